What follows belongs to an exercise in optimizing a design on an open flow for small area and a short achievable clock period; a production flow would make more cautious choices.
At most, simulation tests tie the RTL to the original design; equivalence was not proved.
Runs are listed by start time; runs that overlapped did not see each other's results, and the first one shown may already differ from the original design.
Some runs may be left out. An edit can pass the tests and still lose a function that they never use.
The RTL of runs 2 to 6, 9, 11 to 22, 26, 27, 30 to 33, 36, 37, 47, 48 and 50 to 57 was laid out without a check of its function.
Power and IR drop assume default switching activity.

[design/flow/design.v]
`timescale 1ns / 1ps
module int_to_fp(
    input [7:0] int_in,
    output [31:0] fp
    );
    assign fp[31] = 1'b0;       
    wire [7:0]exponent;
    wire [22:0]mantissa;
    assign {exponent, mantissa} = (int_in[7]) ? {8'd7, {int_in[6:0], 16'd0}}: 
                                  (int_in[6]) ? {8'd6, {int_in[5:0], 17'd0}}: 
                                  (int_in[5]) ? {8'd5, {int_in[4:0], 18'd0}}: 
                                  (int_in[4]) ? {8'd4, {int_in[3:0], 19'd0}}: 
                                  (int_in[3]) ? {8'd3, {int_in[2:0], 20'd0}}: 
                                  (int_in[2]) ? {8'd2, {int_in[1:0], 21'd0}}: 
                                  (int_in[1]) ? {8'd1, {int_in[0]  , 22'd0}}: 
                                                    {8'd0, 23'd0};                   
    assign fp[30:23] = (int_in == 0) ? 8'd0 : exponent + 8'd127;
    assign fp[22:0]  =  (int_in == 0) ? 8'd0 : mantissa;
endmodule
`timescale 1ns / 1ps
module fp_to_int(
    input [31:0] fp,
    output [7:0] int_out
    );
wire unsigned [7:0] e;
wire unsigned [7:0] e_a;
assign e=fp[30:23]-8'd127;
assign e_a=2**(e);
assign int_out= (e==8'd7) ? e_a + {1'd0,fp[22:16]} : 
(e==8'd6) ? e_a + {2'd0,fp[22:17]} : 
(e==8'd5) ? e_a + {3'd0,fp[22:18]} : 
(e==8'd4) ? e_a + {4'd0,fp[22:19]} : 
(e==8'd3) ? e_a + {5'd0,fp[22:20]} : 
(e==8'd2) ? e_a + {6'd0,fp[22:21]} : 
(e==8'd1) ? e_a + {7'd0,fp[22]}:
e_a;
endmodule
module Multiplication(
		input [31:0] a_operand,
		input [31:0] b_operand,
		output Exception,Overflow,Underflow,
		output [31:0] result
		);
wire sign,product_round,normalised,zero;
wire [8:0] exponent,sum_exponent;
wire [22:0] product_mantissa;
wire [23:0] operand_a,operand_b;
wire [47:0] product,product_normalised;  
wire check_mantissa;
wire [8:0] new_exponent_a,new_exponent_b,new_exponent;
assign sign = a_operand[31] ^ b_operand[31];
assign Exception = (&a_operand[30:23]) | (&b_operand[30:23]);
assign operand_a = (|a_operand[30:23]) ? {1'b1,a_operand[22:0]} : {1'b0,a_operand[22:0]};
assign operand_b = (|b_operand[30:23]) ? {1'b1,b_operand[22:0]} : {1'b0,b_operand[22:0]};
assign product = operand_a * operand_b;			 
assign product_round = |product_normalised[22:0];   
assign normalised = product[47] ? 1'b1 : 1'b0;	
assign product_normalised = normalised ? product : product << 1;	 
assign product_mantissa = product_normalised[46:24] + (product_normalised[23] & product_round); 
assign zero = Exception ? 1'b0 : (product_mantissa == 23'd0) ? 1'b1 : 1'b0;
assign sum_exponent = a_operand[30:23] + b_operand[30:23];
assign exponent = sum_exponent - 8'd127 + normalised;
assign Overflow = ((exponent[8] & !exponent[7]) & !zero) ;  
assign Underflow = ((exponent[8] & exponent[7]) & !zero) ? 1'b1 : 1'b0; 
assign check_mantissa = ((a_operand[22:0] == 23'd0) & (b_operand [22:0] == 23'd0)) ? 1'd1 : 1'd0;
assign new_exponent_a= a_operand[30:23] - 8'd127;
assign new_exponent_b= b_operand[30:23] - 8'd127;
assign new_exponent= new_exponent_a+ new_exponent_b +8'd127;
assign result =(a_operand == 32'h3f800000) ? b_operand : (a_operand==32'hbf800000)? {~b_operand[31],b_operand[30:0]} : (b_operand==32'h3f800000) ? a_operand :(b_operand==32'hbf800000)? {~a_operand[31],a_operand[30:0]}
: (a_operand==32'd0 | a_operand==32'h80000000) ? 32'd0 : (b_operand==32'd0 | b_operand==32'h80000000) ? 32'd0: 
	(check_mantissa & sign) ? {1'd1,new_exponent[7:0],23'd0} : (check_mantissa==1'd1 & sign==1'd0) ? {1'd0,new_exponent[7:0],23'd0} :
		Exception ? 32'd0 : zero ? {sign,31'd0} : Overflow ? {sign,8'hFF,23'd0} : Underflow ? {sign,31'd0} : {sign,exponent[7:0],product_mantissa};
endmodule
module priority_encoder(
			input [24:0] significand,
			input [7:0] Exponent_a,
			output reg [24:0] Significand,
			output [7:0] Exponent_sub
			);
reg [4:0] shift;
always @(significand)
begin
	casex (significand)
		25'b1_1xxx_xxxx_xxxx_xxxx_xxxx_xxxx :	begin
													Significand = significand;
									 				shift = 5'd0;
								 			  	end
		25'b1_01xx_xxxx_xxxx_xxxx_xxxx_xxxx : 	begin						
										 			Significand = significand << 1;
									 				shift = 5'd1;
								 			  	end
		25'b1_001x_xxxx_xxxx_xxxx_xxxx_xxxx : 	begin						
										 			Significand = significand << 2;
									 				shift = 5'd2;
								 				end
		25'b1_0001_xxxx_xxxx_xxxx_xxxx_xxxx : 	begin 							
													Significand = significand << 3;
								 	 				shift = 5'd3;
								 				end
		25'b1_0000_1xxx_xxxx_xxxx_xxxx_xxxx : 	begin						
									 				Significand = significand << 4;
								 	 				shift = 5'd4;
								 				end
		25'b1_0000_01xx_xxxx_xxxx_xxxx_xxxx : 	begin						
									 				Significand = significand << 5;
								 	 				shift = 5'd5;
								 				end
		25'b1_0000_001x_xxxx_xxxx_xxxx_xxxx : 	begin						 
									 				Significand = significand << 6;
								 	 				shift = 5'd6;
								 				end
		25'b1_0000_0001_xxxx_xxxx_xxxx_xxxx : 	begin						 
									 				Significand = significand << 7;
								 	 				shift = 5'd7;
								 				end
		25'b1_0000_0000_1xxx_xxxx_xxxx_xxxx : 	begin						 
									 				Significand = significand << 8;
								 	 				shift = 5'd8;
								 				end
		25'b1_0000_0000_01xx_xxxx_xxxx_xxxx : 	begin						 
									 				Significand = significand << 9;
								 	 				shift = 5'd9;
								 				end
		25'b1_0000_0000_001x_xxxx_xxxx_xxxx : 	begin						 
									 				Significand = significand << 10;
								 	 				shift = 5'd10;
								 				end
		25'b1_0000_0000_0001_xxxx_xxxx_xxxx : 	begin						 
									 				Significand = significand << 11;
								 	 				shift = 5'd11;
								 				end
		25'b1_0000_0000_0000_1xxx_xxxx_xxxx : 	begin						 
									 				Significand = significand << 12;
								 	 				shift = 5'd12;
								 				end
		25'b1_0000_0000_0000_01xx_xxxx_xxxx : 	begin						 
									 				Significand = significand << 13;
								 	 				shift = 5'd13;
								 				end
		25'b1_0000_0000_0000_001x_xxxx_xxxx : 	begin						 
									 				Significand = significand << 14;
								 	 				shift = 5'd14;
								 				end
		25'b1_0000_0000_0000_0001_xxxx_xxxx  : 	begin						 
									 				Significand = significand << 15;
								 	 				shift = 5'd15;
								 				end
		25'b1_0000_0000_0000_0000_1xxx_xxxx : 	begin						 
									 				Significand = significand << 16;
								 	 				shift = 5'd16;
								 				end
		25'b1_0000_0000_0000_0000_01xx_xxxx : 	begin						 
											 		Significand = significand << 17;
										 	 		shift = 5'd17;
												end
		25'b1_0000_0000_0000_0000_001x_xxxx : 	begin						 
									 				Significand = significand << 18;
								 	 				shift = 5'd18;
								 				end
		25'b1_0000_0000_0000_0000_0001_xxxx : 	begin						 
									 				Significand = significand << 19;
								 	 				shift = 5'd19;
												end
		25'b1_0000_0000_0000_0000_0000_1xxx :	begin						 
									 				Significand = significand << 20;
								 					shift = 5'd20;
								 				end
		25'b1_0000_0000_0000_0000_0000_01xx : 	begin						 
									 				Significand = significand << 21;
								 	 				shift = 5'd21;
								 				end
		25'b1_0000_0000_0000_0000_0000_001x : 	begin						 
									 				Significand = significand << 22;
								 	 				shift = 5'd22;
								 				end
		25'b1_0000_0000_0000_0000_0000_0001 : 	begin						 
									 				Significand = significand << 23;
								 	 				shift = 5'd23;
								 				end
		25'b1_0000_0000_0000_0000_0000_0000 : 	begin						 
								 					Significand = significand << 24;
							 	 					shift = 5'd24;
								 				end
		default : 	begin
						Significand = (~significand) + 1'b1;
						shift = 5'd0;
					end
	endcase
end
assign Exponent_sub = Exponent_a - shift;
endmodule
module Addition_Subtraction(
input [31:0] a_operand,b_operand,  
input AddBar_Sub,	 
output Exception,
output [31:0] result  
);
wire operation_sub_addBar;
wire Comp_enable;
wire output_sign;
wire perform;
wire [31:0] operand_a,operand_b;
wire [23:0] significand_a,significand_b;
wire [7:0] exponent_diff;
wire [7:0] exp_a,exp_b;
wire [23:0] significand_b_add_sub;
wire [7:0] exponent_b_add_sub;
wire [24:0] significand_add;
wire [30:0] add_sum;
wire [23:0] significand_sub_complement;
wire [24:0] significand_sub;
wire [30:0] sub_diff;
wire [24:0] subtraction_diff; 
wire [7:0] exponent_sub;
assign {Comp_enable,operand_a,operand_b} = (a_operand[30:0] < b_operand[30:0]) ? {1'b1,b_operand,a_operand} : {1'b0,a_operand,b_operand};
assign exp_a = operand_a[30:23];
assign exp_b = operand_b[30:23];
assign Exception = (&operand_a[30:23]) | (&operand_b[30:23]);
assign output_sign = AddBar_Sub ? Comp_enable ? !operand_a[31] : operand_a[31] : operand_a[31] ;
assign operation_sub_addBar = AddBar_Sub ? operand_a[31] ^ operand_b[31] : ~(operand_a[31] ^ operand_b[31]);
assign significand_a = (|operand_a[30:23]) ? {1'b1,operand_a[22:0]} : {1'b0,operand_a[22:0]};
assign significand_b = (|operand_b[30:23]) ? {1'b1,operand_b[22:0]} : {1'b0,operand_b[22:0]};
assign exponent_diff = operand_a[30:23] - operand_b[30:23];
assign significand_b_add_sub = significand_b >> exponent_diff;
assign exponent_b_add_sub = operand_b[30:23] + exponent_diff; 
assign perform = (operand_a[30:23] == exponent_b_add_sub);
assign significand_add = (perform & operation_sub_addBar) ? (significand_a + significand_b_add_sub) : 25'd0; 
assign add_sum[22:0] = significand_add[24] ? significand_add[23:1] : significand_add[22:0];
assign add_sum[30:23] = significand_add[24] ? (1'b1 + operand_a[30:23]) : operand_a[30:23];
assign significand_sub_complement = (perform & !operation_sub_addBar) ? ~(significand_b_add_sub) + 24'd1 : 24'd0 ; 
assign significand_sub = perform ? (significand_a + significand_sub_complement) : 25'd0;
priority_encoder pe(significand_sub,operand_a[30:23],subtraction_diff,exponent_sub);
assign sub_diff[30:23] = exponent_sub;
assign sub_diff[22:0] = subtraction_diff[22:0];
assign result =((b_operand==32'd0) | (b_operand==32'h80000000)) ? a_operand 
						: ((a_operand==32'd0) | (a_operand==32'h80000000)) ? (AddBar_Sub) ? {~(b_operand[31]),b_operand[30:0]} 
							: b_operand
							: Exception ? 32'b0 : ((!operation_sub_addBar) ? {output_sign,sub_diff} : {output_sign,add_sum});
endmodule
`timescale 1ns / 1ps
module Addition(
    input [31:0] a_operand,
    input [31:0] b_operand,
    input [31:0] c_operand,
    output [31:0] result
    );
    wire [31:0] result1, result2;
    Addition_Subtraction add1(.a_operand(a_operand),.b_operand(b_operand),.AddBar_Sub(1'b0),.result(result1));
    Addition_Subtraction add2(.a_operand(result1),.b_operand(c_operand),.AddBar_Sub(1'b0),.result(result2));
    assign result = result2;
endmodule
`timescale 1ns / 1ps
module Datapath(
    input [7:0] R, G, B,
    input CLK,
    input stage0, stage1, stage2, stage3, stage4,
    output reg [7:0] Gray
    );
    reg [7:0] R_reg,G_reg,B_reg;
    always @(posedge CLK) begin
        if(stage0) begin
            R_reg<=R;
            G_reg<=G;
            B_reg<=B;
        end
    end
    wire [31:0] R_fp, G_fp, B_fp;
    reg [31:0] R_fp_reg, G_fp_reg, B_fp_reg;
    int_to_fp getR_fp(.int_in(R_reg),.fp(R_fp));
    int_to_fp getG_fp(.int_in(G_reg),.fp(G_fp));
    int_to_fp getB_fp(.int_in(B_reg),.fp(B_fp));
    always @(posedge CLK) begin
        if (stage1) begin
            R_fp_reg <= R_fp;
            G_fp_reg <= G_fp;
            B_fp_reg <= B_fp;
        end
    end
    wire [31:0] R_mul, G_mul, B_mul;
    reg [31:0] R_mul_reg, G_mul_reg, B_mul_reg;
    Multiplication getR_mul(.a_operand(R_fp_reg),.b_operand(32'h3e991687),.result(R_mul));  
    Multiplication getG_mul(.a_operand(G_fp_reg),.b_operand(32'h3f1645a2),.result(G_mul));  
    Multiplication getB_mul(.a_operand(B_fp_reg),.b_operand(32'h3de978d5),.result(B_mul));  
    always @(posedge CLK) begin
        if (stage2) begin
            R_mul_reg <= R_mul;
            G_mul_reg <= G_mul;
            B_mul_reg <= B_mul;
        end
    end
    wire [31:0] Sum;
    reg [31:0] Sum_reg;
    Addition getSum(.a_operand(R_mul_reg),.b_operand(G_mul_reg),.c_operand(B_mul_reg),.result(Sum));
    always @(posedge CLK) begin
        if (stage3) begin
            Sum_reg <= Sum;
        end
    end
    wire [7:0] Int_Gray;
    fp_to_int getInt(.fp(Sum_reg),.int_out(Int_Gray));
    always @(posedge CLK) begin
        if (stage4) begin
            Gray <= Int_Gray;
        end
    end
endmodule
`timescale 1ns / 1ps
module Controller(
    input CLK,
    input In_Valid,
    output reg stage0,
    output reg stage1,
    output reg stage2,
    output reg stage3,
    output reg stage4,
    output reg Out_Valid
    );
    reg s0_stage1, s0_stage2, s0_stage3, s0_stage4, s0_OutValid;
    always @(posedge CLK) begin 
        if(In_Valid==1'd1) begin
            stage0      <=1'd1;
            s0_stage1   <=1'd1;
            s0_stage2   <=1'd1;
            s0_stage3   <=1'd1;
            s0_stage4   <=1'd1;
            s0_OutValid <=1'd1;
        end else begin
            stage0      <=1'd0;
            s0_stage1   <=1'd0;
            s0_stage2   <=1'd0;
            s0_stage3   <=1'd0;
            s0_stage4   <=1'd0;
            s0_OutValid <=1'd0;
         end      
    end
    reg s1_stage2, s1_stage3, s1_stage4, s1_OutValid;
    always @(posedge CLK) begin 
        if(s0_stage1==1'd1) begin
            stage1      <=1'd1;
            s1_stage2   <=s0_stage2;
            s1_stage3   <=s0_stage3;
            s1_stage4   <=s0_stage4;
            s1_OutValid <=s0_OutValid;
        end else begin
            stage1      <=1'd0;
            s1_stage2   <=1'd0;
            s1_stage3   <=1'd0;
            s1_stage4   <=1'd0;
            s1_OutValid <=1'd0;
         end      
    end
    reg s2_stage3, s2_stage4, s2_OutValid;
    always @(posedge CLK) begin 
        if(s1_stage2==1'd1) begin
            stage2      <=1'd1;
            s2_stage3   <=s1_stage3;
            s2_stage4   <=s1_stage4;
            s2_OutValid <=s1_OutValid;
        end else begin
            stage2      <=1'd0;
            s2_stage3   <=1'd0;
            s2_stage4   <=1'd0;
            s2_OutValid <=1'd0;
         end      
    end
    reg s3_stage4,s3_OutValid;
    always @(posedge CLK) begin 
        if(s2_stage3==1'd1) begin
            stage3          <=1'd1;
            s3_stage4       <=s2_stage4;
            s3_OutValid     <=s2_OutValid;
        end else begin
            stage3          <=1'd0;
            s3_stage4       <=1'd0;
            s3_OutValid     <=1'd0;
         end      
    end
        reg s4_OutValid;
        always @(posedge CLK) begin
        if(s3_stage4==1'd1) begin
            stage4          <=1'd1;
            s4_OutValid     <=s3_OutValid;
        end else begin
            stage4          <=1'd0;
            s4_OutValid     <=1'd0;
        end
    end 
        always @(posedge CLK) begin
        if(s3_OutValid==1'd1) begin
            Out_Valid       <=s3_OutValid;
        end else begin
            Out_Valid       <=1'd0;
        end
    end        
endmodule
`timescale 1ns / 1ps
module RGB_to_Gray(
    input CLK,
    input [7:0] R,
    input [7:0] G,
    input [7:0] B,
    input In_Valid,
    output [7:0] Gray,
    output Out_Valid
    );
wire stage0, stage1, stage2, stage3, stage4;    
Datapath Dtp(
    .R(R), 
    .G(G), 
    .B(B),
    .CLK(CLK),
    .stage0(In_Valid), 
    .stage1(stage0), 
    .stage2(stage1), 
    .stage3(stage2), 
    .stage4(stage3),
    .Gray(Gray)
    );
Controller Ctl(
    .CLK(CLK),
    .In_Valid(In_Valid),
    .stage0(stage0),
    .stage1(stage1),
    .stage2(stage2),
    .stage3(stage3),
    .stage4(stage4),
    .Out_Valid(Out_Valid)
    );
endmodule
[design/flow/run.sh]
#!/bin/bash
# synth_recipe.tcl (not shown) runs the flow's synth.tcl, then flattens the netlist and writes it again
# the make line also repeats each setting of config.mk as NAME=value (left out here)
make -C /OpenROAD-flow-scripts/flow DESIGN_CONFIG=/design/flow/config.mk WORK_HOME=/design/flow/orfs CLKGATE_MAP_FILE= SYNTH_SCRIPT=/design/flow/synth_recipe.tcl finish
[design/flow/config.mk]
export PLATFORM = sky130hd
export DESIGN_NAME = RGB_to_Gray
export DESIGN_NICKNAME = RGB_to_Gray
export VERILOG_FILES = /design/flow/design.v
export SDC_FILE = /design/flow/constraint.sdc
export NUM_CORES = 8
export LEC_CHECK = 0
export CAP_MARGIN = 20
export CORE_MARGIN = 2
export CORE_UTILIZATION = 40
export SLEW_MARGIN = 20
[design/flow/constraint.sdc]
create_clock -name core_clock -period 16.0 [get_ports {CLK}]
set_input_delay 3.2000 -clock core_clock [delete_from_list [all_inputs] [get_ports {CLK}]]
set_output_delay 3.2000 -clock core_clock [all_outputs]
set_load 0.01 [all_outputs]
==> summary.txt, run 1 <==
- Outcome: complete, no violations
- Final setup fails: 0
- Top FF cell, synth: edfxtp_1
- Die area: 91300 sq um
- # hold bufs at CTS: 0
- Iter 0 DRT Violations: 2778
- Commonest cells in the netlist: ha_1, inv_1, nor2_1, nand2_1, a21oi_1
- Core Area: 88200 sq um
- Register area share after synthesis: 15.4%
- Worst path required time: 16.38 ns
- Max clock buf depth: 2
- Hold Vio Cnt, Final: 0
- TritonCTS clock tree: built
- Leading area contributor after synthesis: ha_1
- Syn-to-layout area delta: 7.90%
- Largest family of logic cells by synthesized area: adder cells
- Synth top area share: 22.7%
- CP top delay family: compound AO/OA/AOI/OAI gates
- CP most frequent cell: a21oi_1
- Worst-Skew Late Latency: 0.52 ns
- PortBufs: 34
- Routed len/inst: 18.2 microns
- Simple-gate portion of the synthesized area: 18.8%
- Post-synth EDFFs: 179
- Area share of fa/ha/maj cells after synthesis: 28.8%
- Placed Area: 37500 sq um
- Share of post-route cells with drive strength above 1: 6.08%
- R2R Path End: Dtp.Sum_reg[20]$_DFFE_PP_
- Setup TNS: 0 ns
- Post-synthesis xor/xnor area fraction: 5.67%
- Critical path arrival: 15.68 ns
- Post-synthesis compound-gate area fraction: 19.2%
- Vias in the first global route: 30600
- Final ANT Viol Nets: 0
- Std cell rows: 109
- Total of warnings raised by yosys: 3
- Root buf cell: clkbuf_16
- Final net count: 5193
- Finished Cell Area: 38400 sq um
- WS Path Type: reg -> reg
- CP Max Fanout: 14
- Post-Syn Area: 35600 sq um
- Crit end category: flip-flop
- DP HPWL: 83300 microns
- Asr flop ratio synth: 0%
- Synthesized flop and latch total: 184
- Min-delay worst type: reg -> reg
- Die height: 302 microns
- Fillers: 8834
- Max Cap Violations: 0
- Crit-path slowest cell: a311oi_1
- Fin crit period: 15.30 ns
- R2R Setup Slk: 0.70 ns
- Num CTS Buffers: 17
- Clock Sinks: 184
- GR Overflow Total: 0
- Final-report max-slew violation count: 0
- Post-synthesis mux area share: 5.15%
- Hold Startpoint: Ctl.s3_OutValid$_DFF_P_
- Starting Density: 40.3%
- Pin count of the biggest net entering global routing: 84
- Startpoint types: flip-flop
- Clk pin slew, worst setup/hold paths: 0.08 ns
- Worst slew margin: 20.6%
- Residual DRC: 0
- RR Startpoint: Dtp.G_mul_reg[8]$_SDFFCE_PP1P_
- GR Util All Layers: 22.5%
- Pre-Repair DR Iteration Count: 6
- Synth cell types: 109
- Chip width: 302 microns
- First-pass GRT wire length: 165000 microns
- Cells after DPL: 5546
- Mapped Cells: 4412
- Top-count cell post-synth: ha_1
- Via count: 32100
- I/O Pins: 35
- Hold endpoint: Ctl.Out_Valid$_DFF_P_
- Post-Route WL: 102000 microns
- Via density: 5.75
- Fin cells: 5590
- Ranking of synthesized cells by area: ha_1, edfxtp_1, fa_1
- Fmax: 65.4 MHz
- Antenna Cells: 0
- Max incr delay on CP: 0.54 ns
- Syn Area/Cell: 8.06 sq um
- CP bufs+invs: 7
- Period utilization: 95.6%
- Initial antenna violation count: 2
- R2R cell count: 77
- Clock Skew: 0.0271 ns
- RePlAce Congestion: 0.944
- Hold depth: 0
- Slew @ Worst Pin: 1.19 ns
- Fin Hold WS: 0.522 ns
- H-Tree Level Count: 4
-- per-stage QoR --
| stage | util [%] | setup slack (ns) |
|---|---|---|
| global placement | 42.5 | 0.214 |
| detailed placement | 42.5 | -0.0232 |
| finish | 43.5 | 0.701 |
| floorplan | - | 1.12 |
| CTS | 43.2 | 0.139 |
| global route | 43.5 | -0.157 |
-- metal layers --
layer | track usage [%] | part of all wire, %
met1 | 31.3 | 47
met2 | 36.3 | 45
met3 | 2.59 | 5.3
met4 | 6.75 | 2.7
met5 | 0 | 0
-- what timing repair did --
| item | in CTS | in global routing |
|---|---|---|
| gates resized for setup | 3 | 41 |
| setup buffers | 0 | 12 |
| setup endpoints to repair | 8 | 15 |
| pin swaps | 0 | 6 |
-- kinds of logic after synthesis --
kind of cell,count (synthesis)
multiplexers,170
flip-flops,184
AO/OA/AOI/OAI,1054
adder cells (fa/ha/maj),754
AND/OR/NAND/NOR,1375
XOR/XNOR,226
buffers and inverters,649
-- worst max-delay path by stage --
| stage | from | endpoint | slack (ns) | depth (start not counted) |
|---|---|---|---|---|
| after floorplan | Dtp.G_mul_reg[27]$_SDFFCE_PP1P_ | Dtp.Sum_reg[24]$_DFFE_PP_ | 1.12 | 79 |
| after global placement | Dtp.R_mul_reg[2]$_SDFFCE_PP1P_ | Dtp.Sum_reg[24]$_DFFE_PP_ | 0.21 | 73 |
| after detailed placement | Dtp.R_mul_reg[2]$_SDFFCE_PP1P_ | Dtp.Sum_reg[24]$_DFFE_PP_ | -0.02 | 74 |
| after CTS | Dtp.R_mul_reg[18]$_SDFFCE_PP0P_ | Dtp.Sum_reg[24]$_DFFE_PP_ | 0.14 | 75 |
| after global routing | Dtp.G_mul_reg[9]$_SDFFCE_PP0P_ | Dtp.Sum_reg[20]$_DFFE_PP_ | -0.16 | 77 |
| final | Dtp.G_mul_reg[8]$_SDFFCE_PP1P_ | Dtp.Sum_reg[20]$_DFFE_PP_ | 0.70 | 77 |
-- final cells by class --
type                       count  area, sq um  share of cell area (%)
multi-input combinational   3579        27800                    72.5
timing repair buffer         140         1160                    3.03
sequential                   184         5480                    14.3
clock inverter                13          165                   0.430
clock buffer                  18          429                    1.12
inverter                     491         1840                    4.80
tap                         1165         1460                    3.80
-- worst reg2reg max path: cells and delay by family (launching register included) --
kind            cells  cell delay (ns)
compound gates     39             7.67
xor+xnor            1             0.23
buf+inv             7             1.04
simple gates       24             3.93
fa+ha+maj           6             1.86
flops               1             0.40
-- cell usage in the layout (no fill, tap or decap), types with 64 or more instances in the layout --
master,instances
edfxtp_1,179
nor2_1,406
a21oi_1,305
xnor2_1,144
ha_1,644
o21ai_0,217
xor2_1,75
fa_1,109
a21o_1,64
nor3_1,113
nand3_1,112
inv_1,488
buf_4,100
nor4_1,65
mux2i_1,135
nand2_1,313
Power of run 1 is not shown: default switching activity piles up to over one toggle a cycle in this logic, so the estimate is an artifact.
## Run 2: large edit since run 1, in outline
design/flow/design.v: 429 -> 500 lines; modules unchanged: 0
  RGB_to_Gray: edited, 33 -> 500 lines, shown in part
  removed: int_to_fp, fp_to_int, Multiplication, priority_encoder, Addition_Subtraction, Addition, Datapath, Controller
  code outside the modules changed too, not shown
==> module RGB_to_Gray, changes in run 2, first 38 of 533 lines <==
@@ -1,33 +1,500 @@
-module RGB_to_Gray(
-    input CLK,
-    input [7:0] R,
-    input [7:0] G,
-    input [7:0] B,
-    input In_Valid,
-    output [7:0] Gray,
-    output Out_Valid
-    );
-wire stage0, stage1, stage2, stage3, stage4;    
-Datapath Dtp(
-    .R(R), 
-    .G(G), 
-    .B(B),
-    .CLK(CLK),
-    .stage0(In_Valid), 
-    .stage1(stage0), 
-    .stage2(stage1), 
-    .stage3(stage2), 
-    .stage4(stage3),
-    .Gray(Gray)
-    );
-Controller Ctl(
-    .CLK(CLK),
-    .In_Valid(In_Valid),
-    .stage0(stage0),
-    .stage1(stage1),
-    .stage2(stage2),
-    .stage3(stage3),
-    .stage4(stage4),
-    .Out_Valid(Out_Valid)
-    );
+module RGB_to_Gray(input CLK, input [7:0] R, input [7:0] G, input [7:0] B, input In_Valid, output reg [7:0] Gray, output reg Out_Valid);
+    reg [7:0] r, g, b; reg v;
+    always @(posedge CLK) begin r <= R; g <= G; b <= B; v <= In_Valid; end
+    reg [3:0] kR;
+    always @* begin
==> run 2 against run 1 <==
  * Critical path depth decreased by 31
  * Design area is 72% lower
  * Final cell count fell by 74%
  * Sequential share of layout area down 7.8 points
  * Register-to-register slack better by 4.5 ns
  * Die area down 72%
  * Clock skew fell by 0.021 ns
  * Non-clock buffer count down 105
  * Still clean
  * Critical path type unchanged
  * Fmax grew 42%
  * Critical endpoint is now Gray[7]$_DFF_P_
==> summary.txt, run 2 <==
- Outcome: complete, no violations
- Initial antenna violation count: 0
- Vias in the first global route: 7898
- Simple-gate portion of the synthesized area: 10.7%
- Max Cap Violations: 0
- RePlAce Congestion: 0.905
- Max Used Layer: met4
- Post-synth EDFFs: 0
- I/O Pins: 35
- Syn-to-layout area delta: 8.83%
- Chip width: 160 microns
- Post-Route M1 WL: 11700 microns
- Final net count: 1447
- # resized after CTS: 0
- Std cell rows: 57
- Worst-Skew Late Latency: 0.29 ns
- Core Area: 24100 sq um
- Ranking of synthesized cells by area: fa_1, ha_1, inv_1
- Synthesized flop and latch total: 34
- Pre-Repair DR Iteration Count: 6
- Fmax: 92.5 MHz
- Synth cell types: 69
- Area share of fa/ha/maj cells after synthesis: 52.3%
- Metal2 WL: 12300 microns
- First-pass GRT wire length: 42200 microns
- Max incr delay on CP: 0.73 ns
- Register area share after synthesis: 7.00%
- Routed len/inst: 18.1 microns
- Crit-path slowest cell: o311ai_0
- Residual DRC: 0
- Post-synthesis compound-gate area fraction: 16.2%
- Post-Route WL: 25900 microns
- Fin crit period: 10.81 ns
- Via density: 5.21
- Met3 Resource Use GR: 2.31%
- Iter 0 DRT Violations: 388
- Root buf cell: clkbuf_16
- Clock Skew: 0.00623 ns
- Crit end category: flip-flop
- Fin Hold WS: 0.332 ns
- Clk pin slew, worst setup/hold paths: 0.06 ns
- Starting Density: 40.3%
- Syn Area/Cell: 9.06 sq um
- Top-count cell post-synth: inv_1
- Worst path required time: 16.22 ns
- Final-report max-slew violation count: 0
- GR Util All Layers: 21.1%
- GRT met1 Usage: 27.5%
- CP Max Fanout: 12
- Post-synthesis xor/xnor area fraction: 4.51%
- Setup TNS: 0 ns
- DP HPWL: 22400 microns
- Antenna Cells: 0
- WS Path Type: reg -> reg
- Top FF cell, synth: dfxtp_1
- PortBufs: 34
- Die height: 160 microns
- Commonest cells in the netlist: inv_1, ha_1, fa_1, a21oi_1, nor2_1
- Synth top area share: 30.9%
- Total of warnings raised by yosys: 1
- Post-synthesis mux area share: 0.322%
- Min-delay worst type: reg -> reg
- Hold Vio Cnt, Final: 0
- Final setup fails: 0
- Clock Sinks: 34
- H-Tree Level Count: 2
- Slew @ Worst Pin: 0.870 ns
- WL met3: 831 microns
- # hold bufs at CTS: 0
- TritonCTS clock tree: built
- Num CTS Buffers: 5
- Worst slew margin: 41.9%
- Asr flop ratio synth: 0%
- Startpoint types: flip-flop
- Max clock buf depth: 2
- CP most frequent cell: ha_1
- Share of post-route cells with drive strength above 1: 2.08%
- Postcts setup bufs: 0
- Mapped Cells: 1073
- Post-Syn Area: 9720 sq um
- Via count: 7444
- Leading area contributor after synthesis: fa_1
- Global Route met2 Usage: 36.0%
- Die area: 25600 sq um
- Busiest grt layer: met2
- GR Overflow Total: 0
- Pin count of the biggest net entering global routing: 15
- Fillers: 2457
- Most frequent cells in the layout: inv_1, ha_1, fa_1
- Largest family of logic cells by synthesized area: adder cells
- RSZ-0062 raised after global routing: no
- Critical path arrival: 11.03 ns
- Commonest non-fill, non-tap cell in the layout: inv_1
- Final ANT Viol Nets: 0
- Period utilization: 67.6%
## run 2: changes by cell type after synthesis, moves of 65 or more
cell	previous run	this run
ha_1	645	166
nor2_1	409	41
nand2_1	314	39
inv_1	488	218
a21oi_1	310	67
o21ai_0	221	35
edfxtp_1	179	0
mux2i_1	135	2
clkbuf_1	126	8
xnor2_1	147	40
nor3_1	114	19
nand3_1	112	22
xor2_1	75	10
## run 2: final timing paths
path / cells after the start / startpoint / to / slack (ns)
max: 46 / r[4]$_DFF_P_ / Gray[7]$_DFF_P_ / 5.19
min: 0 / v$_DFF_P_ / Out_Valid$_DFF_P_ / 0.33
max reg2reg: 46 / r[4]$_DFF_P_ / Gray[7]$_DFF_P_ / 5.19
min reg2reg: 0 / v$_DFF_P_ / Out_Valid$_DFF_P_ / 0.33
## run 2: final cells by class
| class | instances | area [sq um] | area share [%] |
|---|---|---|---|
| Clock buffer | 7 | 143 | 1.35 |
| Clock inverter | 1 | 5.00 | 0.0473 |
| Inverter | 219 | 822 | 7.77 |
| Multi-Input combinational cell | 810 | 8170 | 77.3 |
| Sequential cell | 34 | 681 | 6.43 |
| Tap cell | 324 | 405 | 3.83 |
| Timing Repair Buffer | 35 | 348 | 3.29 |
## run 2: per-stage QoR
step / utilization, % / cells / worst slack [ns] / cell area, sq um
final: 43.9 / 1430 / 5.19 / 10600
after global routing: 43.9 / 1430 / 4.15 / 10600
after CTS: 43.9 / 1430 / 5.19 / 10600
after detailed placement: 43.3 / 1422 / 5.25 / 10400
after global placement: 43.3 / 1422 / 5.58 / 10400
after floorplan: - / 1075 / 6.36 / 9730
## run 2: cells by family after synthesis
| kind of cell | after synthesis |
|---|---|
| other cells | 2 |
| flops | 34 |
| compound gates | 236 |
| fa+ha+maj | 316 |
| buf+inv | 231 |
| simple gates | 201 |
| xor+xnor | 50 |
| mux | 3 |
## run 2: worst max-delay path, delay by kind of cell, from the launching register on
family                   cells  cell delay (ns)
AO/OA/AOI/OAI               22             4.43
adder cells (fa/ha/maj)      9             3.26
AND/OR/NAND/NOR              8             1.19
buffers and inverters        4             0.62
XOR/XNOR                     3             0.71
flip-flops                   1             0.51
Power of run 2 is left out for the same reason.
## Run 3: large edit since run 2, in outline
design/flow/design.v: 500 -> 747 lines; modules unchanged: 0
  RGB_to_Gray: edited, 500 -> 724 lines, shown in part
  fa: new, 4 lines, not shown
  ha: new, 4 lines, not shown
  xr: new, 3 lines
  xn: new, 3 lines, not shown
  ao: new, 3 lines, not shown
  an2: new, 3 lines
  or2: new, 3 lines
==> module RGB_to_Gray, changes in run 3, first 7 of 1163 lines <==
@@ -13,6 +13,15 @@
         else if (r[0]) kR = 4'd0;
         else kR = 4'd0;
     end
+    wire [7:0] hR, mR;
+    assign hR[0] = (kR > 4'd1); assign mR[0] = (kR <= 4'd0);
+    assign hR[1] = (kR > 4'd2); assign mR[1] = (kR <= 4'd1);
==> module xr as of run 3 <==
module xr(input a, input b, output y);
    assign y = a ^ b;
endmodule
==> module an2 as of run 3 <==
module an2(input a, input b, output y);
    assign y = a & b;
endmodule
==> module or2 as of run 3 <==
module or2(input a, input b, output y);
    assign y = a | b;
endmodule
--- a/design/flow/config.mk
+++ b/design/flow/config.mk
@@ -9,3 +9,5 @@
 export CORE_MARGIN = 2
 export CORE_UTILIZATION = 40
 export SLEW_MARGIN = 20
+export SYNTH_HIERARCHICAL = 1
+export SYNTH_MINIMUM_KEEP_SIZE = 0
==> run 3 against run 2 <==
  * Still clean
  * Non-clock buffer count is 1 lower
  * Utilization is 0.65 points higher
  * Fmax grew 45%
  * Critical path depth fell by 23
  * Global-route usage is 2.4 points lower
  * Via count is 23% lower
==> summary.txt, run 3 <==
- Std cell rows: 54
- Residual DRC: 0
- Critical path arrival: 7.61 ns
- Startpoint types: flip-flop
- GR Util All Layers: 18.8%
- Area occupied by registers: 681 sq um
- Fin crit period: 7.44 ns
- Worst-Skew Late Latency: 0.29 ns
- Placed Area: 9570 sq um
- Post-synth EDFFs: 0
- Post-Route WL: 20900 microns
- Max incr delay on CP: 0.97 ns
- Top FF cell, synth: dfxtp_1
- Synthesized flop and latch total: 34
- Pre-Repair DR Iteration Count: 4
- GR Overflow Total: 0
- Number of non-clock inverters: 47
- Cells after DPL: 1099
- Pin count of the biggest net entering global routing: 21
- Multi-input gate area in the final layout: 8020 sq um
- Outcome: complete, no violations
- Hold Startpoint: v$_DFF_P_
- Max Cap Violations: 0
- WS Path Type: reg -> reg
- Setup ws final: 8.56 ns
- Period utilization: 46.5%
- Core Area: 21800 sq um
- Vias in the first global route: 6273
- Total of warnings raised by yosys: 7
- Initial antenna violation count: 0
- Min-delay worst type: reg -> reg
- H-Tree Level Count: 2
- Final-report max-slew violation count: 0
- Slew @ Worst Pin: 1.00 ns
- Fin Hold WS: 0.340 ns
- Top-count cell post-synth: fa_1
- Asr flop ratio synth: 0%
- Clock Skew: 0.00651 ns
- Crit end category: flip-flop
- Iter 0 DRT Violations: 212
- R2R Path End: Gray[3]$_DFF_P_
- Finished Cell Area: 9720 sq um
- Postcts setup bufs: 0
- Critical-path cell list: fa_1 > or2_1 > fa_1 > fa_1 > ha_1 > and2_1 > a21o_1 > a21o_1 > a21o_1 > xor2_1 > or3_4 > or4_4 > or3_4 > and2_1 > inv_1 > fa_1 > ha_1 > a21o_1 > a21o_1 > a21o_1 > a21o_1 > a21o_1 > xor2_1
- RR Startpoint: g[4]$_DFF_P_
- Clock buffers: 7
- Hold Vio Cnt, Final: 0
- Tapcells: 280
- Crit-path slowest cell: dfxtp_1
- Via count: 5769
- Clk pin slew, worst setup/hold paths: 0.06 ns
- Hold endpoint: Out_Valid$_DFF_P_
- Final net count: 1157
- Non-clock buffer share of cell area: 3.50%
- Fraction of area in multi-input gates: 82.6%
- Via density: 5.21
- I/O Pins: 35
- Seq cells: 34
- # resized after CTS: 0
- Share of post-route cells with drive strength above 1: 1.93%
- Ranking of synthesized cells by area: fa_1, ha_1, a21o_1
- Syn-to-layout area delta: 9.44%
- R2R Setup Slk: 8.56 ns
- RePlAce Congestion: 0.877
- Seq area share: 7.00%
- PortBufs: 34
- Non-CTS buffers: 34
- Synth cell types: 36
- Final ANT Viol Nets: 0
- Fin cells: 1107
- CP most frequent cell: a21o_1
- RSZ-0062 raised after global routing: no
- TritonCTS clock tree: built
- Chip width: 153 microns
- Hold depth: 0
- Worst slew margin: 33.3%
- Num CTS Buffers: 5
- Die area: 23400 sq um
- Most frequent cells in the layout: fa_1, a21o_1, ha_1
- Setup TNS: 0 ns
- Post-Syn Area: 8880 sq um
- Clk tree area frac: 1.52%
- Commonest non-fill, non-tap cell in the layout: fa_1
- Routed len/inst: 18.9 microns
- DP HPWL: 18000 microns
- Max clock buf depth: 2
- Multi-input logic cell count: 704
- First-pass GRT wire length: 34200 microns
- Root buf cell: clkbuf_16
- Dpl ws: 8.56 ns
- Largest cell class by area: multi-input combinational cells
- Mapped Cells: 785
- # hold bufs at CTS: 0
- Syn Area/Cell: 11.3 sq um
- Synth top area share: 43.7%
- Worst path required time: 16.16 ns
- Leading area contributor after synthesis: fa_1
- Fmax: 134 MHz
- Starting Density: 40.7%
- Die height: 153 microns
- Antenna Cells: 0
- Final setup fails: 0
- Fillers: 2057
- Register area share after synthesis: 7.67%
- Clock Sinks: 34
- R2R cell count: 23
- Commonest cells in the netlist: fa_1, a21o_1, ha_1, and2_1, inv_1
- CP Max Fanout: 18
- Final core occ: 44.5%
==> run 3: changes by cell type after synthesis, moves of 44 or more <==
cell	delta
a21oi_1	-59
a21o_1	+81
ha_1	-55
and2_1	+96
inv_1	-171
fa_1	+44
==> run 3: cell families (layout without fill, tap and decap cells) <==
| family | Yosys count | after routing | share of synthesized area [%] |
|---|---|---|---|
| other | 1 | 3 | 0.0422 |
| DFF | 34 | 34 | 7.67 |
| and+or+nand+nor | 186 | 186 | 12.4 |
| buffers and inverters | 49 | 89 | 2.07 |
| xor gates and xnor gates | 66 | 66 | 6.51 |
| AOI/OAI and AO/OA | 144 | 144 | 11.9 |
| adders and majority gates | 305 | 305 | 59.4 |
==> run 3: routing by layer <==
| metal | track usage [%] | share of wire [%] | vias to the layer above |
|---|---|---|---|
| li1 | - | - | 2703 |
| met1 | 25.4 | 45 | 2933 |
| met2 | 32.5 | 50 | 106 |
| met3 | 1.59 | 2.6 | 27 |
| met4 | 5.34 | 2.6 | 0 |
| met5 | 0 | 0 | - |
==> run 3: per-module statistics from Yosys (local to each module, per instance) <==
module	area, sq um	flip-flops and latches	times used
fa	20.0	0	194
ha	12.5	0	111
RGB_to_Gray	1340	34	1
an2	6.26	0	102
xn	8.76	0	27
or2	6.26	0	27
xr	8.76	0	39
ao	7.51	0	117
==> run 3: critical path, delay by kind of cell, from the launching register on <==
family	cells	cell delay (ns)
adders and majority gates	6	2.68
and+or+nand+nor	6	1.74
AOI/OAI and AO/OA	8	1.52
DFF	1	0.97
xor gates and xnor gates	2	0.32
buffers and inverters	1	0.06
==> run 3: worst max-delay path by stage <==
stage | startpoint | end | slack, ns | cells past startpoint
detailed placement | g[4]$_DFF_P_ | Gray[3]$_DFF_P_ | 8.56 | 23
floorplan | g[4]$_DFF_P_ | Gray[1]$_DFF_P_ | 9.20 | 23
CTS | g[4]$_DFF_P_ | Gray[3]$_DFF_P_ | 8.56 | 23
global placement | g[3]$_DFF_P_ | Gray[5]$_DFF_P_ | 8.61 | 23
finish | g[4]$_DFF_P_ | Gray[3]$_DFF_P_ | 8.56 | 23
global route | g[3]$_DFF_P_ | Gray[3]$_DFF_P_ | 8.23 | 23
Power of run 3 is not shown: the default activity estimate is doubtful for this run.
## Run 4: large edit since run 3, in outline
design/flow/design.v: 747 -> 927 lines; modules unchanged: 7
  RGB_to_Gray: edited, 724 -> 904 lines, shown in part
==> module RGB_to_Gray, changes in run 4, first 18 of 1626 lines <==
@@ -1,724 +1,904 @@
 module RGB_to_Gray(input CLK, input [7:0] R, input [7:0] G, input [7:0] B, input In_Valid, output reg [7:0] Gray, output reg Out_Valid);
-    reg [7:0] r, g, b; reg v;
-    always @(posedge CLK) begin r <= R; g <= G; b <= B; v <= In_Valid; end
-    reg [3:0] kR;
-    always @* begin
-        if (r[7]) kR = ((r >= 8'd215) ? 4'd8 : 4'd7);
-        else if (r[6]) kR = ((r >= 8'd108) ? 4'd7 : 4'd6);
-        else if (r[5]) kR = ((r >= 8'd54) ? 4'd6 : 4'd5);
-        else if (r[4]) kR = ((r >= 8'd27) ? 4'd5 : 4'd4);
-        else if (r[3]) kR = ((r >= 8'd14) ? 4'd4 : 4'd3);
-        else if (r[2]) kR = ((r >= 8'd7) ? 4'd3 : 4'd2);
-        else if (r[1]) kR = 4'd1;
-        else if (r[0]) kR = 4'd0;
-        else kR = 4'd0;
+    reg [7:0] r, g, b; reg v0;
+    always @(posedge CLK) begin r <= R; g <= G; b <= B; v0 <= In_Valid; end
+    wire w8 = ({p7_0_1, p6_0_1, p5_0_1, p4_0_1, p3_0_1, p2_0_1, p1_0_1, p0_0_1} >= 8'd2);
==> run 4 against run 3 <==
  * Worst setup slack improved by 3.0 ns
  * Design area rose by 28%
  * Count of clock-buffer cells in the layout up 10
  * Worst hold slack worse by 0.011 ns
  * Via count rose by 9.4%
  * Largest cell class unchanged
  * Die area increased by 24%
  * Highest routed layer unchanged
==> summary.txt, run 4 <==
- Period utilization: 28.1%
- Share of post-route cells with drive strength above 1: 5.02%
- Total of warnings raised by yosys: 7
- Setup TNS: 0 ns
- Pre-Repair DR Iteration Count: 4
- Core Area: 27000 sq um
- Ranking of synthesized cells by area: fa_1, dfxtp_1, ha_1
- RePlAce Congestion: 0.817
- Hold Vio Cnt, Final: 0
- Via count: 6314
- Max Cap Violations: 0
- Synth cell types: 38
- Crit-path slowest cell: clkdlybuf4s50_1
- CP bufs+invs: 1
- Dpl ws: 11.96 ns
- Postcts setup bufs: 0
- Final net count: 1238
- Post-Syn Area: 11100 sq um
- RR Startpoint: p35_0_1$_DFF_P_
- Min-delay worst type: reg -> reg
- Worst vdd ir: 0.0000793 V
- H-Tree Level Count: 4
- Worst slew margin: 38.2%
- GR Util All Layers: 17.8%
- Pin count of the biggest net entering global routing: 21
- Register area share after synthesis: 28.2%
- Initial antenna violation count: 3
- Critical-path cell list: clkdlybuf4s50_1
- Asr flop ratio synth: 0%
- Iter 0 DRT Violations: 269
- Clock Skew: 0.0131 ns
- Worst path required time: 12.80 ns
- Leading area contributor after synthesis: fa_1
- Root buf cell: clkbuf_16
- Commonest cells in the netlist: fa_1, dfxtp_1, a21o_1, ha_1, and2_1
- Syn Area/Cell: 13.0 sq um
- Residual DRC: 0
- Commonest non-fill, non-tap cell in the layout: fa_1
- Routed len/inst: 18.3 microns
- Power per Cell Area: 183 nW/um^2
- Clk pin slew, worst setup/hold paths: 0.08 ns
- DP HPWL: 18400 microns
- Final ANT Viol Nets: 0
- Setup ws final: 11.51 ns
- Post-synthesis compound-gate area fraction: 9.37%
- Outcome: complete, no violations
- Area share of fa/ha/maj cells after synthesis: 48.3%
- Post-Route WL: 23000 microns
- Post-synthesis xor/xnor area fraction: 3.33%
- CP Max Fanout: 1
- Via density: 5.02
- Critical path arrival: 1.29 ns
- Syn-to-layout area delta: 12.6%
- Slew @ Worst Pin: 0.926 ns
- Hold Startpoint: v0$_DFF_P_
- Post-synth EDFFs: 0
- # resized after CTS: 0
- Critical path origin: Gray[0]$_DFF_P_
- Synthesized flop and latch total: 156
- Max clock buf depth: 2
- Final-report max-slew violation count: 0
- First-pass GRT wire length: 38200 microns
- RSZ-0062 raised after global routing: no
- Mapped Cells: 851
- Worst-Skew Late Latency: 0.43 ns
- Starting Density: 40.9%
- Std cell rows: 60
- Vias in the first global route: 7100
- TritonCTS clock tree: built
- Final setup fails: 0
- Clock Sinks: 156
- Die height: 170 microns
- Largest family of logic cells by synthesized area: adder cells
- Crit end category: primary output
- Leak pwr: 5.74 nW
- Num CTS Buffers: 17
- Fin crit period: 4.49 ns
- I/O Pins: 35
- Top FF cell, synth: dfxtp_1
- Synth top area share: 35.9%
- Most frequent cells in the layout: fa_1, dfxtp_1, a21o_1
- GR Overflow Total: 0
- Startpoint types: flip-flop
- WS Path Type: reg -> out
- Chip width: 170 microns
- Top-count cell post-synth: fa_1
- CP top delay family: buffers and inverters
- Die area: 29000 sq um
- # hold bufs at CTS: 0
- PortBufs: 34
- Fmax: 223 MHz
- Post-synthesis mux area share: 0%
- Simple-gate portion of the synthesized area: 9.50%
- Antenna Cells: 0
- Max incr delay on CP: 0.53 ns
## run 4: cell types whose count changed in the layout (fill, tap and decap cells not counted), moves of 7 or more
cell,change
dfxtp_1,+122
or2_1,-16
inv_1,-15
xnor2_1,-15
clkbuf_16,+12
xor2_1,-9
clkinv_8,+7
## run 4: area by class of cell
| cell class | count | area, sq um |
|---|---|---|
| clock buffers | 17 | 425 |
| clock inverters | 15 | 209 |
| fillers | 2473 | 14600 |
| inverters | 34 | 128 |
| multi-input cells | 660 | 7790 |
| flip-flops and latches | 156 | 3120 |
| well taps | 341 | 427 |
| repair buffers | 35 | 348 |
## run 4: Yosys stat by module, one instance, submodules excluded
module | copies in the design | cell area [sq um] | flops+latches | cells inside
ao | 117 | 7.51 | 0 | 1
RGB_to_Gray | 1 | 3760 | 156 | 270
or2 | 12 | 6.26 | 0 | 1
fa | 198 | 20.0 | 0 | 1
xn | 12 | 8.76 | 0 | 1
xr | 30 | 8.76 | 0 | 1
ha | 110 | 12.5 | 0 | 1
an2 | 102 | 6.26 | 0 | 1
## run 4: stage by stage
stage	hold slack (ns)	cells	total power, mW	util, %	area (sq um)
after floorplan	0.310	851	1.51	-	11100
after global placement	0.311	1226	1.85	43.7	11800
after detailed placement	0.313	1226	1.87	43.7	11800
after CTS	0.333	1258	2.31	46.1	12500
after global routing	0.340	1258	2.52	46.1	12500
final	0.330	1258	2.27	46.1	12500
## run 4: per-layer routing
layer / part of all wire, % / track usage, %
met1: 46 / 23.9
met2: 48 / 29.3
met3: 2.8 / 2.84
met4: 2.7 / 6.32
met5: 0 / 0
## run 4: report_power, final
group          internal (mW)  switching (mW)
Sequential             0.525           0.104
Combinational          0.629           0.595
Clock                  0.216           0.204
## run 4: final timing paths
path / end / slack (ns) / cells past startpoint
min: v1$_DFF_P_ / 0.33 / 0
max: Gray[0] / 11.51 / 1
max reg2reg: p564_0_1$_DFF_P_ / 11.99 / 11
min reg2reg: v1$_DFF_P_ / 0.33 / 0
==> run 5: too many edits to list; what changed since run 4 <==
design/flow/design.v: 927 -> 896 lines; modules unchanged: 7
  RGB_to_Gray: edited, 904 -> 873 lines, not shown
==> run 5 against run 4 <==
  * Via count fell by 3.5%
  * Final cell count fell by 1.4%
  * Sequential power fell by 12%
  * Critical path type unchanged
  * Die area fell by 2.9%
  * Still clean on timing, DRC and antenna
  * Register-to-register slack got worse by 0.26 ns
  * Worst hold slack got worse by 0.0019 ns
  * Synthesized area fell by 2.9%
  * Critical path depth did not move
  * First-iteration DRC count rose by 16%
  * Sequential share of layout area fell by 2.0 points
  * Global-route usage fell by 0.57 points
  * Power rose by 8.4%
  * Highest routed layer unchanged
==> summary.txt, run 5 <==
- Outcome: complete, no violations
- Post-Route WL: 22200 microns
- Num CTS Buffers: 17
- Via count: 6094
- Final ANT Viol Nets: 0
- Die area: 28200 sq um
- Max Cap Violations: 0
- # resized after CTS: 0
- Synthesized flop and latch total: 140
- CP Max Fanout: 1
- Critical-path cell list: clkdlybuf4s50_1
- Fin Hold WS: 0.328 ns
- DP HPWL: 17800 microns
- Max clock buf depth: 2
- PortBufs: 34
- Worst path required time: 12.80 ns
- Leak pwr: 5.58 nW
- I/O Pins: 35
- Asr flop ratio synth: 0%
- TritonCTS clock tree: built
- WS Path Type: reg -> out
- Postcts setup bufs: 0
- Max incr delay on CP: 0.53 ns
- Via density: 4.91
- Clock Skew: 0.0143 ns
- Worst vdd ir: 0.0000972 V
- Fillers: 2367
- Synth cell types: 36
- Final core occ: 46.3%
- Setup TNS: 0 ns
- Setup ws final: 11.52 ns
- Synth top area share: 36.9%
- H-Tree Level Count: 4
- Syn-to-layout area delta: 13.0%
- Syn Area/Cell: 12.9 sq um
- First-pass GRT wire length: 36700 microns
- Top FF cell, synth: dfxtp_1
- Clock Sinks: 140
- Design Power: 2.46 mW
- Final setup fails: 0
- Vias in the first global route: 6561
- Root buf cell: clkbuf_16
- Core Area: 26200 sq um
- Crit-path slowest cell: clkdlybuf4s50_1
- Fin crit period: 4.48 ns
- Pre-Repair DR Iteration Count: 4
- Ranking of synthesized cells by area: fa_1, dfxtp_1, ha_1
- GR Overflow Total: 0
- RSZ-0062 raised after global routing: no
- Worst slew margin: 36.0%
- Residual DRC: 0
- Final net count: 1227
- Crit end category: primary output
- Fmax: 223 MHz
- Slew @ Worst Pin: 0.959 ns
- Post-Syn Area: 10700 sq um
- Mapped Cells: 831
- Worst-Skew Late Latency: 0.43 ns
- # hold bufs at CTS: 0
- Share of post-route cells with drive strength above 1: 6.18%
- Antenna Cells: 0
- Dpl ws: 11.72 ns
- Std cell rows: 59
- Chip width: 168 microns
- Die height: 168 microns
- Post-synth EDFFs: 0
- Starting Density: 41.0%
- Register area share after synthesis: 26.1%
- Initial antenna violation count: 0
- Leading area contributor after synthesis: fa_1
- Commonest cells in the netlist: fa_1, dfxtp_1, a21o_1, ha_1, and2_1
- Final-report max-slew violation count: 0
- Clk pin slew, worst setup/hold paths: 0.06 ns
- CP top delay family: buffers and inverters
- CP bufs+invs: 1
- RePlAce Congestion: 0.825
- Min-delay worst type: reg -> reg
- Most frequent cells in the layout: fa_1, dfxtp_1, a21o_1
- Period utilization: 28.0%
- Hold Vio Cnt, Final: 0
- Startpoint types: flip-flop
- GR Util All Layers: 17.2%
- Commonest non-fill, non-tap cell in the layout: fa_1
- Power per Cell Area: 203 nW/um^2
- Iter 0 DRT Violations: 312
- Routed len/inst: 17.9 microns
- Critical path arrival: 1.28 ns
- Top-count cell post-synth: fa_1
- Pin count of the biggest net entering global routing: 18
- Total of warnings raised by yosys: 7
==> run 5: changes by cell type after synthesis, sizes merged, moves of 2 or more <==
cell,before,now
or3,2,4
nand4,2,0
nand3,5,1
and3,0,2
dfxtp,156,140
a31oi,1,3
nor3,7,5
==> run 5: stage by stage <==
stage / instance area [sq um] / cells
floorplan: 10700 / 831
global placement: 11600 / 1209
detailed placement: 11600 / 1209
CTS: 12100 / 1241
global route: 12100 / 1241
finish: 12100 / 1241
==> run 5: logic make-up (layout without fill, tap and decap cells) <==
family | Yosys count | count (layout) | synth area share, %
adder cells (fa/ha/maj) | 308 | 308 | 49.8
AO/OA/AOI/OAI | 141 | 141 | 9.82
flip-flops | 140 | 140 | 26.1
buffers and inverters | 34 | 109 | 1.19
XOR/XNOR | 42 | 42 | 3.43
AND/OR/NAND/NOR | 166 | 166 | 9.69
==> run 5: metal layers <==
layer,track usage (%),vias to the layer above,routed length (microns)
met5,0,-,0
li1,-,2914,-
met3,3.81,18,1130
met4,4.50,0,403
met1,26.2,3032,11300
met2,24.8,130,9410
==> run 5: worst paths after layout <==
| check | start | endpoint | slack [ns] | cells after the start |
|---|---|---|---|---|
| worst min-delay path | v0$_DFF_P_ | v1$_DFF_P_ | 0.33 | 0 |
| worst max register to register | p37_0_1$_DFF_P_ | Gray[2]$_DFF_P_ | 11.73 | 12 |
| worst min register to register | v0$_DFF_P_ | v1$_DFF_P_ | 0.33 | 0 |
| worst max-delay path | Gray[3]$_DFF_P_ | Gray[3] | 11.52 | 1 |
==> run 5: power breakdown <==
| group | internal [mW] | switching [mW] | total [mW] |
|---|---|---|---|
| clock | 0.208 | 0.170 | 0.378 |
| combinational | 0.780 | 0.753 | 1.53 |
| sequential | 0.469 | 0.0830 | 0.552 |
| total | 1.46 | 1.01 | 2.46 |
==> run 5: area by class of cell <==
type                            count  area [sq um]  share of cell area (%)
Multi-Input combinational cell    657          7800                    64.3
Inverter                           33           124                    1.02
Tap cell                          335           419                    3.46
Clock inverter                     14           126                    1.04
Timing Repair Buffer               44           415                    3.42
Sequential cell                   140          2800                    23.1
Clock buffer                       18           439                    3.62
--- run 6: outline of the changes from run 5 ---
design/flow/design.v: 896 -> 741 lines; modules unchanged: 7
  RGB_to_Gray: edited, 873 -> 718 lines, not shown
==> run 6 against run 5 <==
  * Worst setup slack got worse by 0.66 ns
  * Highest routed layer unchanged
  * Count of clock-buffer cells in the layout fell by 9
  * Worst hold slack barely moved
  * Largest power group unchanged
  * Still clean
==> summary.txt, run 6 <==
- Outcome: complete, no violations
- Fin Hold WS: 0.327 ns
- Post-Syn Area: 9420 sq um
- Commonest cells in the netlist: fa_1, ha_1, dfxtp_1, a21o_1, and2_1
- Top-count cell post-synth: fa_1
- Std cell rows: 56
- Synth top area share: 42.1%
- Chip width: 157 microns
- TritonCTS clock tree: built
- Clock Skew: 0.00951 ns
- Final setup fails: 0
- Leading area contributor after synthesis: fa_1
- Clock Sinks: 103
- Post-Route WL: 18400 microns
- R2R Setup Slk: 10.86 ns
- Worst slew margin: 38.4%
- Logic pwr share: 68.8%
- Via density: 4.82
- Commonest non-fill, non-tap cell in the layout: fa_1
- # hold bufs at CTS: 0
- Non-CTS buffers: 45
- Min-delay worst type: reg -> reg
- Startpoint types: flip-flop
- GR Util All Layers: 16.7%
- Pin count of the biggest net entering global routing: 22
- Fraction of area in multi-input gates: 68.6%
- Worst vdd ir: 0.000126 V
- Worst-Skew Late Latency: 0.36 ns
- CP Max Fanout: 17
- P_comb: 1.29 mW
- Clk pin slew, worst setup/hold paths: 0.08 ns
- Psw: 0.773 mW
- Internal power: 1.10 mW
- Routed len/inst: 16.8 microns
- Num CTS Buffers: 9
- Most frequent cells in the layout: fa_1, ha_1, dfxtp_1
- Initial antenna violation count: 1
- Syn Area/Cell: 13.1 sq um
- Clock Power Share: 11.9%
- Clock Power: 0.222 mW
- Ranking of synthesized cells by area: fa_1, dfxtp_1, ha_1
- Critical path arrival: 5.39 ns
- H-Tree Level Count: 3
- Root buf cell: clkbuf_16
- First-pass GRT wire length: 31000 microns
- Net switching fraction of the power: 41.3%
- Vias in the first global route: 5927
- Fin crit period: 5.14 ns
- Asr flop ratio synth: 0%
- Synthesized flop and latch total: 103
- Largest cell class by area: multi-input combinational cells
- GR Overflow Total: 0
- Final ANT Viol Nets: 0
- Die height: 157 microns
- Residual DRC: 0
- Seq area share: 19.6%
- Starting Density: 40.5%
- # resized after CTS: 0
- Final-report max-slew violation count: 0
- Setup TNS: 0 ns
- Worst path required time: 16.26 ns
- WS Path Type: reg -> reg
- Multi-input logic cell count: 582
- Iter 0 DRT Violations: 200
- Hold Vio Cnt, Final: 0
- DP HPWL: 15300 microns
- I/O Pins: 35
- PortBufs: 34
- Sequential cell power: 0.362 mW
- Multi-input gate area in the final layout: 7230 sq um
- Pre-Repair DR Iteration Count: 4
- Final net count: 1103
- Fillers: 2169
- Post-synth EDFFs: 0
- Top FF cell, synth: dfxtp_1
- Final core occ: 45.3%
- Top Consumer: combinational cells
- Tapcells: 319
- Max Cap Violations: 0
- Postcts setup bufs: 0
- RSZ-0062 raised after global routing: no
- Clock buffers: 9
- Core Area: 23300 sq um
- Leak pwr: 4.74 nW
- Power per Cell Area: 178 nW/um^2
- Fmax: 195 MHz
- Max clock buf depth: 2
- Period utilization: 32.1%
- Area occupied by registers: 2060 sq um
- Register area share after synthesis: 21.9%
- RePlAce Congestion: 0.777
- Sequential Power Share: 19.3%
- Number of non-clock inverters: 31
- Mapped Cells: 717
- Total of warnings raised by yosys: 7
- Die area: 24800 sq um
- Seq cells: 103
- Synth cell types: 36
- Via count: 5282
- Non-clock buffer share of cell area: 4.01%
- Slew @ Worst Pin: 0.923 ns
- Share of post-route cells with drive strength above 1: 4.89%
- Clk tree area frac: 2.95%
- Antenna Cells: 0
- Crit end category: flip-flop
- Syn-to-layout area delta: 12.0%
==> run 6: changes by cell type in the layout (fill, tap and decap cells not counted), moves of 5 or more <==
cell and delta:
a21o_1 -39, and2_1 -35, clkbuf_16 -8, clkinvlp_4 -5, dfxtp_1 -36, nor2_1 +5
==> run 6: metrics by stage <==
stage	setup slack [ns]	instance area [sq um]	power (mW)	std cells
floorplan	11.16	9420	1.35	717
global placement	10.87	10200	1.66	1080
detailed placement	10.85	10200	1.68	1080
CTS	10.81	10500	1.92	1096
global route	10.60	10500	2.12	1096
finish	10.86	10500	1.87	1096
==> run 6: final timing paths <==
check                 startpoint          endpoint  cells after the start
setup / recovery  p3_0_1$_DFF_P_  p572_0_1$_DFF_P_                     12
hold / removal      b[3]$_DFF_P_   p35_0_1$_DFF_P_                      0
setup reg to reg  p3_0_1$_DFF_P_  p572_0_1$_DFF_P_                     12
hold reg to reg     b[3]$_DFF_P_   p35_0_1$_DFF_P_                      0
==> run 6: kinds of logic (layout without fill, tap and decap cells) <==
family / count (synthesis) / in the layout / share of synthesized area [%]
buf+inv: 32 / 92 / 1.28
xor+xnor: 42 / 42 / 3.91
fa+ha+maj: 305 / 305 / 56.3
simple gates: 136 / 136 / 8.80
flops: 103 / 103 / 21.9
compound gates: 99 / 99 / 7.81
==> run 6: critical path: stages, from the launching register on <==
cell,delay (ns)
dfxtp_1,0.93
fa_1,0.58
fa_1,0.39
fa_1,0.50
fa_1,0.47
or2_1,0.27
fa_1,0.52
fa_1,0.42
ha_1,0.29
and2_1,0.17
and2_1,0.16
and2_1,0.16
a21o_1,0.17
==> run 6: modules after synthesis, one instance, submodules excluded <==
| module | times used | flip-flops and latches | area [sq um] |
|---|---|---|---|
| or2 | 12 | 0 | 6.26 |
| xn | 12 | 0 | 8.76 |
| xr | 30 | 0 | 8.76 |
| ha | 107 | 0 | 12.5 |
| fa | 198 | 0 | 20.0 |
| an2 | 64 | 0 | 6.26 |
| ao | 78 | 0 | 7.51 |
| RGB_to_Gray | 1 | 103 | 2690 |
==> run 6: layer usage <==
metal  global-route usage, %  routed length (microns)
met2                    28.1                     9270
met1                    22.2                     8250
met4                    3.16                      142
met5                       0                        0
met3                    4.16                      767
==> run 7, diff against run 6 <==
--- a/design/flow/design.v
+++ b/design/flow/design.v
@@ -18,9 +18,9 @@
     wire w30 = ({p23_0_1, p22_0_1, p21_0_1, p20_0_1, p19_0_1, p18_0_1, p17_0_1, p16_0_1} >= 8'd110);
     wire w31 = ({p23_0_1, p22_0_1, p21_0_1, p20_0_1, p19_0_1, p18_0_1, p17_0_1, p16_0_1} >= 8'd219);
     wire w41 = ({p39_0_1, p38_0_1, p37_0_1, p36_0_1, p35_0_1, p34_0_1, p33_0_1, p32_0_1} >= 8'd3);
-    wire w42 = ({p39_0_1, p38_0_1, p37_0_1, p36_0_1, p35_0_1, p34_0_1, p33_0_1, p32_0_1} >= 8'd5);
+    wire w42 = ({b[7], b[6], b[5], b[4], b[3], b[2], b[1], b[0]} >= 8'd5);
     wire w43 = ({p39_0_1, p38_0_1, p37_0_1, p36_0_1, p35_0_1, p34_0_1, p33_0_1, p32_0_1} >= 8'd9);
-    wire w44 = ({p39_0_1, p38_0_1, p37_0_1, p36_0_1, p35_0_1, p34_0_1, p33_0_1, p32_0_1} >= 8'd18);
+    wire w44 = ({b[7], b[6], b[5], b[4], b[3], b[2], b[1], b[0]} >= 8'd18);
     wire w45 = ({p39_0_1, p38_0_1, p37_0_1, p36_0_1, p35_0_1, p34_0_1, p33_0_1, p32_0_1} >= 8'd36);
     wire w46 = ({p39_0_1, p38_0_1, p37_0_1, p36_0_1, p35_0_1, p34_0_1, p33_0_1, p32_0_1} >= 8'd71);
     wire w47 = ({p39_0_1, p38_0_1, p37_0_1, p36_0_1, p35_0_1, p34_0_1, p33_0_1, p32_0_1} >= 8'd141);
@@ -293,7 +293,7 @@
     wire w327_0, w327_1; fa u327 (p33_0_1, w313, w320_1, w327_0, w327_1);
     wire w328_0, w328_1; fa u328 (p38_0_1, p34_0_1, w314, w328_0, w328_1);
     wire w329_0, w329_1; ha u329 (p34_0_1, p32_0_1, w329_0, w329_1);
-    wire w330_0, w330_1; fa u330 (p35_0_1, p33_0_1, w44, w330_0, w330_1);
+    wire w330_0, w330_1; fa u330 (p35_0_1, p33_0_1, p44_0_1, w330_0, w330_1);
     wire w331_0, w331_1; fa u331 (p32_0_1, w322_0, w45, w331_0, w331_1);
     wire w332_0, w332_1; fa u332 (w322_1, w46, w323_0, w332_0, w332_1);
     wire w333; xn u333 (w323_1, w324_0, w333);
@@ -303,7 +303,7 @@
     wire w337_0, w337_1; fa u337 (w321_0, w326_1, w327_0, w337_0, w337_1);
     wire w338_0, w338_1; fa u338 (w321_1, w328_0, w327_1, w338_0, w338_1);
     wire w339_0, w339_1; ha u339 (p32_0_1, w41, w339_0, w339_1);
-    wire w340_0, w340_1; ha u340 (p33_0_1, w42, w340_0, w340_1);
+    wire w340_0, w340_1; ha u340 (p33_0_1, p42_0_1, w340_0, w340_1);
     wire w341_0, w341_1; ha u341 (w329_0, w43, w341_0, w341_1);
     wire w342_0, w342_1; ha u342 (w329_1, w330_0, w342_0, w342_1);
     wire w343_0, w343_1; ha u343 (w330_1, w331_0, w343_0, w343_1);
@@ -332,7 +332,7 @@
     wire w367; xr u367 (w347_0, w356, w367);
     wire w368; xr u368 (w348_0, w357, w368);
     wire w369; xr u369 (w349_0, w358, w369);
-    wire w370 = ~w42;
+    wire w370 = ~p42_0_1;
     wire w371; an2 u371 (w361, w370, w371);
     wire w372; an2 u372 (w371, w301, w372);
     wire w373 = ~w372;
@@ -340,18 +340,18 @@
     wire w375; an2 u375 (w362, w374, w375);
     wire w376; an2 u376 (w375, w302, w376);
     wire w377 = ~w376;
-    wire w378 = ~w44;
+    wire w378 = ~p44_0_1;
     wire w379; an2 u379 (w363, w378, w379);
     wire w380; an2 u380 (w379, w303, w380);
     wire w381 = ~w380;
     wire w382 = ~w45;
     wire w383; an2 u383 (w364, w382, w383);
     wire w384; an2 u384 (w383, w304, w384);
-    wire w385 = ~w384;
+    wire w385 = ~p384_0_1;
     wire w386 = ~w46;
     wire w387; an2 u387 (w365, w386, w387);
     wire w388; an2 u388 (w387, w305, w388);
-    wire w389 = ~w388;
+    wire w389 = ~p388_0_1;
     wire w390 = ~w47;
     wire w391; an2 u391 (w366, w390, w391);
     wire w392; an2 u392 (w391, w306, w392);
@@ -359,7 +359,7 @@
     wire w394; an2 u394 (w367, w307, w394);
     wire w395 = ~w394;
     wire w396; an2 u396 (w368, w308, w396);
-    wire w397 = ~p396_0_1;
+    wire w397 = ~w396;
     wire w398; an2 u398 (w369, w309, w398);
     wire w399 = ~w398;
     wire w400_0, w400_1; fa u400 (p39_0_1, p35_0_1, w315, w400_0, w400_1);
@@ -444,11 +444,11 @@
     wire w479_0, w479_1; ha u479 (w447_0, w373, w479_0, w479_1);
     wire w480_0, w480_1; fa u480 (w447_1, w448_0, w377, w480_0, w480_1);
     wire w481_0, w481_1; fa u481 (w448_1, w449_0, w381, w481_0, w481_1);
-    wire w482_0, w482_1; fa u482 (w449_1, w450_0, w385, w482_0, w482_1);
-    wire w483_0, w483_1; fa u483 (p450_1_1, p451_0_1, p389_0_1, w483_0, w483_1);
+    wire w482_0, w482_1; fa u482 (p449_1_1, p450_0_1, w385, w482_0, w482_1);
+    wire w483_0, w483_1; fa u483 (p450_1_1, p451_0_1, w389, w483_0, w483_1);
     wire w484_0, w484_1; fa u484 (p451_1_1, p452_0_1, w393, w484_0, w484_1);
     wire w485_0, w485_1; fa u485 (p452_1_1, p453_0_1, p395_0_1, w485_0, w485_1);
-    wire w486_0, w486_1; fa u486 (p453_1_1, p454_0_1, w397, w486_0, w486_1);
+    wire w486_0, w486_1; fa u486 (p453_1_1, p454_0_1, p397_0_1, w486_0, w486_1);
     wire w487_0, w487_1; fa u487 (p454_1_1, p455_0_1, p399_0_1, w487_0, w487_1);
     wire w488_0, w488_1; fa u488 (w359, w456_0, w455_1, w488_0, w488_1);
     wire w489_0, w489_1; fa u489 (w222_1, w457_0, w456_1, w489_0, w489_1);
@@ -479,10 +479,10 @@
     wire w514; xn u514 (w478_0, w477_1, w514);
     wire w515; or2 u515 (w478_0, w477_1, w515);
     wire w516 = ~w478_1;
-    wire w518_0, w518_1; ha u518 (w479_1, w480_0, w518_0, w518_1);
+    wire w518_0, w518_1; ha u518 (p479_1_1, p480_0_1, w518_0, w518_1);
     wire w519_0, w519_1; ha u519 (p480_1_1, p481_0_1, w519_0, w519_1);
-    wire w520_0, w520_1; ha u520 (p481_1_1, p482_0_1, w520_0, w520_1);
-    wire w521_0, w521_1; ha u521 (p482_1_1, w483_0, w521_0, w521_1);
+    wire w520_0, w520_1; ha u520 (p481_1_1, w482_0, w520_0, w520_1);
+    wire w521_0, w521_1; ha u521 (w482_1, w483_0, w521_0, w521_1);
     wire w522_0, w522_1; ha u522 (w483_1, w484_0, w522_0, w522_1);
     wire w523_0, w523_1; ha u523 (w484_1, w485_0, w523_0, w523_1);
     wire w524_0, w524_1; ha u524 (w485_1, w486_0, w524_0, w524_1);
@@ -533,8 +533,8 @@
     wire w569; an2 u569 (w567, w529_0, w569);
     wire w570; ao u570 (w564, w565, w568, w570);
     wire w571; an2 u571 (w565, w569, w571);
-    wire w572; ao u572 (w560, w561, w570, w572);
-    wire w573; an2 u573 (w561, w571, w573);
+    wire w572; ao u572 (p560_0_1, p561_0_1, p570_0_1, w572);
+    wire w573; an2 u573 (p561_0_1, p571_0_1, w573);
     wire w574; ao u574 (w528_1, w528_0, w527_1, w574);
     wire w575; an2 u575 (w528_0, w527_0, w575);
     wire w576; ao u576 (p574_0_1, p575_0_1, w526_1, w576);
@@ -549,25 +549,25 @@
     wire w585; an2 u585 (w522_0, w521_0, w585);
     wire w586; ao u586 (w584, w585, w520_1, w586);
     wire w587; an2 u587 (w585, w520_0, w587);
-    wire w588; ao u588 (w519_1, w519_0, p518_1_1, w588);
-    wire w589; an2 u589 (w519_0, p518_0_1, w589);
+    wire w588; ao u588 (w519_1, w519_0, w518_1, w588);
+    wire w589; an2 u589 (w519_0, w518_0, w589);
     wire w590; ao u590 (w588, w589, p479_0_1, w590);
     wire w592; ao u592 (w586, w587, w590, w592);
     wire w594; ao u594 (w582, w583, w592, w594);
-    wire w596; ao u596 (p572_0_1, p573_0_1, w594, w596);
+    wire w596; ao u596 (w572, w573, w594, w596);
     wire w598; ao u598 (p542_1_1, p542_0_1, w596, w598);
     wire w599; ao u599 (p543_1_1, p543_0_1, w598, w599);
     wire w601; ao u601 (p545_1_1, p545_0_1, p544_1_1, w601);
     wire w602; an2 u602 (p545_0_1, p544_0_1, w602);
-    wire w603; ao u603 (w547_1, w547_0, w546_1, w603);
+    wire w603; ao u603 (p547_1_1, p547_0_1, p546_1_1, w603);
     wire w604; an2 u604 (p547_0_1, p546_0_1, w604);
     wire w607; ao u607 (p544_1_1, p544_0_1, w599, w607);
     wire w609; ao u609 (w601, w602, w599, w609);
-    wire w611; ao u611 (w548_1, w548_0, w603, w611);
+    wire w611; ao u611 (p548_1_1, p548_0_1, w603, w611);
     wire w612; an2 u612 (p548_0_1, w604, w612);
     wire w615; ao u615 (p546_1_1, p546_0_1, w609, w615);
-    wire w617; ao u617 (p603_0_1, w604, w609, w617);
-    wire w619; ao u619 (p611_0_1, w612, w609, w619);
+    wire w617; ao u617 (w603, w604, w609, w617);
+    wire w619; ao u619 (w611, w612, w609, w619);
     wire w623; xr u623 (p542_0_1, w596, w623);
     wire w624; xr u624 (p543_0_1, w598, w624);
     wire w625; xr u625 (p544_0_1, w599, w625);
@@ -600,11 +600,15 @@
     reg p37_0_1;
     reg p38_0_1;
     reg p39_0_1;
+    reg p44_0_1;
+    reg p42_0_1;
+    reg p384_0_1;
+    reg p388_0_1;
     reg p392_0_1;
-    reg p396_0_1;
+    reg p449_1_1;
+    reg p450_0_1;
     reg p450_1_1;
     reg p451_0_1;
-    reg p389_0_1;
     reg p451_1_1;
     reg p452_0_1;
     reg p452_1_1;
@@ -612,22 +616,23 @@
     reg p395_0_1;
     reg p453_1_1;
     reg p454_0_1;
+    reg p397_0_1;
     reg p454_1_1;
     reg p455_0_1;
     reg p399_0_1;
+    reg p479_1_1;
+    reg p480_0_1;
     reg p480_1_1;
     reg p481_0_1;
     reg p481_1_1;
-    reg p482_0_1;
-    reg p482_1_1;
     reg p488_0_1;
+    reg p560_0_1;
+    reg p561_0_1;
+    reg p570_0_1;
+    reg p571_0_1;
     reg p574_0_1;
     reg p575_0_1;
-    reg p518_1_1;
-    reg p518_0_1;
     reg p479_0_1;
-    reg p572_0_1;
-    reg p573_0_1;
     reg p542_1_1;
     reg p542_0_1;
     reg p543_1_1;
@@ -636,12 +641,12 @@
     reg p545_0_1;
     reg p544_1_1;
     reg p544_0_1;
+    reg p547_1_1;
     reg p547_0_1;
     reg p546_1_1;
     reg p546_0_1;
+    reg p548_1_1;
     reg p548_0_1;
-    reg p603_0_1;
-    reg p611_0_1;
     reg p549_0_1;
     always @(posedge CLK) begin
         p0_0_1 <= r[0];
@@ -668,11 +673,15 @@
         p37_0_1 <= b[5];
         p38_0_1 <= b[6];
         p39_0_1 <= b[7];
+        p44_0_1 <= w44;
+        p42_0_1 <= w42;
+        p384_0_1 <= w384;
+        p388_0_1 <= w388;
         p392_0_1 <= w392;
-        p396_0_1 <= w396;
+        p449_1_1 <= w449_1;
+        p450_0_1 <= w450_0;
         p450_1_1 <= w450_1;
         p451_0_1 <= w451_0;
-        p389_0_1 <= w389;
         p451_1_1 <= w451_1;
         p452_0_1 <= w452_0;
         p452_1_1 <= w452_1;
@@ -680,22 +689,23 @@
         p395_0_1 <= w395;
         p453_1_1 <= w453_1;
         p454_0_1 <= w454_0;
+        p397_0_1 <= w397;
         p454_1_1 <= w454_1;
         p455_0_1 <= w455_0;
         p399_0_1 <= w399;
+        p479_1_1 <= w479_1;
+        p480_0_1 <= w480_0;
         p480_1_1 <= w480_1;
         p481_0_1 <= w481_0;
         p481_1_1 <= w481_1;
-        p482_0_1 <= w482_0;
-        p482_1_1 <= w482_1;
         p488_0_1 <= w488_0;
+        p560_0_1 <= w560;
+        p561_0_1 <= w561;
+        p570_0_1 <= w570;
+        p571_0_1 <= w571;
         p574_0_1 <= w574;
         p575_0_1 <= w575;
-        p518_1_1 <= w518_1;
-        p518_0_1 <= w518_0;
         p479_0_1 <= w479_0;
-        p572_0_1 <= w572;
-        p573_0_1 <= w573;
         p542_1_1 <= w542_1;
         p542_0_1 <= w542_0;
         p543_1_1 <= w543_1;
@@ -704,12 +714,12 @@
         p545_0_1 <= w545_0;
         p544_1_1 <= w544_1;
         p544_0_1 <= w544_0;
+        p547_1_1 <= w547_1;
         p547_0_1 <= w547_0;
         p546_1_1 <= w546_1;
         p546_0_1 <= w546_0;
+        p548_1_1 <= w548_1;
         p548_0_1 <= w548_0;
-        p603_0_1 <= w603;
-        p611_0_1 <= w611;
         p549_0_1 <= w549_0;
     end
     reg v1; always @(posedge CLK) v1 <= v0;
==> run 7 against run 6 <==
  * Via count increased by 1.5%
  * Fmax increased by 1.4%
  * Register-to-register slack improved by 0.07 ns
  * Sequential share of layout area increased by 0.84 points
  * Utilization about the same
  * Critical path type unchanged
  * Highest routed layer unchanged
==> summary.txt, run 7 <==
- Crit-path slowest cell: dfxtp_1
- Final ANT Viol Nets: 0
- Chip width: 158 microns
- Max incr delay on CP: 0.95 ns
- Core Area: 23400 sq um
- Register area share after synthesis: 22.7%
- Die height: 158 microns
- Fillers: 2142
- Synth top area share: 41.7%
- Slew @ Worst Pin: 1.04 ns
- Design Power: 1.87 mW
- Clock Skew: 0.0146 ns
- Iter 0 DRT Violations: 217
- Share of post-route cells with drive strength above 1: 4.74%
- Leading area contributor after synthesis: fa_1
- Residual DRC: 0
- Post-Syn Area: 9510 sq um
- Worst-Skew Late Latency: 0.37 ns
- Std cell rows: 56
- Final-report max-slew violation count: 0
- Pin count of the biggest net entering global routing: 20
- Cells after DPL: 1083
- Max clock buf depth: 2
- CP most frequent cell: fa_1
- Worst path required time: 16.23 ns
- Syn-to-layout area delta: 11.5%
- RePlAce Congestion: 0.792
- Worst vdd ir: 0.000129 V
- Postcts setup bufs: 0
- Commonest cells in the netlist: fa_1, dfxtp_1, ha_1, a21o_1, and2_1
- Post-Route WL: 18900 microns
- Mapped Cells: 722
- Top FF cell, synth: dfxtp_1
- Via density: 4.88
- Clk pin slew, worst setup/hold paths: 0.08 ns
- Final core occ: 45.3%
- Post-synthesis mux area share: 0%
- Initial antenna violation count: 2
- Pre-Repair DR Iteration Count: 5
- GR Util All Layers: 17.1%
- Commonest non-fill, non-tap cell in the layout: fa_1
- Num CTS Buffers: 9
- PortBufs: 34
- Post-synthesis compound-gate area fraction: 7.66%
- Final setup fails: 0
- Fmax: 197 MHz
- Simple-gate portion of the synthesized area: 8.73%
- Critical-path cell list: fa_1 > fa_1 > fa_1 > fa_1 > ha_1 > a21o_1 > a21o_1 > a21o_1 > or4_1 > and2_1 > inv_1 > fa_1
- RSZ-0062 raised after global routing: no
- Fin cells: 1100
- Total of warnings raised by yosys: 7
- CP top delay family: adder cells
- GR Overflow Total: 0
- Synth cell types: 37
- Largest family of logic cells by synthesized area: adder cells
- Power per Cell Area: 176 nW/um^2
- Min-delay worst type: reg -> reg
- Hold Vio Cnt, Final: 0
- Max Cap Violations: 0
- Crit end category: flip-flop
- Area occupied by registers: 2160 sq um
- Vias in the first global route: 6026
- First-pass GRT wire length: 31900 microns
- Multi-input gate area in the final layout: 7230 sq um
- I/O Pins: 35
- Synthesized flop and latch total: 108
- Top-count cell post-synth: fa_1
- Setup TNS: 0 ns
- DP HPWL: 15600 microns
- Ranking of synthesized cells by area: fa_1, dfxtp_1, ha_1
- Startpoint types: flip-flop
- Syn Area/Cell: 13.2 sq um
- Via count: 5363
- Asr flop ratio synth: 0%
- Worst slew margin: 30.4%
- # resized after CTS: 0
- TritonCTS clock tree: built
- Area share of fa/ha/maj cells after synthesis: 55.7%
- Fin crit period: 5.07 ns
- # hold bufs at CTS: 0
- CP Max Fanout: 17
- Clock Sinks: 108
- Outcome: complete, no violations
- Leak pwr: 4.77 nW
- Root buf cell: clkbuf_16
- Post-synthesis xor/xnor area fraction: 3.87%
- Routed len/inst: 17.2 microns
- Period utilization: 31.7%
- Post-synth EDFFs: 0
- H-Tree Level Count: 3
- Final net count: 1106
- Critical path arrival: 5.30 ns
- Fin Hold WS: 0.329 ns
- Starting Density: 40.6%
- WS Path Type: reg -> reg
- Die area: 25000 sq um
- Most frequent cells in the layout: fa_1, dfxtp_1, ha_1
- CP bufs+invs: 1
## run 7: cell types whose count changed after synthesis, moves of 2 or more
cell	delta
and2_1	-3
dfxtp_1	+5
o21ai_0	+2
or3_1	-2
## run 7: cell families after synthesis
logic type | count (synthesis)
fa+ha+maj | 305
simple gates | 136
buf+inv | 32
xor+xnor | 42
compound gates | 99
flops | 108
## run 7: final timing paths
check / startpoint / to / slack (ns) / depth (start not counted)
setup / recovery: p3_0_1$_DFF_P_ / p481_0_1$_DFF_P_ / 10.93 / 12
hold / removal: g[5]$_DFF_P_ / p21_0_1$_DFF_P_ / 0.33 / 0
setup reg to reg: p3_0_1$_DFF_P_ / p481_0_1$_DFF_P_ / 10.93 / 12
hold reg to reg: g[5]$_DFF_P_ / p21_0_1$_DFF_P_ / 0.33 / 0
## run 7: Yosys stat by module, one instance, submodules excluded, excerpt
module	times used	flops+latches
RGB_to_Gray	1	108
xn	12	0
or2	12	0
xr	30	0
fa	198	0
ao	78	0
an2	64	0
## run 7: per-stage QoR
stage                     area, sq um  setup slack, ns
after floorplan                  9510            11.32
after global placement          10300            11.01
after detailed placement        10300            10.92
after CTS                       10600            10.89
after global routing            10600            10.74
final                           10600            10.93
## run 7: cell type report
class                   instances  share of cell area, %
multi-input cells             582                   68.2
flip-flops and latches        108                   20.4
repair buffers                 42                   3.78
well taps                     319                   3.76
clock buffers                  10                   2.25
inverters                      32                   1.13
clock inverters                 6                  0.496
diodes                          1                 0.0236
## run 7: where the power goes
group	leakage (nW)	switching, mW	internal (mW)
combinational	3.72	0.612	0.648
sequential	0.905	0.0399	0.344
clock	0.143	0.112	0.113
## run 7: metal layers
| layer | global-route usage (%) | part of all wire [%] | vias to the layer above |
|---|---|---|---|
| li1 | - | - | 2508 |
| met1 | 23.2 | 45 | 2739 |
| met2 | 27.6 | 49 | 93 |
| met3 | 3.28 | 4.0 | 23 |
| met4 | 5.58 | 1.9 | 0 |
| met5 | 0 | 0 | - |
==> run 8, diff against run 7 <==
==> design/flow/flow/run.sh (new file) <==
#!/bin/bash
# Standard ORFS layout, with timing repair asked to reach a larger setup slack
# at the design's own clock period and constraints.
set -euo pipefail
export SETUP_SLACK_MARGIN=${MARGIN:-11.6}
bash standard.sh synth > synth.log 2>&1
bash standard.sh > layout.log 2>&1
==> design/flow/standard.sh (new file) <==
#!/bin/bash
# synth_recipe.tcl (not shown) runs the flow's synth.tcl, then flattens the netlist and writes it again
# the make line also repeats each setting of config.mk as NAME=value (left out here)
make -C /OpenROAD-flow-scripts/flow DESIGN_CONFIG=/design/flow/config.mk WORK_HOME=/design/flow/orfs CLKGATE_MAP_FILE= SYNTH_SCRIPT=/design/flow/synth_recipe.tcl "${@:-finish}"
removed: design/flow/run.sh
==> run 8 against run 7 <==
  * Synthesized cell count unchanged
  * Still clean
  * Power increased by 5.0%
  * Via count increased by 4.9%
  * Worst setup slack improved by 0.73 ns
  * Synthesized area unchanged
  * Routed wire length increased by 6.3%
  * Design area increased by 6.5%
  * Critical path type unchanged
  * Highest routed layer unchanged
==> summary.txt, run 8 <==
- Outcome: complete, no violations
- Fin crit period: 4.34 ns
- Pre-Repair DR Iteration Count: 4
- Critical-path cell list: buf_12 > fa_2 > fa_2 > fa_1 > fa_2 > fa_2 > fa_2 > fa_1 > ha_1 > and2_4 > a21o_1 > a21o_1
- RePlAce Congestion: 0.874
- CP bufs+invs: 1
- Std cell rows: 56
- Clk pin slew, worst setup/hold paths: 0.08 ns
- Core Area: 23400 sq um
- Pin count of the biggest net entering global routing: 21
- Synth top area share: 41.7%
- Placed Area: 10300 sq um
- Setup TNS: 0 ns
- Synth cell types: 37
- Top FF cell, synth: dfxtp_1
- Most frequent cells in the layout: fa_1, ha_1, dfxtp_1
- Via count: 5628
- Largest cell class by area: multi-input combinational cells
- WS Path Type: reg -> reg
- Leading area contributor after synthesis: fa_1
- Clk tree area frac: 2.58%
- Fillers: 2135
- GR Overflow Total: 0
- DP HPWL: 15600 microns
- Max clock buf depth: 2
- Initial antenna violation count: 2
- Multi-input logic cell count: 582
- Mapped Cells: 722
- Total of warnings raised by yosys: 7
- CP most frequent cell: fa_2
- TritonCTS clock tree: built
- Number of non-clock inverters: 32
- Power per Cell Area: 174 nW/um^2
- Startpoint types: flip-flop
- Max Cap Violations: 0
- Post-synth EDFFs: 0
- Non-clock buffer share of cell area: 7.78%
- Final core occ: 48.3%
- Worst slew margin: 76.4%
- Syn Area/Cell: 13.2 sq um
- Commonest non-fill, non-tap cell in the layout: fa_1
- Post-Route WL: 20100 microns
- Fraction of area in multi-input gates: 65.0%
- Design Power: 1.96 mW
- Antenna Cells: 0
- Via density: 4.87
- Top-count cell post-synth: fa_1
- I/O Pins: 35
- Synthesized flop and latch total: 108
- Post-Syn Area: 9510 sq um
- Worst-Skew Late Latency: 0.36 ns
- Worst path required time: 16.26 ns
- Min-delay worst type: reg -> reg
- Asr flop ratio synth: 0%
- Area occupied by registers: 2240 sq um
- First-pass GRT wire length: 32200 microns
- Multi-input gate area in the final layout: 7350 sq um
- Chip width: 158 microns
- Iter 0 DRT Violations: 263
- Residual DRC: 0
- Die area: 25000 sq um
- Seq cells: 108
- Vias in the first global route: 6055
- Num CTS Buffers: 9
- Finished Cell Area: 11300 sq um
- Root buf cell: clkbuf_16
- Fmax: 231 MHz
- Crit end category: flip-flop
- Commonest cells in the netlist: fa_1, dfxtp_1, ha_1, a21o_1, and2_1
- Register area share after synthesis: 22.7%
- Non-CTS buffers: 99
- Period utilization: 27.1%
- Slew @ Worst Pin: 0.354 ns
- Syn-to-layout area delta: 18.8%
- CP Max Fanout: 4
- Routed len/inst: 17.4 microns
- Starting Density: 40.6%
- Share of post-route cells with drive strength above 1: 18.0%
- Worst vdd ir: 0.000106 V
- Hold Vio Cnt, Final: 0
- Critical path arrival: 4.60 ns
- Crit-path slowest cell: fa_1
- Ranking of synthesized cells by area: fa_1, dfxtp_1, ha_1
- Final ANT Viol Nets: 0
- CP top delay family: adder cells
- GR Util All Layers: 17.4%
- Seq area share: 19.8%
- Clock buffers: 9
- Final setup fails: 0
- Die height: 158 microns
- PortBufs: 34
- Max incr delay on CP: 0.52 ns
- H-Tree Level Count: 3
- Final-report max-slew violation count: 0
- Leak pwr: 5.06 nW
- Clock Skew: 0.0101 ns
- Tapcells: 319
- Final net count: 1163
- RSZ-0062 raised after global routing: yes
- Clock Sinks: 108
[run 8: path summary, 6_finish.rpt]
check                                    start                to  slack [ns]  cells after the start
worst max register to register  p7_0_1$_DFF_P_  p570_0_1$_DFF_P_       11.66                     12
worst min register to register    r[7]$_DFF_P_    p7_0_1$_DFF_P_        0.32                      0
worst min-delay path              r[7]$_DFF_P_    p7_0_1$_DFF_P_        0.32                      0
worst max-delay path            p7_0_1$_DFF_P_  p570_0_1$_DFF_P_       11.66                     12
[run 8: layer usage]
layer	routed length, microns	part of all wire [%]	track usage (%)	vias to the layer above
li1	-	-	-	2621
met1	8780	44	23.2	2899
met2	10100	50	29.4	90
met3	895	4.4	3.18	18
met4	320	1.6	4.16	0
met5	0	0	0	-
[run 8: cell families after synthesis]
kind of cell / after synthesis / share of synthesized area [%]
XOR/XNOR: 42 / 3.87
AND/OR/NAND/NOR: 136 / 8.73
adder cells (fa/ha/maj): 305 / 55.7
buffers and inverters: 32 / 1.26
AO/OA/AOI/OAI: 99 / 7.66
flip-flops: 108 / 22.7
[run 8: metrics by stage]
step	worst slack (ns)	std cells	hold slack, ns
2_1_floorplan	11.56	722	0.310
4_1_cts	11.55	1120	0.327
3_3_place_gp	11.22	1078	0.312
6_report	11.66	1156	0.324
5_1_grt	11.53	1156	0.330
3_5_place_dp	11.18	1078	0.312
[run 8: Yosys stat by module (local to each module, per instance)]
module / flops+latches / times used / cells inside / area (sq um)
RGB_to_Gray: 108 / 1 / 221 / 2780
fa: 0 / 198 / 1 / 20.0
ha: 0 / 107 / 1 / 12.5
xn: 0 / 12 / 1 / 8.76
xr: 0 / 30 / 1 / 8.76
ao: 0 / 78 / 1 / 7.51
an2: 0 / 64 / 1 / 6.26
or2: 0 / 12 / 1 / 6.26
[run 8: report_power, final]
part / leakage [nW] / internal [mW] / switching (mW)
registers: 0.912 / 0.343 / 0.0371
clock network: 0.141 / 0.109 / 0.113
logic: 4.00 / 0.719 / 0.640
total: 5.06 / 1.17 / 0.791
[run 8: what timing repair did]
item                       in CTS  in global routing
setup endpoints to repair      20                 10
resized for setup              40                 41
hold buffers                    0                  0
buffers inserted               26                 36
pin swaps                       0                 14
==> run 9, diff against run 8 <==
==> design/flow/design.v: back to that of run 5 <==
==> design/flow/flow/run.sh (replaced) <==
#!/bin/bash
# Standard ORFS layout (standard synthesis unchanged); timing repair is asked to
# reach a setup slack of 11.8 ns at the design's own clock period and constraints.
set -euo pipefail
export SETUP_SLACK_MARGIN=11.8
bash standard.sh synth > synth.log 2>&1
bash standard.sh > layout.log 2>&1
==> run 9 against run 8 <==
  * Still clean on timing, DRC and antenna
  * Sequential share of layout area rose by 3.3 points
  * Final cell count rose by 7.6%
  * Synthesized area rose by 13%
  * Sequential power rose by 45%
  * Worst hold slack improved by 0.0036 ns
  * Critical path type is now reg -> out
  * Largest power group unchanged
==> summary.txt, run 9 <==
- Met3 Resource Use GR: 3.81%
- Final setup fails: 0
- Hold endpoint: v1$_DFF_P_
- Top-count cell post-synth: fa_1
- Vias in the first global route: 6561
- Post-Syn Area: 10700 sq um
- PortBufs: 34
- Commonest non-fill, non-tap cell in the layout: fa_1
- Worst vdd ir: 0.0000973 V
- Startpoint types: flip-flop
- # resized after CTS: 18
- Mapped Cells: 831
- Multi-input gate area in the final layout: 7810 sq um
- Die area: 28200 sq um
- Asr flop ratio synth: 0%
- Starting Density: 41.0%
- Max incr delay on CP: 0.31 ns
- WS Path Type: reg -> out
- Root buf cell: clkbuf_16
- Final-report max-slew violation count: 0
- Outcome: complete, no violations
- Period utilization: 26.0%
- Worst path required time: 12.80 ns
- Postcts setup bufs: 0
- Clock Sinks: 140
- Busiest grt layer: met1
- Slew @ Worst Pin: 0.959 ns
- Worst slew margin: 36.0%
- R2R Setup Slk: 11.99 ns
- Hold Vio Cnt, Final: 0
- Hold Startpoint: v0$_DFF_P_
- Synth cell types: 36
- Clk pin slew, worst setup/hold paths: 0.06 ns
- Fin crit period: 4.17 ns
- CP bufs+invs: 1
- Syn Area/Cell: 12.9 sq um
- Post-Route WL: 22200 microns
- Fmax: 240 MHz
- Setup TNS: 0 ns
- Iter 0 DRT Violations: 359
- Synth top area share: 36.9%
- Min-delay worst type: reg -> reg
- Final ANT Viol Nets: 0
- Pre-Repair DR Iteration Count: 4
- Finished Cell Area: 12100 sq um
- TritonCTS clock tree: built
- Worst-Skew Late Latency: 0.43 ns
- Fin Hold WS: 0.328 ns
- CP Max Fanout: 1
- Post-Route M1 WL: 11300 microns
- Std cell rows: 59
- Chip width: 168 microns
- R2R Path End: Gray[2]$_DFF_P_
- Leading area contributor after synthesis: fa_1
- R2R cell count: 12
- Die height: 168 microns
- RR Startpoint: p37_0_1$_DFF_P_
- GR Util All Layers: 17.2%
- GRT met1 Usage: 26.2%
- RePlAce Congestion: 0.825
- CP top delay family: flip-flops
- Initial antenna violation count: 0
- I/O Pins: 35
- Clock Skew: 0.0155 ns
- Register area share after synthesis: 26.1%
- Total of warnings raised by yosys: 7
- Hold depth: 0
- Most frequent cells in the layout: fa_1, dfxtp_1, a21o_1
- H-Tree Level Count: 4
- Fin cells: 1244
- Syn-to-layout area delta: 13.1%
- Residual DRC: 0
- Commonest cells in the netlist: fa_1, dfxtp_1, a21o_1, ha_1, and2_1
- Share of post-route cells with drive strength above 1: 7.81%
- Fillers: 2361
- First-pass GRT wire length: 36700 microns
- Routed len/inst: 17.9 microns
- Pin count of the biggest net entering global routing: 18
- Synthesized flop and latch total: 140
- Cells after DPL: 1209
- Via count: 6071
- Placed Area: 11600 sq um
- Num CTS Buffers: 17
- Max Used Layer: met4
- Max Cap Violations: 0
- Critical-path cell list: clkdlybuf4s15_1
- Final net count: 1230
- RSZ-0062 raised after global routing: no
- Antenna Cells: 0
- Post-synth EDFFs: 0
- Critical path arrival: 0.97 ns
- Crit-path slowest cell: dfxtp_1
- Leak pwr: 5.59 nW
- Ranking of synthesized cells by area: fa_1, dfxtp_1, ha_1
- Global Route met2 Usage: 24.8%
- DP HPWL: 17800 microns
- Via density: 4.88
- Metal2 WL: 9540 microns
- Area occupied by registers: 2810 sq um
- Design Power: 2.47 mW
- # hold bufs at CTS: 0
- WL met3: 1060 microns
- Core Area: 26200 sq um
- Power per Cell Area: 203 nW/um^2
- GR Overflow Total: 0
- Top FF cell, synth: dfxtp_1
- Max clock buf depth: 2
- Crit end category: primary output
## run 9: modules after synthesis (local to each module, per instance)
module | cell area [sq um] | cells | flip-flops and latches | copies in the design
xn | 8.76 | 1 | 0 | 12
xr | 8.76 | 1 | 0 | 30
ha | 12.5 | 1 | 0 | 110
fa | 20.0 | 1 | 0 | 198
ao | 7.51 | 1 | 0 | 117
an2 | 6.26 | 1 | 0 | 102
or2 | 6.26 | 1 | 0 | 12
RGB_to_Gray | 3430 | 250 | 140 | 1
## run 9: worst max path at each step
stage | from | endpoint | slack [ns] | depth (start not counted)
finish | Gray[0]$_DFF_P_ | Gray[0] | 11.83 | 1
global placement | p37_0_1$_DFF_P_ | Gray[7]$_DFF_P_ | 11.77 | 12
global route | Gray[0]$_DFF_P_ | Gray[0] | 11.80 | 1
detailed placement | p37_0_1$_DFF_P_ | Gray[7]$_DFF_P_ | 11.72 | 12
floorplan | p37_0_1$_DFF_P_ | Gray[1]$_DFF_P_ | 12.06 | 12
CTS | Gray[3]$_DFF_P_ | Gray[3] | 11.77 | 1
## run 9: metrics by stage
| stage | setup slack (ns) | utilization [%] |
|---|---|---|
| after floorplan | 12.06 | - |
| after global placement | 11.77 | 44.1 |
| after detailed placement | 11.72 | 44.1 |
| after CTS | 11.77 | 46.3 |
| after global routing | 11.80 | 46.3 |
| final | 11.83 | 46.3 |
## run 9: logic make-up after synthesis
| group | after synthesis | synth area share [%] |
|---|---|---|
| flops | 140 | 26.1 |
| buf+inv | 34 | 1.19 |
| fa+ha+maj | 308 | 49.8 |
| xor+xnor | 42 | 3.43 |
| simple gates | 166 | 9.69 |
| compound gates | 141 | 9.82 |
## run 9: area by class of cell
type,count,area share (%)
Clock buffer,18,3.62
Clock inverter,14,1.04
Timing Repair Buffer,47,3.32
Tap cell,335,3.45
Multi-Input combinational cell,657,64.4
Sequential cell,140,23.2
Inverter,33,1.05
## run 9: power by group
group	internal (mW)	total, mW	leakage, nW	switching (mW)
clock network	0.208	0.378	0.264	0.169
logic	0.781	1.54	4.16	0.758
registers	0.469	0.552	1.17	0.0824
total	1.46	2.47	5.59	1.01
==> run 10, diff against run 9 <==
==> design/flow/design.v: back to that of run 7 <==
==> run 10 against run 9 <==
  * Still clean
  * Worst hold slack got worse by 0.0042 ns
  * Sequential share of layout area down 3.4 points
  * Clock skew shrank 0.0037 ns
  * Count of clock-buffer cells in the layout fell by 9
  * Largest cell class unchanged
  * Largest power group unchanged
  * Highest routed layer unchanged
==> summary.txt, run 10 <==
- Num CTS Buffers: 9
- CP bufs+invs: 2
- Ranking of synthesized cells by area: fa_1, dfxtp_1, ha_1
- Residual DRC: 0
- Crit-path slowest cell: fa_1
- Post-Route WL: 20500 microns
- Share of post-route cells with drive strength above 1: 20.4%
- Most frequent cells in the layout: fa_1, ha_1, dfxtp_1
- Multi-input logic cell count: 582
- Largest cell class by area: multi-input combinational cells
- GR Util All Layers: 18.0%
- I/O Pins: 35
- Fin crit period: 4.32 ns
- Syn-to-layout area delta: 19.9%
- Clock buffers: 9
- Critical-path cell list: buf_6 > fa_2 > fa_2 > fa_1 > fa_1 > ha_4 > a21o_1 > a21o_1 > a21o_1 > or4_4 > and2_4 > inv_1 > fa_1
- Die height: 158 microns
- Seq area share: 19.8%
- Clock Sinks: 108
- Post-synth EDFFs: 0
- Clock Skew: 0.0118 ns
- Pre-Repair DR Iteration Count: 4
- H-Tree Level Count: 3
- Worst slew margin: 75.5%
- Setup TNS: 0 ns
- PortBufs: 34
- RR Startpoint: p4_0_1$_DFF_P_
- Leading area contributor after synthesis: fa_1
- Slew @ Worst Pin: 0.366 ns
- RePlAce Congestion: 0.820
- WS Path Type: reg -> reg
- Critical path arrival: 4.56 ns
- Worst path required time: 16.24 ns
- Design Power: 1.99 mW
- Startpoint types: flip-flop
- Top-count cell post-synth: fa_1
- Die area: 25000 sq um
- CP Max Fanout: 5
- Area share of fa/ha/maj cells after synthesis: 55.7%
- DP HPWL: 15900 microns
- Commonest non-fill, non-tap cell in the layout: fa_1
- Fmax: 231 MHz
- Number of non-clock inverters: 32
- Synth top area share: 41.7%
- Hold Startpoint: r[1]$_DFF_P_
- Fraction of area in multi-input gates: 65.0%
- Final-report max-slew violation count: 0
- Crit end category: flip-flop
- Pin count of the biggest net entering global routing: 20
- Period utilization: 27.0%
- Post-synthesis mux area share: 0%
- Max clock buf depth: 2
- Antenna Cells: 0
- Max Cap Violations: 0
- Chip width: 158 microns
- Hold depth: 0
- Mapped Cells: 722
- Root buf cell: clkbuf_16
- RSZ-0062 raised after global routing: yes
- Largest family of logic cells by synthesized area: adder cells
- Via count: 5639
- Iter 0 DRT Violations: 212
- Register area share after synthesis: 22.7%
- Hold endpoint: p1_0_1$_DFF_P_
- Outcome: complete, no violations
- Synth cell types: 37
- Final ANT Viol Nets: 0
- Non-CTS buffers: 101
- Routed len/inst: 17.7 microns
- Worst vdd ir: 0.000106 V
- Clk tree area frac: 2.70%
- Std cell rows: 56
- Clk pin slew, worst setup/hold paths: 0.08 ns
- Max incr delay on CP: 0.59 ns
- GR Overflow Total: 0
- Min-delay worst type: reg -> reg
- Final net count: 1165
- Cells after DPL: 1075
- Multi-input gate area in the final layout: 7410 sq um
- R2R cell count: 13
- Commonest cells in the netlist: fa_1, dfxtp_1, ha_1, a21o_1, and2_1
- Tapcells: 319
- Core Area: 23400 sq um
- R2R Setup Slk: 11.68 ns
- Leak pwr: 5.08 nW
- Asr flop ratio synth: 0%
- CP top delay family: adder cells
- Starting Density: 40.6%
- Seq cells: 108
- Fillers: 2111
- R2R Path End: p481_0_1$_DFF_P_
- Syn Area/Cell: 13.2 sq um
- Synthesized flop and latch total: 108
- Non-clock buffer share of cell area: 7.85%
- Simple-gate portion of the synthesized area: 8.73%
- TritonCTS clock tree: built
- Vias in the first global route: 6406
- Top FF cell, synth: dfxtp_1
- First-pass GRT wire length: 33400 microns
- # hold bufs at CTS: 0
- Total of warnings raised by yosys: 7
- Post-synthesis compound-gate area fraction: 7.66%
- Post-Syn Area: 9510 sq um
- Worst-Skew Late Latency: 0.37 ns
- Hold Vio Cnt, Final: 0
- Fin Hold WS: 0.324 ns
- Power per Cell Area: 175 nW/um^2
- Initial antenna violation count: 1
- Area occupied by registers: 2250 sq um
- Fin cells: 1158
- Via density: 4.87
- Final setup fails: 0
- Post-synthesis xor/xnor area fraction: 3.87%
-- run 10: cell types whose count changed in the layout (fill, tap and decap cells not counted), sizes merged, moves of 10 or more --
cell and delta:
a21o -39, and2 -38, buf +54, clkbuf -16
dfxtp -32, inv -10
-- run 10: logic make-up (layout without fill, tap and decap cells) --
kind of cell | Yosys count | after routing
AOI/OAI and AO/OA | 99 | 99
xor gates and xnor gates | 42 | 42
adders and majority gates | 305 | 305
buffers and inverters | 32 | 149
DFF | 108 | 108
and+or+nand+nor | 136 | 136
-- run 10: routing by layer --
layer / global-route usage (%) / share of wire [%] / wire, microns / up-vias
met5: 0 / 0 / 0 / -
met4: 5.23 / 2.2 / 446 / 0
met3: 3.15 / 4.0 / 811 / 31
met2: 30.2 / 51 / 10400 / 87
met1: 23.9 / 43 / 8800 / 2894
li1: - / - / - / 2627
-- run 10: repair_timing --
item	in CTS	in global routing
gates resized for setup	62	21
setup buffers	42	25
endpoints found under the hold margin	0	0
pin swaps	15	13
endpoints found under the setup margin	20	11
-- run 10: stage by stage --
step	worst slack (ns)	util [%]	cell area [sq um]
after detailed placement	11.19	44.1	10300
final	11.68	48.7	11400
after global placement	11.25	44.1	10300
after floorplan	11.78	-	9570
after CTS	11.67	47.5	11100
after global routing	11.58	48.7	11400
-- run 10: report_power, final --
group / leakage, nW / internal [mW] / switching (mW) / total (mW)
Clock: 0.150 / 0.124 / 0.111 / 0.235
Combinational: 4.02 / 0.727 / 0.651 / 1.38
Sequential: 0.913 / 0.342 / 0.0381 / 0.380
Total: 5.08 / 1.19 / 0.800 / 1.99
-- run 10: how the worst max path moves through the flow --
stage	from	slack, ns	to	cells after the start
3_3_place_gp	p38_0_1$_DFF_P_	11.25	p575_0_1$_DFF_P_	15
2_1_floorplan	p6_0_1$_DFF_P_	11.78	p560_0_1$_DFF_P_	11
4_1_cts	p7_0_1$_DFF_P_	11.67	p570_0_1$_DFF_P_	12
5_1_grt	p3_0_1$_DFF_P_	11.58	p570_0_1$_DFF_P_	12
3_5_place_dp	p38_0_1$_DFF_P_	11.19	p575_0_1$_DFF_P_	15
6_report	p4_0_1$_DFF_P_	11.68	p481_0_1$_DFF_P_	13
==> run 11, diff against run 10 <==
==> design/flow/design.v: back to that of run 5 <==
==> design/flow/flow/run.sh (replaced) <==
#!/bin/bash
# Standard ORFS layout (standard synthesis unchanged); timing repair is asked to
# reach a setup slack of 11.9 ns at the design's own clock period and constraints.
set -euo pipefail
export SETUP_SLACK_MARGIN=11.9
export BUFFER_PORTS_ARGS="-buffer_cell sky130_fd_sc_hd__buf_2"
bash standard.sh synth > synth.log 2>&1
bash standard.sh > layout.log 2>&1
==> run 11 against run 10 <==
  * Still clean
  * Synthesized area is 13% higher
  * Worst hold slack better by 0.0048 ns
  * Register-to-register slack better by 0.38 ns
  * Clock skew is 0.0029 ns higher
  * Sequential share of layout area is 3.7 points higher
  * Routed wire length is 8.4% higher
  * Die area is 12% higher
  * Count of clock-buffer cells in the layout is 9 higher
  * Non-clock buffer count is 58 lower
  * Largest cell class unchanged
  * Largest power group unchanged
==> summary.txt, run 11 <==
- R2R Setup Slk: 12.06 ns
- Vias in the first global route: 6623
- Final-report max-slew violation count: 0
- Multi-input gate area in the final layout: 7810 sq um
- Clock Sinks: 140
- Min-delay worst type: reg -> reg
- Syn Area/Cell: 12.9 sq um
- Seq area share: 23.4%
- Chip width: 168 microns
- Clock Skew: 0.0147 ns
- Die area: 28200 sq um
- # resized after CTS: 5
- Non-clock buffer share of cell area: 1.98%
- Share of post-route cells with drive strength above 1: 10.6%
- Multi-input logic cell count: 657
- Final core occ: 45.8%
- Iter 0 DRT Violations: 340
- GR Util All Layers: 17.1%
- Final setup fails: 0
- Hold Vio Cnt, Final: 0
- Worst path required time: 12.80 ns
- R2R cell count: 12
- Leading area contributor after synthesis: fa_1
- Asr flop ratio synth: 0%
- Routed len/inst: 17.9 microns
- Worst slew margin: 26.1%
- Fin Hold WS: 0.328 ns
- Largest cell class by area: multi-input combinational cells
- Residual DRC: 0
- RR Startpoint: p37_0_1$_DFF_P_
- First-pass GRT wire length: 36500 microns
- Mapped Cells: 831
- TritonCTS clock tree: built
- Startpoint types: flip-flop
- RePlAce Congestion: 0.847
- Clk pin slew, worst setup/hold paths: 0.06 ns
- DP HPWL: 17800 microns
- Root buf cell: clkbuf_16
- Synth top area share: 36.9%
- Fillers: 2358
- Hold depth: 0
- R2R Path End: Gray[3]$_DFF_P_
- Hold endpoint: Out_Valid$_DFF_P_
- Pin count of the biggest net entering global routing: 18
- Top FF cell, synth: dfxtp_1
- Post-synth EDFFs: 0
- Via density: 4.99
- Syn-to-layout area delta: 11.8%
- Die height: 168 microns
- Final ANT Viol Nets: 0
- Post-Route WL: 22200 microns
- Non-CTS buffers: 43
- Max Cap Violations: 0
- CP top delay family: flip-flops
- Area occupied by registers: 2810 sq um
- Fraction of area in multi-input gates: 65.1%
- Post-Syn Area: 10700 sq um
- RSZ-0062 raised after global routing: no
- Power per Cell Area: 206 nW/um^2
- Commonest non-fill, non-tap cell in the layout: fa_1
- Leak pwr: 5.59 nW
- Seq cells: 140
- Std cell rows: 59
- H-Tree Level Count: 4
- Total of warnings raised by yosys: 7
- Worst vdd ir: 0.0000930 V
- Crit end category: primary output
- Clk tree area frac: 4.94%
- PortBufs: 34
- Fin crit period: 4.06 ns
- Period utilization: 25.4%
- # hold bufs at CTS: 0
- Most frequent cells in the layout: fa_1, dfxtp_1, a21o_1
- Num CTS Buffers: 17
- Core Area: 26200 sq um
- Final net count: 1226
- Postcts setup bufs: 0
- Antenna Cells: 0
- GR Overflow Total: 0
- Pre-Repair DR Iteration Count: 8
- Max incr delay on CP: 0.31 ns
- Commonest cells in the netlist: fa_1, dfxtp_1, a21o_1, ha_1, and2_1
- Slew @ Worst Pin: 1.11 ns
- CP Max Fanout: 1
- I/O Pins: 35
- Outcome: complete, no violations
- Synth cell types: 36
- Crit-path slowest cell: dfxtp_1
- Critical path arrival: 0.86 ns
- Via count: 6189
- Worst-Skew Late Latency: 0.43 ns
- Fmax: 246 MHz
- Tapcells: 335
- Max clock buf depth: 2
- Starting Density: 41.0%
- Top-count cell post-synth: fa_1
- Hold Startpoint: v1$_DFF_P_
- CP bufs+invs: 1
- Number of non-clock inverters: 33
- Ranking of synthesized cells by area: fa_1, dfxtp_1, ha_1
- Register area share after synthesis: 26.1%
- Critical-path cell list: buf_2
- Initial antenna violation count: 0
- Clock buffers: 18
- Setup TNS: 0 ns
- WS Path Type: reg -> out
- Synthesized flop and latch total: 140
[run 11: cells by family (layout without fill, tap and decap cells)]
| family | count (synthesis) | after routing | synth area share, % |
|---|---|---|---|
| adder cells (fa/ha/maj) | 308 | 308 | 49.8 |
| XOR/XNOR | 42 | 42 | 3.43 |
| buffers and inverters | 34 | 108 | 1.19 |
| AO/OA/AOI/OAI | 141 | 141 | 9.82 |
| AND/OR/NAND/NOR | 166 | 166 | 9.69 |
| flip-flops | 140 | 140 | 26.1 |
[run 11: routing by layer]
layer	global-route usage, %	up-vias	wire length (microns)
li1	-	2917	-
met1	25.2	3084	11200
met2	24.8	167	9390
met3	4.61	21	1330
met4	4.57	0	247
met5	0	-	0
[run 11: power by group]
part | leakage (nW) | internal, mW | switching [mW]
combinational | 4.14 | 0.776 | 0.753
clock | 0.280 | 0.225 | 0.166
sequential | 1.17 | 0.470 | 0.0868
total | 5.59 | 1.47 | 1.01
[run 11: per-module statistics from Yosys, one instance, submodules excluded]
module,area (sq um),copies in the design,cells,flip-flops and latches
xr,8.76,30,1,0
RGB_to_Gray,3430,1,250,140
an2,6.26,102,1,0
ao,7.51,117,1,0
ha,12.5,110,1,0
fa,20.0,198,1,0
or2,6.26,12,1,0
xn,8.76,12,1,0
[run 11: per-stage QoR]
stage               cell area, sq um  setup WS, ns  power (mW)  instances
finish                         12000         11.94        2.48       1240
global placement               11400         11.78        2.05       1208
detailed placement             11400         11.71        2.08       1208
CTS                            12000         11.90        2.49       1240
floorplan                      10700         12.06        1.71        831
global route                   12000         11.90        2.75       1240
[run 11: worst max path at each step]
stage	from	endpoint	slack, ns	depth (start not counted)
CTS	p35_0_1$_DFF_P_	Gray[7]$_DFF_P_	11.90	11
detailed placement	p37_0_1$_DFF_P_	Gray[4]$_DFF_P_	11.71	12
finish	Gray[4]$_DFF_P_	Gray[4]	11.94	1
global placement	p37_0_1$_DFF_P_	Gray[5]$_DFF_P_	11.78	12
global route	Gray[6]$_DFF_P_	Gray[6]	11.90	1
floorplan	p37_0_1$_DFF_P_	Gray[1]$_DFF_P_	12.06	12
==> run 12, diff against run 11 <==
==> design/flow/flow/run.sh (replaced) <==
#!/bin/bash
# Standard ORFS layout (standard synthesis unchanged); timing repair is asked to
# reach a setup slack of 11.9 ns at the design's own clock period and constraints.
set -euo pipefail
export SETUP_SLACK_MARGIN=11.9
export BUFFER_PORTS_ARGS="-buffer_cell sky130_fd_sc_hd__buf_4"
bash standard.sh synth > synth.log 2>&1
bash standard.sh > layout.log 2>&1
==> run 12 against run 11 <==
  * Still clean on timing, DRC and antenna
  * Critical path depth did not move
  * Flip-flop and latch count did not move
  * Register-to-register slack improved by 0.03 ns
  * Sequential share of layout area fell by 0.23 points
  * Via count fell by 0.89%
  * Global-route usage rose by 0.39 points
  * Sequential power barely moved
  * Clock skew fell by 0.0026 ns
  * Worst setup slack got worse by 0.00090 ns
  * Synthesized area did not move
  * Utilization rose by 0.47 points
  * Largest cell class unchanged
==> summary.txt, run 12 <==
- Slew @ Worst Pin: 1.02 ns
- Clock Sinks: 140
- Chip width: 168 microns
- Dpl ws: 11.69 ns
- Post-Syn Area: 10700 sq um
- Leading area contributor after synthesis: fa_1
- Asr flop ratio synth: 0%
- Startpoint types: flip-flop
- Min-delay worst type: reg -> reg
- Total of warnings raised by yosys: 7
- Outcome: complete, no violations
- WS Path Type: reg -> out
- Hold Vio Cnt, Final: 0
- Iter 0 DRT Violations: 311
- Hold Startpoint: v0$_DFF_P_
- Setup TNS: 0 ns
- R2R cell count: 12
- # hold bufs at CTS: 0
- # resized after CTS: 7
- Clk pin slew, worst setup/hold paths: 0.06 ns
- Setup ws final: 11.94 ns
- Core Area: 26200 sq um
- Max incr delay on CP: 0.30 ns
- CP Max Fanout: 1
- Design Power: 2.53 mW
- Critical-path cell list: buf_4
- H-Tree Level Count: 4
- Via count: 6134
- Top-count cell post-synth: fa_1
- Hold endpoint: v1$_DFF_P_
- RSZ-0062 raised after global routing: no
- Worst-Skew Late Latency: 0.43 ns
- Worst slew margin: 32.0%
- Fillers: 2371
- Share of post-route cells with drive strength above 1: 10.5%
- Final-report max-slew violation count: 0
- Hold depth: 0
- Fin crit period: 4.06 ns
- Initial antenna violation count: 0
- Worst path required time: 12.80 ns
- CP top delay family: flip-flops
- Num CTS Buffers: 17
- Pin count of the biggest net entering global routing: 18
- Finished Cell Area: 12100 sq um
- R2R Path End: Gray[6]$_DFF_P_
- First-pass GRT wire length: 37100 microns
- Synthesized flop and latch total: 140
- Fin cells: 1238
- Die area: 28200 sq um
- Die height: 168 microns
- Final net count: 1225
- Mapped Cells: 831
- RePlAce Congestion: 0.831
- Clock Skew: 0.0121 ns
- Fin Hold WS: 0.327 ns
- Final core occ: 46.2%
- GR Util All Layers: 17.5%
- Leak pwr: 5.65 nW
- Post-synth EDFFs: 0
- Period utilization: 25.4%
- PortBufs: 34
- I/O Pins: 35
- Post-Route WL: 22400 microns
- Top FF cell, synth: dfxtp_1
- Commonest non-fill, non-tap cell in the layout: fa_1
- Max Cap Violations: 0
- Pre-Repair DR Iteration Count: 5
- Synth cell types: 36
- Register area share after synthesis: 26.1%
- Crit-path slowest cell: dfxtp_1
- Ranking of synthesized cells by area: fa_1, dfxtp_1, ha_1
- CP bufs+invs: 1
- Postcts setup bufs: 0
- Worst vdd ir: 0.0000946 V
- Syn Area/Cell: 12.9 sq um
- Starting Density: 41.0%
- GR Overflow Total: 0
- Routed len/inst: 18.1 microns
- Crit end category: primary output
- Fmax: 246 MHz
- Final setup fails: 0
- Std cell rows: 59
- R2R Setup Slk: 12.09 ns
- Synth top area share: 36.9%
- TritonCTS clock tree: built
- Most frequent cells in the layout: fa_1, dfxtp_1, a21o_1
- DP HPWL: 17900 microns
- Placed Area: 11500 sq um
- Critical path arrival: 0.86 ns
- Max clock buf depth: 2
- Vias in the first global route: 6704
- Commonest cells in the netlist: fa_1, dfxtp_1, a21o_1, ha_1, and2_1
- RR Startpoint: p37_0_1$_DFF_P_
- Antenna Cells: 0
- Power per Cell Area: 208 nW/um^2
- Final ANT Viol Nets: 0
- Via density: 4.95
- Root buf cell: clkbuf_16
- Residual DRC: 0
- Cells after DPL: 1207
- Syn-to-layout area delta: 12.9%
-- run 12: changes by cell type in the layout (fill, tap and decap cells not counted), sizes merged --
cell,delta
buf,-1
bufinv,+3
clkbuf,-1
clkinv,+2
clkinvlp,-4
inv,-1
-- run 12: layer usage --
metal | global-route usage, % | part of all wire, % | vias up
met2 | 25.3 | 43 | 146
met1 | 25.8 | 50 | 3057
met3 | 5.17 | 6.3 | 14
li1 | - | - | 2917
met5 | 0 | 0 | -
met4 | 4.12 | 0.95 | 0
-- run 12: area by class of cell --
cell class | instances | area (sq um) | area share (%)
Tap cell | 335 | 419 | 3.46
Sequential cell | 140 | 2810 | 23.2
Multi-Input combinational cell | 657 | 7810 | 64.4
Clock inverter | 14 | 204 | 1.68
Inverter | 33 | 126 | 1.04
Clock buffer | 17 | 425 | 3.51
Timing Repair Buffer | 42 | 323 | 2.66
-- run 12: worst max-delay path by stage --
stage,startpoint,to,slack (ns),cells after the start
floorplan,p37_0_1$_DFF_P_,Gray[1]$_DFF_P_,12.06,12
global placement,p37_0_1$_DFF_P_,Gray[5]$_DFF_P_,11.78,12
detailed placement,p37_0_1$_DFF_P_,Gray[3]$_DFF_P_,11.69,12
CTS,p35_0_1$_DFF_P_,Gray[6]$_DFF_P_,11.91,11
global route,Gray[3]$_DFF_P_,Gray[3],11.90,1
finish,Gray[4]$_DFF_P_,Gray[4],11.94,1
-- run 12: cell families (layout without fill, tap and decap cells) --
kind of cell	after synthesis	count (layout)	synth area share, %
XOR/XNOR	42	42	3.43
flip-flops	140	140	26.1
adder cells (fa/ha/maj)	308	308	49.8
AND/OR/NAND/NOR	166	166	9.69
buffers and inverters	34	106	1.19
AO/OA/AOI/OAI	141	141	9.82
-- run 12: per-module statistics from Yosys, one instance, submodules excluded, a selection --
module	copies in the design	cells
fa	198	1
ha	110	1
xn	12	1
xr	30	1
ao	117	1
an2	102	1
or2	12	1
-- run 12: power breakdown --
group | internal, mW | total (mW) | switching, mW
Combinational | 0.786 | 1.54 | 0.754
Sequential | 0.470 | 0.558 | 0.0879
Clock | 0.263 | 0.428 | 0.164
--- run 13: outline of the changes from run 12 ---
design/flow/design.v: 896 -> 827 lines; modules unchanged: 7
  RGB_to_Gray: edited, 873 -> 804 lines, shown in part
==> module RGB_to_Gray as of run 13, first 7 of 804 lines <==
module RGB_to_Gray(input CLK, input [7:0] R, input [7:0] G, input [7:0] B, input In_Valid, output reg [7:0] Gray, output reg Out_Valid);
    reg [7:0] r, g, b; reg v0;
    always @(posedge CLK) begin r <= R; g <= G; b <= B; v0 <= In_Valid; end
    wire w8 = ({r[7], r[6], r[5], r[4], r[3], r[2], r[1], r[0]} >= 8'd2);
    wire w9 = ({r[7], r[6], r[5], r[4], r[3], r[2], r[1], r[0]} >= 8'd4);
    wire w10 = ({r[7], r[6], r[5], r[4], r[3], r[2], r[1], r[0]} >= 8'd7);
    wire w11 = ({r[7], r[6], r[5], r[4], r[3], r[2], r[1], r[0]} >= 8'd14);
==> design/flow/flow/run.sh (replaced) <==
#!/bin/bash
# Standard ORFS layout with the standard synthesis unchanged. Port buffers are
# sky130_fd_sc_hd__buf_2, and timing repair is asked to reach a setup slack of
# 11.95 ns at the design's own clock period and constraints.
set -euo pipefail
export SETUP_SLACK_MARGIN=11.95
export BUFFER_PORTS_ARGS="-buffer_cell sky130_fd_sc_hd__buf_2"
bash standard.sh synth > synth.log 2>&1
bash standard.sh > layout.log 2>&1
==> run 13 against run 12 <==
  * First-iteration DRC count decreased by 11%
  * Critical path depth unchanged
  * Sequential power increased by 3%
  * Fmax increased by 0.37%
  * Die area decreased by 4.1%
  * Via count decreased by 6.9%
  * Highest routed layer unchanged
  * Still clean
  * Critical endpoint is now Gray[7]
  * Clock power decreased by 9.1%
==> summary.txt, run 13 <==
- I/O Pins: 35
- Fmax: 247 MHz
- Max Cap Violations: 0
- Dpl ws: 12.24 ns
- Root buf cell: clkbuf_16
- Leak pwr: 5.21 nW
- Crit end category: primary output
- Syn-to-layout area delta: 11.9%
- Final net count: 1149
- Starting Density: 40.8%
- Via density: 4.92
- Synthesized flop and latch total: 146
- Pin count of the biggest net entering global routing: 18
- Min-delay worst type: reg -> reg
- GR Overflow Total: 0
- CP bufs+invs: 1
- Worst vdd ir: 0.0000815 V
- Num CTS Buffers: 17
- Chip width: 164 microns
- PortBufs: 34
- WS Path Type: reg -> out
- Core Area: 25200 sq um
- Die area: 27000 sq um
- Iter 0 DRT Violations: 277
- Setup ws final: 11.95 ns
- Final ANT Viol Nets: 0
- Fin Hold WS: 0.328 ns
- Mapped Cells: 757
- Final core occ: 45.7%
- Hold depth: 0
- Post-Syn Area: 10300 sq um
- Vias in the first global route: 6326
- Residual DRC: 0
- RR Startpoint: r[6]$_DFF_P_
- Max clock buf depth: 2
- Post-Route WL: 20700 microns
- Setup TNS: 0 ns
- Critical path origin: Gray[7]$_DFF_P_
- Fillers: 2288
- Via count: 5708
- Ranking of synthesized cells by area: fa_1, dfxtp_1, ha_1
- Clock Sinks: 146
- Critical path arrival: 0.85 ns
- Period utilization: 25.3%
- Std cell rows: 58
- Top-count cell post-synth: fa_1
- First-pass GRT wire length: 34100 microns
- Synth cell types: 36
- CP top delay family: flip-flops
- Syn Area/Cell: 13.6 sq um
- Clock Skew: 0.0114 ns
- Hold Vio Cnt, Final: 0
- Worst slew margin: 29.9%
- CP Max Fanout: 1
- Cells after DPL: 1129
- DP HPWL: 16900 microns
- Hold Startpoint: v0$_DFF_P_
- Worst path required time: 12.80 ns
- # resized after CTS: 0
- Fin crit period: 4.05 ns
- Outcome: complete, no violations
- RePlAce Congestion: 0.841
- Asr flop ratio synth: 0%
- Total of warnings raised by yosys: 7
- Fin cells: 1161
- GR Util All Layers: 17.2%
- Final setup fails: 0
- # hold bufs at CTS: 0
- R2R cell count: 11
- Post-synth EDFFs: 0
- Power per Cell Area: 180 nW/um^2
- Most frequent cells in the layout: fa_1, dfxtp_1, ha_1
- Pre-Repair DR Iteration Count: 4
- Commonest cells in the netlist: fa_1, dfxtp_1, ha_1, a21o_1, and2_1
- TritonCTS clock tree: built
- Routed len/inst: 17.9 microns
- Clk pin slew, worst setup/hold paths: 0.07 ns
- Top FF cell, synth: dfxtp_1
- Leading area contributor after synthesis: fa_1
- RSZ-0062 raised after global routing: yes
- Critical-path cell list: buf_2
- Register area share after synthesis: 28.4%
- Crit-path slowest cell: dfxtp_1
- Initial antenna violation count: 0
- Startpoint types: flip-flop
- Worst-Skew Late Latency: 0.43 ns
- Max incr delay on CP: 0.30 ns
- H-Tree Level Count: 4
- Antenna Cells: 0
- Share of post-route cells with drive strength above 1: 10.6%
- Final-report max-slew violation count: 0
- Die height: 164 microns
- Slew @ Worst Pin: 1.05 ns
- Stages on worst setup path: 1
- Commonest non-fill, non-tap cell in the layout: fa_1
- Synth top area share: 38.5%
-- run 13: layer usage --
metal	wire [microns]	GRT usage [%]	up-vias
met5	0	0	-
met4	203	3.87	0
met3	768	3.33	16
met2	10300	28.5	107
met1	9440	23.3	2936
li1	-	-	2649
-- run 13: timing repair --
action | 4_1_cts | 5_1_grt
cloned | 0 | 0
setup buffers | 0 | 0
endpoints found under the setup margin | 9 | 9
-- run 13: final timing paths --
path	slack, ns	end
setup / recovery	11.95	Gray[7]
hold / removal	0.33	v1$_DFF_P_
setup reg to reg	12.23	p452_0_1$_DFF_P_
hold reg to reg	0.33	v1$_DFF_P_
-- run 13: report_power, final --
part / switching, mW / leakage (nW) / internal, mW
sequential: 0.0895 / 1.22 / 0.484
combinational: 0.544 / 3.71 / 0.565
clock: 0.171 / 0.271 / 0.218
total: 0.804 / 5.21 / 1.27
-- run 13: kinds of logic after synthesis --
group	count (synthesis)	synth area share, %
AOI/OAI and AO/OA	102	7.40
xor gates and xnor gates	42	3.58
adders and majority gates	305	51.6
buffers and inverters	34	1.24
DFF	146	28.4
and+or+nand+nor	128	7.80
-- run 13: final cells by class --
cell class / count / area [sq um] / share of cell area [%]
tap: 330 / 413 / 3.59
clock buffer: 17 / 425 / 3.70
sequential: 146 / 2920 / 25.4
multi-input combinational: 577 / 7230 / 62.9
inverter: 33 / 124 / 1.08
clock inverter: 15 / 149 / 1.29
timing repair buffer: 43 / 238 / 2.07
-- run 13: Yosys stat by module (local to each module, per instance) --
module       area [sq um]  flip-flops and latches  cells inside  copies in the design
RGB_to_Gray          3550                     146           256                     1
fa                   20.0                       0             1                   198
ha                   12.5                       0             1                   107
xn                   8.76                       0             1                    12
xr                   8.76                       0             1                    30
ao                   7.51                       0             1                    78
an2                  6.26                       0             1                    64
or2                  6.26                       0             1                    12
-- run 13: stage by stage --
| stage | area [sq um] | power (mW) |
|---|---|---|
| final | 11500 | 2.07 |
| after global routing | 11500 | 2.31 |
| after CTS | 11500 | 2.11 |
| after detailed placement | 10900 | 1.70 |
| after global placement | 10900 | 1.68 |
| after floorplan | 10300 | 1.39 |
## Run 14: large edit since run 13, in outline
design/flow/design.v: 827 -> 845 lines; modules unchanged: 7
  RGB_to_Gray: edited, 804 -> 822 lines, shown in part
==> module RGB_to_Gray, changes in run 14, first 13 of 784 lines <==
@@ -220,18 +220,18 @@
     wire w241_0, w241_1; fa u241 (w197_1, w219_0, w218_1, w241_0, w241_1);
     wire w242_0, w242_1; fa u242 (w198_1, w220_0, w219_1, w242_0, w242_1);
     wire w243_0, w243_1; fa u243 (r[7], g[6], w220_1, w243_0, w243_1);
-    wire w244_0, w244_1; ha u244 (p231_1_1, p232_0_1, w244_0, w244_1);
-    wire w245_0, w245_1; ha u245 (p232_1_1, p233_0_1, w245_0, w245_1);
-    wire w246_0, w246_1; ha u246 (p233_1_1, p234_0_1, w246_0, w246_1);
-    wire w247_0, w247_1; ha u247 (p234_1_1, p235_0_1, w247_0, w247_1);
-    wire w248_0, w248_1; ha u248 (p235_1_1, p236_0_1, w248_0, w248_1);
-    wire w249_0, w249_1; ha u249 (p236_1_1, p237_0_1, w249_0, w249_1);
-    wire w250_0, w250_1; ha u250 (p237_1_1, p238_0_1, w250_0, w250_1);
-    wire w251_0, w251_1; ha u251 (p238_1_1, p239_0_1, w251_0, w251_1);
-    wire w252_0, w252_1; ha u252 (p239_1_1, p240_0_1, w252_0, w252_1);
==> run 14 against run 13 <==
  * Clock skew about the same
  * Critical endpoint unchanged
  * Via count increased by 2.9%
  * Register-to-register slack worse by 0.05 ns
  * Worst setup slack worse by 0.014 ns
  * Synthesized cell count grew 4.0%
  * Fmax decreased by 0.35%
  * Worst hold slack better by 0.0015 ns
  * Routed wire length increased by 6.5%
  * Clock power grew 4%
  * Power up 13%
  * Still clean on timing, DRC and antenna
==> summary.txt, run 14 <==
- TritonCTS clock tree: built
- Logic pwr share: 59.1%
- Clock Power Share: 17.2%
- Chip width: 165 microns
- DP HPWL: 17500 microns
- Setup TNS: 0 ns
- Placed Area: 11000 sq um
- Share of post-route cells with drive strength above 1: 11.6%
- Leading area contributor after synthesis: fa_1
- Iter 0 DRT Violations: 260
- Critical path origin: Gray[7]$_DFF_P_
- Commonest cells in the netlist: fa_1, dfxtp_1, ha_1, a21o_1, and2_1
- Final net count: 1181
- Synth top area share: 38.2%
- Max Cap Violations: 0
- Hold Vio Cnt, Final: 0
- Critical path arrival: 0.86 ns
- Worst-Skew Late Latency: 0.43 ns
- Post-Syn Area: 10400 sq um
- R2R Path End: p453_0_1$_DFF_P_
- Power per Cell Area: 201 nW/um^2
- First-pass GRT wire length: 36900 microns
- RePlAce Congestion: 0.829
- Fmax: 246 MHz
- CP Max Fanout: 1
- Die height: 165 microns
- Pin count of the biggest net entering global routing: 20
- Net switching fraction of the power: 40.9%
- Cells after DPL: 1161
- # resized after CTS: 2
- WS Path Type: reg -> out
- RSZ-0062 raised after global routing: yes
- CP bufs+invs: 1
- Commonest non-fill, non-tap cell in the layout: fa_1
- Critical-path cell list: buf_2
- GR Util All Layers: 18.4%
- Worst slew margin: 53.5%
- # hold bufs at CTS: 0
- Max incr delay on CP: 0.31 ns
- Leak pwr: 5.35 nW
- Pre-Repair DR Iteration Count: 4
- Residual DRC: 0
- Outcome: complete, no violations
- Final ANT Viol Nets: 0
- Fin crit period: 4.06 ns
- Synth cell types: 33
- Final-report max-slew violation count: 0
- Routed len/inst: 18.5 microns
- Final core occ: 46.1%
- Mapped Cells: 787
- Worst path required time: 12.80 ns
- Fin cells: 1193
- PortBufs: 34
- Slew @ Worst Pin: 0.697 ns
- Startpoint types: flip-flop
- R2R cell count: 13
- Final setup fails: 0
- Clk pin slew, worst setup/hold paths: 0.07 ns
- R2R Setup Slk: 12.18 ns
- Total of warnings raised by yosys: 7
- Register area share after synthesis: 26.8%
- Asr flop ratio synth: 0%
- Synthesized flop and latch total: 139
- Psw: 0.959 mW
- Crit end category: primary output
- Top FF cell, synth: dfxtp_1
- GR Overflow Total: 0
- Ranking of synthesized cells by area: fa_1, dfxtp_1, ha_1
- Vias in the first global route: 6541
- Finished Cell Area: 11700 sq um
- H-Tree Level Count: 4
- Antenna Cells: 0
- Syn Area/Cell: 13.2 sq um
- RR Startpoint: b[4]$_DFF_P_
- Num CTS Buffers: 17
- Max clock buf depth: 2
- Hold depth: 0
- Internal power: 1.38 mW
- Clock Sinks: 139
- Die area: 27200 sq um
- Root buf cell: clkbuf_16
- Sequential Power Share: 23.7%
- Via density: 4.93
- Core Area: 25300 sq um
- Post-Route WL: 22100 microns
- Top-count cell post-synth: fa_1
- Via count: 5876
- Postcts setup bufs: 0
- Worst vdd ir: 0.000105 V
- Min-delay worst type: reg -> reg
- Syn-to-layout area delta: 12.5%
- Hold Startpoint: v0$_DFF_P_
- Initial antenna violation count: 0
- Most frequent cells in the layout: fa_1, dfxtp_1, ha_1
- CP top delay family: flip-flops
- Design Power: 2.34 mW
- Hold endpoint: v1$_DFF_P_
- Starting Density: 41.0%
- Post-synth EDFFs: 0
- Crit-path slowest cell: dfxtp_1
- Clock Skew: 0.0110 ns
- Std cell rows: 58
- I/O Pins: 35
- Period utilization: 25.4%
[run 14: how the worst max path moves through the flow]
stage / end / slack [ns] / cells past startpoint
2_1_floorplan: p499_0_1$_DFF_P_ / 12.12 / 7
4_1_cts: Gray[7] / 11.91 / 1
6_report: Gray[7] / 11.94 / 1
5_1_grt: Gray[4] / 11.88 / 1
3_3_place_gp: p499_0_1$_DFF_P_ / 11.96 / 7
3_5_place_dp: p499_0_1$_DFF_P_ / 11.90 / 7
[run 14: power groups by stage]
| stage | clock network [mW] | logic (mW) | registers [mW] |
|---|---|---|---|
| 3_3_place_gp | 0 | 1.36 | 0.564 |
| 6_report | 0.403 | 1.38 | 0.556 |
| 4_1_cts | 0.412 | 1.40 | 0.558 |
| 3_5_place_dp | 0 | 1.38 | 0.565 |
| 2_1_floorplan | 0 | 1.03 | 0.555 |
| 5_1_grt | 0.427 | 1.60 | 0.570 |
[run 14: logic make-up after synthesis]
| family | after synthesis | synth area share (%) |
|---|---|---|
| xor+xnor | 42 | 3.55 |
| flops | 139 | 26.8 |
| buf+inv | 33 | 1.19 |
| fa+ha+maj | 305 | 51.1 |
| simple gates | 154 | 9.10 |
| compound gates | 114 | 8.21 |
[run 14: layer usage]
metal  vias up  global-route usage, %  part of all wire, %
met1      2967                   25.8                   47
met3        12                   4.52                  5.6
met2       133                   29.3                   46
met4         0                   3.28                 0.90
met5         -                      0                    0
li1       2764                      -                    -
[run 14: layout make-up]
class | instances | area [sq um]
multi-input cells | 615 | 7470
clock buffers | 17 | 425
fillers | 2280 | 13700
inverters | 32 | 124
repair buffers | 45 | 259
well taps | 330 | 413
flip-flops and latches | 139 | 2790
clock inverters | 15 | 186
[run 14: modules after synthesis (local to each module, per instance), excerpt]
module	flip-flops and latches	cell area, sq um	times used
RGB_to_Gray	139	3430	1
ha	0	12.5	107
fa	0	20.0	198
ao	0	7.51	94
xr	0	8.76	30
an2	0	6.26	79
or2	0	6.26	12
[run 14: metrics by stage]
stage	setup WS, ns	hold slack, ns
floorplan	12.12	0.310
global placement	11.96	0.314
CTS	11.91	0.331
finish	11.94	0.329
detailed placement	11.90	0.314
global route	11.88	0.339
## Run 15: large edit since run 14, in outline
design/flow/design.v: 845 -> 797 lines; modules unchanged: 7
  RGB_to_Gray: edited, 822 -> 774 lines, shown in part
==> module RGB_to_Gray, changes in run 15, first 14 of 716 lines <==
@@ -228,11 +228,11 @@
     wire w249_0, w249_1; ha u249 (w236_1, w237_0, w249_0, w249_1);
     wire w250_0, w250_1; ha u250 (w237_1, w238_0, w250_0, w250_1);
     wire w251_0, w251_1; ha u251 (w238_1, w239_0, w251_0, w251_1);
-    wire w252_0, w252_1; ha u252 (w239_1, w240_0, w252_0, w252_1);
-    wire w253_0, w253_1; ha u253 (w240_1, w241_0, w253_0, w253_1);
-    wire w254_0, w254_1; ha u254 (w241_1, w242_0, w254_0, w254_1);
-    wire w255_0, w255_1; ha u255 (w242_1, w243_0, w255_0, w255_1);
-    wire w256_0, w256_1; ha u256 (w243_1, g[7], w256_0, w256_1);
+    wire w252_0, w252_1; ha u252 (p239_1_1, p240_0_1, w252_0, w252_1);
+    wire w253_0, w253_1; ha u253 (p240_1_1, p241_0_1, w253_0, w253_1);
+    wire w254_0, w254_1; ha u254 (p241_1_1, p242_0_1, w254_0, w254_1);
+    wire w255_0, w255_1; ha u255 (p242_1_1, p243_0_1, w255_0, w255_1);
+    wire w256_0, w256_1; ha u256 (p243_1_1, p23_0_1, w256_0, w256_1);
==> run 15 against run 14 <==
  * Still clean on timing, DRC and antenna
  * Count of clock-buffer cells in the layout up 2
  * Power shrank 11%
  * Clock power is 12% higher
  * Via count fell by 4.4%
  * Die area down 3.3%
  * Routed wire length fell by 6.7%
  * Flip-flop and latch count shrank 8
  * Final cell count down 3.2%
  * Register-to-register slack worse by 0.16 ns
  * Clock skew is 0.0030 ns higher
  * Non-clock buffer count grew 11
  * Synthesized area decreased by 3.4%
  * Critical path type unchanged
  * Critical endpoint is now Gray[0]
  * Largest cell class unchanged
  * Largest power group unchanged
  * Highest routed layer unchanged
==> summary.txt, run 15 <==
- Commonest cells in the netlist: fa_1, dfxtp_1, ha_1, a21o_1, and2_1
- Hold Vio Cnt, Final: 0
- Syn-to-layout area delta: 15.0%
- Pin count of the biggest net entering global routing: 19
- RePlAce Congestion: 0.864
- Startpoint types: flip-flop
- Most frequent cells in the layout: fa_1, dfxtp_1, ha_1
- Via count: 5620
- Die height: 162 microns
- Critical path origin: Gray[0]$_DFF_P_
- Final core occ: 47.1%
- Fin cells: 1155
- Max incr delay on CP: 0.31 ns
- CP bufs+invs: 1
- Stages on worst setup path: 1
- Chip width: 162 microns
- Share of post-route cells with drive strength above 1: 15.5%
- Starting Density: 41.0%
- Final-report max-slew violation count: 0
- Routed len/inst: 17.8 microns
- I/O Pins: 35
- PortBufs: 34
- Critical path endpoint: Gray[0]
- Synth cell types: 34
- RSZ-0062 raised after global routing: yes
- Dpl ws: 11.63 ns
- Clock Power Share: 21.6%
- Internal power: 1.31 mW
- Finished Cell Area: 11500 sq um
- R2R Setup Slk: 12.02 ns
- Commonest non-fill, non-tap cell in the layout: fa_1
- First-pass GRT wire length: 34100 microns
- Sequential Power Share: 25.1%
- Clock Skew: 0.0139 ns
- Residual DRC: 0
- R2R Path End: p553_0_1$_DFF_P_
- Min-delay worst type: reg -> reg
- Final ANT Viol Nets: 0
- CP top delay family: flip-flops
- Period utilization: 25.3%
- Ranking of synthesized cells by area: fa_1, dfxtp_1, ha_1
- Vias in the first global route: 6106
- R2R cell count: 8
- CP Max Fanout: 1
- H-Tree Level Count: 4
- Worst slew margin: 64.6%
- Setup ws final: 11.95 ns
- Initial antenna violation count: 0
- GR Overflow Total: 0
- TritonCTS clock tree: built
- Leading area contributor after synthesis: fa_1
- Core Area: 24500 sq um
- Crit end category: primary output
- Worst-Skew Late Latency: 0.43 ns
- Post-Syn Area: 10000 sq um
- Crit-path slowest cell: dfxtp_2
- Via density: 4.87
- Hold Startpoint: v1$_DFF_P_
- Synth top area share: 39.5%
- GR Util All Layers: 17.5%
- Antenna Cells: 0
- Top FF cell, synth: dfxtp_1
- Synthesized flop and latch total: 131
- Clock Sinks: 131
- Register area share after synthesis: 26.2%
- Placed Area: 10600 sq um
- Final setup fails: 0
- Pre-Repair DR Iteration Count: 4
- RR Startpoint: r[1]$_DFF_P_
- Top-count cell post-synth: fa_1
- Cells after DPL: 1104
- Post-Route WL: 20600 microns
- Iter 0 DRT Violations: 257
- Net switching fraction of the power: 37.4%
- Logic pwr share: 53.3%
- Slew @ Worst Pin: 0.531 ns
- DP HPWL: 16200 microns
- Worst path required time: 12.80 ns
- Fmax: 247 MHz
- Std cell rows: 57
- Clk pin slew, worst setup/hold paths: 0.06 ns
- Post-synth EDFFs: 0
- Asr flop ratio synth: 0%
- Worst vdd ir: 0.000139 V
- Fin crit period: 4.05 ns
- Critical-path cell list: buf_6
- Total of warnings raised by yosys: 7
- Final net count: 1151
- Power per Cell Area: 182 nW/um^2
- Die area: 26300 sq um
- Syn Area/Cell: 13.4 sq um
- Max Cap Violations: 0
- Max clock buf depth: 2
- Setup TNS: 0 ns
- Leak pwr: 5.22 nW
- Critical path arrival: 0.85 ns
- Root buf cell: clkbuf_16
- Psw: 0.783 mW
- Num CTS Buffers: 17
- WS Path Type: reg -> out
- Outcome: complete, no violations
- Mapped Cells: 746
run 15: final cells by class:
type,instances,area (sq um)
Clock buffer,19,453
Sequential cell,131,2690
Clock inverter,11,225
Fill cell,2170,12900
Tap cell,324,405
Timing Repair Buffer,56,342
Inverter,31,121
Multi-Input combinational cell,583,7290
run 15: per-module statistics from Yosys (local to each module, per instance):
module | cells inside | area (sq um)
RGB_to_Gray | 245 | 3290
ao | 1 | 7.51
ha | 1 | 12.5
xn | 1 | 8.76
an2 | 1 | 6.26
fa | 1 | 20.0
xr | 1 | 8.76
or2 | 1 | 6.26
run 15: repair_timing:
item	CTS	global route
hold endpoints to repair	0	0
hold buffers	0	0
endpoints found under the setup margin	40	18
gates resized for setup	29	10
setup buffers	3	18
run 15: how the worst min path moves through the flow:
stage	end	slack, ns	cells after the start
after floorplan	Out_Valid$_DFF_P_	0.31	0
after global placement	v2$_DFF_P_	0.31	0
after detailed placement	v2$_DFF_P_	0.32	0
after CTS	v2$_DFF_P_	0.33	0
after global routing	v2$_DFF_P_	0.34	0
final	v2$_DFF_P_	0.33	0
run 15: kinds of logic after synthesis:
logic type	share of synthesized area, %
xor+xnor	3.67
flops	26.2
fa+ha+maj	52.9
simple gates	8.71
buf+inv	1.20
compound gates	7.36
run 15: stage by stage:
| step | total power, mW | hold slack, ns |
|---|---|---|
| detailed placement | 1.64 | 0.316 |
| global route | 2.30 | 0.341 |
| global placement | 1.63 | 0.310 |
| CTS | 2.12 | 0.330 |
| floorplan | 1.30 | 0.310 |
| finish | 2.09 | 0.327 |
run 15: power by group through the flow:
stage | sequential [mW] | combinational [mW] | clock (mW)
after floorplan | 0.523 | 0.782 | 0
after global placement | 0.535 | 1.09 | 0
after detailed placement | 0.537 | 1.10 | 0
after CTS | 0.530 | 1.13 | 0.464
after global routing | 0.539 | 1.28 | 0.479
final | 0.525 | 1.12 | 0.453
run 15: per-layer routing:
layer	GRT usage, %	vias to the layer above	wire, microns	share of wire [%]
met4	4.79	0	334	1.6
met3	3.29	22	641	3.1
met2	28.5	80	10100	49
met5	0	-	0	0
met1	24.0	2869	9590	46
li1	-	2649	-	-
==> run 16: too many edits to list; what changed since run 15 <==
design/flow/design.v: 797 -> 776 lines; modules unchanged: 7
  RGB_to_Gray: edited, 774 -> 753 lines, shown in part
==> module RGB_to_Gray as of run 16, first 12 of 753 lines <==
module RGB_to_Gray(input CLK, input [7:0] R, input [7:0] G, input [7:0] B, input In_Valid, output reg [7:0] Gray, output reg Out_Valid);
    reg [7:0] r, g, b; reg v0;
    always @(posedge CLK) begin r <= R; g <= G; b <= B; v0 <= In_Valid; end
    wire w8 = ({r[7], r[6], r[5], r[4], r[3], r[2], r[1], r[0]} >= 8'd2);
    wire w9 = ({r[7], r[6], r[5], r[4], r[3], r[2], r[1], r[0]} >= 8'd4);
    wire w10 = ({r[7], r[6], r[5], r[4], r[3], r[2], r[1], r[0]} >= 8'd7);
    wire w11 = ({r[7], r[6], r[5], r[4], r[3], r[2], r[1], r[0]} >= 8'd14);
    wire w12 = ({r[7], r[6], r[5], r[4], r[3], r[2], r[1], r[0]} >= 8'd27);
    wire w13 = ({r[7], r[6], r[5], r[4], r[3], r[2], r[1], r[0]} >= 8'd54);
    wire w14 = ({r[7], r[6], r[5], r[4], r[3], r[2], r[1], r[0]} >= 8'd108);
    wire w15 = ({r[7], r[6], r[5], r[4], r[3], r[2], r[1], r[0]} >= 8'd215);
    wire w24 = ({g[7], g[6], g[5], g[4], g[3], g[2], g[1], g[0]} >= 8'd2);
==> run 16 against run 15 <==
  * Worst setup slack gained 0.0032 ns
  * Design area shrank 3.1%
  * Utilization grew 0.31 points
  * Register-to-register slack is essentially flat
  * Non-clock buffer count grew 9
  * Critical path depth is the same
  * Flip-flop and latch count grew 12
  * First-iteration DRC count grew 22%
  * Fmax is essentially flat
  * Largest power group unchanged
==> summary.txt, run 16 <==
- Outcome: complete, no violations
- Crit-path slowest cell: dfxtp_2
- GR Overflow Total: 0
- # resized after CTS: 35
- Fmax: 247 MHz
- Via count: 5281
- WS Path Type: reg -> out
- Synthesized flop and latch total: 143
- Placed Area: 10200 sq um
- Pre-Repair DR Iteration Count: 4
- Internal power: 1.27 mW
- Postcts setup bufs: 10
- Final-report max-slew violation count: 0
- Startpoint types: flip-flop
- Dpl ws: 11.53 ns
- Routed len/inst: 19.1 microns
- Clock Skew: 0.00561 ns
- Max clock buf depth: 2
- Design Power: 2.07 mW
- Num CTS Buffers: 17
- CP Max Fanout: 1
- Std cell rows: 56
- GR Util All Layers: 17.8%
- H-Tree Level Count: 4
- Setup TNS: 0 ns
- Commonest non-fill, non-tap cell in the layout: fa_1
- Min-delay worst type: reg -> reg
- Leak pwr: 4.68 nW
- Net switching fraction of the power: 38.6%
- Pin count of the biggest net entering global routing: 17
- Clock Sinks: 143
- Period utilization: 25.3%
- Share of post-route cells with drive strength above 1: 19.9%
- Commonest cells in the netlist: fa_1, dfxtp_1, ha_1, inv_1
- Worst-Skew Late Latency: 0.43 ns
- Worst vdd ir: 0.000109 V
- Worst path required time: 12.80 ns
- Core Area: 23500 sq um
- Fin Hold WS: 0.325 ns
- RePlAce Congestion: 0.871
- Final ANT Viol Nets: 0
- I/O Pins: 35
- Final net count: 1079
- First-pass GRT wire length: 33800 microns
- Top-count cell post-synth: fa_1
- Starting Density: 40.9%
- Finished Cell Area: 11200 sq um
- Die area: 25300 sq um
- Asr flop ratio synth: 0%
- Crit end category: primary output
- Fin cells: 1079
- Clock Power Share: 19.2%
- Vias in the first global route: 6259
- CP top delay family: flip-flops
- Iter 0 DRT Violations: 314
- PortBufs: 34
- Leading area contributor after synthesis: fa_1
- Synth top area share: 46.0%
- Max incr delay on CP: 0.31 ns
- Worst slew margin: 39.6%
- TritonCTS clock tree: built
- Final setup fails: 0
- Ranking of synthesized cells by area: fa_1, dfxtp_1, ha_1
- Syn Area/Cell: 14.5 sq um
- Psw: 0.799 mW
- Critical-path cell list: buf_6
- Total of warnings raised by yosys: 7
- Post-synth EDFFs: 0
- Cells after DPL: 1018
- Hold Vio Cnt, Final: 0
- Critical path arrival: 0.85 ns
- Power per Cell Area: 186 nW/um^2
- Post-Syn Area: 9620 sq um
- Residual DRC: 0
- Via density: 4.89
- Die height: 159 microns
- Slew @ Worst Pin: 0.905 ns
- Root buf cell: clkbuf_16
- Register area share after synthesis: 29.8%
- Mapped Cells: 664
- CP bufs+invs: 1
- Max Cap Violations: 0
- Final core occ: 47.4%
- Antenna Cells: 0
- DP HPWL: 15800 microns
- Post-Route WL: 20600 microns
- Fillers: 2124
- Fin crit period: 4.05 ns
- Chip width: 159 microns
- Top FF cell, synth: dfxtp_1
- Most frequent cells in the layout: fa_1, dfxtp_1, ha_1
- Synth cell types: 44
- Sequential Power Share: 26.6%
- Logic pwr share: 54.2%
- RSZ-0062 raised after global routing: yes
- # hold bufs at CTS: 0
- Syn-to-layout area delta: 16.1%
- Setup ws final: 11.95 ns
- Initial antenna violation count: 0
- Clk pin slew, worst setup/hold paths: 0.06 ns
## run 16: cell count changes after synthesis, sizes merged, moves of 9 or more
cell / delta
fa: +23
a21o: -60
ha: -23
and2: -64
nand2: +11
dfxtp: +12
xor2: -22
o21ai: +12
and3: +9
## run 16: cell families (layout without fill, tap and decap cells)
family | after synthesis | after routing | share of synthesized area, %
compound gates | 70 | 70 | 5.02
xor+xnor | 20 | 20 | 1.82
fa+ha+maj | 305 | 305 | 56.9
buf+inv | 24 | 120 | 0.936
flops | 143 | 143 | 29.8
other cells | 1 | 1 | 0.0390
simple gates | 101 | 101 | 5.53
## run 16: final timing paths
kind                                  startpoint           endpoint  slack (ns)  cells after the start
worst max-delay path             Gray[5]$_DFF_P_            Gray[5]       11.95                      1
worst min-delay path                  v2$_DFF_P_  Out_Valid$_DFF_P_        0.33                      0
worst max register to register  p308_0_1$_DFF_P_   p550_0_1$_DFF_P_       12.03                     11
worst min register to register        v2$_DFF_P_  Out_Valid$_DFF_P_        0.33                      0
## run 16: modules after synthesis, one instance, submodules excluded
module	area, sq um	cells	copies in the design	flip-flops and latches
RGB_to_Gray	3970	339	1	143
xr	8.76	1	8	0
xn	8.76	1	12	0
fa	20.0	1	221	0
ha	12.5	1	84	0
## run 16: final cells by class
type | count | area (sq um) | area share, %
Multi-Input combinational cell | 497 | 6710 | 60.1
Sequential cell | 143 | 2930 | 26.3
Clock buffer | 20 | 457 | 4.09
Timing Repair Buffer | 65 | 432 | 3.87
Tap cell | 319 | 399 | 3.57
Clock inverter | 11 | 131 | 1.18
Inverter | 24 | 104 | 0.930
## run 16: metal layers
metal | vias to the layer above | global-route usage [%] | share of wire (%)
met5 | - | 0 | 0
met1 | 2755 | 22.3 | 42
li1 | 2387 | - | -
met2 | 119 | 30.7 | 52
met3 | 20 | 3.91 | 4.0
met4 | 0 | 6.12 | 1.9
## run 16: power by group through the flow
stage / clock, mW / sequential (mW) / combinational, mW
after floorplan: 0 / 0.548 / 0.771
after global placement: 0 / 0.561 / 1.05
after detailed placement: 0 / 0.564 / 1.08
after CTS: 0.406 / 0.555 / 1.12
after global routing: 0.422 / 0.566 / 1.30
final: 0.397 / 0.552 / 1.12
--- run 17: outline of the changes from run 16 ---
design/flow/design.v: 776 -> 685 lines; modules unchanged: 7
  RGB_to_Gray: edited, 753 -> 662 lines, not shown
==> run 17 against run 16 <==
  * Clock power decreased by 44%
  * Non-clock buffer count up 2
  * Critical path depth up 12
  * Flip-flop and latch count down 46
  * Sequential power shrank 33%
  * Critical path type is now reg -> reg
  * Largest power group unchanged
==> summary.txt, run 17 <==
- Net switching fraction of the power: 43.6%
- Share of post-route cells with drive strength above 1: 27.4%
- Mapped Cells: 626
- Critical path arrival: 4.96 ns
- Antenna Cells: 0
- Root buf cell: clkbuf_16
- Top FF cell, synth: dfxtp_1
- Clock Power Share: 11.0%
- Fmax: 213 MHz
- Clk pin slew, worst setup/hold paths: 0.08 ns
- Via density: 5.18
- Register area share after synthesis: 22.2%
- Synth cell types: 44
- CP most frequent cell: fa_1
- Die area: 23100 sq um
- PortBufs: 34
- Multi-input gate area in the final layout: 7000 sq um
- Internal power: 1.13 mW
- CP bufs+invs: 1
- Chip width: 152 microns
- Clock Skew: 0.00970 ns
- R2R cell count: 13
- Critical-path cell list: buf_4 > fa_1 > fa_1 > fa_1 > fa_1 > fa_1 > fa_1 > ha_1 > a21o_1 > a21o_1 > a21o_1 > a21o_1 > a21o_1
- Ranking of synthesized cells by area: fa_1, dfxtp_1, ha_1
- Final-report max-slew violation count: 0
- Residual DRC: 0
- Setup TNS: 0 ns
- Max Used Layer: met4
- Leak pwr: 4.24 nW
- Max Cap Violations: 0
- Vias in the first global route: 5819
- Final net count: 1035
- CP top delay family: adder cells
- Hold endpoint: v1$_DFF_P_
- CP Max Fanout: 5
- Initial antenna violation count: 0
- Post-synth EDFFs: 0
- Asr flop ratio synth: 0%
- Num CTS Buffers: 9
- Min-delay worst type: reg -> reg
- Most frequent cells in the layout: fa_1, ha_1, dfxtp_1
- Crit end category: flip-flop
- Total of warnings raised by yosys: 7
- Synthesized flop and latch total: 97
- # resized after CTS: 56
- Worst-Skew Late Latency: 0.36 ns
- Logic pwr share: 70.6%
- Synth top area share: 50.6%
- Hold depth: 0
- Post-Route WL: 20200 microns
- Startpoint types: flip-flop
- RePlAce Congestion: 0.891
- Metal2 WL: 10300 microns
- GRT met1 Usage: 25.2%
- Top-count cell post-synth: fa_1
- Clock Sinks: 97
- TritonCTS clock tree: built
- RR Startpoint: r[4]$_DFF_P_
- Final ANT Viol Nets: 0
- Power per Cell Area: 196 nW/um^2
- Die height: 152 microns
- Max clock buf depth: 2
- Hold Vio Cnt, Final: 0
- Pin count of the biggest net entering global routing: 20
- Area occupied by registers: 2020 sq um
- Final setup fails: 0
- First-pass GRT wire length: 32400 microns
- Outcome: complete, no violations
- # hold bufs at CTS: 0
- Postcts setup bufs: 25
- P_comb: 1.41 mW
- Syn-to-layout area delta: 17.0%
- Fin crit period: 4.70 ns
- Fillers: 1914
- WL met3: 965 microns
- Via count: 5124
- Sequential Power Share: 18.4%
- R2R Setup Slk: 11.30 ns
- Period utilization: 29.3%
- Core Area: 21600 sq um
- I/O Pins: 35
- Post-Route M1 WL: 8490 microns
- Syn Area/Cell: 14.0 sq um
- Top Consumer: combinational cells
- GR Util All Layers: 18.6%
- Max incr delay on CP: 0.56 ns
- RSZ-0062 raised after global routing: yes
- WS Path Type: reg -> reg
- Worst path required time: 16.26 ns
- Commonest cells in the netlist: fa_1, dfxtp_1, ha_1, nand2_1, nor2_1
- Std cell rows: 54
- Iter 0 DRT Violations: 256
- Commonest non-fill, non-tap cell in the layout: fa_1
- Pre-Repair DR Iteration Count: 5
- Hold Startpoint: v0$_DFF_P_
- H-Tree Level Count: 3
- Leading area contributor after synthesis: fa_1
- Starting Density: 40.5%
- Worst vdd ir: 0.000153 V
- Design Power: 2.00 mW
- Met3 Resource Use GR: 3.05%
- Global Route met2 Usage: 31.2%
- Post-Syn Area: 8750 sq um
- Worst slew margin: 62.8%
- Slew @ Worst Pin: 0.558 ns
- Psw: 0.873 mW
- R2R Path End: p514_0_1$_DFF_P_
- Sequential cell power: 0.368 mW
- Busiest grt layer: met2
- Routed len/inst: 20.4 microns
- DP HPWL: 16300 microns
- Clock Power: 0.221 mW
- GR Overflow Total: 0
- Crit-path slowest cell: fa_1
[run 17: cell families (layout without fill, tap and decap cells)]
kind of cell             count (synthesis)  after routing  synth area share [%]
other                                    1              1                0.0429
adder cells (fa/ha/maj)                305            305                  62.6
flip-flops                              97             97                  22.2
buffers and inverters                   22            105                 0.944
AO/OA/AOI/OAI                           71             71                  5.95
XOR/XNOR                                20             20                  2.00
AND/OR/NAND/NOR                        110            110                  6.29
[run 17: how the worst max path moves through the flow]
stage | start | end | slack (ns) | cells past startpoint
finish | r[4]$_DFF_P_ | p514_0_1$_DFF_P_ | 11.30 | 13
global route | r[4]$_DFF_P_ | p514_0_1$_DFF_P_ | 11.20 | 13
CTS | r[4]$_DFF_P_ | p514_0_1$_DFF_P_ | 11.28 | 13
detailed placement | g[7]$_DFF_P_ | p514_0_1$_DFF_P_ | 11.16 | 14
global placement | g[7]$_DFF_P_ | p514_0_1$_DFF_P_ | 11.17 | 14
floorplan | r[7]$_DFF_P_ | p514_0_1$_DFF_P_ | 11.36 | 14
[run 17: final cells by class]
| type | instances | share of cell area (%) |
|---|---|---|
| multi-input combinational | 507 | 68.4 |
| tap | 280 | 3.42 |
| inverter | 22 | 0.929 |
| timing repair buffer | 67 | 4.59 |
| clock buffer | 9 | 2.20 |
| sequential | 97 | 19.8 |
| clock inverter | 7 | 0.684 |
[run 17: metrics by stage]
| stage | hold slack, ns | setup slack [ns] | cells | utilization [%] | instance area [sq um] |
|---|---|---|---|---|---|
| 5_1_grt | 0.339 | 11.20 | 989 | 47.4 | 10200 |
| 6_report | 0.330 | 11.30 | 989 | 47.4 | 10200 |
| 3_3_place_gp | 0.317 | 11.17 | 941 | 43.4 | 9380 |
| 3_5_place_dp | 0.315 | 11.16 | 941 | 43.4 | 9380 |
| 2_1_floorplan | 0.310 | 11.36 | 626 | - | 8850 |
| 4_1_cts | 0.333 | 11.28 | 982 | 46.4 | 10000 |
[run 17: Yosys stat by module (local to each module, per instance)]
module | flops+latches | area (sq um) | cells
RGB_to_Gray | 97 | 3100 | 301
ha | 0 | 12.5 | 1
fa | 0 | 20.0 | 1
xn | 0 | 8.76 | 1
xr | 0 | 8.76 | 1
==> run 18, diff against run 17 <==
--- a/design/flow/design.v
+++ b/design/flow/design.v
@@ -298,7 +298,7 @@
     wire w332 = ~w44;
     wire w333 = w317_0 & w332;
     wire w334 = w333 & w277;
-    wire w335 = ~w334;
+    wire w335 = ~p334_0_1;
     wire w336 = ~w45;
     wire w337 = w318_0 & w336;
     wire w338 = w337 & w278;
@@ -306,11 +306,11 @@
     wire w340 = ~w46;
     wire w341 = w319_0 & w340;
     wire w342 = w341 & w279;
-    wire w343 = ~p342_0_1;
+    wire w343 = ~w342;
     wire w344 = ~w47;
     wire w345 = w320_0 & w344;
-    wire w346 = p345_0_1 & p280_0_1;
-    wire w347 = ~w346;
+    wire w346 = w345 & w280;
+    wire w347 = ~p346_0_1;
     wire w348 = w321_0 & p281_0_1;
     wire w349 = ~w348;
     wire w350 = w322_0 & p282_0_1;
@@ -398,9 +398,9 @@
     wire w432_0, w432_1; ha u432 (g[7], w217_1, w432_0, w432_1);
     wire w433_0, w433_1; ha u433 (w401_0, w327, w433_0, w433_1);
     wire w434_0, w434_1; fa u434 (w401_1, w402_0, w331, w434_0, w434_1);
-    wire w435_0, w435_1; fa u435 (p402_1_1, p403_0_1, p335_0_1, w435_0, w435_1);
+    wire w435_0, w435_1; fa u435 (p402_1_1, p403_0_1, w335, w435_0, w435_1);
     wire w436_0, w436_1; fa u436 (p403_1_1, p404_0_1, p339_0_1, w436_0, w436_1);
-    wire w437_0, w437_1; fa u437 (p404_1_1, w343, p405_0_1, w437_0, w437_1);
+    wire w437_0, w437_1; fa u437 (p404_1_1, p343_0_1, p405_0_1, w437_0, w437_1);
     wire w438_0, w438_1; fa u438 (p405_1_1, w347, w406_0, w438_0, w438_1);
     wire w439_0, w439_1; fa u439 (w406_1, w349, w407_0, w439_0, w439_1);
     wire w440_0, w440_1; fa u440 (w407_1, w351, w408_0, w440_0, w440_1);
@@ -512,17 +512,17 @@
     wire w550 = w526 | (w527 & w548);
     wire w552 = p496_1_1 | (p496_0_1 & w550);
     wire w553 = p497_1_1 | (p497_0_1 & w552);
-    wire w555 = p499_1_1 | (p499_0_1 & p498_1_1);
+    wire w555 = w499_1 | (w499_0 & w498_1);
     wire w556 = p499_0_1 & p498_0_1;
     wire w557 = w501_1 | (w501_0 & w500_1);
     wire w558 = p501_0_1 & p500_0_1;
     wire w561 = p498_1_1 | (p498_0_1 & w553);
-    wire w563 = w555 | (w556 & w553);
-    wire w565 = w502_1 | (w502_0 & w557);
+    wire w563 = p555_0_1 | (w556 & w553);
+    wire w565 = p502_1_1 | (p502_0_1 & p557_0_1);
     wire w566 = p502_0_1 & w558;
     wire w569 = p500_1_1 | (p500_0_1 & w563);
     wire w571 = p557_0_1 | (w558 & w563);
-    wire w573 = p565_0_1 | (w566 & w563);
+    wire w573 = w565 | (w566 & w563);
     wire w577; xr u577 (p496_0_1, w550, w577);
     wire w578; xr u578 (p497_0_1, w552, w578);
     wire w579; xr u579 (p498_0_1, w553, w579);
@@ -544,9 +544,9 @@
     reg p311_0_1;
     reg p311_1_1;
     reg p312_0_1;
-    reg p342_0_1;
+    reg p334_0_1;
     reg p345_0_1;
-    reg p280_0_1;
+    reg p346_0_1;
     reg p281_0_1;
     reg p282_0_1;
     reg p98_0_1;
@@ -559,11 +559,11 @@
     reg p360_0_1;
     reg p402_1_1;
     reg p403_0_1;
-    reg p335_0_1;
     reg p403_1_1;
     reg p404_0_1;
     reg p339_0_1;
     reg p404_1_1;
+    reg p343_0_1;
     reg p405_0_1;
     reg p405_1_1;
     reg p411_0_1;
@@ -582,16 +582,16 @@
     reg p496_0_1;
     reg p497_1_1;
     reg p497_0_1;
-    reg p499_1_1;
     reg p499_0_1;
     reg p498_1_1;
     reg p498_0_1;
     reg p501_0_1;
     reg p500_1_1;
     reg p500_0_1;
+    reg p555_0_1;
+    reg p502_1_1;
     reg p502_0_1;
     reg p557_0_1;
-    reg p565_0_1;
     reg p503_0_1;
     always @(posedge CLK) begin
         p173_0_1 <= w173_0;
@@ -607,9 +607,9 @@
         p311_0_1 <= w311_0;
         p311_1_1 <= w311_1;
         p312_0_1 <= w312_0;
-        p342_0_1 <= w342;
+        p334_0_1 <= w334;
         p345_0_1 <= w345;
-        p280_0_1 <= w280;
+        p346_0_1 <= w346;
         p281_0_1 <= w281;
         p282_0_1 <= w282;
         p98_0_1 <= w98;
@@ -622,11 +622,11 @@
         p360_0_1 <= w360_0;
         p402_1_1 <= w402_1;
         p403_0_1 <= w403_0;
-        p335_0_1 <= w335;
         p403_1_1 <= w403_1;
         p404_0_1 <= w404_0;
         p339_0_1 <= w339;
         p404_1_1 <= w404_1;
+        p343_0_1 <= w343;
         p405_0_1 <= w405_0;
         p405_1_1 <= w405_1;
         p411_0_1 <= w411_0;
@@ -645,16 +645,16 @@
         p496_0_1 <= w496_0;
         p497_1_1 <= w497_1;
         p497_0_1 <= w497_0;
-        p499_1_1 <= w499_1;
         p499_0_1 <= w499_0;
         p498_1_1 <= w498_1;
         p498_0_1 <= w498_0;
         p501_0_1 <= w501_0;
         p500_1_1 <= w500_1;
         p500_0_1 <= w500_0;
+        p555_0_1 <= w555;
+        p502_1_1 <= w502_1;
         p502_0_1 <= w502_0;
         p557_0_1 <= w557;
-        p565_0_1 <= w565;
         p503_0_1 <= w503_0;
     end
     reg v1; always @(posedge CLK) v1 <= v0;
==> run 18 against run 17 <==
  * Still clean on timing, DRC and antenna
  * First-iteration DRC count grew 18%
  * Non-clock buffer count grew 29
  * Routed wire length grew 7.5%
==> summary.txt, run 18 <==
- Share of post-route cells with drive strength above 1: 34.4%
- Final-report max-slew violation count: 0
- GRT met1 Usage: 25.9%
- Critical path endpoint: p514_0_1$_DFF_P_
- Net switching fraction of the power: 43.8%
- # hold bufs at CTS: 0
- Final net count: 1077
- Power per Cell Area: 211 nW/um^2
- Post-Syn Area: 8830 sq um
- First-pass GRT wire length: 35100 microns
- Via density: 5.29
- Post-synth EDFFs: 0
- Num CTS Buffers: 9
- TritonCTS clock tree: built
- Largest family of logic cells by synthesized area: adder cells
- Total of warnings raised by yosys: 7
- Internal power: 1.28 mW
- Commonest non-fill, non-tap cell in the layout: fa_1
- Hold Vio Cnt, Final: 0
- R2R cell count: 14
- Sequential Power Share: 16.3%
- Most frequent cells in the layout: fa_1, dfxtp_1, ha_1
- Starting Density: 40.6%
- Hold Startpoint: v1$_DFF_P_
- Post-synthesis mux area share: 0%
- Synthesized flop and latch total: 97
- Logic pwr share: 74.4%
- Fmax: 226 MHz
- Worst vdd ir: 0.000200 V
- Stages on worst setup path: 14
- Fin crit period: 4.42 ns
- Top FF cell, synth: dfxtp_1
- Crit-path slowest cell: fa_2
- CP top delay family: adder cells
- Clk pin slew, worst setup/hold paths: 0.07 ns
- Iter 0 DRT Violations: 301
- Busiest grt layer: met2
- Pre-Repair DR Iteration Count: 5
- Clock Power Share: 9.4%
- Final ANT Viol Nets: 0
- Clock Sinks: 97
- CP Max Fanout: 4
- WS Path Type: reg -> reg
- Startpoint types: flip-flop
- Post-synthesis xor/xnor area fraction: 1.98%
- I/O Pins: 35
- PortBufs: 34
- Mapped Cells: 639
- RePlAce Congestion: 0.890
- Design Power: 2.27 mW
- Hold depth: 0
- Chip width: 153 microns
- Pin count of the biggest net entering global routing: 19
- GR Util All Layers: 19.8%
- Clock Skew: 0.00936 ns
- Worst path required time: 16.24 ns
- Fin cells: 1031
- Leading area contributor after synthesis: fa_1
- RR Startpoint: r[4]$_DFF_P_
- Via count: 5449
- Worst slew margin: 53.1%
- Syn-to-layout area delta: 22.2%
- Min-delay worst type: reg -> reg
- R2R Setup Slk: 11.58 ns
- Initial antenna violation count: 0
- Final setup fails: 0
- Crit end category: flip-flop
- Commonest cells in the netlist: fa_1, dfxtp_1, ha_1, nand2_1
- Post-Route WL: 21700 microns
- Top-count cell post-synth: fa_1
- CP bufs+invs: 1
- Max Cap Violations: 0
- Post-synthesis compound-gate area fraction: 6.77%
- Met3 Resource Use GR: 3.27%
- CP most frequent cell: fa_2
- Critical-path cell list: buf_12 > fa_1 > fa_2 > fa_2 > fa_2 > ha_1 > fa_1 > fa_2 > ha_1 > a21o_1 > a21o_1 > a21o_1 > a21oi_2 > o21ai_1
- Routed len/inst: 21.0 microns
- Residual DRC: 0
- Multi-input gate area in the final layout: 7280 sq um
- Fillers: 1851
- Antenna Cells: 0
- Die height: 153 microns
- Dpl ws: 11.26 ns
- Std cell rows: 54
- Area occupied by registers: 2030 sq um
- Global Route met2 Usage: 33.1%
- Max clock buf depth: 2
- Area share of fa/ha/maj cells after synthesis: 62.0%
- DP HPWL: 16800 microns
- Synth top area share: 50.1%
- Max incr delay on CP: 0.54 ns
- Simple-gate portion of the synthesized area: 6.19%
- H-Tree Level Count: 3
- Hold endpoint: Out_Valid$_DFF_P_
- Period utilization: 27.6%
- RSZ-0062 raised after global routing: yes
- Register area share after synthesis: 22.0%
- Cells after DPL: 954
- Worst-Skew Late Latency: 0.36 ns
- Leak pwr: 4.40 nW
- Ranking of synthesized cells by area: fa_1, dfxtp_1, ha_1
- Slew @ Worst Pin: 0.702 ns
- Root buf cell: clkbuf_16
- Outcome: complete, no violations
- Psw: 0.996 mW
- Vias in the first global route: 6339
- Setup TNS: 0 ns
- Setup ws final: 11.58 ns
- Synth cell types: 44
- GR Overflow Total: 0
- R2R Path End: p514_0_1$_DFF_P_
- Syn Area/Cell: 13.8 sq um
- Critical path arrival: 4.66 ns
- Die area: 23300 sq um
- Critical path origin: r[4]$_DFF_P_
- Asr flop ratio synth: 0%
- Core Area: 21800 sq um
run 18: changes by cell type in the layout (fill, tap and decap cells not counted), moves of 5 or more:
cell	before	now
buf_4	21	41
buf_6	10	17
fa_1	182	163
fa_2	39	58
ha_1	79	69
ha_4	1	12
o21ai_1	3	8
run 18: what timing repair did:
item | 4_1_cts | 5_1_grt
pin swaps | 61 | 51
gates resized for setup | 104 | 44
setup buffers | 51 | 10
endpoints found under the setup margin | 32 | 34
run 18: routing by layer:
metal	wire length (microns)	up-vias
met4	742	0
met2	11100	149
met1	8850	2880
met3	1010	45
li1	-	2375
met5	0	-
run 18: metrics by stage:
| step | area, sq um | util, % | hold WS [ns] |
|---|---|---|---|
| after detailed placement | 9450 | 43.5 | 0.313 |
| after floorplan | 8930 | - | 0.310 |
| final | 10800 | 49.6 | 0.329 |
| after CTS | 10500 | 48.4 | 0.329 |
| after global routing | 10800 | 49.6 | 0.336 |
| after global placement | 9450 | 43.5 | 0.310 |
run 18: cell families (layout without fill, tap and decap cells):
kind of cell | count (synthesis) | after routing
adder cells (fa/ha/maj) | 305 | 305
AND/OR/NAND/NOR | 110 | 110
flip-flops | 97 | 97
AO/OA/AOI/OAI | 81 | 81
buffers and inverters | 25 | 137
XOR/XNOR | 20 | 20
other | 1 | 1
run 18: layout make-up:
type	count	area share (%)
tap	280	3.25
sequential	97	18.8
clock buffer	9	2.09
inverter	25	1.02
clock inverter	7	0.556
timing repair buffer	96	6.90
multi-input combinational	517	67.4
run 18: power groups by stage:
stage / registers (mW) / clock network (mW) / logic [mW]
2_1_floorplan: 0.374 / 0 / 0.981
3_3_place_gp: 0.383 / 0 / 1.31
3_5_place_dp: 0.386 / 0 / 1.34
4_1_cts: 0.371 / 0.219 / 1.54
5_1_grt: 0.378 / 0.229 / 1.90
6_report: 0.370 / 0.214 / 1.69
run 18: Yosys stat by module, one instance, submodules excluded:
module,flops+latches,copies in the design,cell area [sq um]
RGB_to_Gray,97,1,3180
fa,0,221,20.0
ha,0,84,12.5
xn,0,12,8.76
xr,0,8,8.76
--- run 19: outline of the changes from run 18 ---
design/flow/design.v: 685 -> 728 lines; modules unchanged: 7
  RGB_to_Gray: edited, 662 -> 705 lines, shown in part
==> module RGB_to_Gray as of run 19, first 12 of 705 lines <==
module RGB_to_Gray(input CLK, input [7:0] R, input [7:0] G, input [7:0] B, input In_Valid, output reg [7:0] Gray, output reg Out_Valid);
    reg [7:0] r, g, b; reg v0;
    always @(posedge CLK) begin r <= R; g <= G; b <= B; v0 <= In_Valid; end
    wire w8 = ({r[7], r[6], r[5], r[4], r[3], r[2], r[1], r[0]} >= 8'd2);
    wire w9 = ({r[7], r[6], r[5], r[4], r[3], r[2], r[1], r[0]} >= 8'd4);
    wire w10 = ({r[7], r[6], r[5], r[4], r[3], r[2], r[1], r[0]} >= 8'd7);
    wire w11 = ({r[7], r[6], r[5], r[4], r[3], r[2], r[1], r[0]} >= 8'd14);
    wire w12 = ({r[7], r[6], r[5], r[4], r[3], r[2], r[1], r[0]} >= 8'd27);
    wire w13 = ({r[7], r[6], r[5], r[4], r[3], r[2], r[1], r[0]} >= 8'd54);
    wire w14 = ({r[7], r[6], r[5], r[4], r[3], r[2], r[1], r[0]} >= 8'd108);
    wire w15 = ({r[7], r[6], r[5], r[4], r[3], r[2], r[1], r[0]} >= 8'd215);
    wire w24 = ({g[7], g[6], g[5], g[4], g[3], g[2], g[1], g[0]} >= 8'd2);
==> run 19 against run 18 <==
  * Via count is 3.5% higher
  * Count of clock-buffer cells in the layout is 1 higher
  * Design area is 1.3% higher
  * Power is 11% lower
  * Worst setup slack better by 0.32 ns
  * Flip-flop and latch count is 1 lower
  * Routed wire length is 0.45% higher
  * Worst hold slack better by 0.0065 ns
  * Synthesized cell count is 6.7% higher
  * Register-to-register slack better by 0.32 ns
  * Critical path depth is 3 lower
  * Fmax is 7.8% higher
  * Critical endpoint is now p558_0_1$_DFF_P_
  * Highest routed layer unchanged
==> summary.txt, run 19 <==
- Outcome: complete, no violations
- Fin crit period: 4.10 ns
- Final ANT Viol Nets: 0
- Via count: 5641
- R2R Path End: p558_0_1$_DFF_P_
- Pre-Repair DR Iteration Count: 5
- Final net count: 1134
- Critical path origin: r[5]$_DFF_P_
- Pin count of the biggest net entering global routing: 19
- Clock Skew: 0.0105 ns
- Hold depth: 0
- Asr flop ratio synth: 0%
- TritonCTS clock tree: built
- R2R Setup Slk: 11.90 ns
- Final-report max-slew violation count: 0
- RePlAce Congestion: 0.907
- Post-synth EDFFs: 0
- Finished Cell Area: 10900 sq um
- Antenna Cells: 0
- Num CTS Buffers: 9
- Vias in the first global route: 6529
- Top FF cell, synth: dfxtp_1
- Post-Syn Area: 8980 sq um
- Commonest non-fill, non-tap cell in the layout: fa_1
- Placed Area: 9540 sq um
- Startpoint types: flip-flop
- Clk pin slew, worst setup/hold paths: 0.07 ns
- CP Max Fanout: 6
- Syn-to-layout area delta: 21.8%
- Residual DRC: 0
- Critical path arrival: 4.35 ns
- Clock Sinks: 96
- Routed len/inst: 20.0 microns
- Cells after DPL: 996
- Power per Cell Area: 184 nW/um^2
- Worst vdd ir: 0.0000908 V
- Leak pwr: 4.68 nW
- RR Startpoint: r[5]$_DFF_P_
- Clock Power Share: 11.7%
- Hold Startpoint: v1$_DFF_P_
- Syn Area/Cell: 13.2 sq um
- Net switching fraction of the power: 42.0%
- Synth top area share: 44.2%
- Min-delay worst type: reg -> reg
- Worst-Skew Late Latency: 0.36 ns
- Std cell rows: 54
- Mapped Cells: 682
- Worst path required time: 16.26 ns
- First-pass GRT wire length: 35400 microns
- Leading area contributor after synthesis: fa_1
- R2R cell count: 11
- Fin cells: 1088
- Initial antenna violation count: 0
- RSZ-0062 raised after global routing: yes
- Period utilization: 25.6%
- Total of warnings raised by yosys: 7
- Max clock buf depth: 2
- Synth cell types: 43
- Die height: 154 microns
- Setup TNS: 0 ns
- Hold Vio Cnt, Final: 0
- Iter 0 DRT Violations: 227
- Chip width: 154 microns
- Max Cap Violations: 0
- Fmax: 244 MHz
- GR Util All Layers: 19.7%
- Register area share after synthesis: 21.4%
- I/O Pins: 35
- Fin Hold WS: 0.336 ns
- Share of post-route cells with drive strength above 1: 30.4%
- Logic pwr share: 69.8%
- GR Overflow Total: 0
- Synthesized flop and latch total: 96
- # hold bufs at CTS: 0
- Internal power: 1.17 mW
- Final setup fails: 0
- Psw: 0.845 mW
- Critical path endpoint: p558_0_1$_DFF_P_
- Hold endpoint: Out_Valid$_DFF_P_
- DP HPWL: 16800 microns
- Crit end category: flip-flop
- H-Tree Level Count: 3
- Core Area: 22000 sq um
- Via density: 5.18
- Commonest cells in the netlist: fa_1, ha_1, dfxtp_1, a21o_1, xor2_1
- Ranking of synthesized cells by area: fa_1, dfxtp_1, ha_1
- PortBufs: 34
- Most frequent cells in the layout: fa_1, ha_1, dfxtp_1
- Root buf cell: clkbuf_16
- Design Power: 2.01 mW
- Starting Density: 40.9%
- Sequential Power Share: 18.5%
- WS Path Type: reg -> reg
- Die area: 23700 sq um
- Top-count cell post-synth: fa_1
- Post-Route WL: 21800 microns
-- run 19: per-layer routing --
| metal | track usage, % | share of wire [%] |
|---|---|---|
| met1 | 26.1 | 43 |
| met2 | 32.5 | 47 |
| met3 | 4.93 | 7.2 |
| met4 | 5.34 | 2.3 |
| met5 | 0 | 0 |
-- run 19: worst max-delay path, stage by stage, from the launching register on --
cell     delay, ns
dfxtp_4       0.40
buf_6         0.15
ha_4          0.15
fa_1          0.46
fa_2          0.55
fa_1          0.46
or2_4         0.28
fa_1          0.50
fa_1          0.42
ha_1          0.30
a21o_1        0.16
a21o_1        0.16
-- run 19: Yosys stat by module (local to each module, per instance) --
module       cells inside  flops+latches  copies in the design  cell area (sq um)
RGB_to_Gray           335             96                     1               3310
ha                      1              0                   107               12.5
xn                      1              0                    12               8.76
fa                      1              0                   198               20.0
xr                      1              0                    30               8.76
-- run 19: power by group through the flow --
stage                     Combinational (mW)  Clock, mW  Sequential [mW]
after floorplan                        0.879          0            0.377
after CTS                               1.33      0.243            0.375
after global routing                    1.60      0.252            0.381
after detailed placement                1.22          0            0.387
final                                   1.41      0.236            0.372
after global placement                  1.18          0            0.386
-- run 19: kinds of logic (layout without fill, tap and decap cells) --
| family | count (synthesis) | count (layout) | share of synthesized area, % |
|---|---|---|---|
| buf+inv | 25 | 151 | 1.05 |
| flops | 96 | 96 | 21.4 |
| compound gates | 97 | 97 | 7.71 |
| other cells | 1 | 1 | 0.0418 |
| xor+xnor | 42 | 42 | 4.10 |
| fa+ha+maj | 305 | 305 | 59.1 |
| simple gates | 116 | 116 | 6.63 |
-- run 19: area by class of cell --
type                       instances  area (sq um)
clock buffer                      10           239
sequential                        96          2010
tap                              280           350
fill                            1882         11000
multi-input combinational        561          7310
timing repair buffer             110           815
clock inverter                     6          86.3
inverter                          25           125
-- run 19: timing repair --
action / CTS / global route
pin swaps: 21 / 22
endpoints found under the setup margin: 30 / 23
setup buffers: 48 / 28
gates resized for setup: 77 / 40
-- run 19: metrics by stage --
step,setup slack [ns],utilization [%]
finish,11.90,49.8
global route,11.78,49.8
CTS,11.87,47.9
detailed placement,11.46,43.4
global placement,11.51,43.4
floorplan,11.91,-
--- run 20: outline of the changes from run 19 ---
design/flow/design.v: 728 -> 766 lines; modules unchanged: 7
  RGB_to_Gray: edited, 705 -> 743 lines, shown in part
==> module RGB_to_Gray as of run 20, first 12 of 743 lines <==
module RGB_to_Gray(input CLK, input [7:0] R, input [7:0] G, input [7:0] B, input In_Valid, output reg [7:0] Gray, output reg Out_Valid);
    reg [7:0] r, g, b; reg v0;
    always @(posedge CLK) begin r <= R; g <= G; b <= B; v0 <= In_Valid; end
    wire w8 = ({r[7], r[6], r[5], r[4], r[3], r[2], r[1], r[0]} >= 8'd2);
    wire w9 = ({r[7], r[6], r[5], r[4], r[3], r[2], r[1], r[0]} >= 8'd4);
    wire w10 = ({r[7], r[6], r[5], r[4], r[3], r[2], r[1], r[0]} >= 8'd7);
    wire w11 = ({r[7], r[6], r[5], r[4], r[3], r[2], r[1], r[0]} >= 8'd14);
    wire w12 = ({r[7], r[6], r[5], r[4], r[3], r[2], r[1], r[0]} >= 8'd27);
    wire w13 = ({r[7], r[6], r[5], r[4], r[3], r[2], r[1], r[0]} >= 8'd54);
    wire w14 = ({r[7], r[6], r[5], r[4], r[3], r[2], r[1], r[0]} >= 8'd108);
    wire w15 = ({r[7], r[6], r[5], r[4], r[3], r[2], r[1], r[0]} >= 8'd215);
    wire w24 = ({g[7], g[6], g[5], g[4], g[3], g[2], g[1], g[0]} >= 8'd2);
==> run 20 against run 19 <==
  * Routed wire length shrank 1.7%
  * Final cell count decreased by 2.4%
  * Clock power down 5%
  * Power increased by 1.8%
  * Combinational power barely moved
  * Global-route usage is 0.56 points higher
==> summary.txt, run 20 <==
- Outcome: complete, no violations
- Worst path required time: 16.23 ns
- Leak pwr: 4.37 nW
- Hold endpoint: Out_Valid$_DFF_P_
- WS Path Type: reg -> reg
- CP Max Fanout: 6
- Critical path origin: r[3]$_DFF_P_
- Hold Vio Cnt, Final: 0
- Logic pwr share: 70.1%
- Starting Density: 41.0%
- Fillers: 1870
- Critical path endpoint: p312_0_1$_DFF_P_
- Leading area contributor after synthesis: fa_1
- Asr flop ratio synth: 0%
- Iter 0 DRT Violations: 239
- Pin count of the biggest net entering global routing: 19
- Root buf cell: clkbuf_16
- H-Tree Level Count: 3
- Postcts setup bufs: 37
- Pre-Repair DR Iteration Count: 5
- Via count: 5599
- Post-Syn Area: 8640 sq um
- Worst slew margin: 57.4%
- Die area: 22800 sq um
- Chip width: 151 microns
- Final-report max-slew violation count: 0
- Hold depth: 0
- Post-Route WL: 21400 microns
- Synth top area share: 45.9%
- Die height: 151 microns
- RSZ-0062 raised after global routing: yes
- Net switching fraction of the power: 42.7%
- Residual DRC: 0
- Via density: 5.27
- Critical path arrival: 4.59 ns
- Std cell rows: 53
- Total of warnings raised by yosys: 7
- Vias in the first global route: 6241
- Fmax: 230 MHz
- Mapped Cells: 663
- Syn-to-layout area delta: 21.0%
- Post-synth EDFFs: 0
- Commonest non-fill, non-tap cell in the layout: fa_1
- Min-delay worst type: reg -> reg
- Ranking of synthesized cells by area: fa_1, dfxtp_1, ha_1
- Share of post-route cells with drive strength above 1: 31.4%
- DP HPWL: 16100 microns
- Design Power: 2.05 mW
- Most frequent cells in the layout: fa_1, dfxtp_1, buf_4
- Clock Skew: 0.00866 ns
- Psw: 0.875 mW
- Syn Area/Cell: 13.0 sq um
- Synthesized flop and latch total: 97
- RePlAce Congestion: 0.896
- # resized after CTS: 63
- Final net count: 1076
- R2R Setup Slk: 11.64 ns
- Final ANT Viol Nets: 0
- Max clock buf depth: 2
- Core Area: 21100 sq um
- Clock Sinks: 97
- Worst-Skew Late Latency: 0.35 ns
- Clock Power Share: 10.9%
- TritonCTS clock tree: built
- Register area share after synthesis: 22.5%
- Startpoint types: flip-flop
- Clk pin slew, worst setup/hold paths: 0.07 ns
- R2R cell count: 13
- Power per Cell Area: 196 nW/um^2
- Internal power: 1.18 mW
- PortBufs: 34
- Top FF cell, synth: dfxtp_1
- Hold Startpoint: v1$_DFF_P_
- Setup TNS: 0 ns
- Synth cell types: 50
- Top-count cell post-synth: fa_1
- Slew @ Worst Pin: 0.633 ns
- Period utilization: 27.2%
- Commonest cells in the netlist: fa_1, dfxtp_1, ha_1, nor2_1, a21o_1
- Initial antenna violation count: 0
- R2R Path End: p312_0_1$_DFF_P_
- Crit end category: flip-flop
- Worst vdd ir: 0.0000985 V
- Routed len/inst: 20.1 microns
- GR Util All Layers: 20.3%
- I/O Pins: 35
- # hold bufs at CTS: 0
- Fin crit period: 4.36 ns
- Sequential Power Share: 18.9%
- Antenna Cells: 0
- Final setup fails: 0
- First-pass GRT wire length: 34100 microns
- Max Cap Violations: 0
- GR Overflow Total: 0
- RR Startpoint: r[3]$_DFF_P_
- Num CTS Buffers: 9
run 20: Yosys stat by module (local to each module, per instance):
module | cell area, sq um | times used | flip-flops and latches | cells
RGB_to_Gray | 3440 | 1 | 97 | 353
fa | 20.0 | 198 | 0 | 1
ha | 12.5 | 70 | 0 | 1
xn | 8.76 | 12 | 0 | 1
xr | 8.76 | 30 | 0 | 1
run 20: metrics by stage:
stage	cells	setup slack (ns)	hold slack [ns]	util, %	instance area (sq um)
2_1_floorplan	663	11.76	0.310	-	8690
3_3_place_gp	974	11.51	0.314	43.8	9230
3_5_place_dp	974	11.42	0.312	43.8	9230
4_1_cts	1027	11.64	0.329	47.5	10000
5_1_grt	1062	11.54	0.339	49.6	10500
6_report	1062	11.64	0.328	49.6	10500
run 20: logic make-up (layout without fill, tap and decap cells):
group | after synthesis | count (layout) | share of synthesized area [%]
compound gates | 108 | 108 | 8.83
xor+xnor | 42 | 42 | 4.26
fa+ha+maj | 278 | 278 | 57.2
buf+inv | 24 | 148 | 1.04
flops | 97 | 97 | 22.5
other cells | 1 | 1 | 0.0434
simple gates | 113 | 113 | 6.17
run 20: metal layers:
layer	share of wire (%)	global-route usage, %
met3	4.6	3.89
met1	44	27.6
met5	0	0
met2	50	32.7
met4	2.3	6.82
run 20: power by group through the flow:
stage / combinational [mW] / clock (mW) / sequential (mW)
global placement: 1.14 / 0 / 0.399
finish: 1.44 / 0.225 / 0.388
floorplan: 0.874 / 0 / 0.386
detailed placement: 1.18 / 0 / 0.400
CTS: 1.29 / 0.231 / 0.391
global route: 1.61 / 0.242 / 0.398
run 20: final cells by class:
type                    count  area [sq um]  area share, %
clock buffers              13           260           2.49
clock inverters             3          47.5          0.455
repair buffers            109           748           7.15
well taps                 275           344           3.29
inverters                  23           104          0.993
flip-flops and latches     97          2010           19.2
multi-input cells         542          6940           66.4
run 20: critical path, stage by stage (launching register included):
cell and delay [ns]:
dfxtp_4 0.38, fa_1 0.53, fa_2 0.36, fa_1 0.51, fa_2 0.49, a211oi_2 0.20, o21ai_1 0.07, o21ai_1 0.13
a41o_2 0.17, a31oi_4 0.09, maj3_2 0.32, maj3_2 0.32, maj3_2 0.33, maj3_2 0.32
--- run 21: outline of the changes from run 20 ---
design/flow/design.v: 766 -> 776 lines; modules unchanged: 7
  RGB_to_Gray: edited, 743 -> 753 lines, shown in part
==> module RGB_to_Gray as of run 21, first 12 of 753 lines <==
module RGB_to_Gray(input CLK, input [7:0] R, input [7:0] G, input [7:0] B, input In_Valid, output reg [7:0] Gray, output reg Out_Valid);
    reg [7:0] r, g, b; reg v0;
    always @(posedge CLK) begin r <= R; g <= G; b <= B; v0 <= In_Valid; end
    wire w8 = ({r[7], r[6], r[5], r[4], r[3], r[2], r[1], r[0]} >= 8'd2);
    wire w9 = ({r[7], r[6], r[5], r[4], r[3], r[2], r[1], r[0]} >= 8'd4);
    wire w10 = ({r[7], r[6], r[5], r[4], r[3], r[2], r[1], r[0]} >= 8'd7);
    wire w11 = ({r[7], r[6], r[5], r[4], r[3], r[2], r[1], r[0]} >= 8'd14);
    wire w12 = ({r[7], r[6], r[5], r[4], r[3], r[2], r[1], r[0]} >= 8'd27);
    wire w13 = ({r[7], r[6], r[5], r[4], r[3], r[2], r[1], r[0]} >= 8'd54);
    wire w14 = ({r[7], r[6], r[5], r[4], r[3], r[2], r[1], r[0]} >= 8'd108);
    wire w15 = ({r[7], r[6], r[5], r[4], r[3], r[2], r[1], r[0]} >= 8'd215);
    wire w24 = ({g[7], g[6], g[5], g[4], g[3], g[2], g[1], g[0]} >= 8'd2);
==> run 21 against run 20 <==
  * Final cell count fell by 0.28%
  * Critical path depth fell by 12
  * Flip-flop and latch count is 28 higher
  * Die area up 4.8%
  * Sequential power increased by 23%
  * Worst setup slack improved by 0.29 ns
  * Worst hold slack worse by 0.0031 ns
  * Critical path type is now reg -> out
==> summary.txt, run 21 <==
- Outcome: complete, no violations
- Final core occ: 48.9%
- # hold bufs at CTS: 0
- CP Max Fanout: 1
- Synthesized flop and latch total: 125
- Period utilization: 25.4%
- R2R cell count: 11
- Logic pwr share: 59.8%
- Stages on worst setup path: 1
- Synth cell types: 52
- First-pass GRT wire length: 35200 microns
- Pre-Repair DR Iteration Count: 6
- Post-Route M1 WL: 9350 microns
- Via density: 5.25
- Final-report max-slew violation count: 0
- Residual DRC: 0
- Top FF cell, synth: dfxtp_1
- I/O Pins: 35
- Crit end category: primary output
- RR Startpoint: r[4]$_DFF_P_
- Register area share after synthesis: 27.6%
- Crit-path slowest cell: dfxtp_2
- GR Overflow Total: 0
- RSZ-0062 raised after global routing: yes
- Area share of fa/ha/maj cells after synthesis: 56.3%
- Post-Route WL: 22300 microns
- Simple-gate portion of the synthesized area: 6.12%
- Clock Power Share: 18.2%
- R2R Path End: p554_0_1$_DFF_P_
- CP top delay family: flip-flops
- Chip width: 155 microns
- Core Area: 22400 sq um
- Die area: 23900 sq um
- Num CTS Buffers: 17
- Die height: 155 microns
- Met3 Resource Use GR: 4.54%
- Syn Area/Cell: 13.8 sq um
- Worst vdd ir: 0.000125 V
- Min-delay worst type: reg -> reg
- CP bufs+invs: 1
- Most frequent cells in the layout: fa_1, dfxtp_1, buf_4
- Iter 0 DRT Violations: 333
- Dpl ws: 11.43 ns
- Post-synth EDFFs: 0
- Busiest grt layer: met2
- Starting Density: 40.4%
- Fmax: 246 MHz
- Finished Cell Area: 11000 sq um
- Slew @ Worst Pin: 0.558 ns
- Max clock buf depth: 2
- Leading area contributor after synthesis: fa_1
- Max incr delay on CP: 0.32 ns
- Global Route met2 Usage: 32.9%
- Syn-to-layout area delta: 21.0%
- Critical path arrival: 0.86 ns
- Fin Hold WS: 0.324 ns
- Startpoint types: flip-flop
- Post-Syn Area: 9070 sq um
- Final net count: 1055
- Synth top area share: 48.8%
- Psw: 0.894 mW
- Commonest non-fill, non-tap cell in the layout: fa_1
- RePlAce Congestion: 0.840
- Metal2 WL: 10900 microns
- Worst slew margin: 62.7%
- H-Tree Level Count: 4
- Clk pin slew, worst setup/hold paths: 0.06 ns
- Largest family of logic cells by synthesized area: adder cells
- Root buf cell: clkbuf_16
- Initial antenna violation count: 0
- WL met3: 1110 microns
- Final setup fails: 0
- Via count: 5561
- Worst-Skew Late Latency: 0.43 ns
- Ranking of synthesized cells by area: fa_1, dfxtp_1, ha_1
- Critical path origin: Gray[7]$_DFF_P_
- GR Util All Layers: 20.1%
- Hold Vio Cnt, Final: 0
- Max Used Layer: met4
- Sequential Power Share: 22.0%
- PortBufs: 34
- Placed Area: 9620 sq um
- Net switching fraction of the power: 41.1%
- R2R Setup Slk: 11.94 ns
- Routed len/inst: 21.1 microns
- Setup TNS: 0 ns
- Post-synthesis xor/xnor area fraction: 1.93%
- Fin crit period: 4.06 ns
- Vias in the first global route: 6352
- Critical-path cell list: buf_6
- Fillers: 1959
- Antenna Cells: 0
- Commonest cells in the netlist: fa_1, dfxtp_1, ha_1, inv_1, nor2_1
- Post-synthesis mux area share: 0%
- Power per Cell Area: 198 nW/um^2
- Mapped Cells: 655
- Share of post-route cells with drive strength above 1: 28.8%
- Total of warnings raised by yosys: 7
- Internal power: 1.28 mW
- Leak pwr: 4.39 nW
- Final ANT Viol Nets: 0
- Pin count of the biggest net entering global routing: 17
- Max Cap Violations: 0
- DP HPWL: 16200 microns
- WS Path Type: reg -> out
- Clock Sinks: 125
- Asr flop ratio synth: 0%
- Top-count cell post-synth: fa_1
- Clock Skew: 0.00781 ns
- Worst path required time: 12.80 ns
- GRT met1 Usage: 25.6%
- Post-synthesis compound-gate area fraction: 6.66%
- Critical path endpoint: Gray[7]
- TritonCTS clock tree: built
- Std cell rows: 55
- Setup ws final: 11.94 ns
## run 21: cells by family after synthesis
group	after synthesis
AOI/OAI and AO/OA	85
and+or+nand+nor	114
adders and majority gates	277
xor gates and xnor gates	20
buffers and inverters	33
DFF	125
other	1
## run 21: power by group through the flow
stage / Sequential, mW / Combinational (mW) / Clock, mW
after global routing: 0.489 / 1.44 / 0.418
after floorplan: 0.479 / 0.854 / 0
after CTS: 0.478 / 1.24 / 0.402
after detailed placement: 0.492 / 1.16 / 0
after global placement: 0.490 / 1.13 / 0
final: 0.478 / 1.30 / 0.397
## run 21: metrics by stage
step,power (mW),std cells
3_5_place_dp,1.66,973
4_1_cts,2.12,1053
5_1_grt,2.35,1059
6_report,2.18,1059
2_1_floorplan,1.33,655
3_3_place_gp,1.62,973
## run 21: worst min path at each step
stage	startpoint	endpoint	slack, ns	depth (start not counted)
2_1_floorplan	p612_0_1$_DFF_P_	Gray[0]$_DFF_P_	0.31	0
3_3_place_gp	v2$_DFF_P_	Out_Valid$_DFF_P_	0.31	0
3_5_place_dp	v0$_DFF_P_	v1$_DFF_P_	0.31	0
4_1_cts	p612_0_1$_DFF_P_	Gray[0]$_DFF_P_	0.33	0
5_1_grt	p615_0_1$_DFF_P_	Gray[3]$_DFF_P_	0.33	0
6_report	p612_0_1$_DFF_P_	Gray[0]$_DFF_P_	0.32	0
## run 21: timing repair
item,CTS,global route
gates resized for setup,65,39
buffers inserted,48,6
pin swaps,9,21
endpoints found under the setup margin,51,31
## run 21: layout make-up
class	instances	area, sq um	share of cell area, %
Clock inverter	15	175	1.60
Tap cell	285	357	3.25
Multi-Input combinational cell	497	6630	60.4
Timing Repair Buffer	88	642	5.85
Inverter	32	156	1.43
Clock buffer	17	425	3.88
Sequential cell	125	2580	23.6
## run 21: Yosys stat by module (local to each module, per instance)
module       flops+latches  cells  copies in the design  area [sq um]
RGB_to_Gray            125    367                     1          3880
fa                       0      1                   221          20.0
ha                       0      1                    47          12.5
xn                       0      1                    12          8.76
xr                       0      1                     8          8.76
==> run 22: too many edits to list; what changed since run 21 <==
design/flow/design.v: 776 -> 829 lines; modules unchanged: 7
  RGB_to_Gray: edited, 753 -> 806 lines, shown in part
==> module RGB_to_Gray as of run 22, first 12 of 806 lines <==
module RGB_to_Gray(input CLK, input [7:0] R, input [7:0] G, input [7:0] B, input In_Valid, output reg [7:0] Gray, output reg Out_Valid);
    reg [7:0] r, g, b; reg v0;
    always @(posedge CLK) begin r <= R; g <= G; b <= B; v0 <= In_Valid; end
    wire w8 = ({r[7], r[6], r[5], r[4], r[3], r[2], r[1], r[0]} >= 8'd2);
    wire w9 = ({r[7], r[6], r[5], r[4], r[3], r[2], r[1], r[0]} >= 8'd4);
    wire w10 = ({r[7], r[6], r[5], r[4], r[3], r[2], r[1], r[0]} >= 8'd7);
    wire w11 = ({r[7], r[6], r[5], r[4], r[3], r[2], r[1], r[0]} >= 8'd14);
    wire w12 = ({r[7], r[6], r[5], r[4], r[3], r[2], r[1], r[0]} >= 8'd27);
    wire w13 = ({r[7], r[6], r[5], r[4], r[3], r[2], r[1], r[0]} >= 8'd54);
    wire w14 = ({r[7], r[6], r[5], r[4], r[3], r[2], r[1], r[0]} >= 8'd108);
    wire w15 = ({r[7], r[6], r[5], r[4], r[3], r[2], r[1], r[0]} >= 8'd215);
    wire w24 = ({g[7], g[6], g[5], g[4], g[3], g[2], g[1], g[0]} >= 8'd2);
==> run 22 against run 21 <==
  * Still clean
  * Synthesized area is 4.7% higher
  * First-iteration DRC count shrank 2.4%
  * Design area is 1.8% higher
  * Final cell count rose by 9.4%
  * Fmax up 0.37%
  * Count of clock-buffer cells in the layout rose by 3
  * Routed wire length shrank 5.2%
  * Critical path type unchanged
  * Largest power group unchanged
==> summary.txt, run 22 <==
- Synthesized flop and latch total: 129
- Critical path arrival: 0.85 ns
- Core Area: 23400 sq um
- Pre-Repair DR Iteration Count: 5
- PortBufs: 34
- Fin crit period: 4.05 ns
- Register area share after synthesis: 27.2%
- DP HPWL: 16100 microns
- Metal2 WL: 10300 microns
- CP bufs+invs: 1
- Final-report max-slew violation count: 0
- Top FF cell, synth: dfxtp_1
- Area occupied by registers: 2640 sq um
- Synth top area share: 41.7%
- Top-count cell post-synth: fa_1
- Fmax: 247 MHz
- Max Used Layer: met4
- Post-Route M1 WL: 9630 microns
- Std cell rows: 56
- GR Overflow Total: 0
- Synth cell types: 56
- Leading area contributor after synthesis: fa_1
- Vias in the first global route: 6233
- Worst-Skew Late Latency: 0.43 ns
- Worst slew margin: 35.6%
- Share of post-route cells with drive strength above 1: 21.4%
- Clk pin slew, worst setup/hold paths: 0.06 ns
- Post-synth EDFFs: 0
- Mapped Cells: 725
- Clock Skew: 0.00859 ns
- Die area: 25000 sq um
- Multi-input gate area in the final layout: 6880 sq um
- Via density: 5.02
- Chip width: 158 microns
- CP top delay family: flip-flops
- Busiest grt layer: met2
- Max Cap Violations: 0
- # hold bufs at CTS: 0
- Post-Route WL: 21200 microns
- TritonCTS clock tree: built
- I/O Pins: 35
- WL met3: 743 microns
- GRT met1 Usage: 24.8%
- Routed len/inst: 18.3 microns
- Residual DRC: 0
- Slew @ Worst Pin: 0.964 ns
- First-pass GRT wire length: 34200 microns
- Global Route met2 Usage: 30.2%
- Startpoint types: flip-flop
- Max clock buf depth: 2
- Setup TNS: 0 ns
- H-Tree Level Count: 4
- Pin count of the biggest net entering global routing: 18
- Commonest cells in the netlist: fa_1, dfxtp_1, ha_1, nor2_1
- Min-delay worst type: reg -> reg
- Ranking of synthesized cells by area: fa_1, dfxtp_1, ha_1
- Crit-path slowest cell: dfxtp_2
- RePlAce Congestion: 0.832
- RSZ-0062 raised after global routing: yes
- Most frequent cells in the layout: fa_1, dfxtp_1, ha_1
- Clock Sinks: 129
- Commonest non-fill, non-tap cell in the layout: fa_1
- Initial antenna violation count: 0
- CP Max Fanout: 1
- Antenna Cells: 0
- Period utilization: 25.3%
- Root buf cell: clkbuf_16
- Met3 Resource Use GR: 3.28%
- GR Util All Layers: 18.5%
- Worst vdd ir: 0.000142 V
- Final setup fails: 0
- Power per Cell Area: 180 nW/um^2
- Via count: 5821
- Crit end category: primary output
- Final ANT Viol Nets: 0
- Final core occ: 47.8%
- Syn-to-layout area delta: 17.7%
- WS Path Type: reg -> out
- # resized after CTS: 23
- Starting Density: 40.6%
- Outcome: complete, no violations
- Post-Syn Area: 9500 sq um
- Fillers: 2125
- Critical-path cell list: buf_6
- Postcts setup bufs: 11
- Total of warnings raised by yosys: 7
- Max incr delay on CP: 0.31 ns
- Syn Area/Cell: 13.1 sq um
- Hold Vio Cnt, Final: 0
- Leak pwr: 4.68 nW
- Iter 0 DRT Violations: 325
- Worst path required time: 12.80 ns
- Asr flop ratio synth: 0%
- Final net count: 1122
- Die height: 158 microns
- Num CTS Buffers: 17
[run 22: worst register-to-register path, cell delays in order (launching register included)]
cell	delay (ns)
dfxtp_4	0.37
buf_4	0.14
fa_1	0.47
fa_1	0.40
fa_1	0.46
fa_2	0.64
nor2_2	0.05
inv_1	0.10
fa_1	0.43
fa_1	0.49
ha_1	0.30
[run 22: power by group]
part	total (mW)	leakage, nW	internal, mW	switching [mW]
logic	1.13	3.33	0.534	0.592
registers	0.513	1.09	0.448	0.0647
clock network	0.376	0.271	0.226	0.150
[run 22: final cells by class]
type | count | share of cell area [%]
clock buffer | 20 | 4.18
tap | 319 | 3.57
inverter | 25 | 0.929
timing repair buffer | 85 | 5.21
sequential | 129 | 23.6
multi-input combinational | 570 | 61.6
clock inverter | 11 | 0.940
[run 22: Yosys stat by module, one instance, submodules excluded]
module	flip-flops and latches	cells inside
fa	0	1
xn	0	1
ha	0	1
xr	0	1
RGB_to_Gray	129	415
[run 22: logic make-up (layout without fill, tap and decap cells)]
family                     after synthesis  in the layout  share of synthesized area, %
xor gates and xnor gates                42             42                          3.87
adders and majority gates              274            274                          51.6
AOI/OAI and AO/OA                      125            125                          9.58
other                                    1              1                        0.0395
and+or+nand+nor                        128            128                          6.68
DFF                                    129            129                          27.2
buffers and inverters                   26            141                          1.03
[run 22: stage by stage]
step | power [mW] | setup WS, ns | std cells | hold slack (ns) | instance area, sq um
detailed placement | 1.62 | 11.58 | 1082 | 0.312 | 10100
CTS | 2.01 | 11.94 | 1124 | 0.326 | 10800
global route | 2.20 | 11.89 | 1159 | 0.331 | 11200
floorplan | 1.29 | 11.96 | 725 | 0.310 | 9510
finish | 2.01 | 11.95 | 1159 | 0.324 | 11200
global placement | 1.59 | 11.66 | 1082 | 0.312 | 10100
[run 22: final timing paths]
path | slack, ns | to | depth (start not counted) | start
min reg2reg | 0.32 | v2$_DFF_P_ | 0 | v1$_DFF_P_
max reg2reg | 12.04 | p578_0_1$_DFF_P_ | 10 | r[4]$_DFF_P_
max | 11.95 | Gray[7] | 1 | Gray[7]$_DFF_P_
min | 0.32 | v2$_DFF_P_ | 0 | v1$_DFF_P_
--- run 23: outline of the changes from run 22 ---
design/flow/design.v: 829 -> 818 lines; modules unchanged: 7
  RGB_to_Gray: edited, 806 -> 795 lines, shown in part
==> module RGB_to_Gray as of run 23, first 12 of 795 lines <==
module RGB_to_Gray(input CLK, input [7:0] R, input [7:0] G, input [7:0] B, input In_Valid, output reg [7:0] Gray, output reg Out_Valid);
    reg [7:0] r, g, b; reg v0;
    always @(posedge CLK) begin r <= R; g <= G; b <= B; v0 <= In_Valid; end
    wire w8 = ({r[7], r[6], r[5], r[4], r[3], r[2], r[1], r[0]} >= 8'd2);
    wire w9 = ({r[7], r[6], r[5], r[4], r[3], r[2], r[1], r[0]} >= 8'd4);
    wire w10 = ({r[7], r[6], r[5], r[4], r[3], r[2], r[1], r[0]} >= 8'd7);
    wire w11 = ({r[7], r[6], r[5], r[4], r[3], r[2], r[1], r[0]} >= 8'd14);
    wire w12 = ({r[7], r[6], r[5], r[4], r[3], r[2], r[1], r[0]} >= 8'd27);
    wire w13 = ({r[7], r[6], r[5], r[4], r[3], r[2], r[1], r[0]} >= 8'd54);
    wire w14 = ({r[7], r[6], r[5], r[4], r[3], r[2], r[1], r[0]} >= 8'd108);
    wire w15 = ({r[7], r[6], r[5], r[4], r[3], r[2], r[1], r[0]} >= 8'd215);
    wire w24 = ({g[7], g[6], g[5], g[4], g[3], g[2], g[1], g[0]} >= 8'd2);
==> run 23 against run 22 <==
  * Still clean on timing, DRC and antenna
  * Critical path depth is 11 higher
  * First-iteration DRC count is 8.9% lower
  * Clock power is 14% higher
  * Critical endpoint is now p354_0_1$_DFF_P_
==> summary.txt, run 23 <==
- Hold Startpoint: v2$_DFF_P_
- Top-count cell post-synth: fa_1
- Design Power: 2.02 mW
- Register area share after synthesis: 31.2%
- Root buf cell: clkbuf_16
- Global Route met2 Usage: 32.1%
- Met3 Resource Use GR: 3.85%
- PortBufs: 34
- R2R cell count: 12
- Final setup fails: 0
- GR Overflow Total: 0
- Max clock buf depth: 2
- Most frequent cells in the layout: fa_1, dfxtp_1, ha_1
- Die height: 157 microns
- Initial antenna violation count: 0
- Final net count: 1033
- Critical path origin: b[6]$_DFF_P_
- Mapped Cells: 653
- RR Startpoint: b[6]$_DFF_P_
- Fillers: 1991
- Crit end category: flip-flop
- Final-report max-slew violation count: 0
- RSZ-0062 raised after global routing: yes
- Cells after DPL: 1000
- First-pass GRT wire length: 33100 microns
- Leading area contributor after synthesis: fa_1
- WS Path Type: reg -> reg
- Fin Hold WS: 0.329 ns
- Slew @ Worst Pin: 0.845 ns
- Worst-Skew Late Latency: 0.44 ns
- Post-synth EDFFs: 0
- Placed Area: 9930 sq um
- Post-Syn Area: 9360 sq um
- Pre-Repair DR Iteration Count: 4
- Critical path arrival: 4.43 ns
- Clock Sinks: 146
- Max Used Layer: met4
- Via density: 4.96
- TritonCTS clock tree: built
- Post-Route WL: 20500 microns
- Syn Area/Cell: 14.3 sq um
- Core Area: 22800 sq um
- Fin crit period: 4.07 ns
- Num CTS Buffers: 17
- Antenna Cells: 0
- Hold depth: 0
- Share of post-route cells with drive strength above 1: 20.6%
- R2R Setup Slk: 11.93 ns
- RePlAce Congestion: 0.863
- Commonest cells in the netlist: fa_1, dfxtp_1, ha_1, inv_1
- Via count: 5284
- CP bufs+invs: 1
- Std cell rows: 55
- Syn-to-layout area delta: 16.8%
- Finished Cell Area: 10900 sq um
- # hold bufs at CTS: 0
- Metal2 WL: 10900 microns
- CP most frequent cell: fa_1
- Residual DRC: 0
- CP Max Fanout: 10
- I/O Pins: 35
- Asr flop ratio synth: 0%
- Leak pwr: 4.45 nW
- R2R Path End: p354_0_1$_DFF_P_
- Synth cell types: 43
- Synthesized flop and latch total: 146
- Max incr delay on CP: 0.49 ns
- Hold endpoint: Out_Valid$_DFF_P_
- Total of warnings raised by yosys: 7
- GRT met1 Usage: 22.9%
- Iter 0 DRT Violations: 296
- Busiest grt layer: met2
- Critical-path cell list: nor3_4 > nand2_1 > a2111o_1 > ha_1 > fa_1 > fa_1 > fa_1 > fa_1 > fa_1 > fa_1 > inv_1 > nor2_1
- Fmax: 246 MHz
- Worst slew margin: 43.6%
- Outcome: complete, no violations
- Period utilization: 25.4%
- Top FF cell, synth: dfxtp_1
- WL met3: 742 microns
- Clk pin slew, worst setup/hold paths: 0.06 ns
- Worst vdd ir: 0.0000918 V
- Post-Route M1 WL: 8480 microns
- Vias in the first global route: 6054
- Commonest non-fill, non-tap cell in the layout: fa_1
- GR Util All Layers: 18.4%
- Synth top area share: 47.2%
- Ranking of synthesized cells by area: fa_1, dfxtp_1, ha_1
- Hold Vio Cnt, Final: 0
- Worst path required time: 16.36 ns
- Max Cap Violations: 0
- Power per Cell Area: 184 nW/um^2
- Min-delay worst type: reg -> reg
- Die area: 24700 sq um
- Starting Density: 41.1%
- CP top delay family: adder cells
- H-Tree Level Count: 4
- Setup TNS: 0 ns
- Fin cells: 1065
- Routed len/inst: 19.2 microns
- Final ANT Viol Nets: 0
- Crit-path slowest cell: fa_1
- Clock Skew: 0.0210 ns
- Multi-input gate area in the final layout: 6370 sq um
- Chip width: 157 microns
- Startpoint types: flip-flop
- Area occupied by registers: 2990 sq um
- DP HPWL: 15700 microns
- Pin count of the biggest net entering global routing: 17
## run 23: cell types whose count changed after synthesis, sizes merged, moves of 8 or more
cell   previous run  this run
fa              198       221
ha               70        47
xor2             30         8
a21o             26         8
dfxtp           129       146
o21ai            18         8
nor2             32        24
## run 23: layout make-up
class,instances,share of cell area (%)
tap,313,3.58
timing repair buffer,67,3.99
sequential,146,27.3
inverter,26,0.996
clock buffer,17,3.89
multi-input combinational,481,58.3
clock inverter,15,1.93
## run 23: modules after synthesis, one instance, submodules excluded
| module | flops+latches | cell area [sq um] | cells inside |
|---|---|---|---|
| ha | 0 | 12.5 | 1 |
| RGB_to_Gray | 146 | 4180 | 365 |
| fa | 0 | 20.0 | 1 |
| xn | 0 | 8.76 | 1 |
| xr | 0 | 8.76 | 1 |
## run 23: report_power, final
part | total [mW] | switching, mW | internal (mW)
registers | 0.562 | 0.0730 | 0.489
clock network | 0.430 | 0.176 | 0.254
logic | 1.02 | 0.526 | 0.498
total | 2.02 | 0.776 | 1.24
## run 23: cells by family after synthesis
| kind of cell | Yosys count | share of synthesized area, % |
|---|---|---|
| fa+ha+maj | 277 | 54.6 |
| flops | 146 | 31.2 |
| simple gates | 110 | 5.91 |
| compound gates | 73 | 5.37 |
| buf+inv | 26 | 1.04 |
| xor+xnor | 20 | 1.87 |
| other cells | 1 | 0.0400 |
## run 23: per-stage QoR
stage | setup slack (ns) | util, %
floorplan | 11.95 | -
global placement | 11.62 | 43.6
detailed placement | 11.56 | 43.6
CTS | 11.91 | 47.0
global route | 11.70 | 48.0
finish | 11.93 | 48.0
## run 23: worst max path at each step
stage	end	slack, ns	cells past startpoint
3_3_place_gp	p354_0_1$_DFF_P_	11.62	12
6_report	p354_0_1$_DFF_P_	11.93	12
3_5_place_dp	p354_0_1$_DFF_P_	11.56	12
5_1_grt	p354_0_1$_DFF_P_	11.70	12
4_1_cts	p354_0_1$_DFF_P_	11.91	12
2_1_floorplan	p528_0_1$_DFF_P_	11.95	8
## run 23: timing repair
item	in CTS	in global routing
setup buffers	9	24
pin swaps	0	1
setup endpoints to repair	41	22
gates resized for setup	28	16
==> run 24, diff against run 23 <==
--- a/design/flow/config.mk
+++ b/design/flow/config.mk
@@ -7,7 +7,8 @@
 export LEC_CHECK = 0
 export CAP_MARGIN = 20
 export CORE_MARGIN = 2
-export CORE_UTILIZATION = 40
+export CORE_UTILIZATION = 60
+export PLACE_DENSITY = 0.75
 export SLEW_MARGIN = 20
 export SYNTH_HIERARCHICAL = 1
 export SYNTH_MINIMUM_KEEP_SIZE = 0
==> run 24 against run 23 <==
  * Sequential power is essentially flat
  * Final cell count fell by 13%
  * Global-route usage is 9.2 points higher
  * Power increased by 0.57%
  * Utilization increased by 22 points
  * Clock skew shrank 0.014 ns
  * Critical endpoint is now Gray[6]
  * Largest cell class unchanged
  * Largest power group unchanged
==> summary.txt, run 24 <==
- Outcome: complete, no violations
- Starting Density: 61.6%
- Final setup fails: 0
- DP HPWL: 15400 microns
- RePlAce Congestion: 0.907
- GR Overflow Total: 0
- Net switching fraction of the power: 39.1%
- Fin crit period: 4.05 ns
- Pin count of the biggest net entering global routing: 17
- GRT met1 Usage: 34.3%
- Post-Syn Area: 9360 sq um
- Synth cell types: 43
- R2R Setup Slk: 11.98 ns
- Die area: 16600 sq um
- Top-count cell post-synth: fa_1
- # hold bufs at CTS: 0
- Post-Route WL: 20400 microns
- Mapped Cells: 653
- Busiest grt layer: met2
- Die height: 129 microns
- TritonCTS clock tree: built
- Final core occ: 70.2%
- Logic pwr share: 52.6%
- Fmax: 247 MHz
- Postcts setup bufs: 12
- Num CTS Buffers: 17
- Clock Skew: 0.00654 ns
- Syn-to-layout area delta: 14.0%
- Initial antenna violation count: 0
- Crit-path slowest cell: dfxtp_2
- Total of warnings raised by yosys: 7
- Most frequent cells in the layout: fa_1, dfxtp_1, ha_1
- CP bufs+invs: 1
- Via count: 5410
- Synthesized flop and latch total: 146
- Max Cap Violations: 0
- Residual DRC: 0
- Finished Cell Area: 10700 sq um
- Sequential Power Share: 27.8%
- RSZ-0062 raised after global routing: yes
- Min-delay worst type: reg -> reg
- Antenna Cells: 0
- Power per Cell Area: 190 nW/um^2
- Final ANT Viol Nets: 0
- Hold Startpoint: v2$_DFF_P_
- Chip width: 129 microns
- Synth top area share: 47.2%
- Hold depth: 0
- GR Util All Layers: 27.6%
- Worst-Skew Late Latency: 0.43 ns
- Leading area contributor after synthesis: fa_1
- Critical-path cell list: buf_6
- Final net count: 1020
- Post-synth EDFFs: 0
- Global Route met2 Usage: 46.8%
- Max incr delay on CP: 0.32 ns
- Stages on worst setup path: 1
- PortBufs: 34
- Top FF cell, synth: dfxtp_1
- RR Startpoint: b[6]$_DFF_P_
- Max clock buf depth: 2
- Setup TNS: 0 ns
- Ranking of synthesized cells by area: fa_1, dfxtp_1, ha_1
- Asr flop ratio synth: 0%
- Final-report max-slew violation count: 0
- H-Tree Level Count: 4
- Startpoint types: flip-flop
- Commonest non-fill, non-tap cell in the layout: fa_1
- Critical path endpoint: Gray[6]
- Clock Sinks: 146
- Worst slew margin: 34.8%
- Register area share after synthesis: 31.2%
- Commonest cells in the netlist: fa_1, dfxtp_1, ha_1, inv_1
- Period utilization: 25.3%
- Share of post-route cells with drive strength above 1: 19.2%
- Critical path arrival: 0.85 ns
- Fin Hold WS: 0.327 ns
- Clock Power Share: 19.6%
- Hold Vio Cnt, Final: 0
- CP top delay family: flip-flops
- R2R Path End: p354_0_1$_DFF_P_
- I/O Pins: 35
- First-pass GRT wire length: 32800 microns
- Placed Area: 9780 sq um
- Pre-Repair DR Iteration Count: 4
- Worst path required time: 12.80 ns
- Vias in the first global route: 6119
- Clk pin slew, worst setup/hold paths: 0.06 ns
- Critical path origin: Gray[6]$_DFF_P_
- CP Max Fanout: 1
- Worst vdd ir: 0.000130 V
- # resized after CTS: 32
- Crit end category: primary output
- Iter 0 DRT Violations: 437
- Core Area: 15200 sq um
- Internal power: 1.24 mW
- Std cell rows: 45
- Routed len/inst: 22.0 microns
- Met3 Resource Use GR: 5.95%
- Root buf cell: clkbuf_16
- Slew @ Worst Pin: 0.978 ns
- WS Path Type: reg -> out
- R2R cell count: 12
- Syn Area/Cell: 14.3 sq um
- Leak pwr: 4.37 nW
- Hold endpoint: Out_Valid$_DFF_P_
- Via density: 5.84
- Psw: 0.792 mW
## run 24: through the flow
| stage | instances | setup slack, ns | total power, mW |
|---|---|---|---|
| 2_1_floorplan | 653 | 11.95 | 1.28 |
| 3_5_place_dp | 875 | 11.57 | 1.58 |
| 3_3_place_gp | 875 | 11.67 | 1.53 |
| 5_1_grt | 927 | 11.83 | 2.18 |
| 6_report | 927 | 11.95 | 2.03 |
| 4_1_cts | 919 | 11.92 | 2.01 |
## run 24: cell families (layout without fill, tap and decap cells)
| logic type | count (synthesis) | in the layout | synth area share, % |
|---|---|---|---|
| adder cells (fa/ha/maj) | 277 | 277 | 54.6 |
| other | 1 | 1 | 0.0400 |
| AO/OA/AOI/OAI | 73 | 73 | 5.37 |
| AND/OR/NAND/NOR | 110 | 110 | 5.91 |
| flip-flops | 146 | 146 | 31.2 |
| XOR/XNOR | 20 | 20 | 1.87 |
| buffers and inverters | 26 | 112 | 1.04 |
## run 24: layout make-up
| type | count | area [sq um] |
|---|---|---|
| Multi-Input combinational cell | 481 | 6390 |
| Tap cell | 188 | 235 |
| Inverter | 26 | 105 |
| Clock inverter | 12 | 148 |
| Sequential cell | 146 | 2990 |
| Timing Repair Buffer | 54 | 364 |
| Fill cell | 1006 | 4530 |
| Clock buffer | 20 | 447 |
## run 24: routing by layer
metal / up-vias / routed length (microns)
met1: 2860 / 7900
li1: 2311 / -
met3: 52 / 1050
met4: 0 / 837
met2: 187 / 10600
met5: - / 0
## run 24: power by group through the flow
stage	Combinational, mW	Clock, mW	Sequential [mW]
after floorplan	0.727	0	0.557
after CTS	1.04	0.405	0.565
after global routing	1.18	0.422	0.577
after detailed placement	1.01	0	0.574
final	1.07	0.398	0.563
after global placement	0.961	0	0.569
## run 24: per-module statistics from Yosys, one instance, submodules excluded
module / flops+latches / cells / area, sq um / times used
fa: 0 / 1 / 20.0 / 221
xr: 0 / 1 / 8.76 / 8
RGB_to_Gray: 146 / 365 / 4180 / 1
ha: 0 / 1 / 12.5 / 47
xn: 0 / 1 / 8.76 / 12
==> run 25, diff against run 24 <==
--- a/design/flow/config.mk
+++ b/design/flow/config.mk
@@ -8,6 +8,8 @@
 export CAP_MARGIN = 20
 export CORE_MARGIN = 2
 export CORE_UTILIZATION = 60
+export CTS_CLUSTER_DIAMETER = 150
+export CTS_CLUSTER_SIZE = 60
 export PLACE_DENSITY = 0.75
 export SLEW_MARGIN = 20
 export SYNTH_HIERARCHICAL = 1
==> run 25 against run 24 <==
  * Combinational power hardly changed
  * Flip-flop and latch count did not move
  * Register-to-register slack is essentially flat
  * Critical path type unchanged
  * Critical endpoint unchanged
  * Highest routed layer unchanged
==> summary.txt, run 25 <==
- Outcome: complete, no violations
- Pin count of the biggest net entering global routing: 17
- Psw: 0.792 mW
- RePlAce Congestion: 0.907
- Register area share after synthesis: 31.2%
- Startpoint types: flip-flop
- PortBufs: 34
- Fillers: 1006
- GR Overflow Total: 0
- Leak pwr: 4.37 nW
- Share of post-route cells with drive strength above 1: 19.2%
- Clock Sinks: 146
- Syn Area/Cell: 14.3 sq um
- Crit end category: primary output
- Power per Cell Area: 190 nW/um^2
- Final ANT Viol Nets: 0
- RSZ-0062 raised after global routing: yes
- Final net count: 1020
- Max clock buf depth: 2
- Pre-Repair DR Iteration Count: 4
- Dpl ws: 11.57 ns
- Residual DRC: 0
- CP Max Fanout: 1
- Clock Skew: 0.00654 ns
- Max incr delay on CP: 0.32 ns
- # hold bufs at CTS: 0
- Setup TNS: 0 ns
- Worst path required time: 12.80 ns
- Fin crit period: 4.05 ns
- Synthesized flop and latch total: 146
- Hold Vio Cnt, Final: 0
- Post-Route WL: 20400 microns
- Antenna Cells: 0
- Crit-path slowest cell: dfxtp_2
- DP HPWL: 15400 microns
- Iter 0 DRT Violations: 437
- Asr flop ratio synth: 0%
- Worst vdd ir: 0.000130 V
- Min-delay worst type: reg -> reg
- Syn-to-layout area delta: 14.0%
- Top FF cell, synth: dfxtp_1
- Via count: 5410
- Most frequent cells in the layout: fa_1, dfxtp_1, ha_1
- Critical-path cell list: buf_6
- Worst-Skew Late Latency: 0.43 ns
- Core Area: 15200 sq um
- TritonCTS clock tree: built
- Ranking of synthesized cells by area: fa_1, dfxtp_1, ha_1
- Vias in the first global route: 6119
- Critical path arrival: 0.85 ns
- Num CTS Buffers: 17
- WS Path Type: reg -> out
- CP top delay family: flip-flops
- Synth top area share: 47.2%
- Logic pwr share: 52.6%
- Mapped Cells: 653
- Internal power: 1.24 mW
- Slew @ Worst Pin: 0.978 ns
- Final core occ: 70.2%
- Max Cap Violations: 0
- Starting Density: 61.6%
- Synth cell types: 43
- Final setup fails: 0
- Multi-input gate area in the final layout: 6390 sq um
- H-Tree Level Count: 4
- First-pass GRT wire length: 32800 microns
- Cells after DPL: 875
- Chip width: 129 microns
- CP bufs+invs: 1
- Root buf cell: clkbuf_16
- Die height: 129 microns
- Routed len/inst: 22.0 microns
- Commonest non-fill, non-tap cell in the layout: fa_1
- Clock Power Share: 19.6%
- Total of warnings raised by yosys: 7
- Period utilization: 25.3%
- Initial antenna violation count: 0
- GR Util All Layers: 27.6%
- Final-report max-slew violation count: 0
- Top-count cell post-synth: fa_1
- Setup ws final: 11.95 ns
- Leading area contributor after synthesis: fa_1
- Fin cells: 927
- Sequential Power Share: 27.8%
- Net switching fraction of the power: 39.1%
- Clk pin slew, worst setup/hold paths: 0.06 ns
- Post-Syn Area: 9360 sq um
- Std cell rows: 45
- Fmax: 247 MHz
- Commonest cells in the netlist: fa_1, dfxtp_1, ha_1, inv_1
- Worst slew margin: 34.8%
- Via density: 5.84
- Die area: 16600 sq um
- Post-synth EDFFs: 0
- Area occupied by registers: 2990 sq um
- I/O Pins: 35
## run 25: logic make-up (layout without fill, tap and decap cells)
| group | after synthesis | count (layout) | synth area share [%] |
|---|---|---|---|
| AO/OA/AOI/OAI | 73 | 73 | 5.37 |
| XOR/XNOR | 20 | 20 | 1.87 |
| adder cells (fa/ha/maj) | 277 | 277 | 54.6 |
| buffers and inverters | 26 | 112 | 1.04 |
| flip-flops | 146 | 146 | 31.2 |
| other | 1 | 1 | 0.0400 |
| AND/OR/NAND/NOR | 110 | 110 | 5.91 |
## run 25: path summary, 6_finish.rpt
kind / start / end / slack (ns) / cells after the start
hold / removal: v2$_DFF_P_ / Out_Valid$_DFF_P_ / 0.33 / 0
hold reg to reg: v2$_DFF_P_ / Out_Valid$_DFF_P_ / 0.33 / 0
setup reg to reg: b[6]$_DFF_P_ / p354_0_1$_DFF_P_ / 11.98 / 12
setup / recovery: Gray[6]$_DFF_P_ / Gray[6] / 11.95 / 1
## run 25: layout make-up
cell class	count	area share (%)
flip-flops and latches	146	28.0
repair buffers	54	3.41
inverters	26	0.985
well taps	188	2.20
clock buffers	20	4.19
clock inverters	12	1.38
multi-input cells	481	59.8
## run 25: timing repair
action / 4_1_cts / 5_1_grt
gates cloned: 0 / 0
setup endpoints to repair: 41 / 18
gates resized for setup: 32 / 16
buffers inserted: 12 / 8
pin swaps: 0 / 1
endpoints found under the hold margin: 0 / 0
## run 25: per-stage QoR
stage	hold WS, ns	area (sq um)	power, mW
finish	0.327	10700	2.03
global route	0.332	10700	2.18
CTS	0.331	10500	2.01
detailed placement	0.316	9780	1.58
global placement	0.314	9780	1.53
floorplan	0.310	9370	1.28
## run 25: power by group through the flow
stage	sequential (mW)	combinational [mW]	clock (mW)
after floorplan	0.557	0.727	0
after global placement	0.569	0.961	0
after detailed placement	0.574	1.01	0
after CTS	0.565	1.04	0.405
after global routing	0.577	1.18	0.422
final	0.563	1.07	0.398
## run 25: layer usage
layer  wire, microns  part of all wire [%]  track usage [%]
met5               0                     0                0
met4             837                   4.1             12.9
met3            1050                   5.1             5.95
met2           10600                    52             46.8
met1            7900                    39             34.3
## Run 26: large edit since run 25, in outline
design/flow/design.v: 818 -> 753 lines; modules unchanged: 7
  RGB_to_Gray: edited, 795 -> 730 lines, not shown
--- a/design/flow/config.mk
+++ b/design/flow/config.mk
@@ -8,8 +8,6 @@
 export CAP_MARGIN = 20
 export CORE_MARGIN = 2
 export CORE_UTILIZATION = 60
-export CTS_CLUSTER_DIAMETER = 150
-export CTS_CLUSTER_SIZE = 60
 export PLACE_DENSITY = 0.75
 export SLEW_MARGIN = 20
 export SYNTH_HIERARCHICAL = 1
==> run 26 against run 25 <==
  * Synthesized area decreased by 6.8%
  * Sequential share of layout area shrank 6.8 points
  * Power increased by 5.3%
  * Final cell count grew 1.8%
  * Still clean
  * Via count up 4.0%
  * Largest cell class unchanged
  * Worst hold slack better by 0.0017 ns
  * First-iteration DRC count down 17%
==> summary.txt, run 26 <==
- Hold endpoint: v1$_DFF_P_
- Most frequent cells in the layout: fa_1, dfxtp_1, buf_4
- CP top delay family: adder cells
- Register area share after synthesis: 24.5%
- CP most frequent cell: fa_2
- Routed len/inst: 22.4 microns
- Commonest cells in the netlist: fa_1, dfxtp_1, ha_1, nor2_1, nand2_1
- Max Cap Violations: 0
- CP Max Fanout: 3
- GR Util All Layers: 28.5%
- Pre-Repair DR Iteration Count: 5
- Setup TNS: 0 ns
- H-Tree Level Count: 3
- Num CTS Buffers: 9
- Hold Startpoint: v0$_DFF_P_
- Post-synthesis mux area share: 0%
- Post-synth EDFFs: 0
- PortBufs: 34
- Clock Skew: 0.0123 ns
- Die height: 125 microns
- Hold depth: 0
- RSZ-0062 raised after global routing: yes
- Chip width: 125 microns
- Period utilization: 26.9%
- Pin count of the biggest net entering global routing: 18
- GR Overflow Total: 0
- Fin cells: 944
- Total of warnings raised by yosys: 7
- Residual DRC: 0
- Clock Sinks: 107
- Cells after DPL: 862
- Clk pin slew, worst setup/hold paths: 0.07 ns
- First-pass GRT wire length: 33100 microns
- Fin crit period: 4.30 ns
- Max clock buf depth: 2
- Simple-gate portion of the synthesized area: 6.52%
- R2R Path End: Gray[7]$_DFF_P_
- Area share of fa/ha/maj cells after synthesis: 58.4%
- Final net count: 1049
- Post-synthesis compound-gate area fraction: 7.21%
- Iter 0 DRT Violations: 362
- Crit end category: flip-flop
- Share of post-route cells with drive strength above 1: 32.8%
- Syn Area/Cell: 13.6 sq um
- R2R cell count: 13
- Critical path arrival: 4.56 ns
- Commonest non-fill, non-tap cell in the layout: fa_1
- Core Area: 14400 sq um
- Min-delay worst type: reg -> reg
- Asr flop ratio synth: 0%
- Synth top area share: 50.7%
- Post-synthesis xor/xnor area fraction: 2.01%
- Stages on worst setup path: 13
- Worst path required time: 16.26 ns
- Worst vdd ir: 0.000178 V
- Leading area contributor after synthesis: fa_1
- RR Startpoint: p322_1_1$_DFF_P_
- Final-report max-slew violation count: 0
- Std cell rows: 44
- Antenna Cells: 0
- Vias in the first global route: 6207
- Top FF cell, synth: dfxtp_1
- Outcome: complete, no violations
- DP HPWL: 15200 microns
- I/O Pins: 35
- Synth cell types: 53
- Root buf cell: clkbuf_16
- Largest family of logic cells by synthesized area: adder cells
- Syn-to-layout area delta: 20.2%
- Max incr delay on CP: 0.60 ns
- Crit-path slowest cell: fa_2
- Via count: 5629
- Leak pwr: 4.17 nW
- Post-Syn Area: 8730 sq um
- Synthesized flop and latch total: 107
- Mapped Cells: 644
- Critical path origin: p322_1_1$_DFF_P_
- Final setup fails: 0
- R2R Setup Slk: 11.70 ns
- Fmax: 232 MHz
- # hold bufs at CTS: 0
- Initial antenna violation count: 0
- Power per Cell Area: 203 nW/um^2
- Critical-path cell list: fa_2 > fa_2 > fa_2 > fa_1 > fa_1 > o22ai_2 > nor4_1 > a211oi_2 > o31ai_4 > a31o_4 > a221oi_4 > o21ai_1 > xor2_1
- Top-count cell post-synth: fa_1
- Ranking of synthesized cells by area: fa_1, dfxtp_1, ha_1
- CP bufs+invs: 0
- Post-Route WL: 21200 microns
- WS Path Type: reg -> reg
- RePlAce Congestion: 0.893
- Critical path endpoint: Gray[7]$_DFF_P_
- Starting Density: 60.8%
- Final ANT Viol Nets: 0
- Hold Vio Cnt, Final: 0
- Worst-Skew Late Latency: 0.37 ns
- TritonCTS clock tree: built
- Startpoint types: flip-flop
- Die area: 15500 sq um
- Via density: 5.96
[run 26: cell types whose count changed after synthesis, moves of 6 or more]
cell / before / now
a21oi_1: 15 / 22
nor2_1: 24 / 36
dfxtp_1: 146 / 107
or2_2: 18 / 6
and2_1: 10 / 4
nand2_1: 24 / 32
[run 26: cell type report]
type	count	area (sq um)
fillers	897	3870
flip-flops and latches	107	2220
inverters	31	146
clock buffers	11	243
clock inverters	5	60.1
well taps	184	230
multi-input cells	506	6850
repair buffers	100	746
[run 26: metal layers]
metal / share of wire, % / up-vias / track usage (%)
met5: 0 / - / 0
met4: 3.6 / 0 / 10.4
met3: 6.6 / 47 / 5.24
met2: 52 / 221 / 48.7
met1: 38 / 2979 / 36.7
li1: - / 2382 / -
[run 26: where the power goes]
part	internal (mW)	switching [mW]	leakage (nW)	total (mW)
registers	0.353	0.0508	0.902	0.404
logic	0.736	0.763	3.12	1.50
clock network	0.127	0.104	0.152	0.231
[run 26: cells by family (layout without fill, tap and decap cells)]
| logic type | Yosys count | count (layout) |
|---|---|---|
| other | 1 | 1 |
| adder cells (fa/ha/maj) | 276 | 276 |
| AND/OR/NAND/NOR | 121 | 121 |
| buffers and inverters | 31 | 147 |
| XOR/XNOR | 20 | 20 |
| AO/OA/AOI/OAI | 88 | 88 |
| flip-flops | 107 | 107 |
[run 26: timing repair]
item,CTS,global route
setup buffers,37,29
gates resized for setup,72,68
endpoints found under the setup margin,40,33
pin swaps,18,58
[run 26: Yosys stat by module (local to each module, per instance)]
module,flip-flops and latches,area [sq um],cells,times used
RGB_to_Gray,107,3540,356,1
fa,0,20.0,1,221
ha,0,12.5,1,47
xn,0,8.76,1,12
xr,0,8.76,1,8
[run 26: stage by stage]
stage	worst slack [ns]	total power [mW]	hold WS [ns]	cell area (sq um)	utilization (%)
floorplan	11.83	1.35	0.310	8770	-
global placement	11.52	1.60	0.314	9170	63.8
detailed placement	11.49	1.66	0.312	9170	63.8
CTS	11.64	1.99	0.329	10000	69.8
global route	11.53	2.31	0.343	10500	73.1
finish	11.70	2.13	0.329	10500	73.1
## Run 27: large edit since run 26, in outline
design/flow/design.v: 753 -> 808 lines; modules unchanged: 7
  RGB_to_Gray: edited, 730 -> 785 lines, not shown
==> run 27 against run 26 <==
  * Still clean
  * Sequential power increased by about 30%
  * Power up 0.59%
  * Worst setup slack better by 0.17 ns
  * Non-clock buffer count shrank 37
  * Critical path depth unchanged
  * Synthesized area grew 5.5%
  * Combinational power down 18%
  * First-iteration DRC count rose by 31%
  * Utilization down 2.1 points
  * Largest power group unchanged
==> summary.txt, run 27 <==
- Period utilization: 25.8%
- Pin count of the biggest net entering global routing: 17
- CP top delay family: adder cells
- Crit end category: flip-flop
- Post-synth EDFFs: 0
- GR Util All Layers: 28.4%
- Multi-input gate area in the final layout: 6540 sq um
- Share of post-route cells with drive strength above 1: 24.1%
- Clock Sinks: 135
- Worst path required time: 16.32 ns
- Psw: 0.877 mW
- Starting Density: 61.0%
- PortBufs: 34
- Max incr delay on CP: 0.56 ns
- Pre-Repair DR Iteration Count: 5
- Outcome: complete, no violations
- CP most frequent cell: fa_2
- H-Tree Level Count: 4
- Met3 Resource Use GR: 8.06%
- Most frequent cells in the layout: fa_1, dfxtp_1, ha_1
- Critical-path cell list: fa_2 > fa_2 > fa_2 > fa_2 > fa_2 > fa_2 > o211a_1 > a221oi_2 > or4_1 > o211ai_1 > buf_4 > or2_4 > a41o_1
- Mapped Cells: 652
- Via density: 6.00
- Setup ws final: 11.87 ns
- Commonest non-fill, non-tap cell in the layout: fa_1
- Final setup fails: 0
- GR Overflow Total: 0
- Critical path arrival: 4.45 ns
- Clock Power: 0.389 mW
- Area occupied by registers: 2770 sq um
- Sequential cell power: 0.526 mW
- Cells after DPL: 874
- Commonest cells in the netlist: fa_1, dfxtp_1, ha_1, inv_1, nor2_1
- CP bufs+invs: 1
- Syn Area/Cell: 14.1 sq um
- Sequential Power Share: 24.5%
- Die area: 16400 sq um
- RePlAce Congestion: 0.965
- Std cell rows: 45
- GRT met1 Usage: 34.6%
- Worst vdd ir: 0.000165 V
- Leak pwr: 4.33 nW
- Clock Power Share: 18.1%
- RSZ-0062 raised after global routing: yes
- Fillers: 989
- Initial antenna violation count: 0
- Chip width: 128 microns
- Synth cell types: 44
- Max clock buf depth: 2
- Worst-Skew Late Latency: 0.43 ns
- Root buf cell: clkbuf_16
- Vias in the first global route: 6371
- # hold bufs at CTS: 0
- Fin crit period: 4.13 ns
- Internal power: 1.27 mW
- Register area share after synthesis: 29.4%
- Design Power: 2.15 mW
- Synthesized flop and latch total: 135
- Top Consumer: combinational cells
- Routed len/inst: 22.4 microns
- Final core occ: 71.0%
- Final-report max-slew violation count: 0
- Crit-path slowest cell: fa_2
- Synth top area share: 48.1%
- Final net count: 1028
- Max Cap Violations: 0
- Top FF cell, synth: dfxtp_1
- Fmax: 242 MHz
- CP Max Fanout: 3
- Iter 0 DRT Violations: 473
- Fin cells: 935
- Dpl ws: 11.64 ns
- Post-Route WL: 21000 microns
- Net switching fraction of the power: 40.8%
- Leading area contributor after synthesis: fa_1
- Hold Vio Cnt, Final: 0
- Busiest grt layer: met2
- Startpoint types: flip-flop
- Syn-to-layout area delta: 16.3%
- Die height: 128 microns
- WS Path Type: reg -> reg
- Slew @ Worst Pin: 0.812 ns
- Power per Cell Area: 200 nW/um^2
- DP HPWL: 15500 microns
- Worst slew margin: 45.8%
- TritonCTS clock tree: built
- Logic pwr share: 57.4%
- P_comb: 1.23 mW
- Asr flop ratio synth: 0%
- Final ANT Viol Nets: 0
- First-pass GRT wire length: 33700 microns
- Top-count cell post-synth: fa_1
- Setup TNS: 0 ns
- Num CTS Buffers: 17
- Clk pin slew, worst setup/hold paths: 0.06 ns
- I/O Pins: 35
- Via count: 5614
- Global Route met2 Usage: 47.2%
- Residual DRC: 0
- Core Area: 15100 sq um
- Clock Skew: 0.00915 ns
- Ranking of synthesized cells by area: fa_1, dfxtp_1, ha_1
- Antenna Cells: 0
- Post-Syn Area: 9210 sq um
- Min-delay worst type: reg -> reg
- Total of warnings raised by yosys: 7
==> run 27: cell types whose count changed in the layout (fill, tap and decap cells not counted), sizes merged, moves of 5 or more <==
cell / delta
buf: -37
or2: +5
dfxtp: +28
o21ai: +6
nor2: -11
o22a: +5
nand3: +5
nand2: -11
clkbuf: +6
==> run 27: kinds of logic after synthesis <==
| family | share of synthesized area [%] |
|---|---|
| adder cells (fa/ha/maj) | 55.3 |
| flip-flops | 29.4 |
| AND/OR/NAND/NOR | 6.14 |
| AO/OA/AOI/OAI | 6.28 |
| buffers and inverters | 1.02 |
| XOR/XNOR | 1.90 |
| other | 0.0407 |
==> run 27: final cells by class <==
type | count | area share [%]
sequential | 135 | 25.9
tap | 188 | 2.20
inverter | 25 | 1.04
multi-input combinational | 492 | 61.1
clock inverter | 15 | 1.51
clock buffer | 17 | 3.97
timing repair buffer | 63 | 4.31
==> run 27: per-module statistics from Yosys (local to each module, per instance) <==
module	cell area, sq um	cells
RGB_to_Gray	4020	364
fa	20.0	1
ha	12.5	1
xn	8.76	1
xr	8.76	1
==> run 27: layer usage <==
layer	vias to the layer above	routed length [microns]
li1	2365	-
met1	2923	7810
met2	263	10700
met3	63	1590
met4	0	855
met5	-	0
==> run 27: final timing paths <==
check,startpoint,to,slack (ns),depth (start not counted)
worst max-delay path,p332_1_1$_DFF_P_,p613_0_1$_DFF_P_,11.87,13
worst min-delay path,v2$_DFF_P_,Out_Valid$_DFF_P_,0.32,0
worst max register to register,p332_1_1$_DFF_P_,p613_0_1$_DFF_P_,11.87,13
worst min register to register,v2$_DFF_P_,Out_Valid$_DFF_P_,0.32,0
==> run 27: what timing repair did <==
item / 4_1_cts / 5_1_grt
pin swaps: 11 / 15
gates cloned: 0 / 0
endpoints found under the setup margin: 41 / 29
setup buffers: 18 / 11
gates resized for setup: 40 / 50
==> run 27: stage by stage <==
step | instance area, sq um | hold WS (ns)
2_1_floorplan | 9220 | 0.310
3_3_place_gp | 9620 | 0.310
3_5_place_dp | 9620 | 0.312
5_1_grt | 10700 | 0.339
6_report | 10700 | 0.325
4_1_cts | 10500 | 0.326
==> run 28, diff against run 27 <==
==> design/flow/design.v: back to that of run 23 <==
--- a/design/flow/config.mk
+++ b/design/flow/config.mk
@@ -7,8 +7,8 @@
 export LEC_CHECK = 0
 export CAP_MARGIN = 20
 export CORE_MARGIN = 2
-export CORE_UTILIZATION = 60
-export PLACE_DENSITY = 0.75
+export CORE_UTILIZATION = 75
+export PLACE_DENSITY = 0.85
 export SLEW_MARGIN = 20
 export SYNTH_HIERARCHICAL = 1
 export SYNTH_MINIMUM_KEEP_SIZE = 0
==> run 28 against run 27 <==
  * Clock power rose by 12%
  * Utilization rose by 19 points
  * Die area fell by 18%
  * Register-to-register slack got worse by 0.10 ns
  * Count of clock-buffer cells in the layout rose by 2
  * Global-route usage rose by 13 points
  * Combinational power barely moved
  * Non-clock buffer count rose by 6
  * Sequential share of layout area rose by 1.6 points
  * Routed wire length rose by 31%
  * Design area rose by 1.7%
  * Critical path type unchanged
  * Highest routed layer unchanged
==> summary.txt, run 28 <==
- Outcome: complete, no violations
- Post-Route WL: 27400 microns
- Critical path endpoint: p530_0_1$_DFF_P_
- Via density: 7.00
- Post-Syn Area: 9360 sq um
- I/O Pins: 35
- Worst slew margin: 25.5%
- Via count: 6454
- Routed len/inst: 29.8 microns
- R2R Path End: p530_0_1$_DFF_P_
- Fmax: 236 MHz
- RSZ-0062 raised after global routing: yes
- Leak pwr: 4.46 nW
- WL met3: 2980 microns
- Crit-path slowest cell: fa_1
- Hold Vio Cnt, Final: 0
- Clock Power: 0.434 mW
- Final-report max-slew violation count: 0
- Setup ws final: 11.77 ns
- Clock Skew: 0.00808 ns
- RR Startpoint: r[6]$_DFF_P_
- Vias in the first global route: 6819
- CP top delay family: adder cells
- Clock Power Share: 19.3%
- Cells after DPL: 855
- Commonest cells in the netlist: fa_1, dfxtp_1, ha_1, inv_1
- Pre-Repair DR Iteration Count: 8
- Fillers: 441
- Syn Area/Cell: 14.3 sq um
- Startpoint types: flip-flop
- Post-synth EDFFs: 0
- Metal2 WL: 13100 microns
- Register area share after synthesis: 31.2%
- Total of warnings raised by yosys: 7
- Clk pin slew, worst setup/hold paths: 0.06 ns
- Max clock buf depth: 2
- Critical path origin: r[6]$_DFF_P_
- Synth cell types: 43
- Core Area: 12100 sq um
- Ranking of synthesized cells by area: fa_1, dfxtp_1, ha_1
- Slew @ Worst Pin: 1.12 ns
- Num CTS Buffers: 17
- Leading area contributor after synthesis: fa_1
- Net switching fraction of the power: 41.2%
- CP Max Fanout: 8
- R2R cell count: 8
- Fin crit period: 4.23 ns
- Power per Cell Area: 207 nW/um^2
- Asr flop ratio synth: 0%
- P_comb: 1.24 mW
- Initial antenna violation count: 0
- Top-count cell post-synth: fa_1
- Starting Density: 77.3%
- Internal power: 1.32 mW
- Finished Cell Area: 10900 sq um
- Dpl ws: 11.53 ns
- PortBufs: 34
- Critical-path cell list: fa_2 > fa_1 > fa_1 > fa_1 > or2_2 > fa_1 > fa_1 > or2_2
- Final setup fails: 0
- RePlAce Congestion: 0.901
- Most frequent cells in the layout: fa_1, dfxtp_1, ha_1
- Clock Sinks: 146
- Synthesized flop and latch total: 146
- Antenna Cells: 0
- Top Consumer: combinational cells
- Mapped Cells: 653
- GR Util All Layers: 41.8%
- Fin cells: 922
- GR Overflow Total: 0
- Share of post-route cells with drive strength above 1: 23.5%
- Psw: 0.927 mW
- Std cell rows: 40
- Iter 0 DRT Violations: 854
- Chip width: 116 microns
- Placed Area: 9750 sq um
- Commonest non-fill, non-tap cell in the layout: fa_1
- Final core occ: 89.9%
- # hold bufs at CTS: 0
- H-Tree Level Count: 4
- Die area: 13400 sq um
- Max incr delay on CP: 0.55 ns
- Crit end category: flip-flop
- Stages on worst setup path: 8
- Top FF cell, synth: dfxtp_1
- CP bufs+invs: 0
- Pin count of the biggest net entering global routing: 17
- Final ANT Viol Nets: 0
- Design Power: 2.25 mW
- DP HPWL: 16200 microns
- Max Used Layer: met4
- Logic pwr share: 55.1%
- Residual DRC: 0
- First-pass GRT wire length: 38700 microns
- Post-Route M1 WL: 8300 microns
- Sequential Power Share: 25.6%
- Worst vdd ir: 0.000166 V
- Setup TNS: 0 ns
- GRT met1 Usage: 48.4%
- CP most frequent cell: fa_1
- TritonCTS clock tree: built
- R2R Setup Slk: 11.77 ns
- Final net count: 1035
- Global Route met2 Usage: 69.9%
- Syn-to-layout area delta: 16.3%
- Critical path arrival: 4.54 ns
- Met3 Resource Use GR: 9.41%
- Fin Hold WS: 0.327 ns
- Worst path required time: 16.31 ns
- Root buf cell: clkbuf_16
- Worst-Skew Late Latency: 0.42 ns
- Die height: 116 microns
- Synth top area share: 47.2%
- Period utilization: 26.4%
- Sequential cell power: 0.574 mW
- Max Cap Violations: 0
- Min-delay worst type: reg -> reg
- Busiest grt layer: met2
- WS Path Type: reg -> reg
==> run 28: changes by cell type in the layout (fill, tap and decap cells not counted), sizes merged, moves of 4 or more <==
cell / before / now
o22a: 7 / 0
buf: 63 / 69
a21o: 3 / 8
a31oi: 13 / 9
nand3: 10 / 6
o21ai: 12 / 8
inv: 31 / 27
a22oi: 4 / 0
dfxtp: 135 / 146
o22ai: 1 / 5
==> run 28: per-module statistics from Yosys (local to each module, per instance) <==
module	flip-flops and latches	copies in the design	cells inside	cell area (sq um)
RGB_to_Gray	146	1	365	4180
fa	0	221	1	20.0
ha	0	47	1	12.5
xn	0	12	1	8.76
xr	0	8	1	8.76
==> run 28: final cells by class <==
type | instances | area, sq um | area share, %
Clock inverter | 13 | 199 | 1.83
Sequential cell | 146 | 2990 | 27.5
Inverter | 26 | 109 | 1.00
Multi-Input combinational cell | 481 | 6440 | 59.1
Timing Repair Buffer | 69 | 487 | 4.47
Clock buffer | 19 | 453 | 4.16
Tap cell | 168 | 210 | 1.93
==> run 28: cells by family after synthesis <==
| logic type | count (synthesis) | synth area share [%] |
|---|---|---|
| XOR/XNOR | 20 | 1.87 |
| flip-flops | 146 | 31.2 |
| AO/OA/AOI/OAI | 73 | 5.37 |
| other | 1 | 0.0400 |
| buffers and inverters | 26 | 1.04 |
| adder cells (fa/ha/maj) | 277 | 54.6 |
| AND/OR/NAND/NOR | 110 | 5.91 |
==> run 28: how the worst min path moves through the flow <==
stage	startpoint	to	slack, ns	depth (start not counted)
after global placement	v0$_DFF_P_	v1$_DFF_P_	0.31	0
after global routing	v1$_DFF_P_	v2$_DFF_P_	0.33	0
after CTS	v1$_DFF_P_	v2$_DFF_P_	0.33	0
after floorplan	v2$_DFF_P_	Out_Valid$_DFF_P_	0.31	0
after detailed placement	v1$_DFF_P_	v2$_DFF_P_	0.32	0
final	v1$_DFF_P_	v2$_DFF_P_	0.33	0
==> run 28: repair_timing <==
item | CTS | global route
gates resized for setup | 34 | 35
pin swaps | 1 | 3
setup buffers | 21 | 14
endpoints found under the setup margin | 47 | 25
endpoints found under the hold margin | 0 | 0
==> run 29, diff against run 28 <==
--- a/design/flow/config.mk
+++ b/design/flow/config.mk
@@ -7,8 +7,9 @@
 export LEC_CHECK = 0
 export CAP_MARGIN = 20
 export CORE_MARGIN = 2
-export CORE_UTILIZATION = 75
-export PLACE_DENSITY = 0.85
+export CORE_UTILIZATION = 60
+export CTS_BUF_LIST = sky130_fd_sc_hd__clkbuf_8
+export PLACE_DENSITY = 0.75
 export SLEW_MARGIN = 20
 export SYNTH_HIERARCHICAL = 1
 export SYNTH_MINIMUM_KEEP_SIZE = 0
==> run 29 against run 28 <==
  * First-iteration DRC count shrank 55%
  * Non-clock buffer count down 10
  * Critical path depth fell by 7
  * Final cell count rose by 1.1%
  * Combinational power decreased by 15%
  * Die area up 24%
  * Fmax is 3.5% higher
  * Synthesized cell count stayed put
  * Design area is 3.6% lower
  * Routed wire length is 28% lower
  * Sequential power fell by 2%
  * Critical endpoint is now Gray[6]
==> summary.txt, run 29 <==
- Outcome: complete, no violations
- Via density: 5.76
- Final core occ: 69.0%
- Max Cap Violations: 0
- Root buf cell: clkbuf_8
- Worst-Skew Late Latency: 0.46 ns
- Most frequent cells in the layout: fa_1, dfxtp_1, ha_1
- Slew @ Worst Pin: 0.973 ns
- Post-Syn Area: 9360 sq um
- Hold Vio Cnt, Final: 0
- Pre-Repair DR Iteration Count: 4
- Clock Sinks: 146
- Via count: 5366
- Routed len/inst: 21.3 microns
- Final-report max-slew violation count: 0
- Final setup fails: 0
- Die area: 16600 sq um
- Post-synth EDFFs: 0
- Syn-to-layout area delta: 12.1%
- Syn Area/Cell: 14.3 sq um
- CP top delay family: flip-flops
- Finished Cell Area: 10500 sq um
- Antenna Cells: 0
- Pin count of the biggest net entering global routing: 17
- PortBufs: 34
- Startpoint types: flip-flop
- Stages on worst setup path: 1
- Leading area contributor after synthesis: fa_1
- Net switching fraction of the power: 40.3%
- Asr flop ratio synth: 0%
- Design Power: 1.91 mW
- Hold depth: 0
- Synthesized flop and latch total: 146
- Residual DRC: 0
- Commonest non-fill, non-tap cell in the layout: fa_1
- Logic pwr share: 55.4%
- I/O Pins: 35
- Postcts setup bufs: 13
- Fmax: 245 MHz
- Fin cells: 932
- Share of post-route cells with drive strength above 1: 20.2%
- Leak pwr: 4.31 nW
- # resized after CTS: 32
- Post-Route WL: 19900 microns
- TritonCTS clock tree: built
- Clk pin slew, worst setup/hold paths: 0.08 ns
- Synth cell types: 43
- Clock Skew: 0.00976 ns
- Critical path arrival: 0.89 ns
- Total of warnings raised by yosys: 7
- Internal power: 1.14 mW
- Iter 0 DRT Violations: 386
- GR Util All Layers: 26.8%
- Std cell rows: 45
- Setup TNS: 0 ns
- # hold bufs at CTS: 0
- Fin Hold WS: 0.332 ns
- Mapped Cells: 653
- First-pass GRT wire length: 32000 microns
- DP HPWL: 15400 microns
- CP Max Fanout: 1
- Top FF cell, synth: dfxtp_1
- Placed Area: 9780 sq um
- Starting Density: 61.6%
- Fillers: 1041
- Register area share after synthesis: 31.2%
- Top-count cell post-synth: fa_1
- Initial antenna violation count: 0
- Cells after DPL: 875
- Fin crit period: 4.09 ns
- WS Path Type: reg -> out
- Commonest cells in the netlist: fa_1, dfxtp_1, ha_1, inv_1
- Setup ws final: 11.91 ns
- Die height: 129 microns
- H-Tree Level Count: 4
- Final net count: 1025
- RePlAce Congestion: 0.907
- Vias in the first global route: 6021
- Crit end category: primary output
- GR Overflow Total: 0
- Crit-path slowest cell: dfxtp_2
- Max incr delay on CP: 0.32 ns
- Core Area: 15200 sq um
- Psw: 0.770 mW
- R2R cell count: 11
- Period utilization: 25.5%
- Dpl ws: 11.57 ns
- Critical-path cell list: buf_6
- Worst path required time: 12.80 ns
- Num CTS Buffers: 17
- Worst vdd ir: 0.000126 V
- CP bufs+invs: 1
- Chip width: 129 microns
- Power per Cell Area: 182 nW/um^2
- Clock Power Share: 15.3%
- Min-delay worst type: reg -> reg
- Final ANT Viol Nets: 0
- RSZ-0062 raised after global routing: yes
- Sequential Power Share: 29.4%
- Worst slew margin: 35.1%
- Max clock buf depth: 2
- Ranking of synthesized cells by area: fa_1, dfxtp_1, ha_1
- Synth top area share: 47.2%
==> run 29: cell counts after synthesis <==
No cell type changed its count.
==> run 29: area by class of cell <==
| cell class | count | area, sq um | share of cell area, % |
|---|---|---|---|
| timing repair buffer | 59 | 377 | 3.59 |
| clock buffer | 18 | 248 | 2.36 |
| clock inverter | 14 | 155 | 1.48 |
| tap | 188 | 235 | 2.24 |
| sequential | 146 | 2990 | 28.5 |
| inverter | 26 | 108 | 1.03 |
| multi-input combinational | 481 | 6390 | 60.8 |
==> run 29: power groups by stage <==
| stage | clock network [mW] | registers, mW | logic [mW] |
|---|---|---|---|
| floorplan | 0 | 0.557 | 0.727 |
| global route | 0.315 | 0.574 | 1.18 |
| detailed placement | 0 | 0.574 | 1.01 |
| global placement | 0 | 0.569 | 0.961 |
| CTS | 0.298 | 0.563 | 1.03 |
| finish | 0.292 | 0.561 | 1.06 |
==> run 29: cell families (layout without fill, tap and decap cells) <==
group           count (synthesis)  in the layout  synth area share [%]
buf+inv                        26            117                  1.04
fa+ha+maj                     277            277                  54.6
flops                         146            146                  31.2
simple gates                  110            110                  5.91
xor+xnor                       20             20                  1.87
other cells                     1              1                0.0400
compound gates                 73             73                  5.37
==> run 29: final timing paths <==
path | slack, ns | from | end
max reg2reg | 12.01 | p321_0_1$_DFF_P_ | p585_0_1$_DFF_P_
max | 11.91 | Gray[6]$_DFF_P_ | Gray[6]
min | 0.33 | v2$_DFF_P_ | Out_Valid$_DFF_P_
min reg2reg | 0.33 | v2$_DFF_P_ | Out_Valid$_DFF_P_
==> run 29: worst register-to-register path: stages, from the launching register on <==
cell and delay, ns:
dfxtp_1 0.33, fa_1 0.43, fa_1 0.39, fa_1 0.42, fa_2 0.59, fa_1 0.44
fa_1 0.43, a31oi_1 0.21, nor2_1 0.07, a21oi_1 0.13, o311a_1 0.32, o21ai_2 0.12
==> run 29: metal layers <==
metal / global-route usage, % / vias up / part of all wire, %
met3: 5.90 / 51 / 4.9
li1: - / 2335 / -
met4: 11.4 / 0 / 3.7
met1: 34.3 / 2811 / 40
met2: 44.8 / 169 / 52
met5: 0 / - / 0
## Run 30: large edit since run 29, in outline
design/flow/design.v: 818 -> 755 lines; modules unchanged: 7
  RGB_to_Gray: edited, 795 -> 732 lines, shown in part
==> module RGB_to_Gray, changes in run 30, first 25 of 679 lines <==
@@ -54,7 +54,7 @@
     wire w75_0, w75_1; fa u75 (g[3], w29, w74_1, w75_0, w75_1);
     wire w76_0, w76_1; fa u76 (w69_0, w30, w75_1, w76_0, w76_1);
     wire w77_0, w77_1; fa u77 (w69_1, w70_0, w76_1, w77_0, w77_1);
-    wire w78_0, w78_1; fa u78 (p70_1_1, p71_0_1, p77_1_1, w78_0, w78_1);
+    wire w78_0, w78_1; fa u78 (w70_1, w71_0, w77_1, w78_0, w78_1);
     wire w79 = ~w8;
     wire w80 = w61_0 & w79;
     wire w81 = ~w24;
@@ -80,12 +80,12 @@
     wire w101 = ~w29;
     wire w102 = w76_0 & w101;
     wire w103 = ~w14;
-    wire w104 = p67_0_1 & p103_0_1;
+    wire w104 = w67_0 & w103;
     wire w105 = ~w30;
     wire w106 = w77_0 & w105;
-    wire w107 = ~w15;
-    wire w108 = w68_0 & p107_0_1;
-    wire w109 = ~p31_0_1;
+    wire w107 = ~p15_0_1;
+    wire w108 = w68_0 & w107;
+    wire w109 = ~w31;
     wire w110 = w78_0 & w109;
     wire w111_0, w111_1; ha u111 (r[7], r[6], w111_0, w111_1);
==> run 30 against run 29 <==
  * First-iteration DRC count grew 6.5%
  * Register-to-register slack lost 0.46 ns
  * Sequential share of layout area shrank 6.9 points
  * Sequential power shrank 27%
  * Routed wire length grew 4.3%
  * Fmax shrank 8.1%
  * Power grew 8.5%
  * Final cell count grew 0.32%
  * Clock power shrank 43%
  * Combinational power grew 42%
  * Largest cell class unchanged
==> summary.txt, run 30 <==
- Pin count of the biggest net entering global routing: 18
- Logic pwr share: 72.4%
- RSZ-0062 raised after global routing: yes
- Core Area: 14400 sq um
- Synth top area share: 50.5%
- Placed Area: 9220 sq um
- R2R Path End: Gray[7]$_DFF_P_
- Vias in the first global route: 6223
- Clock Power: 0.165 mW
- Net switching fraction of the power: 43.6%
- Setup ws final: 11.55 ns
- Root buf cell: clkbuf_8
- Met3 Resource Use GR: 7.13%
- H-Tree Level Count: 3
- Via count: 5555
- GR Util All Layers: 28.3%
- Critical-path cell list: fa_2 > fa_2 > fa_1 > fa_1 > fa_2 > o211ai_1 > a21oi_2 > a2111oi_4 > o21ai_2 > a221o_1 > a31o_1 > a21o_1 > xor2_1
- Post-Route WL: 20700 microns
- Residual DRC: 0
- PortBufs: 34
- Commonest non-fill, non-tap cell in the layout: fa_1
- Global Route met2 Usage: 47.6%
- Max incr delay on CP: 0.53 ns
- # hold bufs at CTS: 0
- Synth cell types: 61
- Startpoint types: flip-flop
- Ranking of synthesized cells by area: fa_1, dfxtp_1, ha_1
- Dpl ws: 11.39 ns
- Hold Vio Cnt, Final: 0
- Worst slew margin: 63.3%
- Most frequent cells in the layout: fa_1, dfxtp_1, buf_4
- Post-synthesis mux area share: 0%
- Crit-path slowest cell: fa_1
- RePlAce Congestion: 0.932
- Min-delay worst type: reg -> reg
- R2R Setup Slk: 11.55 ns
- Setup TNS: 0 ns
- Sequential cell power: 0.408 mW
- Total of warnings raised by yosys: 7
- CP Max Fanout: 3
- Leading area contributor after synthesis: fa_1
- Clock Sinks: 108
- CP bufs+invs: 0
- Psw: 0.903 mW
- Top-count cell post-synth: fa_1
- Chip width: 125 microns
- Period utilization: 27.8%
- I/O Pins: 35
- P_comb: 1.50 mW
- Final ANT Viol Nets: 0
- GRT met1 Usage: 35.9%
- Routed len/inst: 22.2 microns
- Initial antenna violation count: 0
- Final-report max-slew violation count: 0
- Syn-to-layout area delta: 18.4%
- Sequential Power Share: 19.7%
- Area share of fa/ha/maj cells after synthesis: 57.9%
- Antenna Cells: 0
- Clock Power Share: 8.0%
- CP top delay family: adder cells
- Worst-Skew Late Latency: 0.39 ns
- Final net count: 1041
- Post-synthesis xor/xnor area fraction: 2.00%
- Post-synthesis compound-gate area fraction: 7.47%
- Std cell rows: 44
- Post-synth EDFFs: 0
- Crit end category: flip-flop
- TritonCTS clock tree: built
- Die area: 15600 sq um
- Max clock buf depth: 2
- DP HPWL: 15500 microns
- R2R cell count: 13
- Mapped Cells: 637
- Commonest cells in the netlist: fa_1, dfxtp_1, ha_1, nor2_1, inv_1
- Busiest grt layer: met2
- Top FF cell, synth: dfxtp_1
- Hold Startpoint: v1$_DFF_P_
- Synthesized flop and latch total: 108
- Fin crit period: 4.45 ns
- Largest family of logic cells by synthesized area: adder cells
- Fin Hold WS: 0.334 ns
- Cells after DPL: 854
- Top Consumer: combinational cells
- Fin cells: 935
- Num CTS Buffers: 9
- Syn Area/Cell: 13.8 sq um
- Outcome: complete, no violations
- Final setup fails: 0
- Simple-gate portion of the synthesized area: 6.72%
- Fillers: 927
- Iter 0 DRT Violations: 411
- Finished Cell Area: 10400 sq um
- Power per Cell Area: 200 nW/um^2
- Worst path required time: 16.29 ns
- Multi-input gate area in the final layout: 6830 sq um
- Via density: 5.94
- CP most frequent cell: fa_2
- Pre-Repair DR Iteration Count: 7
- Die height: 125 microns
- Internal power: 1.17 mW
- Max Cap Violations: 0
- Fmax: 225 MHz
- Asr flop ratio synth: 0%
- Post-Syn Area: 8760 sq um
- Hold depth: 0
- GR Overflow Total: 0
- RR Startpoint: p322_1_1$_DFF_P_
- Share of post-route cells with drive strength above 1: 33.3%
- Clk pin slew, worst setup/hold paths: 0.10 ns
- Area occupied by registers: 2240 sq um
- Hold endpoint: Out_Valid$_DFF_P_
- Worst vdd ir: 0.000159 V
- Clock Skew: 0.0215 ns
- Critical path arrival: 4.74 ns
- Starting Density: 60.8%
- Register area share after synthesis: 24.7%
- WS Path Type: reg -> reg
- First-pass GRT wire length: 33100 microns
- Leak pwr: 4.14 nW
- Slew @ Worst Pin: 0.549 ns
[run 30: worst max-delay path by stage]
| stage | cells after the start | end | start | slack, ns |
|---|---|---|---|---|
| after detailed placement | 14 | Gray[7]$_DFF_P_ | p322_1_1$_DFF_P_ | 11.39 |
| after global routing | 13 | Gray[7]$_DFF_P_ | p322_1_1$_DFF_P_ | 11.42 |
| after global placement | 14 | Gray[7]$_DFF_P_ | p322_1_1$_DFF_P_ | 11.46 |
| after CTS | 13 | Gray[7]$_DFF_P_ | p322_1_1$_DFF_P_ | 11.55 |
| after floorplan | 8 | p548_0_1$_DFF_P_ | g[0]$_DFF_P_ | 11.83 |
| final | 13 | Gray[7]$_DFF_P_ | p322_1_1$_DFF_P_ | 11.55 |
[run 30: per-layer routing]
layer	part of all wire [%]	vias up
met3	6.8	49
met4	3.4	0
li1	-	2372
met1	38	2891
met5	0	-
met2	52	243
[run 30: modules after synthesis, one instance, submodules excluded]
| module | flops+latches | cells | cell area (sq um) | times used |
|---|---|---|---|---|
| xr | 0 | 1 | 8.76 | 8 |
| fa | 0 | 1 | 20.0 | 221 |
| RGB_to_Gray | 108 | 349 | 3580 | 1 |
| xn | 0 | 1 | 8.76 | 12 |
| ha | 0 | 1 | 12.5 | 47 |
[run 30: cell type report]
| cell class | count | area share, % |
|---|---|---|
| multi-input combinational | 501 | 65.8 |
| sequential | 108 | 21.6 |
| timing repair buffer | 100 | 7.40 |
| tap | 184 | 2.22 |
| clock buffer | 9 | 1.19 |
| inverter | 27 | 1.17 |
| clock inverter | 6 | 0.615 |
[run 30: timing repair]
action	CTS	global route
setup buffers	50	16
endpoints found under the setup margin	39	39
cloned	0	0
pin swaps	50	49
resized for setup	94	43
[run 30: stage by stage]
| stage | power, mW | util [%] |
|---|---|---|
| after floorplan | 1.34 | - |
| after global placement | 1.62 | 63.9 |
| after detailed placement | 1.69 | 63.9 |
| after CTS | 1.99 | 69.9 |
| after global routing | 2.24 | 72.0 |
| final | 2.07 | 72.0 |
--- run 31: outline of the changes from run 30 ---
design/flow/design.v: 755 -> 741 lines; modules unchanged: 7
  RGB_to_Gray: edited, 732 -> 718 lines, shown in part
==> module RGB_to_Gray, changes in run 31, first 20 of 352 lines <==
@@ -44,7 +44,7 @@
     wire w65_0, w65_1; fa u65 (w56_1, w57_0, w64_1, w65_0, w65_1);
     wire w66_0, w66_1; fa u66 (w57_1, w58_0, w65_1, w66_0, w66_1);
     wire w67_0, w67_1; fa u67 (w58_1, w59_0, w66_1, w67_0, w67_1);
-    wire w68_0, w68_1; fa u68 (p59_1_1, p60_0_1, p67_1_1, w68_0, w68_1);
+    wire w68_0, w68_1; fa u68 (w59_1, w60_0, w67_1, w68_0, w68_1);
     wire w69_0, w69_1; ha u69 (g[4], g[0], w69_0, w69_1);
     wire w70_0, w70_1; fa u70 (g[5], g[1], w31, w70_0, w70_1);
     wire w71_0, w71_1; fa u71 (g[6], g[2], g[0], w71_0, w71_1);
@@ -84,7 +84,7 @@
     wire w105 = ~w30;
     wire w106 = w77_0 & w105;
     wire w107 = ~p15_0_1;
-    wire w108 = w68_0 & w107;
+    wire w108 = p68_0_1 & w107;
     wire w109 = ~w31;
     wire w110 = w78_0 & w109;
     wire w111_0, w111_1; ha u111 (r[7], r[6], w111_0, w111_1);
@@ -172,7 +172,7 @@
     wire w193_0, w193_1; fa u193 (g[4], w172_0, w170_1, w193_0, w193_1);
==> run 31 against run 30 <==
  * Critical path type unchanged
  * Design area rose by 1.2%
  * Flip-flop and latch count fell by 7
  * Die area fell by 0.53%
  * Routed wire length rose by 5.1%
  * Via count rose by 5.9%
  * Worst hold slack barely moved
  * Global-route usage rose by 0.69 points
  * Fmax rose by 5.0%
  * Register-to-register slack improved by 0.21 ns
  * Critical path depth fell by 2
  * Worst setup slack improved by 0.21 ns
  * Non-clock buffer count rose by 6
==> summary.txt, run 31 <==
- Max clock buf depth: 2
- Crit end category: flip-flop
- Slew @ Worst Pin: 0.543 ns
- Pre-Repair DR Iteration Count: 5
- R2R Setup Slk: 11.76 ns
- Final setup fails: 0
- RePlAce Congestion: 0.897
- Area occupied by registers: 2110 sq um
- Register area share after synthesis: 23.2%
- Chip width: 125 microns
- CP bufs+invs: 1
- I/O Pins: 35
- Synthesized flop and latch total: 101
- Max Cap Violations: 0
- GR Util All Layers: 29.0%
- Startpoint types: flip-flop
- Core Area: 14400 sq um
- PortBufs: 34
- Mapped Cells: 662
- Post-synth EDFFs: 0
- Multi-input gate area in the final layout: 7060 sq um
- Share of post-route cells with drive strength above 1: 34.6%
- Fmax: 236 MHz
- Clk pin slew, worst setup/hold paths: 0.11 ns
- Final net count: 1072
- Asr flop ratio synth: 0%
- Pin count of the biggest net entering global routing: 19
- Commonest cells in the netlist: fa_1, dfxtp_1, ha_1, nor2_1, nand2_1
- Post-Syn Area: 8720 sq um
- Vias in the first global route: 6445
- Critical path arrival: 4.53 ns
- Ranking of synthesized cells by area: fa_1, dfxtp_1, ha_1
- Total of warnings raised by yosys: 7
- # hold bufs at CTS: 0
- Post-Route WL: 21800 microns
- Via count: 5882
- Crit-path slowest cell: fa_1
- Fillers: 936
- Residual DRC: 0
- TritonCTS clock tree: built
- CP top delay family: adder cells
- RSZ-0062 raised after global routing: yes
- Fin crit period: 4.24 ns
- Setup TNS: 0 ns
- Worst-Skew Late Latency: 0.40 ns
- Cells after DPL: 879
- Top-count cell post-synth: fa_1
- Routed len/inst: 22.5 microns
- Hold Vio Cnt, Final: 0
- Via density: 6.08
- Iter 0 DRT Violations: 328
- Std cell rows: 44
- Most frequent cells in the layout: fa_1, dfxtp_1, buf_4
- Top FF cell, synth: dfxtp_1
- Root buf cell: clkbuf_8
- CP most frequent cell: fa_1
- Clock Sinks: 101
- CP Max Fanout: 6
- First-pass GRT wire length: 34100 microns
- Starting Density: 60.7%
- WS Path Type: reg -> reg
- Final ANT Viol Nets: 0
- Initial antenna violation count: 0
- Final-report max-slew violation count: 0
- Fin cells: 967
- Syn-to-layout area delta: 20.5%
- Max incr delay on CP: 0.49 ns
- Commonest non-fill, non-tap cell in the layout: fa_1
- Synth top area share: 50.8%
- Leading area contributor after synthesis: fa_1
- Synth cell types: 55
- DP HPWL: 15500 microns
- Worst path required time: 16.30 ns
- Antenna Cells: 0
- Num CTS Buffers: 9
- Die height: 125 microns
- Worst slew margin: 63.5%
- GR Overflow Total: 0
- Syn Area/Cell: 13.2 sq um
- Clock Skew: 0.0170 ns
- Die area: 15500 sq um
- Critical-path cell list: buf_4 > fa_2 > fa_1 > fa_1 > fa_1 > ha_1 > fa_2 > fa_1 > o21a_1 > maj3_2 > maj3_2
- Period utilization: 26.5%
- H-Tree Level Count: 3
- Outcome: complete, no violations
- Min-delay worst type: reg -> reg
==> run 31: cell type report <==
class	instances	share of cell area, %
inverters	31	1.16
clock buffers	9	1.18
flip-flops and latches	101	20.1
well taps	184	2.19
multi-input cells	529	67.2
clock inverters	7	0.774
repair buffers	106	7.48
==> run 31: per-module statistics from Yosys, one instance, submodules excluded <==
module	cell area [sq um]	flip-flops and latches
RGB_to_Gray	3530	101
fa	20.0	0
ha	12.5	0
xn	8.76	0
xr	8.76	0
==> run 31: layer usage <==
metal | GRT usage [%] | vias to the layer above | part of all wire (%)
li1 | - | 2473 | -
met4 | 10.5 | 0 | 3.4
met3 | 6.79 | 45 | 7.2
met1 | 38.7 | 3099 | 38
met2 | 47.0 | 265 | 51
met5 | 0 | - | 0
==> run 31: worst paths after layout <==
kind,from,to,depth (start not counted)
worst max-delay path,r[3]$_DFF_P_,p548_0_1$_DFF_P_,11
worst min-delay path,v1$_DFF_P_,Out_Valid$_DFF_P_,0
worst max register to register,r[3]$_DFF_P_,p548_0_1$_DFF_P_,11
worst min register to register,v1$_DFF_P_,Out_Valid$_DFF_P_,0
==> run 31: through the flow <==
stage | utilization, % | setup WS (ns) | hold slack, ns | cell area (sq um)
after floorplan | - | 11.83 | 0.310 | 8790
after global placement | 63.9 | 11.61 | 0.312 | 9190
after detailed placement | 63.9 | 11.57 | 0.318 | 9190
after CTS | 69.6 | 11.74 | 0.343 | 10000
after global routing | 73.1 | 11.70 | 0.349 | 10500
final | 73.1 | 11.76 | 0.334 | 10500
==> run 31: logic make-up after synthesis <==
| kind of cell | Yosys count | synth area share, % |
|---|---|---|
| adders and majority gates | 276 | 58.5 |
| and+or+nand+nor | 136 | 7.44 |
| DFF | 101 | 23.2 |
| AOI/OAI and AO/OA | 96 | 7.48 |
| buffers and inverters | 32 | 1.38 |
| xor gates and xnor gates | 20 | 2.01 |
| other | 1 | 0.0430 |
==> run 31: what timing repair did <==
item	4_1_cts	5_1_grt
setup endpoints to repair	43	45
buffers inserted	43	29
endpoints found under the hold margin	0	0
gates resized for setup	81	65
pin swaps	26	49
Power of run 31 is not shown: the default activity estimate is doubtful for this run.
## Run 32: large edit since run 31, in outline
design/flow/design.v: 741 -> 814 lines; modules unchanged: 7
  RGB_to_Gray: edited, 718 -> 791 lines, not shown
==> run 32 against run 31 <==
  * Design area increased by 1.5%
  * Flip-flop and latch count is 37 higher
  * Via count decreased by 4.7%
  * Clock skew decreased by 0.0057 ns
  * Global-route usage down 1.9 points
  * Die area up 6.5%
  * Fmax is 4.2% higher
  * Count of clock-buffer cells in the layout up 9
  * Routed wire length decreased by 5.5%
  * Critical path depth fell by 10
  * Register-to-register slack better by 0.20 ns
  * Sequential share of layout area increased by 6.5 points
  * Critical endpoint is now Gray[6]
  * Largest cell class unchanged
==> summary.txt, run 32 <==
- Outcome: complete, no violations
- Most frequent cells in the layout: fa_1, dfxtp_1, ha_1, buf_4, buf_2
- Fin Hold WS: 0.330 ns
- Period utilization: 25.4%
- Power per Cell Area: 186 nW/um^2
- Antenna Cells: 0
- H-Tree Level Count: 4
- I/O Pins: 35
- Chip width: 128 microns
- Die height: 128 microns
- Design Power: 1.98 mW
- Num CTS Buffers: 17
- Initial antenna violation count: 0
- Commonest cells in the netlist: fa_1, dfxtp_1, ha_1, nor2_1, nand2_1
- Critical-path cell list: buf_6
- Iter 0 DRT Violations: 408
- Setup ws final: 11.93 ns
- Crit end category: primary output
- Pre-Repair DR Iteration Count: 5
- Via count: 5608
- Top FF cell, synth: dfxtp_1
- Hold Startpoint: v0$_DFF_P_
- GR Overflow Total: 0
- Vias in the first global route: 6290
- Post-synth EDFFs: 0
- Final-report max-slew violation count: 0
- DP HPWL: 15400 microns
- Synth top area share: 47.6%
- GR Util All Layers: 27.1%
- Final ANT Viol Nets: 0
- Startpoint types: flip-flop
- Worst-Skew Late Latency: 0.44 ns
- Syn Area/Cell: 14.1 sq um
- Commonest non-fill, non-tap cell in the layout: fa_1
- Starting Density: 61.4%
- Register area share after synthesis: 29.7%
- Clock Skew: 0.0113 ns
- Core Area: 15100 sq um
- Min-delay worst type: reg -> reg
- Critical path origin: Gray[6]$_DFF_P_
- Ranking of synthesized cells by area: fa_1, dfxtp_1, ha_1
- Std cell rows: 45
- Share of post-route cells with drive strength above 1: 24.0%
- RR Startpoint: b[5]$_DFF_P_
- CP bufs+invs: 1
- Crit-path slowest cell: dfxtp_2
- CP top delay family: flip-flops
- Synthesized flop and latch total: 138
- Worst slew margin: 54.2%
- WS Path Type: reg -> out
- Leading area contributor after synthesis: fa_1
- Slew @ Worst Pin: 0.686 ns
- Mapped Cells: 659
- Hold Vio Cnt, Final: 0
- Max Cap Violations: 0
- Root buf cell: clkbuf_8
- Worst path required time: 12.80 ns
- Fin crit period: 4.07 ns
- Post-Syn Area: 9300 sq um
- Final net count: 1056
- Die area: 16500 sq um
- Post-Route WL: 20600 microns
- RSZ-0062 raised after global routing: yes
- Top-count cell post-synth: fa_1
- Final core occ: 70.4%
- Clock Sinks: 138
- Syn-to-layout area delta: 14.6%
- TritonCTS clock tree: built
- Clk pin slew, worst setup/hold paths: 0.07 ns
- First-pass GRT wire length: 32600 microns
- Critical path arrival: 0.87 ns
- R2R Setup Slk: 11.96 ns
- Routed len/inst: 21.4 microns
- Dpl ws: 11.63 ns
- Max incr delay on CP: 0.32 ns
- CP Max Fanout: 1
- Asr flop ratio synth: 0%
- RePlAce Congestion: 0.884
- Pin count of the biggest net entering global routing: 17
- Synth cell types: 49
- Via density: 5.83
- Fmax: 246 MHz
- Max clock buf depth: 2
- PortBufs: 34
- Total of warnings raised by yosys: 7
- Residual DRC: 0
- Leak pwr: 4.36 nW
- Final setup fails: 0
- Setup TNS: 0 ns
- Worst vdd ir: 0.000123 V
## run 32: changes by cell type after synthesis, moves of 4 or more
cell / delta
or2_2: +7
o22ai_1: -4
inv_1: -10
nand2_1: -9
dfxtp_1: +37
nor2_1: -14
## run 32: cell type report
type / count / area [sq um]
Inverter: 21 / 90.1
Clock buffer: 18 / 248
Sequential cell: 138 / 2830
Multi-Input combinational cell: 500 / 6540
Fill cell: 1006 / 4490
Tap cell: 188 / 235
Timing Repair Buffer: 84 / 587
Clock inverter: 13 / 126
## run 32: stage by stage
| step | cells | area, sq um |
|---|---|---|
| detailed placement | 882 | 9730 |
| floorplan | 659 | 9320 |
| CTS | 947 | 10500 |
| finish | 962 | 10700 |
| global placement | 882 | 9730 |
| global route | 962 | 10700 |
## run 32: final timing paths
path,cells after the start,endpoint
setup / recovery,1,Gray[6]
hold / removal,0,v1$_DFF_P_
setup reg to reg,10,p417_0_1$_DFF_P_
hold reg to reg,0,v1$_DFF_P_
## run 32: kinds of logic after synthesis
logic type               share of synthesized area (%)
flip-flops                                        29.7
AND/OR/NAND/NOR                                   6.19
XOR/XNOR                                          1.88
buffers and inverters                            0.848
adder cells (fa/ha/maj)                           55.0
other                                           0.0403
AO/OA/AOI/OAI                                     6.31
## run 32: routing by layer
| layer | vias up | global-route usage, % | share of wire, % |
|---|---|---|---|
| li1 | 2429 | - | - |
| met2 | 213 | 45.5 | 51 |
| met5 | - | 0 | 0 |
| met1 | 2917 | 34.2 | 39 |
| met3 | 49 | 6.36 | 6.1 |
| met4 | 0 | 11.3 | 3.6 |
## run 32: where the power goes
part           internal, mW  total (mW)  switching, mW
logic                 0.581        1.18          0.600
clock network         0.140       0.268          0.129
registers             0.463       0.533         0.0704
## run 32: timing repair
| item | CTS | global route |
|---|---|---|
| pin swaps | 3 | 8 |
| gates resized for setup | 28 | 25 |
| endpoints found under the setup margin | 20 | 20 |
| cloned | 0 | 0 |
| hold buffers | 0 | 0 |
| setup buffers | 34 | 15 |
## run 32: Yosys stat by module, one instance, submodules excluded
module / copies in the design / cell area [sq um]
ha: 47 / 12.5
fa: 221 / 20.0
RGB_to_Gray: 1 / 4110
xr: 8 / 8.76
xn: 12 / 8.76
## Run 33: large edit since run 32, in outline
design/flow/design.v: 814 -> 794 lines; modules unchanged: 7
  RGB_to_Gray: edited, 791 -> 771 lines, shown in part
==> module RGB_to_Gray, changes in run 33, first 21 of 639 lines <==
@@ -54,7 +54,7 @@
     wire w75_0, w75_1; fa u75 (g[3], w29, w74_1, w75_0, w75_1);
     wire w76_0, w76_1; fa u76 (w69_0, w30, w75_1, w76_0, w76_1);
     wire w77_0, w77_1; fa u77 (w69_1, w70_0, w76_1, w77_0, w77_1);
-    wire w78_0, w78_1; fa u78 (p70_1_1, p71_0_1, p77_1_1, w78_0, w78_1);
+    wire w78_0, w78_1; fa u78 (w70_1, w71_0, w77_1, w78_0, w78_1);
     wire w79 = ~w8;
     wire w80 = w61_0 & w79;
     wire w81 = ~w24;
@@ -85,7 +85,7 @@
     wire w106 = w77_0 & w105;
     wire w107 = ~p15_0_1;
     wire w108 = w68_0 & w107;
-    wire w109 = ~p31_0_1;
+    wire w109 = ~w31;
     wire w110 = w78_0 & w109;
     wire w111_0, w111_1; ha u111 (r[7], r[6], w111_0, w111_1);
     wire w112_0, w112_1; fa u112 (r[7], r[2], r[0], w112_0, w112_1);
@@ -149,7 +149,7 @@
     wire w170_0, w170_1; fa u170 (r[7], r[4], g[6], w170_0, w170_1);
     wire w171_0, w171_1; ha u171 (g[3], w132_1, w171_0, w171_1);
==> run 33 against run 32 <==
  * Synthesized area fell by 1.6%
  * Routed wire length shrank 2.1%
  * Global-route usage rose by 0.057 points
  * Still clean on timing, DRC and antenna
  * Utilization rose by 0.29 points
  * Count of clock-buffer cells in the layout increased by 1
  * Combinational power increased by 14%
  * Fmax shrank 1.9%
==> summary.txt, run 33 <==
- Top-count cell post-synth: fa_1
- H-Tree Level Count: 4
- Power per Cell Area: 197 nW/um^2
- Worst slew margin: 63.2%
- Fin crit period: 4.15 ns
- Vias in the first global route: 6410
- R2R Setup Slk: 11.85 ns
- Setup TNS: 0 ns
- Critical path origin: r[7]$_DFF_P_
- Pin count of the biggest net entering global routing: 17
- Asr flop ratio synth: 0%
- Commonest non-fill, non-tap cell in the layout: fa_1
- Dpl ws: 11.55 ns
- Commonest cells in the netlist: fa_1, dfxtp_1, ha_1, nor2_1, nand2_1
- WS Path Type: reg -> reg
- Most frequent cells in the layout: fa_1, dfxtp_1, ha_1
- PortBufs: 34
- Final setup fails: 0
- Crit-path slowest cell: fa_2
- Clk pin slew, worst setup/hold paths: 0.07 ns
- I/O Pins: 35
- TritonCTS clock tree: built
- Num CTS Buffers: 17
- Initial antenna violation count: 0
- Routed len/inst: 21.2 microns
- Worst path required time: 16.33 ns
- Top FF cell, synth: dfxtp_1
- RePlAce Congestion: 0.904
- Total of warnings raised by yosys: 7
- Max Cap Violations: 0
- Register area share after synthesis: 28.0%
- Crit end category: flip-flop
- Leak pwr: 4.27 nW
- Fillers: 966
- GR Overflow Total: 0
- Clock Sinks: 128
- Final net count: 1044
- Worst vdd ir: 0.000173 V
- Placed Area: 9600 sq um
- Max incr delay on CP: 0.55 ns
- Critical path arrival: 4.47 ns
- R2R cell count: 10
- Post-Syn Area: 9150 sq um
- CP most frequent cell: fa_2
- Max clock buf depth: 2
- RSZ-0062 raised after global routing: yes
- Pre-Repair DR Iteration Count: 4
- Startpoint types: flip-flop
- Outcome: complete, no violations
- Leading area contributor after synthesis: fa_1
- Slew @ Worst Pin: 0.551 ns
- Std cell rows: 45
- Die height: 127 microns
- R2R Path End: p548_0_1$_DFF_P_
- Fmax: 241 MHz
- Iter 0 DRT Violations: 333
- Final core occ: 70.7%
- First-pass GRT wire length: 32500 microns
- Core Area: 15000 sq um
- Setup ws final: 11.85 ns
- Critical path endpoint: p548_0_1$_DFF_P_
- Final ANT Viol Nets: 0
- Finished Cell Area: 10600 sq um
- Hold Vio Cnt, Final: 0
- Hold Startpoint: p538_0_1$_DFF_P_
- Fin cells: 950
- Post-synth EDFFs: 0
- Root buf cell: clkbuf_8
- Mapped Cells: 655
- Die area: 16300 sq um
- Synth cell types: 44
- Fin Hold WS: 0.328 ns
- Worst-Skew Late Latency: 0.44 ns
- Period utilization: 25.9%
- Final-report max-slew violation count: 0
- Synthesized flop and latch total: 128
- Design Power: 2.09 mW
- Antenna Cells: 0
- GR Util All Layers: 27.1%
- Via density: 5.93
- Chip width: 127 microns
- Cells after DPL: 878
- Synth top area share: 48.4%
- Critical-path cell list: fa_1 > fa_2 > fa_2 > fa_2 > ha_4 > fa_2 > fa_1 > o21a_1 > maj3_2 > maj3_2
- Syn-to-layout area delta: 16.1%
- Post-Route WL: 20200 microns
- DP HPWL: 15300 microns
- Ranking of synthesized cells by area: fa_1, dfxtp_1, ha_1
- CP Max Fanout: 8
- Clock Skew: 0.00910 ns
- Via count: 5631
- RR Startpoint: r[7]$_DFF_P_
- Starting Density: 60.9%
- Min-delay worst type: reg -> reg
- Residual DRC: 0
- Syn Area/Cell: 14.0 sq um
- Share of post-route cells with drive strength above 1: 29.3%
==> run 33: kinds of logic after synthesis <==
| group | share of synthesized area [%] |
|---|---|
| buf+inv | 0.985 |
| flops | 28.0 |
| xor+xnor | 1.91 |
| other cells | 0.0410 |
| compound gates | 6.13 |
| fa+ha+maj | 56.3 |
| simple gates | 6.62 |
==> run 33: report_power, final <==
group	total, mW	internal, mW	leakage [nW]	switching, mW
combinational	1.34	0.652	3.00	0.687
sequential	0.482	0.431	1.08	0.0503
clock	0.274	0.146	0.191	0.128
total	2.09	1.23	4.27	0.865
==> run 33: worst min-delay path by stage <==
stage	end	slack, ns	cells after the start
2_1_floorplan	Out_Valid$_DFF_P_	0.31	0
3_3_place_gp	p537_0_2$_DFF_P_	0.31	0
3_5_place_dp	p536_1_2$_DFF_P_	0.31	0
4_1_cts	p538_0_2$_DFF_P_	0.33	0
5_1_grt	p538_0_2$_DFF_P_	0.34	0
6_report	p538_0_2$_DFF_P_	0.33	0
==> run 33: critical path, delay by kind of cell (launching register included) <==
family                     cells  cell delay [ns]
DFF                            1             0.39
AOI/OAI and AO/OA              1             0.12
adders and majority gates      9             3.53
==> run 33: repair_timing <==
action                                  CTS  global route
pin swaps                                12            19
hold buffers                              0             0
gates resized for setup                  67            34
endpoints found under the setup margin   38            33
setup buffers                            30            11
==> run 33: per-module statistics from Yosys, one instance, submodules excluded <==
module	cells	cell area [sq um]	times used
xn	1	8.76	12
xr	1	8.76	8
RGB_to_Gray	367	3960	1
fa	1	20.0	221
ha	1	12.5	47
==> run 33: layer usage <==
metal	global-route usage, %	wire (microns)	up-vias	part of all wire (%)
met4	13.1	975	0	4.8
met5	0	0	-	0
met3	6.57	1220	65	6.1
li1	-	-	2385	-
met2	46.7	10500	257	52
met1	32.3	7440	2924	37
==> run 33: layout make-up <==
class	count	area, sq um	share of cell area (%)
clock buffer	19	262	2.46
clock inverter	12	133	1.25
inverter	24	103	0.966
multi-input combinational	503	6730	63.3
sequential	128	2640	24.9
tap	188	235	2.21
timing repair buffer	76	523	4.92
==> run 34, diff against run 33 <==
==> design/flow/design.v: back to that of run 23 <==
==> design/flow/flow/run.sh (replaced) <==
#!/bin/bash
# Standard ORFS layout with the standard synthesis unchanged. Port buffers are
# sky130_fd_sc_hd__buf_2, and timing repair is asked to reach a setup slack of
# 11.90 ns at the design's own clock period and constraints.
set -euo pipefail
export SETUP_SLACK_MARGIN=11.90
export BUFFER_PORTS_ARGS="-buffer_cell sky130_fd_sc_hd__buf_2"
bash standard.sh synth > synth.log 2>&1
bash standard.sh > layout.log 2>&1
==> run 34 against run 33 <==
  * Clock skew up 0.0095 ns
  * Routed wire length down 3.5%
  * Clock power up 4%
  * Flip-flop and latch count up 18
  * Fmax up 1.2%
  * Largest cell class unchanged
  * Largest power group unchanged
==> summary.txt, run 34 <==
- Finished Cell Area: 10600 sq um
- Iter 0 DRT Violations: 305
- Ranking of synthesized cells by area: fa_1, dfxtp_1, ha_1
- Top FF cell, synth: dfxtp_1
- Chip width: 129 microns
- Final setup fails: 0
- GR Overflow Total: 0
- Fmax: 244 MHz
- Fin cells: 947
- H-Tree Level Count: 4
- Global Route met2 Usage: 42.9%
- RePlAce Congestion: 0.905
- Num CTS Buffers: 17
- Met3 Resource Use GR: 7.28%
- CP top delay family: flip-flops
- Max clock buf depth: 2
- Total of warnings raised by yosys: 7
- Worst vdd ir: 0.000142 V
- Crit-path slowest cell: dfxtp_2
- Power per Cell Area: 177 nW/um^2
- Setup TNS: 0 ns
- Min-delay worst type: reg -> reg
- Leak pwr: 4.36 nW
- Share of post-route cells with drive strength above 1: 21.1%
- CP bufs+invs: 1
- Dpl ws: 11.57 ns
- Max Used Layer: met4
- Max incr delay on CP: 0.33 ns
- Mapped Cells: 653
- Via density: 5.69
- Asr flop ratio synth: 0%
- Via count: 5391
- Vias in the first global route: 6005
- Synth cell types: 43
- Final-report max-slew violation count: 0
- First-pass GRT wire length: 31400 microns
- Crit end category: primary output
- Core Area: 15200 sq um
- Slew @ Worst Pin: 0.856 ns
- Critical-path cell list: buf_6
- Final net count: 1039
- Startpoint types: flip-flop
- GR Util All Layers: 26.2%
- CP Max Fanout: 1
- Clock Sinks: 146
- Commonest cells in the netlist: fa_1, dfxtp_1, ha_1, inv_1
- Placed Area: 9780 sq um
- Root buf cell: clkbuf_8
- GRT met1 Usage: 33.0%
- DP HPWL: 14900 microns
- Die height: 129 microns
- Synthesized flop and latch total: 146
- Worst-Skew Late Latency: 0.47 ns
- Clk pin slew, worst setup/hold paths: 0.08 ns
- Syn Area/Cell: 14.3 sq um
- # hold bufs at CTS: 0
- Most frequent cells in the layout: fa_1, dfxtp_1, ha_1
- Post-Route M1 WL: 7850 microns
- Worst path required time: 12.80 ns
- Critical path arrival: 0.90 ns
- Final core occ: 69.6%
- Post-Route WL: 19500 microns
- PortBufs: 34
- Post-Syn Area: 9360 sq um
- TritonCTS clock tree: built
- Outcome: complete, no violations
- Top-count cell post-synth: fa_1
- Fin crit period: 4.10 ns
- Metal2 WL: 9890 microns
- Cells after DPL: 876
- Commonest non-fill, non-tap cell in the layout: fa_1
- Post-synth EDFFs: 0
- Register area share after synthesis: 31.2%
- Pre-Repair DR Iteration Count: 5
- Design Power: 1.87 mW
- Starting Density: 61.6%
- Leading area contributor after synthesis: fa_1
- Max Cap Violations: 0
- Busiest grt layer: met2
- I/O Pins: 35
- Syn-to-layout area delta: 12.9%
- Residual DRC: 0
- Pin count of the biggest net entering global routing: 18
- Synth top area share: 47.2%
- Clock Skew: 0.0186 ns
- Initial antenna violation count: 0
- Fin Hold WS: 0.331 ns
- Die area: 16600 sq um
- Std cell rows: 45
- Routed len/inst: 20.5 microns
- Worst slew margin: 42.9%
- RSZ-0062 raised after global routing: yes
- Period utilization: 25.6%
- WL met3: 993 microns
- Final ANT Viol Nets: 0
- Setup ws final: 11.90 ns
- WS Path Type: reg -> out
- Hold Vio Cnt, Final: 0
==> run 34: changes by cell type in the layout (fill, tap and decap cells not counted), moves of 4 or more <==
cell and delta:
or2_2 +5, o22a_1 -4, dfxtp_2 +6, fa_2 -42, dfxtp_4 -8, dfxtp_1 +20
fa_1 +42, maj3_1 -8, and2_1 +4, nor4_1 +4
==> run 34: where the power goes <==
part	leakage [nW]	internal, mW	total, mW	switching [mW]
logic	2.94	0.500	1.03	0.526
clock network	0.198	0.132	0.285	0.153
registers	1.23	0.490	0.561	0.0717
total	4.36	1.12	1.87	0.751
==> run 34: cells by family after synthesis <==
| logic type | Yosys count | share of synthesized area (%) |
|---|---|---|
| adder cells (fa/ha/maj) | 277 | 54.6 |
| flip-flops | 146 | 31.2 |
| AND/OR/NAND/NOR | 110 | 5.91 |
| AO/OA/AOI/OAI | 73 | 5.37 |
| buffers and inverters | 26 | 1.04 |
| XOR/XNOR | 20 | 1.87 |
| other | 1 | 0.0400 |
==> run 34: path summary, 6_finish.rpt <==
kind,start,to,slack (ns),depth (start not counted)
setup / recovery,Gray[6]$_DFF_P_,Gray[6],11.90,1
hold / removal,v1$_DFF_P_,v2$_DFF_P_,0.33,0
setup reg to reg,p321_0_1$_DFF_P_,p585_0_1$_DFF_P_,12.01,9
hold reg to reg,v1$_DFF_P_,v2$_DFF_P_,0.33,0
==> run 34: cell type report <==
class | instances | area (sq um)
Clock inverter | 14 | 144
Antenna cell | 1 | 2.50
Fill cell | 1051 | 4630
Sequential cell | 146 | 2980
Timing Repair Buffer | 73 | 492
Inverter | 26 | 108
Tap cell | 188 | 235
Clock buffer | 18 | 248
Multi-Input combinational cell | 481 | 6370
==> run 34: timing repair <==
| item | 4_1_cts | 5_1_grt |
|---|---|---|
| resized for setup | 25 | 18 |
| gates cloned | 0 | 0 |
| setup endpoints to repair | 38 | 21 |
| buffers inserted | 4 | 34 |
| hold endpoints to repair | 0 | 0 |
==> run 34: modules after synthesis (local to each module, per instance) <==
module	cells inside	area (sq um)	times used	flip-flops and latches
xn	1	8.76	12	0
ha	1	12.5	47	0
xr	1	8.76	8	0
fa	1	20.0	221	0
RGB_to_Gray	365	4180	1	146
==> run 35, diff against run 34 <==
==> design/flow/flow/run.sh (replaced) <==
#!/bin/bash
# Standard ORFS layout with the standard synthesis unchanged. Port buffers are
# sky130_fd_sc_hd__buf_2, and timing repair is asked to reach a setup slack of
# 12.00 ns at the design's own clock period and constraints.
set -euo pipefail
export SETUP_SLACK_MARGIN=12.00
export BUFFER_PORTS_ARGS="-buffer_cell sky130_fd_sc_hd__buf_2"
bash standard.sh synth > synth.log 2>&1
bash standard.sh > layout.log 2>&1
==> run 35 against run 34 <==
  * Still clean on timing, DRC and antenna
  * Utilization down 0.28 points
  * Global-route usage up 0.46 points
  * Worst hold slack about the same
  * Largest cell class unchanged
  * Highest routed layer unchanged
==> summary.txt, run 35 <==
- Max clock buf depth: 2
- Asr flop ratio synth: 0%
- Residual DRC: 0
- Via density: 5.80
- Chip width: 129 microns
- Hold Vio Cnt, Final: 0
- Clock Skew: 0.0148 ns
- Top-count cell post-synth: fa_1
- Clock Power Share: 15.0%
- Fin Hold WS: 0.331 ns
- CP Max Fanout: 1
- Worst slew margin: 44.2%
- CP bufs+invs: 1
- Leading area contributor after synthesis: fa_1
- Top FF cell, synth: dfxtp_1
- DP HPWL: 15300 microns
- RSZ-0062 raised after global routing: yes
- Most frequent cells in the layout: fa_1, dfxtp_1, ha_1
- GRT met1 Usage: 35.2%
- P_comb: 1.05 mW
- Placed Area: 9790 sq um
- Hold depth: 0
- Hold Startpoint: v0$_DFF_P_
- Via count: 5420
- Root buf cell: clkbuf_8
- Commonest cells in the netlist: fa_1, dfxtp_1, ha_1, inv_1
- Clk pin slew, worst setup/hold paths: 0.08 ns
- Post-Syn Area: 9360 sq um
- Startpoint types: flip-flop
- GR Overflow Total: 0
- R2R Setup Slk: 12.01 ns
- Initial antenna violation count: 0
- H-Tree Level Count: 4
- Final ANT Viol Nets: 0
- Final setup fails: 0
- Hold endpoint: v1$_DFF_P_
- Iter 0 DRT Violations: 341
- Outcome: complete, no violations
- Starting Density: 61.6%
- I/O Pins: 35
- Stages on worst setup path: 1
- # hold bufs at CTS: 0
- TritonCTS clock tree: built
- Final-report max-slew violation count: 0
- Dpl ws: 11.56 ns
- Total of warnings raised by yosys: 7
- R2R Path End: p354_0_1$_DFF_P_
- Post-Route WL: 19800 microns
- CP top delay family: flip-flops
- Die height: 129 microns
- Setup TNS: 0 ns
- Clock Sinks: 146
- Psw: 0.759 mW
- Vias in the first global route: 5959
- Synth top area share: 47.2%
- Worst-Skew Late Latency: 0.48 ns
- Ranking of synthesized cells by area: fa_1, dfxtp_1, ha_1
- Worst vdd ir: 0.000173 V
- Setup ws final: 11.90 ns
- Period utilization: 25.6%
- Finished Cell Area: 10500 sq um
- Die area: 16600 sq um
- Commonest non-fill, non-tap cell in the layout: fa_1
- Sequential Power Share: 29.6%
- R2R cell count: 12
- Max incr delay on CP: 0.32 ns
- Crit-path slowest cell: dfxtp_2
- Multi-input gate area in the final layout: 6400 sq um
- Mapped Cells: 653
- Area occupied by registers: 2990 sq um
- Post-synth EDFFs: 0
- Global Route met2 Usage: 43.7%
- Fin crit period: 4.10 ns
- Fillers: 1051
- Max Cap Violations: 0
- Std cell rows: 45
- Slew @ Worst Pin: 0.837 ns
- Sequential cell power: 0.559 mW
- Routed len/inst: 21.2 microns
- Synth cell types: 43
- Leak pwr: 4.32 nW
- Critical path arrival: 0.90 ns
- Internal power: 1.13 mW
- RePlAce Congestion: 0.906
- Synthesized flop and latch total: 146
- Crit end category: primary output
- Num CTS Buffers: 17
- Core Area: 15200 sq um
- First-pass GRT wire length: 31900 microns
- Logic pwr share: 55.4%
- Net switching fraction of the power: 40.2%
- Power per Cell Area: 179 nW/um^2
- Antenna Cells: 0
- Met3 Resource Use GR: 5.61%
- Final net count: 1028
- Min-delay worst type: reg -> reg
- Busiest grt layer: met2
- Worst path required time: 12.80 ns
- Share of post-route cells with drive strength above 1: 20.6%
- WS Path Type: reg -> out
- Pre-Repair DR Iteration Count: 5
- PortBufs: 34
- Fmax: 244 MHz
- Syn Area/Cell: 14.3 sq um
- Clock Power: 0.284 mW
- Syn-to-layout area delta: 12.5%
- GR Util All Layers: 26.7%
- Critical-path cell list: buf_6
- Top Consumer: combinational cells
- RR Startpoint: b[5]$_DFF_P_
- Pin count of the biggest net entering global routing: 17
- Register area share after synthesis: 31.2%
## run 35: cell counts after synthesis
Identical to the previous run, type by type.
## run 35: cells by family (layout without fill, tap and decap cells)
family | count (synthesis) | count (layout) | share of synthesized area, %
flip-flops | 146 | 146 | 31.2
XOR/XNOR | 20 | 20 | 1.87
AND/OR/NAND/NOR | 110 | 110 | 5.91
buffers and inverters | 26 | 120 | 1.04
other | 1 | 1 | 0.0400
AO/OA/AOI/OAI | 73 | 73 | 5.37
adder cells (fa/ha/maj) | 277 | 277 | 54.6
## run 35: layout make-up
type | count | area share (%)
multi-input combinational | 481 | 60.7
sequential | 146 | 28.4
timing repair buffer | 62 | 3.91
clock buffer | 19 | 2.48
tap | 188 | 2.23
clock inverter | 13 | 1.20
inverter | 26 | 1.01
## run 35: per-module statistics from Yosys (local to each module, per instance)
module | area (sq um) | times used | cells inside | flip-flops and latches
xn | 8.76 | 12 | 1 | 0
ha | 12.5 | 47 | 1 | 0
RGB_to_Gray | 4180 | 1 | 365 | 146
fa | 20.0 | 221 | 1 | 0
xr | 8.76 | 8 | 1 | 0
## run 35: stage by stage
step	util (%)	instances	power [mW]
6_report	69.3	935	1.89
4_1_cts	68.0	919	1.88
3_5_place_dp	64.4	876	1.57
5_1_grt	69.3	935	2.07
2_1_floorplan	-	653	1.28
3_3_place_gp	64.4	876	1.53
## run 35: how the worst max path moves through the flow
stage / startpoint / endpoint / slack [ns]
2_1_floorplan: r[3]$_DFF_P_ / p530_0_1$_DFF_P_ / 12.00
3_3_place_gp: b[5]$_DFF_P_ / p354_0_1$_DFF_P_ / 11.71
3_5_place_dp: b[5]$_DFF_P_ / p354_0_1$_DFF_P_ / 11.56
4_1_cts: Gray[7]$_DFF_P_ / Gray[7] / 11.87
5_1_grt: Gray[0]$_DFF_P_ / Gray[0] / 11.85
6_report: Gray[6]$_DFF_P_ / Gray[6] / 11.90
## run 35: per-layer routing
metal	part of all wire [%]	up-vias
met5	0	-
li1	-	2332
met3	5.8	42
met4	3.2	0
met2	50	208
met1	41	2838
## run 35: what timing repair did
action / in CTS / in global routing
resized for setup: 30 / 24
endpoints found under the setup margin: 33 / 19
gates cloned: 0 / 0
setup buffers: 11 / 16
==> run 36: too many edits to list; what changed since run 35 <==
design/flow/design.v: 818 -> 834 lines; modules unchanged: 7
  RGB_to_Gray: edited, 795 -> 811 lines, not shown
==> design/flow/flow/run.sh (replaced) <==
#!/bin/bash
# Standard ORFS layout with the standard synthesis unchanged. Port buffers are
# sky130_fd_sc_hd__buf_2, and timing repair is asked to reach a setup slack of
# 11.95 ns at the design's own clock period and constraints.
set -euo pipefail
export SETUP_SLACK_MARGIN=11.95
export BUFFER_PORTS_ARGS="-buffer_cell sky130_fd_sc_hd__buf_2"
bash standard.sh synth > synth.log 2>&1
bash standard.sh > layout.log 2>&1
==> run 36 against run 35 <==
  * Still clean
  * Clock power grew 7.7%
  * Die area grew 2.6%
  * Synthesized cell count rose by 2.8%
  * Worst setup slack improved by 0.021 ns
  * Sequential share of layout area increased by 1.0 points
  * Utilization shrank 2.0 points
  * Via count grew 1.9%
  * Count of clock-buffer cells in the layout shrank 1
  * Highest routed layer unchanged
==> summary.txt, run 36 <==
- Outcome: complete, no violations
- Final ANT Viol Nets: 0
- Syn-to-layout area delta: 10.4%
- H-Tree Level Count: 4
- Hold Vio Cnt, Final: 0
- Busiest grt layer: met2
- Register area share after synthesis: 32.1%
- Ranking of synthesized cells by area: fa_1, dfxtp_1, ha_1
- Syn Area/Cell: 14.3 sq um
- Chip width: 131 microns
- Internal power: 1.17 mW
- RePlAce Congestion: 0.891
- Slew @ Worst Pin: 0.847 ns
- First-pass GRT wire length: 32900 microns
- Critical-path cell list: buf_6
- Share of post-route cells with drive strength above 1: 16.8%
- Top FF cell, synth: dfxtp_1
- Fmax: 245 MHz
- Iter 0 DRT Violations: 333
- Final net count: 1021
- Fin cells: 956
- Worst slew margin: 43.5%
- GR Overflow Total: 0
- GR Util All Layers: 26.6%
- Min-delay worst type: reg -> reg
- Post-synth EDFFs: 0
- Final-report max-slew violation count: 0
- Die area: 17000 sq um
- Startpoint types: flip-flop
- Cells after DPL: 923
- Die height: 131 microns
- DP HPWL: 15700 microns
- CP Max Fanout: 1
- PortBufs: 34
- TritonCTS clock tree: built
- Core Area: 15800 sq um
- # hold bufs at CTS: 0
- CP top delay family: flip-flops
- Total of warnings raised by yosys: 7
- Fin Hold WS: 0.333 ns
- Global Route met2 Usage: 45.7%
- Via count: 5522
- Max Cap Violations: 0
- Synthesized flop and latch total: 154
- Asr flop ratio synth: 0%
- R2R Setup Slk: 12.06 ns
- Num CTS Buffers: 17
- Crit end category: primary output
- Leading area contributor after synthesis: fa_1
- Std cell rows: 46
- Residual DRC: 0
- Synth top area share: 46.0%
- Worst-Skew Late Latency: 0.46 ns
- Most frequent cells in the layout: fa_1, dfxtp_1, ha_1
- Net switching fraction of the power: 39.5%
- Via density: 5.78
- Critical path arrival: 0.88 ns
- Setup TNS: 0 ns
- Clock Sinks: 154
- Leak pwr: 4.30 nW
- Power per Cell Area: 183 nW/um^2
- Top-count cell post-synth: fa_1
- Setup ws final: 11.92 ns
- Pre-Repair DR Iteration Count: 6
- Mapped Cells: 671
- Postcts setup bufs: 0
- Crit-path slowest cell: dfxtp_2
- Met3 Resource Use GR: 5.54%
- Clock Power Share: 15.8%
- Vias in the first global route: 6280
- Clock Skew: 0.0140 ns
- Logic pwr share: 53.0%
- RSZ-0062 raised after global routing: yes
- Root buf cell: clkbuf_8
- CP bufs+invs: 1
- Starting Density: 60.9%
- Commonest non-fill, non-tap cell in the layout: fa_1
- Sequential Power Share: 31.2%
- Max incr delay on CP: 0.32 ns
- Period utilization: 25.5%
- GRT met1 Usage: 33.8%
- Worst path required time: 12.80 ns
- Final setup fails: 0
- Fin crit period: 4.08 ns
- Psw: 0.766 mW
- Routed len/inst: 21.1 microns
- # resized after CTS: 17
- Antenna Cells: 0
- WS Path Type: reg -> out
- Max clock buf depth: 2
- Pin count of the biggest net entering global routing: 18
- Post-Route WL: 20200 microns
- Post-Syn Area: 9610 sq um
- Dpl ws: 11.68 ns
- Clk pin slew, worst setup/hold paths: 0.08 ns
- Commonest cells in the netlist: fa_1, dfxtp_1, ha_1, nand2_1
- I/O Pins: 35
- Synth cell types: 48
- Initial antenna violation count: 0
- Worst vdd ir: 0.000130 V
## run 36: cell count changes in the layout (fill, tap and decap cells not counted), moves of 5 or more
cell	delta
dfxtp_4	-11
dfxtp_1	+8
buf_4	-24
nand2_1	+8
maj3_2	-5
a21oi_1	-5
dfxtp_2	+11
## run 36: metrics by stage
| step | power (mW) | utilization (%) | cell area, sq um |
|---|---|---|---|
| detailed placement | 1.60 | 63.8 | 10100 |
| floorplan | 1.29 | - | 9610 |
| CTS | 1.92 | 66.7 | 10500 |
| finish | 1.94 | 67.3 | 10600 |
| global placement | 1.54 | 63.8 | 10100 |
| global route | 2.10 | 67.3 | 10600 |
## run 36: cell families (layout without fill, tap and decap cells)
family | count (synthesis) | in the layout | synth area share, %
xor+xnor | 20 | 20 | 1.82
compound gates | 79 | 79 | 5.88
simple gates | 122 | 122 | 6.51
buf+inv | 20 | 89 | 0.781
fa+ha+maj | 275 | 275 | 52.9
flops | 154 | 154 | 32.1
other cells | 1 | 1 | 0.0390
## run 36: per-layer routing
layer,up-vias,share of wire [%]
met1,2891,40
met2,211,52
met4,0,2.7
met3,42,5.0
met5,-,0
li1,2378,-
## run 36: power by group through the flow
stage               Sequential (mW)  Combinational (mW)  Clock [mW]
floorplan                     0.595               0.700           0
global route                  0.622                1.15       0.331
CTS                           0.604               0.999       0.314
finish                        0.605                1.03       0.306
detailed placement            0.611               0.986           0
global placement              0.606               0.937           0
## run 36: final cells by class
type / instances / area (sq um)
multi-input combinational: 497 / 6480
sequential: 154 / 3130
clock buffer: 18 / 248
clock inverter: 14 / 171
timing repair buffer: 37 / 230
inverter: 20 / 82.6
tap: 216 / 270
fill: 1161 / 5160
## run 36: path summary, 6_finish.rpt
path / to / from / cells after the start
worst min register to register: p471_1_2$_DFF_P_ / p471_1_1$_DFF_P_ / 0
worst max-delay path: Gray[3] / Gray[3]$_DFF_P_ / 1
worst min-delay path: p471_1_2$_DFF_P_ / p471_1_1$_DFF_P_ / 0
worst max register to register: p526_0_1$_DFF_P_ / g[3]$_DFF_P_ / 7
--- run 37: outline of the changes from run 36 ---
design/flow/design.v: 834 -> 808 lines; modules unchanged: 7
  RGB_to_Gray: edited, 811 -> 785 lines, not shown
==> run 37 against run 36 <==
  * Still clean on timing, DRC and antenna
  * Design area fell by 0.77%
  * First-iteration DRC count rose by 19%
  * Sequential power fell by 9.3%
  * Worst hold slack improved by 0.0075 ns
  * Critical endpoint unchanged
==> summary.txt, run 37 <==
- Die height: 129 microns
- Antenna Cells: 0
- Via density: 5.79
- RePlAce Congestion: 0.920
- CP bufs+invs: 1
- Clock Skew: 0.0137 ns
- Worst path required time: 12.80 ns
- Most frequent cells in the layout: fa_1, dfxtp_1, ha_1
- Starting Density: 61.4%
- Critical path endpoint: Gray[3]
- Metal2 WL: 10800 microns
- Commonest cells in the netlist: fa_1, dfxtp_1, ha_1, nor2_1
- Residual DRC: 0
- Setup ws final: 11.91 ns
- Stages on worst setup path: 1
- DP HPWL: 15900 microns
- Outcome: complete, no violations
- Crit end category: primary output
- Fillers: 1018
- Post-synthesis compound-gate area fraction: 6.36%
- Commonest non-fill, non-tap cell in the layout: fa_1
- CP Max Fanout: 1
- Mapped Cells: 660
- Pin count of the biggest net entering global routing: 18
- Top-count cell post-synth: fa_1
- Leading area contributor after synthesis: fa_1
- Post-Route M1 WL: 8310 microns
- Startpoint types: flip-flop
- Fin crit period: 4.09 ns
- Slew @ Worst Pin: 0.703 ns
- Area share of fa/ha/maj cells after synthesis: 54.3%
- Asr flop ratio synth: 0%
- Std cell rows: 45
- R2R Setup Slk: 12.01 ns
- RR Startpoint: r[5]$_DFF_P_
- Post-synthesis mux area share: 0%
- GR Util All Layers: 27.7%
- Max Used Layer: met4
- Pre-Repair DR Iteration Count: 4
- Syn-to-layout area delta: 12.8%
- Register area share after synthesis: 30.2%
- GR Overflow Total: 0
- Leak pwr: 4.32 nW
- WS Path Type: reg -> out
- Max Cap Violations: 0
- Routed len/inst: 21.9 microns
- Min-delay worst type: reg -> reg
- Post-synth EDFFs: 0
- Final-report max-slew violation count: 0
- # hold bufs at CTS: 0
- Share of post-route cells with drive strength above 1: 21.7%
- First-pass GRT wire length: 33000 microns
- TritonCTS clock tree: built
- Initial antenna violation count: 0
- R2R Path End: p528_0_1$_DFF_P_
- Largest family of logic cells by synthesized area: adder cells
- Via count: 5502
- Vias in the first global route: 6142
- Post-Syn Area: 9340 sq um
- Die area: 16600 sq um
- I/O Pins: 35
- Iter 0 DRT Violations: 395
- Period utilization: 25.6%
- Post-synthesis xor/xnor area fraction: 1.88%
- R2R cell count: 8
- Simple-gate portion of the synthesized area: 6.24%
- Worst-Skew Late Latency: 0.47 ns
- Critical path origin: Gray[3]$_DFF_P_
- Critical path arrival: 0.89 ns
- Chip width: 129 microns
- PortBufs: 34
- Hold Startpoint: p612_0_1$_DFF_P_
- Worst vdd ir: 0.000174 V
- RSZ-0062 raised after global routing: yes
- Critical-path cell list: buf_6
- Final setup fails: 0
- Synth top area share: 47.4%
- H-Tree Level Count: 4
- Setup TNS: 0 ns
- Hold Vio Cnt, Final: 0
- Clk pin slew, worst setup/hold paths: 0.08 ns
- Post-Route WL: 20800 microns
- Top FF cell, synth: dfxtp_1
- Worst slew margin: 52.7%
- CP top delay family: flip-flops
- Dpl ws: 11.60 ns
- Max clock buf depth: 2
- Root buf cell: clkbuf_8
- Num CTS Buffers: 17
- Synth cell types: 44
- Syn Area/Cell: 14.2 sq um
- Clock Sinks: 141
- Total of warnings raised by yosys: 7
- Final net count: 1043
- Max incr delay on CP: 0.32 ns
- Hold depth: 0
- Fmax: 244 MHz
- Final ANT Viol Nets: 0
- Hold endpoint: Gray[0]$_DFF_P_
- Core Area: 15200 sq um
- Power per Cell Area: 179 nW/um^2
- WL met3: 1180 microns
- Crit-path slowest cell: dfxtp_2
- Ranking of synthesized cells by area: fa_1, dfxtp_1, ha_1
- Synthesized flop and latch total: 141
==> run 37: cell types whose count changed after synthesis, sizes merged, moves of 3 or more <==
cell	previous run	this run
nand2	32	23
a31oi	8	13
o2111ai	3	0
a21oi	10	17
a2bb2oi	0	3
nor2	20	26
dfxtp	154	141
o21ai	12	9
inv	20	23
==> run 37: layer usage <==
metal / up-vias / global-route usage, %
met1: 2882 / 36.1
li1: 2403 / -
met4: 0 / 10.1
met2: 179 / 45.2
met5: - / 0
met3: 38 / 7.40
==> run 37: final cells by class <==
| class | count | area (sq um) | share of cell area (%) |
|---|---|---|---|
| Multi-Input combinational cell | 496 | 6460 | 61.4 |
| Timing Repair Buffer | 70 | 490 | 4.66 |
| Tap cell | 188 | 235 | 2.23 |
| Inverter | 23 | 98.8 | 0.939 |
| Clock inverter | 13 | 92.6 | 0.879 |
| Clock buffer | 19 | 262 | 2.48 |
| Sequential cell | 141 | 2890 | 27.4 |
==> run 37: stage by stage <==
step | power [mW] | hold slack [ns] | cells | area [sq um] | util (%)
2_1_floorplan | 1.29 | 0.310 | 660 | 9350 | -
3_3_place_gp | 1.54 | 0.310 | 882 | 9750 | 64.1
3_5_place_dp | 1.58 | 0.320 | 882 | 9750 | 64.1
4_1_cts | 1.87 | 0.341 | 922 | 10200 | 67.3
5_1_grt | 2.04 | 0.344 | 950 | 10500 | 69.3
6_report | 1.88 | 0.340 | 950 | 10500 | 69.3
==> run 37: where the power goes <==
| group | leakage, nW | switching, mW | internal (mW) |
|---|---|---|---|
| logic | 2.95 | 0.556 | 0.517 |
| registers | 1.19 | 0.0743 | 0.475 |
| clock network | 0.187 | 0.142 | 0.116 |
==> run 37: Yosys stat by module, one instance, submodules excluded <==
module	times used	cells	area (sq um)	flops+latches
xn	12	1	8.76	0
RGB_to_Gray	1	372	4150	141
fa	221	1	20.0	0
ha	47	1	12.5	0
xr	8	1	8.76	0
==> run 37: what timing repair did <==
| item | in CTS | in global routing |
|---|---|---|
| setup endpoints to repair | 43 | 27 |
| gates resized for setup | 30 | 28 |
| setup buffers | 8 | 28 |
| pin swaps | 2 | 1 |
==> run 38, diff against run 37 <==
==> design/flow/design.v: back to that of run 23 <==
--- a/design/flow/config.mk
+++ b/design/flow/config.mk
@@ -7,9 +7,9 @@
 export LEC_CHECK = 0
 export CAP_MARGIN = 20
 export CORE_MARGIN = 2
-export CORE_UTILIZATION = 60
+export CORE_UTILIZATION = 65
 export CTS_BUF_LIST = sky130_fd_sc_hd__clkbuf_8
-export PLACE_DENSITY = 0.75
+export PLACE_DENSITY = 0.8
 export SLEW_MARGIN = 20
 export SYNTH_HIERARCHICAL = 1
 export SYNTH_MINIMUM_KEEP_SIZE = 0
==> run 38 against run 37 <==
  * Still clean on timing, DRC and antenna
  * Critical path depth unchanged
  * Utilization rose by 6.3 points
  * Worst setup slack better by 0.0025 ns
  * Combinational power is essentially flat
  * Register-to-register slack got worse by 0.03 ns
  * Critical endpoint is now Gray[5]
==> summary.txt, run 38 <==
- Post-synthesis mux area share: 0%
- Post-synthesis compound-gate area fraction: 5.37%
- Via density: 5.94
- Commonest cells in the netlist: fa_1, dfxtp_1, ha_1, inv_1
- CP bufs+invs: 1
- Most frequent cells in the layout: fa_1, dfxtp_1, ha_1
- Simple-gate portion of the synthesized area: 5.91%
- Final ANT Viol Nets: 0
- Internal power: 1.14 mW
- Commonest non-fill, non-tap cell in the layout: fa_1
- Fin cells: 930
- Stages on worst setup path: 1
- Slew @ Worst Pin: 0.942 ns
- Post-synth EDFFs: 0
- Post-synthesis xor/xnor area fraction: 1.87%
- Worst slew margin: 37.2%
- R2R cell count: 8
- CP top delay family: flip-flops
- Worst-Skew Late Latency: 0.47 ns
- I/O Pins: 35
- GR Overflow Total: 0
- Synth top area share: 47.2%
- Syn-to-layout area delta: 12.9%
- H-Tree Level Count: 4
- Psw: 0.797 mW
- PortBufs: 34
- Net switching fraction of the power: 41.1%
- Die area: 15400 sq um
- Clock Power Share: 14.4%
- Post-Route WL: 20600 microns
- Register area share after synthesis: 31.2%
- Post-Syn Area: 9360 sq um
- Syn Area/Cell: 14.3 sq um
- Clk pin slew, worst setup/hold paths: 0.08 ns
- Ranking of synthesized cells by area: fa_1, dfxtp_1, ha_1
- Crit end category: primary output
- Period utilization: 25.6%
- Std cell rows: 43
- WS Path Type: reg -> out
- Num CTS Buffers: 17
- Fin Hold WS: 0.329 ns
- Final-report max-slew violation count: 0
- Max incr delay on CP: 0.32 ns
- GR Util All Layers: 30.1%
- Pre-Repair DR Iteration Count: 5
- Startpoint types: flip-flop
- Min-delay worst type: reg -> reg
- Pin count of the biggest net entering global routing: 17
- Leak pwr: 4.33 nW
- Final net count: 1031
- Initial antenna violation count: 0
- Mapped Cells: 653
- Hold Vio Cnt, Final: 0
- Root buf cell: clkbuf_8
- Top FF cell, synth: dfxtp_1
- Crit-path slowest cell: dfxtp_2
- Sequential Power Share: 29.0%
- RePlAce Congestion: 0.898
- DP HPWL: 15600 microns
- Clock Skew: 0.0159 ns
- Asr flop ratio synth: 0%
- Starting Density: 66.9%
- RSZ-0062 raised after global routing: yes
- Area share of fa/ha/maj cells after synthesis: 54.6%
- Core Area: 14000 sq um
- Routed len/inst: 22.2 microns
- Worst path required time: 12.80 ns
- Final setup fails: 0
- Top-count cell post-synth: fa_1
- Power per Cell Area: 184 nW/um^2
- Total of warnings raised by yosys: 7
- Share of post-route cells with drive strength above 1: 21.9%
- Chip width: 124 microns
- TritonCTS clock tree: built
- Max Cap Violations: 0
- Fillers: 861
- Worst vdd ir: 0.000135 V
- Fin crit period: 4.09 ns
- Critical-path cell list: buf_6
- Antenna Cells: 0
- Die height: 124 microns
- Logic pwr share: 56.6%
- Residual DRC: 0
- Max clock buf depth: 2
- Iter 0 DRT Violations: 401
- CP Max Fanout: 1
- Leading area contributor after synthesis: fa_1
- Hold depth: 0
- Setup TNS: 0 ns
- Vias in the first global route: 6250
- Synth cell types: 43
- Fmax: 244 MHz
- Outcome: complete, no violations
- Synthesized flop and latch total: 146
- Via count: 5527
- R2R Setup Slk: 11.98 ns
- Critical path arrival: 0.89 ns
- Largest family of logic cells by synthesized area: adder cells
- Clock Sinks: 146
- Cells after DPL: 867
- First-pass GRT wire length: 32700 microns
[run 38: power by group through the flow]
stage                     clock [mW]  sequential, mW  combinational [mW]
final                          0.279           0.563                1.10
after global placement             0           0.568               0.961
after floorplan                    0           0.557               0.727
after CTS                      0.283           0.563                1.06
after global routing           0.299           0.577                1.22
after detailed placement           0           0.574                1.03
[run 38: per-stage QoR]
stage                     setup slack (ns)  instance area (sq um)  power, mW  util (%)
after detailed placement             11.58                   9770       1.60      69.8
after CTS                            11.88                  10300       1.91      73.8
after floorplan                      11.95                   9370       1.28         -
final                                11.91                  10600       1.94      75.6
after global placement               11.70                   9770       1.53      69.8
after global routing                 11.84                  10600       2.10      75.6
[run 38: what timing repair did]
item	CTS	global route
setup endpoints to repair	40	23
pin swaps	1	3
resized for setup	33	31
hold buffers	0	0
gates cloned	0	0
buffers inserted	13	18
[run 38: per-layer routing]
metal / wire length, microns / vias up / track usage [%]
li1: - / 2349 / -
met1: 7800 / 2863 / 37.5
met2: 10500 / 248 / 49.8
met3: 1210 / 67 / 6.91
met4: 1050 / 0 / 15.2
met5: 0 / - / 0
[run 38: logic make-up (layout without fill, tap and decap cells)]
family | count (synthesis) | count (layout)
adders and majority gates | 277 | 277
DFF | 146 | 146
and+or+nand+nor | 110 | 110
AOI/OAI and AO/OA | 73 | 73
buffers and inverters | 26 | 123
xor gates and xnor gates | 20 | 20
other | 1 | 1
[run 38: area by class of cell]
class | instances | area, sq um | share of cell area [%]
clock inverter | 15 | 145 | 1.37
sequential | 146 | 3000 | 28.4
inverter | 26 | 110 | 1.04
clock buffer | 17 | 234 | 2.21
tap | 180 | 225 | 2.13
timing repair buffer | 65 | 453 | 4.29
multi-input combinational | 481 | 6400 | 60.6
[run 38: worst reg2reg max path: cells and delay by family, from the launching register on]
family                     cells  cell delay, ns
DFF                            1            0.40
adders and majority gates      6            2.83
and+or+nand+nor                2            0.68
[run 38: path summary, 6_finish.rpt]
kind | end | start
worst max-delay path | Gray[5] | Gray[5]$_DFF_P_
worst min-delay path | v2$_DFF_P_ | v1$_DFF_P_
worst max register to register | p530_0_1$_DFF_P_ | r[6]$_DFF_P_
worst min register to register | v2$_DFF_P_ | v1$_DFF_P_
==> run 39, diff against run 38 <==
--- a/design/flow/config.mk
+++ b/design/flow/config.mk
@@ -7,9 +7,9 @@
 export LEC_CHECK = 0
 export CAP_MARGIN = 20
 export CORE_MARGIN = 2
-export CORE_UTILIZATION = 65
+export CORE_UTILIZATION = 50
 export CTS_BUF_LIST = sky130_fd_sc_hd__clkbuf_8
-export PLACE_DENSITY = 0.8
+export PLACE_DENSITY = 0.65
 export SLEW_MARGIN = 20
 export SYNTH_HIERARCHICAL = 1
 export SYNTH_MINIMUM_KEEP_SIZE = 0
==> run 39 against run 38 <==
  * First-iteration DRC count decreased by 19%
  * Still clean
  * Power is 2.2% lower
  * Via count decreased by 3.4%
==> summary.txt, run 39 <==
- First-pass GRT wire length: 32900 microns
- Top FF cell, synth: dfxtp_1
- Crit-path slowest cell: dfxtp_1
- Setup ws final: 11.92 ns
- Startpoint types: flip-flop
- Synth cell types: 43
- TritonCTS clock tree: built
- Final net count: 1033
- Leading area contributor after synthesis: fa_1
- DP HPWL: 15500 microns
- Max incr delay on CP: 0.31 ns
- Pre-Repair DR Iteration Count: 5
- Synth top area share: 47.2%
- Post-Route WL: 20300 microns
- Die area: 19800 sq um
- Setup TNS: 0 ns
- Antenna Cells: 0
- Root buf cell: clkbuf_8
- Fin Hold WS: 0.332 ns
- Std cell rows: 50
- Worst slew margin: 46.0%
- GR Util All Layers: 22.3%
- Cells after DPL: 921
- CP Max Fanout: 1
- Ranking of synthesized cells by area: fa_1, dfxtp_1, ha_1
- Register area share after synthesis: 31.2%
- Period utilization: 25.5%
- Fin cells: 984
- Fin crit period: 4.08 ns
- Worst path required time: 12.80 ns
- Share of post-route cells with drive strength above 1: 21.1%
- Asr flop ratio synth: 0%
- Final setup fails: 0
- Vias in the first global route: 6106
- Most frequent cells in the layout: fa_1, dfxtp_1, ha_1
- Leak pwr: 4.33 nW
- Clock Skew: 0.0105 ns
- CP bufs+invs: 1
- Clk pin slew, worst setup/hold paths: 0.07 ns
- Chip width: 141 microns
- GR Overflow Total: 0
- H-Tree Level Count: 4
- Commonest cells in the netlist: fa_1, dfxtp_1, ha_1, inv_1
- Residual DRC: 0
- Clock Sinks: 146
- Max clock buf depth: 2
- Final-report max-slew violation count: 0
- Final core occ: 57.3%
- Starting Density: 50.6%
- Post-Syn Area: 9360 sq um
- Max Cap Violations: 0
- Placed Area: 9830 sq um
- Total of warnings raised by yosys: 7
- Crit end category: primary output
- Mapped Cells: 653
- Pin count of the biggest net entering global routing: 17
- Via density: 5.43
- Die height: 141 microns
- CP top delay family: flip-flops
- Synthesized flop and latch total: 146
- Fmax: 245 MHz
- Critical path arrival: 0.88 ns
- Post-synth EDFFs: 0
- RePlAce Congestion: 0.922
- Via count: 5340
- Outcome: complete, no violations
- Critical-path cell list: buf_2
- Power per Cell Area: 179 nW/um^2
- Final ANT Viol Nets: 0
- Dpl ws: 11.55 ns
- RSZ-0062 raised after global routing: yes
- Min-delay worst type: reg -> reg
- Commonest non-fill, non-tap cell in the layout: fa_1
- Core Area: 18500 sq um
- Top-count cell post-synth: fa_1
- Slew @ Worst Pin: 0.809 ns
- WS Path Type: reg -> out
- Iter 0 DRT Violations: 323
- PortBufs: 34
- Finished Cell Area: 10600 sq um
- Num CTS Buffers: 17
- Worst vdd ir: 0.000122 V
- Worst-Skew Late Latency: 0.45 ns
- Syn Area/Cell: 14.3 sq um
- Hold Vio Cnt, Final: 0
- Routed len/inst: 20.6 microns
- I/O Pins: 35
- Syn-to-layout area delta: 13.4%
- Design Power: 1.90 mW
- Initial antenna violation count: 0
[run 39: cell counts after synthesis]
Identical to the previous run, type by type.
[run 39: logic make-up (layout without fill, tap and decap cells)]
logic type,after synthesis,count (layout),share of synthesized area (%)
adders and majority gates,277,277,54.6
other,1,1,0.0400
DFF,146,146,31.2
xor gates and xnor gates,20,20,1.87
buffers and inverters,26,123,1.04
AOI/OAI and AO/OA,73,73,5.37
and+or+nand+nor,110,110,5.91
[run 39: layer usage]
layer  GRT usage (%)  up-vias  share of wire (%)
li1                -     2345                  -
met3            3.46       29                4.4
met1            29.2     2809                 42
met5               0        -                  0
met2            38.4      157                 52
met4            7.58        0                2.1
[run 39: path summary, 6_finish.rpt]
check,startpoint,end,cells after the start,slack (ns)
hold reg to reg,v0$_DFF_P_,v1$_DFF_P_,0,0.33
setup / recovery,Gray[2]$_DFF_P_,Gray[2],1,11.92
setup reg to reg,r[7]$_DFF_P_,p459_0_1$_DFF_P_,8,12.02
hold / removal,v0$_DFF_P_,v1$_DFF_P_,0,0.33
[run 39: worst reg2reg max path: cells and delay by family (launching register included)]
family | cells | cell delay (ns)
buffers and inverters | 1 | 0.20
flip-flops | 1 | 0.42
adder cells (fa/ha/maj) | 7 | 3.24
[run 39: power breakdown]
| group | internal [mW] | switching (mW) | total [mW] | leakage, nW |
|---|---|---|---|---|
| sequential | 0.489 | 0.0723 | 0.562 | 1.23 |
| combinational | 0.505 | 0.536 | 1.04 | 2.91 |
| clock | 0.153 | 0.142 | 0.294 | 0.194 |
[run 39: repair_timing]
action                                 CTS  global route
buffers inserted                        15            18
endpoints found under the hold margin    0             0
pin swaps                                0             1
setup endpoints to repair               43            23
resized for setup                       30            21
hold buffers                             0             0
[run 39: final cells by class]
class | count | area (sq um)
Clock inverter | 13 | 163
Clock buffer | 17 | 234
Timing Repair Buffer | 67 | 449
Fill cell | 1481 | 7900
Multi-Input combinational cell | 481 | 6380
Sequential cell | 146 | 2990
Inverter | 26 | 108
Tap cell | 234 | 293
[run 39: Yosys stat by module (local to each module, per instance)]
module       cells  cell area, sq um
RGB_to_Gray    365              4180
fa               1              20.0
ha               1              12.5
xn               1              8.76
xr               1              8.76
## Run 40: large edit since run 39, in outline
design/flow/design.v: 818 -> 830 lines; modules unchanged: 7
  RGB_to_Gray: edited, 795 -> 807 lines, not shown
--- a/design/flow/flow/run.sh
+++ b/design/flow/flow/run.sh
@@ -4,6 +4,7 @@
 # 11.95 ns at the design's own clock period and constraints.
 set -euo pipefail
 export SETUP_SLACK_MARGIN=11.95
+export CTS_ARGS="-sink_clustering_enable -repair_clock_nets -dont_use_dummy_load -buf_list sky130_fd_sc_hd__clkbuf_8"
 export BUFFER_PORTS_ARGS="-buffer_cell sky130_fd_sc_hd__buf_2"
 bash standard.sh synth > synth.log 2>&1
 bash standard.sh > layout.log 2>&1
--- a/design/flow/config.mk
+++ b/design/flow/config.mk
@@ -7,9 +7,9 @@
 export LEC_CHECK = 0
 export CAP_MARGIN = 20
 export CORE_MARGIN = 2
-export CORE_UTILIZATION = 50
+export CORE_UTILIZATION = 60
 export CTS_BUF_LIST = sky130_fd_sc_hd__clkbuf_8
-export PLACE_DENSITY = 0.65
+export PLACE_DENSITY = 0.75
 export SLEW_MARGIN = 20
 export SYNTH_HIERARCHICAL = 1
 export SYNTH_MINIMUM_KEEP_SIZE = 0
==> run 40 against run 39 <==
  * Critical path type unchanged
  * Synthesized cell count increased by 1.1%
  * Count of clock-buffer cells in the layout stayed put
  * Non-clock buffer count down 17
  * Clock skew grew 0.020 ns
  * First-iteration DRC count rose by 20%
  * Critical path depth stayed put
  * Via count grew 1.4%
  * Sequential power increased by 2%
  * Die area fell by 16%
  * Fmax decreased by 0.27%
  * Highest routed layer unchanged
  * Worst hold slack lost 0.020 ns
==> summary.txt, run 40 <==
- Outcome: complete, no violations
- Post-synth EDFFs: 0
- Simple-gate portion of the synthesized area: 6.06%
- Pin count of the biggest net entering global routing: 18
- Fmax: 245 MHz
- Setup ws final: 11.91 ns
- Critical path origin: Gray[4]$_DFF_P_
- Initial antenna violation count: 0
- Max Cap Violations: 0
- CP bufs+invs: 1
- Final ANT Viol Nets: 0
- Finished Cell Area: 10300 sq um
- Logic pwr share: 57.1%
- RSZ-0062 raised after global routing: yes
- Num CTS Buffers: 17
- Clock Skew: 0.0303 ns
- Largest family of logic cells by synthesized area: adder cells
- Iter 0 DRT Violations: 386
- Final setup fails: 0
- Clock Sinks: 146
- RR Startpoint: b[0]$_DFF_P_
- Via density: 5.77
- Std cell rows: 45
- Post-synthesis compound-gate area fraction: 5.93%
- Final net count: 1023
- Via count: 5413
- H-Tree Level Count: 4
- Slew @ Worst Pin: 0.726 ns
- Die height: 129 microns
- Fillers: 1052
- Power per Cell Area: 176 nW/um^2
- Vias in the first global route: 5932
- I/O Pins: 35
- R2R Setup Slk: 12.02 ns
- Stages on worst setup path: 1
- Top FF cell, synth: dfxtp_1
- Root buf cell: clkbuf_8
- R2R cell count: 11
- Core Area: 15300 sq um
- CP Max Fanout: 1
- Commonest non-fill, non-tap cell in the layout: fa_1
- Mapped Cells: 660
- Crit-path slowest cell: dfxtp_2
- Sequential Power Share: 31.5%
- Internal power: 1.09 mW
- GR Overflow Total: 0
- R2R Path End: p354_0_1$_DFF_P_
- Critical-path cell list: buf_6
- GR Util All Layers: 26.0%
- Leading area contributor after synthesis: fa_1
- Post-synthesis mux area share: 0%
- Commonest cells in the netlist: fa_1, dfxtp_1, ha_1, nor2_1, inv_1
- TritonCTS clock tree: built
- First-pass GRT wire length: 31500 microns
- Synthesized flop and latch total: 146
- Asr flop ratio synth: 0%
- Fin cells: 938
- Worst slew margin: 51.5%
- Post-synthesis xor/xnor area fraction: 1.86%
- Post-Syn Area: 9410 sq um
- RePlAce Congestion: 0.905
- Cells after DPL: 905
- Worst-Skew Late Latency: 0.46 ns
- Die area: 16700 sq um
- Fin crit period: 4.09 ns
- Top-count cell post-synth: fa_1
- # hold bufs at CTS: 0
- Hold Vio Cnt, Final: 0
- Leak pwr: 4.20 nW
- Ranking of synthesized cells by area: fa_1, dfxtp_1, ha_1
- Synth cell types: 44
- Pre-Repair DR Iteration Count: 6
- Dpl ws: 11.66 ns
- Routed len/inst: 20.8 microns
- Net switching fraction of the power: 39.9%
- Register area share after synthesis: 31.0%
- Crit end category: primary output
- Hold depth: 0
- PortBufs: 34
- Psw: 0.722 mW
- Placed Area: 9850 sq um
- Hold Startpoint: p473_0_1$_DFF_P_
- Max clock buf depth: 2
- CP top delay family: flip-flops
- Hold endpoint: p473_0_2$_DFF_P_
- Total of warnings raised by yosys: 7
- Final-report max-slew violation count: 0
- Max incr delay on CP: 0.33 ns
- Critical path endpoint: Gray[4]
- Share of post-route cells with drive strength above 1: 17.5%
- Startpoint types: flip-flop
- Period utilization: 25.6%
- Post-Route WL: 19500 microns
- Worst vdd ir: 0.000137 V
- Antenna Cells: 0
- Residual DRC: 0
- Critical path arrival: 0.89 ns
- Clk pin slew, worst setup/hold paths: 0.09 ns
- Syn Area/Cell: 14.3 sq um
- DP HPWL: 15500 microns
- Chip width: 129 microns
- Setup TNS: 0 ns
- Most frequent cells in the layout: fa_1, dfxtp_1, ha_1
- Syn-to-layout area delta: 9.53%
- Area share of fa/ha/maj cells after synthesis: 54.0%
- Final core occ: 67.6%
- Starting Density: 61.7%
- Clock Power Share: 11.4%
- Min-delay worst type: reg -> reg
- Worst path required time: 12.80 ns
- WS Path Type: reg -> out
- Synth top area share: 47.0%
-- run 40: modules after synthesis, one instance, submodules excluded --
module	cells inside	times used	area [sq um]	flops+latches
fa	1	221	20.0	0
ha	1	47	12.5	0
xr	1	8	8.76	0
RGB_to_Gray	372	1	4230	146
xn	1	12	8.76	0
-- run 40: what timing repair did --
action,CTS,global route
pin swaps,2,4
buffers inserted,0,16
endpoints found under the hold margin,0,0
resized for setup,24,20
setup endpoints to repair,35,18
-- run 40: area by class of cell --
class / count / area, sq um / area share [%]
sequential: 146 / 2980 / 28.9
multi-input combinational: 488 / 6420 / 62.2
inverter: 26 / 101 / 0.983
clock buffer: 17 / 234 / 2.27
tap: 211 / 264 / 2.56
timing repair buffer: 50 / 315 / 3.06
-- run 40: power by group through the flow --
stage / clock network, mW / logic [mW] / registers, mW
after floorplan: 0 / 0.735 / 0.560
after global placement: 0 / 0.949 / 0.573
after detailed placement: 0 / 0.997 / 0.579
after CTS: 0.213 / 1.01 / 0.571
after global routing: 0.230 / 1.17 / 0.585
final: 0.206 / 1.03 / 0.571
-- run 40: worst register-to-register path: cells and delay by family (launching register included) --
family / cells / cell delay, ns
buf+inv: 2 / 0.42
fa+ha+maj: 7 / 2.74
compound gates: 1 / 0.16
simple gates: 1 / 0.09
flops: 1 / 0.52
-- run 40: per-stage QoR --
stage / hold WS (ns) / total power, mW
floorplan: 0.310 / 1.29
global placement: 0.315 / 1.52
detailed placement: 0.313 / 1.58
CTS: 0.313 / 1.80
global route: 0.311 / 1.99
finish: 0.312 / 1.81
-- run 40: cell families (layout without fill, tap and decap cells) --
logic type	after synthesis	count (layout)
compound gates	79	79
other cells	1	1
flops	146	146
fa+ha+maj	275	275
xor+xnor	20	20
simple gates	113	113
buf+inv	26	93
-- run 40: routing by layer --
| layer | GRT usage, % | up-vias | wire, microns |
|---|---|---|---|
| met2 | 42.5 | 201 | 9880 |
| met5 | 0 | - | 0 |
| met4 | 8.70 | 0 | 664 |
| li1 | - | 2332 | - |
| met3 | 5.70 | 50 | 1000 |
| met1 | 35.2 | 2830 | 7930 |
==> run 41, diff against run 40 <==
==> design/flow/flow/run.sh (replaced) <==
#!/bin/bash
# Standard ORFS layout with the standard synthesis unchanged. Port buffers are
# sky130_fd_sc_hd__buf_2, and timing repair is asked to reach a setup slack of
# 11.95 ns at the design's own clock period and constraints.
set -euo pipefail
export SETUP_SLACK_MARGIN=11.95
export CTS_ARGS="-sink_clustering_enable -repair_clock_nets -dont_use_dummy_load -buf_list sky130_fd_sc_hd__clkbuf_16 -sink_buffer_max_cap_derate 0.3"
export BUFFER_PORTS_ARGS="-buffer_cell sky130_fd_sc_hd__buf_2"
bash standard.sh synth > synth.log 2>&1
bash standard.sh > layout.log 2>&1
==> run 41 against run 40 <==
  * Still clean
  * Final cell count up 1.4%
  * Design area up 3.1%
  * Worst hold slack better by 0.012 ns
  * Clock skew down 0.013 ns
  * Utilization up 2.1 points
  * Combinational power about the same
  * Global-route usage up 0.65 points
  * Critical path depth unchanged
  * Count of clock-buffer cells in the layout unchanged
  * Via count about the same
  * Critical endpoint unchanged
  * Highest routed layer unchanged
==> summary.txt, run 41 <==
- First-pass GRT wire length: 32200 microns
- GR Util All Layers: 26.7%
- Pre-Repair DR Iteration Count: 4
- Worst-Skew Late Latency: 0.43 ns
- Vias in the first global route: 5957
- Period utilization: 25.3%
- Ranking of synthesized cells by area: fa_1, dfxtp_1, ha_1
- Max clock buf depth: 2
- Critical path arrival: 0.86 ns
- Mapped Cells: 660
- Startpoint types: flip-flop
- Synthesized flop and latch total: 146
- Via density: 5.69
- Routed len/inst: 21.3 microns
- Std cell rows: 45
- Final-report max-slew violation count: 0
- Dpl ws: 11.66 ns
- Slew @ Worst Pin: 0.710 ns
- Clock Sinks: 146
- Top-count cell post-synth: fa_1
- Final net count: 1036
- Post-Syn Area: 9410 sq um
- CP top delay family: flip-flops
- Leading area contributor after synthesis: fa_1
- GR Overflow Total: 0
- Most frequent cells in the layout: fa_1, dfxtp_1, ha_1
- Worst vdd ir: 0.000136 V
- RSZ-0062 raised after global routing: yes
- Antenna Cells: 0
- Clock Skew: 0.0177 ns
- Cells after DPL: 905
- Area occupied by registers: 2980 sq um
- CP bufs+invs: 1
- Multi-input gate area in the final layout: 6420 sq um
- Clk pin slew, worst setup/hold paths: 0.06 ns
- Max Cap Violations: 0
- Final ANT Viol Nets: 0
- Asr flop ratio synth: 0%
- Final setup fails: 0
- Via count: 5412
- Fin cells: 951
- Post-Route WL: 20300 microns
- CP Max Fanout: 1
- Critical-path cell list: buf_6
- Synth cell types: 44
- Max incr delay on CP: 0.32 ns
- # hold bufs at CTS: 0
- Share of post-route cells with drive strength above 1: 19.1%
- PortBufs: 34
- Commonest non-fill, non-tap cell in the layout: fa_1
- DP HPWL: 15500 microns
- Crit end category: primary output
- Setup ws final: 11.94 ns
- Post-Route M1 WL: 8320 microns
- Top FF cell, synth: dfxtp_1
- I/O Pins: 35
- Commonest cells in the netlist: fa_1, dfxtp_1, ha_1, nor2_1, inv_1
- Fmax: 247 MHz
- Iter 0 DRT Violations: 375
- Num CTS Buffers: 17
- Die area: 16700 sq um
- Final core occ: 69.7%
- Syn-to-layout area delta: 12.9%
- Setup TNS: 0 ns
- Starting Density: 61.7%
- Register area share after synthesis: 31.0%
- Max Used Layer: met4
- Core Area: 15300 sq um
- Chip width: 129 microns
- Total of warnings raised by yosys: 7
- TritonCTS clock tree: built
- Crit-path slowest cell: dfxtp_2
- Residual DRC: 0
- Die height: 129 microns
- Synth top area share: 47.0%
- Initial antenna violation count: 0
- Pin count of the biggest net entering global routing: 18
- WS Path Type: reg -> out
- Worst path required time: 12.80 ns
- Hold Vio Cnt, Final: 0
- Metal2 WL: 10400 microns
- Leak pwr: 4.35 nW
- Fin crit period: 4.06 ns
- Outcome: complete, no violations
- WL met3: 962 microns
- Power per Cell Area: 182 nW/um^2
- RePlAce Congestion: 0.905
- Min-delay worst type: reg -> reg
- Root buf cell: clkbuf_16
- Syn Area/Cell: 14.3 sq um
- Fillers: 1013
- H-Tree Level Count: 4
- Worst slew margin: 52.6%
- Post-synth EDFFs: 0
## run 41: cells by family after synthesis
group                    Yosys count  share of synthesized area [%]
AO/OA/AOI/OAI                     79                           5.93
XOR/XNOR                          20                           1.86
adder cells (fa/ha/maj)          275                           54.0
buffers and inverters             26                           1.04
flip-flops                       146                           31.0
other                              1                         0.0398
AND/OR/NAND/NOR                  113                           6.06
## run 41: worst paths after layout
path         depth (start not counted)               to             from  slack, ns
max                                  1          Gray[4]  Gray[4]$_DFF_P_      11.94
min                                  0       v2$_DFF_P_       v1$_DFF_P_       0.32
max reg2reg                         10  p67_0_1$_DFF_P_     r[4]$_DFF_P_      12.04
min reg2reg                          0       v2$_DFF_P_       v1$_DFF_P_       0.32
## run 41: final cells by class
cell class | instances | share of cell area [%]
timing repair buffer | 63 | 4.12
multi-input combinational | 488 | 60.4
sequential | 146 | 28.0
clock buffer | 17 | 4.00
tap | 211 | 2.48
inverter | 26 | 0.977
## run 41: power by group
group          internal [mW]  total [mW]  switching [mW]
Combinational          0.509        1.05           0.541
Clock                  0.183       0.312           0.128
Sequential             0.493       0.571          0.0786
Total                   1.19        1.93           0.748
## run 41: stage by stage
stage	hold WS [ns]	area, sq um	power, mW
2_1_floorplan	0.310	9420	1.29
3_3_place_gp	0.315	9850	1.52
3_5_place_dp	0.313	9850	1.58
4_1_cts	0.326	10300	1.91
5_1_grt	0.340	10600	2.11
6_report	0.324	10600	1.93
## run 41: routing by layer
layer | vias up | global-route usage, %
met1 | 2839 | 35.9
li1 | 2361 | -
met3 | 32 | 5.70
met2 | 180 | 43.8
met4 | 0 | 9.14
met5 | - | 0
## run 41: repair_timing
action	in CTS	in global routing
setup endpoints to repair	32	19
cloned	0	0
gates resized for setup	26	21
setup buffers	0	29
pin swaps	2	4
## run 41: per-module statistics from Yosys, one instance, submodules excluded
module | flip-flops and latches | copies in the design | cell area, sq um | cells
xr | 0 | 8 | 8.76 | 1
xn | 0 | 12 | 8.76 | 1
fa | 0 | 221 | 20.0 | 1
ha | 0 | 47 | 12.5 | 1
RGB_to_Gray | 146 | 1 | 4230 | 372
==> run 42, diff against run 41 <==
==> design/flow/flow/run.sh (replaced) <==
#!/bin/bash
# Standard ORFS layout with the standard synthesis unchanged. Port buffers are
# sky130_fd_sc_hd__buf_2, and timing repair is asked to reach a setup slack of
# 11.95 ns at the design's own clock period and constraints.
set -euo pipefail
export SETUP_SLACK_MARGIN=11.95
export BUFFER_PORTS_ARGS="-buffer_cell sky130_fd_sc_hd__buf_2"
bash standard.sh synth > synth.log 2>&1
bash standard.sh > layout.log 2>&1
==> run 42 against run 41 <==
  * Non-clock buffer count is 11 lower
  * Via count decreased by 0.61%
  * Critical path depth stayed put
  * Register-to-register slack lost 0.02 ns
  * Combinational power barely moved
  * Utilization decreased by 1.1 points
  * Die area is the same
  * Critical endpoint is now Out_Valid
==> summary.txt, run 42 <==
- I/O Pins: 35
- Pre-Repair DR Iteration Count: 5
- Max incr delay on CP: 0.30 ns
- CP bufs+invs: 1
- Crit end category: primary output
- Syn Area/Cell: 14.3 sq um
- Top FF cell, synth: dfxtp_1
- Design Power: 1.87 mW
- Fmax: 245 MHz
- Fin crit period: 4.09 ns
- Iter 0 DRT Violations: 343
- Via count: 5379
- Crit-path slowest cell: dfxtp_1
- Vias in the first global route: 5969
- Final ANT Viol Nets: 0
- Synth cell types: 44
- CP top delay family: flip-flops
- Post-Route WL: 19600 microns
- Num CTS Buffers: 17
- Asr flop ratio synth: 0%
- Post-synthesis xor/xnor area fraction: 1.86%
- Leak pwr: 4.26 nW
- Max clock buf depth: 2
- GR Overflow Total: 0
- Antenna Cells: 0
- Min-delay worst type: reg -> reg
- GR Util All Layers: 26.1%
- Synthesized flop and latch total: 146
- Initial antenna violation count: 0
- Post-synthesis compound-gate area fraction: 5.93%
- Commonest non-fill, non-tap cell in the layout: fa_1
- Fin cells: 955
- Critical-path cell list: buf_2
- Root buf cell: clkbuf_8
- Std cell rows: 45
- Post-synth EDFFs: 0
- Synth top area share: 47.0%
- Commonest cells in the netlist: fa_1, dfxtp_1, ha_1, nor2_1, inv_1
- Clock Sinks: 146
- Outcome: complete, no violations
- Syn-to-layout area delta: 11.1%
- Clock Skew: 0.0148 ns
- Final-report max-slew violation count: 0
- Die height: 129 microns
- Cells after DPL: 905
- RSZ-0062 raised after global routing: yes
- TritonCTS clock tree: built
- Hold Vio Cnt, Final: 0
- Slew @ Worst Pin: 0.772 ns
- Max Cap Violations: 0
- Simple-gate portion of the synthesized area: 6.06%
- Largest family of logic cells by synthesized area: adder cells
- Power per Cell Area: 179 nW/um^2
- Mapped Cells: 660
- DP HPWL: 15500 microns
- Startpoint types: flip-flop
- Worst slew margin: 48.2%
- Via density: 5.63
- Clk pin slew, worst setup/hold paths: 0.09 ns
- Register area share after synthesis: 31.0%
- Final setup fails: 0
- Routed len/inst: 20.5 microns
- Period utilization: 25.5%
- Worst-Skew Late Latency: 0.46 ns
- H-Tree Level Count: 4
- Pin count of the biggest net entering global routing: 18
- Final net count: 1025
- Die area: 16700 sq um
- Area share of fa/ha/maj cells after synthesis: 54.0%
- Leading area contributor after synthesis: fa_1
- Ranking of synthesized cells by area: fa_1, dfxtp_1, ha_1
- Post-synthesis mux area share: 0%
- Residual DRC: 0
- Chip width: 129 microns
- # hold bufs at CTS: 0
- CP Max Fanout: 1
- First-pass GRT wire length: 31700 microns
- Worst vdd ir: 0.000130 V
- RePlAce Congestion: 0.905
- Top-count cell post-synth: fa_1
- Setup TNS: 0 ns
- PortBufs: 34
- Critical path arrival: 0.89 ns
- Worst path required time: 12.80 ns
- Share of post-route cells with drive strength above 1: 19.4%
- Post-Syn Area: 9410 sq um
- Core Area: 15300 sq um
- WS Path Type: reg -> out
- Most frequent cells in the layout: fa_1, dfxtp_1, ha_1
- Total of warnings raised by yosys: 7
- Starting Density: 61.7%
run 42: cell count changes in the layout (fill, tap and decap cells not counted), moves of 2 or more:
cell and change:
clkinvlp_4 +4, inv_6 +4, buf_4 -9, clkbuf_8 +17, clkinv_4 +2, buf_12 -2, clkbuf_16 -17, inv_8 +5
run 42: modules after synthesis, one instance, submodules excluded:
module       cells  flip-flops and latches  cell area [sq um]  times used
RGB_to_Gray    372                     146               4230           1
fa               1                       0               20.0         221
ha               1                       0               12.5          47
xn               1                       0               8.76          12
xr               1                       0               8.76           8
run 42: stage by stage:
step	worst slack [ns]	utilization [%]	area [sq um]	hold WS, ns
after floorplan	11.99	-	9420	0.310
after global placement	11.77	64.6	9850	0.315
after detailed placement	11.66	64.6	9850	0.313
after CTS	11.88	67.3	10300	0.331
after global routing	11.85	68.6	10500	0.330
final	11.91	68.6	10500	0.331
run 42: worst paths after layout:
path,start,end,slack [ns],depth (start not counted)
worst min-delay path,p473_0_1$_DFF_P_,p473_0_2$_DFF_P_,0.33,0
worst max register to register,b[3]$_DFF_P_,p354_0_1$_DFF_P_,12.02,12
worst max-delay path,Out_Valid$_DFF_P_,Out_Valid,11.91,1
worst min register to register,p473_0_1$_DFF_P_,p473_0_2$_DFF_P_,0.33,0
run 42: what timing repair did:
item / CTS / global route
endpoints found under the hold margin: 0 / 0
endpoints found under the setup margin: 35 / 18
pin swaps: 2 / 4
buffers inserted: 0 / 18
resized for setup: 25 / 19
run 42: layer usage:
layer  vias up  track usage, %  share of wire (%)
li1       2354               -                  -
met4         0            9.21                2.4
met2       180            42.8                 52
met1      2817            35.3                 41
met5         -               0                  0
met3        28            5.49                5.0
run 42: cell type report:
| class | count | area, sq um |
|---|---|---|
| Clock inverter | 15 | 139 |
| Timing Repair Buffer | 52 | 330 |
| Fill cell | 1041 | 4800 |
| Multi-Input combinational cell | 488 | 6410 |
| Tap cell | 211 | 264 |
| Inverter | 26 | 101 |
| Clock buffer | 17 | 234 |
| Sequential cell | 146 | 2980 |
run 42: power by group:
part	switching, mW	leakage (nW)	internal, mW
registers	0.0789	1.23	0.491
logic	0.530	2.86	0.502
clock network	0.157	0.179	0.114
==> run 43, diff against run 42 <==
--- a/design/flow/flow/run.sh
+++ b/design/flow/flow/run.sh
@@ -4,6 +4,7 @@
 # 11.95 ns at the design's own clock period and constraints.
 set -euo pipefail
 export SETUP_SLACK_MARGIN=11.95
+export CTS_ARGS="-sink_clustering_enable -repair_clock_nets -dont_use_dummy_load -buf_list sky130_fd_sc_hd__clkbuf_16 -sink_clustering_size 40 -sink_clustering_max_diameter 80"
 export BUFFER_PORTS_ARGS="-buffer_cell sky130_fd_sc_hd__buf_2"
 bash standard.sh synth > synth.log 2>&1
 bash standard.sh > layout.log 2>&1
==> run 43 against run 42 <==
  * Still clean
  * Clock skew is 0.0029 ns higher
  * Power is 3.1% higher
  * Count of clock-buffer cells in the layout stayed put
  * Critical endpoint is now Gray[4]
  * Largest cell class unchanged
==> summary.txt, run 43 <==
- Outcome: complete, no violations
- Power per Cell Area: 182 nW/um^2
- Period utilization: 25.3%
- Post-Syn Area: 9410 sq um
- Min-delay worst type: reg -> reg
- GR Overflow Total: 0
- Hold Startpoint: v1$_DFF_P_
- Via count: 5412
- R2R Path End: p67_0_1$_DFF_P_
- Leak pwr: 4.35 nW
- DP HPWL: 15500 microns
- Max incr delay on CP: 0.32 ns
- R2R Setup Slk: 12.04 ns
- Iter 0 DRT Violations: 375
- Worst slew margin: 52.6%
- R2R cell count: 10
- Most frequent cells in the layout: fa_1, dfxtp_1, ha_1
- Worst path required time: 12.80 ns
- Final ANT Viol Nets: 0
- Final setup fails: 0
- Commonest cells in the netlist: fa_1, dfxtp_1, ha_1, nor2_1, inv_1
- Clock Sinks: 146
- Starting Density: 61.7%
- Post-synthesis compound-gate area fraction: 5.93%
- Synth cell types: 44
- Clock Skew: 0.0177 ns
- Hold Vio Cnt, Final: 0
- CP top delay family: flip-flops
- Max Cap Violations: 0
- CP Max Fanout: 1
- Synthesized flop and latch total: 146
- PortBufs: 34
- Syn Area/Cell: 14.3 sq um
- Syn-to-layout area delta: 12.9%
- Chip width: 129 microns
- Register area share after synthesis: 31.0%
- Core Area: 15300 sq um
- Via density: 5.69
- Num CTS Buffers: 17
- Mapped Cells: 660
- Setup ws final: 11.94 ns
- Slew @ Worst Pin: 0.710 ns
- Final-report max-slew violation count: 0
- Vias in the first global route: 5957
- Pre-Repair DR Iteration Count: 4
- Dpl ws: 11.66 ns
- Root buf cell: clkbuf_16
- Post-synth EDFFs: 0
- RePlAce Congestion: 0.905
- Residual DRC: 0
- H-Tree Level Count: 4
- GR Util All Layers: 26.7%
- Max clock buf depth: 2
- I/O Pins: 35
- RR Startpoint: r[4]$_DFF_P_
- Largest family of logic cells by synthesized area: adder cells
- Fin crit period: 4.06 ns
- TritonCTS clock tree: built
- Ranking of synthesized cells by area: fa_1, dfxtp_1, ha_1
- Synth top area share: 47.0%
- Critical path arrival: 0.86 ns
- Die area: 16700 sq um
- CP bufs+invs: 1
- Leading area contributor after synthesis: fa_1
- Simple-gate portion of the synthesized area: 6.06%
- Post-Route WL: 20300 microns
- # hold bufs at CTS: 0
- Commonest non-fill, non-tap cell in the layout: fa_1
- Design Power: 1.93 mW
- Routed len/inst: 21.3 microns
- Initial antenna violation count: 0
- RSZ-0062 raised after global routing: yes
- Crit-path slowest cell: dfxtp_2
- Top-count cell post-synth: fa_1
- Std cell rows: 45
- Critical-path cell list: buf_6
- Startpoint types: flip-flop
- Hold endpoint: v2$_DFF_P_
- Die height: 129 microns
- Crit end category: primary output
- Worst-Skew Late Latency: 0.43 ns
- Fmax: 247 MHz
- Final net count: 1036
- WS Path Type: reg -> out
- Post-synthesis mux area share: 0%
- Pin count of the biggest net entering global routing: 18
- Setup TNS: 0 ns
- Fin Hold WS: 0.324 ns
- First-pass GRT wire length: 32200 microns
- Top FF cell, synth: dfxtp_1
- Asr flop ratio synth: 0%
- Area share of fa/ha/maj cells after synthesis: 54.0%
- Hold depth: 0
- Antenna Cells: 0
- Worst vdd ir: 0.000136 V
- Post-synthesis xor/xnor area fraction: 1.86%
- Share of post-route cells with drive strength above 1: 19.1%
- Total of warnings raised by yosys: 7
- Clk pin slew, worst setup/hold paths: 0.06 ns
==> run 43: cell count changes in the layout (fill, tap and decap cells not counted), sizes merged <==
cell / change
buf: +11
inv: -9
clkinvlp: -4
clkinv: -2
==> run 43: through the flow <==
step           std cells  util (%)  cell area, sq um
2_1_floorplan        660         -              9420
3_3_place_gp         905      64.6              9850
3_5_place_dp         905      64.6              9850
4_1_cts              922      67.7             10300
5_1_grt              951      69.7             10600
6_report             951      69.7             10600
==> run 43: per-layer routing <==
layer  part of all wire (%)  global-route usage [%]
met1                     41                    35.9
met2                     52                    43.8
met3                    4.7                    5.70
met4                    2.7                    9.14
met5                      0                       0
==> run 43: report_power, final <==
part	total (mW)	leakage, nW	switching (mW)	internal [mW]
sequential	0.571	1.23	0.0786	0.493
clock	0.312	0.209	0.128	0.183
combinational	1.05	2.92	0.541	0.509
==> run 43: final cells by class <==
class | instances | area [sq um]
multi-input combinational | 488 | 6420
fill | 1013 | 4630
sequential | 146 | 2980
timing repair buffer | 63 | 438
clock buffer | 17 | 425
tap | 211 | 264
inverter | 26 | 104
==> run 43: logic make-up (layout without fill, tap and decap cells) <==
| family | count (synthesis) | count (layout) |
|---|---|---|
| flops | 146 | 146 |
| xor+xnor | 20 | 20 |
| compound gates | 79 | 79 |
| buf+inv | 26 | 106 |
| simple gates | 113 | 113 |
| fa+ha+maj | 275 | 275 |
| other cells | 1 | 1 |
==> run 43: worst max-delay path by stage <==
stage	start	endpoint	slack (ns)	cells after the start
global route	b[6]$_DFF_P_	p354_0_1$_DFF_P_	11.87	12
floorplan	r[1]$_DFF_P_	p522_0_1$_DFF_P_	11.99	7
finish	Gray[4]$_DFF_P_	Gray[4]	11.94	1
CTS	Gray[4]$_DFF_P_	Gray[4]	11.92	1
detailed placement	r[2]$_DFF_P_	p528_0_1$_DFF_P_	11.66	8
global placement	r[1]$_DFF_P_	p522_0_1$_DFF_P_	11.77	7
==> run 43: timing repair <==
action                     4_1_cts  5_1_grt
resized for setup               26       21
buffers inserted                 0       29
cloned                           0        0
setup endpoints to repair       32       19
pin swaps                        2        4
==> run 44, diff against run 43 <==
==> design/flow/flow/run.sh (replaced) <==
#!/bin/bash
# Standard ORFS layout with the standard synthesis unchanged. Port buffers are
# sky130_fd_sc_hd__buf_2, and timing repair is asked to reach a setup slack of
# 11.95 ns at the design's own clock period and constraints.
set -euo pipefail
export SETUP_SLACK_MARGIN=11.95
export CTS_ARGS="-sink_clustering_enable -repair_clock_nets -dont_use_dummy_load -buf_list sky130_fd_sc_hd__clkbuf_16 -sink_clustering_size 50 -sink_clustering_max_diameter 500 -sink_clustering_levels 1"
export BUFFER_PORTS_ARGS="-buffer_cell sky130_fd_sc_hd__buf_2"
bash standard.sh synth > synth.log 2>&1
bash standard.sh > layout.log 2>&1
==> run 44 against run 43 <==
  * Critical endpoint unchanged
  * Design area unchanged
  * Final cell count unchanged
  * Critical path depth unchanged
  * Critical path type unchanged
  * Fmax unchanged
  * Register-to-register slack about the same
  * Largest cell class unchanged
==> summary.txt, run 44 <==
- Residual DRC: 0
- RSZ-0062 raised after global routing: yes
- Share of post-route cells with drive strength above 1: 19.1%
- Fin crit period: 4.06 ns
- I/O Pins: 35
- GR Overflow Total: 0
- Worst vdd ir: 0.000136 V
- Post-Syn Area: 9410 sq um
- Final ANT Viol Nets: 0
- Clock Sinks: 146
- Commonest cells in the netlist: fa_1, dfxtp_1, ha_1, nor2_1, inv_1
- Critical path arrival: 0.86 ns
- Max Cap Violations: 0
- DP HPWL: 15500 microns
- Leak pwr: 4.35 nW
- Slew @ Worst Pin: 0.710 ns
- Fmax: 247 MHz
- Num CTS Buffers: 17
- Worst-Skew Late Latency: 0.43 ns
- Cells after DPL: 905
- Startpoint types: flip-flop
- Max clock buf depth: 2
- CP top delay family: flip-flops
- Register area share after synthesis: 31.0%
- Min-delay worst type: reg -> reg
- Ranking of synthesized cells by area: fa_1, dfxtp_1, ha_1
- Die area: 16700 sq um
- Most frequent cells in the layout: fa_1, dfxtp_1, ha_1
- Post-synth EDFFs: 0
- Commonest non-fill, non-tap cell in the layout: fa_1
- Chip width: 129 microns
- Antenna Cells: 0
- Mapped Cells: 660
- Via count: 5412
- Final setup fails: 0
- Fin Hold WS: 0.324 ns
- Root buf cell: clkbuf_16
- Final net count: 1036
- Crit end category: primary output
- Asr flop ratio synth: 0%
- Power per Cell Area: 182 nW/um^2
- Fin cells: 951
- PortBufs: 34
- Starting Density: 61.7%
- Initial antenna violation count: 0
- Pin count of the biggest net entering global routing: 18
- Outcome: complete, no violations
- First-pass GRT wire length: 32200 microns
- Clock Skew: 0.0177 ns
- Synth cell types: 44
- H-Tree Level Count: 4
- Worst slew margin: 52.6%
- Final-report max-slew violation count: 0
- Vias in the first global route: 5957
- Iter 0 DRT Violations: 375
- Die height: 129 microns
- Top-count cell post-synth: fa_1
- WS Path Type: reg -> out
- Clk pin slew, worst setup/hold paths: 0.06 ns
- Routed len/inst: 21.3 microns
- Leading area contributor after synthesis: fa_1
- Hold Vio Cnt, Final: 0
- TritonCTS clock tree: built
- Pre-Repair DR Iteration Count: 4
- Fillers: 1013
- Post-Route WL: 20300 microns
- RePlAce Congestion: 0.905
- Total of warnings raised by yosys: 7
- Final core occ: 69.7%
- GR Util All Layers: 26.7%
- Syn Area/Cell: 14.3 sq um
- Core Area: 15300 sq um
- CP Max Fanout: 1
- Syn-to-layout area delta: 12.9%
- Top FF cell, synth: dfxtp_1
- Period utilization: 25.3%
- Via density: 5.69
- Critical-path cell list: buf_6
- Synthesized flop and latch total: 146
- Dpl ws: 11.66 ns
- Max incr delay on CP: 0.32 ns
- Setup TNS: 0 ns
- CP bufs+invs: 1
- Crit-path slowest cell: dfxtp_2
- Setup ws final: 11.94 ns
- Worst path required time: 12.80 ns
- Synth top area share: 47.0%
- Std cell rows: 45
run 44: cell counts after synthesis:
No cell type changed its count.
run 44: cell type report:
class	instances	area, sq um	area share [%]
Sequential cell	146	2980	28.0
Tap cell	211	264	2.48
Clock buffer	17	425	4.00
Timing Repair Buffer	63	438	4.12
Multi-Input combinational cell	488	6420	60.4
Inverter	26	104	0.977
run 44: cell families after synthesis:
group / Yosys count / synth area share, %
AOI/OAI and AO/OA: 79 / 5.93
and+or+nand+nor: 113 / 6.06
adders and majority gates: 275 / 54.0
DFF: 146 / 31.0
buffers and inverters: 26 / 1.04
other: 1 / 0.0398
xor gates and xnor gates: 20 / 1.86
run 44: final timing paths:
kind	from	end	slack, ns	cells after the start
hold reg to reg	v1$_DFF_P_	v2$_DFF_P_	0.32	0
setup reg to reg	r[4]$_DFF_P_	p67_0_1$_DFF_P_	12.04	10
setup / recovery	Gray[4]$_DFF_P_	Gray[4]	11.94	1
hold / removal	v1$_DFF_P_	v2$_DFF_P_	0.32	0
run 44: stage by stage:
stage | instance area (sq um) | power, mW
2_1_floorplan | 9420 | 1.29
3_3_place_gp | 9850 | 1.52
3_5_place_dp | 9850 | 1.58
4_1_cts | 10300 | 1.91
5_1_grt | 10600 | 2.11
6_report | 10600 | 1.93
run 44: power breakdown:
part | switching (mW) | total, mW | internal (mW)
Combinational | 0.541 | 1.05 | 0.509
Clock | 0.128 | 0.312 | 0.183
Sequential | 0.0786 | 0.571 | 0.493
run 44: layer usage:
metal,up-vias,global-route usage (%),wire length [microns]
li1,2361,-,-
met4,0,9.14,543
met3,32,5.70,962
met1,2839,35.9,8320
met2,180,43.8,10400
met5,-,0,0
run 44: repair_timing:
action,CTS,global route
pin swaps,2,4
hold buffers,0,0
setup endpoints to repair,32,19
resized for setup,26,21
setup buffers,0,29
run 44: per-module statistics from Yosys (local to each module, per instance):
module / flops+latches / cell area, sq um
xr: 0 / 8.76
fa: 0 / 20.0
RGB_to_Gray: 146 / 4230
xn: 0 / 8.76
ha: 0 / 12.5
==> run 45, diff against run 44 <==
==> design/flow/flow/run.sh (replaced) <==
#!/bin/bash
# Standard ORFS layout with the standard synthesis unchanged. Port buffers are
# sky130_fd_sc_hd__buf_2, and timing repair is asked to reach a setup slack of
# 11.95 ns at the design's own clock period and constraints.
set -euo pipefail
export SETUP_SLACK_MARGIN=11.95
export CTS_ARGS="-repair_clock_nets -dont_use_dummy_load -buf_list sky130_fd_sc_hd__clkbuf_16 -distance_between_buffers 1000 -branching_point_buffers_distance 1000"
export BUFFER_PORTS_ARGS="-buffer_cell sky130_fd_sc_hd__buf_2"
bash standard.sh synth > synth.log 2>&1
bash standard.sh > layout.log 2>&1
==> run 45 against run 44 <==
  * Largest cell class unchanged
  * Non-clock buffer count fell by 7
  * Highest routed layer unchanged
  * Power fell by 0.42%
  * Worst hold slack got worse by 0.0070 ns
  * Largest power group unchanged
  * Still clean
==> summary.txt, run 45 <==
- Most frequent cells in the layout: fa_1, dfxtp_1, ha_1
- Die height: 129 microns
- R2R cell count: 10
- Total of warnings raised by yosys: 7
- Top FF cell, synth: dfxtp_1
- Hold depth: 0
- Fin cells: 944
- Synth top area share: 47.0%
- Post-synth EDFFs: 0
- Clock Power: 0.310 mW
- Initial antenna violation count: 0
- Clock Sinks: 146
- Hold Vio Cnt, Final: 0
- I/O Pins: 35
- Iter 0 DRT Violations: 388
- Min-delay worst type: reg -> reg
- WL met3: 963 microns
- Worst path required time: 12.80 ns
- Logic pwr share: 54.2%
- Via density: 5.70
- Root buf cell: clkbuf_16
- Clock Skew: 0.0179 ns
- Max incr delay on CP: 0.32 ns
- Final-report max-slew violation count: 0
- Routed len/inst: 21.3 microns
- R2R Path End: p67_0_1$_DFF_P_
- GR Overflow Total: 0
- GR Util All Layers: 26.8%
- Setup TNS: 0 ns
- Final ANT Viol Nets: 0
- Critical-path cell list: buf_6
- Critical path arrival: 0.86 ns
- Top-count cell post-synth: fa_1
- RR Startpoint: r[4]$_DFF_P_
- Antenna Cells: 0
- Design Power: 1.92 mW
- Worst-Skew Late Latency: 0.43 ns
- H-Tree Level Count: 4
- Leading area contributor after synthesis: fa_1
- Commonest non-fill, non-tap cell in the layout: fa_1
- Hold Startpoint: p473_0_1$_DFF_P_
- Leak pwr: 4.31 nW
- # hold bufs at CTS: 0
- CP bufs+invs: 1
- Crit-path slowest cell: dfxtp_2
- Period utilization: 25.4%
- Commonest cells in the netlist: fa_1, dfxtp_1, ha_1, nor2_1, inv_1
- Power per Cell Area: 182 nW/um^2
- Residual DRC: 0
- R2R Setup Slk: 12.04 ns
- Fmax: 246 MHz
- Startpoint types: flip-flop
- Fillers: 1022
- Register area share after synthesis: 31.0%
- Syn-to-layout area delta: 12.1%
- Die area: 16700 sq um
- Final setup fails: 0
- Via count: 5383
- Final core occ: 69.2%
- Post-Route M1 WL: 8170 microns
- Metal2 WL: 10500 microns
- Mapped Cells: 660
- DP HPWL: 15500 microns
- Outcome: complete, no violations
- Max Used Layer: met4
- Psw: 0.741 mW
- Core Area: 15300 sq um
- Syn Area/Cell: 14.3 sq um
- CP top delay family: flip-flops
- Worst slew margin: 51.1%
- Clk pin slew, worst setup/hold paths: 0.07 ns
- Final net count: 1029
- Crit end category: primary output
- Net switching fraction of the power: 38.5%
- Setup ws final: 11.94 ns
- Clock Power Share: 16.1%
- Asr flop ratio synth: 0%
- Cells after DPL: 905
- P_comb: 1.04 mW
- Pre-Repair DR Iteration Count: 6
- Starting Density: 61.7%
- RePlAce Congestion: 0.905
- RSZ-0062 raised after global routing: yes
- First-pass GRT wire length: 32200 microns
- Stages on worst setup path: 1
- Worst vdd ir: 0.000137 V
- Max Cap Violations: 0
- Post-Route WL: 20100 microns
- Vias in the first global route: 5940
- CP Max Fanout: 1
- Share of post-route cells with drive strength above 1: 18.1%
- Internal power: 1.18 mW
- Top Consumer: combinational cells
- Post-Syn Area: 9410 sq um
- Hold endpoint: p473_0_2$_DFF_P_
- Fin crit period: 4.06 ns
- TritonCTS clock tree: built
- Sequential cell power: 0.572 mW
- Ranking of synthesized cells by area: fa_1, dfxtp_1, ha_1
- Sequential Power Share: 29.7%
- Slew @ Worst Pin: 0.728 ns
- Synth cell types: 44
- Chip width: 129 microns
- WS Path Type: reg -> out
- Num CTS Buffers: 17
- PortBufs: 34
- Synthesized flop and latch total: 146
- Dpl ws: 11.66 ns
- Pin count of the biggest net entering global routing: 18
- Max clock buf depth: 2
- Std cell rows: 45
-- run 45: cell counts after synthesis --
Identical to the previous run, type by type.
-- run 45: Yosys stat by module (local to each module, per instance) --
module	flops+latches	times used
ha	0	47
fa	0	221
RGB_to_Gray	146	1
xn	0	12
xr	0	8
-- run 45: cell families (layout without fill, tap and decap cells) --
kind of cell,count (synthesis),after routing,synth area share [%]
AND/OR/NAND/NOR,113,113,6.06
other,1,1,0.0398
XOR/XNOR,20,20,1.86
flip-flops,146,146,31.0
buffers and inverters,26,99,1.04
adder cells (fa/ha/maj),275,275,54.0
AO/OA/AOI/OAI,79,79,5.93
-- run 45: cell type report --
cell class	instances	area (sq um)	area share, %
multi-input cells	488	6410	60.8
repair buffers	56	360	3.41
flip-flops and latches	146	2980	28.3
clock buffers	17	425	4.03
inverters	26	104	0.984
well taps	211	264	2.50
-- run 45: per-layer routing --
| metal | vias up | global-route usage, % |
|---|---|---|
| met4 | 0 | 8.63 |
| met2 | 162 | 44.3 |
| li1 | 2351 | - |
| met1 | 2840 | 35.7 |
| met5 | - | 0 |
| met3 | 30 | 6.19 |
-- run 45: what timing repair did --
item	in CTS	in global routing
endpoints found under the setup margin	34	17
gates resized for setup	26	21
pin swaps	2	4
buffers inserted	0	22
gates cloned	0	0
-- run 45: metrics by stage --
stage                     area [sq um]  hold WS [ns]
after global routing             10600         0.317
final                            10600         0.317
after CTS                        10300         0.317
after global placement            9850         0.315
after floorplan                   9420         0.310
after detailed placement          9850         0.313
-- run 45: how the worst max path moves through the flow --
| stage | from | slack (ns) | to |
|---|---|---|---|
| CTS | Gray[4]$_DFF_P_ | 11.91 | Gray[4] |
| floorplan | r[1]$_DFF_P_ | 11.99 | p522_0_1$_DFF_P_ |
| global route | b[6]$_DFF_P_ | 11.87 | p354_0_1$_DFF_P_ |
| finish | Gray[4]$_DFF_P_ | 11.94 | Gray[4] |
| detailed placement | r[2]$_DFF_P_ | 11.66 | p528_0_1$_DFF_P_ |
| global placement | r[1]$_DFF_P_ | 11.77 | p522_0_1$_DFF_P_ |
==> run 46, diff against run 45 <==
==> design/flow/flow/run.sh (replaced) <==
#!/bin/bash
# Standard ORFS layout with the standard synthesis unchanged. Port buffers are
# sky130_fd_sc_hd__buf_2, and timing repair is asked to reach a setup slack of
# 11.95 ns at the design's own clock period and constraints.
set -euo pipefail
export SETUP_SLACK_MARGIN=11.95
export CTS_ARGS="-sink_clustering_enable -repair_clock_nets -dont_use_dummy_load -buf_list sky130_fd_sc_hd__clkbuf_16 -num_static_layers 1"
export BUFFER_PORTS_ARGS="-buffer_cell sky130_fd_sc_hd__buf_2"
bash standard.sh synth > synth.log 2>&1
bash standard.sh > layout.log 2>&1
==> run 46 against run 45 <==
  * Combinational power hardly changed
  * Non-clock buffer count is 3 higher
  * Clock power hardly changed
  * Synthesized area stayed put
==> summary.txt, run 46 <==
- RR Startpoint: r[4]$_DFF_P_
- Startpoint types: flip-flop
- Synth cell types: 44
- Largest family of logic cells by synthesized area: adder cells
- Vias in the first global route: 5929
- Fmax: 247 MHz
- Post-synth EDFFs: 0
- Synthesized flop and latch total: 146
- Syn Area/Cell: 14.3 sq um
- Final net count: 1032
- WS Path Type: reg -> out
- Setup TNS: 0 ns
- Critical path origin: Gray[4]$_DFF_P_
- Starting Density: 61.7%
- Antenna Cells: 0
- Fin crit period: 4.06 ns
- Final ANT Viol Nets: 0
- Top-count cell post-synth: fa_1
- Setup ws final: 11.94 ns
- R2R Setup Slk: 12.02 ns
- Top FF cell, synth: dfxtp_1
- Pre-Repair DR Iteration Count: 6
- Register area share after synthesis: 31.0%
- Final-report max-slew violation count: 0
- First-pass GRT wire length: 31800 microns
- Core Area: 15300 sq um
- # hold bufs at CTS: 0
- Internal power: 1.18 mW
- Clock Power Share: 16.2%
- Fillers: 1022
- Slew @ Worst Pin: 0.767 ns
- Worst-Skew Late Latency: 0.43 ns
- P_comb: 1.04 mW
- Commonest cells in the netlist: fa_1, dfxtp_1, ha_1, nor2_1, inv_1
- Via count: 5423
- Post-Route WL: 19900 microns
- Critical-path cell list: buf_6
- Min-delay worst type: reg -> reg
- Outcome: complete, no violations
- Clock Skew: 0.0181 ns
- Commonest non-fill, non-tap cell in the layout: fa_1
- Critical path endpoint: Gray[4]
- Std cell rows: 45
- PortBufs: 34
- Worst path required time: 12.80 ns
- GR Util All Layers: 26.3%
- Post-synthesis xor/xnor area fraction: 1.86%
- Max Cap Violations: 0
- Asr flop ratio synth: 0%
- Via density: 5.73
- DP HPWL: 15500 microns
- Net switching fraction of the power: 38.5%
- Final setup fails: 0
- Design Power: 1.92 mW
- Max incr delay on CP: 0.32 ns
- Finished Cell Area: 10600 sq um
- I/O Pins: 35
- GR Overflow Total: 0
- Worst slew margin: 48.5%
- R2R cell count: 10
- R2R Path End: p67_0_1$_DFF_P_
- CP Max Fanout: 1
- Area share of fa/ha/maj cells after synthesis: 54.0%
- Worst vdd ir: 0.000135 V
- Most frequent cells in the layout: fa_1, dfxtp_1, ha_1
- Logic pwr share: 54.1%
- Synth top area share: 47.0%
- Dpl ws: 11.66 ns
- Total of warnings raised by yosys: 7
- Period utilization: 25.3%
- Sequential cell power: 0.571 mW
- Max clock buf depth: 2
- Post-synthesis compound-gate area fraction: 5.93%
- Initial antenna violation count: 0
- RSZ-0062 raised after global routing: yes
- Chip width: 129 microns
- Root buf cell: clkbuf_16
- Clock Power: 0.311 mW
- Mapped Cells: 660
- Crit end category: primary output
- Psw: 0.739 mW
- Share of post-route cells with drive strength above 1: 18.5%
- CP bufs+invs: 1
- H-Tree Level Count: 4
- Power per Cell Area: 181 nW/um^2
- Residual DRC: 0
- Sequential Power Share: 29.7%
- Iter 0 DRT Violations: 356
- Die area: 16700 sq um
- Placed Area: 9850 sq um
- RePlAce Congestion: 0.905
- Post-Syn Area: 9410 sq um
- Hold Vio Cnt, Final: 0
- Clock Sinks: 146
- Clk pin slew, worst setup/hold paths: 0.07 ns
- Num CTS Buffers: 17
- CP top delay family: flip-flops
- Fin Hold WS: 0.318 ns
- Leak pwr: 4.33 nW
- Routed len/inst: 21.0 microns
- Ranking of synthesized cells by area: fa_1, dfxtp_1, ha_1
- Critical path arrival: 0.86 ns
- Crit-path slowest cell: dfxtp_2
- Simple-gate portion of the synthesized area: 6.06%
- Die height: 129 microns
- Top Consumer: combinational cells
- Post-synthesis mux area share: 0%
- Syn-to-layout area delta: 12.5%
- TritonCTS clock tree: built
- Leading area contributor after synthesis: fa_1
- Pin count of the biggest net entering global routing: 18
- Stages on worst setup path: 1
==> run 46: cell counts after synthesis <==
No cell type changed its count.
==> run 46: cells by family (layout without fill, tap and decap cells) <==
group	Yosys count	in the layout
adder cells (fa/ha/maj)	275	275
flip-flops	146	146
AND/OR/NAND/NOR	113	113
AO/OA/AOI/OAI	79	79
buffers and inverters	26	102
XOR/XNOR	20	20
other	1	1
==> run 46: cell type report <==
cell class	count	area, sq um	area share [%]
multi-input cells	488	6410	60.6
well taps	211	264	2.49
inverters	26	104	0.981
clock buffers	17	425	4.02
flip-flops and latches	146	2980	28.2
repair buffers	59	395	3.73
==> run 46: worst min path at each step <==
stage / end / from / depth (start not counted) / slack [ns]
6_report: p473_0_2$_DFF_P_ / p473_0_1$_DFF_P_ / 0 / 0.32
5_1_grt: p473_0_2$_DFF_P_ / p473_0_1$_DFF_P_ / 0 / 0.33
4_1_cts: p473_0_2$_DFF_P_ / p473_0_1$_DFF_P_ / 0 / 0.32
3_5_place_dp: p473_0_2$_DFF_P_ / p473_0_1$_DFF_P_ / 0 / 0.31
3_3_place_gp: Out_Valid$_DFF_P_ / v2$_DFF_P_ / 0 / 0.31
2_1_floorplan: Out_Valid$_DFF_P_ / v2$_DFF_P_ / 0 / 0.31
==> run 46: what timing repair did <==
item                                    CTS  global route
endpoints found under the setup margin   34            18
setup buffers                             0            25
pin swaps                                 2             4
resized for setup                        26            21
==> run 46: through the flow <==
stage / util [%] / instances
5_1_grt: 69.4 / 947
3_5_place_dp: 64.6 / 905
6_report: 69.4 / 947
2_1_floorplan: - / 660
4_1_cts: 67.7 / 922
3_3_place_gp: 64.6 / 905
==> run 46: metal layers <==
| metal | routed length (microns) | global-route usage [%] |
|---|---|---|
| met1 | 8180 | 35.5 |
| met3 | 856 | 5.28 |
| met4 | 573 | 10.1 |
| met2 | 10300 | 42.9 |
| met5 | 0 | 0 |
==> run 46: Yosys stat by module, one instance, submodules excluded <==
module	flip-flops and latches	times used	cells
xr	0	8	1
ha	0	47	1
xn	0	12	1
fa	0	221	1
RGB_to_Gray	146	1	372
## Run 47: large edit since run 46, in outline
design/flow/design.v: 830 -> 852 lines; modules unchanged: 7
  RGB_to_Gray: edited, 807 -> 829 lines, not shown
==> design/flow/flow/run.sh (replaced) <==
#!/bin/bash
set -euo pipefail
export SETUP_SLACK_MARGIN=11.95
export CTS_ARGS="-sink_clustering_enable -repair_clock_nets -dont_use_dummy_load -buf_list sky130_fd_sc_hd__clkbuf_8"
export BUFFER_PORTS_ARGS="-buffer_cell sky130_fd_sc_hd__buf_2"
bash standard.sh synth > synth.log 2>&1
bash standard.sh > layout.log 2>&1
==> run 47 against run 46 <==
  * First-iteration DRC count shrank 8.1%
  * Still clean
  * Synthesized area is 2.2% higher
  * Routed wire length down 3.6%
  * Largest cell class unchanged
  * Non-clock buffer count fell by 23
  * Power is 4.8% lower
  * Highest routed layer is now met5
==> summary.txt, run 47 <==
- Power per Cell Area: 175 nW/um^2
- CP bufs+invs: 1
- Routed len/inst: 20.5 microns
- Fin crit period: 4.08 ns
- GR Overflow Total: 0
- Clk pin slew, worst setup/hold paths: 0.08 ns
- RePlAce Congestion: 0.896
- Top FF cell, synth: dfxtp_1
- Post-Syn Area: 9630 sq um
- Die area: 17100 sq um
- Critical-path cell list: buf_6
- Via density: 5.74
- Syn Area/Cell: 14.4 sq um
- Clock Skew: 0.0342 ns
- Worst-Skew Late Latency: 0.46 ns
- Total of warnings raised by yosys: 7
- R2R Setup Slk: 12.06 ns
- Clock Sinks: 157
- Num CTS Buffers: 17
- Hold Vio Cnt, Final: 0
- CP top delay family: flip-flops
- Met3 Resource Use GR: 6.68%
- Share of post-route cells with drive strength above 1: 15.3%
- Leading area contributor after synthesis: fa_1
- R2R cell count: 11
- Core Area: 15800 sq um
- Pre-Repair DR Iteration Count: 5
- Commonest non-fill, non-tap cell in the layout: fa_1
- Cells after DPL: 919
- Period utilization: 25.5%
- Fillers: 1175
- Asr flop ratio synth: 0%
- Design Power: 1.83 mW
- Fin cells: 937
- Pin count of the biggest net entering global routing: 18
- Max incr delay on CP: 0.32 ns
- Global Route met2 Usage: 41.2%
- RSZ-0062 raised after global routing: yes
- Via count: 5381
- PortBufs: 34
- GR Util All Layers: 25.3%
- Outcome: complete, no violations
- Fin Hold WS: 0.324 ns
- Busiest grt layer: met2
- First-pass GRT wire length: 31400 microns
- Synth cell types: 46
- Slew @ Worst Pin: 0.828 ns
- TritonCTS clock tree: built
- CP Max Fanout: 1
- Die height: 131 microns
- R2R Path End: p583_0_1$_DFF_P_
- Setup ws final: 11.92 ns
- Final net count: 1017
- Post-Route WL: 19200 microns
- Final-report max-slew violation count: 0
- Hold endpoint: v2$_DFF_P_
- Min-delay worst type: reg -> reg
- Mapped Cells: 668
- Initial antenna violation count: 1
- Worst path required time: 12.80 ns
- Metal2 WL: 9790 microns
- Top-count cell post-synth: fa_1
- Syn-to-layout area delta: 8.29%
- Antenna Cells: 0
- Leak pwr: 4.20 nW
- RR Startpoint: p321_0_1$_DFF_P_
- Post-synth EDFFs: 0
- Final ANT Viol Nets: 0
- Startpoint types: flip-flop
- WL met3: 1060 microns
- Max clock buf depth: 2
- Hold depth: 0
- Ranking of synthesized cells by area: fa_1, dfxtp_1, ha_1
- Crit-path slowest cell: dfxtp_2
- Setup TNS: 0 ns
- Register area share after synthesis: 32.7%
- Commonest cells in the netlist: fa_1, dfxtp_1, ha_1, nand2_1, nor2_1
- Max Used Layer: met5
- Root buf cell: clkbuf_8
- GRT met1 Usage: 33.8%
- Crit end category: primary output
- Max Cap Violations: 0
- Iter 0 DRT Violations: 327
- DP HPWL: 15300 microns
- H-Tree Level Count: 4
- Worst slew margin: 44.7%
- Residual DRC: 0
- Hold Startpoint: v1$_DFF_P_
- Final setup fails: 0
- Synth top area share: 46.0%
- Starting Density: 61.0%
- Chip width: 131 microns
- Std cell rows: 46
- Synthesized flop and latch total: 157
- Fmax: 245 MHz
- Critical path arrival: 0.88 ns
- Worst vdd ir: 0.000116 V
- WS Path Type: reg -> out
- Vias in the first global route: 5942
- Dpl ws: 11.59 ns
- I/O Pins: 35
- Most frequent cells in the layout: fa_1, dfxtp_1, ha_1
- Post-Route M1 WL: 7940 microns
- Stages on worst setup path: 1
run 47: cell count changes in the layout (fill, tap and decap cells not counted), sizes merged, moves of 7 or more:
cell	before	now
buf	59	36
o21ai	7	16
nand2	22	29
nor2	27	19
inv	25	16
dfxtp	146	157
run 47: stage by stage:
stage               utilization [%]  instance area [sq um]
floorplan                         -                   9630
global placement               63.9                  10100
detailed placement             63.9                  10100
CTS                            65.5                  10300
global route                   66.1                  10400
finish                         66.1                  10400
run 47: how the worst max path moves through the flow:
stage                          startpoint               end  slack (ns)
after global routing      Gray[2]$_DFF_P_           Gray[2]       11.87
final                     Gray[3]$_DFF_P_           Gray[3]       11.92
after CTS                 Gray[3]$_DFF_P_           Gray[3]       11.88
after global placement       r[3]$_DFF_P_  p471_0_1$_DFF_P_       11.76
after detailed placement     r[3]$_DFF_P_  p471_0_1$_DFF_P_       11.59
after floorplan              r[3]$_DFF_P_  p471_0_1$_DFF_P_       11.98
run 47: timing repair:
action / CTS / global route
endpoints found under the setup margin: 33 / 23
endpoints found under the hold margin: 0 / 0
gates cloned: 0 / 0
resized for setup: 11 / 30
setup buffers: 0 / 1
pin swaps: 0 / 2
hold buffers: 0 / 0
run 47: final cells by class:
cell class / instances / area [sq um] / area share, %
multi-input cells: 494 / 6450 / 61.9
flip-flops and latches: 157 / 3180 / 30.5
well taps: 216 / 270 / 2.59
clock buffers: 17 / 234 / 2.24
repair buffers: 36 / 223 / 2.14
inverters: 17 / 67.6 / 0.648
run 47: kinds of logic after synthesis:
kind of cell	Yosys count	synth area share, %
fa+ha+maj	276	53.0
flops	157	32.7
simple gates	110	5.77
compound gates	87	6.10
xor+xnor	20	1.82
buf+inv	17	0.663
other cells	1	0.0390
run 47: power breakdown:
part           internal, mW  switching (mW)
Combinational         0.486           0.506
Sequential            0.531          0.0907
Clock                0.0934           0.120
Total                  1.11           0.716
run 47: per-module statistics from Yosys, one instance, submodules excluded:
module       copies in the design  cells  cell area [sq um]  flip-flops and latches
RGB_to_Gray                     1    380               4440                     157
fa                            221      1               20.0                       0
ha                             47      1               12.5                       0
xn                             12      1               8.76                       0
xr                              8      1               8.76                       0
--- run 48: outline of the changes from run 47 ---
design/flow/design.v: 852 -> 848 lines; modules unchanged: 7
  RGB_to_Gray: edited, 829 -> 825 lines, not shown
==> run 48 against run 47 <==
  * Largest power group unchanged
  * Synthesized cell count is 0.45% higher
  * Clock power about the same
  * Worst setup slack improved by 0.0051 ns
  * Sequential power shrank 4.8%
  * Power rose by 4.2%
  * Register-to-register slack barely moved
  * Critical endpoint unchanged
  * Still clean on timing, DRC and antenna
  * Worst hold slack better by 0.0046 ns
  * Count of clock-buffer cells in the layout did not move
  * Critical path type unchanged
  * First-iteration DRC count rose by 11%
  * Fmax up 0.12%
==> summary.txt, run 48 <==
- Outcome: complete, no violations
- Max clock buf depth: 2
- Final setup fails: 0
- # hold bufs at CTS: 0
- Most frequent cells in the layout: fa_1, dfxtp_1, ha_1
- Finished Cell Area: 10500 sq um
- Vias in the first global route: 6105
- Final net count: 1029
- Crit-path slowest cell: dfxtp_1
- First-pass GRT wire length: 31900 microns
- GR Util All Layers: 25.6%
- Area share of fa/ha/maj cells after synthesis: 53.0%
- Post-Syn Area: 9620 sq um
- Clock Sinks: 155
- Leak pwr: 4.28 nW
- Via density: 5.75
- Max incr delay on CP: 0.30 ns
- Die area: 17100 sq um
- Residual DRC: 0
- Antenna Cells: 0
- Worst slew margin: 35.7%
- Initial antenna violation count: 0
- Period utilization: 25.5%
- Syn Area/Cell: 14.3 sq um
- CP top delay family: flip-flops
- Crit end category: primary output
- Fillers: 1190
- Final ANT Viol Nets: 0
- Design Power: 1.90 mW
- Asr flop ratio synth: 0%
- Total of warnings raised by yosys: 7
- Power per Cell Area: 182 nW/um^2
- Synth top area share: 46.0%
- Chip width: 131 microns
- Ranking of synthesized cells by area: fa_1, dfxtp_1, ha_1
- TritonCTS clock tree: built
- Starting Density: 61.0%
- Root buf cell: clkbuf_8
- Clock Skew: 0.0265 ns
- Iter 0 DRT Violations: 362
- H-Tree Level Count: 4
- Die height: 131 microns
- Largest family of logic cells by synthesized area: adder cells
- Clk pin slew, worst setup/hold paths: 0.08 ns
- Cells after DPL: 930
- CP bufs+invs: 1
- Synth cell types: 49
- Area occupied by registers: 3110 sq um
- Critical path arrival: 0.88 ns
- Pre-Repair DR Iteration Count: 5
- Slew @ Worst Pin: 0.963 ns
- Setup TNS: 0 ns
- Final-report max-slew violation count: 0
- Fmax: 245 MHz
- Syn-to-layout area delta: 8.75%
- Worst path required time: 12.80 ns
- Via count: 5458
- Worst-Skew Late Latency: 0.45 ns
- Std cell rows: 46
- Pin count of the biggest net entering global routing: 18
- Post-Route WL: 19400 microns
- PortBufs: 34
- Min-delay worst type: reg -> reg
- I/O Pins: 35
- Max Cap Violations: 0
- Multi-input gate area in the final layout: 6480 sq um
- Post-synth EDFFs: 0
- Post-synthesis mux area share: 0%
- DP HPWL: 15700 microns
- Top FF cell, synth: dfxtp_1
- Simple-gate portion of the synthesized area: 5.46%
- Leading area contributor after synthesis: fa_1
- Critical-path cell list: buf_2
- Num CTS Buffers: 17
- Post-synthesis xor/xnor area fraction: 1.82%
- RePlAce Congestion: 0.967
- CP Max Fanout: 1
- Hold Vio Cnt, Final: 0
- RSZ-0062 raised after global routing: yes
- Routed len/inst: 20.5 microns
- Startpoint types: flip-flop
- Placed Area: 10100 sq um
- Post-synthesis compound-gate area fraction: 6.58%
- Commonest non-fill, non-tap cell in the layout: fa_1
- Share of post-route cells with drive strength above 1: 13.6%
- Final core occ: 66.3%
- Commonest cells in the netlist: fa_1, dfxtp_1, ha_1, nor2_1, nand2_1
- Core Area: 15800 sq um
- Top-count cell post-synth: fa_1
- Fin cells: 949
- Mapped Cells: 671
- Synthesized flop and latch total: 155
- WS Path Type: reg -> out
- GR Overflow Total: 0
- Worst vdd ir: 0.000111 V
- Fin crit period: 4.08 ns
- Register area share after synthesis: 32.3%
[run 48: cell types whose count changed in the layout (fill, tap and decap cells not counted), moves of 5 or more]
cell     previous run  this run
dfxtp_2            20         6
dfxtp_1           134       148
a31oi_1            13         6
buf_4               2        11
a21o_1              8        13
or2_2              14         9
o21ai_0            16         9
nor2_1             19        28
nand2_1            29        24
inv_1              15        22
[run 48: power by group]
group / switching [mW] / internal (mW)
clock: 0.121 / 0.0935
sequential: 0.0882 / 0.503
combinational: 0.553 / 0.544
total: 0.762 / 1.14
[run 48: stage by stage]
| step | setup WS [ns] | hold slack, ns |
|---|---|---|
| 2_1_floorplan | 12.01 | 0.310 |
| 4_1_cts | 11.89 | 0.333 |
| 3_5_place_dp | 11.82 | 0.314 |
| 6_report | 11.92 | 0.329 |
| 5_1_grt | 11.87 | 0.337 |
| 3_3_place_gp | 11.86 | 0.312 |
[run 48: path summary, 6_finish.rpt]
path                    start               end  slack, ns  cells past startpoint
max           Gray[3]$_DFF_P_           Gray[3]      11.92                      1
min                v0$_DFF_P_        v1$_DFF_P_       0.33                      0
max reg2reg  p321_0_1$_DFF_P_  p583_0_1$_DFF_P_      12.06                     12
min reg2reg        v0$_DFF_P_        v1$_DFF_P_       0.33                      0
[run 48: layer usage]
layer / vias up / part of all wire [%] / global-route usage [%]
met5: - / 0 / 0
met3: 30 / 5.9 / 5.99
met4: 0 / 2.3 / 8.32
met1: 2861 / 42 / 35.1
met2: 195 / 50 / 41.1
li1: 2372 / - / -
[run 48: layout make-up]
class                   instances  share of cell area, %
repair buffers                 45                   2.65
inverters                      22                  0.789
multi-input cells             494                   62.0
flip-flops and latches        155                   29.8
well taps                     216                   2.58
clock buffers                  17                   2.24
[run 48: what timing repair did]
item / 4_1_cts / 5_1_grt
gates resized for setup: 7 / 17
pin swaps: 3 / 7
endpoints found under the setup margin: 10 / 16
setup buffers: 0 / 2
[run 48: modules after synthesis (local to each module, per instance)]
module | flip-flops and latches | area (sq um) | times used | cells inside
RGB_to_Gray | 155 | 4430 | 1 | 383
fa | 0 | 20.0 | 221 | 1
ha | 0 | 12.5 | 47 | 1
xn | 0 | 8.76 | 12 | 1
xr | 0 | 8.76 | 8 | 1
==> run 49, diff against run 48 <==
==> design/flow/design.v: back to that of run 40 <==
==> run 49 against run 48 <==
  * First-iteration DRC count rose by 6.6%
  * Utilization rose by 1.2 points
  * Clock power fell by 4%
  * Final cell count fell by 1.2%
  * Design area fell by 1.4%
  * Largest cell class unchanged
==> summary.txt, run 49 <==
- Outcome: complete, no violations
- Final net count: 1023
- Area share of fa/ha/maj cells after synthesis: 54.0%
- PortBufs: 34
- Slew @ Worst Pin: 0.726 ns
- GR Overflow Total: 0
- Pin count of the biggest net entering global routing: 18
- Top FF cell, synth: dfxtp_1
- CP bufs+invs: 1
- Max clock buf depth: 2
- Share of post-route cells with drive strength above 1: 17.5%
- WS Path Type: reg -> out
- Logic pwr share: 57.1%
- Post-synthesis mux area share: 0%
- Multi-input gate area in the final layout: 6420 sq um
- Internal power: 1.09 mW
- DP HPWL: 15500 microns
- CP Max Fanout: 1
- Worst-Skew Late Latency: 0.46 ns
- Via density: 5.77
- Post-Syn Area: 9410 sq um
- RSZ-0062 raised after global routing: yes
- Worst slew margin: 51.5%
- Syn-to-layout area delta: 9.53%
- Design Power: 1.81 mW
- Power per Cell Area: 176 nW/um^2
- Worst path required time: 12.80 ns
- Root buf cell: clkbuf_8
- Crit-path slowest cell: dfxtp_2
- Synthesized flop and latch total: 146
- Post-synth EDFFs: 0
- Startpoint types: flip-flop
- Residual DRC: 0
- Max incr delay on CP: 0.33 ns
- Top-count cell post-synth: fa_1
- Post-synthesis xor/xnor area fraction: 1.86%
- Fin crit period: 4.09 ns
- Post-Route WL: 19500 microns
- Cells after DPL: 905
- H-Tree Level Count: 4
- Hold Vio Cnt, Final: 0
- CP top delay family: flip-flops
- TritonCTS clock tree: built
- Most frequent cells in the layout: fa_1, dfxtp_1, ha_1
- Sequential Power Share: 31.5%
- Commonest cells in the netlist: fa_1, dfxtp_1, ha_1, nor2_1, inv_1
- Leading area contributor after synthesis: fa_1
- RePlAce Congestion: 0.905
- Chip width: 129 microns
- Setup ws final: 11.91 ns
- Crit end category: primary output
- Die height: 129 microns
- Register area share after synthesis: 31.0%
- Ranking of synthesized cells by area: fa_1, dfxtp_1, ha_1
- Critical path arrival: 0.89 ns
- Std cell rows: 45
- Fillers: 1052
- Asr flop ratio synth: 0%
- Period utilization: 25.6%
- Final setup fails: 0
- Min-delay worst type: reg -> reg
- Iter 0 DRT Violations: 386
- Mapped Cells: 660
- GR Util All Layers: 26.0%
- Core Area: 15300 sq um
- Area occupied by registers: 2980 sq um
- Die area: 16700 sq um
- Stages on worst setup path: 1
- Initial antenna violation count: 0
- Vias in the first global route: 5932
- Net switching fraction of the power: 39.9%
- Fin Hold WS: 0.312 ns
- Dpl ws: 11.66 ns
- Final-report max-slew violation count: 0
- Commonest non-fill, non-tap cell in the layout: fa_1
- Max Cap Violations: 0
- Worst vdd ir: 0.000137 V
- Fin cells: 938
- Hold depth: 0
- Clock Skew: 0.0303 ns
- First-pass GRT wire length: 31500 microns
- Total of warnings raised by yosys: 7
- Placed Area: 9850 sq um
- Finished Cell Area: 10300 sq um
- Simple-gate portion of the synthesized area: 6.06%
- Largest family of logic cells by synthesized area: adder cells
- Syn Area/Cell: 14.3 sq um
- Final ANT Viol Nets: 0
- Leak pwr: 4.20 nW
- I/O Pins: 35
- Pre-Repair DR Iteration Count: 6
- Clock Sinks: 146
- Critical-path cell list: buf_6
- Routed len/inst: 20.8 microns
- Clock Power Share: 11.4%
- Via count: 5413
- Synth cell types: 44
- Synth top area share: 47.0%
- Antenna Cells: 0
- Psw: 0.722 mW
- # hold bufs at CTS: 0
- R2R cell count: 11
- Post-synthesis compound-gate area fraction: 5.93%
- Starting Density: 61.7%
- Clk pin slew, worst setup/hold paths: 0.09 ns
- Num CTS Buffers: 17
- Final core occ: 67.6%
- Setup TNS: 0 ns
- Fmax: 245 MHz
[run 49: changes by cell type after synthesis, sizes merged, moves of 5 or more]
cell,previous run,this run
or2,12,19
and2,2,8
a21o,13,8
o21ai,13,7
dfxtp,155,146
o22ai,10,5
[run 49: logic make-up after synthesis]
logic type,after synthesis
fa+ha+maj,275
compound gates,79
buf+inv,26
flops,146
simple gates,113
other cells,1
xor+xnor,20
[run 49: power groups by stage]
stage / clock [mW] / sequential (mW) / combinational (mW)
CTS: 0.213 / 0.571 / 1.01
finish: 0.206 / 0.571 / 1.03
global placement: 0 / 0.573 / 0.949
global route: 0.230 / 0.585 / 1.17
floorplan: 0 / 0.560 / 0.735
detailed placement: 0 / 0.579 / 0.997
[run 49: worst paths after layout]
path                                  startpoint          endpoint  slack, ns
worst max register to register      b[0]$_DFF_P_  p354_0_1$_DFF_P_      12.02
worst min-delay path            p473_0_1$_DFF_P_  p473_0_2$_DFF_P_       0.31
worst min register to register  p473_0_1$_DFF_P_  p473_0_2$_DFF_P_       0.31
worst max-delay path             Gray[4]$_DFF_P_           Gray[4]      11.91
[run 49: area by class of cell]
| type | instances | area share (%) |
|---|---|---|
| Inverter | 26 | 0.983 |
| Tap cell | 211 | 2.56 |
| Multi-Input combinational cell | 488 | 62.2 |
| Clock buffer | 17 | 2.27 |
| Timing Repair Buffer | 50 | 3.06 |
| Sequential cell | 146 | 28.9 |
[run 49: repair_timing]
item	CTS	global route
buffers inserted	0	16
gates resized for setup	24	20
pin swaps	2	4
setup endpoints to repair	35	18
[run 49: routing by layer]
metal  wire length [microns]  track usage (%)  vias to the layer above
li1                        -                -                     2332
met1                    7930             35.2                     2830
met2                    9880             42.5                      201
met3                    1000             5.70                       50
met4                     664             8.70                        0
met5                       0                0                        -
[run 49: Yosys stat by module (local to each module, per instance)]
module       area [sq um]  copies in the design  flip-flops and latches  cells inside
xr                   8.76                     8                       0             1
fa                   20.0                   221                       0             1
xn                   8.76                    12                       0             1
RGB_to_Gray          4230                     1                     146           372
ha                   12.5                    47                       0             1
## Run 50: large edit since run 49, in outline
design/flow/design.v: 830 -> 822 lines; modules unchanged: 7
  RGB_to_Gray: edited, 807 -> 799 lines, shown in part
==> module RGB_to_Gray, changes in run 50, first 26 of 434 lines <==
@@ -83,8 +83,8 @@
     wire w104 = p67_0_1 & w103;
     wire w105 = ~w30;
     wire w106 = w77_0 & w105;
-    wire w107 = ~w15;
-    wire w108 = w68_0 & p107_0_1;
+    wire w107 = ~p15_0_1;
+    wire w108 = w68_0 & w107;
     wire w109 = ~p31_0_1;
     wire w110 = w78_0 & w109;
     wire w111_0, w111_1; ha u111 (r[7], r[6], w111_0, w111_1);
@@ -302,7 +302,7 @@
     wire w337 = ~w42;
     wire w338 = w328_0 & w337;
     wire w339 = w338 & w288;
-    wire w340 = ~p339_0_1;
+    wire w340 = ~w339;
     wire w341 = ~w43;
     wire w342 = w329_0 & w341;
     wire w343 = w342 & w289;
@@ -376,10 +376,10 @@
     wire w411_0, w411_1; ha u411 (b[5], w213_1, w411_0, w411_1);
     wire w412_0, w412_1; ha u412 (p38_0_1, p215_0_1, w412_0, w412_1);
     wire w413_0, w413_1; ha u413 (p39_0_1, p216_0_1, w413_0, w413_1);
-    wire w414_0, w414_1; ha u414 (w80, w338, w414_0, w414_1);
+    wire w414_0, w414_1; ha u414 (p80_0_1, p338_0_1, w414_0, w414_1);
==> run 50 against run 49 <==
  * Still clean on timing, DRC and antenna
  * Fmax increased by 0.20%
  * Flip-flop and latch count shrank 4
  * Sequential share of layout area decreased by 0.71 points
  * Count of clock-buffer cells in the layout unchanged
  * Combinational power is 5% higher
  * Critical endpoint unchanged
  * Largest power group unchanged
==> summary.txt, run 50 <==
- Outcome: complete, no violations
- Synthesized flop and latch total: 142
- Max Cap Violations: 0
- Ranking of synthesized cells by area: fa_1, dfxtp_1, ha_1
- Power per Cell Area: 178 nW/um^2
- Area occupied by registers: 2910 sq um
- Top FF cell, synth: dfxtp_1
- Num CTS Buffers: 17
- Worst path required time: 12.80 ns
- Startpoint types: flip-flop
- Starting Density: 61.4%
- Max incr delay on CP: 0.32 ns
- Routed len/inst: 21.4 microns
- R2R Setup Slk: 11.97 ns
- Hold Startpoint: v1$_DFF_P_
- Worst-Skew Late Latency: 0.46 ns
- CP Max Fanout: 1
- Post-Route WL: 19600 microns
- Clock Power Share: 11.3%
- P_comb: 1.08 mW
- Final net count: 1028
- # hold bufs at CTS: 0
- Synth top area share: 47.6%
- Most frequent cells in the layout: fa_1, dfxtp_1, ha_1
- Design Power: 1.84 mW
- Setup TNS: 0 ns
- Crit-path slowest cell: dfxtp_2
- Residual DRC: 0
- R2R Path End: p585_0_1$_DFF_P_
- RSZ-0062 raised after global routing: yes
- I/O Pins: 35
- Fmax: 245 MHz
- Hold endpoint: v2$_DFF_P_
- PortBufs: 34
- CP top delay family: flip-flops
- Post-Syn Area: 9300 sq um
- Max clock buf depth: 2
- TritonCTS clock tree: built
- Sequential cell power: 0.552 mW
- Hold Vio Cnt, Final: 0
- Critical-path cell list: buf_6
- Psw: 0.748 mW
- DP HPWL: 15200 microns
- Commonest non-fill, non-tap cell in the layout: fa_1
- Top-count cell post-synth: fa_1
- Share of post-route cells with drive strength above 1: 18.9%
- Clk pin slew, worst setup/hold paths: 0.07 ns
- WS Path Type: reg -> out
- Net switching fraction of the power: 40.6%
- Internal power: 1.09 mW
- Via count: 5424
- Worst slew margin: 51.7%
- Logic pwr share: 58.7%
- Clock Power: 0.208 mW
- Crit end category: primary output
- Register area share after synthesis: 30.6%
- Pin count of the biggest net entering global routing: 18
- Final ANT Viol Nets: 0
- Pre-Repair DR Iteration Count: 8
- Initial antenna violation count: 0
- Die area: 16500 sq um
- Slew @ Worst Pin: 0.724 ns
- GR Overflow Total: 0
- Top Consumer: combinational cells
- RR Startpoint: p321_0_1$_DFF_P_
- Syn-to-layout area delta: 11.0%
- Clock Skew: 0.0227 ns
- Leak pwr: 4.21 nW
- Clock Sinks: 142
- GR Util All Layers: 26.2%
- Cells after DPL: 873
- Antenna Cells: 0
- Mapped Cells: 651
- R2R cell count: 11
- Fin crit period: 4.08 ns
- Total of warnings raised by yosys: 7
- Iter 0 DRT Violations: 415
- Root buf cell: clkbuf_8
- Hold depth: 0
- Via density: 5.90
- Die height: 128 microns
- Std cell rows: 45
- Vias in the first global route: 6074
- Min-delay worst type: reg -> reg
- Final-report max-slew violation count: 0
- Leading area contributor after synthesis: fa_1
- Chip width: 128 microns
- Fillers: 1022
- Sequential Power Share: 30.0%
- RePlAce Congestion: 0.900
- Core Area: 15100 sq um
- Critical path arrival: 0.88 ns
- Syn Area/Cell: 14.3 sq um
- Fin cells: 920
- Period utilization: 25.5%
- H-Tree Level Count: 4
- Multi-input gate area in the final layout: 6400 sq um
- Worst vdd ir: 0.000142 V
- Commonest cells in the netlist: fa_1, dfxtp_1, ha_1, nor2_1, inv_1
- Asr flop ratio synth: 0%
- Final setup fails: 0
- Synth cell types: 44
- Critical path origin: Gray[4]$_DFF_P_
- CP bufs+invs: 1
- Post-synth EDFFs: 0
- First-pass GRT wire length: 31400 microns
[run 50: logic make-up (layout without fill, tap and decap cells)]
group           Yosys count  in the layout  synth area share [%]
compound gates           85             85                  6.18
xor+xnor                 20             20                  1.88
fa+ha+maj               276            276                  54.8
buf+inv                  23            104                 0.929
flops                   142            142                  30.6
other cells               1              1                0.0403
simple gates            104            104                  5.58
[run 50: metrics by stage]
stage / hold slack, ns / instance area, sq um / setup slack (ns) / util (%)
final: 0.326 / 10300 / 11.92 / 68.1
after global routing: 0.343 / 10300 / 11.86 / 68.1
after CTS: 0.329 / 10000 / 11.88 / 66.2
after detailed placement: 0.313 / 9710 / 11.61 / 64.1
after global placement: 0.313 / 9710 / 11.65 / 64.1
after floorplan: 0.310 / 9300 / 11.96 / -
[run 50: how the worst max path moves through the flow]
stage,to,slack (ns),cells past startpoint
final,Gray[4],11.92,1
after global routing,Gray[3],11.86,1
after CTS,Gray[4],11.88,1
after detailed placement,p512_0_1$_DFF_P_,11.61,8
after global placement,p512_0_1$_DFF_P_,11.65,8
after floorplan,p528_0_1$_DFF_P_,11.96,8
[run 50: area by class of cell]
class / count / area share, %
Tap cell: 188 / 2.28
Timing Repair Buffer: 64 / 4.32
Sequential cell: 142 / 28.2
Clock buffer: 17 / 2.27
Multi-Input combinational cell: 486 / 62.0
Inverter: 23 / 0.909
[run 50: repair_timing]
| item | in CTS | in global routing |
|---|---|---|
| cloned | 0 | 0 |
| buffers inserted | 2 | 28 |
| setup endpoints to repair | 43 | 22 |
| gates resized for setup | 34 | 17 |
| pin swaps | 7 | 3 |
[run 50: layer usage]
metal / global-route usage, % / wire length [microns] / up-vias
li1: - / - / 2341
met1: 33.5 / 7630 / 2799
met2: 42.7 / 10000 / 233
met3: 6.78 / 1280 / 51
met4: 12.2 / 697 / 0
met5: 0 / 0 / -
[run 50: modules after synthesis, one instance, submodules excluded]
module       flops+latches  times used
RGB_to_Gray            142           1
fa                       0         221
ha                       0          47
xn                       0          12
xr                       0           8
==> run 51: too many edits to list; what changed since run 50 <==
design/flow/design.v: 822 -> 826 lines; modules unchanged: 7
  RGB_to_Gray: edited, 799 -> 803 lines, shown in part
==> module RGB_to_Gray, changes in run 51, first 29 of 391 lines <==
@@ -79,14 +79,14 @@
     wire w100 = w66_0 & w99;
     wire w101 = ~w29;
     wire w102 = w76_0 & w101;
-    wire w103 = ~p14_0_1;
-    wire w104 = p67_0_1 & w103;
+    wire w103 = ~w14;
+    wire w104 = p67_0_1 & p103_0_1;
     wire w105 = ~w30;
     wire w106 = w77_0 & w105;
     wire w107 = ~p15_0_1;
     wire w108 = w68_0 & w107;
-    wire w109 = ~p31_0_1;
-    wire w110 = w78_0 & w109;
+    wire w109 = ~w31;
+    wire w110 = w78_0 & p109_0_1;
     wire w111_0, w111_1; ha u111 (r[7], r[6], w111_0, w111_1);
     wire w112_0, w112_1; fa u112 (r[7], r[2], r[0], w112_0, w112_1);
     wire w113_0, w113_1; fa u113 (g[7], g[3], g[1], w113_0, w113_1);
@@ -306,7 +306,7 @@
     wire w341 = ~w43;
     wire w342 = w329_0 & w341;
     wire w343 = w342 & w289;
-    wire w344 = ~p343_0_1;
+    wire w344 = ~w343;
     wire w345 = ~w44;
     wire w346 = w330_0 & w345;
     wire w347 = p346_0_1 & p290_0_1;
@@ -376,10 +376,10 @@
==> run 51 against run 50 <==
  * Combinational power is essentially flat
  * Synthesized area grew 1.3%
  * Synthesized cell count grew 1.8%
  * Critical endpoint is now Gray[3]
==> summary.txt, run 51 <==
- Outcome: complete, no violations
- Root buf cell: clkbuf_8
- CP Max Fanout: 1
- Synthesized flop and latch total: 144
- Net switching fraction of the power: 40.4%
- GR Util All Layers: 25.4%
- Fillers: 1056
- Slew @ Worst Pin: 0.748 ns
- Finished Cell Area: 10400 sq um
- Chip width: 129 microns
- Min-delay worst type: reg -> reg
- CP bufs+invs: 1
- PortBufs: 34
- Clock Power Share: 11.0%
- Simple-gate portion of the synthesized area: 5.79%
- Critical path arrival: 0.87 ns
- Antenna Cells: 0
- Via count: 5479
- Final net count: 1038
- WS Path Type: reg -> out
- CP top delay family: flip-flops
- Worst vdd ir: 0.000173 V
- DP HPWL: 15100 microns
- Crit-path slowest cell: dfxtp_2
- Period utilization: 25.4%
- RSZ-0062 raised after global routing: yes
- GR Overflow Total: 0
- Cells after DPL: 908
- Starting Density: 61.7%
- Area share of fa/ha/maj cells after synthesis: 54.5%
- First-pass GRT wire length: 30800 microns
- Std cell rows: 45
- Final ANT Viol Nets: 0
- Pin count of the biggest net entering global routing: 18
- Syn Area/Cell: 14.2 sq um
- Startpoint types: flip-flop
- Clk pin slew, worst setup/hold paths: 0.07 ns
- Die height: 129 microns
- Logic pwr share: 59.1%
- Final core occ: 68.3%
- Largest family of logic cells by synthesized area: adder cells
- Busiest grt layer: met2
- Fin Hold WS: 0.324 ns
- Routed len/inst: 20.2 microns
- Die area: 16700 sq um
- Design Power: 1.87 mW
- Max Cap Violations: 0
- TritonCTS clock tree: built
- Sequential Power Share: 29.9%
- Residual DRC: 0
- Dpl ws: 11.66 ns
- Synth top area share: 47.0%
- Placed Area: 9860 sq um
- Clock Skew: 0.0309 ns
- Post-synthesis xor/xnor area fraction: 1.86%
- Fin cells: 953
- Worst slew margin: 50.1%
- Via density: 5.75
- Commonest non-fill, non-tap cell in the layout: fa_1
- Share of post-route cells with drive strength above 1: 18.9%
- Num CTS Buffers: 17
- Fin crit period: 4.07 ns
- Core Area: 15300 sq um
- Max incr delay on CP: 0.32 ns
- Vias in the first global route: 5907
- Syn-to-layout area delta: 10.8%
- Asr flop ratio synth: 0%
- Hold Vio Cnt, Final: 0
- Fmax: 246 MHz
- Max clock buf depth: 2
- Power per Cell Area: 180 nW/um^2
- Ranking of synthesized cells by area: fa_1, dfxtp_1, ha_1
- Top-count cell post-synth: fa_1
- Initial antenna violation count: 0
- Setup ws final: 11.93 ns
- Setup TNS: 0 ns
- Crit end category: primary output
- Commonest cells in the netlist: fa_1, dfxtp_1, ha_1, nor2_1, nand2_1
- Final setup fails: 0
- Area occupied by registers: 2940 sq um
- GRT met1 Usage: 33.1%
- Clock Sinks: 144
- Worst path required time: 12.80 ns
- Mapped Cells: 663
- Post-synthesis mux area share: 0%
- Register area share after synthesis: 30.6%
- Internal power: 1.12 mW
- Critical-path cell list: buf_6
- Top FF cell, synth: dfxtp_1
- Post-synthesis compound-gate area fraction: 6.31%
- Most frequent cells in the layout: fa_1, dfxtp_1, ha_1
- Psw: 0.756 mW
- Leading area contributor after synthesis: fa_1
- Global Route met2 Usage: 41.8%
- Met3 Resource Use GR: 6.52%
- Synth cell types: 42
- Leak pwr: 4.27 nW
- Multi-input gate area in the final layout: 6470 sq um
- Post-Route WL: 19300 microns
- Final-report max-slew violation count: 0
- H-Tree Level Count: 4
- Iter 0 DRT Violations: 345
- I/O Pins: 35
- Worst-Skew Late Latency: 0.46 ns
- Post-Syn Area: 9420 sq um
- RePlAce Congestion: 0.849
- Pre-Repair DR Iteration Count: 5
- Post-synth EDFFs: 0
- Total of warnings raised by yosys: 7
run 51: cell types whose count changed after synthesis, moves of 3 or more:
cell / delta
a31oi_1: +3
a22oi_1: -3
or3_1: -3
o22ai_1: -5
nand2_1: +3
and2_1: +3
or2_2: +3
a21oi_1: +4
o31ai_1: +4
run 51: area by class of cell:
| class | count | area share, % |
|---|---|---|
| clock buffer | 17 | 2.24 |
| inverter | 23 | 0.900 |
| multi-input combinational | 496 | 62.1 |
| sequential | 144 | 28.2 |
| tap | 211 | 2.53 |
| timing repair buffer | 62 | 4.07 |
run 51: power groups by stage:
stage,registers (mW),clock network [mW],logic (mW)
final,0.560,0.205,1.11
after floorplan,0.553,0,0.778
after detailed placement,0.569,0,1.07
after global routing,0.574,0.227,1.24
after CTS,0.561,0.213,1.08
after global placement,0.563,0,1.02
run 51: kinds of logic (layout without fill, tap and decap cells):
family / after synthesis / in the layout
fa+ha+maj: 279 / 279
flops: 144 / 144
simple gates: 108 / 108
compound gates: 88 / 88
buf+inv: 23 / 102
xor+xnor: 20 / 20
other cells: 1 / 1
run 51: per-layer routing:
metal / vias to the layer above / share of wire [%]
met5: - / 0
met4: 0 / 3.3
met3: 47 / 5.2
met2: 195 / 51
met1: 2866 / 40
li1: 2371 / -
run 51: Yosys stat by module (local to each module, per instance):
module       flip-flops and latches  cell area, sq um
RGB_to_Gray                     144              4230
fa                                0              20.0
ha                                0              12.5
xn                                0              8.76
xr                                0              8.76
run 51: path summary, 6_finish.rpt:
path | startpoint | to | slack (ns) | cells past startpoint
hold reg to reg | v2$_DFF_P_ | Out_Valid$_DFF_P_ | 0.32 | 0
hold / removal | v2$_DFF_P_ | Out_Valid$_DFF_P_ | 0.32 | 0
setup / recovery | Gray[3]$_DFF_P_ | Gray[3] | 11.93 | 1
setup reg to reg | p321_0_1$_DFF_P_ | p583_0_1$_DFF_P_ | 12.00 | 11
run 51: timing repair:
| action | in CTS | in global routing |
|---|---|---|
| endpoints found under the setup margin | 37 | 27 |
| hold buffers | 0 | 0 |
| buffers inserted | 0 | 28 |
| pin swaps | 0 | 4 |
| gates resized for setup | 20 | 23 |
## Run 52: large edit since run 51, in outline
design/flow/design.v: 826 -> 816 lines; modules unchanged: 7
  RGB_to_Gray: edited, 803 -> 793 lines, shown in part
==> module RGB_to_Gray, changes in run 52, first 33 of 395 lines <==
@@ -80,11 +80,11 @@
     wire w101 = ~w29;
     wire w102 = w76_0 & w101;
     wire w103 = ~w14;
-    wire w104 = p67_0_1 & p103_0_1;
+    wire w104 = w67_0 & w103;
     wire w105 = ~w30;
     wire w106 = w77_0 & w105;
-    wire w107 = ~p15_0_1;
-    wire w108 = w68_0 & w107;
+    wire w107 = ~w15;
+    wire w108 = w68_0 & p107_0_1;
     wire w109 = ~w31;
     wire w110 = w78_0 & p109_0_1;
     wire w111_0, w111_1; ha u111 (r[7], r[6], w111_0, w111_1);
@@ -302,15 +302,15 @@
     wire w337 = ~w42;
     wire w338 = w328_0 & w337;
     wire w339 = w338 & w288;
-    wire w340 = ~w339;
+    wire w340 = ~p339_0_1;
     wire w341 = ~w43;
     wire w342 = w329_0 & w341;
     wire w343 = w342 & w289;
-    wire w344 = ~w343;
+    wire w344 = ~p343_0_1;
     wire w345 = ~w44;
     wire w346 = w330_0 & w345;
-    wire w347 = p346_0_1 & p290_0_1;
-    wire w348 = ~w347;
+    wire w347 = w346 & w290;
+    wire w348 = ~p347_0_1;
     wire w349 = ~w45;
==> run 52 against run 51 <==
  * Still clean
  * Critical path depth rose by 9
  * Register-to-register slack got worse by 0.08 ns
  * Routed wire length rose by 5.2%
  * Worst setup slack got worse by 0.014 ns
  * Critical path type is now reg -> reg
==> summary.txt, run 52 <==
- CP top delay family: adder cells
- Synth cell types: 45
- Final net count: 1054
- Vias in the first global route: 6085
- Crit end category: flip-flop
- Period utilization: 25.5%
- Design Power: 1.89 mW
- CP Max Fanout: 4
- Iter 0 DRT Violations: 346
- WS Path Type: reg -> reg
- Clock Skew: 0.0242 ns
- Post-Route WL: 20200 microns
- Top-count cell post-synth: fa_1
- R2R cell count: 10
- Max clock buf depth: 2
- Via density: 5.79
- Fin cells: 946
- Pin count of the biggest net entering global routing: 17
- TritonCTS clock tree: built
- Setup ws final: 11.92 ns
- Ranking of synthesized cells by area: fa_1, dfxtp_1, ha_1
- Fmax: 245 MHz
- Share of post-route cells with drive strength above 1: 21.8%
- Root buf cell: clkbuf_8
- Routed len/inst: 21.4 microns
- Fillers: 1036
- Max incr delay on CP: 0.52 ns
- Worst-Skew Late Latency: 0.44 ns
- Commonest non-fill, non-tap cell in the layout: fa_1
- Min-delay worst type: reg -> reg
- Slew @ Worst Pin: 0.815 ns
- CP bufs+invs: 1
- DP HPWL: 15400 microns
- Residual DRC: 0
- Startpoint types: flip-flop
- Critical path arrival: 4.39 ns
- Die area: 16500 sq um
- Final-report max-slew violation count: 0
- Final ANT Viol Nets: 0
- Core Area: 15200 sq um
- Starting Density: 61.2%
- Antenna Cells: 0
- Setup TNS: 0 ns
- Synth top area share: 47.6%
- Initial antenna violation count: 0
- Worst slew margin: 45.6%
- Outcome: complete, no violations
- Synthesized flop and latch total: 139
- Hold Vio Cnt, Final: 0
- Die height: 129 microns
- Leak pwr: 4.30 nW
- Fin Hold WS: 0.326 ns
- Critical-path cell list: buf_4 > fa_1 > fa_1 > fa_1 > fa_1 > fa_1 > fa_1 > a31oi_1 > nor2_1 > maj3_1
- # hold bufs at CTS: 0
- Pre-Repair DR Iteration Count: 5
- Syn-to-layout area delta: 12.7%
- Worst vdd ir: 0.000153 V
- Fin crit period: 4.08 ns
- Dpl ws: 11.52 ns
- Register area share after synthesis: 29.9%
- CP most frequent cell: fa_1
- PortBufs: 34
- Worst path required time: 16.31 ns
- Cells after DPL: 882
- Area occupied by registers: 2860 sq um
- Multi-input gate area in the final layout: 6470 sq um
- I/O Pins: 35
- Syn Area/Cell: 14.1 sq um
- Leading area contributor after synthesis: fa_1
- Crit-path slowest cell: fa_1
- Chip width: 129 microns
- Num CTS Buffers: 17
- GR Overflow Total: 0
- GR Util All Layers: 26.9%
- Clock Sinks: 139
- Most frequent cells in the layout: fa_1, dfxtp_1, ha_1
- Final core occ: 69.0%
- Total of warnings raised by yosys: 7
- RSZ-0062 raised after global routing: yes
- Std cell rows: 45
- Final setup fails: 0
- First-pass GRT wire length: 32400 microns
- Hold depth: 0
- Stages on worst setup path: 10
- Finished Cell Area: 10500 sq um
- Asr flop ratio synth: 0%
- Max Cap Violations: 0
- H-Tree Level Count: 4
- RePlAce Congestion: 0.902
- Power per Cell Area: 180 nW/um^2
- Top FF cell, synth: dfxtp_1
- Clk pin slew, worst setup/hold paths: 0.06 ns
- Post-Syn Area: 9300 sq um
- Via count: 5477
- Commonest cells in the netlist: fa_1, dfxtp_1, ha_1, inv_1, nor2_1
- Post-synth EDFFs: 0
- Mapped Cells: 660
- Placed Area: 9730 sq um
==> run 52: power breakdown <==
part | internal [mW] | switching (mW)
clock | 0.0933 | 0.110
sequential | 0.467 | 0.0673
combinational | 0.552 | 0.598
==> run 52: worst paths after layout <==
check,start,end,slack [ns]
max,r[1]$_DFF_P_,p554_0_1$_DFF_P_,11.92
min,p532_1_1$_DFF_P_,p532_1_2$_DFF_P_,0.33
max reg2reg,r[1]$_DFF_P_,p554_0_1$_DFF_P_,11.92
min reg2reg,p532_1_1$_DFF_P_,p532_1_2$_DFF_P_,0.33
==> run 52: cell type report <==
type | count | area share [%]
clock buffers | 17 | 2.23
inverters | 30 | 1.19
well taps | 188 | 2.24
repair buffers | 81 | 5.35
flip-flops and latches | 139 | 27.3
multi-input cells | 491 | 61.7
==> run 52: repair_timing <==
action / in CTS / in global routing
pin swaps: 0 / 6
setup endpoints to repair: 23 / 17
resized for setup: 39 / 23
setup buffers: 24 / 23
==> run 52: metal layers <==
metal | part of all wire, % | track usage (%) | vias up
met5 | 0 | 0 | -
met3 | 5.0 | 6.03 | 27
met2 | 51 | 44.3 | 168
met1 | 42 | 36.5 | 2890
met4 | 2.2 | 8.25 | 0
li1 | - | - | 2392
==> run 52: per-module statistics from Yosys, one instance, submodules excluded <==
module	times used	area, sq um	flops+latches
ha	47	12.5	0
RGB_to_Gray	1	4120	139
fa	221	20.0	0
xn	12	8.76	0
xr	8	8.76	0
==> run 52: kinds of logic (layout without fill, tap and decap cells) <==
kind of cell,Yosys count,in the layout,synth area share [%]
fa+ha+maj,279,279,55.1
flops,139,139,29.9
simple gates,109,109,5.80
compound gates,82,82,6.04
buf+inv,30,128,1.21
xor+xnor,20,20,1.88
other cells,1,1,0.0403
--- run 53: outline of the changes from run 52 ---
design/flow/design.v: 816 -> 804 lines; modules unchanged: 7
  RGB_to_Gray: edited, 793 -> 781 lines, not shown
==> run 53 against run 52 <==
  * Still clean
  * Combinational power increased by 7%
  * Fmax hardly changed
  * Sequential power fell by 4.7%
  * Largest cell class unchanged
  * Highest routed layer unchanged
==> summary.txt, run 53 <==
- Residual DRC: 0
- Final ANT Viol Nets: 0
- Fmax: 245 MHz
- Post-Syn Area: 9110 sq um
- RePlAce Congestion: 0.879
- Via count: 5449
- H-Tree Level Count: 4
- Post-synth EDFFs: 0
- Psw: 0.799 mW
- Power per Cell Area: 188 nW/um^2
- Hold depth: 0
- Die height: 127 microns
- Syn Area/Cell: 14.3 sq um
- Asr flop ratio synth: 0%
- I/O Pins: 35
- R2R Path End: p554_0_1$_DFF_P_
- Via density: 5.90
- Hold endpoint: v2$_DFF_P_
- Pre-Repair DR Iteration Count: 5
- Ranking of synthesized cells by area: fa_1, dfxtp_1, ha_1
- Fin cells: 923
- Logic pwr share: 63.4%
- GR Util All Layers: 26.9%
- # hold bufs at CTS: 0
- Clock Power: 0.201 mW
- Clock Sinks: 133
- Fillers: 1009
- Startpoint types: flip-flop
- Cells after DPL: 859
- PortBufs: 34
- Iter 0 DRT Violations: 435
- Num CTS Buffers: 17
- Critical path arrival: 0.88 ns
- Initial antenna violation count: 0
- CP top delay family: flip-flops
- Chip width: 127 microns
- Period utilization: 25.5%
- Final-report max-slew violation count: 0
- Leading area contributor after synthesis: fa_1
- Commonest non-fill, non-tap cell in the layout: fa_1
- Worst vdd ir: 0.000177 V
- Slew @ Worst Pin: 0.760 ns
- Placed Area: 9540 sq um
- Crit-path slowest cell: dfxtp_2
- Setup TNS: 0 ns
- Net switching fraction of the power: 41.2%
- Max clock buf depth: 2
- Share of post-route cells with drive strength above 1: 24.2%
- DP HPWL: 14900 microns
- Root buf cell: clkbuf_8
- Clock Power Share: 10.4%
- Post-Route WL: 20600 microns
- Top Consumer: combinational cells
- Vias in the first global route: 6061
- Worst-Skew Late Latency: 0.45 ns
- Worst path required time: 12.80 ns
- Hold Vio Cnt, Final: 0
- Clock Skew: 0.0257 ns
- RSZ-0062 raised after global routing: yes
- Min-delay worst type: reg -> reg
- Max incr delay on CP: 0.32 ns
- GR Overflow Total: 0
- Crit end category: primary output
- CP Max Fanout: 1
- Internal power: 1.14 mW
- Pin count of the biggest net entering global routing: 17
- Syn-to-layout area delta: 13.4%
- Mapped Cells: 637
- Register area share after synthesis: 29.2%
- Critical-path cell list: buf_6
- Routed len/inst: 22.3 microns
- Commonest cells in the netlist: fa_1, dfxtp_1, ha_1, nor2_1, inv_1
- WS Path Type: reg -> out
- Fin crit period: 4.08 ns
- R2R Setup Slk: 11.96 ns
- TritonCTS clock tree: built
- Final net count: 1031
- Leak pwr: 4.20 nW
- Starting Density: 60.6%
- Final setup fails: 0
- Total of warnings raised by yosys: 7
- Std cell rows: 45
- Most frequent cells in the layout: fa_1, dfxtp_1, ha_1
- RR Startpoint: r[4]$_DFF_P_
- Finished Cell Area: 10300 sq um
- Synthesized flop and latch total: 133
- R2R cell count: 9
- Clk pin slew, worst setup/hold paths: 0.07 ns
- Sequential cell power: 0.509 mW
- Synth top area share: 48.6%
- Die area: 16200 sq um
- Sequential Power Share: 26.2%
- Top-count cell post-synth: fa_1
- CP bufs+invs: 1
- P_comb: 1.23 mW
- Top FF cell, synth: dfxtp_1
- Max Cap Violations: 0
- First-pass GRT wire length: 32000 microns
- Final core occ: 68.7%
- Worst slew margin: 49.3%
- Outcome: complete, no violations
- Antenna Cells: 0
- Synth cell types: 45
- Hold Startpoint: v1$_DFF_P_
- Core Area: 15000 sq um
## run 53: cell types whose count changed after synthesis, sizes merged, moves of 3 or more
cell / previous run / this run
a31o: 1 / 4
and2: 7 / 3
or2: 13 / 17
inv: 30 / 22
dfxtp: 139 / 133
nor3: 9 / 4
## run 53: layout make-up
type | instances | area (sq um) | share of cell area [%]
Sequential cell | 133 | 2730 | 26.4
Timing Repair Buffer | 81 | 563 | 5.45
Clock buffer | 17 | 234 | 2.27
Multi-Input combinational cell | 482 | 6470 | 62.6
Inverter | 22 | 97.6 | 0.945
Tap cell | 188 | 235 | 2.28
## run 53: per-module statistics from Yosys, one instance, submodules excluded
module	times used	cells
RGB_to_Gray	1	349
fa	221	1
ha	47	1
xn	12	1
xr	8	1
## run 53: worst max path at each step
stage                    startpoint               end  slack [ns]  depth (start not counted)
global route           b[2]$_DFF_P_  p354_0_1$_DFF_P_       11.84                         11
detailed placement     g[4]$_DFF_P_  p554_0_1$_DFF_P_       11.58                          9
CTS                 Gray[5]$_DFF_P_           Gray[5]       11.89                          1
global placement       g[4]$_DFF_P_  p554_0_1$_DFF_P_       11.71                          9
finish              Gray[5]$_DFF_P_           Gray[5]       11.92                          1
floorplan              r[0]$_DFF_P_  p554_0_1$_DFF_P_       11.95                         10
## run 53: metrics by stage
stage	hold WS (ns)	total power [mW]	setup slack, ns
3_5_place_dp	0.315	1.65	11.58
2_1_floorplan	0.310	1.33	11.95
4_1_cts	0.329	1.87	11.89
3_3_place_gp	0.311	1.59	11.71
6_report	0.325	1.94	11.92
5_1_grt	0.331	2.11	11.84
## run 53: layer usage
metal / track usage [%] / routed length (microns)
met1: 34.9 / 8150
met2: 44.1 / 10600
met3: 5.82 / 1020
met4: 12.2 / 813
met5: 0 / 0
## run 53: cells by family after synthesis
kind of cell | synth area share, %
AOI/OAI and AO/OA | 6.34
DFF | 29.2
other | 0.0412
and+or+nand+nor | 5.40
xor gates and xnor gates | 1.92
buffers and inverters | 0.906
adders and majority gates | 56.2
## run 53: repair_timing
| item | CTS | global route |
|---|---|---|
| buffers inserted | 18 | 29 |
| resized for setup | 25 | 37 |
| pin swaps | 1 | 16 |
| endpoints found under the setup margin | 29 | 23 |
--- run 54: outline of the changes from run 53 ---
design/flow/design.v: 804 -> 757 lines; modules unchanged: 7
  RGB_to_Gray: edited, 781 -> 734 lines, shown in part
==> module RGB_to_Gray, changes in run 54, first 27 of 517 lines <==
@@ -209,16 +209,16 @@
     wire w231 = w211_1 & w212_0;
     wire w232 = w212_1 | w213_0;
     wire w233 = w212_1 & w213_0;
-    wire w234 = p213_1_1 | p214_0_1;
-    wire w235 = p213_1_1 & p214_0_1;
-    wire w236 = p214_1_1 | p215_0_1;
-    wire w237 = p214_1_1 & p215_0_1;
-    wire w238 = p215_1_1 | p216_0_1;
-    wire w239 = p215_1_1 & p216_0_1;
-    wire w240 = p216_1_1 | p217_0_1;
-    wire w241 = p216_1_1 & p217_0_1;
-    wire w242 = p217_1_1 | p23_0_1;
-    wire w243 = p217_1_1 & p23_0_1;
+    wire w234 = w213_1 | w214_0;
+    wire w235 = w213_1 & w214_0;
+    wire w236 = w214_1 | w215_0;
+    wire w237 = w214_1 & w215_0;
+    wire w238 = w215_1 | w216_0;
+    wire w239 = w215_1 & w216_0;
+    wire w240 = w216_1 | w217_0;
+    wire w241 = w216_1 & w217_0;
+    wire w242 = w217_1 | g[7];
+    wire w243 = w217_1 & g[7];
     wire w244 = w221 | (w220 & w219);
     wire w246 = w225 | (w224 & w223);
     wire w247 = w224 & w222;
==> run 54 against run 53 <==
  * Final cell count grew 2.7%
  * Non-clock buffer count grew 26
  * Power grew 5.5%
  * Sequential power shrank 19%
  * Combinational power grew 22%
  * Count of clock-buffer cells in the layout shrank 8
  * Critical path depth grew 9
  * Synthesized area shrank 3.0%
  * Sequential share of layout area shrank 4.5 points
  * Global-route usage grew 1.2 points
  * Highest routed layer unchanged
==> summary.txt, run 54 <==
- CP Max Fanout: 3
- Most frequent cells in the layout: fa_1, dfxtp_1, buf_4
- Die height: 125 microns
- Crit-path slowest cell: fa_1
- Top-count cell post-synth: fa_1
- Std cell rows: 44
- Clk pin slew, worst setup/hold paths: 0.09 ns
- Worst-Skew Late Latency: 0.40 ns
- DP HPWL: 15600 microns
- Via count: 5673
- Post-synthesis compound-gate area fraction: 7.57%
- Via density: 5.98
- Area share of fa/ha/maj cells after synthesis: 57.4%
- Mapped Cells: 648
- CP most frequent cell: fa_1
- Power per Cell Area: 198 nW/um^2
- Final ANT Viol Nets: 0
- Post-synthesis xor/xnor area fraction: 1.98%
- Critical path arrival: 4.48 ns
- PortBufs: 34
- Commonest non-fill, non-tap cell in the layout: fa_1
- Synthesized flop and latch total: 109
- Chip width: 125 microns
- Num CTS Buffers: 9
- # resized after CTS: 75
- Leak pwr: 4.13 nW
- RSZ-0062 raised after global routing: yes
- Outcome: complete, no violations
- Total of warnings raised by yosys: 7
- Clock Sinks: 109
- Starting Density: 61.0%
- R2R cell count: 10
- I/O Pins: 35
- Share of post-route cells with drive strength above 1: 30.8%
- Final net count: 1059
- First-pass GRT wire length: 32800 microns
- Finished Cell Area: 10300 sq um
- Root buf cell: clkbuf_8
- Min-delay worst type: reg -> reg
- TritonCTS clock tree: built
- Largest family of logic cells by synthesized area: adder cells
- GR Util All Layers: 28.0%
- Initial antenna violation count: 0
- Slew @ Worst Pin: 0.664 ns
- Period utilization: 26.4%
- RePlAce Congestion: 0.861
- Core Area: 14500 sq um
- Placed Area: 9270 sq um
- WS Path Type: reg -> reg
- Max incr delay on CP: 0.56 ns
- Hold Vio Cnt, Final: 0
- Crit end category: flip-flop
- Worst path required time: 16.26 ns
- Residual DRC: 0
- Vias in the first global route: 6229
- Asr flop ratio synth: 0%
- Post-synth EDFFs: 0
- Commonest cells in the netlist: fa_1, dfxtp_1, ha_1, nor2_1, inv_1
- GR Overflow Total: 0
- Startpoint types: flip-flop
- Syn-to-layout area delta: 17.1%
- Critical-path cell list: buf_4 > ha_1 > fa_1 > fa_1 > fa_2 > or2_4 > fa_1 > fa_1 > maj3_2 > maj3_2
- Fin crit period: 4.22 ns
- H-Tree Level Count: 3
- Max Cap Violations: 0
- Worst slew margin: 55.5%
- Post-Route WL: 20900 microns
- Pin count of the biggest net entering global routing: 22
- Pre-Repair DR Iteration Count: 5
- Post-synthesis mux area share: 0%
- Final setup fails: 0
- Routed len/inst: 22.0 microns
- Hold depth: 0
- Post-Syn Area: 8840 sq um
- Iter 0 DRT Violations: 399
- Fillers: 951
- Setup ws final: 11.78 ns
- Setup TNS: 0 ns
- Post-Route M1 WL: 8150 microns
- Clock Skew: 0.0390 ns
- Final core occ: 71.5%
- Register area share after synthesis: 24.7%
- Syn Area/Cell: 13.6 sq um
- Max Used Layer: met4
- Worst vdd ir: 0.000214 V
- Max clock buf depth: 2
- WL met3: 1220 microns
- Final-report max-slew violation count: 0
- Simple-gate portion of the synthesized area: 6.98%
- Die area: 15700 sq um
- # hold bufs at CTS: 0
- Synth cell types: 56
- Metal2 WL: 10500 microns
- Fmax: 237 MHz
- Postcts setup bufs: 35
- Top FF cell, synth: dfxtp_1
- Ranking of synthesized cells by area: fa_1, dfxtp_1, ha_1
- Leading area contributor after synthesis: fa_1
- Synth top area share: 50.1%
- Dpl ws: 11.51 ns
==> run 54: per-stage QoR <==
step / std cells / total power, mW / hold slack, ns
after floorplan: 648 / 1.35 / 0.310
after global placement: 865 / 1.63 / 0.310
after detailed placement: 865 / 1.70 / 0.312
after CTS: 909 / 1.95 / 0.334
after global routing: 947 / 2.21 / 0.346
final: 948 / 2.05 / 0.332
==> run 54: power by group <==
part / internal (mW) / switching (mW)
Clock: 0.0507 / 0.0851
Sequential: 0.362 / 0.0502
Combinational: 0.713 / 0.786
Total: 1.12 / 0.922
==> run 54: per-layer routing <==
metal / track usage, % / vias up
li1: - / 2420
met1: 36.2 / 2958
met2: 47.1 / 240
met3: 4.54 / 55
met4: 13.0 / 0
met5: 0 / -
==> run 54: kinds of logic after synthesis <==
| logic type | after synthesis |
|---|---|
| buf+inv | 29 |
| compound gates | 98 |
| xor+xnor | 20 |
| fa+ha+maj | 274 |
| simple gates | 117 |
| other cells | 1 |
| flops | 109 |
==> run 54: worst paths after layout <==
path / start / to / slack [ns]
hold / removal: v1$_DFF_P_ / Out_Valid$_DFF_P_ / 0.33
setup / recovery: r[5]$_DFF_P_ / p548_0_1$_DFF_P_ / 11.78
hold reg to reg: v1$_DFF_P_ / Out_Valid$_DFF_P_ / 0.33
setup reg to reg: r[5]$_DFF_P_ / p548_0_1$_DFF_P_ / 11.78
==> run 54: final cells by class <==
type	count	area, sq um	area share [%]
clock buffer	9	124	1.20
sequential	109	2260	21.9
inverter	28	138	1.33
tap	184	230	2.23
timing repair buffer	107	762	7.36
antenna	1	2.50	0.0242
multi-input combinational	510	6830	66.0
==> run 54: worst max-delay path, delay by kind of cell (launching register included) <==
kind,cells,cell delay [ns]
fa+ha+maj,8,3.33
flops,1,0.36
simple gates,1,0.26
buf+inv,1,0.15
==> run 54: Yosys stat by module (local to each module, per instance) <==
module       times used  cells  area, sq um
RGB_to_Gray           1    360         3650
fa                  221      1         20.0
ha                   47      1         12.5
xn                   12      1         8.76
xr                    8      1         8.76
## Run 55: large edit since run 54, in outline
design/flow/design.v: 757 -> 840 lines; modules unchanged: 7
  RGB_to_Gray: edited, 734 -> 817 lines, shown in part
==> module RGB_to_Gray as of run 55, first 12 of 817 lines <==
module RGB_to_Gray(input CLK, input [7:0] R, input [7:0] G, input [7:0] B, input In_Valid, output reg [7:0] Gray, output reg Out_Valid);
    reg [7:0] r, g, b; reg v0;
    always @(posedge CLK) begin r <= R; g <= G; b <= B; v0 <= In_Valid; end
    wire w8 = ({r[7], r[6], r[5], r[4], r[3], r[2], r[1], r[0]} >= 8'd2);
    wire w9 = ({r[7], r[6], r[5], r[4], r[3], r[2], r[1], r[0]} >= 8'd4);
    wire w10 = ({r[7], r[6], r[5], r[4], r[3], r[2], r[1], r[0]} >= 8'd7);
    wire w11 = ({r[7], r[6], r[5], r[4], r[3], r[2], r[1], r[0]} >= 8'd14);
    wire w12 = ({r[7], r[6], r[5], r[4], r[3], r[2], r[1], r[0]} >= 8'd27);
    wire w13 = ({r[7], r[6], r[5], r[4], r[3], r[2], r[1], r[0]} >= 8'd54);
    wire w14 = ({r[7], r[6], r[5], r[4], r[3], r[2], r[1], r[0]} >= 8'd108);
    wire w15 = ({r[7], r[6], r[5], r[4], r[3], r[2], r[1], r[0]} >= 8'd215);
    wire w24 = ({g[7], g[6], g[5], g[4], g[3], g[2], g[1], g[0]} >= 8'd2);
==> run 55 against run 54 <==
  * Fmax is 3.6% lower
  * Global-route usage is 1.9 points higher
  * Critical path depth is 6 higher
  * Worst hold slack worse by 0.0044 ns
  * Routed wire length is 9.1% higher
  * Clock skew is 0.0072 ns lower
  * Sequential share of layout area is 2.9 points higher
  * Die area is 5.7% higher
  * First-iteration DRC count is 5.3% lower
==> summary.txt, run 55 <==
- Outcome: complete, no violations
- CP bufs+invs: 0
- Post-synthesis mux area share: 0%
- GR Util All Layers: 29.9%
- RR Startpoint: p23_0_1$_DFF_P_
- Post-Syn Area: 9360 sq um
- Period utilization: 27.3%
- Crit end category: flip-flop
- Final-report max-slew violation count: 0
- H-Tree Level Count: 4
- R2R Path End: Gray[7]$_DFF_P_
- Synthesized flop and latch total: 128
- CP most frequent cell: or3_4
- Most frequent cells in the layout: fa_1, dfxtp_1, ha_1
- # hold bufs at CTS: 0
- Crit-path slowest cell: or4_4
- Synth cell types: 54
- Worst slew margin: 53.5%
- Final net count: 1104
- Root buf cell: clkbuf_8
- Chip width: 129 microns
- Clk pin slew, worst setup/hold paths: 0.07 ns
- Leak pwr: 4.54 nW
- Die height: 129 microns
- Multi-input gate area in the final layout: 6880 sq um
- Cells after DPL: 926
- RePlAce Congestion: 0.887
- Hold depth: 0
- Worst-Skew Late Latency: 0.47 ns
- Top FF cell, synth: dfxtp_1
- Placed Area: 9800 sq um
- Final core occ: 70.1%
- Share of post-route cells with drive strength above 1: 23.8%
- Final ANT Viol Nets: 0
- Pin count of the biggest net entering global routing: 18
- Post-synth EDFFs: 0
- Setup ws final: 11.62 ns
- Via count: 6010
- GR Overflow Total: 0
- Area occupied by registers: 2640 sq um
- Fmax: 229 MHz
- Total of warnings raised by yosys: 7
- RSZ-0062 raised after global routing: yes
- Design Power: 2.01 mW
- Commonest non-fill, non-tap cell in the layout: fa_1
- Leading area contributor after synthesis: fa_1
- Critical path origin: p23_0_1$_DFF_P_
- Startpoint types: flip-flop
- DP HPWL: 16800 microns
- Core Area: 15200 sq um
- Max incr delay on CP: 0.52 ns
- Post-Route WL: 22800 microns
- Syn-to-layout area delta: 14.0%
- Max clock buf depth: 2
- Max Cap Violations: 0
- Critical-path cell list: or4_4 > or3_4 > or3_4 > or3_4 > o41ai_4 > fa_1 > a222oi_1 > o31ai_1 > o2111ai_1 > a31oi_1 > o211ai_1 > a311o_1 > o21ai_2 > o22a_1 > a21o_1 > xor2_1
- R2R cell count: 16
- Mapped Cells: 705
- Fin cells: 996
- Post-synthesis xor/xnor area fraction: 3.93%
- CP top delay family: compound AO/OA/AOI/OAI gates
- Hold Vio Cnt, Final: 0
- Residual DRC: 0
- Fin Hold WS: 0.327 ns
- Largest family of logic cells by synthesized area: adder cells
- Slew @ Worst Pin: 0.697 ns
- Power per Cell Area: 189 nW/um^2
- Asr flop ratio synth: 0%
- Commonest cells in the netlist: fa_1, dfxtp_1, ha_1, nand2_1, nor2_1
- Critical path endpoint: Gray[7]$_DFF_P_
- Routed len/inst: 22.9 microns
- Setup TNS: 0 ns
- Die area: 16600 sq um
- Vias in the first global route: 6729
- Finished Cell Area: 10700 sq um
- Clock Sinks: 128
- Min-delay worst type: reg -> reg
- WS Path Type: reg -> reg
- Num CTS Buffers: 17
- R2R Setup Slk: 11.62 ns
- First-pass GRT wire length: 36000 microns
- Worst vdd ir: 0.0000794 V
- Std cell rows: 45
- CP Max Fanout: 2
- Worst path required time: 16.35 ns
- Area share of fa/ha/maj cells after synthesis: 52.9%
- I/O Pins: 35
- Via density: 6.03
- Antenna Cells: 0
- Stages on worst setup path: 16
- Clock Skew: 0.0319 ns
- Initial antenna violation count: 0
- Dpl ws: 11.54 ns
- Post-synthesis compound-gate area fraction: 7.40%
- Ranking of synthesized cells by area: fa_1, dfxtp_1, ha_1
- Iter 0 DRT Violations: 378
- Final setup fails: 0
- Starting Density: 61.5%
- Pre-Repair DR Iteration Count: 5
- TritonCTS clock tree: built
- Syn Area/Cell: 13.3 sq um
- Fillers: 1043
- Fin crit period: 4.38 ns
- Synth top area share: 42.4%
- PortBufs: 34
- Simple-gate portion of the synthesized area: 7.46%
- Register area share after synthesis: 27.4%
- Top-count cell post-synth: fa_1
- Critical path arrival: 4.72 ns
[run 55: changes by cell type after synthesis, sizes merged, moves of 18 or more]
cell / change
xor2: +22
dfxtp: +19
a21o: +18
fa: -23
ha: +23
[run 55: repair_timing]
item                       4_1_cts  5_1_grt
gates resized for setup         35       31
setup endpoints to repair       19       25
gates cloned                     0        0
pin swaps                       22       16
setup buffers                   42       11
[run 55: cell type report]
class | count | area share [%]
Sequential cell | 128 | 24.7
Timing Repair Buffer | 87 | 5.55
Inverter | 22 | 0.774
Tap cell | 188 | 2.21
Clock buffer | 17 | 2.19
Multi-Input combinational cell | 554 | 64.5
[run 55: layer usage]
| metal | routed length, microns | share of wire (%) | vias to the layer above | global-route usage (%) |
|---|---|---|---|---|
| li1 | - | - | 2593 | - |
| met4 | 773 | 3.4 | 0 | 12.1 |
| met3 | 1710 | 7.5 | 57 | 8.48 |
| met1 | 9180 | 40 | 3100 | 38.5 |
| met5 | 0 | 0 | - | 0 |
| met2 | 11100 | 49 | 260 | 48.4 |
[run 55: kinds of logic after synthesis]
family / Yosys count
flops: 128
compound gates: 96
fa+ha+maj: 278
xor+xnor: 42
buf+inv: 23
simple gates: 137
other cells: 1
[run 55: where the power goes]
group	total, mW	leakage [nW]	switching (mW)	internal, mW
registers	0.527	1.08	0.0789	0.448
clock network	0.204	0.122	0.111	0.0931
logic	1.28	3.34	0.669	0.613
[run 55: how the worst min path moves through the flow]
stage | start | end | slack (ns)
6_report | v1$_DFF_P_ | Out_Valid$_DFF_P_ | 0.33
5_1_grt | v1$_DFF_P_ | Out_Valid$_DFF_P_ | 0.34
4_1_cts | v1$_DFF_P_ | Out_Valid$_DFF_P_ | 0.33
3_5_place_dp | v1$_DFF_P_ | Out_Valid$_DFF_P_ | 0.31
3_3_place_gp | v0$_DFF_P_ | v1$_DFF_P_ | 0.31
2_1_floorplan | v1$_DFF_P_ | Out_Valid$_DFF_P_ | 0.31
[run 55: per-module statistics from Yosys (local to each module, per instance)]
module       times used  flops+latches  cell area, sq um
ha                   70              0              12.5
fa                  198              0              20.0
xn                   12              0              8.76
RGB_to_Gray           1            128              4150
xr                   30              0              8.76
==> run 56, diff against run 55 <==
--- a/design/flow/design.v
+++ b/design/flow/design.v
@@ -423,14 +423,14 @@
     wire w459_0, w459_1; ha u459 (p39_0_1, p242_0_1, w459_0, w459_1);
     wire w460_0, w460_1; ha u460 (p106_0_1, p384_0_1, w460_0, w460_1);
     wire w461_0, w461_1; fa u461 (w108, w110, w388, w461_0, w461_1);
-    wire w462_0, w462_1; fa u462 (w112, w114, w392, w462_0, w462_1);
-    wire w463_0, w463_1; fa u463 (w116, w118, w396, w463_0, w463_1);
+    wire w462_0, w462_1; fa u462 (p112_0_1, p114_0_1, p392_0_1, w462_0, w462_1);
+    wire w463_0, w463_1; fa u463 (p116_0_1, p118_0_1, p396_0_1, w463_0, w463_1);
     wire w464_0, w464_1; fa u464 (w120, w122, w400, w464_0, w464_1);
     wire w465_0, w465_1; fa u465 (w124, w126, w404, w465_0, w465_1);
     wire w466_0, w466_1; fa u466 (w128, w130, w380, w466_0, w466_1);
     wire w467_0, w467_1; fa u467 (w132, w134, w381, w467_0, w467_1);
-    wire w468_0, w468_1; fa u468 (p221_0_1, p75_0_1, p382_0_1, w468_0, w468_1);
-    wire w469_0, w469_1; fa u469 (p419_0_1, p221_1_1, p222_0_1, w469_0, w469_1);
+    wire w468_0, w468_1; fa u468 (w221_0, w75, w382, w468_0, w468_1);
+    wire w469_0, w469_1; fa u469 (w419_0, w221_1, w222_0, w469_0, w469_1);
     wire w470_0, w470_1; fa u470 (w420_0, w419_1, w421_0, w470_0, w470_1);
     wire w471_0, w471_1; fa u471 (w422_0, w420_1, w421_1, w471_0, w471_1);
     wire w472_0, w472_1; fa u472 (w422_1, w425, w423_1, w472_0, w472_1);
@@ -455,15 +455,15 @@
     wire w491_0, w491_1; ha u491 (p23_0_1, p243_1_1, w491_0, w491_1);
     wire w492_0, w492_1; ha u492 (w460_0, w386, w492_0, w492_1);
     wire w493_0, w493_1; fa u493 (w460_1, p461_0_1, w390, w493_0, w493_1);
-    wire w494_0, w494_1; fa u494 (p461_1_1, p462_0_1, w394, w494_0, w494_1);
-    wire w495_0, w495_1; fa u495 (p462_1_1, p463_0_1, w398, w495_0, w495_1);
-    wire w496_0, w496_1; fa u496 (p463_1_1, p464_0_1, w402, w496_0, w496_1);
+    wire w494_0, w494_1; fa u494 (p461_1_1, w462_0, w394, w494_0, w494_1);
+    wire w495_0, w495_1; fa u495 (w462_1, w463_0, w398, w495_0, w495_1);
+    wire w496_0, w496_1; fa u496 (w463_1, p464_0_1, w402, w496_0, w496_1);
     wire w497_0, w497_1; fa u497 (p464_1_1, p465_0_1, w406, w497_0, w497_1);
     wire w498_0, w498_1; fa u498 (p465_1_1, p466_0_1, w408, w498_0, w498_1);
     wire w499_0, w499_1; fa u499 (p466_1_1, p467_0_1, w410, w499_0, w499_1);
-    wire w500_0, w500_1; fa u500 (p467_1_1, w468_0, w412, w500_0, w500_1);
-    wire w501_0, w501_1; fa u501 (p372_0_1, w469_0, w468_1, w501_0, w501_1);
-    wire w502_0, w502_1; fa u502 (p222_1_1, p470_0_1, w469_1, w502_0, w502_1);
+    wire w500_0, w500_1; fa u500 (p467_1_1, p468_0_1, w412, w500_0, w500_1);
+    wire w501_0, w501_1; fa u501 (p372_0_1, p469_0_1, p468_1_1, w501_0, w501_1);
+    wire w502_0, w502_1; fa u502 (p222_1_1, p470_0_1, p469_1_1, w502_0, w502_1);
     wire w503_0, w503_1; fa u503 (w423_0, w470_1, w471_0, w503_0, w503_1);
     wire w504_0, w504_1; fa u504 (p424_0_1, p471_1_1, p472_0_1, w504_0, w504_1);
     wire w505_0, w505_1; fa u505 (p427_0_1, p472_1_1, p473_0_1, w505_0, w505_1);
@@ -521,18 +521,18 @@
     wire w557 = w505_1 & w506_0;
     wire w558 = w506_1 | p507_0_1;
     wire w559 = w506_1 & p507_0_1;
-    wire w560 = p507_1_1 | p508_0_1;
-    wire w561 = p507_1_1 & p508_0_1;
+    wire w560 = w507_1 | w508_0;
+    wire w561 = w507_1 & w508_0;
     wire w562 = w508_1 | w509;
     wire w563 = w508_1 & w509;
     wire w564 = p510_0_1 | p511_0_1;
     wire w565 = p510_0_1 & p511_0_1;
-    wire w566 = p511_1_1 | p512_0_1;
-    wire w567 = p511_1_1 & p512_0_1;
+    wire w566 = w511_1 | w512_0;
+    wire w567 = w511_1 & w512_0;
     wire w568 = p512_1_1 | p513_0_1;
     wire w569 = p512_1_1 & p513_0_1;
-    wire w570 = p513_1_1 | p514_0_1;
-    wire w571 = p513_1_1 & p514_0_1;
+    wire w570 = w513_1 | w514_0;
+    wire w571 = w513_1 & w514_0;
     wire w572 = p514_1_1 | p515_0_1;
     wire w573 = p514_1_1 & p515_0_1;
     wire w574 = p515_1_1 | p516_0_1;
@@ -549,18 +549,18 @@
     wire w585_0, w585_1; ha u585 (w528, w529, w585_0, w585_1);
     wire w586 = w577 | (w576 & w575);
     wire w587 = w576 & w574;
-    wire w588 = w573 | (w572 & w571);
-    wire w589 = w572 & w570;
+    wire w588 = w573 | (w572 & p571_0_1);
+    wire w589 = w572 & p570_0_1;
     wire w590 = w586 | (w587 & w588);
     wire w591 = w587 & w589;
-    wire w592 = w569 | (w568 & w567);
-    wire w593 = w568 & w566;
+    wire w592 = w569 | (w568 & p567_0_1);
+    wire w593 = w568 & p566_0_1;
     wire w594 = w592 | (w593 & w565);
     wire w595 = w593 & w564;
     wire w596 = w590 | (w591 & w594);
     wire w597 = w591 & w595;
-    wire w598 = p563_0_1 | (p562_0_1 & w561);
-    wire w599 = p562_0_1 & w560;
+    wire w598 = p563_0_1 | (p562_0_1 & p561_0_1);
+    wire w599 = p562_0_1 & p560_0_1;
     wire w600 = w598 | (w599 & w559);
     wire w601 = w599 & w558;
     wire w602 = w557 | (w556 & w555);
@@ -658,17 +658,12 @@
     reg p381_0_1;
     reg p382_0_1;
     reg p106_0_1;
-    reg p221_0_1;
-    reg p75_0_1;
-    reg p419_0_1;
-    reg p221_1_1;
-    reg p222_0_1;
+    reg p112_0_1;
+    reg p114_0_1;
+    reg p116_0_1;
+    reg p118_0_1;
     reg p461_0_1;
     reg p461_1_1;
-    reg p462_0_1;
-    reg p462_1_1;
-    reg p463_0_1;
-    reg p463_1_1;
     reg p464_0_1;
     reg p464_1_1;
     reg p465_0_1;
@@ -677,9 +672,13 @@
     reg p466_1_1;
     reg p467_0_1;
     reg p467_1_1;
+    reg p468_0_1;
     reg p372_0_1;
+    reg p469_0_1;
+    reg p468_1_1;
     reg p222_1_1;
     reg p470_0_1;
+    reg p469_1_1;
     reg p424_0_1;
     reg p471_1_1;
     reg p472_0_1;
@@ -694,16 +693,10 @@
     reg p503_0_1;
     reg p503_1_1;
     reg p507_0_1;
-    reg p507_1_1;
-    reg p508_0_1;
     reg p510_0_1;
     reg p511_0_1;
-    reg p511_1_1;
-    reg p512_0_1;
     reg p512_1_1;
     reg p513_0_1;
-    reg p513_1_1;
-    reg p514_0_1;
     reg p514_1_1;
     reg p515_0_1;
     reg p515_1_1;
@@ -715,8 +708,14 @@
     reg p518_1_1;
     reg p519_0_1;
     reg p519_1_1;
+    reg p571_0_1;
+    reg p570_0_1;
+    reg p567_0_1;
+    reg p566_0_1;
     reg p563_0_1;
     reg p562_0_1;
+    reg p561_0_1;
+    reg p560_0_1;
     always @(posedge CLK) begin
         p23_0_1 <= g[7];
         p37_0_1 <= b[5];
@@ -752,17 +751,12 @@
         p381_0_1 <= w381;
         p382_0_1 <= w382;
         p106_0_1 <= w106;
-        p221_0_1 <= w221_0;
-        p75_0_1 <= w75;
-        p419_0_1 <= w419_0;
-        p221_1_1 <= w221_1;
-        p222_0_1 <= w222_0;
+        p112_0_1 <= w112;
+        p114_0_1 <= w114;
+        p116_0_1 <= w116;
+        p118_0_1 <= w118;
         p461_0_1 <= w461_0;
         p461_1_1 <= w461_1;
-        p462_0_1 <= w462_0;
-        p462_1_1 <= w462_1;
-        p463_0_1 <= w463_0;
-        p463_1_1 <= w463_1;
         p464_0_1 <= w464_0;
         p464_1_1 <= w464_1;
         p465_0_1 <= w465_0;
@@ -771,9 +765,13 @@
         p466_1_1 <= w466_1;
         p467_0_1 <= w467_0;
         p467_1_1 <= w467_1;
+        p468_0_1 <= w468_0;
         p372_0_1 <= w372;
+        p469_0_1 <= w469_0;
+        p468_1_1 <= w468_1;
         p222_1_1 <= w222_1;
         p470_0_1 <= w470_0;
+        p469_1_1 <= w469_1;
         p424_0_1 <= w424_0;
         p471_1_1 <= w471_1;
         p472_0_1 <= w472_0;
@@ -788,16 +786,10 @@
         p503_0_1 <= w503_0;
         p503_1_1 <= w503_1;
         p507_0_1 <= w507_0;
-        p507_1_1 <= w507_1;
-        p508_0_1 <= w508_0;
         p510_0_1 <= w510;
         p511_0_1 <= w511_0;
-        p511_1_1 <= w511_1;
-        p512_0_1 <= w512_0;
         p512_1_1 <= w512_1;
         p513_0_1 <= w513_0;
-        p513_1_1 <= w513_1;
-        p514_0_1 <= w514_0;
         p514_1_1 <= w514_1;
         p515_0_1 <= w515_0;
         p515_1_1 <= w515_1;
@@ -809,8 +801,14 @@
         p518_1_1 <= w518_1;
         p519_0_1 <= w519_0;
         p519_1_1 <= w519_1;
+        p571_0_1 <= w571;
+        p570_0_1 <= w570;
+        p567_0_1 <= w567;
+        p566_0_1 <= w566;
         p563_0_1 <= w563;
         p562_0_1 <= w562;
+        p561_0_1 <= w561;
+        p560_0_1 <= w560;
     end
     reg v1; always @(posedge CLK) v1 <= v0;
     always @(posedge CLK) begin Gray <= {w672, w671, w670, w669, w668, w667, w666, w665}; Out_Valid <= v1; end
==> run 56 against run 55 <==
  * Worst setup slack worse by 0.16 ns
  * Design area grew 1.0%
  * Fmax fell by 3.5%
  * Sequential share of layout area decreased by 0.39 points
  * Final cell count rose by 1.0%
  * Die area is 0.50% lower
  * Count of clock-buffer cells in the layout unchanged
  * First-iteration DRC count shrank 6.3%
  * Critical path depth grew 1
  * Non-clock buffer count increased by 10
  * Worst hold slack improved by 0.0011 ns
  * Clock skew fell by 0.0050 ns
  * Critical path type unchanged
  * Highest routed layer unchanged
==> summary.txt, run 56 <==
- Post-synthesis xor/xnor area fraction: 3.95%
- Chip width: 129 microns
- Clk pin slew, worst setup/hold paths: 0.07 ns
- Mapped Cells: 704
- Commonest non-fill, non-tap cell in the layout: fa_1
- RePlAce Congestion: 0.930
- Top FF cell, synth: dfxtp_1
- Final core occ: 70.9%
- Worst-Skew Late Latency: 0.44 ns
- Iter 0 DRT Violations: 354
- Starting Density: 61.2%
- Setup TNS: 0 ns
- Design Power: 1.94 mW
- Power per Cell Area: 180 nW/um^2
- Largest family of logic cells by synthesized area: adder cells
- Routed len/inst: 21.4 microns
- Share of post-route cells with drive strength above 1: 24.8%
- Final setup fails: 0
- Critical path arrival: 4.86 ns
- Period utilization: 28.3%
- Post-Syn Area: 9310 sq um
- Via density: 5.88
- Residual DRC: 0
- Crit-path slowest cell: or4_4
- Post-synthesis compound-gate area fraction: 7.94%
- Clock Skew: 0.0268 ns
- Worst vdd ir: 0.0000944 V
- Dpl ws: 11.31 ns
- Critical-path cell list: or4_4 > or3_4 > or3_4 > or3_4 > o41ai_4 > fa_1 > nor2_1 > o31a_1 > a2111oi_1 > o41ai_2 > o211ai_2 > buf_4 > buf_4 > buf_4 > a21o_1 > a21o_1 > xor2_1
- Crit end category: flip-flop
- Fin crit period: 4.53 ns
- Num CTS Buffers: 17
- Core Area: 15200 sq um
- Leading area contributor after synthesis: fa_1
- Startpoint types: flip-flop
- Fin cells: 1006
- Commonest cells in the netlist: fa_1, dfxtp_1, ha_1, nor2_1, xor2_1
- Max incr delay on CP: 0.53 ns
- Vias in the first global route: 6425
- I/O Pins: 35
- Area occupied by registers: 2620 sq um
- Syn-to-layout area delta: 15.7%
- Pre-Repair DR Iteration Count: 5
- Root buf cell: clkbuf_8
- Finished Cell Area: 10800 sq um
- Synth cell types: 54
- Area share of fa/ha/maj cells after synthesis: 52.8%
- Pin count of the biggest net entering global routing: 17
- Max Cap Violations: 0
- GR Overflow Total: 0
- Final-report max-slew violation count: 0
- Synthesized flop and latch total: 127
- # hold bufs at CTS: 0
- Fillers: 1039
- Fin Hold WS: 0.328 ns
- PortBufs: 34
- First-pass GRT wire length: 33800 microns
- Top-count cell post-synth: fa_1
- GR Util All Layers: 27.9%
- Final ANT Viol Nets: 0
- CP Max Fanout: 2
- CP top delay family: simple AND/OR/NAND/NOR gates
- Antenna Cells: 0
- Multi-input gate area in the final layout: 6870 sq um
- TritonCTS clock tree: built
- Max clock buf depth: 2
- Setup ws final: 11.47 ns
- Worst slew margin: 57.3%
- Die area: 16500 sq um
- Leak pwr: 4.58 nW
- Most frequent cells in the layout: fa_1, dfxtp_1, ha_1
- Syn Area/Cell: 13.2 sq um
- Cells after DPL: 929
- Post-synth EDFFs: 0
- Hold Vio Cnt, Final: 0
- Asr flop ratio synth: 0%
- Simple-gate portion of the synthesized area: 7.10%
- Synth top area share: 42.6%
- Min-delay worst type: reg -> reg
- H-Tree Level Count: 4
- Fmax: 221 MHz
- DP HPWL: 16000 microns
- Slew @ Worst Pin: 0.635 ns
- Clock Sinks: 127
- Outcome: complete, no violations
- CP bufs+invs: 3
- Ranking of synthesized cells by area: fa_1, dfxtp_1, ha_1
- Post-synthesis mux area share: 0%
- Die height: 129 microns
- Final net count: 1114
- Post-Route WL: 21600 microns
- WS Path Type: reg -> reg
- Placed Area: 9770 sq um
- RSZ-0062 raised after global routing: yes
- Register area share after synthesis: 27.3%
- Std cell rows: 45
- Via count: 5917
- Worst path required time: 16.33 ns
- Total of warnings raised by yosys: 7
- Initial antenna violation count: 1
[run 56: cell types whose count changed in the layout (fill, tap and decap cells not counted), moves of 4 or more]
cell,previous run,this run
and3_1,15,11
o31ai_1,9,5
dfxtp_4,16,20
o21ai_0,8,12
a21oi_1,14,18
nor3_1,5,10
clkinvlp_4,0,4
dfxtp_2,12,4
buf_4,50,55
[run 56: modules after synthesis, one instance, submodules excluded]
module,times used,flip-flops and latches,cells inside,cell area (sq um)
fa,198,0,1,20.0
xr,30,0,1,8.76
RGB_to_Gray,1,127,394,4100
ha,70,0,1,12.5
xn,12,0,1,8.76
[run 56: path summary, 6_finish.rpt]
kind	from	endpoint	slack [ns]	cells past startpoint
worst max-delay path	p23_0_1$_DFF_P_	Gray[2]$_DFF_P_	11.47	17
worst min-delay path	v0$_DFF_P_	v1$_DFF_P_	0.33	0
worst max register to register	p23_0_1$_DFF_P_	Gray[2]$_DFF_P_	11.47	17
worst min register to register	v0$_DFF_P_	v1$_DFF_P_	0.33	0
[run 56: logic make-up (layout without fill, tap and decap cells)]
group,count (synthesis),count (layout)
AND/OR/NAND/NOR,133,133
other,1,1
flip-flops,127,127
XOR/XNOR,42,42
adder cells (fa/ha/maj),275,275
AO/OA/AOI/OAI,105,105
buffers and inverters,21,135
[run 56: cell type report]
class	count	area share, %
inverters	21	0.871
clock buffers	17	2.17
well taps	188	2.18
flip-flops and latches	127	24.3
multi-input cells	556	63.8
repair buffers	97	6.62
[run 56: power by group]
part | switching (mW) | internal, mW
Sequential | 0.0658 | 0.442
Clock | 0.105 | 0.0930
Combinational | 0.632 | 0.601
[run 56: layer usage]
| layer | wire (microns) | up-vias | global-route usage [%] | part of all wire (%) |
|---|---|---|---|---|
| li1 | - | 2615 | - | - |
| met1 | 9020 | 3050 | 37.0 | 42 |
| met2 | 10400 | 217 | 44.0 | 48 |
| met3 | 1600 | 35 | 8.61 | 7.4 |
| met4 | 527 | 0 | 10.5 | 2.4 |
| met5 | 0 | - | 0 | 0 |
[run 56: timing repair]
item / 4_1_cts / 5_1_grt
endpoints found under the setup margin: 33 / 24
pin swaps: 10 / 15
hold endpoints to repair: 0 / 0
gates resized for setup: 47 / 40
setup buffers: 27 / 33
## Run 57: large edit since run 56, in outline
design/flow/design.v: 838 -> 828 lines; modules unchanged: 7
  RGB_to_Gray: edited, 815 -> 805 lines, shown in part
==> module RGB_to_Gray, changes in run 57, first 9 of 423 lines <==
@@ -278,7 +278,7 @@
     wire w312 = w302 | (w303 & w300);
     wire w314 = |{w236_1, w237_1, w238_1, w239_1, w240_1, w241_1, w242_1, w243_1, w237_0, w238_0, w239_0, w240_0, w241_0, w242_0, w243_0, g[7], w294};
     wire w315 = |{w237_1, w238_1, w239_1, w240_1, w241_1, w242_1, w243_1, w238_0, w239_0, w240_0, w241_0, w242_0, w243_0, g[7], w296};
-    wire w316 = |{p238_1_1, p239_1_1, p240_1_1, p241_1_1, p242_1_1, p243_1_1, p239_0_1, p240_0_1, p241_0_1, p242_0_1, p243_0_1, p23_0_1, p298_0_1};
+    wire w316 = |{w238_1, w239_1, w240_1, w241_1, w242_1, w243_1, w239_0, w240_0, w241_0, w242_0, w243_0, g[7], w298};
     wire w317 = |{p239_1_1, p240_1_1, p241_1_1, p242_1_1, p243_1_1, p240_0_1, p241_0_1, p242_0_1, p243_0_1, p23_0_1, p300_0_1};
     wire w318 = |{p240_1_1, p241_1_1, p242_1_1, p243_1_1, p241_0_1, p242_0_1, p243_0_1, p23_0_1, p304_0_1};
     wire w319 = |{p241_1_1, p242_1_1, p243_1_1, p242_0_1, p243_0_1, p23_0_1, p306_0_1};
==> run 57 against run 56 <==
  * First-iteration DRC count rose by 41%
  * Count of clock-buffer cells in the layout is the same
  * Still clean on timing, DRC and antenna
  * Combinational power up 5%
  * Synthesized cell count is 1.6% higher
  * Synthesized area is 0.15% higher
  * Critical path type unchanged
  * Sequential power shrank 5.1%
  * Highest routed layer unchanged
  * Worst hold slack better by 0.0016 ns
==> summary.txt, run 57 <==
- Die area: 16500 sq um
- Hold endpoint: v1$_DFF_P_
- Power per Cell Area: 185 nW/um^2
- Pin count of the biggest net entering global routing: 20
- Share of post-route cells with drive strength above 1: 23.3%
- RSZ-0062 raised after global routing: yes
- Max clock buf depth: 2
- Antenna Cells: 0
- Period utilization: 26.3%
- Crit end category: flip-flop
- Finished Cell Area: 10600 sq um
- Root buf cell: clkbuf_8
- Setup ws final: 11.80 ns
- Most frequent cells in the layout: fa_1, dfxtp_1, ha_1
- Final ANT Viol Nets: 0
- Fin cells: 994
- Post-Route WL: 21500 microns
- CP most frequent cell: fa_1
- Num CTS Buffers: 17
- Final setup fails: 0
- Post-Syn Area: 9320 sq um
- PortBufs: 34
- Register area share after synthesis: 26.2%
- CP top delay family: adder cells
- Fillers: 1075
- Routed len/inst: 21.6 microns
- Placed Area: 9780 sq um
- Iter 0 DRT Violations: 498
- Post-synth EDFFs: 0
- Worst path required time: 16.31 ns
- Worst slew margin: 57.9%
- DP HPWL: 16300 microns
- Worst vdd ir: 0.0000865 V
- Initial antenna violation count: 0
- Asr flop ratio synth: 0%
- Max Cap Violations: 0
- Leak pwr: 4.49 nW
- Starting Density: 61.3%
- GR Util All Layers: 28.2%
- Ranking of synthesized cells by area: fa_1, dfxtp_1, ha_1
- RR Startpoint: r[6]$_DFF_P_
- Max incr delay on CP: 0.52 ns
- CP Max Fanout: 7
- Die height: 129 microns
- Commonest non-fill, non-tap cell in the layout: fa_1
- Outcome: complete, no violations
- Std cell rows: 45
- R2R Setup Slk: 11.80 ns
- Fmax: 238 MHz
- R2R Path End: p312_0_1$_DFF_P_
- Hold Vio Cnt, Final: 0
- Clock Skew: 0.0304 ns
- Final-report max-slew violation count: 0
- Core Area: 15200 sq um
- Hold Startpoint: v0$_DFF_P_
- R2R cell count: 13
- Pre-Repair DR Iteration Count: 5
- Critical path arrival: 4.52 ns
- Mapped Cells: 715
- WS Path Type: reg -> reg
- Top-count cell post-synth: fa_1
- Worst-Skew Late Latency: 0.44 ns
- Top FF cell, synth: dfxtp_1
- Fin crit period: 4.20 ns
- Setup TNS: 0 ns
- Min-delay worst type: reg -> reg
- GR Overflow Total: 0
- Cells after DPL: 938
- Via count: 5962
- Total of warnings raised by yosys: 7
- First-pass GRT wire length: 34500 microns
- TritonCTS clock tree: built
- Clock Sinks: 122
- Synth cell types: 53
- Startpoint types: flip-flop
- Critical-path cell list: buf_4 > fa_1 > fa_1 > fa_1 > fa_2 > inv_1 > a2bb2o_1 > o31ai_4 > and3_4 > o41ai_4 > a41oi_2 > o221ai_2 > nand3_1
- Leading area contributor after synthesis: fa_1
- Commonest cells in the netlist: fa_1, dfxtp_1, ha_1, xor2_1
- CP bufs+invs: 2
- Hold depth: 0
- Design Power: 1.97 mW
- I/O Pins: 35
- Dpl ws: 11.43 ns
- Crit-path slowest cell: fa_1
- Slew @ Worst Pin: 0.631 ns
- H-Tree Level Count: 4
- Synth top area share: 42.5%
- RePlAce Congestion: 0.916
- Chip width: 129 microns
- Residual DRC: 0
- # hold bufs at CTS: 0
- Via density: 6.00
- Synthesized flop and latch total: 122
- Syn Area/Cell: 13.0 sq um
- Vias in the first global route: 6607
- Final net count: 1102
- Syn-to-layout area delta: 14.2%
- Clk pin slew, worst setup/hold paths: 0.07 ns
run 57: logic make-up (layout without fill, tap and decap cells):
group                    count (synthesis)  in the layout  synth area share (%)
AND/OR/NAND/NOR                        131            131                  7.24
XOR/XNOR                                42             42                  3.95
adder cells (fa/ha/maj)                275            275                  52.7
buffers and inverters                   31            122                  1.25
AO/OA/AOI/OAI                          113            113                  8.66
other                                    1              1                0.0402
flip-flops                             122            122                  26.2
run 57: per-stage QoR:
stage	utilization (%)	hold WS [ns]
detailed placement	64.3	0.313
global placement	64.3	0.311
global route	70.0	0.332
finish	70.0	0.330
floorplan	-	0.310
CTS	68.2	0.331
run 57: worst max path at each step:
stage | from | endpoint | depth (start not counted)
6_report | r[6]$_DFF_P_ | p312_0_1$_DFF_P_ | 13
5_1_grt | r[6]$_DFF_P_ | p312_0_1$_DFF_P_ | 13
4_1_cts | r[6]$_DFF_P_ | p312_0_1$_DFF_P_ | 14
3_5_place_dp | r[0]$_DFF_P_ | p312_0_1$_DFF_P_ | 13
3_3_place_gp | r[0]$_DFF_P_ | p312_0_1$_DFF_P_ | 13
2_1_floorplan | r[3]$_DFF_P_ | p312_0_1$_DFF_P_ | 12
run 57: metal layers:
layer	up-vias	GRT usage (%)	wire [microns]
met5	-	0	0
met4	0	10.5	630
met3	46	8.69	1600
met2	234	45.4	10400
met1	3071	36.5	8890
li1	2611	-	-
run 57: final cells by class:
| class | instances | area (sq um) | share of cell area, % |
|---|---|---|---|
| sequential | 122 | 2520 | 23.7 |
| multi-input combinational | 562 | 7020 | 66.0 |
| tap | 188 | 235 | 2.21 |
| timing repair buffer | 76 | 509 | 4.78 |
| inverter | 29 | 123 | 1.15 |
| clock buffer | 17 | 234 | 2.20 |
run 57: power by group:
group,leakage [nW],switching [mW],internal [mW]
registers,1.03,0.0586,0.423
clock network,0.122,0.105,0.0931
logic,3.34,0.682,0.609
total,4.49,0.846,1.13
run 57: what timing repair did:
| item | 4_1_cts | 5_1_grt |
|---|---|---|
| setup endpoints to repair | 33 | 25 |
| gates resized for setup | 62 | 34 |
| pin swaps | 21 | 22 |
| gates cloned | 0 | 0 |
| setup buffers | 21 | 18 |

## afterwards: timing with drivers on the ports
Ports are ideal in the flow. The routed layouts listed here were re-timed in OpenROAD. Step 1: set_driving_cell puts a clkbuf_16 on CLK and a buf_2 on each other input, an assumption about the parent block. Step 2 times the ports against the registers' clock, not the clock port: input delays grow and output delays shrink by t, the midpoint of the rising clock arrivals with the driver on. a / b / c = ideal ports / drivers / drivers and shift; a / b = the first two.
run | shift t [ns] | setup slack, ns | pins driven straight from the clock port
run 1 | 0.569 | 0.701 / 0.701 / 0.701 | 1
run 2 | 0.337 | 5.188 / 5.188 / 5.188 | 1
run 3 | 0.324 | 8.557 / 8.557 / 8.557 | 1
run 4 | 0.476 | 11.511 / 11.463 / 11.939 | 1
run 5 | 0.468 | 11.521 / 11.479 / 11.729 | 1
run 6 | 0.395 | 10.864 / 10.864 / 10.864 | 1
run 7 | 0.402 | 10.934 / 10.934 / 10.934 | 1
run 8 | 0.401 | 11.664 / 11.664 / 11.664 | 1
run 9 | 0.470 | 11.835 / 11.791 / 11.989 | 1
run 10 | 0.404 | 11.678 / 11.678 / 11.678 | 1
run 11 | 0.467 | 11.939 / 11.892 / 12.061 | 1
run 12 | 0.472 | 11.938 / 11.891 / 12.090 | 1
run 13 | 0.466 | 11.953 / 11.907 / 12.229 | 1
run 14 | 0.477 | 11.939 / 11.892 / 12.176 | 1
run 15 | 0.467 | 11.950 / 11.907 / 12.019 | 1
run 16 | 0.472 | 11.953 / 11.906 / 12.029 | 1
run 17 | 0.397 | 11.304 / 11.304 / 11.304 | 1
run 18 | 0.395 | 11.583 / 11.583 / 11.583 | 1
run 19 | 0.396 | 11.904 / 11.904 / 11.904 | 1
run 20 | 0.395 | 11.645 / 11.645 / 11.645 | 1
run 21 | 0.476 | 11.938 / 11.892 / 11.943 | 1
run 22 | 0.462 | 11.953 / 11.910 / 12.038 | 1
run 23 | 0.478 | 11.933 / 11.895 / 11.933 | 1
run 24 | 0.470 | 11.948 / 11.904 / 11.976 | 1
run 25 | 0.470 | 11.948 / 11.904 / 11.976 | 1
run 26 | 0.406 | 11.698 / 11.698 / 11.698 | 1
run 27 | 0.472 | 11.871 / 11.871 / 11.871 | 1
run 28 | 0.463 | 11.768 / 11.768 / 11.768 | 1
run 29 | 0.492 | 11.913 / 11.873 / 12.014 | 1
run 30 | 0.423 | 11.551 / 11.551 / 11.551 | 1
run 31 | 0.433 | 11.762 / 11.762 / 11.762 | 1
run 32 | 0.478 | 11.932 / 11.893 / 11.965 | 1
run 33 | 0.471 | 11.852 / 11.852 / 11.852 | 1
run 34 | 0.504 | 11.900 / 11.860 / 12.007 | 1
run 35 | 0.514 | 11.899 / 11.858 / 12.013 | 1
run 36 | 0.487 | 11.919 / 11.883 / 12.063 | 1
run 37 | 0.502 | 11.906 / 11.865 / 12.012 | 1
run 38 | 0.497 | 11.909 / 11.873 / 11.978 | 1
run 39 | 0.488 | 11.922 / 11.883 / 12.021 | 1
run 40 | 0.484 | 11.911 / 11.868 / 12.022 | 1
run 41 | 0.460 | 11.944 / 11.901 / 12.039 | 1
run 42 | 0.494 | 11.913 / 11.873 / 12.018 | 1
run 43 | 0.460 | 11.944 / 11.901 / 12.039 | 1
run 44 | 0.460 | 11.944 / 11.901 / 12.039 | 1
run 45 | 0.466 | 11.939 / 11.894 / 12.035 | 1
run 46 | 0.464 | 11.944 / 11.899 / 12.019 | 1
run 47 | 0.481 | 11.918 / 11.882 / 12.059 | 1
run 48 | 0.474 | 11.923 / 11.887 / 12.065 | 1
run 49 | 0.484 | 11.911 / 11.868 / 12.022 | 1
run 50 | 0.491 | 11.919 / 11.876 / 11.974 | 1
run 51 | 0.475 | 11.932 / 11.894 / 11.996 | 1
run 52 | 0.463 | 11.919 / 11.894 / 11.919 | 1
run 53 | 0.482 | 11.920 / 11.876 / 11.960 | 1
run 54 | 0.422 | 11.781 / 11.781 / 11.781 | 1
run 55 | 0.490 | 11.624 / 11.624 / 11.624 | 1
run 56 | 0.468 | 11.468 / 11.468 / 11.468 | 1
run 57 | 0.463 | 11.798 / 11.798 / 11.798 | 1
After both steps every run listed still meets setup and hold.
